Context: an optimization exercise on an open-source flow, tuned for small area, a short achievable clock period and few clock cycles. The choices shown serve that exercise and are no tape-out recipe. At most, simulation tests tie the RTL to the original design; equivalence was not proved. The runs stand in the order in which they began. Some may have run side by side, so a run need not build on the results above it, and the first need not be the original design. Not every run is shown, and edits may drop behaviour that the tests do not exercise. For runs 4, 7 to 11 and 30, only the layout was checked, not whether the RTL still works. Power figures rest on the tool's default switching activity, not on a simulated workload.

==> flow/design.v <==
module flex_counter 
#( 
    parameter NUM_CNT_BITS = 4 
) 
(   input logic clk, 
    input logic n_rst, 
    input logic clear,  
    input logic count_enable,  
    input logic [(NUM_CNT_BITS - 1):0] rollover_val, 
    output logic [(NUM_CNT_BITS - 1):0] count_out, 
    output logic rollover_flag 
); 
  logic [(NUM_CNT_BITS - 1):0] count; 
  logic [(NUM_CNT_BITS - 1):0] next_count; 
  logic next_rollover_flag; 
  always_ff @(posedge clk, negedge n_rst) begin 
    if(n_rst == 1'b0) begin 
      count <= 'b0; 
      rollover_flag <= 'b0; 
    end 
    else begin 
        count <= next_count; 
        rollover_flag <= next_rollover_flag; 
    end 
  end 
  always_comb begin 
    next_rollover_flag = 1'b0; 
    if(clear == 1'b1) begin  
      next_count = '0;
      next_rollover_flag = 1'b0;
    end
    else begin
      if(count_enable == 1'b1) begin  
        if(count == rollover_val) 
          next_count = 'b1;  
        else 
          next_count = count + 1;  
        if(next_count == rollover_val)
          next_rollover_flag = 1'b1;  
        else
          next_rollover_flag = 1'b0;  
      end
      else begin 
        next_count = count; 
        next_rollover_flag = rollover_flag; 
      end
    end
  end
  assign count_out = count;
endmodule
module counter(
    input logic clk,
    input logic n_rst,
    input logic cnt_up,
    input logic clear,
    output logic one_k_samples
);
    logic [9:0] count_value;  
    flex_counter #(.NUM_CNT_BITS(10))
    count_to_a_thousand(
        .clk(clk),
        .n_rst(n_rst),
        .clear(clear),
        .count_enable(cnt_up),
        .rollover_val(10'd1000),  
        .count_out(count_value),
        .rollover_flag(one_k_samples)  
    );
endmodule
module magnitude(input logic [16:0] in, output logic [15:0] out);
    always_comb begin
        if(in[16] == 1'b1)
            out = ~in[15:0] + 1;
        else
            out = in[15:0];
    end
endmodule
module flex_sreg
#(
    parameter NUM_BITS = 17
)
(
    input logic clk,
    input logic n_reset,
    input logic write_enable,
    input logic [(NUM_BITS - 1):0] new_value,
    output logic [(NUM_BITS - 1):0] current_value
);
    always_ff @(posedge clk, negedge n_reset) begin
        if(n_reset == 1'b0)
            current_value <= '0;
        else if(write_enable == 1'b1)
            current_value <= new_value;
    end
endmodule
module register_file(
    input logic clk,
    input logic n_reset,
    input logic w_en,
    input logic [3:0] r1_sel,
    input logic [3:0] r2_sel,
    input logic [3:0] w_sel,
    input logic [16:0] w_data,
    output logic [16:0] r1_data,
    output logic [16:0] r2_data,
    output logic [16:0] outreg_data
);
    logic [15:0][16:0] regs_matrix;
    genvar i;
    generate
        for(i = 0; i < 16; i = i + 1) begin : genblk1
            flex_sreg #(.NUM_BITS(17)) REGX(
                .clk(clk),
                .n_reset(n_reset),
                .write_enable(w_en && (w_sel == i)),
                .new_value(w_data),
                .current_value(regs_matrix[i])
            );
        end
    endgenerate
    assign r1_data = regs_matrix[r1_sel];
    assign r2_data = regs_matrix[r2_sel];
    assign outreg_data = regs_matrix[0];
endmodule
module datapath_decode(
    input logic [2:0] op,
    output logic w_en,
    output logic [1:0] w_data_sel,
    output logic [1:0] alu_op
);
    always_comb begin
        w_en = (op != 3'b000);
        w_data_sel[1] = ~(op[1] & ~op[2]);
        w_data_sel[0] = ~w_data_sel[1] & op[0];
        alu_op[0] = op[2] & ~op[0];
        alu_op[1] = op[1] ? (op[2] & ~op[0]) : (op[2] & op[0]);
    end
endmodule
module alu(
    input logic [16:0] src1_data,
    input logic [16:0] src2_data,
    input logic [1:0] alu_op,
    output logic [16:0] result,
    output logic overflow
);
    logic [31:0] full_mult;
    logic [17:0] large_sum;
    logic [17:0] large_dif;
    always_comb begin
        full_mult = src1_data[15:0] * src2_data[15:0];
        large_sum = {src1_data[16], src1_data} + {src2_data[16], src2_data};
        large_dif = {src1_data[16], src1_data} - {src2_data[16], src2_data};
        case(alu_op)
            2'b00: begin
                result = src1_data;
                overflow = 1'b0;
            end
            2'b01: begin
                result = large_sum[16:0];
                overflow = large_sum[17] ^ large_sum[16];
            end
            2'b10: begin
                result = large_dif[16:0];
                overflow = large_dif[17] ^ large_dif[16];
            end
            default: begin
                result = {1'b0, full_mult[30:15]};
                overflow = full_mult[31];
            end
        endcase
    end
endmodule
module datapath(
    input logic clk,
    input logic n_reset,
    input logic [2:0] op,
    input logic [3:0] src1,
    input logic [3:0] src2,
    input logic [3:0] dest,
    input logic [15:0] ext_data1,
    input logic [15:0] ext_data2,
    output logic [16:0] outreg_data,
    output logic overflow
);
    logic w_en;
    logic [1:0] w_data_sel;
    logic [1:0] alu_op;
    logic [16:0] src1_data;
    logic [16:0] src2_data;
    logic [16:0] alu_result;
    logic [16:0] dest_data;
    datapath_decode DEC(.op(op), .w_en(w_en), .w_data_sel(w_data_sel), .alu_op(alu_op));
    alu CORE(.src1_data(src1_data), .src2_data(src2_data), .alu_op(alu_op),
             .result(alu_result), .overflow(overflow));
    register_file RF(.clk(clk), .n_reset(n_reset), .w_en(w_en), .r1_sel(src1),
                     .r2_sel(src2), .w_sel(dest), .w_data(dest_data),
                     .r1_data(src1_data), .r2_data(src2_data), .outreg_data(outreg_data));
    always_comb begin
        case(w_data_sel)
            2'b00: dest_data = {1'b0, ext_data1};
            2'b01: dest_data = {1'b0, ext_data2};
            default: dest_data = alu_result;
        endcase
    end
endmodule
module controller(
    input logic clk,
    input logic n_rst,
    input logic dr,
    input logic lc,
    input logic overflow,
    output logic cnt_up,
    output logic clear,
    output logic modwait,
    output logic [2:0] op,
    output logic [3:0] src1,
    output logic [3:0] src2,
    output logic [3:0] dest,
    output logic err
);
    typedef enum logic [4:0] {IDLE, COLOAD1, WAIT1, COLOAD2,
                              WAIT2, COLOAD3, WAIT3, COLOAD4,
                              STORE, ZERO, SORT1, SORT2, SORT3,
                              SORT4, MUL1, ADD1, MUL2, SUB2, MUL3,
                              ADD3, MUL4, SUB4, EIDLE} state_t;
    state_t state;
    state_t next_state;
    logic next_modwait;
    always_ff @(posedge clk, negedge n_rst) begin
        if(~n_rst) begin
            state <= IDLE;
            modwait <= 1'b0;
        end
        else begin
            state <= next_state;
            modwait <= next_modwait;
        end
    end
    always_comb begin
        case(state)
        IDLE: begin
            if(dr == 1)
                next_state = STORE;
            else if(lc == 1)
                next_state = COLOAD1;
            else
                next_state = IDLE;
        end
        COLOAD1: begin
            next_state = WAIT1;
        end
        WAIT1: begin
            if(lc == 1)
                next_state = COLOAD2;
            else
                next_state = WAIT1;
        end
        COLOAD2: begin
            next_state = WAIT2;
        end
        WAIT2: begin
            if(lc == 1)
                next_state = COLOAD3;
            else
                next_state = WAIT2;
        end
        COLOAD3: begin
            next_state = WAIT3;
        end
        WAIT3: begin
            if(lc == 1)
                next_state = COLOAD4;
            else
                next_state = WAIT3;
        end
        COLOAD4: begin
            next_state = IDLE;
        end
        STORE: begin
            if(dr == 1)
                next_state = ZERO;
            else
                next_state = EIDLE;
        end
        ZERO: begin
            next_state = SORT1;
        end
        SORT1: begin
            next_state = SORT2;
        end
        SORT2: begin
            next_state = SORT3;
        end
        SORT3: begin
            next_state = SORT4;
        end
        SORT4: begin
            next_state = MUL1;
        end
        MUL1: begin
            if(overflow == 0)
                next_state = ADD1;
            else
                next_state = EIDLE;
        end
        ADD1: begin
            if(overflow == 0)
                next_state = MUL2;
            else
                next_state = EIDLE;
        end
        MUL2: begin
            if(overflow == 0)
                next_state = SUB2;
            else
                next_state = EIDLE;
        end
        SUB2: begin
            if(overflow == 0)
                next_state = MUL3;
            else
                next_state = EIDLE;
        end
        MUL3: begin
            if(overflow == 0)
                next_state = ADD3;
            else
                next_state = EIDLE;
        end
        ADD3: begin
            if(overflow == 0)
                next_state = MUL4;
            else
                next_state = EIDLE;
        end
        MUL4: begin
            if(overflow == 0)
                next_state = SUB4;
            else
                next_state = EIDLE;
        end
        SUB4: begin
            if(overflow == 0)
                next_state = IDLE;
            else
                next_state = EIDLE;
        end
        EIDLE: begin
            if(dr == 1)
                next_state = STORE;
            else if(lc == 1)
                next_state = COLOAD1;
            else
                next_state = EIDLE;
        end
        default: next_state = IDLE;
        endcase
    end
    always_comb begin
        case(state)
        IDLE: begin
            next_modwait = lc || dr;
            cnt_up = 0;
            err = 0;
            op = 3'b000;
            dest = 4'b0000;
            src1 = 4'b0000;
            src2 = 4'b0000;
        end
        COLOAD1: begin
            next_modwait = 1;  
            cnt_up = 0;
            err = 0;
            dest = 4'b1001;
            op = 3'b011;
            src1 = 4'b0000;
            src2 = 4'b0000;
        end
        WAIT1: begin
            next_modwait = 0;
            cnt_up = 0;
            err = 0;
            dest = 4'b0000;
            op = 3'b000;
            src1 = 4'b0000;
            src2 = 4'b0000;
        end
        COLOAD2: begin
            next_modwait = 1;
            cnt_up = 0;
            err = 0;
            dest = 4'b1000;
            op = 3'b011;
            src1 = 4'b0000;
            src2 = 4'b0000;
        end
        WAIT2: begin
            next_modwait = 0;
            cnt_up = 0;
            err = 0;
            dest = 4'b0000;
            op = 3'b000;
            src1 = 4'b0000;
            src2 = 4'b0000;
        end
        COLOAD3: begin
            next_modwait = 1;
            cnt_up = 0;
            err = 0;
            dest = 4'b0111;
            op = 3'b011;
            src1 = 4'b0000;
            src2 = 4'b0000;
        end
        WAIT3: begin
            next_modwait = 0;
            cnt_up = 0;
            err = 0;
            dest = 4'b0000;
            src1 = 4'b0000;
            op = 3'b000;
            src2 = 4'b0000;
        end
        COLOAD4: begin
            next_modwait = 1;
            cnt_up = 0;
            err = 0;
            dest = 4'b0110;
            op = 3'b011;
            src1 = 4'b0000;
            src2 = 4'b0000;
        end
        STORE: begin
            next_modwait = 1;
            cnt_up = 1;
            err = 0;
            dest = 4'b0101;
            op = 3'b010;
            src1 = 4'b0000;
            src2 = 4'b0000;
        end
        ZERO: begin
            next_modwait = 1;
            cnt_up = 0;
            err = 0;
            dest = 4'b0000;
            op = 3'b101;
            src1 = 4'b0000;
            src2 = 4'b0000;
        end
        SORT1: begin
            next_modwait = 1;
            cnt_up = 0;
            err = 0;
            dest = 4'b0001;
            op = 3'b001;
            src1 = 4'b0010;
            src2 = 4'b0000;
        end
        SORT2: begin
            next_modwait = 1;
            cnt_up = 0;
            err = 0;
            dest = 4'b0010;
            src1 = 4'b0011;
            op = 3'b001;
            src2 = 4'b0000;
        end
        SORT3: begin
            next_modwait = 1;
            cnt_up = 0;
            err = 0;
            dest = 4'b0011;
            src1 = 4'b0100;
            op = 3'b001;
            src2 = 4'b0000;
        end
        SORT4: begin
            next_modwait = 1;
            cnt_up = 0;
            err = 0;
            dest = 4'b0100;
            src1 = 4'b0101;
            op = 3'b001;
            src2 = 4'b0000;
        end
        MUL1: begin
            next_modwait = 1;
            cnt_up = 0;
            err = 0;
            dest = 4'b1010;
            op = 3'b110;
            src1 = 4'b0100;
            src2 = 4'b1001;
        end
        ADD1: begin
            next_modwait = 1;
            cnt_up = 0;
            err = 0;
            dest = 4'b0000;
            op = 3'b100;
            src1 = 4'b0000;
            src2 = 4'b1010;
        end
        MUL2: begin
            next_modwait = 1;
            cnt_up = 0;
            err = 0;
            dest = 4'b1010;
            op = 3'b110;
            src1 = 4'b0011;
            src2 = 4'b1000;
        end
        SUB2: begin
            next_modwait = 1;
            cnt_up = 0;
            err = 0;
            dest = 4'b0000;
            op = 3'b101;
            src1 = 4'b0000;
            src2 = 4'b1010;
        end
        MUL3: begin
            next_modwait = 1;
            cnt_up = 0;
            err = 0;
            dest = 4'b1010;
            op = 3'b110;
            src1 = 4'b0010;
            src2 = 4'b0111;
        end
        ADD3: begin
            next_modwait = 1;
            cnt_up = 0;
            err = 0;
            dest = 4'b0000;
            op = 3'b100;
            src1 = 4'b0000;
            src2 = 4'b1010;
        end
        MUL4: begin
            next_modwait = 1;
            cnt_up = 0;
            err = 0;
            dest = 4'b1010;
            op = 3'b110;
            src1 = 4'b0001;
            src2 = 4'b0110;
        end
        SUB4: begin
            next_modwait = 0;  
            cnt_up = 0;
            err = 0;
            dest = 4'b0000;
            op = 3'b101;
            src1 = 4'b0000;
            src2 = 4'b1010;
        end
        EIDLE: begin
            next_modwait = lc || dr;
            cnt_up = 0;
            err = 1;
            op = 3'b000;
            src1 = 4'b0000;
            src2 = 4'b0000;
            dest = 4'b0000;
        end
        default: begin
            next_modwait = 0;
            cnt_up = 0;
            err = 0;
            op = 3'b000;
            src1 = 4'b0000;
            src2 = 4'b0000;
            dest = 4'b0000;
        end
        endcase
    clear = lc;
    end
endmodule
module fir_filter(
    input logic clk,
    input logic n_reset,
    input logic [15:0] sample_data,
    input logic [15:0] fir_coefficient,
    input logic load_coeff,
    input logic data_ready,
    output logic one_k_samples,
    output logic modwait,
    output logic [15:0] fir_out,
    output logic err
);
    logic cnt_up;
    logic clear;
    logic [2:0] op;
    logic [3:0] src1;
    logic [3:0] src2;
    logic [3:0] dest;
    logic [16:0] outreg_data;
    logic overflow;
    controller whooop_whoop(
        .clk(clk),
        .n_rst(n_reset),
        .dr(data_ready),
        .lc(load_coeff),
        .overflow(overflow),
        .cnt_up(cnt_up),
        .clear(clear),
        .modwait(modwait),
        .op(op),
        .src1(src1),
        .src2(src2),
        .dest(dest),
        .err(err)
    );
    counter thats_the(
        .clk(clk),
        .n_rst(n_reset),
        .cnt_up(cnt_up),
        .clear(clear),
        .one_k_samples(one_k_samples)
    );
    datapath sound_of_the(
        .clk(clk),
        .n_reset(n_reset),
        .op(op),
        .src1(src1),
        .src2(src2),
        .dest(dest),
        .ext_data1(sample_data),
        .ext_data2(fir_coefficient),
        .outreg_data(outreg_data),
        .overflow(overflow)
    );
    magnitude police(
        .in(outreg_data),
        .out(fir_out)
    );
endmodule
module coefficient_loader(
    input logic clk,
    input logic n_reset,
    input logic new_coefficient_set,
    input logic modwait,
    output logic load_coeff,
    output logic [1:0] coefficient_num,
    output logic clear_new_coefficient
);
    typedef enum logic [3:0] {IDLE, COLOAD0, WAIT0, COLOAD1,
                              WAIT1, COLOAD2, WAIT2, COLOAD3, WAIT3} state_t;
    state_t state;
    state_t next_state;
    logic next_load_coeff;
    logic next_clear_new_coefficient;
    logic [1:0] next_coefficient_num;
    always_ff @(posedge clk, negedge n_reset) begin
        if(~n_reset) begin
            state <= IDLE;
            load_coeff <= '0;
            coefficient_num <= '0;
        end
        else begin
            state <= next_state;
            load_coeff <= next_load_coeff;
            coefficient_num <= next_coefficient_num;
        end
    end
    always_comb begin
        case(state)
            IDLE: begin
                if(new_coefficient_set == 1)
                    next_state = COLOAD0;
                else
                    next_state = IDLE;
            end
            COLOAD0: begin
                next_state = WAIT0;
            end
            WAIT0: begin
                if(modwait == 1)
                    next_state = WAIT0;
                else
                    next_state = COLOAD1;
            end
            COLOAD1: begin
                next_state = WAIT1;
            end
            WAIT1: begin
                if(modwait == 1)
                    next_state = WAIT1;
                else
                    next_state = COLOAD2;
            end
            COLOAD2: begin
                next_state = WAIT2;
            end
            WAIT2: begin
                if(modwait == 1)
                    next_state = WAIT2;
                else 
                    next_state = COLOAD3;
            end
            COLOAD3: begin
                next_state = WAIT3;
            end
            WAIT3: begin  
                next_state = IDLE;
            end
            default: begin
                next_state = IDLE;
            end
        endcase
    end
    always_comb begin
         case(state)
            IDLE: begin
                next_load_coeff = 0;
                next_coefficient_num = 2'd0;
                next_clear_new_coefficient = 1'b0;
            end
            COLOAD0: begin
                next_load_coeff = 1;
                next_coefficient_num = 2'd0;
                next_clear_new_coefficient = 1'b0;
            end
            WAIT0: begin
                next_load_coeff = 0;
                next_coefficient_num = 2'd0;
                next_clear_new_coefficient = 1'b0;
            end
            COLOAD1: begin
                next_load_coeff = 1;
                next_coefficient_num = 2'd1;
                next_clear_new_coefficient = 1'b0;
            end
            WAIT1: begin
                next_load_coeff = 0;
                next_coefficient_num = 2'd1;
                next_clear_new_coefficient = 1'b0;
            end
            COLOAD2: begin
                next_load_coeff = 1;
                next_coefficient_num = 2'd2;
                next_clear_new_coefficient = 1'b0;
            end
            WAIT2: begin
                next_load_coeff = 0;
                next_coefficient_num = 2'd2;
                next_clear_new_coefficient = 1'b0;
            end
            COLOAD3: begin
                next_load_coeff = 1;
                next_coefficient_num = 2'd3;
                next_clear_new_coefficient = 1'b0;
            end
            WAIT3: begin
                next_load_coeff = 0;
                next_coefficient_num = 2'd3;
                next_clear_new_coefficient = 1'b1;
            end
            default: begin
                next_load_coeff = '0;
                next_coefficient_num = '0;
                next_clear_new_coefficient = '0;
            end
        endcase
    end
endmodule
module ahb_lite_slave
(
	input logic clk,
	input logic n_rst,
	input logic [1:0] coefficient_num,
	input logic modwait,
	input logic [15:0] fir_out,
	input logic err,
	input logic hsel,
	input logic [3:0] haddr,
	input logic hsize,
	input logic [1:0] htrans,
	input logic hwrite,
	input logic [15:0] hwdata,
    input logic clear_new_coefficient,
	output logic [15:0] sample_data,
	output logic data_ready,
	output logic new_coefficient_set,
	output logic [15:0] fir_coefficient,
	output logic [15:0] hrdata,
	output logic hresp
);
	logic [1:0] state;
	logic [1:0] next_state;
	logic [15:0][7:0] Register_Map;
	logic [15:0][7:0] next_Register_Map;
	logic next_data_ready;
	logic [3:0] address_mapping;
	logic size_buffer;
typedef enum logic [1:0] {IDLE,
			WRITE,
			READ,
			ERROR} state_t;
always_comb begin
	next_state = state;
	case(state)
		IDLE: next_state  = (hsel && ((hwrite && ((haddr == 0) | (haddr == 1) | (haddr == 2) | (haddr == 3) | (haddr == 15))) 
					| ((!hwrite) && (haddr == 15)))) ? ERROR :
				   (hsel && hwrite && (htrans != 0)) ? WRITE :
				   (hsel && !hwrite && (htrans != 0)) ? READ :
				   IDLE;
		WRITE: next_state = (hsel && ((hwrite && ((haddr == 0) | (haddr == 1) | (haddr == 2) | (haddr == 3) | (haddr == 15))) 
					| ((!hwrite) && (haddr == 15)))) ? ERROR :
				   (hsel && hwrite && (htrans != 0)) ? WRITE :
				   (hsel && !hwrite && (htrans != 0)) ? READ :
				   IDLE;
		READ: next_state  = (hsel && ((hwrite && ((haddr == 0) | (haddr == 1) | (haddr == 2) | (haddr == 3) | (haddr == 15))) 
					| ((!hwrite) && (haddr == 15)))) ? ERROR :
				   (hsel && hwrite && (htrans != 0)) ? WRITE :
				   (hsel && !hwrite && (htrans != 0)) ? READ :
				   IDLE;
		ERROR: next_state = (hsel && ((hwrite && ((haddr == 0) | (haddr == 1) | (haddr == 2) | (haddr == 3) | (haddr == 15))) 
					| ((!hwrite) && (haddr == 15)))) ? ERROR :
				   (hsel && hwrite && (htrans != 0)) ? WRITE :
				   (hsel && !hwrite && (htrans != 0)) ? READ :
				   IDLE;
	endcase
end
always_ff @(posedge clk, negedge n_rst) begin
	if(!n_rst) begin
		state <= IDLE;
		data_ready <= 0;
		Register_Map <= 0;
		address_mapping <= 0; 
		size_buffer <= 0; 
	end
	else begin
		state <= next_state;
		data_ready <= next_data_ready;
		Register_Map <= next_Register_Map;
		address_mapping <= haddr;
		size_buffer <= hsize;
	end
end
always_comb begin
	hrdata = 0;
	hresp = (hsel && ((hwrite && ((haddr == 0) | (haddr == 1) | (haddr == 2) | (haddr == 3) | (haddr == 15))) 
					| ((!hwrite) && (haddr == 15)))) ? 1 : 0;
	case(state)
		READ: begin
			if (size_buffer == 1)
				if (address_mapping % 2 == 1)
					hrdata = {Register_Map[address_mapping], Register_Map[address_mapping - 1'b1]};
				else
					hrdata = {Register_Map[address_mapping + 1'b1], Register_Map[address_mapping]};
			else
				if (address_mapping % 2 == 1)
					hrdata = {Register_Map[address_mapping], 8'b0};
				else
					hrdata = {8'b0, Register_Map[address_mapping]};
			if (address_mapping == 4'd14) hrdata = {8'b0, Register_Map[14]};
		end
	endcase
end
always_comb begin
	next_Register_Map = Register_Map;
	next_data_ready = data_ready;
	next_Register_Map[1] = {7'b0, err};
	next_Register_Map[0] = {7'b0, new_coefficient_set | modwait};
	next_Register_Map[2] = fir_out[7:0];
	next_Register_Map[3] = fir_out[15:8];
	next_Register_Map[15] = '0;
	if (coefficient_num == 3) begin
		next_Register_Map[14] = '0;
	end
	new_coefficient_set = Register_Map[14];
	sample_data = {Register_Map[5], Register_Map[4]};
	fir_coefficient = {Register_Map[coefficient_num * 2 + 7], Register_Map[coefficient_num * 2 + 6]};
	case(state)
		WRITE: begin
			if(size_buffer == 1)
				if(address_mapping % 2 == 1) begin
					next_Register_Map[address_mapping - 1'b1] = hwdata[7:0];
					next_Register_Map[address_mapping] = hwdata[15:8];
				end
				else begin
					next_Register_Map[address_mapping] = hwdata[7:0];
					next_Register_Map[address_mapping + 1'b1] = hwdata[15:8];
				end
			else
				if(address_mapping % 2 == 1)
					next_Register_Map[address_mapping] = hwdata[15:8];
				else
					next_Register_Map[address_mapping] = hwdata[7:0];
			if(address_mapping == 4 | address_mapping == 5)
				next_data_ready = 1;
		end
	endcase
	if (modwait) next_data_ready = 0;
end
endmodule
module ahb_lite_fir_filter(
    input logic clk,
    input logic n_rst,
    input logic hsel,
    input logic [3:0] haddr,
    input logic hsize,
    input logic [1:0] htrans,
    input logic hwrite,
    input logic [15:0] hwdata,
    output logic [15:0] hrdata,
    output logic hresp
);
    logic [1:0] coefficient_num;
    logic [15:0] sample_data;
    logic data_ready;
    logic new_coefficient_set;
    logic [15:0] fir_coefficient;
    logic modwait;
    logic [15:0] fir_out;
    logic err;
    logic load_coeff;
    logic one_k_samples;
    logic clear_new_coefficient;
    ahb_lite_slave whoever_threw_that_paper(
        .clk(clk),
        .n_rst(n_rst),
        .sample_data(sample_data),
        .data_ready(data_ready),
        .new_coefficient_set(new_coefficient_set),
        .coefficient_num(coefficient_num),
        .fir_coefficient(fir_coefficient),
        .modwait(modwait),
        .fir_out(fir_out),
        .err(err),
        .hsel(hsel),
        .haddr(haddr),
        .hsize(hsize),
        .htrans(htrans),
        .hwrite(hwrite),
        .hwdata(hwdata),
        .clear_new_coefficient(clear_new_coefficient),
        .hrdata(hrdata),
        .hresp(hresp)
    );
    coefficient_loader your_moms(
        .clk(clk),
        .n_reset(n_rst),
        .new_coefficient_set(new_coefficient_set),
        .modwait(modwait),
        .load_coeff(load_coeff),
        .coefficient_num(coefficient_num),
        .clear_new_coefficient(clear_new_coefficient)
    );
    fir_filter a_ho(
        .clk(clk),
        .n_reset(n_rst),
        .sample_data(sample_data),
        .fir_coefficient(fir_coefficient),
        .load_coeff(load_coeff),
        .data_ready(data_ready),
        .one_k_samples(one_k_samples),
        .modwait(modwait),
        .fir_out(fir_out),
        .err(err)
    );
endmodule
==> flow/run.sh <==
#!/bin/bash
# synth_recipe.tcl (not shown) runs the flow's synth.tcl, then flattens the netlist and writes it again
# the make line also repeats each setting of config.mk as NAME=value (left out here)
make -C /OpenROAD-flow-scripts/flow DESIGN_CONFIG=/design/flow/config.mk WORK_HOME=/design/flow/orfs CLKGATE_MAP_FILE= SYNTH_SCRIPT=/design/flow/synth_recipe.tcl finish
==> flow/config.mk <==
export PLATFORM = sky130hd
export DESIGN_NAME = ahb_lite_fir_filter
export DESIGN_NICKNAME = ahb_lite_fir_filter
export VERILOG_FILES = /design/flow/design.v
export SDC_FILE = /design/flow/constraint.sdc
export NUM_CORES = 4
export LEC_CHECK = 0
export CAP_MARGIN = 20
export CORE_MARGIN = 2
export CORE_UTILIZATION = 40
export SLEW_MARGIN = 20
==> flow/constraint.sdc <==
create_clock -name core_clock -period 10.0 [get_ports {clk}]
set_input_delay 2.0000 -clock core_clock [delete_from_list [all_inputs] [get_ports {clk}]]
set_output_delay 2.0000 -clock core_clock [all_outputs]
set_load 0.01 [all_outputs]
==> results of run 1 <==
[cell type report]
class                   instances  area (µm²)  area share (%)
clock buffers                  54        1130            3.33
clock inverters                15         148           0.435
diodes                          1        2.50         0.00737
well taps                    1030        1290            3.80
multi-input cells            2502       20500            60.3
inverters                     323        1210            3.58
flip-flops and latches        336        8410            24.8
repair buffers                156        1300            3.82
[state kept, by name, indices dropped and copies added (netlist names)]
register,count
whoever_threw_that_paper.data_ready,1
your_moms.load_coeff,1
your_moms.state,4
whoever_threw_that_paper.state,2
whoever_threw_that_paper.address_mapping,4
your_moms.coefficient_num,2
whoever_threw_that_paper.size_buffer,1
a_ho.whooop_whoop.state,5
a_ho.sound_of_the.RF.genblk1.REGX.current_value,187
whoever_threw_that_paper.Register_Map,128
a_ho.whooop_whoop.modwait,1
[Yosys cell counts, drive strengths merged (17+ instances only)]
| cell type | n |
|---|---|
| a21o | 50 |
| a21oi | 188 |
| a221oi | 17 |
| a22o | 24 |
| a22oi | 32 |
| a31oi | 20 |
| a32o | 38 |
| and2 | 19 |
| and3 | 18 |
| buf | 61 |
| clkbuf | 154 |
| dfrtp | 336 |
| fa | 195 |
| ha | 156 |
| inv | 313 |
| mux2 | 35 |
| mux2i | 53 |
| mux4 | 140 |
| nand2 | 472 |
| nand2b | 21 |
| nand3 | 52 |
| nand4 | 30 |
| nor2 | 336 |
| nor2b | 20 |
| nor3 | 31 |
| o211ai | 19 |
| o21ai | 206 |
| o22ai | 54 |
| o31ai | 24 |
| xnor2 | 23 |
[worst reg2reg max path: cells and delay by family, from the launching register on]
family | cells | cell delay (ns)
AOI/OAI and AO/OA | 9 | 2.63
DFF | 1 | 0.53
and+or+nand+nor | 4 | 1.61
muxes | 2 | 0.51
buffers and inverters | 5 | 1.05
adders and majority gates | 7 | 2.99
[per-layer routing]
| metal | vias to the layer above | GRT usage (%) | part of all wire (%) |
|---|---|---|---|
| met2 | 1611 | 46.0 | 45 |
| met5 | - | 0 | 0.025 |
| li1 | 11900 | - | - |
| met3 | 344 | 6.02 | 9.7 |
| met1 | 13700 | 38.9 | 39 |
| met4 | 4 | 16.0 | 6.3 |
[metrics by stage]
step                      setup WS [ns]  hold slack, ns  cell area (µm²)
after floorplan                    1.60           0.422            30900
after global placement            0.812           0.454            32700
after detailed placement          0.760           0.457            32700
after CTS                         0.736           0.473            34000
after global routing              0.216           0.491            34000
final                             0.622           0.469            34000
[cell families after synthesis]
family | count (synthesis) | synth area share, %
compound gates | 817 | 17.6
simple gates | 1069 | 15.1
fa+ha+maj | 351 | 19.0
mux | 228 | 13.2
buf+inv | 538 | 6.80
xor+xnor | 37 | 1.05
flops | 336 | 27.2
[path summary, 6_finish.rpt]
check,from,end,slack (ns),cells after the start
hold reg to reg,register,register,0.47,2
min in group asynchronous,n_rst,whoever_threw_that_paper.Register_Map[108],1.40,1
setup reg to reg,a_ho.whooop_whoop.state[1],register,0.62,27
max in group asynchronous,n_rst,asynchronous set/reset pin,6.96,2
hold / removal,register,register,0.47,2
setup / recovery,a_ho.whooop_whoop.state[1],register,0.62,27
==> impl_results.md, run 1 <==
- Initial DRC count: 3425
- Crit path capture type: register
- Htree depth: 2
- Number of flops mapped to enable cells by yosys: 0
- Clock-pin slew on the worst setup and hold paths: 0.06 ns
- Area growth syn-to-layout: 10.0%
- Critical Path Source Type: register
- CTS tree: yes
- Most frequent cells in the layout: nand2_1, dfrtp_1, nor2_1
- Post-Syn Area: 30900 µm²
- Hold Buf Count CTS: 0
- Port bufs: 43
- Post-route setup TNS: 0 ns
- Yosys reg bits: 336
- Top FF cell, synth: dfrtp_1
- Crit path kind: reg2reg
- Cell count after synthesis: 3376
- Fin nets: 3736
- RePlAce Congestion: 0.987
- CTS Sinks: 336
- Routed Antenna Nets: 0
- Post_cts resized: 0
- Maxcap violations: 0
- Vias: 27600
- Final core utilization: 44.6%
- Netlist cell types: 95
- Core area: 76200 µm²
- Largest net degree at the start of global routing: 162
- Final Hold Viols: 0
- Worst EP required: 10.51 ns
- Syn Area/Cell: 9.14 µm²
- Worst Path Buf+Inv: 5
- Seq/Total Area, Yosys: 27.2%
- DP HPWL: 85.6 mm
- Fill cells: 7410
- CP max stage delay: 0.61 ns
- Root Buffer: clkbuf_16
- Post-Syn Nets: 3754
- Global-route wire length before repair: 175 mm
- Initial antenna violation count: 2
- Family with the most delay on the worst path: adder cells
- Vias in the first global route: 27000
- Yosys warns: 9
- Worst hold path type: reg2reg
- Layout cells sized above 1: 12.3%
- Worst-Margin Slew: 1.17 ns
- Final max-slew violation count: 0
- Final worst path period share: 93.8%
- Post-route insts no fill: 4417
- Placed cell count: 4347
- Gr ovfl total: 0
- CP most frequent cell: fa_1
- Chip width: 282 µm
- Arr. time, crit path: 9.88 ns
- 1st-pass router iterations: 6
- # setup viols final: 0
- Skew final: 0.0208 ns
- Synth area leader: dfrtp_1
- Initial Utilization: 40.5%
- Post-synth ARST share: 100%
- Share of the synthesized area in the top cell type: 27.2%
- I/O Pins: 44
- CTS buffer count: 39
- Worst-Skew Late Latency: 0.58 ns
- Status: finished clean
- Die ar.: 79400 µm²
- Fmax: 0.107 GHz
- Core Rows: 101
- Unrepaired setup endpoints after global routing: no
- CTS Buffer Depth: 3
- Drt drc: 0
- Detailed Route WL: 116 mm
- GRT Resource Usage Total: 29.6%
- Crit path max fanout: 16
- Area contributors post-synth: dfrtp_1, fa_1, mux4_2, ha_1, nand2_1
- Slowest CP cell: or4b_1
- Min Clock Period, post-route: 9.38 ns
- Slew margin rel.: 22.2%
- Vias per std cell: 6.24
- Commonest non-fill, non-tap cell in the layout: nand2_1
- Wire per inst: 26.3 µm
- Post-CTS Setup Bufs: 0
- DIE HEIGHT: 282 µm
Testbench counts, summed over its fixed seeds: cycles 8,069.
Power of run 1 is left out: the tool's default activity adds up to more than one toggle a clock period on the data nets, which glitch-free logic cannot reach.
==> run 2: changes to the inputs <==
==> flow/design.v (replaced) <==
module magnitude(input logic [16:0] in, output logic [15:0] out);
    assign out = in[16] ? (~in[15:0] + 16'd1) : in[15:0];
endmodule
module datapath(
    input  logic [15:0] a,
    input  logic [15:0] b,
    output logic [16:0] p
);
    logic [31:0] full;
    assign full = a * b;
    assign p = full[31:15];
endmodule
module fir_filter(
    input  logic        clk,
    input  logic        n_rst,
    input  logic        start_sample,    
    input  logic        start_load,      
    input  logic [15:0] new_sample,      
    input  logic [63:0] coeff_regs,      
    output logic        busy,
    output logic        err,
    output logic [15:0] fir_out
);
    logic [15:0] x0, x1, x2;             
    logic [15:0] f0, f1, f2, f3;         
    logic [16:0] p0;                     
    logic [16:0] q1, q2, q3;             
    logic        act, ld;
    logic [1:0]  slot;
    logic [15:0] ma, mb;
    logic [16:0] mp;
    assign x0 = new_sample;
    always_comb begin
        case (slot)
            2'd0: begin ma = x0; mb = f0; end
            2'd1: begin ma = x0; mb = f1; end
            2'd2: begin ma = x1; mb = f2; end
            default: begin ma = x2; mb = f3; end
        endcase
    end
    datapath mul(.a(ma), .b(mb), .p(mp));
    always_ff @(posedge clk) p0 <= mp;
    logic [17:0] t2, t3, t4;
    logic        ovf3, ovf4, e_next;
    logic [16:0] r;
    logic [15:0] mag;
    always_comb begin
        t2 = {1'b0, p0[15:0]} - {2'b00, q1[15:0]};
        t3 = {1'b0, p0[15:0]} - {2'b00, q1[15:0]} + {2'b00, q2[15:0]};
        t4 = {t3[16], t3[16:0]} - {2'b00, q3[15:0]};
        ovf3 = t3[17] ^ t3[16];
        ovf4 = t4[17] ^ t4[16];
        e_next = 1'b1;
        if (p0[16])       r = 17'd0;
        else if (q1[16])  r = {1'b0, p0[15:0]};
        else if (q2[16])  r = t2[16:0];
        else if (ovf3)    r = t3[16:0];
        else if (q3[16])  r = t3[16:0];
        else begin
            r = t4[16:0];
            e_next = ovf4;
        end
    end
    magnitude mag_u(.in(r), .out(mag));
    wire acc = act & ~ld & (slot == 2'd1);
    always_ff @(posedge clk, negedge n_rst) begin
        if (!n_rst) begin
            x1 <= '0; x2 <= '0;
            f0 <= '0; f1 <= '0; f2 <= '0; f3 <= '0;
            q1 <= '0; q2 <= '0; q3 <= '0;
            act <= 1'b0; ld <= 1'b0; slot <= 2'd0;
            busy <= 1'b0; err <= 1'b0; fir_out <= '0;
        end else begin
            if (start_sample) begin
                x1 <= x0;
                x2 <= x1;
            end
            if (start_load) begin
                f0 <= coeff_regs[15:0];
                f1 <= coeff_regs[31:16];
                f2 <= coeff_regs[47:32];
                f3 <= coeff_regs[63:48];
            end
            if (act) begin
                case (slot)
                    2'd1: q1 <= mp;
                    2'd2: q2 <= mp;
                    2'd3: q3 <= mp;
                    default: ;
                endcase
            end
            if (acc) begin
                fir_out <= mag;
                err <= e_next;
            end else if (start_load) begin
                err <= 1'b0;
            end
            if (start_sample) begin
                act <= 1'b1; ld <= 1'b0; slot <= 2'd0;
            end else if (start_load) begin
                act <= 1'b1; ld <= 1'b1; slot <= 2'd1;
            end else if (act) begin
                slot <= slot + 2'd1;
                if (slot == 2'd3) act <= 1'b0;
            end
            busy <= start_sample | start_load | (act & ~ld & slot == 2'd0)
                  | (act & ld & slot != 2'd3);
        end
    end
endmodule
module ahb_lite_fir_filter(
    input logic clk,
    input logic n_rst,
    input logic hsel,
    input logic [3:0] haddr,
    input logic hsize,
    input logic [1:0] htrans,
    input logic hwrite,
    input logic [15:0] hwdata,
    output logic [15:0] hrdata,
    output logic hresp
);
    logic        wr_q;           
    logic [3:0]  a_q;
    logic        sz_q;
    logic [13:4][7:0] regs;      
    logic [7:1]  reg14;          
    logic        busy, err;
    logic [15:0] fir_out;
    logic [13:4] be;
    assign hresp = hsel & ((hwrite & ((haddr <= 4'd3) | (haddr == 4'd15)))
                         | (~hwrite & (haddr == 4'd15)));
    always_comb begin
        for (int i = 4; i <= 13; i++)
            be[i] = wr_q & (a_q[3:1] == i[3:1]) & (sz_q | (a_q[0] == i[0]));
    end
    wire be14 = wr_q & (a_q == 4'd14);
    wire start_sample = be[4] | be[5];
    wire start_load = be14 & hwdata[0];
    always_ff @(posedge clk, negedge n_rst) begin
        if (!n_rst) begin
            wr_q <= 1'b0;
            a_q <= '0;
            sz_q <= 1'b0;
            for (int i = 4; i <= 13; i++) regs[i] <= '0;
            reg14 <= '0;
        end else begin
            wr_q <= hsel & (htrans != 2'b00) & hwrite & ~hresp;
            a_q <= haddr;
            sz_q <= hsize;
            for (int i = 4; i <= 13; i++)
                if (be[i]) regs[i] <= i[0] ? hwdata[15:8] : hwdata[7:0];
            if (be14) reg14 <= hwdata[0] ? 7'd0 : hwdata[7:1];
        end
    end
    logic [7:0] rb [0:15];
    always_comb begin
        rb[0] = {7'd0, busy};
        rb[1] = {7'd0, err};
        rb[2] = fir_out[7:0];
        rb[3] = fir_out[15:8];
        for (int i = 4; i <= 13; i++) rb[i] = regs[i];
        rb[14] = {reg14, 1'b0};
        rb[15] = 8'd0;
        hrdata[15:8] = (a_q == 4'd14 || (!sz_q && !a_q[0])) ? 8'd0 : rb[{a_q[3:1], 1'b1}];
        hrdata[7:0]  = (!sz_q && a_q[0]) ? 8'd0 : rb[{a_q[3:1], 1'b0}];
    end
    fir_filter filt(
        .clk(clk), .n_rst(n_rst),
        .start_sample(start_sample), .start_load(start_load),
        .new_sample({regs[5], regs[4]}),
        .coeff_regs({regs[13], regs[12], regs[11], regs[10], regs[9], regs[8], regs[7], regs[6]}),
        .busy(busy), .err(err), .fir_out(fir_out)
    );
endmodule
==> impl_results.md, run 2 <==
- Reg-to-reg slack, setup: 0.69 ns (was 0.62 ns)
- Largest Register: regs (was a_ho.sound_of_the.RF.genblk1.REGX.current_value)
- CP max stage delay: 0.83 ns (was 0.61 ns)
- Layout cells sized above 1: 12.6% (was 12.3%)
- Area contributors post-synth: dfrtp_1, fa_1, mux2_2, ha_1, nand2_1 (was dfrtp_1, fa_1, mux4_2, ha_1, nand2_1)
- Post_cts resized: 0 (unchanged)
- Maxcap violations: 0 (unchanged)
- CTS buffer count: 30 (was 39)
- Top FF cell, synth: dfrtp_1 (unchanged)
- # setup viols final: 0 (unchanged)
- Most frequent cell after synthesis: nand2_1 (unchanged)
- Post-route setup TNS: 0 ns (unchanged)
- Initial Utilization: 40.4% (was 40.5%)
- Wire per inst: 19.7 µm (was 26.3 µm)
- Core Rows: 88 (was 101)
- Skew final: 0.0110 ns (was 0.0208 ns)
- Global-route wire length before repair: 103 mm (was 175 mm)
- Commonest non-fill, non-tap cell in the layout: nand2_1 (unchanged)
- DP HPWL: 49.5 mm (was 85.6 mm)
- CTS Buffer Depth: 3 (unchanged)
- CTS Sinks: 279 (was 336)
- Area growth syn-to-layout: 10.5% (was 10.0%)
- Hold Buf Count CTS: 0 (unchanged)
- Die ar.: 59900 µm² (was 79400 µm²)
- GRT Resource Usage Total: 21.9% (was 29.6%)
- I/O Pins: 44 (unchanged)
- R2R depth: 30 (was 27)
- Endpoint of the worst hold path: reg14[3]
- RePlAce Congestion: 0.938 (was 0.987)
- Critical Path Source Type: register (unchanged)
- 1st-pass router iterations: 7 (was 6)
- Worst Hold Depth: 2 (unchanged)
- Worst EP required: 10.45 ns (was 10.51 ns)
- Clock-pin slew on the worst setup and hold paths: 0.06 ns (about the same)
- R2r endpoint: filt.q1[16]
- Chip width: 245 µm (was 282 µm)
- Yosys warns: 3 (was 9)
- Top post-synthesis cells by count: nand2_1, inv_1, dfrtp_1 (was nand2_1, dfrtp_1, nor2_1)
- Routed Antenna Nets: 0 (unchanged)
- Crit path capture type: register (unchanged)
- Worst-Skew Late Latency: 0.60 ns (was 0.58 ns)
- Final max-slew violation count: 0 (unchanged)
- Share of the synthesized area in the top cell type: 28.3% (was 27.2%)
- Detailed Route WL: 64.6 mm (was 116 mm)
- Unrepaired setup endpoints after global routing: no (unchanged)
- Gr ovfl total: 0 (unchanged)
- Min Clock Period, post-route: 9.31 ns (was 9.38 ns)
- Netlist cell types: 80 (was 95)
- Initial DRC count: 1236 (was 3425)
- Initial antenna violation count: 1 (was 2)
- Post-synth ARST share: 93.9% (was 100%)
- # diodes: 0 (was 1)
- Arr. time, crit path: 9.76 ns (was 9.88 ns)
- Drt drc: 0 (unchanged)
- Post-CTS Setup Bufs: 0 (unchanged)
- Final Hold Viols: 0 (unchanged)
- Fmax: 0.107 GHz (about the same)
- Root Buffer: clkbuf_16 (unchanged)
- Most frequent cells in the layout: nand2_1, inv_1, dfrtp_1 (was nand2_1, dfrtp_1, nor2_1)
- Synth area leader: dfrtp_1 (unchanged)
- DIE HEIGHT: 245 µm (was 282 µm)
- Yosys reg bits: 279 (was 336)
- Cell count after synthesis: 2462 (was 3376)
- Worst reg2reg path startpoint: filt.slot[0] (was a_ho.whooop_whoop.state[1])
- CTS tree: yes (unchanged)
- Hold path start: reg14[3]
- Vias per std cell: 5.45 (was 6.24)
- Worst hold path type: reg2reg (unchanged)
- Slowest CP cell: ha_1 (was or4b_1)
- Core area: 57500 µm² (was 76200 µm²)
- Number of flops mapped to enable cells by yosys: 0 (unchanged)
- Slew margin rel.: 23.5% (was 22.2%)
- Crit path max fanout: 20 (was 16)
- Fin nets: 2871 (was 3736)
- Worst-Margin Slew: 1.13 ns (was 1.17 ns)
- Syn Area/Cell: 9.42 µm² (was 9.14 µm²)
- Seq/Total Area, Yosys: 29.7% (was 27.2%)
- Post-Syn Nets: 2841 (was 3754)
- Htree depth: 1 (was 2)
- Vias: 17900 (was 27600)
- Crit path kind: reg2reg (unchanged)
- Post-Syn Area: 23200 µm² (was 30900 µm²)
- Max reg flops: 80 (was 187)
- Final worst path period share: 93.1% (was 93.8%)
- Largest net degree at the start of global routing: 132 (was 162)
- Port bufs: 43 (unchanged)
- Vias in the first global route: 18400 (was 27000)
- Status: finished clean (unchanged)
run 2: critical path: cells and delay by family (launching register included):
family	cells	cell delay [ns]
AOI/OAI and AO/OA	12	3.36
buffers and inverters	6	0.35
xor gates and xnor gates	1	0.19
DFF	1	0.42
and+or+nand+nor	3	0.72
adders and majority gates	8	4.11
run 2: worst max path at each step:
stage / start / end / slack, ns / depth (start not counted)
after global placement: filt.slot[0] / filt.q3[16] / 0.93 / 29
after CTS: filt.slot[0] / filt.q1[16] / 0.65 / 29
final: filt.slot[0] / filt.q1[16] / 0.69 / 30
after detailed placement: filt.slot[0] / filt.q1[16] / 0.71 / 29
after floorplan: filt.slot[0] / filt.q1[16] / 1.89 / 34
after global routing: filt.slot[0] / filt.q1[16] / 0.14 / 29
run 2: kinds of logic after synthesis:
family | count (synthesis) | share of synthesized area (%)
AOI/OAI and AO/OA | 368 | 10.7
xor gates and xnor gates | 65 | 2.45
adders and majority gates | 352 | 25.3
buffers and inverters | 387 | 6.34
DFF | 279 | 29.7
muxes | 213 | 10.4
and+or+nand+nor | 798 | 15.0
run 2: final cells by class:
| class | count | area (µm²) |
|---|---|---|
| clock buffer | 44 | 893 |
| clock inverter | 11 | 114 |
| fill | 5530 | 31800 |
| inverter | 299 | 1120 |
| multi-input combinational | 1796 | 14900 |
| sequential | 279 | 6900 |
| tap | 765 | 957 |
| timing repair buffer | 86 | 791 |
run 2: through the flow:
stage          hold slack (ns)  utilization [%]  instance area (µm²)  cells  setup slack [ns]
2_1_floorplan            0.433                -                23200   2462              1.89
3_3_place_gp             0.450             42.8                24600   3224             0.928
3_5_place_dp             0.461             42.8                24600   3224             0.710
4_1_cts                  0.474             44.5                25600   3279             0.654
5_1_grt                  0.492             44.6                25600   3280             0.141
6_report                 0.475             44.6                25600   3280             0.690
run 2: per-layer routing:
metal / up-vias / part of all wire (%) / GRT usage, %
li1: 8237 / - / -
met1: 9056 / 45 / 30.7
met2: 502 / 48 / 36.4
met3: 78 / 5.0 / 2.38
met4: 0 / 2.0 / 4.77
met5: - / 0 / 0
Testbench counts for the RTL of run 2, summed over its fixed seeds: cycles 2,696.
Power of run 2 is not shown: the default activity estimate is doubtful for this run.
==> run 3: changes to the inputs <==
--- a/flow/config.mk
+++ b/flow/config.mk
@@ -9,3 +9,5 @@
 export CORE_MARGIN = 2
 export CORE_UTILIZATION = 40
+export SETUP_SLACK_MARGIN = 5
 export SLEW_MARGIN = 20
+export TNS_END_PERCENT = 100
==> impl_results.md, run 3 <==
- Status: finished clean (unchanged)
- Crit path kind: reg2reg (unchanged)
- CTS tree: yes (unchanged)
- Family with the most delay on the worst path: adder cells (unchanged)
- RePlAce Congestion: 0.978 (was 0.938)
- Reg-to-reg slack, setup: 2.59 ns (was 0.69 ns)
- Max reg flops: 80 (unchanged)
- Yosys warns: 3 (unchanged)
- Min Clock Period, post-route: 7.41 ns (was 9.31 ns)
- Top FF cell, synth: dfrtp_1 (unchanged)
- Worst-Margin Slew: 1.20 ns (was 1.13 ns)
- Mux cell area share after synthesis: 10.4% (unchanged)
- Crit path max fanout: 16 (was 20)
- Wire per inst: 20.3 µm (was 19.7 µm)
- Fin nets: 3061 (was 2871)
- Arr. time, crit path: 7.87 ns (was 9.76 ns)
- R2r endpoint: filt.q2[14] (was filt.q1[16])
- Final max-slew violation count: 0 (unchanged)
- Fill cells: 5221 (was 5530)
- Worst-Skew Late Latency: 0.57 ns (was 0.60 ns)
- Crit path capture type: register (unchanged)
- Post-route insts no fill: 3474 (was 3280)
- Yosys reg bits: 279 (unchanged)
- Hold path start: reg14[4] (was reg14[3])
- Port bufs: 43 (unchanged)
- I/O Pins: 44 (unchanged)
- Maxcap violations: 0 (unchanged)
- Post-synth ARST share: 93.9% (unchanged)
- Worst hold slack: 0.471 ns (was 0.475 ns)
- CP max stage delay: 0.57 ns (was 0.83 ns)
- Final Hold Viols: 0 (unchanged)
- Core area: 57500 µm² (unchanged)
- Seq/Total Area, Yosys: 29.7% (unchanged)
- Post-Syn Nets: 2841 (unchanged)
- Final worst path period share: 74.1% (was 93.1%)
- Drt drc: 0 (unchanged)
- Worst Path Buf+Inv: 7 (was 6)
- Top post-synthesis cells by count: nand2_1, inv_1, dfrtp_1 (unchanged)
- Endpoint of the worst hold path: reg14[4] (was reg14[3])
- Vias per std cell: 5.48 (was 5.45)
- CTS Sinks: 279 (unchanged)
- Worst reg2reg path startpoint: filt.slot[0] (unchanged)
- DP HPWL: 50.9 mm (was 49.5 mm)
- Die ar.: 59900 µm² (unchanged)
- GRT Resource Usage Total: 24.0% (was 21.9%)
- Post-synthesis xor/xnor area fraction: 2.45% (unchanged)
- DP Area: 25000 µm² (was 24600 µm²)
- Largest family of logic cells by synthesized area: adder cells (unchanged)
- Htree depth: 1 (unchanged)
- CTS buffer count: 30 (unchanged)
- Worst hold path type: reg2reg (unchanged)
- Netlist cell types: 80 (unchanged)
- Syn Area/Cell: 9.42 µm² (unchanged)
- Largest net degree at the start of global routing: 151 (was 132)
- Synth area leader: dfrtp_1 (unchanged)
- Worst EP required: 10.45 ns (about the same)
- 1st-pass router iterations: 5 (was 7)
- Simple-gate area share of the yosys netlist: 15.0% (unchanged)
- Post-Syn Area: 23200 µm² (unchanged)
- Initial Utilization: 40.4% (unchanged)
- Area contributors post-synth: dfrtp_1, fa_1, mux2_2, ha_1, nand2_1 (unchanged)
- Detailed Route WL: 70.7 mm (was 64.6 mm)
- Slowest CP cell: fa_1 (was ha_1)
- Critical Path Source Type: register (unchanged)
- Vias in the first global route: 20100 (was 18400)
- Vias: 19000 (was 17900)
- Placed cell count: 3214 (was 3224)
- R2R depth: 30 (unchanged)
- Initial DRC count: 1347 (was 1236)
- Largest Register: regs (unchanged)
- Area growth syn-to-layout: 25.3% (was 10.5%)
- Slew margin rel.: 20.1% (was 23.5%)
- Hold Buf Count CTS: 0 (unchanged)
- Layout cells sized above 1: 27.8% (was 12.6%)
- CTS Buffer Depth: 3 (unchanged)
- CP most frequent cell: fa_1
- Number of flops mapped to enable cells by yosys: 0 (unchanged)
- Most frequent cell after synthesis: nand2_1 (unchanged)
- Post-synthesis compound-gate area fraction: 10.7% (unchanged)
- Gr ovfl total: 0 (unchanged)
- Post-route setup TNS: 0 ns (unchanged)
- Root Buffer: clkbuf_16 (unchanged)
- Cell count after synthesis: 2462 (unchanged)
- Worst Hold Depth: 2 (unchanged)
- Chip width: 245 µm (unchanged)
- Initial antenna violation count: 4 (was 1)
- Commonest non-fill, non-tap cell in the layout: nand2_1 (unchanged)
- Adder-Cell Fraction of Synth Area: 25.3% (unchanged)
- Core Rows: 88 (unchanged)
- Skew final: 0.0126 ns (was 0.0110 ns)
- Global-route wire length before repair: 113 mm (was 103 mm)
- Unrepaired setup endpoints after global routing: yes (was no)
- Clock-pin slew on the worst setup and hold paths: 0.06 ns (about the same)
- Post-route cell area: 29100 µm² (was 25600 µm²)
- Routed Antenna Nets: 0 (unchanged)
- DIE HEIGHT: 245 µm (unchanged)
- Share of the synthesized area in the top cell type: 28.3% (unchanged)
- Most frequent cells in the layout: nand2_1, inv_1, dfrtp_1 (unchanged)
- # setup viols final: 0 (unchanged)
- Fmax: 0.135 GHz (was 0.107 GHz)
## run 3: cell counts after synthesis
No cell type changed its count.
## run 3: how the worst max path moves through the flow
| stage | endpoint | startpoint | depth (start not counted) | slack, ns |
|---|---|---|---|---|
| detailed placement | filt.q3[15] | filt.slot[0] | 24 | 1.58 |
| finish | filt.q2[14] | filt.slot[0] | 30 | 2.59 |
| CTS | filt.q1[16] | filt.slot[1] | 30 | 2.62 |
| global placement | filt.q1[16] | filt.slot[0] | 27 | 1.79 |
| floorplan | filt.q1[16] | filt.slot[0] | 32 | 2.78 |
| global route | filt.q2[16] | filt.slot[0] | 30 | 2.32 |
## run 3: final cells by class
class / instances / area [µm²] / area share [%]
Clock inverter: 11 / 111 / 0.383
Clock buffer: 45 / 858 / 2.95
Sequential cell: 279 / 6900 / 23.7
Inverter: 299 / 1140 / 3.94
Timing Repair Buffer: 274 / 2540 / 8.74
Tap cell: 765 / 957 / 3.29
Antenna cell: 3 / 7.51 / 0.0258
Multi-Input combinational cell: 1797 / 16500 / 56.9
Timing Repair inverter: 1 / 8.76 / 0.0301
## run 3: through the flow
stage,worst slack (ns),util (%)
after global placement,1.79,43.4
after global routing,2.32,50.6
after CTS,2.62,49.0
after floorplan,2.78,-
after detailed placement,1.58,43.4
final,2.59,50.6
## run 3: routing by layer
metal / track usage [%] / share of wire [%] / up-vias
met4: 6.92 / 3.4 / 0
met2: 40.7 / 48 / 548
met5: 0 / 0 / -
met3: 3.00 / 5.3 / 139
li1: - / - / 8627
met1: 32.2 / 43 / 9725
## run 3: worst register-to-register path, delay by kind of cell, from the launching register on
family | cells | cell delay (ns)
flip-flops | 1 | 0.43
buffers and inverters | 7 | 0.75
adder cells (fa/ha/maj) | 8 | 3.36
XOR/XNOR | 1 | 0.18
AO/OA/AOI/OAI | 11 | 2.05
AND/OR/NAND/NOR | 2 | 0.25
multiplexers | 1 | 0.28
## run 3: logic make-up after synthesis
family	Yosys count
AND/OR/NAND/NOR	798
buffers and inverters	387
AO/OA/AOI/OAI	368
adder cells (fa/ha/maj)	352
flip-flops	279
multiplexers	213
XOR/XNOR	65
## run 3: repair_timing
| item | 4_1_cts | 5_1_grt |
|---|---|---|
| gates cloned | 4 | 0 |
| gates resized for setup | 198 | 137 |
| pin swaps | 85 | 83 |
| endpoints found under the setup margin | 97 | 92 |
| buffers inserted | 142 | 55 |
Power of run 3 is not shown: default switching activity piles up to over one toggle a cycle in this logic, so the estimate is an artifact.
--- run 4: outline of the changes from run 3 ---
flow/design.v: 175 -> 864 lines; modules unchanged: 1
  mul_tree: new, 685 lines, shown in part
  fir_filter: edited, 98 -> 109 lines
  ahb_lite_fir_filter: edited, 65 -> 67 lines
  removed: datapath
==> module mul_tree as of run 4, first 60 of 685 lines <==
module mul_tree(
    input  logic [15:0] a,
    input  logic [15:0] b,
    output logic [31:0] ra,
    output logic [31:0] rb
);
    wire pp0_0 = a[0] & b[0];
    wire pp0_1 = a[1] & b[0];
    wire pp0_2 = a[2] & b[0];
    wire pp0_3 = a[3] & b[0];
    wire pp0_4 = a[4] & b[0];
    wire pp0_5 = a[5] & b[0];
    wire pp0_6 = a[6] & b[0];
    wire pp0_7 = a[7] & b[0];
    wire pp0_8 = a[8] & b[0];
    wire pp0_9 = a[9] & b[0];
    wire pp0_10 = a[10] & b[0];
    wire pp0_11 = a[11] & b[0];
    wire pp0_12 = a[12] & b[0];
    wire pp0_13 = a[13] & b[0];
    wire pp0_14 = a[14] & b[0];
    wire pp0_15 = a[15] & b[0];
    wire pp1_0 = a[0] & b[1];
    wire pp1_1 = a[1] & b[1];
    wire pp1_2 = a[2] & b[1];
    wire pp1_3 = a[3] & b[1];
    wire pp1_4 = a[4] & b[1];
    wire pp1_5 = a[5] & b[1];
    wire pp1_6 = a[6] & b[1];
    wire pp1_7 = a[7] & b[1];
    wire pp1_8 = a[8] & b[1];
    wire pp1_9 = a[9] & b[1];
    wire pp1_10 = a[10] & b[1];
    wire pp1_11 = a[11] & b[1];
    wire pp1_12 = a[12] & b[1];
    wire pp1_13 = a[13] & b[1];
    wire pp1_14 = a[14] & b[1];
    wire pp1_15 = a[15] & b[1];
    wire pp2_0 = a[0] & b[2];
    wire pp2_1 = a[1] & b[2];
    wire pp2_2 = a[2] & b[2];
    wire pp2_3 = a[3] & b[2];
    wire pp2_4 = a[4] & b[2];
    wire pp2_5 = a[5] & b[2];
    wire pp2_6 = a[6] & b[2];
    wire pp2_7 = a[7] & b[2];
    wire pp2_8 = a[8] & b[2];
    wire pp2_9 = a[9] & b[2];
    wire pp2_10 = a[10] & b[2];
    wire pp2_11 = a[11] & b[2];
    wire pp2_12 = a[12] & b[2];
    wire pp2_13 = a[13] & b[2];
    wire pp2_14 = a[14] & b[2];
    wire pp2_15 = a[15] & b[2];
    wire pp3_0 = a[0] & b[3];
    wire pp3_1 = a[1] & b[3];
    wire pp3_2 = a[2] & b[3];
    wire pp3_3 = a[3] & b[3];
    wire pp3_4 = a[4] & b[3];
    wire pp3_5 = a[5] & b[3];
==> module fir_filter as of run 4 <==
module fir_filter(
    input  logic        clk,
    input  logic        n_rst,
    input  logic        start_sample,    
    input  logic        start_load,      
    input  logic [15:0] new_sample,      
    input  logic [63:0] coeff_regs,      
    output logic        busy,
    output logic        err,
    output logic [16:0] r_q              
);
    logic [15:0] x0, x1, x2;             
    logic [15:0] f0, f1, f2, f3;         
    logic [16:0] q1, q2, q3;             
    logic [3:0]  s1;                     
    logic [3:0]  s2;                     
    logic        ld;                     
    logic [15:0] ma, mb;
    logic [31:0] ra, rb;                 
    logic [31:0] pa, pb;                 
    assign x0 = new_sample;
    always_comb begin
        ma = s1[2] ? x1 : (s1[3] ? x2 : x0);
        mb = ({16{s1[0]}} & f0) | ({16{s1[1]}} & f1) | ({16{s1[2]}} & f2) | ({16{s1[3]}} & f3);
    end
    mul_tree tree(.a(ma), .b(mb), .ra(ra), .rb(rb));
    always_ff @(posedge clk) begin
        pa <= ra;
        pb <= rb;
    end
    logic [15:0] lo;
    logic        c15;
    logic [16:0] ph;
    assign {c15, lo[14:0]} = {1'b0, pa[14:0]} + {1'b0, pb[14:0]};
    assign lo[15] = 1'b0;
    assign ph = pa[31:15] + pb[31:15] + {16'd0, c15};
    logic [18:0] ea, eb, nq1, eq2, nq3;
    logic [18:0] s1a, c1a, s2a, c2a, s3a, c3a;
    logic [18:0] t2, t3, t4;
    always_comb begin
        ea  = {2'b00, pa[31:15]};
        eb  = {2'b00, pb[31:15]};
        nq1 = ~{3'b000, q1[15:0]};
        eq2 = {3'b000, q2[15:0]};
        nq3 = ~{3'b000, q3[15:0]};
        s1a = ea ^ eb ^ nq1;
        c1a = {((ea & eb) | (ea & nq1) | (eb & nq1)), c15};
        t2  = s1a + c1a + 19'd1;
        s2a = s1a ^ c1a ^ eq2;
        c2a = {((s1a & c1a) | (s1a & eq2) | (c1a & eq2)), 1'b1};
        t3  = s2a + c2a;
        s3a = s2a ^ c2a ^ nq3;
        c3a = {((s2a & c2a) | (s2a & nq3) | (c2a & nq3)), 1'b1};
        t4  = s3a + c3a;
    end
    logic        ovf3, ovf4, e_next;
    logic [16:0] r;
    always_comb begin
        ovf3 = ~t3[18] & t3[16];
        ovf4 = t4[18] & ~t4[16];
        e_next = 1'b1;
        if (ph[16])       r = 17'd0;
        else if (q1[16])  r = {1'b0, ph[15:0]};
        else if (q2[16])  r = t2[16:0];
        else if (ovf3)    r = t3[16:0];
        else if (q3[16])  r = t3[16:0];
        else begin
            r = t4[16:0];
            e_next = ovf4;
        end
    end
    wire acc = s2[0];
    always_ff @(posedge clk, negedge n_rst) begin
        if (!n_rst) begin
            x1 <= '0; x2 <= '0;
            f0 <= '0; f1 <= '0; f2 <= '0; f3 <= '0;
            q1 <= '0; q2 <= '0; q3 <= '0;
            s1 <= '0; s2 <= '0; ld <= 1'b0;
            busy <= 1'b0; err <= 1'b0; r_q <= '0;
        end else begin
            if (start_sample) begin
                x1 <= x0;
                x2 <= x1;
            end
            if (start_load) begin
                f0 <= coeff_regs[15:0];
                f1 <= coeff_regs[31:16];
                f2 <= coeff_regs[47:32];
                f3 <= coeff_regs[63:48];
            end
            if (s2[1]) q1 <= ph;
            if (s2[2]) q2 <= ph;
            if (s2[3]) q3 <= ph;
            if (acc) begin
                r_q <= r;
                err <= e_next;
            end else if (start_load) begin
                err <= 1'b0;
            end
            if (start_sample)    s1 <= 4'b0001;
            else if (start_load) s1 <= 4'b0010;
            else                 s1 <= {s1[2:0], 1'b0};
            s2 <= s1;
            if (start_sample)    ld <= 1'b0;
            else if (start_load) ld <= 1'b1;
            busy <= start_sample | start_load | (~ld & s1[0]) | (ld & (s1[1] | s1[2] | s1[3]));
        end
    end
endmodule
==> module ahb_lite_fir_filter, changes in run 4 <==
@@ -18,4 +18,5 @@
     logic        busy, err;
     logic [15:0] fir_out;
+    logic [16:0] r_q;
     logic [13:4] be;
     assign hresp = hsel & ((hwrite & ((haddr <= 4'd3) | (haddr == 4'd15)))
@@ -44,4 +45,5 @@
         end
     end
+    magnitude mag_u(.in(r_q), .out(fir_out));
     logic [7:0] rb [0:15];
     always_comb begin
@@ -61,5 +63,5 @@
         .new_sample({regs[5], regs[4]}),
         .coeff_regs({regs[13], regs[12], regs[11], regs[10], regs[9], regs[8], regs[7], regs[6]}),
-        .busy(busy), .err(err), .fir_out(fir_out)
+        .busy(busy), .err(err), .r_q(r_q)
     );
 endmodule
==> impl_results.md, run 4 <==
- Number of flops mapped to enable cells by yosys: 0 (unchanged)
- Worst VDD drop: 125 µV
- Most frequent cell after synthesis: inv_1 (was nand2_1)
- R2R depth: 24 (was 30)
- Fmax: 0.196 GHz (was 0.135 GHz)
- Vias in the first global route: 18600 (was 20100)
- Met2 usage: 35.1% (was 40.7%)
- Layout cells sized above 1: 20.3% (was 27.8%)
- Post-Syn Area: 23900 µm² (was 23200 µm²)
- Arr. time, crit path: 5.55 ns (was 7.87 ns)
- Initial Utilization: 40.4% (about the same)
- Top post-synthesis cells by count: inv_1, nor2_1, dfrtp_1 (was nand2_1, inv_1, dfrtp_1)
- Crit path capture type: register (unchanged)
- CTS tree: yes (unchanged)
- Critical Path Source Type: register (unchanged)
- Final max-slew violation count: 0 (unchanged)
- Die ar.: 61600 µm² (was 59900 µm²)
- Htree depth: 2 (was 1)
- DP HPWL: 45.8 mm (was 50.9 mm)
- I/O Pins: 44 (unchanged)
- DIE HEIGHT: 248 µm (was 245 µm)
- Status: finished clean (unchanged)
- Post-route setup TNS: 0 ns (unchanged)
- Worst hold slack: 0.467 ns (was 0.471 ns)
- Worst hold path type: reg2reg (unchanged)
- Largest net degree at the start of global routing: 163 (was 151)
- Hold path start: reg14[7] (was reg14[4])
- Power density cells: 173 nW/µm²
- CTS Sinks: 328 (was 279)
- CP max stage delay: 0.58 ns (was 0.57 ns)
- Fin nets: 2805 (was 3061)
- Final WS setup: 4.90 ns (was 2.59 ns)
- Final Hold Viols: 0 (unchanged)
- CTS buffer count: 40 (was 30)
- Synth area leader: dfrtp_1 (unchanged)
- Chip width: 248 µm (was 245 µm)
- Core area: 59000 µm² (was 57500 µm²)
- GRT Resource Usage Total: 21.2% (was 24.0%)
- Crit path max fanout: 3 (was 16)
- Commonest non-fill, non-tap cell in the layout: inv_1 (was nand2_1)
- Drt drc: 0 (unchanged)
- Seq/Total Area, Yosys: 33.1% (was 29.7%)
- Cell count after synthesis: 2375 (was 2462)
- Wire per inst: 19.7 µm (was 20.3 µm)
- Global-route wire length before repair: 102 mm (was 113 mm)
- Worst-Margin Slew: 1.14 ns (was 1.20 ns)
- Most frequent cells in the layout: inv_1, nor2_1, dfrtp_1 (was nand2_1, inv_1, dfrtp_1)
- Unrepaired setup endpoints after global routing: yes (unchanged)
- P_leak: 0.0127 µW
- Regs by FF count: regs: 80 flops, filt.pa: 30 flops, filt.pb: 30 flops
- Routed Antenna Nets: 0 (unchanged)
- Endpoint of the worst hold path: reg14[7] (was reg14[4])
- Area contributors post-synth: dfrtp_1, fa_1, mux2_2, inv_1, dfxtp_1 (was dfrtp_1, fa_1, mux2_2, ha_1, nand2_1)
- Skew final: 0.0400 ns (was 0.0126 ns)
- Detailed Route WL: 63.9 mm (was 70.7 mm)
- Worst reg2reg path startpoint: filt.pa[2] (was filt.slot[0])
- R2r endpoint: filt.r_q[14] (was filt.q2[14])
- Syn Area/Cell: 10.1 µm² (was 9.42 µm²)
- Vias: 17500 (was 19000)
- Clock-pin slew on the worst setup and hold paths: 0.06 ns (about the same)
- Worst EP required: 10.46 ns (was 10.45 ns)
- Max reg flops: 80 (unchanged)
- Post-Syn Nets: 2745 (was 2841)
- Slowest CP cell: fa_2 (was fa_1)
- Worst-Skew Late Latency: 0.60 ns (was 0.57 ns)
- Crit path kind: reg2reg (unchanged)
- Slew margin rel.: 23.8% (was 20.1%)
- Port bufs: 43 (unchanged)
- Initial DRC count: 1153 (was 1347)
- Reg-to-reg slack, setup: 4.90 ns (was 2.59 ns)
- Core Rows: 89 (was 88)
- Largest Register: regs (unchanged)
- Gr ovfl total: 0 (unchanged)
- Met3 global-route usage: 2.80% (was 3.00%)
- Final core utilization: 46.7% (was 50.6%)
- Post-synth ARST share: 81.7% (was 93.9%)
- Final worst path period share: 51.0% (was 74.1%)
- Min Clock Period, post-route: 5.10 ns (was 7.41 ns)
- Initial antenna violation count: 1 (was 4)
- M1 GR Usage: 29.0% (was 32.2%)
- RePlAce Congestion: 0.887 (was 0.978)
- Critical path, cell by cell: ha_4, a31o_4, a21o_1, a21o_1, a21o_1, a21oi_2, o211ai_1, a21oi_2, o21ai_2, a21oi_4, fa_2, buf_6, fa_2, fa_2, nor2b_2, o31a_1, o31ai_4, a31oi_2, o211ai_1, buf_4, a21boi_2, or3_1, nand4_1, a22oi_1
- Yosys warns: 3 (unchanged)
- Top FF cell, synth: dfrtp_1 (unchanged)
- Area growth syn-to-layout: 15.5% (was 25.3%)
- 1st-pass router iterations: 6 (was 5)
- Yosys reg bits: 328 (was 279)
- Share of the synthesized area in the top cell type: 28.1% (was 28.3%)
- CTS Buffer Depth: 3 (unchanged)
- Netlist cell types: 70 (was 80)
- Maxcap violations: 0 (unchanged)
- Root Buffer: clkbuf_16 (unchanged)
- Worst slack at placement: 4.20 ns (was 1.58 ns)
- GR peak layer: met2 (unchanged)
- # setup viols final: 0 (unchanged)
- Worst Hold Depth: 2 (unchanged)
- Vias per std cell: 5.40 (was 5.48)
-- run 4: where the power goes --
group	internal, µW	leakage, µW	switching (µW)
Sequential	1480	0.00401	192
Clock	816	0.000617	605
Combinational	763	0.00807	921
Total	3060	0.0127	1720
-- run 4: cell type report --
| type | instances | area [µm²] |
|---|---|---|
| fill | 5436 | 31400 |
| tap | 773 | 967 |
| sequential | 328 | 7920 |
| inverter | 336 | 1260 |
| clock buffer | 60 | 1130 |
| antenna | 1 | 2.50 |
| multi-input combinational | 1613 | 15000 |
| timing repair buffer | 116 | 1110 |
| clock inverter | 13 | 156 |
-- run 4: routing by layer --
layer | vias up | wire (µm)
met2 | 497 | 30600
met3 | 100 | 3180
met5 | - | 0
met4 | 0 | 1640
met1 | 9016 | 28500
li1 | 7872 | -
-- run 4: metrics by stage --
step | std cells | total power, µW | area, µm²
2_1_floorplan | 2375 | 2520 | 23900
3_3_place_gp | 3129 | 2930 | 25300
3_5_place_dp | 3131 | 2940 | 25300
4_1_cts | 3229 | 4610 | 27200
5_1_grt | 3239 | 5010 | 27600
6_report | 3240 | 4780 | 27600
-- run 4: critical path: cells and delay by family (launching register included) --
kind	cells	cell delay (ns)
AOI/OAI and AO/OA	15	2.42
adders and majority gates	4	1.43
DFF	1	0.33
buffers and inverters	2	0.31
and+or+nand+nor	3	0.48
-- run 4: cell families (layout without fill, tap and decap cells) --
group,Yosys count,in the layout,synth area share (%)
buffers and inverters,434,525,6.88
muxes,229,229,10.8
AOI/OAI and AO/OA,330,330,9.39
other,0,1,0
xor gates and xnor gates,60,60,2.20
and+or+nand+nor,651,651,11.9
adders and majority gates,343,343,25.8
DFF,328,328,33.1
-- run 4: timing repair --
action	4_1_cts	5_1_grt
hold buffers	0	0
gates cloned	2	1
resized for setup	93	76
pin swaps	28	43
buffers inserted	23	9
hold endpoints to repair	0	0
setup endpoints to repair	57	52
-- run 4: worst max-delay path by stage --
stage | end | startpoint | depth (start not counted) | slack, ns
global placement | filt.r_q[2] | filt.pb[2] | 23 | 4.27
CTS | hrdata[13] | filt.r_q[2] | 9 | 4.83
global route | filt.err | filt.pa[2] | 23 | 4.65
detailed placement | filt.r_q[2] | filt.pb[2] | 23 | 4.20
finish | filt.r_q[14] | filt.pa[2] | 24 | 4.90
floorplan | filt.pa[16] | filt.s1[3] | 15 | 5.01
==> run 5: changes to the inputs <==
--- a/flow/design.v
+++ b/flow/design.v
@@ -700,5 +700,7 @@
     logic [15:0] x0, x1, x2;             
     logic [15:0] f0, f1, f2, f3;         
-    logic [16:0] q1, q2, q3;             
+    logic [16:0] q3;                     
+    logic [16:0] qd;                     
+    logic        e1, e2;                 
     logic [3:0]  s1;                     
     logic [3:0]  s2;                     
@@ -709,6 +711,6 @@
     assign x0 = new_sample;
     always_comb begin
-        ma = s1[2] ? x1 : (s1[3] ? x2 : x0);
-        mb = ({16{s1[0]}} & f0) | ({16{s1[1]}} & f1) | ({16{s1[2]}} & f2) | ({16{s1[3]}} & f3);
+        ma = s1[1] ? x1 : (s1[2] ? x2 : x0);
+        mb = ({16{s1[0]}} & f0) | ({16{s1[3]}} & f1) | ({16{s1[1]}} & f2) | ({16{s1[2]}} & f3);
     end
     mul_tree tree(.a(ma), .b(mb), .ra(ra), .rb(rb));
@@ -717,40 +719,34 @@
         pb <= rb;
     end
-    logic [15:0] lo;
+    logic [14:0] lo;
     logic        c15;
     logic [16:0] ph;
-    assign {c15, lo[14:0]} = {1'b0, pa[14:0]} + {1'b0, pb[14:0]};
-    assign lo[15] = 1'b0;
+    assign {c15, lo} = {1'b0, pa[14:0]} + {1'b0, pb[14:0]};
     assign ph = pa[31:15] + pb[31:15] + {16'd0, c15};
-    logic [18:0] ea, eb, nq1, eq2, nq3;
-    logic [18:0] s1a, c1a, s2a, c2a, s3a, c3a;
-    logic [18:0] t2, t3, t4;
+    logic [18:0] ea, eb, na, nq3;
+    logic [18:0] s1a, c1a, s2a, c2a;
+    logic [18:0] t3, t4;
     always_comb begin
         ea  = {2'b00, pa[31:15]};
         eb  = {2'b00, pb[31:15]};
-        nq1 = ~{3'b000, q1[15:0]};
-        eq2 = {3'b000, q2[15:0]};
+        if (s2[3]) na = ~{3'b000, qd[16] ? 16'd0 : qd[15:0]};
+        else       na = ~{{2{qd[16]}}, qd};
         nq3 = ~{3'b000, q3[15:0]};
-        s1a = ea ^ eb ^ nq1;
-        c1a = {((ea & eb) | (ea & nq1) | (eb & nq1)), c15};
-        t2  = s1a + c1a + 19'd1;
-        s2a = s1a ^ c1a ^ eq2;
-        c2a = {((s1a & c1a) | (s1a & eq2) | (c1a & eq2)), 1'b1};
-        t3  = s2a + c2a;
-        s3a = s2a ^ c2a ^ nq3;
-        c3a = {((s2a & c2a) | (s2a & nq3) | (c2a & nq3)), 1'b1};
-        t4  = s3a + c3a;
+        s1a = ea ^ eb ^ na;
+        c1a = {((ea & eb) | (ea & na) | (eb & na)), c15};
+        t3  = s1a + c1a + 19'd1;
+        s2a = s1a ^ c1a ^ nq3;
+        c2a = {((s1a & c1a) | (s1a & nq3) | (c1a & nq3)), 1'b1};
+        t4  = s2a + c2a + 19'd1;
     end
     logic        ovf3, ovf4, e_next;
     logic [16:0] r;
     always_comb begin
-        ovf3 = ~t3[18] & t3[16];
+        ovf3 = ~e2 & ~t3[18] & t3[16];
         ovf4 = t4[18] & ~t4[16];
         e_next = 1'b1;
-        if (ph[16])       r = 17'd0;
-        else if (q1[16])  r = {1'b0, ph[15:0]};
-        else if (q2[16])  r = t2[16:0];
-        else if (ovf3)    r = t3[16:0];
-        else if (q3[16])  r = t3[16:0];
+        if (ph[16])                      r = 17'd0;
+        else if (e1)                     r = {1'b0, ph[15:0]};
+        else if (e2 | ovf3 | q3[16])     r = t3[16:0];
         else begin
             r = t4[16:0];
@@ -763,5 +759,5 @@
             x1 <= '0; x2 <= '0;
             f0 <= '0; f1 <= '0; f2 <= '0; f3 <= '0;
-            q1 <= '0; q2 <= '0; q3 <= '0;
+            q3 <= '0; qd <= '0; e1 <= 1'b0; e2 <= 1'b0;
             s1 <= '0; s2 <= '0; ld <= 1'b0;
             busy <= 1'b0; err <= 1'b0; r_q <= '0;
@@ -777,7 +773,11 @@
                 f3 <= coeff_regs[63:48];
             end
-            if (s2[1]) q1 <= ph;
-            if (s2[2]) q2 <= ph;
-            if (s2[3]) q3 <= ph;
+            if (s2[1]) qd <= ph;
+            if (s2[2]) q3 <= ph;
+            if (s2[3]) begin
+                qd <= t3[16:0];
+                e1 <= ph[16];
+                e2 <= qd[16];
+            end
             if (acc) begin
                 r_q <= r;
==> impl_results.md, run 5 <==
- Placed cell count: 2963 (was 3131)
- Layout cells sized above 1: 19.3% (was 20.3%)
- Port bufs: 43 (unchanged)
- R2R depth: 11 (was 24)
- Initial antenna violation count: 2 (was 1)
- Netlist cell types: 74 (was 70)
- Yosys reg bits: 313 (was 328)
- DP HPWL: 43.0 mm (was 45.8 mm)
- Vias per std cell: 5.42 (was 5.40)
- Worst EP required: 8.00 ns (was 10.46 ns)
- Fin nets: 2621 (was 2805)
- Reg-to-reg slack, setup: 5.13 ns (was 4.90 ns)
- Crit path kind: reg2out (was reg2reg)
- Drt drc: 0 (unchanged)
- Yosys warns: 3 (unchanged)
- Clock-pin slew on the worst setup and hold paths: 0.06 ns (about the same)
- Status: finished with violations (was finished clean)
- Final max-slew violation count: 4 (was 0)
- Final worst path period share: 49.5% (was 51.0%)
- Family with the most delay on the worst path: buffers and inverters (was compound AO/OA/AOI/OAI gates)
- CP most frequent cell: buf_4
- Crit path capture type: primary output (was register)
- CTS tree: yes (unchanged)
- Commonest non-fill, non-tap cell in the layout: inv_1 (unchanged)
- Regs by FF count: regs: 80 flops, filt.pa: 30 flops, filt.pb: 30 flops (unchanged)
- Largest Register: regs (unchanged)
- RePlAce Congestion: 0.887 (about the same)
- DP Area: 23900 µm² (was 25300 µm²)
- Share of the synthesized area in the top cell type: 28.2% (was 28.1%)
- Worst-Skew Late Latency: 0.57 ns (was 0.60 ns)
- Worst Path Buf+Inv: 3 (was 2)
- Most frequent cell after synthesis: inv_1 (unchanged)
- Area contributors post-synth: dfrtp_1, fa_1, mux2_2, dfxtp_1, inv_1 (was dfrtp_1, fa_1, mux2_2, inv_1, dfxtp_1)
- Core area: 55300 µm² (was 59000 µm²)
- Slowest CP cell: a222oi_1 (was fa_2)
- Cell count after synthesis: 2222 (was 2375)
- Max reg flops: 80 (unchanged)
- CTS Buffer Depth: 3 (unchanged)
- I/O Pins: 44 (unchanged)
- CP endpoint: hrdata[3] (was filt.r_q[14])
- CTS buffer count: 38 (was 40)
- Worst slack at placement: 4.31 ns (was 4.20 ns)
- Wire per inst: 20.2 µm (was 19.7 µm)
- Routed Antenna Nets: 0 (unchanged)
- Area growth syn-to-layout: 14.7% (was 15.5%)
- Critical path, cell by cell: buf_4, nor2b_1, buf_4, nand2_1, o21ai_0, a222oi_1, nor2_1, clkdlybuf4s50_1 (was ha_4, a31o_4, a21o_1, a21o_1, a21o_1, a21oi_2, o211ai_1, a21oi_2, o21ai_2, a21oi_4, fa_2, buf_6, fa_2, fa_2, nor2b_2, o31a_1, o31ai_4, a31oi_2, o211ai_1, buf_4, a21boi_2, or3_1, nand4_1, a22oi_1)
- Root Buffer: clkbuf_16 (unchanged)
- Fmax: 0.202 GHz (was 0.196 GHz)
- Power density cells: 191 nW/µm² (was 173 nW/µm²)
- # setup viols final: 0 (unchanged)
- Chip width: 241 µm (was 248 µm)
- Top FF cell, synth: dfrtp_1 (unchanged)
- Initial DRC count: 1097 (was 1153)
- Synth area leader: dfrtp_1 (unchanged)
- Unrepaired setup endpoints after global routing: yes (unchanged)
- Crit path max fanout: 29 (was 3)
- GRT Resource Usage Total: 21.9% (was 21.2%)
- Worst-Margin Slew: 1.59 ns (was 1.14 ns)
- Maxcap violations: 1 (was 0)
- P_leak: 0.0117 µW (was 0.0127 µW)
- Post-Syn Nets: 2560 (was 2745)
- DIE HEIGHT: 241 µm (was 248 µm)
- Critical Path Source Type: register (unchanged)
- Htree depth: 2 (unchanged)
- Largest net degree at the start of global routing: 134 (was 163)
- Worst reg2reg path startpoint: filt.s1[0] (was filt.pa[2])
- Die ar.: 58000 µm² (was 61600 µm²)
- Worst setup startpoint: a_q[2] (was filt.pa[2])
- Layout Check Failures: capacitance limit, slew limit
- Slew margin rel.: -8.52% (was 23.8%)
- Worst VDD drop: 124 µV (was 125 µV)
- Final WS setup: 5.05 ns (was 4.90 ns)
- Gr ovfl total: 0 (unchanged)
- Hold Buf Count CTS: 0 (unchanged)
- Most frequent cells in the layout: inv_1, nor2_1, dfrtp_1 (unchanged)
- Vias in the first global route: 17500 (was 18600)
- Syn Area/Cell: 10.1 µm² (about the same)
- Skew final: 0.0200 ns (was 0.0400 ns)
- Top post-synthesis cells by count: inv_1, nor2_1, dfrtp_1 (unchanged)
- Critical path depth in cells: 8 (was 24)
- Core Rows: 86 (was 89)
- Post-route cell area: 25700 µm² (was 27600 µm²)
- Worst hold path type: reg2reg (unchanged)
- Seq/Total Area, Yosys: 33.6% (was 33.1%)
- R2r endpoint: filt.pa[17] (was filt.r_q[14])
- Global-route wire length before repair: 98.2 mm (was 102 mm)
- Detailed Route WL: 61.7 mm (was 63.9 mm)
- Min Clock Period, post-route: 4.95 ns (was 5.10 ns)
- 1st-pass router iterations: 7 (was 6)
- Post-synth ARST share: 80.8% (was 81.7%)
- CP max stage delay: 0.58 ns (about the same)
- CTS Sinks: 313 (was 328)
- Initial Utilization: 40.6% (was 40.4%)
- Post-route insts no fill: 3060 (was 3240)
- Final Hold Viols: 0 (unchanged)
- Vias: 16600 (was 17500)
- Post-route setup TNS: 0 ns (unchanged)
- Number of flops mapped to enable cells by yosys: 0 (unchanged)
- # diodes: 0 (was 1)
- Fill cells: 5133 (was 5436)
- Post-Syn Area: 22400 µm² (was 23900 µm²)
- Arr. time, crit path: 2.95 ns (was 5.55 ns)
[run 5: cell types whose count changed after synthesis, moves of 12 or more]
cell and change:
ha_1 -16, fa_1 -16, nand2_1 -12, mux2i_1 +17, nor2_1 -21, and2_1 +16, mux2_2 -24, dfrtp_1 -15
inv_1 -34
[run 5: what timing repair did]
item | CTS | global route
pin swaps | 10 | 8
buffers inserted | 5 | 20
gates resized for setup | 61 | 34
gates cloned | 0 | 2
setup endpoints to repair | 57 | 44
[run 5: logic make-up after synthesis]
family | after synthesis | synth area share [%]
AOI/OAI and AO/OA | 305 | 9.25
xor gates and xnor gates | 50 | 1.95
adders and majority gates | 311 | 25.1
buffers and inverters | 398 | 6.74
DFF | 313 | 33.6
muxes | 222 | 11.0
and+or+nand+nor | 623 | 12.4
[run 5: per-stage QoR]
stage	hold WS [ns]	utilization (%)	total power [µW]
floorplan	0.352	-	2770
global placement	0.457	43.2	3260
detailed placement	0.463	43.2	3290
CTS	0.477	46.0	4830
global route	0.510	46.5	5200
finish	0.476	46.5	4900
[run 5: where the power goes]
| part | switching (µW) | internal (µW) |
|---|---|---|
| clock network | 581 | 853 |
| registers | 212 | 1450 |
| logic | 1020 | 789 |
[run 5: layout make-up]
| type | instances | area (µm²) | area share [%] |
|---|---|---|---|
| timing repair buffer | 114 | 1020 | 3.97 |
| tap | 748 | 936 | 3.64 |
| clock buffer | 56 | 1140 | 4.43 |
| inverter | 304 | 1140 | 4.43 |
| multi-input combinational | 1512 | 13800 | 53.5 |
| sequential | 313 | 7550 | 29.4 |
| clock inverter | 13 | 165 | 0.642 |
[run 5: worst register-to-register path, cell delays in order, from the launching register on]
cell      delay [ns]
dfrtp_4         0.64
a22o_1          0.29
a221oi_2        0.27
buf_4           0.33
or2_2           0.17
fa_1            0.43
fa_1            0.60
fa_1            0.46
fa_1            0.50
fa_1            0.55
inv_1           0.05
fa_1            0.43
[run 5: metal layers]
| metal | GRT usage, % | part of all wire [%] | up-vias |
|---|---|---|---|
| met2 | 35.7 | 47 | 627 |
| met4 | 6.00 | 2.2 | 2 |
| met3 | 4.51 | 6.8 | 113 |
| li1 | - | - | 7356 |
| met1 | 29.6 | 44 | 8480 |
| met5 | 0 | 0.016 | - |
[run 5: how the worst min path moves through the flow]
stage	endpoint	from	slack, ns	cells past startpoint
floorplan	filt.s2[0]	filt.s1[0]	0.35	0
global placement	filt.x2[6]	filt.x2[6]	0.46	2
detailed placement	filt.x2[10]	filt.x2[10]	0.46	2
CTS	filt.x2[10]	filt.x2[10]	0.48	2
global route	reg14[7]	reg14[7]	0.51	2
finish	filt.x2[10]	filt.x2[10]	0.48	2
==> run 6: changes to the inputs <==
--- a/flow/config.mk
+++ b/flow/config.mk
@@ -9,5 +9,5 @@
 export CORE_MARGIN = 2
 export CORE_UTILIZATION = 40
-export SETUP_SLACK_MARGIN = 5
+export SETUP_SLACK_MARGIN = 4.5
 export SLEW_MARGIN = 20
 export TNS_END_PERCENT = 100
==> impl_results.md, run 6 <==
- Slew margin rel.: 24.5% (was -8.52%)
- Post-CTS Setup Bufs: 0 (was 5)
- Final Hold Viols: 0 (unchanged)
- Hold path start: filt.x2[9] (was filt.x2[10])
- Worst slack at placement: 4.32 ns (was 4.31 ns)
- Final worst path period share: 53.8% (was 49.5%)
- Clock-pin slew on the worst setup and hold paths: 0.06 ns (about the same)
- CTS tree: yes (unchanged)
- Fmax: 0.186 GHz (was 0.202 GHz)
- RePlAce Congestion: 0.883 (was 0.887)
- Power density cells: 190 nW/µm² (was 191 nW/µm²)
- Commonest non-fill, non-tap cell in the layout: inv_1 (unchanged)
- Vias in the first global route: 17400 (was 17500)
- Top FF cell, synth: dfrtp_1 (unchanged)
- Netlist cell types: 74 (unchanged)
- Share of the synthesized area in the top cell type: 28.2% (unchanged)
- DIE HEIGHT: 241 µm (unchanged)
- Initial antenna violation count: 0 (was 2)
- Fin nets: 2591 (was 2621)
- Port bufs: 43 (unchanged)
- Global-route wire length before repair: 97.9 mm (was 98.2 mm)
- Unrepaired setup endpoints after global routing: yes (unchanged)
- GRT Resource Usage Total: 21.8% (was 21.9%)
- I/O Pins: 44 (unchanged)
- Final max-slew violation count: 0 (was 4)
- Final WS setup: 4.62 ns (was 5.05 ns)
- Die ar.: 58000 µm² (unchanged)
- Vias: 16200 (was 16600)
- P_leak: 0.0115 µW (was 0.0117 µW)
- Post-Syn Nets: 2560 (unchanged)
- CTS Buffer Depth: 3 (unchanged)
- Post-route setup TNS: 0 ns (unchanged)
- DP Area: 23900 µm² (about the same)
- Yosys warns: 3 (unchanged)
- Routed Antenna Nets: 0 (unchanged)
- Min Clock Period, post-route: 5.38 ns (was 4.95 ns)
- Post-synth ARST share: 80.8% (unchanged)
- Vias per std cell: 5.34 (was 5.42)
- Worst EP required: 8.00 ns (about the same)
- Area contributors post-synth: dfrtp_1, fa_1, mux2_2, dfxtp_1, inv_1 (unchanged)
- Status: finished clean (was finished with violations)
- Arr. time, crit path: 3.38 ns (was 2.95 ns)
- Max reg flops: 80 (unchanged)
- # diodes: 0 (unchanged)
- Core area: 55300 µm² (unchanged)
- Post-Syn Area: 22400 µm² (unchanged)
- Top post-synthesis cells by count: inv_1, nor2_1, dfrtp_1 (unchanged)
- Maxcap violations: 0 (was 1)
- Crit path max fanout: 5 (was 29)
- Post-route cell area: 25300 µm² (was 25700 µm²)
- Wire per inst: 20.0 µm (was 20.2 µm)
- R2R depth: 13 (was 11)
- Htree depth: 2 (unchanged)
- Gr ovfl total: 0 (unchanged)
- Drt drc: 0 (unchanged)
- Crit path capture type: primary output (unchanged)
- # setup viols final: 0 (unchanged)
- Worst setup startpoint: filt.r_q[0] (was a_q[2])
- Layout cells sized above 1: 16.7% (was 19.3%)
- Worst VDD drop: 132 µV (was 124 µV)
- Critical Path Source Type: register (unchanged)
- Crit path kind: reg2out (unchanged)
- Detailed Route WL: 60.5 mm (was 61.7 mm)
- Cell count after synthesis: 2222 (unchanged)
- Skew final: 0.0222 ns (was 0.0200 ns)
- Power Total: 4810 µW (was 4900 µW)
- Chip width: 241 µm (unchanged)
- Synth area leader: dfrtp_1 (unchanged)
- Worst-Margin Slew: 1.13 ns (was 1.59 ns)
- Initial DRC count: 1029 (was 1097)
- Fill cells: 5241 (was 5133)
- Largest Register: regs (unchanged)
- Root Buffer: clkbuf_16 (unchanged)
- Worst Hold Depth: 2 (unchanged)
- Core Rows: 86 (unchanged)
- Regs by FF count: regs: 80 flops, filt.pa: 30 flops, filt.pb: 30 flops (unchanged)
- CTS Sinks: 313 (unchanged)
- Yosys reg bits: 313 (unchanged)
- Worst-Skew Late Latency: 0.57 ns (about the same)
- Worst hold path type: reg2reg (unchanged)
- Area growth syn-to-layout: 12.7% (was 14.7%)
- Worst reg2reg path startpoint: filt.s1[0] (unchanged)
- Most frequent cell after synthesis: inv_1 (unchanged)
- Seq/Total Area, Yosys: 33.6% (unchanged)
- Most frequent cells in the layout: inv_1, nor2_1, dfrtp_1 (unchanged)
- CTS buffer count: 38 (unchanged)
- Initial Utilization: 40.6% (unchanged)
- Largest net degree at the start of global routing: 124 (was 134)
- Number of flops mapped to enable cells by yosys: 0 (unchanged)
- Syn Area/Cell: 10.1 µm² (unchanged)
- DP HPWL: 43.0 mm (about the same)
- 1st-pass router iterations: 5 (was 7)
- Reg-to-reg slack, setup: 4.72 ns (was 5.13 ns)
run 6: repair_timing:
| action | 4_1_cts | 5_1_grt |
|---|---|---|
| setup endpoints to repair | 29 | 12 |
| gates resized for setup | 4 | 8 |
| hold buffers | 0 | 0 |
| cloned | 0 | 0 |
| pin swaps | 0 | 0 |
| hold endpoints to repair | 0 | 0 |
run 6: final timing paths:
check                                    to
worst max-delay path             hrdata[14]
worst min-delay path             filt.x2[9]
worst max register to register  filt.pa[18]
worst min register to register   filt.x2[9]
max in group asynchronous        filt.qd[3]
min in group asynchronous          regs[30]
run 6: metrics by stage:
| step | utilization [%] | hold slack [ns] | instances |
|---|---|---|---|
| 2_1_floorplan | - | 0.352 | 2222 |
| 3_3_place_gp | 43.2 | 0.451 | 2961 |
| 3_5_place_dp | 43.2 | 0.463 | 2961 |
| 4_1_cts | 45.7 | 0.479 | 3031 |
| 5_1_grt | 45.7 | 0.493 | 3031 |
| 6_report | 45.7 | 0.478 | 3031 |
run 6: layout make-up:
type	instances	area [µm²]	area share, %
inverter	304	1140	4.51
timing repair buffer	85	751	2.97
clock buffer	55	1140	4.50
clock inverter	15	230	0.911
sequential	313	7540	29.8
multi-input combinational	1511	13600	53.6
tap	748	936	3.70
run 6: worst max-delay path, stage by stage, from the launching register on:
cell and delay, ns:
dfrtp_1 0.49, inv_1 0.10, ha_1 0.16, nand2_1 0.06, or2_2 0.29, or3_1 0.44, o21ai_1 0.20, xnor2_1 0.25
a21oi_1 0.14, nor2_1 0.12, clkdlybuf4s50_1 0.54
run 6: kinds of logic after synthesis:
group | after synthesis | share of synthesized area, %
xor+xnor | 50 | 1.95
compound gates | 305 | 9.25
buf+inv | 398 | 6.74
flops | 313 | 33.6
mux | 222 | 11.0
fa+ha+maj | 311 | 25.1
simple gates | 623 | 12.4
run 6: power by group:
group | total, µW | internal, µW | switching [µW] | leakage, µW
Clock | 1500 | 906 | 593 | 0.000662
Sequential | 1650 | 1450 | 204 | 0.00380
Combinational | 1660 | 706 | 958 | 0.00700
Total | 4810 | 3060 | 1760 | 0.0115
run 6: routing by layer:
metal | track usage, % | vias to the layer above | part of all wire [%]
li1 | - | 7294 | -
met4 | 6.45 | 0 | 2.5
met2 | 35.6 | 490 | 47
met1 | 30.4 | 8299 | 45
met5 | 0 | - | 0
met3 | 2.69 | 99 | 5.5
==> run 7: changes to the inputs <==
--- a/flow/design.v
+++ b/flow/design.v
@@ -708,5 +708,6 @@
     logic [15:0] ma, mb;
     logic [31:0] ra, rb;                 
-    logic [31:0] pa, pb;                 
+    logic [16:0] pa, pb;                 
+    logic        c15;                    
     assign x0 = new_sample;
     always_comb begin
@@ -715,34 +716,35 @@
     end
     mul_tree tree(.a(ma), .b(mb), .ra(ra), .rb(rb));
+    logic [14:0] lo;
+    logic        c15_d;
+    assign {c15_d, lo} = {1'b0, ra[14:0]} + {1'b0, rb[14:0]};
     always_ff @(posedge clk) begin
-        pa <= ra;
-        pb <= rb;
+        pa <= ra[31:15];
+        pb <= rb[31:15];
+        c15 <= c15_d;
     end
-    logic [14:0] lo;
-    logic        c15;
     logic [16:0] ph;
-    assign {c15, lo} = {1'b0, pa[14:0]} + {1'b0, pb[14:0]};
-    assign ph = pa[31:15] + pb[31:15] + {16'd0, c15};
-    logic [18:0] ea, eb, na, nq3;
-    logic [18:0] s1a, c1a, s2a, c2a;
-    logic [18:0] t3, t4;
+    assign ph = pa + pb + {16'd0, c15};
+    logic [17:0] ea, eb, na, nq3;
+    logic [17:0] s1a, c1a, s2a, c2a;
+    logic [17:0] t3, t4;
     always_comb begin
-        ea  = {2'b00, pa[31:15]};
-        eb  = {2'b00, pb[31:15]};
-        if (s2[3]) na = ~{3'b000, qd[16] ? 16'd0 : qd[15:0]};
-        else       na = ~{{2{qd[16]}}, qd};
-        nq3 = ~{3'b000, q3[15:0]};
+        ea  = {1'b0, pa};
+        eb  = {1'b0, pb};
+        if (s2[3]) na = ~{2'b00, qd[16] ? 16'd0 : qd[15:0]};
+        else       na = ~{qd[16], qd};
+        nq3 = ~{2'b00, q3[15:0]};
         s1a = ea ^ eb ^ na;
-        c1a = {((ea & eb) | (ea & na) | (eb & na)), c15};
-        t3  = s1a + c1a + 19'd1;
+        c1a = {((ea[16:0] & eb[16:0]) | (ea[16:0] & na[16:0]) | (eb[16:0] & na[16:0])), c15};
+        t3  = s1a + c1a + 18'd1;
         s2a = s1a ^ c1a ^ nq3;
-        c2a = {((s1a & c1a) | (s1a & nq3) | (c1a & nq3)), 1'b1};
-        t4  = s2a + c2a + 19'd1;
+        c2a = {((s1a[16:0] & c1a[16:0]) | (s1a[16:0] & nq3[16:0]) | (c1a[16:0] & nq3[16:0])), 1'b1};
+        t4  = s2a + c2a + 18'd1;
     end
     logic        ovf3, ovf4, e_next;
     logic [16:0] r;
     always_comb begin
-        ovf3 = ~e2 & ~t3[18] & t3[16];
-        ovf4 = t4[18] & ~t4[16];
+        ovf3 = ~e2 & ~t3[17] & t3[16];
+        ovf4 = t4[17] & ~t4[16];
         e_next = 1'b1;
         if (ph[16])                      r = 17'd0;
--- a/flow/config.mk
+++ b/flow/config.mk
@@ -6,8 +6,8 @@
 export NUM_CORES = 4
 export LEC_CHECK = 0
-export CAP_MARGIN = 20
+export CAP_MARGIN = 30
 export CORE_MARGIN = 2
 export CORE_UTILIZATION = 40
-export SETUP_SLACK_MARGIN = 4.5
-export SLEW_MARGIN = 20
+export SETUP_SLACK_MARGIN = 5
+export SLEW_MARGIN = 30
 export TNS_END_PERCENT = 100
==> impl_results.md, run 7 <==
- Worst EP required: 10.47 ns (was 8.00 ns)
- Chip width: 238 µm (was 241 µm)
- Cell count after synthesis: 2210 (was 2222)
- Final worst path period share: 52.9% (was 53.8%)
- Worst slack at placement: 3.89 ns (was 4.32 ns)
- Top post-synthesis cells by count: inv_1, dfrtp_1, fa_1 (was inv_1, nor2_1, dfrtp_1)
- Power density cells: 186 nW/µm² (was 190 nW/µm²)
- Gr ovfl total: 0 (unchanged)
- Layout cells sized above 1: 20.2% (was 16.7%)
- Unrepaired setup endpoints after global routing: yes (unchanged)
- M1 GR Usage: 31.5% (was 30.4%)
- Port bufs: 43 (unchanged)
- Post-synth ARST share: 88.5% (was 80.8%)
- # diodes: 0 (unchanged)
- CP max stage delay: 0.53 ns (was 0.54 ns)
- Initial antenna violation count: 1 (was 0)
- Worst-Skew Late Latency: 0.55 ns (was 0.57 ns)
- Final WS setup: 4.71 ns (was 4.62 ns)
- Family with the most delay on the worst path: adder cells (was simple AND/OR/NAND/NOR gates)
- DP HPWL: 46.0 mm (was 43.0 mm)
- Critical path, cell by cell: buf_12, buf_12, mux2i_1, nor2_1, a21oi_4, nor2_2, fa_1, inv_1, fa_1, fa_1, fa_1, fa_1, inv_1, fa_1, ha_4, and4_4, o211ai_1, o21a_1, a31oi_1 (was inv_1, ha_1, nand2_1, or2_2, or3_1, o21ai_1, xnor2_1, a21oi_1, nor2_1, clkdlybuf4s50_1)
- Initial DRC count: 1254 (was 1029)
- Met3 global-route usage: 3.17% (was 2.69%)
- DIE HEIGHT: 238 µm (was 241 µm)
- Most frequent cells in the layout: inv_1, dfrtp_1, fa_1 (was inv_1, nor2_1, dfrtp_1)
- Most frequent cell after synthesis: inv_1 (unchanged)
- Largest Register: regs (unchanged)
- Adder-Cell Fraction of Synth Area: 25.6% (was 25.1%)
- CTS buffer count: 34 (was 38)
- Final max-slew violation count: 0 (unchanged)
- Number of flops mapped to enable cells by yosys: 0 (unchanged)
- Fmax: 0.189 GHz (was 0.186 GHz)
- Netlist cell types: 73 (was 74)
- CTS Buffer Depth: 3 (unchanged)
- Commonest non-fill, non-tap cell in the layout: inv_1 (unchanged)
- Largest family of logic cells by synthesized area: adder cells (unchanged)
- Critical Path Source Type: register (unchanged)
- I/O Pins: 44 (unchanged)
- Global-route wire length before repair: 100 mm (was 97.9 mm)
- Status: finished clean (unchanged)
- Area contributors post-synth: dfrtp_1, fa_1, mux2_2, inv_1, ha_1 (was dfrtp_1, fa_1, mux2_2, dfxtp_1, inv_1)
- Worst VDD drop: 119 µV (was 132 µV)
- Met2 usage: 37.9% (was 35.6%)
- Worst-Margin Slew: 1.00 ns (was 1.13 ns)
- Top FF cell, synth: dfrtp_1 (unchanged)
- Arr. time, crit path: 5.76 ns (was 3.38 ns)
- Post-synthesis compound-gate area fraction: 10.1% (was 9.25%)
- Vias in the first global route: 17100 (was 17400)
- Slowest CP cell: fa_1 (was clkdlybuf4s50_1)
- Skew final: 0.0395 ns (was 0.0222 ns)
- Clock-pin slew on the worst setup and hold paths: 0.08 ns (was 0.06 ns)
- Drt drc: 0 (unchanged)
- Share of the synthesized area in the top cell type: 28.8% (was 28.2%)
- Area growth syn-to-layout: 15.7% (was 12.7%)
- Die ar.: 56800 µm² (was 58000 µm²)
- Maxcap violations: 0 (unchanged)
- Root Buffer: clkbuf_16 (unchanged)
- Min Clock Period, post-route: 5.29 ns (was 5.38 ns)
- P_leak: 0.0117 µW (was 0.0115 µW)
- GRT Resource Usage Total: 22.7% (was 21.8%)
- Vias per std cell: 5.41 (was 5.34)
- Routed Antenna Nets: 0 (unchanged)
- Seq/Total Area, Yosys: 31.8% (was 33.6%)
- RePlAce Congestion: 0.881 (was 0.883)
- Worst Path Buf+Inv: 4 (was 2)
- Post-synthesis xor/xnor area fraction: 2.03% (was 1.95%)
- Crit path max fanout: 7 (was 5)
- Post-route setup TNS: 0 ns (unchanged)
- Post-Syn Area: 22000 µm² (was 22400 µm²)
- Mux cell area share after synthesis: 11.3% (was 11.0%)
- Core area: 54000 µm² (was 55300 µm²)
- Largest net degree at the start of global routing: 94 (was 124)
- Crit path capture type: register (was primary output)
- Simple-gate area share of the yosys netlist: 12.3% (was 12.4%)
- Max reg flops: 80 (unchanged)
- CTS Sinks: 286 (was 313)
- Final Hold Viols: 0 (unchanged)
- CTS tree: yes (unchanged)
- Syn Area/Cell: 9.93 µm² (was 10.1 µm²)
- Wire per inst: 21.3 µm (was 20.0 µm)
- Yosys reg bits: 286 (was 313)
- Yosys warns: 3 (unchanged)
- GR peak layer: met2 (unchanged)
- # setup viols final: 0 (unchanged)
- Slew margin rel.: 32.7% (was 24.5%)
- Detailed Route WL: 63.9 mm (was 60.5 mm)
- Vias: 16300 (was 16200)
- Synth area leader: dfrtp_1 (unchanged)
- Core Rows: 85 (was 86)
- 1st-pass router iterations: 6 (was 5)
- Post-Syn Nets: 2547 (was 2560)
- CP most frequent cell: fa_1
- Initial Utilization: 40.6% (about the same)
- Worst hold path type: reg2reg (unchanged)
- Htree depth: 2 (unchanged)
- Fin nets: 2620 (was 2591)
- Hold Buf Count CTS: 0 (unchanged)
- Crit path kind: reg2reg (was reg2out)
==> run 7: worst paths after layout <==
kind / cells past startpoint / start / slack [ns] / to
max: 19 / filt.s1[2] / 4.71 / filt.c15
min: 2 / filt.x2[1] / 0.47 / filt.x2[1]
max reg2reg: 19 / filt.s1[2] / 4.71 / filt.c15
min reg2reg: 2 / filt.x2[1] / 0.47 / filt.x2[1]
max in group asynchronous: 2 / n_rst / 7.09 / filt.s1[2]
min in group asynchronous: 1 / n_rst / 1.44 / filt.qd[3]
==> run 7: layout make-up <==
cell class / instances / area, µm²
clock buffers: 46 / 977
clock inverters: 15 / 200
fillers: 5071 / 28600
inverters: 303 / 1140
multi-input cells: 1526 / 13900
flip-flops and latches: 286 / 7010
well taps: 696 / 871
repair buffers: 132 / 1320
==> run 7: repair_timing <==
item	in CTS	in global routing
gates resized for setup	85	63
setup buffers	39	22
pin swaps	21	47
cloned	1	2
endpoints found under the setup margin	49	33
==> run 7: per-stage QoR <==
stage	hold WS (ns)	utilization (%)	instance area (µm²)	total power, µW	std cells
final	0.475	47.0	25400	4740	3004
after global routing	0.506	47.0	25400	5030	3004
after CTS	0.475	46.3	25000	4670	2980
after detailed placement	0.463	43.0	23200	3280	2879
after global placement	0.459	42.9	23200	3250	2878
after floorplan	0.352	-	22100	2760	2210
==> run 7: logic make-up (layout without fill, tap and decap cells) <==
family | count (synthesis) | count (layout)
buffers and inverters | 398 | 496
muxes | 225 | 225
adders and majority gates | 310 | 310
DFF | 286 | 286
xor gates and xnor gates | 51 | 51
and+or+nand+nor | 612 | 612
AOI/OAI and AO/OA | 328 | 328
==> run 7: worst min-delay path, delay by kind of cell, from the launching register on <==
family,cells,cell delay (ns)
flip-flops,1,0.34
AND/OR/NAND/NOR,2,0.11
==> run 7: report_power, final <==
group,internal (µW),leakage [µW],switching [µW]
combinational,835,0.00754,1060
clock,775,0.000581,527
sequential,1340,0.00357,201
total,2950,0.0117,1790
==> run 7: metal layers <==
layer	vias to the layer above	share of wire (%)
li1	7352	-
met2	513	48
met3	93	5.5
met5	-	0.020
met1	8301	44
met4	2	2.5
==> run 8: changes to the inputs <==
==> flow/design.v (replaced) <==
module magnitude(input logic [16:0] in, output logic [15:0] out);
    assign out = in[16] ? (~in[15:0] + 16'd1) : in[15:0];
endmodule
module mul_tree(
    input  logic [15:0] a,
    input  logic [15:0] b,
    output logic [31:0] ra,
    output logic [31:0] rb
);
    wire one0 = b[0] ^ 1'b0;
    wire two0 = (b[1] & ~b[0] & ~1'b0) | (~b[1] & b[0] & 1'b0);
    wire neg0 = b[1] & ~(b[0] & 1'b0);
    wire pp0_0 = ((one0 & a[0]) | (two0 & 1'b0)) ^ neg0;
    wire pp0_1 = ((one0 & a[1]) | (two0 & a[0])) ^ neg0;
    wire pp0_2 = ((one0 & a[2]) | (two0 & a[1])) ^ neg0;
    wire pp0_3 = ((one0 & a[3]) | (two0 & a[2])) ^ neg0;
    wire pp0_4 = ((one0 & a[4]) | (two0 & a[3])) ^ neg0;
    wire pp0_5 = ((one0 & a[5]) | (two0 & a[4])) ^ neg0;
    wire pp0_6 = ((one0 & a[6]) | (two0 & a[5])) ^ neg0;
    wire pp0_7 = ((one0 & a[7]) | (two0 & a[6])) ^ neg0;
    wire pp0_8 = ((one0 & a[8]) | (two0 & a[7])) ^ neg0;
    wire pp0_9 = ((one0 & a[9]) | (two0 & a[8])) ^ neg0;
    wire pp0_10 = ((one0 & a[10]) | (two0 & a[9])) ^ neg0;
    wire pp0_11 = ((one0 & a[11]) | (two0 & a[10])) ^ neg0;
    wire pp0_12 = ((one0 & a[12]) | (two0 & a[11])) ^ neg0;
    wire pp0_13 = ((one0 & a[13]) | (two0 & a[12])) ^ neg0;
    wire pp0_14 = ((one0 & a[14]) | (two0 & a[13])) ^ neg0;
    wire pp0_15 = ((one0 & a[15]) | (two0 & a[14])) ^ neg0;
    wire pp0_16 = ((one0 & 1'b0) | (two0 & a[15])) ^ neg0;
    wire one1 = b[2] ^ b[1];
    wire two1 = (b[3] & ~b[2] & ~b[1]) | (~b[3] & b[2] & b[1]);
    wire neg1 = b[3] & ~(b[2] & b[1]);
    wire pp1_0 = ((one1 & a[0]) | (two1 & 1'b0)) ^ neg1;
    wire pp1_1 = ((one1 & a[1]) | (two1 & a[0])) ^ neg1;
    wire pp1_2 = ((one1 & a[2]) | (two1 & a[1])) ^ neg1;
    wire pp1_3 = ((one1 & a[3]) | (two1 & a[2])) ^ neg1;
    wire pp1_4 = ((one1 & a[4]) | (two1 & a[3])) ^ neg1;
    wire pp1_5 = ((one1 & a[5]) | (two1 & a[4])) ^ neg1;
    wire pp1_6 = ((one1 & a[6]) | (two1 & a[5])) ^ neg1;
    wire pp1_7 = ((one1 & a[7]) | (two1 & a[6])) ^ neg1;
    wire pp1_8 = ((one1 & a[8]) | (two1 & a[7])) ^ neg1;
    wire pp1_9 = ((one1 & a[9]) | (two1 & a[8])) ^ neg1;
    wire pp1_10 = ((one1 & a[10]) | (two1 & a[9])) ^ neg1;
    wire pp1_11 = ((one1 & a[11]) | (two1 & a[10])) ^ neg1;
    wire pp1_12 = ((one1 & a[12]) | (two1 & a[11])) ^ neg1;
    wire pp1_13 = ((one1 & a[13]) | (two1 & a[12])) ^ neg1;
    wire pp1_14 = ((one1 & a[14]) | (two1 & a[13])) ^ neg1;
    wire pp1_15 = ((one1 & a[15]) | (two1 & a[14])) ^ neg1;
    wire pp1_16 = ((one1 & 1'b0) | (two1 & a[15])) ^ neg1;
    wire one2 = b[4] ^ b[3];
    wire two2 = (b[5] & ~b[4] & ~b[3]) | (~b[5] & b[4] & b[3]);
    wire neg2 = b[5] & ~(b[4] & b[3]);
    wire pp2_0 = ((one2 & a[0]) | (two2 & 1'b0)) ^ neg2;
    wire pp2_1 = ((one2 & a[1]) | (two2 & a[0])) ^ neg2;
    wire pp2_2 = ((one2 & a[2]) | (two2 & a[1])) ^ neg2;
    wire pp2_3 = ((one2 & a[3]) | (two2 & a[2])) ^ neg2;
    wire pp2_4 = ((one2 & a[4]) | (two2 & a[3])) ^ neg2;
    wire pp2_5 = ((one2 & a[5]) | (two2 & a[4])) ^ neg2;
    wire pp2_6 = ((one2 & a[6]) | (two2 & a[5])) ^ neg2;
    wire pp2_7 = ((one2 & a[7]) | (two2 & a[6])) ^ neg2;
    wire pp2_8 = ((one2 & a[8]) | (two2 & a[7])) ^ neg2;
    wire pp2_9 = ((one2 & a[9]) | (two2 & a[8])) ^ neg2;
    wire pp2_10 = ((one2 & a[10]) | (two2 & a[9])) ^ neg2;
    wire pp2_11 = ((one2 & a[11]) | (two2 & a[10])) ^ neg2;
    wire pp2_12 = ((one2 & a[12]) | (two2 & a[11])) ^ neg2;
    wire pp2_13 = ((one2 & a[13]) | (two2 & a[12])) ^ neg2;
    wire pp2_14 = ((one2 & a[14]) | (two2 & a[13])) ^ neg2;
    wire pp2_15 = ((one2 & a[15]) | (two2 & a[14])) ^ neg2;
    wire pp2_16 = ((one2 & 1'b0) | (two2 & a[15])) ^ neg2;
    wire one3 = b[6] ^ b[5];
    wire two3 = (b[7] & ~b[6] & ~b[5]) | (~b[7] & b[6] & b[5]);
    wire neg3 = b[7] & ~(b[6] & b[5]);
    wire pp3_0 = ((one3 & a[0]) | (two3 & 1'b0)) ^ neg3;
    wire pp3_1 = ((one3 & a[1]) | (two3 & a[0])) ^ neg3;
    wire pp3_2 = ((one3 & a[2]) | (two3 & a[1])) ^ neg3;
    wire pp3_3 = ((one3 & a[3]) | (two3 & a[2])) ^ neg3;
    wire pp3_4 = ((one3 & a[4]) | (two3 & a[3])) ^ neg3;
    wire pp3_5 = ((one3 & a[5]) | (two3 & a[4])) ^ neg3;
    wire pp3_6 = ((one3 & a[6]) | (two3 & a[5])) ^ neg3;
    wire pp3_7 = ((one3 & a[7]) | (two3 & a[6])) ^ neg3;
    wire pp3_8 = ((one3 & a[8]) | (two3 & a[7])) ^ neg3;
    wire pp3_9 = ((one3 & a[9]) | (two3 & a[8])) ^ neg3;
    wire pp3_10 = ((one3 & a[10]) | (two3 & a[9])) ^ neg3;
    wire pp3_11 = ((one3 & a[11]) | (two3 & a[10])) ^ neg3;
    wire pp3_12 = ((one3 & a[12]) | (two3 & a[11])) ^ neg3;
    wire pp3_13 = ((one3 & a[13]) | (two3 & a[12])) ^ neg3;
    wire pp3_14 = ((one3 & a[14]) | (two3 & a[13])) ^ neg3;
    wire pp3_15 = ((one3 & a[15]) | (two3 & a[14])) ^ neg3;
    wire pp3_16 = ((one3 & 1'b0) | (two3 & a[15])) ^ neg3;
    wire one4 = b[8] ^ b[7];
    wire two4 = (b[9] & ~b[8] & ~b[7]) | (~b[9] & b[8] & b[7]);
    wire neg4 = b[9] & ~(b[8] & b[7]);
    wire pp4_0 = ((one4 & a[0]) | (two4 & 1'b0)) ^ neg4;
    wire pp4_1 = ((one4 & a[1]) | (two4 & a[0])) ^ neg4;
    wire pp4_2 = ((one4 & a[2]) | (two4 & a[1])) ^ neg4;
    wire pp4_3 = ((one4 & a[3]) | (two4 & a[2])) ^ neg4;
    wire pp4_4 = ((one4 & a[4]) | (two4 & a[3])) ^ neg4;
    wire pp4_5 = ((one4 & a[5]) | (two4 & a[4])) ^ neg4;
    wire pp4_6 = ((one4 & a[6]) | (two4 & a[5])) ^ neg4;
    wire pp4_7 = ((one4 & a[7]) | (two4 & a[6])) ^ neg4;
    wire pp4_8 = ((one4 & a[8]) | (two4 & a[7])) ^ neg4;
    wire pp4_9 = ((one4 & a[9]) | (two4 & a[8])) ^ neg4;
    wire pp4_10 = ((one4 & a[10]) | (two4 & a[9])) ^ neg4;
    wire pp4_11 = ((one4 & a[11]) | (two4 & a[10])) ^ neg4;
    wire pp4_12 = ((one4 & a[12]) | (two4 & a[11])) ^ neg4;
    wire pp4_13 = ((one4 & a[13]) | (two4 & a[12])) ^ neg4;
    wire pp4_14 = ((one4 & a[14]) | (two4 & a[13])) ^ neg4;
    wire pp4_15 = ((one4 & a[15]) | (two4 & a[14])) ^ neg4;
    wire pp4_16 = ((one4 & 1'b0) | (two4 & a[15])) ^ neg4;
    wire one5 = b[10] ^ b[9];
    wire two5 = (b[11] & ~b[10] & ~b[9]) | (~b[11] & b[10] & b[9]);
    wire neg5 = b[11] & ~(b[10] & b[9]);
    wire pp5_0 = ((one5 & a[0]) | (two5 & 1'b0)) ^ neg5;
    wire pp5_1 = ((one5 & a[1]) | (two5 & a[0])) ^ neg5;
    wire pp5_2 = ((one5 & a[2]) | (two5 & a[1])) ^ neg5;
    wire pp5_3 = ((one5 & a[3]) | (two5 & a[2])) ^ neg5;
    wire pp5_4 = ((one5 & a[4]) | (two5 & a[3])) ^ neg5;
    wire pp5_5 = ((one5 & a[5]) | (two5 & a[4])) ^ neg5;
    wire pp5_6 = ((one5 & a[6]) | (two5 & a[5])) ^ neg5;
    wire pp5_7 = ((one5 & a[7]) | (two5 & a[6])) ^ neg5;
    wire pp5_8 = ((one5 & a[8]) | (two5 & a[7])) ^ neg5;
    wire pp5_9 = ((one5 & a[9]) | (two5 & a[8])) ^ neg5;
    wire pp5_10 = ((one5 & a[10]) | (two5 & a[9])) ^ neg5;
    wire pp5_11 = ((one5 & a[11]) | (two5 & a[10])) ^ neg5;
    wire pp5_12 = ((one5 & a[12]) | (two5 & a[11])) ^ neg5;
    wire pp5_13 = ((one5 & a[13]) | (two5 & a[12])) ^ neg5;
    wire pp5_14 = ((one5 & a[14]) | (two5 & a[13])) ^ neg5;
    wire pp5_15 = ((one5 & a[15]) | (two5 & a[14])) ^ neg5;
    wire pp5_16 = ((one5 & 1'b0) | (two5 & a[15])) ^ neg5;
    wire one6 = b[12] ^ b[11];
    wire two6 = (b[13] & ~b[12] & ~b[11]) | (~b[13] & b[12] & b[11]);
    wire neg6 = b[13] & ~(b[12] & b[11]);
    wire pp6_0 = ((one6 & a[0]) | (two6 & 1'b0)) ^ neg6;
    wire pp6_1 = ((one6 & a[1]) | (two6 & a[0])) ^ neg6;
    wire pp6_2 = ((one6 & a[2]) | (two6 & a[1])) ^ neg6;
    wire pp6_3 = ((one6 & a[3]) | (two6 & a[2])) ^ neg6;
    wire pp6_4 = ((one6 & a[4]) | (two6 & a[3])) ^ neg6;
    wire pp6_5 = ((one6 & a[5]) | (two6 & a[4])) ^ neg6;
    wire pp6_6 = ((one6 & a[6]) | (two6 & a[5])) ^ neg6;
    wire pp6_7 = ((one6 & a[7]) | (two6 & a[6])) ^ neg6;
    wire pp6_8 = ((one6 & a[8]) | (two6 & a[7])) ^ neg6;
    wire pp6_9 = ((one6 & a[9]) | (two6 & a[8])) ^ neg6;
    wire pp6_10 = ((one6 & a[10]) | (two6 & a[9])) ^ neg6;
    wire pp6_11 = ((one6 & a[11]) | (two6 & a[10])) ^ neg6;
    wire pp6_12 = ((one6 & a[12]) | (two6 & a[11])) ^ neg6;
    wire pp6_13 = ((one6 & a[13]) | (two6 & a[12])) ^ neg6;
    wire pp6_14 = ((one6 & a[14]) | (two6 & a[13])) ^ neg6;
    wire pp6_15 = ((one6 & a[15]) | (two6 & a[14])) ^ neg6;
    wire pp6_16 = ((one6 & 1'b0) | (two6 & a[15])) ^ neg6;
    wire one7 = b[14] ^ b[13];
    wire two7 = (b[15] & ~b[14] & ~b[13]) | (~b[15] & b[14] & b[13]);
    wire neg7 = b[15] & ~(b[14] & b[13]);
    wire pp7_0 = ((one7 & a[0]) | (two7 & 1'b0)) ^ neg7;
    wire pp7_1 = ((one7 & a[1]) | (two7 & a[0])) ^ neg7;
    wire pp7_2 = ((one7 & a[2]) | (two7 & a[1])) ^ neg7;
    wire pp7_3 = ((one7 & a[3]) | (two7 & a[2])) ^ neg7;
    wire pp7_4 = ((one7 & a[4]) | (two7 & a[3])) ^ neg7;
    wire pp7_5 = ((one7 & a[5]) | (two7 & a[4])) ^ neg7;
    wire pp7_6 = ((one7 & a[6]) | (two7 & a[5])) ^ neg7;
    wire pp7_7 = ((one7 & a[7]) | (two7 & a[6])) ^ neg7;
    wire pp7_8 = ((one7 & a[8]) | (two7 & a[7])) ^ neg7;
    wire pp7_9 = ((one7 & a[9]) | (two7 & a[8])) ^ neg7;
    wire pp7_10 = ((one7 & a[10]) | (two7 & a[9])) ^ neg7;
    wire pp7_11 = ((one7 & a[11]) | (two7 & a[10])) ^ neg7;
    wire pp7_12 = ((one7 & a[12]) | (two7 & a[11])) ^ neg7;
    wire pp7_13 = ((one7 & a[13]) | (two7 & a[12])) ^ neg7;
    wire pp7_14 = ((one7 & a[14]) | (two7 & a[13])) ^ neg7;
    wire pp7_15 = ((one7 & a[15]) | (two7 & a[14])) ^ neg7;
    wire pp7_16 = ((one7 & 1'b0) | (two7 & a[15])) ^ neg7;
    wire one8 = 1'b0 ^ b[15];
    wire two8 = (1'b0 & ~1'b0 & ~b[15]) | (~1'b0 & 1'b0 & b[15]);
    wire neg8 = 1'b0 & ~(1'b0 & b[15]);
    wire pp8_0 = ((one8 & a[0]) | (two8 & 1'b0)) ^ neg8;
    wire pp8_1 = ((one8 & a[1]) | (two8 & a[0])) ^ neg8;
    wire pp8_2 = ((one8 & a[2]) | (two8 & a[1])) ^ neg8;
    wire pp8_3 = ((one8 & a[3]) | (two8 & a[2])) ^ neg8;
    wire pp8_4 = ((one8 & a[4]) | (two8 & a[3])) ^ neg8;
    wire pp8_5 = ((one8 & a[5]) | (two8 & a[4])) ^ neg8;
    wire pp8_6 = ((one8 & a[6]) | (two8 & a[5])) ^ neg8;
    wire pp8_7 = ((one8 & a[7]) | (two8 & a[6])) ^ neg8;
    wire pp8_8 = ((one8 & a[8]) | (two8 & a[7])) ^ neg8;
    wire pp8_9 = ((one8 & a[9]) | (two8 & a[8])) ^ neg8;
    wire pp8_10 = ((one8 & a[10]) | (two8 & a[9])) ^ neg8;
    wire pp8_11 = ((one8 & a[11]) | (two8 & a[10])) ^ neg8;
    wire pp8_12 = ((one8 & a[12]) | (two8 & a[11])) ^ neg8;
    wire pp8_13 = ((one8 & a[13]) | (two8 & a[12])) ^ neg8;
    wire pp8_14 = ((one8 & a[14]) | (two8 & a[13])) ^ neg8;
    wire pp8_15 = ((one8 & a[15]) | (two8 & a[14])) ^ neg8;
    wire pp8_16 = ((one8 & 1'b0) | (two8 & a[15])) ^ neg8;
    wire hs0 = pp0_16 ^ pp1_14;
    wire hc0 = pp0_16 & pp1_14;
    wire fs1 = ~neg0 ^ pp1_15 ^ pp2_13;
    wire fc1 = (~neg0 & pp1_15) | (~neg0 & pp2_13) | (pp1_15 & pp2_13);
    wire hs2 = pp1_16 ^ pp2_14;
    wire hc2 = pp1_16 & pp2_14;
    wire hs3 = pp0_10 ^ pp1_8;
    wire hc3 = pp0_10 & pp1_8;
    wire hs4 = pp0_11 ^ pp1_9;
    wire hc4 = pp0_11 & pp1_9;
    wire fs5 = pp0_12 ^ pp1_10 ^ pp2_8;
    wire fc5 = (pp0_12 & pp1_10) | (pp0_12 & pp2_8) | (pp1_10 & pp2_8);
    wire hs6 = pp3_6 ^ pp4_4;
    wire hc6 = pp3_6 & pp4_4;
    wire fs7 = pp0_13 ^ pp1_11 ^ pp2_9;
    wire fc7 = (pp0_13 & pp1_11) | (pp0_13 & pp2_9) | (pp1_11 & pp2_9);
    wire hs8 = pp3_7 ^ pp4_5;
    wire hc8 = pp3_7 & pp4_5;
    wire fs9 = pp0_14 ^ pp1_12 ^ pp2_10;
    wire fc9 = (pp0_14 & pp1_12) | (pp0_14 & pp2_10) | (pp1_12 & pp2_10);
    wire fs10 = pp3_8 ^ pp4_6 ^ pp5_4;
    wire fc10 = (pp3_8 & pp4_6) | (pp3_8 & pp5_4) | (pp4_6 & pp5_4);
    wire hs11 = pp6_2 ^ pp7_0;
    wire hc11 = pp6_2 & pp7_0;
    wire fs12 = pp0_15 ^ pp1_13 ^ pp2_11;
    wire fc12 = (pp0_15 & pp1_13) | (pp0_15 & pp2_11) | (pp1_13 & pp2_11);
    wire fs13 = pp3_9 ^ pp4_7 ^ pp5_5;
    wire fc13 = (pp3_9 & pp4_7) | (pp3_9 & pp5_5) | (pp4_7 & pp5_5);
    wire hs14 = pp6_3 ^ pp7_1;
    wire hc14 = pp6_3 & pp7_1;
    wire fs15 = pp2_12 ^ pp3_10 ^ pp4_8;
    wire fc15 = (pp2_12 & pp3_10) | (pp2_12 & pp4_8) | (pp3_10 & pp4_8);
    wire fs16 = pp5_6 ^ pp6_4 ^ pp7_2;
    wire fc16 = (pp5_6 & pp6_4) | (pp5_6 & pp7_2) | (pp6_4 & pp7_2);
    wire fs17 = pp8_0 ^ neg8 ^ hs0;
    wire fc17 = (pp8_0 & neg8) | (pp8_0 & hs0) | (neg8 & hs0);
    wire fs18 = pp3_11 ^ pp4_9 ^ pp5_7;
    wire fc18 = (pp3_11 & pp4_9) | (pp3_11 & pp5_7) | (pp4_9 & pp5_7);
    wire fs19 = pp6_5 ^ pp7_3 ^ pp8_1;
    wire fc19 = (pp6_5 & pp7_3) | (pp6_5 & pp8_1) | (pp7_3 & pp8_1);
    wire fs20 = 1'b1 ^ fs1 ^ hc0;
    wire fc20 = (1'b1 & fs1) | (1'b1 & hc0) | (fs1 & hc0);
    wire fs21 = pp3_12 ^ pp4_10 ^ pp5_8;
    wire fc21 = (pp3_12 & pp4_10) | (pp3_12 & pp5_8) | (pp4_10 & pp5_8);
    wire fs22 = pp6_6 ^ pp7_4 ^ pp8_2;
    wire fc22 = (pp6_6 & pp7_4) | (pp6_6 & pp8_2) | (pp7_4 & pp8_2);
    wire fs23 = 1'b1 ^ hs2 ^ fc1;
    wire fc23 = (1'b1 & hs2) | (1'b1 & fc1) | (hs2 & fc1);
    wire fs24 = ~neg1 ^ pp2_15 ^ pp3_13;
    wire fc24 = (~neg1 & pp2_15) | (~neg1 & pp3_13) | (pp2_15 & pp3_13);
    wire fs25 = pp4_11 ^ pp5_9 ^ pp6_7;
    wire fc25 = (pp4_11 & pp5_9) | (pp4_11 & pp6_7) | (pp5_9 & pp6_7);
    wire fs26 = pp7_5 ^ pp8_3 ^ hc2;
    wire fc26 = (pp7_5 & pp8_3) | (pp7_5 & hc2) | (pp8_3 & hc2);
    wire fs27 = pp2_16 ^ pp3_14 ^ pp4_12;
    wire fc27 = (pp2_16 & pp3_14) | (pp2_16 & pp4_12) | (pp3_14 & pp4_12);
    wire fs28 = pp5_10 ^ pp6_8 ^ pp7_6;
    wire fc28 = (pp5_10 & pp6_8) | (pp5_10 & pp7_6) | (pp6_8 & pp7_6);
    wire hs29 = pp8_4 ^ 1'b1;
    wire hc29 = pp8_4 & 1'b1;
    wire fs30 = ~neg2 ^ pp3_15 ^ pp4_13;
    wire fc30 = (~neg2 & pp3_15) | (~neg2 & pp4_13) | (pp3_15 & pp4_13);
    wire fs31 = pp5_11 ^ pp6_9 ^ pp7_7;
    wire fc31 = (pp5_11 & pp6_9) | (pp5_11 & pp7_7) | (pp6_9 & pp7_7);
    wire fs32 = pp3_16 ^ pp4_14 ^ pp5_12;
    wire fc32 = (pp3_16 & pp4_14) | (pp3_16 & pp5_12) | (pp4_14 & pp5_12);
    wire hs33 = pp6_10 ^ pp7_8;
    wire hc33 = pp6_10 & pp7_8;
    wire fs34 = ~neg3 ^ pp4_15 ^ pp5_13;
    wire fc34 = (~neg3 & pp4_15) | (~neg3 & pp5_13) | (pp4_15 & pp5_13);
    wire hs35 = pp4_16 ^ pp5_14;
    wire hc35 = pp4_16 & pp5_14;
    wire hs36 = pp0_6 ^ pp1_4;
    wire hc36 = pp0_6 & pp1_4;
    wire hs37 = pp0_7 ^ pp1_5;
    wire hc37 = pp0_7 & pp1_5;
    wire fs38 = pp0_8 ^ pp1_6 ^ pp2_4;
    wire fc38 = (pp0_8 & pp1_6) | (pp0_8 & pp2_4) | (pp1_6 & pp2_4);
    wire hs39 = pp3_2 ^ pp4_0;
    wire hc39 = pp3_2 & pp4_0;
    wire fs40 = pp0_9 ^ pp1_7 ^ pp2_5;
    wire fc40 = (pp0_9 & pp1_7) | (pp0_9 & pp2_5) | (pp1_7 & pp2_5);
    wire hs41 = pp3_3 ^ pp4_1;
    wire hc41 = pp3_3 & pp4_1;
    wire fs42 = pp2_6 ^ pp3_4 ^ pp4_2;
    wire fc42 = (pp2_6 & pp3_4) | (pp2_6 & pp4_2) | (pp3_4 & pp4_2);
    wire fs43 = pp5_0 ^ neg5 ^ hs3;
    wire fc43 = (pp5_0 & neg5) | (pp5_0 & hs3) | (neg5 & hs3);
    wire fs44 = pp2_7 ^ pp3_5 ^ pp4_3;
    wire fc44 = (pp2_7 & pp3_5) | (pp2_7 & pp4_3) | (pp3_5 & pp4_3);
    wire fs45 = pp5_1 ^ hs4 ^ hc3;
    wire fc45 = (pp5_1 & hs4) | (pp5_1 & hc3) | (hs4 & hc3);
    wire fs46 = pp5_2 ^ pp6_0 ^ neg6;
    wire fc46 = (pp5_2 & pp6_0) | (pp5_2 & neg6) | (pp6_0 & neg6);
    wire fs47 = fs5 ^ hs6 ^ hc4;
    wire fc47 = (fs5 & hs6) | (fs5 & hc4) | (hs6 & hc4);
    wire fs48 = pp5_3 ^ pp6_1 ^ fs7;
    wire fc48 = (pp5_3 & pp6_1) | (pp5_3 & fs7) | (pp6_1 & fs7);
    wire fs49 = hs8 ^ fc5 ^ hc6;
    wire fc49 = (hs8 & fc5) | (hs8 & hc6) | (fc5 & hc6);
    wire fs50 = neg7 ^ fs9 ^ fs10;
    wire fc50 = (neg7 & fs9) | (neg7 & fs10) | (fs9 & fs10);
    wire fs51 = hs11 ^ fc7 ^ hc8;
    wire fc51 = (hs11 & fc7) | (hs11 & hc8) | (fc7 & hc8);
    wire fs52 = fs12 ^ fs13 ^ hs14;
    wire fc52 = (fs12 & fs13) | (fs12 & hs14) | (fs13 & hs14);
    wire fs53 = fc9 ^ fc10 ^ hc11;
    wire fc53 = (fc9 & fc10) | (fc9 & hc11) | (fc10 & hc11);
    wire fs54 = fs15 ^ fs16 ^ fs17;
    wire fc54 = (fs15 & fs16) | (fs15 & fs17) | (fs16 & fs17);
    wire fs55 = fc12 ^ fc13 ^ hc14;
    wire fc55 = (fc12 & fc13) | (fc12 & hc14) | (fc13 & hc14);
    wire fs56 = fs18 ^ fs19 ^ fs20;
    wire fc56 = (fs18 & fs19) | (fs18 & fs20) | (fs19 & fs20);
    wire fs57 = fc15 ^ fc16 ^ fc17;
    wire fc57 = (fc15 & fc16) | (fc15 & fc17) | (fc16 & fc17);
    wire fs58 = fs21 ^ fs22 ^ fs23;
    wire fc58 = (fs21 & fs22) | (fs21 & fs23) | (fs22 & fs23);
    wire fs59 = fc18 ^ fc19 ^ fc20;
    wire fc59 = (fc18 & fc19) | (fc18 & fc20) | (fc19 & fc20);
    wire fs60 = fs24 ^ fs25 ^ fs26;
    wire fc60 = (fs24 & fs25) | (fs24 & fs26) | (fs25 & fs26);
    wire fs61 = fc21 ^ fc22 ^ fc23;
    wire fc61 = (fc21 & fc22) | (fc21 & fc23) | (fc22 & fc23);
    wire fs62 = fs27 ^ fs28 ^ hs29;
    wire fc62 = (fs27 & fs28) | (fs27 & hs29) | (fs28 & hs29);
    wire fs63 = fc24 ^ fc25 ^ fc26;
    wire fc63 = (fc24 & fc25) | (fc24 & fc26) | (fc25 & fc26);
    wire fs64 = pp8_5 ^ fs30 ^ fs31;
    wire fc64 = (pp8_5 & fs30) | (pp8_5 & fs31) | (fs30 & fs31);
    wire fs65 = fc27 ^ fc28 ^ hc29;
    wire fc65 = (fc27 & fc28) | (fc27 & hc29) | (fc28 & hc29);
    wire fs66 = pp8_6 ^ 1'b1 ^ fs32;
    wire fc66 = (pp8_6 & 1'b1) | (pp8_6 & fs32) | (1'b1 & fs32);
    wire fs67 = hs33 ^ fc30 ^ fc31;
    wire fc67 = (hs33 & fc30) | (hs33 & fc31) | (fc30 & fc31);
    wire fs68 = pp6_11 ^ pp7_9 ^ pp8_7;
    wire fc68 = (pp6_11 & pp7_9) | (pp6_11 & pp8_7) | (pp7_9 & pp8_7);
    wire fs69 = fs34 ^ fc32 ^ hc33;
    wire fc69 = (fs34 & fc32) | (fs34 & hc33) | (fc32 & hc33);
    wire fs70 = pp6_12 ^ pp7_10 ^ pp8_8;
    wire fc70 = (pp6_12 & pp7_10) | (pp6_12 & pp8_8) | (pp7_10 & pp8_8);
    wire fs71 = 1'b1 ^ hs35 ^ fc34;
    wire fc71 = (1'b1 & hs35) | (1'b1 & fc34) | (hs35 & fc34);
    wire fs72 = ~neg4 ^ pp5_15 ^ pp6_13;
    wire fc72 = (~neg4 & pp5_15) | (~neg4 & pp6_13) | (pp5_15 & pp6_13);
    wire fs73 = pp7_11 ^ pp8_9 ^ hc35;
    wire fc73 = (pp7_11 & pp8_9) | (pp7_11 & hc35) | (pp8_9 & hc35);
    wire fs74 = pp5_16 ^ pp6_14 ^ pp7_12;
    wire fc74 = (pp5_16 & pp6_14) | (pp5_16 & pp7_12) | (pp6_14 & pp7_12);
    wire hs75 = pp8_10 ^ 1'b1;
    wire hc75 = pp8_10 & 1'b1;
    wire fs76 = ~neg5 ^ pp6_15 ^ pp7_13;
    wire fc76 = (~neg5 & pp6_15) | (~neg5 & pp7_13) | (pp6_15 & pp7_13);
    wire hs77 = pp6_16 ^ pp7_14;
    wire hc77 = pp6_16 & pp7_14;
    wire hs78 = pp0_4 ^ pp1_2;
    wire hc78 = pp0_4 & pp1_2;
    wire hs79 = pp0_5 ^ pp1_3;
    wire hc79 = pp0_5 & pp1_3;
    wire fs80 = pp2_2 ^ pp3_0 ^ neg3;
    wire fc80 = (pp2_2 & pp3_0) | (pp2_2 & neg3) | (pp3_0 & neg3);
    wire fs81 = pp2_3 ^ pp3_1 ^ hs37;
    wire fc81 = (pp2_3 & pp3_1) | (pp2_3 & hs37) | (pp3_1 & hs37);
    wire fs82 = neg4 ^ fs38 ^ hs39;
    wire fc82 = (neg4 & fs38) | (neg4 & hs39) | (fs38 & hs39);
    wire fs83 = fs40 ^ hs41 ^ fc38;
    wire fc83 = (fs40 & hs41) | (fs40 & fc38) | (hs41 & fc38);
    wire fs84 = fs42 ^ fs43 ^ fc40;
    wire fc84 = (fs42 & fs43) | (fs42 & fc40) | (fs43 & fc40);
    wire fs85 = fs44 ^ fs45 ^ fc42;
    wire fc85 = (fs44 & fs45) | (fs44 & fc42) | (fs45 & fc42);
    wire fs86 = fs46 ^ fs47 ^ fc44;
    wire fc86 = (fs46 & fs47) | (fs46 & fc44) | (fs47 & fc44);
    wire fs87 = fs48 ^ fs49 ^ fc46;
    wire fc87 = (fs48 & fs49) | (fs48 & fc46) | (fs49 & fc46);
    wire fs88 = fs50 ^ fs51 ^ fc48;
    wire fc88 = (fs50 & fs51) | (fs50 & fc48) | (fs51 & fc48);
    wire fs89 = fs52 ^ fs53 ^ fc50;
    wire fc89 = (fs52 & fs53) | (fs52 & fc50) | (fs53 & fc50);
    wire fs90 = fs54 ^ fs55 ^ fc52;
    wire fc90 = (fs54 & fs55) | (fs54 & fc52) | (fs55 & fc52);
    wire fs91 = fs56 ^ fs57 ^ fc54;
    wire fc91 = (fs56 & fs57) | (fs56 & fc54) | (fs57 & fc54);
    wire fs92 = fs58 ^ fs59 ^ fc56;
    wire fc92 = (fs58 & fs59) | (fs58 & fc56) | (fs59 & fc56);
    wire fs93 = fs60 ^ fs61 ^ fc58;
    wire fc93 = (fs60 & fs61) | (fs60 & fc58) | (fs61 & fc58);
    wire fs94 = fs62 ^ fs63 ^ fc60;
    wire fc94 = (fs62 & fs63) | (fs62 & fc60) | (fs63 & fc60);
    wire fs95 = fs64 ^ fs65 ^ fc62;
    wire fc95 = (fs64 & fs65) | (fs64 & fc62) | (fs65 & fc62);
    wire fs96 = fs66 ^ fs67 ^ fc64;
    wire fc96 = (fs66 & fs67) | (fs66 & fc64) | (fs67 & fc64);
    wire fs97 = fs68 ^ fs69 ^ fc66;
    wire fc97 = (fs68 & fs69) | (fs68 & fc66) | (fs69 & fc66);
    wire fs98 = fs70 ^ fs71 ^ fc68;
    wire fc98 = (fs70 & fs71) | (fs70 & fc68) | (fs71 & fc68);
    wire fs99 = fs72 ^ fs73 ^ fc70;
    wire fc99 = (fs72 & fs73) | (fs72 & fc70) | (fs73 & fc70);
    wire fs100 = fs74 ^ hs75 ^ fc72;
    wire fc100 = (fs74 & hs75) | (fs74 & fc72) | (hs75 & fc72);
    wire fs101 = pp8_11 ^ fs76 ^ fc74;
    wire fc101 = (pp8_11 & fs76) | (pp8_11 & fc74) | (fs76 & fc74);
    wire fs102 = pp8_12 ^ 1'b1 ^ hs77;
    wire fc102 = (pp8_12 & 1'b1) | (pp8_12 & hs77) | (1'b1 & hs77);
    wire fs103 = ~neg6 ^ pp7_15 ^ pp8_13;
    wire fc103 = (~neg6 & pp7_15) | (~neg6 & pp8_13) | (pp7_15 & pp8_13);
    wire hs104 = pp7_16 ^ pp8_14;
    wire hc104 = pp7_16 & pp8_14;
    wire hs105 = pp0_2 ^ pp1_0;
    wire hc105 = pp0_2 & pp1_0;
    wire hs106 = pp0_3 ^ pp1_1;
    wire hc106 = pp0_3 & pp1_1;
    wire fs107 = pp2_0 ^ neg2 ^ hs78;
    wire fc107 = (pp2_0 & neg2) | (pp2_0 & hs78) | (neg2 & hs78);
    wire fs108 = pp2_1 ^ hs79 ^ hc78;
    wire fc108 = (pp2_1 & hs79) | (pp2_1 & hc78) | (hs79 & hc78);
    wire fs109 = hs36 ^ fs80 ^ hc79;
    wire fc109 = (hs36 & fs80) | (hs36 & hc79) | (fs80 & hc79);
    wire fs110 = hc36 ^ fs81 ^ fc80;
    wire fc110 = (hc36 & fs81) | (hc36 & fc80) | (fs81 & fc80);
    wire fs111 = hc37 ^ fs82 ^ fc81;
    wire fc111 = (hc37 & fs82) | (hc37 & fc81) | (fs82 & fc81);
    wire fs112 = hc39 ^ fs83 ^ fc82;
    wire fc112 = (hc39 & fs83) | (hc39 & fc82) | (fs83 & fc82);
    wire fs113 = hc41 ^ fs84 ^ fc83;
    wire fc113 = (hc41 & fs84) | (hc41 & fc83) | (fs84 & fc83);
    wire fs114 = fc43 ^ fs85 ^ fc84;
    wire fc114 = (fc43 & fs85) | (fc43 & fc84) | (fs85 & fc84);
    wire fs115 = fc45 ^ fs86 ^ fc85;
    wire fc115 = (fc45 & fs86) | (fc45 & fc85) | (fs86 & fc85);
    wire fs116 = fc47 ^ fs87 ^ fc86;
    wire fc116 = (fc47 & fs87) | (fc47 & fc86) | (fs87 & fc86);
    wire fs117 = fc49 ^ fs88 ^ fc87;
    wire fc117 = (fc49 & fs88) | (fc49 & fc87) | (fs88 & fc87);
    wire fs118 = fc51 ^ fs89 ^ fc88;
    wire fc118 = (fc51 & fs89) | (fc51 & fc88) | (fs89 & fc88);
    wire fs119 = fc53 ^ fs90 ^ fc89;
    wire fc119 = (fc53 & fs90) | (fc53 & fc89) | (fs90 & fc89);
    wire fs120 = fc55 ^ fs91 ^ fc90;
    wire fc120 = (fc55 & fs91) | (fc55 & fc90) | (fs91 & fc90);
    wire fs121 = fc57 ^ fs92 ^ fc91;
    wire fc121 = (fc57 & fs92) | (fc57 & fc91) | (fs92 & fc91);
    wire fs122 = fc59 ^ fs93 ^ fc92;
    wire fc122 = (fc59 & fs93) | (fc59 & fc92) | (fs93 & fc92);
    wire fs123 = fc61 ^ fs94 ^ fc93;
    wire fc123 = (fc61 & fs94) | (fc61 & fc93) | (fs94 & fc93);
    wire fs124 = fc63 ^ fs95 ^ fc94;
    wire fc124 = (fc63 & fs95) | (fc63 & fc94) | (fs95 & fc94);
    wire fs125 = fc65 ^ fs96 ^ fc95;
    wire fc125 = (fc65 & fs96) | (fc65 & fc95) | (fs96 & fc95);
    wire fs126 = fc67 ^ fs97 ^ fc96;
    wire fc126 = (fc67 & fs97) | (fc67 & fc96) | (fs97 & fc96);
    wire fs127 = fc69 ^ fs98 ^ fc97;
    wire fc127 = (fc69 & fs98) | (fc69 & fc97) | (fs98 & fc97);
    wire fs128 = fc71 ^ fs99 ^ fc98;
    wire fc128 = (fc71 & fs99) | (fc71 & fc98) | (fs99 & fc98);
    wire fs129 = fc73 ^ fs100 ^ fc99;
    wire fc129 = (fc73 & fs100) | (fc73 & fc99) | (fs100 & fc99);
    wire fs130 = hc75 ^ fs101 ^ fc100;
    wire fc130 = (hc75 & fs101) | (hc75 & fc100) | (fs101 & fc100);
    wire fs131 = fc76 ^ fs102 ^ fc101;
    wire fc131 = (fc76 & fs102) | (fc76 & fc101) | (fs102 & fc101);
    wire fs132 = hc77 ^ fs103 ^ fc102;
    wire fc132 = (hc77 & fs103) | (hc77 & fc102) | (fs103 & fc102);
    wire fs133 = 1'b1 ^ hs104 ^ fc103;
    wire fc133 = (1'b1 & hs104) | (1'b1 & fc103) | (hs104 & fc103);
    wire fs134 = ~neg7 ^ pp8_15 ^ hc104;
    wire fc134 = (~neg7 & pp8_15) | (~neg7 & hc104) | (pp8_15 & hc104);
    assign ra = {fs134, fs133, fs132, fs131, fs130, fs129, fs128, fs127, fs126, fs125, fs124, fs123, fs122, fs121, fs120, fs119, fs118, fs117, fs116, fs115, fs114, fs113, fs112, fs111, fs110, fs109, fs108, fs107, hs106, neg1, pp0_1, pp0_0};
    assign rb = {fc133, fc132, fc131, fc130, fc129, fc128, fc127, fc126, fc125, fc124, fc123, fc122, fc121, fc120, fc119, fc118, fc117, fc116, fc115, fc114, fc113, fc112, fc111, fc110, fc109, fc108, fc107, hc106, hc105, hs105, 1'b0, neg0};
endmodule
module fir_filter(
    input  logic        clk,
    input  logic        n_rst,
    input  logic        start_sample,    
    input  logic        start_load,      
    input  logic [15:0] new_sample,      
    input  logic [63:0] coeff_regs,      
    output logic        busy,
    output logic        err,
    output logic [16:0] r_q              
);
    logic [15:0] x0, x1, x2;             
    logic [15:0] f0, f1, f2, f3;         
    logic [16:0] q3;                     
    logic [16:0] qd;                     
    logic        e1, e2;                 
    logic [3:0]  s1;                     
    logic [3:0]  s2;                     
    logic        ld;                     
    logic [15:0] ma, mb;
    logic [31:0] ra, rb;                 
    logic [16:0] pa, pb;                 
    logic        c15;                    
    assign x0 = new_sample;
    always_comb begin
        ma = s1[1] ? x1 : (s1[2] ? x2 : x0);
        mb = ({16{s1[0]}} & f0) | ({16{s1[3]}} & f1) | ({16{s1[1]}} & f2) | ({16{s1[2]}} & f3);
    end
    mul_tree tree(.a(ma), .b(mb), .ra(ra), .rb(rb));
    logic [14:0] lo;
    logic        c15_d;
    assign {c15_d, lo} = {1'b0, ra[14:0]} + {1'b0, rb[14:0]};
    always_ff @(posedge clk) begin
        pa <= ra[31:15];
        pb <= rb[31:15];
        c15 <= c15_d;
    end
    logic [16:0] ph;
    assign ph = pa + pb + {16'd0, c15};
    logic [17:0] ea, eb, na, nq3;
    logic [17:0] s1a, c1a, s2a, c2a;
    logic [17:0] t3, t4;
    always_comb begin
        ea  = {1'b0, pa};
        eb  = {1'b0, pb};
        if (s2[3]) na = ~{2'b00, qd[16] ? 16'd0 : qd[15:0]};
        else       na = ~{qd[16], qd};
        nq3 = ~{2'b00, q3[15:0]};
        s1a = ea ^ eb ^ na;
        c1a = {((ea[16:0] & eb[16:0]) | (ea[16:0] & na[16:0]) | (eb[16:0] & na[16:0])), c15};
        t3  = s1a + c1a + 18'd1;
        s2a = s1a ^ c1a ^ nq3;
        c2a = {((s1a[16:0] & c1a[16:0]) | (s1a[16:0] & nq3[16:0]) | (c1a[16:0] & nq3[16:0])), 1'b1};
        t4  = s2a + c2a + 18'd1;
    end
    logic        ovf3, ovf4, e_next;
    logic [16:0] r;
    always_comb begin
        ovf3 = ~e2 & ~t3[17] & t3[16];
        ovf4 = t4[17] & ~t4[16];
        e_next = 1'b1;
        if (ph[16])                      r = 17'd0;
        else if (e1)                     r = {1'b0, ph[15:0]};
        else if (e2 | ovf3 | q3[16])     r = t3[16:0];
        else begin
            r = t4[16:0];
            e_next = ovf4;
        end
    end
    wire acc = s2[0];
    always_ff @(posedge clk, negedge n_rst) begin
        if (!n_rst) begin
            x1 <= '0; x2 <= '0;
            f0 <= '0; f1 <= '0; f2 <= '0; f3 <= '0;
            q3 <= '0; qd <= '0; e1 <= 1'b0; e2 <= 1'b0;
            s1 <= '0; s2 <= '0; ld <= 1'b0;
            busy <= 1'b0; err <= 1'b0; r_q <= '0;
        end else begin
            if (start_sample) begin
                x1 <= x0;
                x2 <= x1;
            end
            if (start_load) begin
                f0 <= coeff_regs[15:0];
                f1 <= coeff_regs[31:16];
                f2 <= coeff_regs[47:32];
                f3 <= coeff_regs[63:48];
            end
            if (s2[1]) qd <= ph;
            if (s2[2]) q3 <= ph;
            if (s2[3]) begin
                qd <= t3[16:0];
                e1 <= ph[16];
                e2 <= qd[16];
            end
            if (acc) begin
                r_q <= r;
                err <= e_next;
            end else if (start_load) begin
                err <= 1'b0;
            end
            if (start_sample)    s1 <= 4'b0001;
            else if (start_load) s1 <= 4'b0010;
            else                 s1 <= {s1[2:0], 1'b0};
            s2 <= s1;
            if (start_sample)    ld <= 1'b0;
            else if (start_load) ld <= 1'b1;
            busy <= start_sample | start_load | (~ld & s1[0]) | (ld & (s1[1] | s1[2] | s1[3]));
        end
    end
endmodule
module ahb_lite_fir_filter(
    input logic clk,
    input logic n_rst,
    input logic hsel,
    input logic [3:0] haddr,
    input logic hsize,
    input logic [1:0] htrans,
    input logic hwrite,
    input logic [15:0] hwdata,
    output logic [15:0] hrdata,
    output logic hresp
);
    logic        wr_q;           
    logic [3:0]  a_q;
    logic        sz_q;
    logic [13:4][7:0] regs;      
    logic [7:1]  reg14;          
    logic        busy, err;
    logic [15:0] fir_out;
    logic [16:0] r_q;
    logic [13:4] be;
    assign hresp = hsel & ((hwrite & ((haddr <= 4'd3) | (haddr == 4'd15)))
                         | (~hwrite & (haddr == 4'd15)));
    always_comb begin
        for (int i = 4; i <= 13; i++)
            be[i] = wr_q & (a_q[3:1] == i[3:1]) & (sz_q | (a_q[0] == i[0]));
    end
    wire be14 = wr_q & (a_q == 4'd14);
    wire start_sample = be[4] | be[5];
    wire start_load = be14 & hwdata[0];
    always_ff @(posedge clk, negedge n_rst) begin
        if (!n_rst) begin
            wr_q <= 1'b0;
            a_q <= '0;
            sz_q <= 1'b0;
            for (int i = 4; i <= 13; i++) regs[i] <= '0;
            reg14 <= '0;
        end else begin
            wr_q <= hsel & (htrans != 2'b00) & hwrite & ~hresp;
            a_q <= haddr;
            sz_q <= hsize;
            for (int i = 4; i <= 13; i++)
                if (be[i]) regs[i] <= i[0] ? hwdata[15:8] : hwdata[7:0];
            if (be14) reg14 <= hwdata[0] ? 7'd0 : hwdata[7:1];
        end
    end
    magnitude mag_u(.in(r_q), .out(fir_out));
    logic [7:0] rb [0:15];
    always_comb begin
        rb[0] = {7'd0, busy};
        rb[1] = {7'd0, err};
        rb[2] = fir_out[7:0];
        rb[3] = fir_out[15:8];
        for (int i = 4; i <= 13; i++) rb[i] = regs[i];
        rb[14] = {reg14, 1'b0};
        rb[15] = 8'd0;
        hrdata[15:8] = (a_q == 4'd14 || (!sz_q && !a_q[0])) ? 8'd0 : rb[{a_q[3:1], 1'b1}];
        hrdata[7:0]  = (!sz_q && a_q[0]) ? 8'd0 : rb[{a_q[3:1], 1'b0}];
    end
    fir_filter filt(
        .clk(clk), .n_rst(n_rst),
        .start_sample(start_sample), .start_load(start_load),
        .new_sample({regs[5], regs[4]}),
        .coeff_regs({regs[13], regs[12], regs[11], regs[10], regs[9], regs[8], regs[7], regs[6]}),
        .busy(busy), .err(err), .r_q(r_q)
    );
endmodule
==> impl_results.md, run 8 <==
- Post-Syn Area: 21900 µm² (was 22000 µm²)
- Seq/Total Area, Yosys: 32.1% (was 31.8%)
- Worst setup startpoint: filt.r_q[4] (was filt.s1[2])
- Clock-pin slew on the worst setup and hold paths: 0.06 ns (was 0.08 ns)
- Status: finished clean (unchanged)
- Drt drc: 0 (unchanged)
- Fmax: 0.199 GHz (was 0.189 GHz)
- Most frequent cell after synthesis: nand2_1 (was inv_1)
- Routed Antenna Nets: 0 (unchanged)
- Max reg flops: 80 (unchanged)
- Core area: 53900 µm² (was 54000 µm²)
- Cell count after synthesis: 2315 (was 2210)
- Worst EP required: 8.00 ns (was 10.47 ns)
- Worst hold path type: reg2reg (unchanged)
- Chip width: 238 µm (about the same)
- Commonest non-fill, non-tap cell in the layout: nand2_1 (was inv_1)
- Hold path start: filt.x2[3] (was filt.x2[1])
- Min Clock Period, post-route: 5.03 ns (was 5.29 ns)
- CTS Sinks: 288 (was 286)
- Post-synth ARST share: 87.8% (was 88.5%)
- I/O Pins: 44 (unchanged)
- DP HPWL: 47.4 mm (was 46.0 mm)
- Share of the synthesized area in the top cell type: 28.9% (was 28.8%)
- Initial antenna violation count: 0 (was 1)
- Crit path max fanout: 3 (was 7)
- Root Buffer: clkbuf_16 (unchanged)
- Die ar.: 56600 µm² (was 56800 µm²)
- CTS Buffer Depth: 3 (unchanged)
- GRT Resource Usage Total: 23.4% (was 22.7%)
- DP Area: 23100 µm² (was 23200 µm²)
- Final worst path period share: 50.3% (was 52.9%)
- Worst reg2reg path startpoint: filt.s1[3] (was filt.s1[2])
- Post-Syn Nets: 2579 (was 2547)
- Core Rows: 85 (unchanged)
- Maxcap violations: 0 (unchanged)
- P_leak: 0.0117 µW (about the same)
- Layout cells sized above 1: 18.6% (was 20.2%)
- Initial DRC count: 1451 (was 1254)
- Placed cell count: 2986 (was 2879)
- Wire per inst: 21.6 µm (was 21.3 µm)
- Number of flops mapped to enable cells by yosys: 0 (unchanged)
- Most frequent cells in the layout: nand2_1, inv_1, dfrtp_1 (was inv_1, dfrtp_1, fa_1)
- Vias in the first global route: 17400 (was 17100)
- Largest Register: regs (unchanged)
- Syn Area/Cell: 9.45 µm² (was 9.93 µm²)
- Worst hold slack: 0.476 ns (was 0.475 ns)
- Slew margin rel.: 32.3% (was 32.7%)
- # setup viols final: 0 (unchanged)
- Detailed Route WL: 67.4 mm (was 63.9 mm)
- Skew final: 0.0383 ns (was 0.0395 ns)
- Post-route insts no fill: 3125 (was 3004)
- 1st-pass router iterations: 6 (unchanged)
- Top post-synthesis cells by count: nand2_1, inv_1, dfrtp_1 (was inv_1, dfrtp_1, fa_1)
- Area of the multi-input gates: 14000 µm² (was 13900 µm²)
- Register area: 7050 µm² (was 7010 µm²)
- Gr ovfl total: 0 (unchanged)
- Crit path capture type: primary output (was register)
- Area growth syn-to-layout: 16.5% (was 15.7%)
- CTS buffer count: 34 (unchanged)
- # diodes: 0 (unchanged)
- Port bufs: 43 (unchanged)
- Post-route setup TNS: 0 ns (unchanged)
- Crit path kind: reg2out (was reg2reg)
- Htree depth: 2 (unchanged)
- Synth area leader: dfrtp_1 (unchanged)
- CTS tree: yes (unchanged)
- Yosys warns: 3 (unchanged)
- Critical Path Source Type: register (unchanged)
- Power Total: 6870 µW (was 4740 µW)
- Yosys reg bits: 288 (was 286)
- Netlist cell types: 71 (was 73)
- Power density cells: 270 nW/µm² (was 186 nW/µm²)
- Arr. time, crit path: 3.03 ns (was 5.76 ns)
- Final max-slew violation count: 0 (unchanged)
- Worst-Skew Late Latency: 0.55 ns (about the same)
- Unrepaired setup endpoints after global routing: yes (unchanged)
- Worst-Margin Slew: 1.01 ns (was 1.00 ns)
- Post-route cell area: 25500 µm² (was 25400 µm²)
- Fin nets: 2668 (was 2620)
- RePlAce Congestion: 0.932 (was 0.881)
- Vias per std cell: 5.53 (was 5.41)
- DIE HEIGHT: 238 µm (about the same)
- Vias: 17300 (was 16300)
- Largest net degree at the start of global routing: 90 (was 94)
- Hold Buf Count CTS: 0 (unchanged)
- Global-route wire length before repair: 103 mm (was 100 mm)
- Area contributors post-synth: dfrtp_1, fa_1, mux2_2, ha_1, nand2_1 (was dfrtp_1, fa_1, mux2_2, inv_1, ha_1)
- Fill cells: 5083 (was 5071)
- Worst VDD drop: 258 µV (was 119 µV)
- Final Hold Viols: 0 (unchanged)
- Initial Utilization: 40.6% (about the same)
- Top FF cell, synth: dfrtp_1 (unchanged)
[run 8: cell count changes in the layout (fill, tap and decap cells not counted), moves of 15 or more]
cell and delta:
nand2_1 +93, o31ai_1 +15, nor2_1 -117, xnor2_1 +71
nor2b_1 +15, or2_2 -31, nand2b_1 -18, o21ai_0 +93
xor2_1 +43, inv_1 -45, o21ai_1 +21, buf_4 +24
fa_1 -87
[run 8: kinds of logic (layout without fill, tap and decap cells)]
kind of cell | count (synthesis) | after routing | synth area share (%)
AND/OR/NAND/NOR | 553 | 553 | 10.8
AO/OA/AOI/OAI | 481 | 482 | 14.0
buffers and inverters | 360 | 473 | 6.42
flip-flops | 288 | 288 | 32.1
adder cells (fa/ha/maj) | 237 | 237 | 18.3
multiplexers | 222 | 222 | 11.3
XOR/XNOR | 174 | 174 | 7.00
[run 8: repair_timing]
item                                    in CTS  in global routing
endpoints found under the hold margin        0                  0
pin swaps                                   11                 33
gates cloned                                 1                  4
gates resized for setup                     73                 74
endpoints found under the setup margin      39                 31
setup buffers                               16                 57
[run 8: metrics by stage]
step	util, %	worst slack [ns]
final	47.3	4.97
after global routing	47.3	4.83
after CTS	45.8	4.85
after detailed placement	42.8	4.36
after global placement	42.8	4.43
after floorplan	-	5.00
[run 8: metal layers]
| layer | track usage [%] | up-vias | wire length, µm |
|---|---|---|---|
| li1 | - | 7922 | - |
| met1 | 31.2 | 8649 | 28400 |
| met2 | 39.4 | 585 | 32600 |
| met3 | 3.63 | 123 | 4290 |
| met4 | 6.63 | 0 | 1990 |
| met5 | 0 | - | 0 |
[run 8: final timing paths]
kind	slack, ns	depth (start not counted)	end
min in group asynchronous	1.48	1	filt.err
worst max register to register	5.01	17	filt.c15
worst min-delay path	0.48	2	filt.x2[3]
max in group asynchronous	7.14	2	filt.s1[0]
worst min register to register	0.48	2	filt.x2[3]
worst max-delay path	4.97	9	hrdata[13]
[run 8: cell type report]
class,count,share of cell area (%)
Timing Repair Buffer,155,5.72
Clock inverter,10,0.658
Sequential cell,288,27.7
Multi-Input combinational cell,1668,54.7
Tap cell,696,3.42
Inverter,257,3.86
Clock buffer,51,3.95
[run 8: worst max-delay path, stage by stage, from the launching register on]
cell           delay, ns
dfrtp_2             0.43
nor3_2              0.19
nand2_1             0.09
or3_4               0.35
or4_4               0.49
o41ai_4             0.27
xnor2_2             0.15
a21oi_2             0.19
nor2_1              0.06
dlygate4sd2_1       0.29
[run 8: report_power, final]
part,switching (µW),internal [µW]
clock,517,781
sequential,236,1380
combinational,2370,1590
==> run 9: changes to the inputs <==
--- a/flow/design.v
+++ b/flow/design.v
@@ -482,6 +482,5 @@
     logic [15:0] ma, mb;
     logic [31:0] ra, rb;                 
-    logic [16:0] pa, pb;                 
-    logic        c15;                    
+    logic [31:0] pa, pb;                 
     assign x0 = new_sample;
     always_comb begin
@@ -490,35 +489,34 @@
     end
     mul_tree tree(.a(ma), .b(mb), .ra(ra), .rb(rb));
-    logic [14:0] lo;
-    logic        c15_d;
-    assign {c15_d, lo} = {1'b0, ra[14:0]} + {1'b0, rb[14:0]};
     always_ff @(posedge clk) begin
-        pa <= ra[31:15];
-        pb <= rb[31:15];
-        c15 <= c15_d;
+        pa <= ra;
+        pb <= rb;
     end
+    logic [14:0] lo;
+    logic        c15;
     logic [16:0] ph;
-    assign ph = pa + pb + {16'd0, c15};
-    logic [17:0] ea, eb, na, nq3;
-    logic [17:0] s1a, c1a, s2a, c2a;
-    logic [17:0] t3, t4;
+    assign {c15, lo} = {1'b0, pa[14:0]} + {1'b0, pb[14:0]};
+    assign ph = pa[31:15] + pb[31:15] + {16'd0, c15};
+    logic [18:0] ea, eb, na, nq3;
+    logic [18:0] s1a, c1a, s2a, c2a;
+    logic [18:0] t3, t4;
     always_comb begin
-        ea  = {1'b0, pa};
-        eb  = {1'b0, pb};
-        if (s2[3]) na = ~{2'b00, qd[16] ? 16'd0 : qd[15:0]};
-        else       na = ~{qd[16], qd};
-        nq3 = ~{2'b00, q3[15:0]};
+        ea  = {2'b00, pa[31:15]};
+        eb  = {2'b00, pb[31:15]};
+        if (s2[3]) na = ~{3'b000, qd[16] ? 16'd0 : qd[15:0]};
+        else       na = ~{{2{qd[16]}}, qd};
+        nq3 = ~{3'b000, q3[15:0]};
         s1a = ea ^ eb ^ na;
-        c1a = {((ea[16:0] & eb[16:0]) | (ea[16:0] & na[16:0]) | (eb[16:0] & na[16:0])), c15};
-        t3  = s1a + c1a + 18'd1;
+        c1a = {((ea & eb) | (ea & na) | (eb & na)), c15};
+        t3  = s1a + c1a + 19'd1;
         s2a = s1a ^ c1a ^ nq3;
-        c2a = {((s1a[16:0] & c1a[16:0]) | (s1a[16:0] & nq3[16:0]) | (c1a[16:0] & nq3[16:0])), 1'b1};
-        t4  = s2a + c2a + 18'd1;
+        c2a = {((s1a & c1a) | (s1a & nq3) | (c1a & nq3)), 1'b1};
+        t4  = s2a + c2a + 19'd1;
     end
     logic        ovf3, ovf4, e_next;
     logic [16:0] r;
     always_comb begin
-        ovf3 = ~e2 & ~t3[17] & t3[16];
-        ovf4 = t4[17] & ~t4[16];
+        ovf3 = ~e2 & ~t3[18] & t3[16];
+        ovf4 = t4[18] & ~t4[16];
         e_next = 1'b1;
         if (ph[16])                      r = 17'd0;
==> impl_results.md, run 9 <==
- Wire per inst: 20.0 µm (was 21.6 µm)
- DP HPWL: 45.6 mm (was 47.4 mm)
- Unrepaired setup endpoints after global routing: yes (unchanged)
- Placed cell count: 3068 (was 2986)
- Initial Utilization: 40.6% (about the same)
- Maxcap violations: 0 (unchanged)
- Vias in the first global route: 17600 (was 17400)
- Most frequent cell after synthesis: nand2_1 (unchanged)
- Min Clock Period, post-route: 4.96 ns (was 5.03 ns)
- CTS Sinks: 316 (was 288)
- Final worst path period share: 49.6% (was 50.3%)
- Die ar.: 58000 µm² (was 56600 µm²)
- R2r endpoint: filt.pa[17] (was filt.c15)
- Chip width: 241 µm (was 238 µm)
- Largest Register: regs (unchanged)
- Worst EP required: 8.00 ns (about the same)
- Yosys warns: 3 (unchanged)
- Top FF cell, synth: dfrtp_1 (unchanged)
- Simple-gate area share of the yosys netlist: 10.9% (was 10.8%)
- Drt drc: 0 (unchanged)
- Arr. time, crit path: 2.96 ns (was 3.03 ns)
- Critical path, cell by cell: buf_12, nor2b_4, buf_12, a22oi_1, a21oi_1, a21oi_1, nor2_1, clkdlybuf4s50_1 (was nor3_2, nand2_1, or3_4, or4_4, o41ai_4, xnor2_2, a21oi_2, nor2_1, dlygate4sd2_1)
- GRT Resource Usage Total: 22.2% (was 23.4%)
- Crit path max fanout: 39 (was 3)
- Post-route setup TNS: 0 ns (unchanged)
- Detailed Route WL: 63.1 mm (was 67.4 mm)
- Final Hold Viols: 0 (unchanged)
- # setup viols final: 0 (unchanged)
- Global-route wire length before repair: 100 mm (was 103 mm)
- Seq/Total Area, Yosys: 33.8% (was 32.1%)
- Reg-to-reg slack, setup: 5.19 ns (was 5.01 ns)
- Core area: 55300 µm² (was 53900 µm²)
- Gr ovfl total: 0 (unchanged)
- Worst hold slack: 0.470 ns (was 0.476 ns)
- Status: finished clean (unchanged)
- Final max-slew violation count: 0 (unchanged)
- Post-Syn Nets: 2612 (was 2579)
- Most frequent cells in the layout: nand2_1, dfrtp_1, inv_1 (was nand2_1, inv_1, dfrtp_1)
- Port bufs: 43 (unchanged)
- Number of flops mapped to enable cells by yosys: 0 (unchanged)
- Post-Syn Area: 22400 µm² (was 21900 µm²)
- Vias per std cell: 5.42 (was 5.53)
- Layout cells sized above 1: 16.6% (was 18.6%)
- Fmax: 0.202 GHz (was 0.199 GHz)
- Fin nets: 2650 (was 2668)
- Post-synthesis xor/xnor area fraction: 6.83% (was 7.00%)
- RePlAce Congestion: 0.896 (was 0.932)
- Fill cells: 5259 (was 5083)
- CTS buffer count: 37 (was 34)
- Worst reg2reg path startpoint: filt.s1[0] (was filt.s1[3])
- Crit path capture type: primary output (unchanged)
- Power density cells: 281 nW/µm² (was 270 nW/µm²)
- CP max stage delay: 0.56 ns (was 0.49 ns)
- Clock-pin slew on the worst setup and hold paths: 0.06 ns (about the same)
- # diodes: 0 (unchanged)
- Post-route insts no fill: 3160 (was 3125)
- Netlist cell types: 74 (was 71)
- Worst VDD drop: 271 µV (was 258 µV)
- Regs by FF count: regs: 80 flops, filt.pa: 32 flops, filt.pb: 31 flops
- Area growth syn-to-layout: 14.2% (was 16.5%)
- Area contributors post-synth: dfrtp_1, fa_1, mux2_2, ha_1, nand2_1 (unchanged)
- Crit path kind: reg2out (unchanged)
- Cell count after synthesis: 2345 (was 2315)
- Max reg flops: 80 (unchanged)
- Initial DRC count: 1250 (was 1451)
- Largest family of logic cells by synthesized area: adder cells (unchanged)
- Vias: 17100 (was 17300)
- Critical Path Source Type: register (unchanged)
- Synth area leader: dfrtp_1 (unchanged)
- Mux cell area share after synthesis: 11.3% (about the same)
- DIE HEIGHT: 241 µm (was 238 µm)
- Worst-Skew Late Latency: 0.58 ns (was 0.55 ns)
- Post-synthesis compound-gate area fraction: 13.2% (was 14.0%)
- CTS tree: yes (unchanged)
- Worst Hold Depth: 2 (unchanged)
- 1st-pass router iterations: 5 (was 6)
- R2R depth: 14 (was 17)
- Largest net degree at the start of global routing: 129 (was 90)
- Hold Buf Count CTS: 0 (unchanged)
- Endpoint of the worst hold path: reg14[3] (was filt.x2[3])
- Routed Antenna Nets: 0 (unchanged)
- Yosys reg bits: 316 (was 288)
- Syn Area/Cell: 9.57 µm² (was 9.45 µm²)
- Worst setup startpoint: a_q[2] (was filt.r_q[4])
- Initial antenna violation count: 1 (was 0)
- Commonest non-fill, non-tap cell in the layout: nand2_1 (unchanged)
- Top post-synthesis cells by count: nand2_1, dfrtp_1, inv_1 (was nand2_1, inv_1, dfrtp_1)
- Adder-Cell Fraction of Synth Area: 18.0% (was 18.3%)
- Slowest CP cell: clkdlybuf4s50_1 (was or4_4)
- Root Buffer: clkbuf_16 (unchanged)
- Slew margin rel.: 28.5% (was 32.3%)
- Worst-Margin Slew: 1.07 ns (was 1.01 ns)
- Core Rows: 86 (was 85)
- Share of the synthesized area in the top cell type: 28.2% (was 28.9%)
- Post-synth ARST share: 80.1% (was 87.8%)
- Hold path start: reg14[3] (was filt.x2[3])
- I/O Pins: 44 (unchanged)
- Skew final: 0.0373 ns (was 0.0383 ns)
- Htree depth: 2 (unchanged)
- P_leak: 0.0116 µW (was 0.0117 µW)
- Worst hold path type: reg2reg (unchanged)
- CTS Buffer Depth: 3 (unchanged)
## run 9: cell count changes after synthesis, moves of 15 or more
cell and delta:
dfxtp_1 +28, inv_1 -20, nand2_1 +16, o31ai_1 -18, xnor2_1 +15
## run 9: power by group
group | internal (µW) | switching [µW] | leakage (µW)
Clock | 851 | 573 | 0.000630
Combinational | 1690 | 2360 | 0.00713
Sequential | 1500 | 227 | 0.00380
Total | 4040 | 3150 | 0.0116
## run 9: layout make-up
| class | instances | area, µm² | area share, % |
|---|---|---|---|
| multi-input combinational | 1687 | 14000 | 54.5 |
| tap | 748 | 936 | 3.65 |
| sequential | 316 | 7600 | 29.7 |
| clock buffer | 54 | 1100 | 4.29 |
| timing repair buffer | 101 | 921 | 3.59 |
| inverter | 240 | 905 | 3.53 |
| clock inverter | 14 | 204 | 0.796 |
## run 9: repair_timing
item                                    CTS  global route
pin swaps                                 8            17
gates cloned                              2             0
buffers inserted                          9            12
resized for setup                        58            58
endpoints found under the setup margin   62            57
## run 9: logic make-up after synthesis
kind of cell | Yosys count
AOI/OAI and AO/OA | 475
DFF | 316
muxes | 228
xor gates and xnor gates | 175
and+or+nand+nor | 569
adders and majority gates | 240
buffers and inverters | 342
## run 9: critical path, delay by kind of cell (launching register included)
kind                   cells  cell delay, ns
buffers and inverters      3            0.95
AO/OA/AOI/OAI              3            0.64
AND/OR/NAND/NOR            2            0.40
flip-flops                 1            0.37
## run 9: worst max path at each step
stage                              to  depth (start not counted)  slack (ns)
after floorplan           filt.pa[19]                         17        5.05
after global placement    filt.pa[19]                         15        4.60
after detailed placement  filt.pa[19]                         15        4.60
after CTS                  hrdata[13]                          9        4.95
after global routing       hrdata[13]                          9        4.95
final                       hrdata[5]                          8        5.04
## run 9: metrics by stage
| stage | utilization [%] | total power, µW | worst slack (ns) | instance area [µm²] |
|---|---|---|---|---|
| after global placement | 42.8 | 5430 | 4.60 | 23700 |
| after global routing | 46.3 | 7720 | 4.95 | 25600 |
| final | 46.3 | 7190 | 5.04 | 25600 |
| after floorplan | - | 4430 | 5.05 | 22400 |
| after CTS | 45.7 | 7070 | 4.95 | 25300 |
| after detailed placement | 42.9 | 5480 | 4.60 | 23700 |
## run 9: routing by layer
layer / track usage, % / vias to the layer above / share of wire [%]
met5: 0 / - / 0
met4: 7.88 / 0 / 3.1
met3: 2.61 / 131 / 4.8
met2: 36.4 / 510 / 47
met1: 30.5 / 8563 / 45
li1: - / 7928 / -
==> run 10: changes to the inputs <==
==> flow/flow/run.sh (new file) <==
#!/bin/bash
set -euo pipefail
bash standard.sh SETUP_SLACK_MARGIN=5.6 finish > orfs_make.log 2>&1
==> flow/standard.sh (new file) <==
#!/bin/bash
# synth_recipe.tcl (not shown) runs the flow's synth.tcl, then flattens the netlist and writes it again
# the make line also repeats each setting of config.mk as NAME=value (left out here)
make -C /OpenROAD-flow-scripts/flow DESIGN_CONFIG=/design/flow/config.mk WORK_HOME=/design/flow/orfs CLKGATE_MAP_FILE= SYNTH_SCRIPT=/design/flow/synth_recipe.tcl "${@:-finish}"
removed: flow/run.sh
==> impl_results.md, run 10 <==
- Power density cells: 296 nW/µm² (was 281 nW/µm²)
- CTS buffer count: 37 (unchanged)
- Crit path kind: reg2out (unchanged)
- Initial Utilization: 40.6% (unchanged)
- Slew margin rel.: 34.1% (was 28.5%)
- Detailed Route WL: 68.8 mm (was 63.1 mm)
- Worst-Margin Slew: 0.987 ns (was 1.07 ns)
- Commonest non-fill, non-tap cell in the layout: nand2_1 (unchanged)
- Post-Syn Area: 22400 µm² (unchanged)
- Clock-pin slew on the worst setup and hold paths: 0.06 ns (about the same)
- Yosys warns: 3 (unchanged)
- Met3 global-route usage: 2.86% (was 2.61%)
- Final Hold Viols: 0 (unchanged)
- Status: finished clean (unchanged)
- Synth area leader: dfrtp_1 (unchanged)
- Initial antenna violation count: 0 (was 1)
- Area growth syn-to-layout: 24.5% (was 14.2%)
- Met2 usage: 39.0% (was 36.4%)
- Worst slack at placement: 4.51 ns (was 4.60 ns)
- Slowest CP cell: or4_4 (was clkdlybuf4s50_1)
- Fill cells: 5037 (was 5259)
- Netlist cell types: 74 (unchanged)
- Min Clock Period, post-route: 4.94 ns (was 4.96 ns)
- Top post-synthesis cells by count: nand2_1, dfrtp_1, inv_1 (unchanged)
- Max reg flops: 80 (unchanged)
- Root Buffer: clkbuf_16 (unchanged)
- Worst EP required: 8.00 ns (about the same)
- Post-route setup TNS: 0 ns (unchanged)
- Largest Register: regs (unchanged)
- Crit path max fanout: 3 (was 39)
- Post-Syn Nets: 2612 (unchanged)
- M1 GR Usage: 31.9% (was 30.5%)
- Vias per std cell: 5.48 (was 5.42)
- Arr. time, crit path: 2.94 ns (was 2.96 ns)
- Final max-slew violation count: 0 (unchanged)
- Core Rows: 86 (unchanged)
- R2r endpoint: filt.r_q[9] (was filt.pa[17])
- Worst-Skew Late Latency: 0.58 ns (about the same)
- # setup viols final: 0 (unchanged)
- Vias in the first global route: 18100 (was 17600)
- CTS tree: yes (unchanged)
- Final core utilization: 50.5% (was 46.3%)
- Number of flops mapped to enable cells by yosys: 0 (unchanged)
- Die ar.: 58000 µm² (unchanged)
- Gr ovfl total: 0 (unchanged)
- Worst reg2reg path startpoint: filt.s2[3] (was filt.s1[0])
- Final worst path period share: 49.4% (was 49.6%)
- Worst VDD drop: 255 µV (was 271 µV)
- Worst Hold Depth: 2 (unchanged)
- Top FF cell, synth: dfrtp_1 (unchanged)
- Endpoint of the worst hold path: reg14[6] (was reg14[3])
- Most frequent cell after synthesis: nand2_1 (unchanged)
- Post-synth ARST share: 80.1% (unchanged)
- Worst hold slack: 0.462 ns (was 0.470 ns)
- Reg-to-reg slack, setup: 5.41 ns (was 5.19 ns)
- Wire per inst: 21.0 µm (was 20.0 µm)
- DP HPWL: 45.7 mm (was 45.6 mm)
- Unrepaired setup endpoints after global routing: yes (unchanged)
- P_leak: 0.0125 µW (was 0.0116 µW)
- Final WS setup: 5.06 ns (was 5.04 ns)
- Crit path capture type: primary output (unchanged)
- Critical path, cell by cell: nor3_4, nand2_2, or3_4, or4_4, o41ai_4, xnor2_1, nand2_1, a21oi_1, buf_2 (was buf_12, nor2b_4, buf_12, a22oi_1, a21oi_1, a21oi_1, nor2_1, clkdlybuf4s50_1)
- Worst hold path type: reg2reg (unchanged)
- Initial DRC count: 1375 (was 1250)
- Syn Area/Cell: 9.57 µm² (unchanged)
- Htree depth: 2 (unchanged)
- # diodes: 0 (unchanged)
- GR peak layer: met2 (unchanged)
- GRT Resource Usage Total: 23.5% (was 22.2%)
- DIE HEIGHT: 241 µm (unchanged)
- CTS Buffer Depth: 3 (unchanged)
- Skew final: 0.0389 ns (was 0.0373 ns)
- Core area: 55300 µm² (unchanged)
- Cell count after synthesis: 2345 (unchanged)
- Fin nets: 2767 (was 2650)
- Maxcap violations: 0 (unchanged)
- Drt drc: 0 (unchanged)
- I/O Pins: 44 (unchanged)
- Layout cells sized above 1: 27.6% (was 16.6%)
- Routed Antenna Nets: 0 (unchanged)
- Vias: 17900 (was 17100)
- Hold Buf Count CTS: 0 (unchanged)
- CP max stage delay: 0.48 ns (was 0.56 ns)
- Area contributors post-synth: dfrtp_1, fa_1, mux2_2, ha_1, nand2_1 (unchanged)
- Global-route wire length before repair: 106 mm (was 100 mm)
- Hold path start: reg14[6] (was reg14[3])
- Chip width: 241 µm (unchanged)
- 1st-pass router iterations: 6 (was 5)
- Regs by FF count: regs: 80 flops, filt.pa: 32 flops, filt.pb: 31 flops (unchanged)
- Largest net degree at the start of global routing: 118 (was 129)
- Share of the synthesized area in the top cell type: 28.2% (unchanged)
- RePlAce Congestion: 0.896 (about the same)
- R2R depth: 18 (was 14)
- Most frequent cells in the layout: nand2_1, dfrtp_1, inv_1 (unchanged)
- Seq/Total Area, Yosys: 33.8% (unchanged)
- Port bufs: 43 (unchanged)
- Yosys reg bits: 316 (unchanged)
- CTS Sinks: 316 (unchanged)
- Fmax: 0.203 GHz (was 0.202 GHz)
- Critical Path Source Type: register (unchanged)
[run 10: worst max-delay path by stage]
| stage | startpoint | endpoint | cells after the start |
|---|---|---|---|
| 2_1_floorplan | filt.s1[1] | filt.pa[19] | 17 |
| 3_3_place_gp | filt.s1[1] | filt.pa[17] | 13 |
| 3_5_place_dp | filt.s1[2] | filt.pa[17] | 14 |
| 4_1_cts | filt.r_q[0] | hrdata[13] | 9 |
| 5_1_grt | filt.r_q[1] | hrdata[13] | 9 |
| 6_report | filt.r_q[0] | hrdata[13] | 9 |
[run 10: worst max-delay path, delay by kind of cell (launching register included)]
kind	cells	cell delay (ns)
AOI/OAI and AO/OA	2	0.38
DFF	1	0.43
buffers and inverters	1	0.16
and+or+nand+nor	5	1.23
xor gates and xnor gates	1	0.17
[run 10: timing repair]
item / 4_1_cts / 5_1_grt
pin swaps: 78 / 119
buffers inserted: 64 / 66
resized for setup: 301 / 206
cloned: 8 / 6
setup endpoints to repair: 86 / 68
[run 10: logic make-up (layout without fill, tap and decap cells)]
group           Yosys count  after routing  share of synthesized area, %
simple gates            569            569                          10.9
flops                   316            316                          33.8
mux                     228            228                          11.3
compound gates          475            475                          13.2
fa+ha+maj               240            240                          18.0
xor+xnor                175            176                          6.83
buf+inv                 342            523                          5.84
[run 10: metal layers]
layer	routed length [µm]	vias to the layer above	share of wire (%)
li1	-	8178	-
met1	29500	8944	43
met2	32700	649	47
met3	4140	174	6.0
met4	2470	0	3.6
met5	0	-	0
[run 10: layout make-up]
class | count | area, µm² | area share [%]
flip-flops and latches | 316 | 7620 | 27.3
clock buffers | 50 | 1060 | 3.78
multi-input cells | 1688 | 15100 | 54.0
well taps | 748 | 936 | 3.35
repair buffers | 217 | 2140 | 7.66
clock inverters | 16 | 188 | 0.672
inverters | 240 | 915 | 3.27
[run 10: power breakdown]
part           switching, µW  leakage [µW]  total, µW  internal, µW
clock                    591      0.000617       1400           806
sequential               244       0.00379       1740          1500
combinational           2810       0.00808       5140          2330
total                   3650        0.0125       8280          4640
[run 10: metrics by stage]
step           total power [µW]  cells  area, µm²
5_1_grt                    8780   3275      27900
2_1_floorplan              4430   2345      22500
3_3_place_gp               5410   3064      23700
3_5_place_dp               5460   3064      23700
6_report                   8280   3275      27900
4_1_cts                    7900   3202      26600
==> run 11: changes to the inputs <==
--- a/flow/design.v
+++ b/flow/design.v
@@ -5,6 +5,6 @@
     input  logic [15:0] a,
     input  logic [15:0] b,
-    output logic [31:0] ra,
-    output logic [31:0] rb
+    output logic [32:0] ra,
+    output logic [32:0] rb
 );
     wire one0 = b[0] ^ 1'b0;
@@ -458,6 +458,8 @@
     wire fs134 = ~neg7 ^ pp8_15 ^ hc104;
     wire fc134 = (~neg7 & pp8_15) | (~neg7 & hc104) | (pp8_15 & hc104);
-    assign ra = {fs134, fs133, fs132, fs131, fs130, fs129, fs128, fs127, fs126, fs125, fs124, fs123, fs122, fs121, fs120, fs119, fs118, fs117, fs116, fs115, fs114, fs113, fs112, fs111, fs110, fs109, fs108, fs107, hs106, neg1, pp0_1, pp0_0};
-    assign rb = {fc133, fc132, fc131, fc130, fc129, fc128, fc127, fc126, fc125, fc124, fc123, fc122, fc121, fc120, fc119, fc118, fc117, fc116, fc115, fc114, fc113, fc112, fc111, fc110, fc109, fc108, fc107, hc106, hc105, hs105, 1'b0, neg0};
+    wire hs135 = pp8_16 ^ 1'b1;
+    wire hc135 = pp8_16 & 1'b1;
+    assign ra = {hs135, fs134, fs133, fs132, fs131, fs130, fs129, fs128, fs127, fs126, fs125, fs124, fs123, fs122, fs121, fs120, fs119, fs118, fs117, fs116, fs115, fs114, fs113, fs112, fs111, fs110, fs109, fs108, fs107, hs106, neg1, pp0_1, pp0_0};
+    assign rb = {fc134, fc133, fc132, fc131, fc130, fc129, fc128, fc127, fc126, fc125, fc124, fc123, fc122, fc121, fc120, fc119, fc118, fc117, fc116, fc115, fc114, fc113, fc112, fc111, fc110, fc109, fc108, fc107, hc106, hc105, hs105, 1'b0, neg0};
 endmodule
 module fir_filter(
@@ -481,6 +483,6 @@
     logic        ld;                     
     logic [15:0] ma, mb;
-    logic [31:0] ra, rb;                 
-    logic [31:0] pa, pb;                 
+    logic [32:0] ra, rb;                 
+    logic [32:0] pa, pb;                 
     assign x0 = new_sample;
     always_comb begin
@@ -498,25 +500,25 @@
     assign {c15, lo} = {1'b0, pa[14:0]} + {1'b0, pb[14:0]};
     assign ph = pa[31:15] + pb[31:15] + {16'd0, c15};
-    logic [18:0] ea, eb, na, nq3;
-    logic [18:0] s1a, c1a, s2a, c2a;
-    logic [18:0] t3, t4;
+    logic [17:0] ea, eb, na, nq3;
+    logic [17:0] s1a, c1a, s2a, c2a;
+    logic [17:0] t3, t4;
     always_comb begin
-        ea  = {2'b00, pa[31:15]};
-        eb  = {2'b00, pb[31:15]};
-        if (s2[3]) na = ~{3'b000, qd[16] ? 16'd0 : qd[15:0]};
-        else       na = ~{{2{qd[16]}}, qd};
-        nq3 = ~{3'b000, q3[15:0]};
+        ea  = pa[32:15];
+        eb  = pb[32:15];
+        if (s2[3]) na = ~{2'b00, qd[16] ? 16'd0 : qd[15:0]};
+        else       na = ~{qd[16], qd};
+        nq3 = ~{2'b00, q3[15:0]};
         s1a = ea ^ eb ^ na;
         c1a = {((ea & eb) | (ea & na) | (eb & na)), c15};
-        t3  = s1a + c1a + 19'd1;
+        t3  = s1a + c1a + 18'd1;
         s2a = s1a ^ c1a ^ nq3;
         c2a = {((s1a & c1a) | (s1a & nq3) | (c1a & nq3)), 1'b1};
-        t4  = s2a + c2a + 19'd1;
+        t4  = s2a + c2a + 18'd1;
     end
     logic        ovf3, ovf4, e_next;
     logic [16:0] r;
     always_comb begin
-        ovf3 = ~e2 & ~t3[18] & t3[16];
-        ovf4 = t4[18] & ~t4[16];
+        ovf3 = ~e2 & ~t3[17] & t3[16];
+        ovf4 = t4[17] & ~t4[16];
         e_next = 1'b1;
         if (ph[16])                      r = 17'd0;
==> flow/run.sh (new file) <==
#!/bin/bash
# synth_recipe.tcl (not shown) runs the flow's synth.tcl, then flattens the netlist and writes it again
# the make line also repeats each setting of config.mk as NAME=value (left out here)
make -C /OpenROAD-flow-scripts/flow DESIGN_CONFIG=/design/flow/config.mk WORK_HOME=/design/flow/orfs CLKGATE_MAP_FILE= SYNTH_SCRIPT=/design/flow/synth_recipe.tcl finish
--- a/flow/config.mk
+++ b/flow/config.mk
@@ -9,4 +9,5 @@
 export CORE_MARGIN = 2
 export CORE_UTILIZATION = 40
+export CTS_BUF_LIST = sky130_fd_sc_hd__clkbuf_4
 export SETUP_SLACK_MARGIN = 5
 export SLEW_MARGIN = 30
removed: flow/flow/run.sh
removed: flow/standard.sh
==> impl_results.md, run 11 <==
- Wire per inst: 19.9 µm (was 21.0 µm)
- Most frequent cell after synthesis: nand2_1 (unchanged)
- Gr ovfl total: 0 (unchanged)
- Largest Register: regs (unchanged)
- Maxcap violations: 0 (unchanged)
- Area growth syn-to-layout: 14.5% (was 24.5%)
- Unrepaired setup endpoints after global routing: yes (unchanged)
- Placed cell count: 3054 (was 3064)
- Power Total: 6830 µW (was 8280 µW)
- Largest net degree at the start of global routing: 134 (was 118)
- Yosys reg bits: 317 (was 316)
- Worst-Margin Slew: 1.04 ns (was 0.987 ns)
- Top FF cell, synth: dfrtp_1 (unchanged)
- Crit path capture type: primary output (unchanged)
- Slew margin rel.: 30.3% (was 34.1%)
- Min Clock Period, post-route: 5.21 ns (was 4.94 ns)
- Hold Buf Count CTS: 0 (unchanged)
- Global-route wire length before repair: 101 mm (was 106 mm)
- Area contributors post-synth: dfrtp_1, fa_1, mux2_2, dfxtp_1, nand2_1 (was dfrtp_1, fa_1, mux2_2, ha_1, nand2_1)
- Worst EP required: 8.00 ns (about the same)
- Post-synth ARST share: 79.8% (was 80.1%)
- P_leak: 0.0117 µW (was 0.0125 µW)
- Synth area leader: dfrtp_1 (unchanged)
- Seq/Total Area, Yosys: 33.9% (was 33.8%)
- Vias per std cell: 5.36 (was 5.48)
- Core Rows: 86 (unchanged)
- Fmax: 0.192 GHz (was 0.203 GHz)
- Htree depth: 3 (was 2)
- DP Area: 23700 µm² (about the same)
- Worst-Skew Late Latency: 0.85 ns (was 0.58 ns)
- Core area: 55300 µm² (unchanged)
- Arr. time, crit path: 3.21 ns (was 2.94 ns)
- Worst VDD drop: 255 µV (about the same)
- Chip width: 241 µm (about the same)
- CTS buffer count: 88 (was 37)
- Skew final: 0.0885 ns (was 0.0389 ns)
- # setup viols final: 0 (unchanged)
- DP HPWL: 45.9 mm (was 45.7 mm)
- Syn Area/Cell: 9.66 µm² (was 9.57 µm²)
- Post-route insts no fill: 3252 (was 3275)
- Detailed Route WL: 64.8 mm (was 68.8 mm)
- Final Hold Viols: 0 (unchanged)
- Power density cells: 266 nW/µm² (was 296 nW/µm²)
- Sw Pwr: 3060 µW (was 3650 µW)
- Comb pwr share: 57.8% (was 62.1%)
- Crit path kind: reg2out (unchanged)
- Share of the synthesized area in the top cell type: 28.2% (about the same)
- Die ar.: 58100 µm² (was 58000 µm²)
- Max reg flops: 80 (unchanged)
- Worst hold slack: 0.466 ns (was 0.462 ns)
- Clk pwr share: 17.1% (was 16.9%)
- Fin nets: 2701 (was 2767)
- Seq pwr share: 25.1% (was 21.1%)
- Initial DRC count: 1261 (was 1375)
- Post-Syn Area: 22500 µm² (was 22400 µm²)
- Layout cells sized above 1: 20.8% (was 27.6%)
- Regs by FF count: regs: 80 flops, filt.pa: 32 flops, filt.pb: 32 flops (was regs: 80 flops, filt.pa: 32 flops, filt.pb: 31 flops)
- Drt drc: 0 (unchanged)
- Post-route cell area: 25700 µm² (was 27900 µm²)
- Root Buffer: clkbuf_4 (was clkbuf_16)
- Vias: 17400 (was 17900)
- CTS tree: yes (unchanged)
- Commonest non-fill, non-tap cell in the layout: nand2_1 (unchanged)
- Initial antenna violation count: 2 (was 0)
- Initial Utilization: 40.6% (about the same)
- Routed Antenna Nets: 0 (unchanged)
- 1st-pass router iterations: 5 (was 6)
- Critical Path Source Type: register (unchanged)
- Vias in the first global route: 17700 (was 18100)
- CTS Buffer Depth: 3 (unchanged)
- Crit path max fanout: 3 (unchanged)
- Internal Power: 3780 µW (was 4640 µW)
- Number of flops mapped to enable cells by yosys: 0 (unchanged)
- GRT Resource Usage Total: 22.6% (was 23.5%)
- I/O Pins: 44 (unchanged)
- Top post-synthesis cells by count: nand2_1, dfrtp_1, inv_1 (unchanged)
- Final max-slew violation count: 0 (unchanged)
- Sw Share: 44.7% (was 44.0%)
- Cell count after synthesis: 2327 (was 2345)
- Port bufs: 43 (unchanged)
- Post-route setup TNS: 0 ns (unchanged)
- Yosys warns: 3 (unchanged)
- Final worst path period share: 52.1% (was 49.4%)
- RePlAce Congestion: 0.901 (was 0.896)
- Netlist cell types: 88 (was 74)
- CTS Sinks: 317 (was 316)
- Worst hold path type: reg2reg (unchanged)
- Clock-pin slew on the worst setup and hold paths: 0.07 ns (was 0.06 ns)
- Post-Syn Nets: 2592 (was 2612)
- Status: finished clean (unchanged)
- DIE HEIGHT: 241 µm (about the same)
- Most frequent cells in the layout: nand2_1, dfrtp_1, inv_1 (unchanged)
run 11: changes by cell type after synthesis, sizes merged, moves of 8 or more:
cell | previous run | this run
o31ai | 3 | 11
a21oi | 87 | 77
nor2b | 23 | 15
nor2 | 102 | 94
buf | 36 | 44
xor2 | 40 | 30
xnor2 | 135 | 144
a31oi | 4 | 13
clkbuf | 66 | 53
run 11: per-stage QoR:
step	setup slack (ns)	util, %
2_1_floorplan	5.18	-
3_3_place_gp	4.52	42.8
3_5_place_dp	4.39	42.9
4_1_cts	4.75	45.6
5_1_grt	4.60	46.5
6_report	4.79	46.5
run 11: final timing paths:
check                            start      endpoint  slack (ns)  cells past startpoint
min                           reg14[3]      reg14[3]        0.47                      2
max                        filt.r_q[2]    hrdata[15]        4.79                     10
min reg2reg                   reg14[3]      reg14[3]        0.47                      2
min in group asynchronous        n_rst    filt.f0[7]        1.08                      1
max in group asynchronous        n_rst    filt.s1[1]        7.58                      4
max reg2reg                 filt.pa[2]  filt.r_q[14]        5.22                     23
run 11: power by group through the flow:
stage	Sequential [µW]	Combinational (µW)	Clock, µW
floorplan	1630	2680	0
global placement	1720	3490	0
detailed placement	1730	3550	0
CTS	1710	3750	1210
global route	1740	4330	1280
finish	1720	3950	1170
run 11: routing by layer:
layer  share of wire (%)  vias to the layer above  track usage [%]
met5                   0                        -                0
met4                 2.5                        0             7.65
met3                 5.9                      115             4.33
met2                  47                      559             36.1
met1                  45                     8681             30.9
li1                    -                     8078                -
run 11: logic make-up (layout without fill, tap and decap cells):
logic type / Yosys count / count (layout) / share of synthesized area [%]
adder cells (fa/ha/maj): 238 / 238 / 17.9
other: 0 / 5 / 0
XOR/XNOR: 174 / 174 / 6.81
AND/OR/NAND/NOR: 561 / 561 / 10.9
flip-flops: 317 / 317 / 33.9
buffers and inverters: 338 / 510 / 5.95
AO/OA/AOI/OAI: 468 / 468 / 13.1
multiplexers: 231 / 231 / 11.4
run 11: worst max-delay path, cell delays in order, from the launching register on:
cell and delay (ns):
dfrtp_1 0.40, nor2_2 0.15, nand4b_1 0.14, or3_4 0.35, or4_4 0.48, buf_6 0.15, o31ai_4 0.19, xnor2_2 0.14
nand2_1 0.10, a21oi_2 0.12, buf_2 0.15
run 11: timing repair:
| item | in CTS | in global routing |
|---|---|---|
| gates cloned | 2 | 1 |
| setup endpoints to repair | 61 | 56 |
| gates resized for setup | 95 | 65 |
| setup buffers | 14 | 20 |
| pin swaps | 12 | 21 |
run 11: final cells by class:
class	instances	area [µm²]
diodes	5	12.5
clock buffers	131	983
clock inverters	22	108
fillers	5258	29600
inverters	240	911
multi-input cells	1672	14000
flip-flops and latches	317	7620
well taps	748	936
repair buffers	117	1130
==> run 12: changes to the inputs <==
--- a/flow/design.v
+++ b/flow/design.v
@@ -5,6 +5,6 @@
     input  logic [15:0] a,
     input  logic [15:0] b,
-    output logic [32:0] ra,
-    output logic [32:0] rb
+    output logic [33:0] ra,
+    output logic [33:0] rb
 );
     wire one0 = b[0] ^ 1'b0;
@@ -460,6 +460,6 @@
     wire hs135 = pp8_16 ^ 1'b1;
     wire hc135 = pp8_16 & 1'b1;
-    assign ra = {hs135, fs134, fs133, fs132, fs131, fs130, fs129, fs128, fs127, fs126, fs125, fs124, fs123, fs122, fs121, fs120, fs119, fs118, fs117, fs116, fs115, fs114, fs113, fs112, fs111, fs110, fs109, fs108, fs107, hs106, neg1, pp0_1, pp0_0};
-    assign rb = {fc134, fc133, fc132, fc131, fc130, fc129, fc128, fc127, fc126, fc125, fc124, fc123, fc122, fc121, fc120, fc119, fc118, fc117, fc116, fc115, fc114, fc113, fc112, fc111, fc110, fc109, fc108, fc107, hc106, hc105, hs105, 1'b0, neg0};
+    assign ra = {~neg8, hs135, fs134, fs133, fs132, fs131, fs130, fs129, fs128, fs127, fs126, fs125, fs124, fs123, fs122, fs121, fs120, fs119, fs118, fs117, fs116, fs115, fs114, fs113, fs112, fs111, fs110, fs109, fs108, fs107, hs106, neg1, pp0_1, pp0_0};
+    assign rb = {hc135, fc134, fc133, fc132, fc131, fc130, fc129, fc128, fc127, fc126, fc125, fc124, fc123, fc122, fc121, fc120, fc119, fc118, fc117, fc116, fc115, fc114, fc113, fc112, fc111, fc110, fc109, fc108, fc107, hc106, hc105, hs105, 1'b0, neg0};
 endmodule
 module fir_filter(
@@ -483,6 +483,6 @@
     logic        ld;                     
     logic [15:0] ma, mb;
-    logic [32:0] ra, rb;                 
-    logic [32:0] pa, pb;                 
+    logic [33:0] ra, rb;                 
+    logic [33:0] pa, pb;                 
     assign x0 = new_sample;
     always_comb begin
@@ -500,25 +500,25 @@
     assign {c15, lo} = {1'b0, pa[14:0]} + {1'b0, pb[14:0]};
     assign ph = pa[31:15] + pb[31:15] + {16'd0, c15};
-    logic [17:0] ea, eb, na, nq3;
-    logic [17:0] s1a, c1a, s2a, c2a;
-    logic [17:0] t3, t4;
+    logic [18:0] ea, eb, na, nq3;
+    logic [18:0] s1a, c1a, s2a, c2a;
+    logic [18:0] t3, t4;
     always_comb begin
-        ea  = pa[32:15];
-        eb  = pb[32:15];
-        if (s2[3]) na = ~{2'b00, qd[16] ? 16'd0 : qd[15:0]};
-        else       na = ~{qd[16], qd};
-        nq3 = ~{2'b00, q3[15:0]};
+        ea  = pa[33:15];
+        eb  = pb[33:15];
+        if (s2[3]) na = ~{3'b000, qd[16] ? 16'd0 : qd[15:0]};
+        else       na = ~{{2{qd[16]}}, qd};
+        nq3 = ~{3'b000, q3[15:0]};
         s1a = ea ^ eb ^ na;
         c1a = {((ea & eb) | (ea & na) | (eb & na)), c15};
-        t3  = s1a + c1a + 18'd1;
+        t3  = s1a + c1a + 19'd1;
         s2a = s1a ^ c1a ^ nq3;
         c2a = {((s1a & c1a) | (s1a & nq3) | (c1a & nq3)), 1'b1};
-        t4  = s2a + c2a + 18'd1;
+        t4  = s2a + c2a + 19'd1;
     end
     logic        ovf3, ovf4, e_next;
     logic [16:0] r;
     always_comb begin
-        ovf3 = ~e2 & ~t3[17] & t3[16];
-        ovf4 = t4[17] & ~t4[16];
+        ovf3 = ~e2 & ~t3[18] & t3[16];
+        ovf4 = t4[18] & ~t4[16];
         e_next = 1'b1;
         if (ph[16])                      r = 17'd0;
--- a/flow/config.mk
+++ b/flow/config.mk
@@ -9,5 +9,4 @@
 export CORE_MARGIN = 2
 export CORE_UTILIZATION = 40
-export CTS_BUF_LIST = sky130_fd_sc_hd__clkbuf_4
 export SETUP_SLACK_MARGIN = 5
 export SLEW_MARGIN = 30
==> impl_results.md, run 12 <==
- Post-synth ARST share: 79.8% (unchanged)
- Die ar.: 57600 µm² (was 58100 µm²)
- Syn Area/Cell: 9.04 µm² (was 9.66 µm²)
- GRT Resource Usage Total: 23.2% (was 22.6%)
- Netlist cell types: 65 (was 88)
- Regs by FF count: regs: 80 flops, filt.pa: 32 flops, filt.pb: 32 flops (unchanged)
- P_leak: 0.0118 µW (was 0.0117 µW)
- Top FF cell, synth: dfrtp_1 (unchanged)
- I/O Pins: 44 (unchanged)
- Maxcap violations: 0 (unchanged)
- Worst-Margin Slew: 1.01 ns (was 1.04 ns)
- RePlAce Congestion: 0.950 (was 0.901)
- Yosys reg bits: 317 (unchanged)
- Vias in the first global route: 18400 (was 17700)
- # setup viols final: 0 (unchanged)
- Status: finished clean (unchanged)
- Most frequent cells in the layout: nand2_1, dfrtp_1, inv_1 (unchanged)
- DP Area: 23500 µm² (was 23700 µm²)
- Layout cells sized above 1: 13.3% (was 20.8%)
- Wire per inst: 19.8 µm (was 19.9 µm)
- CTS Buffer Depth: 3 (unchanged)
- Power density cells: 271 nW/µm² (was 266 nW/µm²)
- Cell count after synthesis: 2465 (was 2327)
- DP HPWL: 47.0 mm (was 45.9 mm)
- Root Buffer: clkbuf_16 (was clkbuf_4)
- Yosys warns: 3 (unchanged)
- Final worst path period share: 49.8% (was 52.1%)
- Post-route setup TNS: 0 ns (unchanged)
- CTS Sinks: 317 (unchanged)
- CTS buffer count: 38 (was 88)
- Fin nets: 2795 (was 2701)
- Post-route cell area: 25600 µm² (was 25700 µm²)
- Final Hold Viols: 0 (unchanged)
- Htree depth: 2 (was 3)
- Worst VDD drop: 211 µV (was 255 µV)
- Initial DRC count: 1350 (was 1261)
- Core area: 55100 µm² (was 55300 µm²)
- Worst-Skew Late Latency: 0.59 ns (was 0.85 ns)
- Fmax: 0.201 GHz (was 0.192 GHz)
- DIE HEIGHT: 240 µm (was 241 µm)
- CTS tree: yes (unchanged)
- Top post-synthesis cells by count: nand2_1, dfrtp_1, inv_1 (unchanged)
- Seq/Total Area, Yosys: 34.2% (was 33.9%)
- Worst EP required: 8.00 ns (about the same)
- Drt drc: 0 (unchanged)
- # diodes: 0 (was 5)
- Final max-slew violation count: 0 (unchanged)
- Initial Utilization: 40.4% (was 40.6%)
- Min Clock Period, post-route: 4.98 ns (was 5.21 ns)
- Crit path max fanout: 4 (was 3)
- Vias per std cell: 5.36 (about the same)
- 1st-pass router iterations: 5 (unchanged)
- Synth area leader: dfrtp_1 (unchanged)
- Core Rows: 86 (unchanged)
- Commonest non-fill, non-tap cell in the layout: nand2_1 (unchanged)
- Post-Syn Area: 22300 µm² (was 22500 µm²)
- Slew margin rel.: 32.0% (was 30.3%)
- Fill cells: 5260 (was 5258)
- Chip width: 240 µm (was 241 µm)
- Crit path capture type: primary output (unchanged)
- Share of the synthesized area in the top cell type: 28.4% (was 28.2%)
- Detailed Route WL: 65.4 mm (was 64.8 mm)
- Most frequent cell after synthesis: nand2_1 (unchanged)
- Number of flops mapped to enable cells by yosys: 0 (unchanged)
- Unrepaired setup endpoints after global routing: yes (unchanged)
- Clock-pin slew on the worst setup and hold paths: 0.06 ns (was 0.07 ns)
- Hold Buf Count CTS: 0 (unchanged)
- Skew final: 0.0431 ns (was 0.0885 ns)
- Gr ovfl total: 0 (unchanged)
- Max reg flops: 80 (unchanged)
- Vias: 17700 (was 17400)
- Area growth syn-to-layout: 14.8% (was 14.5%)
- Largest Register: regs (unchanged)
- Area contributors post-synth: dfrtp_1, fa_1, nand2_1, mux2_2, ha_1 (was dfrtp_1, fa_1, mux2_2, dfxtp_1, nand2_1)
- Arr. time, crit path: 2.98 ns (was 3.21 ns)
- Largest net degree at the start of global routing: 113 (was 134)
- Critical Path Source Type: register (unchanged)
- Worst hold path type: reg2reg (unchanged)
- Port bufs: 43 (unchanged)
- Initial antenna violation count: 0 (was 2)
- Routed Antenna Nets: 0 (unchanged)
- Global-route wire length before repair: 104 mm (was 101 mm)
- Post-Syn Nets: 2734 (was 2592)
- Crit path kind: reg2out (unchanged)
-- run 12: cell types whose count changed after synthesis, moves of 5 or more --
cell      previous run  this run
o211ai_1            13        24
or2_2                6         1
mux2_2             176       115
o31ai_1              9         4
buf_2               13         4
a221oi_1             7        12
mux2i_1             52        44
a21oi_1             73        81
clkbuf_1            51        83
nand2_1            335       540
-- run 12: worst max-delay path: stages, from the launching register on --
cell and delay [ns]:
dfrtp_2 0.46, nor3_2 0.26, nand4_1 0.19, or4_4 0.49, o41ai_2 0.27, xnor2_1 0.20, nand2_1 0.09, a21oi_1 0.17
dlygate4sd2_1 0.29
-- run 12: metrics by stage --
step	util (%)	hold WS [ns]	std cells	total power (µW)	setup slack, ns
floorplan	-	0.352	2465	4160	5.20
global placement	42.7	0.447	3180	5170	4.49
CTS	45.8	0.466	3284	6800	4.85
detailed placement	42.7	0.451	3180	5230	4.53
finish	46.4	0.463	3303	6930	5.02
global route	46.4	0.492	3303	7430	4.90
-- run 12: timing repair --
item / CTS / global route
cloned: 0 / 0
setup buffers: 35 / 18
pin swaps: 6 / 17
endpoints found under the setup margin: 55 / 54
gates resized for setup: 43 / 48
-- run 12: layer usage --
metal	vias to the layer above	routed length, µm	share of wire, %	track usage [%]
met3	133	3940	6.0	3.89
met2	555	30600	47	37.9
met5	-	0	0	0
li1	8245	-	-	-
met4	0	1890	2.9	8.15
met1	8777	29000	44	31.1
-- run 12: worst paths after layout --
kind / start / end / slack (ns) / depth (start not counted)
worst min register to register: reg14[3] / reg14[3] / 0.46 / 2
worst min-delay path: reg14[3] / reg14[3] / 0.46 / 2
min in group asynchronous: n_rst / filt.q3[16] / 1.34 / 1
max in group asynchronous: n_rst / filt.s1[0] / 7.17 / 3
worst max register to register: filt.s1[0] / filt.pa[17] / 5.15 / 13
worst max-delay path: filt.r_q[4] / hrdata[13] / 5.02 / 8
-- run 12: power breakdown --
part	internal (µW)	total (µW)	switching (µW)
Clock	860	1450	587
Combinational	1520	3750	2230
Sequential	1500	1720	221
-- run 12: area by class of cell --
class | count | area (µm²) | area share, %
clock inverters | 20 | 265 | 1.04
repair buffers | 130 | 1150 | 4.50
well taps | 748 | 936 | 3.66
flip-flops and latches | 317 | 7620 | 29.8
inverters | 243 | 921 | 3.60
multi-input cells | 1796 | 13600 | 53.3
clock buffers | 49 | 1050 | 4.12
-- run 12: cell families (layout without fill, tap and decap cells) --
logic type	after synthesis	count (layout)	synth area share (%)
compound gates	463	463	12.7
xor+xnor	176	176	6.92
fa+ha+maj	242	242	18.3
buf+inv	352	442	5.95
flops	317	317	34.2
mux	160	160	7.89
simple gates	755	755	14.0
Testbench counts for the RTL of run 12, summed over its fixed seeds: cycles 2,696.
==> run 13: changes to the inputs <==
--- a/flow/design.v
+++ b/flow/design.v
@@ -5,6 +5,6 @@
     input  logic [15:0] a,
     input  logic [15:0] b,
-    output logic [33:0] ra,
-    output logic [33:0] rb
+    output logic [32:0] ra,
+    output logic [32:0] rb
 );
     wire one0 = b[0] ^ 1'b0;
@@ -460,6 +460,6 @@
     wire hs135 = pp8_16 ^ 1'b1;
     wire hc135 = pp8_16 & 1'b1;
-    assign ra = {~neg8, hs135, fs134, fs133, fs132, fs131, fs130, fs129, fs128, fs127, fs126, fs125, fs124, fs123, fs122, fs121, fs120, fs119, fs118, fs117, fs116, fs115, fs114, fs113, fs112, fs111, fs110, fs109, fs108, fs107, hs106, neg1, pp0_1, pp0_0};
-    assign rb = {hc135, fc134, fc133, fc132, fc131, fc130, fc129, fc128, fc127, fc126, fc125, fc124, fc123, fc122, fc121, fc120, fc119, fc118, fc117, fc116, fc115, fc114, fc113, fc112, fc111, fc110, fc109, fc108, fc107, hc106, hc105, hs105, 1'b0, neg0};
+    assign ra = {hs135, fs134, fs133, fs132, fs131, fs130, fs129, fs128, fs127, fs126, fs125, fs124, fs123, fs122, fs121, fs120, fs119, fs118, fs117, fs116, fs115, fs114, fs113, fs112, fs111, fs110, fs109, fs108, fs107, hs106, neg1, pp0_1, pp0_0};
+    assign rb = {fc134, fc133, fc132, fc131, fc130, fc129, fc128, fc127, fc126, fc125, fc124, fc123, fc122, fc121, fc120, fc119, fc118, fc117, fc116, fc115, fc114, fc113, fc112, fc111, fc110, fc109, fc108, fc107, hc106, hc105, hs105, 1'b0, neg0};
 endmodule
 module fir_filter(
@@ -483,6 +483,6 @@
     logic        ld;                     
     logic [15:0] ma, mb;
-    logic [33:0] ra, rb;                 
-    logic [33:0] pa, pb;                 
+    logic [32:0] ra, rb;                 
+    logic [32:0] pa, pb;                 
     assign x0 = new_sample;
     always_comb begin
@@ -497,32 +497,33 @@
     logic [14:0] lo;
     logic        c15;
-    logic [16:0] ph;
+    logic [16:0] xs;
     assign {c15, lo} = {1'b0, pa[14:0]} + {1'b0, pb[14:0]};
-    assign ph = pa[31:15] + pb[31:15] + {16'd0, c15};
-    logic [18:0] ea, eb, na, nq3;
-    logic [18:0] s1a, c1a, s2a, c2a;
-    logic [18:0] t3, t4;
+    assign xs = pa[31:15] + pb[31:15] + {16'd0, c15};
+    wire e0 = xs[16];
+    logic [17:0] ea, eb, na, nq3;
+    logic [17:0] s1a, c1a, s2a, c2a;
+    logic [17:0] t3, t4;
     always_comb begin
-        ea  = pa[33:15];
-        eb  = pb[33:15];
-        if (s2[3]) na = ~{3'b000, qd[16] ? 16'd0 : qd[15:0]};
-        else       na = ~{{2{qd[16]}}, qd};
-        nq3 = ~{3'b000, q3[15:0]};
+        ea  = pa[32:15];
+        eb  = pb[32:15];
+        if (s2[3])           na = ~{2'b00, qd[16] ? 16'd0 : qd[15:0]};
+        else if (s2[0] & ~e1) na = ~{qd[16], qd};
+        else                 na = '1;
+        nq3 = ~{2'b00, q3[15:0]};
         s1a = ea ^ eb ^ na;
-        c1a = {((ea & eb) | (ea & na) | (eb & na)), c15};
-        t3  = s1a + c1a + 19'd1;
+        c1a = {((ea[16:0] & eb[16:0]) | (ea[16:0] & na[16:0]) | (eb[16:0] & na[16:0])), c15};
+        t3  = s1a + c1a + 18'd1;
         s2a = s1a ^ c1a ^ nq3;
-        c2a = {((s1a & c1a) | (s1a & nq3) | (c1a & nq3)), 1'b1};
-        t4  = s2a + c2a + 19'd1;
+        c2a = {((s1a[16:0] & c1a[16:0]) | (s1a[16:0] & nq3[16:0]) | (c1a[16:0] & nq3[16:0])), 1'b1};
+        t4  = s2a + c2a + 18'd1;
     end
     logic        ovf3, ovf4, e_next;
     logic [16:0] r;
     always_comb begin
-        ovf3 = ~e2 & ~t3[18] & t3[16];
-        ovf4 = t4[18] & ~t4[16];
+        ovf3 = ~e2 & ~t3[17] & t3[16];
+        ovf4 = t4[17] & ~t4[16];
         e_next = 1'b1;
-        if (ph[16])                      r = 17'd0;
-        else if (e1)                     r = {1'b0, ph[15:0]};
-        else if (e2 | ovf3 | q3[16])     r = t3[16:0];
+        if (e0)                               r = 17'd0;
+        else if (e1 | e2 | ovf3 | q3[16])     r = t3[16:0];
         else begin
             r = t4[16:0];
@@ -549,9 +550,9 @@
                 f3 <= coeff_regs[63:48];
             end
-            if (s2[1]) qd <= ph;
-            if (s2[2]) q3 <= ph;
+            if (s2[1]) qd <= t3[16:0];
+            if (s2[2]) q3 <= t3[16:0];
             if (s2[3]) begin
                 qd <= t3[16:0];
-                e1 <= ph[16];
+                e1 <= e0;
                 e2 <= qd[16];
             end
==> impl_results.md, run 13 <==
- Crit path capture type: primary output (unchanged)
- Largest net degree at the start of global routing: 125 (was 113)
- # diodes: 0 (unchanged)
- Min Clock Period, post-route: 5.15 ns (was 4.98 ns)
- Routed Antenna Nets: 0 (unchanged)
- Detailed Route WL: 63.4 mm (was 65.4 mm)
- Core area: 53900 µm² (was 55100 µm²)
- Placed cell count: 3030 (was 3180)
- Clk pwr share: 23.2% (was 20.9%)
- DP Area: 23100 µm² (was 23500 µm²)
- Seq/Total Area, Yosys: 34.8% (was 34.2%)
- Fin nets: 2658 (was 2795)
- Initial DRC count: 1446 (was 1350)
- Yosys warns: 3 (unchanged)
- Worst EP required: 8.00 ns (about the same)
- Skew final: 0.0215 ns (was 0.0431 ns)
- GRT Resource Usage Total: 22.7% (was 23.2%)
- Post-route setup TNS: 0 ns (unchanged)
- Max reg flops: 80 (unchanged)
- CTS buffer count: 39 (was 38)
- 1st-pass router iterations: 5 (unchanged)
- CTS tree: yes (unchanged)
- Vias in the first global route: 17000 (was 18400)
- Port bufs: 43 (unchanged)
- Netlist cell types: 75 (was 65)
- Final max-slew violation count: 0 (unchanged)
- Worst-Skew Late Latency: 0.58 ns (was 0.59 ns)
- Die ar.: 56600 µm² (was 57600 µm²)
- Synth area leader: dfrtp_1 (unchanged)
- Global-route wire length before repair: 99.5 mm (was 104 mm)
- # setup viols final: 0 (unchanged)
- Core Rows: 85 (was 86)
- Cell count after synthesis: 2356 (was 2465)
- Post-synth ARST share: 79.8% (unchanged)
- DP HPWL: 45.7 mm (was 47.0 mm)
- Regs by FF count: regs: 80 flops, filt.pa: 32 flops, filt.pb: 32 flops (unchanged)
- Sw Share: 42.7% (was 43.9%)
- RePlAce Congestion: 0.929 (was 0.950)
- Top post-synthesis cells by count: nand2_1, dfrtp_1, inv_1 (unchanged)
- Number of flops mapped to enable cells by yosys: 0 (unchanged)
- Most frequent cell after synthesis: nand2_1 (unchanged)
- Share of the synthesized area in the top cell type: 28.9% (was 28.4%)
- Sw Pwr: 2610 µW (was 3040 µW)
- Drt drc: 0 (unchanged)
- Layout cells sized above 1: 13.5% (was 13.3%)
- Fmax: 0.194 GHz (was 0.201 GHz)
- Post-route cell area: 25000 µm² (was 25600 µm²)
- Final Hold Viols: 0 (unchanged)
- Fill cells: 5066 (was 5260)
- Crit path max fanout: 3 (was 4)
- Area contributors post-synth: dfrtp_1, fa_1, nand2_1, mux2_2, dfxtp_1 (was dfrtp_1, fa_1, nand2_1, mux2_2, ha_1)
- Initial Utilization: 40.6% (was 40.4%)
- Critical Path Source Type: register (unchanged)
- Vias: 16900 (was 17700)
- Slew margin rel.: 32.1% (was 32.0%)
- Maxcap violations: 0 (unchanged)
- Internal Power: 3500 µW (was 3890 µW)
- Wire per inst: 20.3 µm (was 19.8 µm)
- Commonest non-fill, non-tap cell in the layout: nand2_1 (unchanged)
- Gr ovfl total: 0 (unchanged)
- Yosys reg bits: 317 (unchanged)
- Post-Syn Area: 21900 µm² (was 22300 µm²)
- Most frequent cells in the layout: nand2_1, dfrtp_1, inv_1 (unchanged)
- DIE HEIGHT: 238 µm (was 240 µm)
- Vias per std cell: 5.42 (was 5.36)
- Chip width: 238 µm (was 240 µm)
- Final core utilization: 46.3% (was 46.4%)
- Crit path kind: reg2out (unchanged)
- CTS Buffer Depth: 3 (unchanged)
- Unrepaired setup endpoints after global routing: yes (unchanged)
- Post-route insts no fill: 3120 (was 3303)
- Comb pwr share: 48.3% (was 54.2%)
- Seq pwr share: 28.5% (was 24.9%)
- Largest Register: regs (unchanged)
- Worst-Margin Slew: 1.01 ns (about the same)
- Arr. time, crit path: 3.15 ns (was 2.98 ns)
- Power density cells: 245 nW/µm² (was 271 nW/µm²)
- Worst VDD drop: 183 µV (was 211 µV)
- Top FF cell, synth: dfrtp_1 (unchanged)
- P_leak: 0.0116 µW (was 0.0118 µW)
- Root Buffer: clkbuf_16 (unchanged)
- Status: finished clean (unchanged)
- Htree depth: 2 (unchanged)
- CTS Sinks: 317 (unchanged)
- Post-Syn Nets: 2620 (was 2734)
- Clock-pin slew on the worst setup and hold paths: 0.06 ns (about the same)
- I/O Pins: 44 (unchanged)
- Worst hold path type: reg2reg (unchanged)
- Initial antenna violation count: 1 (was 0)
- Area growth syn-to-layout: 14.0% (was 14.8%)
- Final worst path period share: 51.5% (was 49.8%)
- Syn Area/Cell: 9.29 µm² (was 9.04 µm²)
- Reg-to-reg slack, setup: 5.20 ns (was 5.15 ns)
-- run 13: changes by cell type after synthesis, moves of 10 or more --
cell      previous run  this run
inv_1              239       223
o31ai_1              4        22
buf_2                4        14
o21ai_0            183       147
nand2_1            540       503
clkbuf_1            83        64
a21oi_1             81        62
o211ai_1            24         3
-- run 13: per-stage QoR --
stage | setup WS, ns | hold WS [ns] | power (µW)
detailed placement | 4.24 | 0.460 | 4520
floorplan | 5.17 | 0.349 | 3600
global placement | 4.29 | 0.453 | 4500
CTS | 4.82 | 0.475 | 6070
global route | 4.74 | 0.494 | 6510
finish | 4.85 | 0.470 | 6110
-- run 13: final timing paths --
path,startpoint,to,depth (start not counted)
worst max-delay path,filt.r_q[4],hrdata[15],9
worst min-delay path,reg14[4],reg14[4],2
worst max register to register,filt.pb[8],filt.r_q[2],17
worst min register to register,reg14[4],reg14[4],2
max in group asynchronous,n_rst,filt.x2[5],3
min in group asynchronous,n_rst,filt.q3[5],1
-- run 13: critical path, stage by stage, from the launching register on --
cell and delay (ns):
dfrtp_2 0.44, nor3_2 0.17, nand2_1 0.09, or3_4 0.34, or4_4 0.49, o31ai_4 0.23, xnor2_2 0.19, a221oi_2 0.26
nor2_1 0.06, dlygate4sd2_1 0.29
-- run 13: logic make-up (layout without fill, tap and decap cells) --
kind of cell | Yosys count | in the layout | synth area share [%]
AO/OA/AOI/OAI | 396 | 396 | 11.4
XOR/XNOR | 174 | 174 | 6.96
adder cells (fa/ha/maj) | 237 | 237 | 18.2
buffers and inverters | 332 | 400 | 5.86
flip-flops | 317 | 317 | 34.8
multiplexers | 174 | 174 | 8.83
AND/OR/NAND/NOR | 726 | 726 | 14.0
-- run 13: layer usage --
layer	GRT usage, %	up-vias	routed length (µm)
met5	0	-	0
met4	9.17	0	2370
met3	4.03	122	4360
met2	36.1	549	29200
met1	30.7	8391	27400
li1	-	7840	-
-- run 13: layout make-up --
cell class                      count  area (µm²)  share of cell area, %
Multi-Input combinational cell   1707       13400                   53.6
Sequential cell                   317        7620                   30.5
Clock buffer                       57        1100                   4.42
Timing Repair Buffer              100         917                   3.67
Tap cell                          696         871                   3.49
Inverter                          228         868                   3.48
Clock inverter                     14         198                  0.792
Timing Repair inverter              1        5.00                 0.0201
-- run 13: power groups by stage --
| stage | registers, µW | logic (µW) | clock network [µW] |
|---|---|---|---|
| floorplan | 1650 | 1950 | 0 |
| global placement | 1740 | 2770 | 0 |
| detailed placement | 1740 | 2780 | 0 |
| CTS | 1740 | 2870 | 1460 |
| global route | 1770 | 3220 | 1520 |
| finish | 1740 | 2950 | 1420 |
-- run 13: timing repair --
action,in CTS,in global routing
endpoints found under the hold margin,0,0
cloned,0,1
hold buffers,0,0
pin swaps,5,12
endpoints found under the setup margin,57,43
gates resized for setup,60,35
buffers inserted,9,7
Testbench counts for the RTL of run 13, summed over its fixed seeds: cycles 2,696.
==> run 14: changes to the inputs <==
--- a/flow/config.mk
+++ b/flow/config.mk
@@ -9,4 +9,6 @@
 export CORE_MARGIN = 2
 export CORE_UTILIZATION = 40
+export CTS_CLUSTER_DIAMETER = 100
+export CTS_CLUSTER_SIZE = 30
 export SETUP_SLACK_MARGIN = 5
 export SLEW_MARGIN = 30
==> impl_results.md, run 14 <==
- Unrepaired setup endpoints after global routing: yes (unchanged)
- Wire per inst: 20.4 µm (was 20.3 µm)
- Netlist cell types: 75 (unchanged)
- Worst-Skew Late Latency: 0.56 ns (was 0.58 ns)
- Share of the synthesized area in the top cell type: 28.9% (unchanged)
- Post-route setup TNS: 0 ns (unchanged)
- Top post-synthesis cells by count: nand2_1, dfrtp_1, inv_1 (unchanged)
- CP max stage delay: 0.47 ns (was 0.49 ns)
- Post-Syn Area: 21900 µm² (unchanged)
- Initial antenna violation count: 1 (unchanged)
- Drt drc: 0 (unchanged)
- Syn Area/Cell: 9.29 µm² (unchanged)
- RePlAce Congestion: 0.929 (unchanged)
- Area contributors post-synth: dfrtp_1, fa_1, nand2_1, mux2_2, dfxtp_1 (unchanged)
- DP HPWL: 45.7 mm (unchanged)
- Final WS setup: 4.89 ns (was 4.85 ns)
- Vias: 16700 (was 16900)
- Crit path kind: reg2out (unchanged)
- Gr ovfl total: 0 (unchanged)
- Initial DRC count: 1440 (was 1446)
- Largest Register: regs (unchanged)
- Worst VDD drop: 188 µV (was 183 µV)
- Final Hold Viols: 0 (unchanged)
- Vias in the first global route: 16900 (was 17000)
- Die ar.: 56600 µm² (unchanged)
- Fin nets: 2640 (was 2658)
- Global-route wire length before repair: 98.7 mm (was 99.5 mm)
- Largest net degree at the start of global routing: 125 (unchanged)
- Worst EP required: 8.00 ns (about the same)
- CTS Buffer Depth: 3 (unchanged)
- Layout cells sized above 1: 12.6% (was 13.5%)
- Fmax: 0.196 GHz (was 0.194 GHz)
- Post-Syn Nets: 2620 (unchanged)
- Critical path, cell by cell: nor3_2, nand2_1, or3_4, or4_4, buf_4, o41ai_4, xnor2_2, a21oi_2, nor2_1, buf_2 (was nor3_2, nand2_1, or3_4, or4_4, o31ai_4, xnor2_2, a221oi_2, nor2_1, dlygate4sd2_1)
- CTS buffer count: 18 (was 39)
- Family with the most delay on the worst path: simple AND/OR/NAND/NOR gates (unchanged)
- Clock-pin slew on the worst setup and hold paths: 0.10 ns (was 0.06 ns)
- Min Clock Period, post-route: 5.11 ns (was 5.15 ns)
- CTS tree: yes (unchanged)
- # setup viols final: 0 (unchanged)
- Slew margin rel.: 31.3% (was 32.1%)
- Port bufs: 43 (unchanged)
- Core area: 53900 µm² (unchanged)
- Detailed Route WL: 63.1 mm (was 63.4 mm)
- Commonest non-fill, non-tap cell in the layout: nand2_1 (unchanged)
- Synth area leader: dfrtp_1 (unchanged)
- Seq/Total Area, Yosys: 34.8% (unchanged)
- Htree depth: 1 (was 2)
- Power density cells: 231 nW/µm² (was 245 nW/µm²)
- Core Rows: 85 (unchanged)
- Worst-Margin Slew: 1.02 ns (was 1.01 ns)
- Worst hold path type: reg2reg (unchanged)
- Yosys reg bits: 317 (unchanged)
- Vias per std cell: 5.42 (about the same)
- Maxcap violations: 0 (unchanged)
- Critical Path Source Type: register (unchanged)
- Chip width: 238 µm (unchanged)
- GRT Resource Usage Total: 22.4% (was 22.7%)
- Post-synth ARST share: 79.8% (unchanged)
- P_leak: 0.0113 µW (was 0.0116 µW)
- I/O Pins: 44 (unchanged)
- Regs by FF count: regs: 80 flops, filt.pa: 32 flops, filt.pb: 32 flops (unchanged)
- Slowest CP cell: or4_4 (unchanged)
- Hold Buf Count CTS: 0 (unchanged)
- Top FF cell, synth: dfrtp_1 (unchanged)
- Initial Utilization: 40.6% (unchanged)
- Crit path max fanout: 3 (unchanged)
- 1st-pass router iterations: 6 (was 5)
- Worst Path Buf+Inv: 2 (was 1)
- Final worst path period share: 51.1% (was 51.5%)
- Area growth syn-to-layout: 11.3% (was 14.0%)
- Worst slack at placement: 4.24 ns (unchanged)
- CTS Sinks: 317 (unchanged)
- Root Buffer: clkbuf_16 (unchanged)
- Yosys warns: 3 (unchanged)
- Cell count after synthesis: 2356 (unchanged)
- Most frequent cell after synthesis: nand2_1 (unchanged)
- DIE HEIGHT: 238 µm (unchanged)
- Most frequent cells in the layout: nand2_1, dfrtp_1, inv_1 (unchanged)
- Skew final: 0.0380 ns (was 0.0215 ns)
- Crit path capture type: primary output (unchanged)
- # diodes: 0 (unchanged)
- Final max-slew violation count: 0 (unchanged)
- Routed Antenna Nets: 0 (unchanged)
- Final core utilization: 45.2% (was 46.3%)
- Number of flops mapped to enable cells by yosys: 0 (unchanged)
- Max reg flops: 80 (unchanged)
- Status: finished clean (unchanged)
- Arr. time, crit path: 3.11 ns (was 3.15 ns)
-- run 14: path summary, 6_finish.rpt --
kind | cells after the start | slack [ns] | endpoint | startpoint
max in group asynchronous | 3 | 7.09 | filt.x2[3] | n_rst
setup / recovery | 10 | 4.89 | hrdata[13] | filt.r_q[4]
hold reg to reg | 2 | 0.48 | filt.x2[11] | filt.x2[11]
min in group asynchronous | 1 | 1.34 | filt.r_q[9] | n_rst
setup reg to reg | 14 | 5.21 | filt.pa[17] | filt.s1[2]
hold / removal | 2 | 0.48 | filt.x2[11] | filt.x2[11]
-- run 14: tightest hold or removal path: stages (launching register included) --
cell	delay (ns)
dfrtp_1	0.35
nand2_1	0.05
nand2_1	0.05
-- run 14: per-layer routing --
metal | wire length (µm) | global-route usage [%] | up-vias
li1 | - | - | 7791
met3 | 3710 | 3.38 | 112
met1 | 27700 | 30.6 | 8315
met2 | 29300 | 36.4 | 493
met4 | 2320 | 7.68 | 0
met5 | 0 | 0 | -
-- run 14: final cells by class --
cell class | instances | area [µm²]
clock buffer | 24 | 504
clock inverter | 8 | 166
fill | 5108 | 29600
inverter | 228 | 868
multi-input combinational | 1707 | 13400
sequential | 317 | 7620
tap | 696 | 871
timing repair buffer | 103 | 925
timing repair inverter | 1 | 5.00
-- run 14: cells by family (layout without fill, tap and decap cells) --
kind of cell / Yosys count / count (layout) / share of synthesized area, %
AO/OA/AOI/OAI: 396 / 396 / 11.4
XOR/XNOR: 174 / 174 / 6.96
adder cells (fa/ha/maj): 237 / 237 / 18.2
buffers and inverters: 332 / 364 / 5.86
flip-flops: 317 / 317 / 34.8
multiplexers: 174 / 174 / 8.83
AND/OR/NAND/NOR: 726 / 726 / 14.0
-- run 14: repair_timing --
action / 4_1_cts / 5_1_grt
cloned: 0 / 1
resized for setup: 75 / 34
pin swaps: 9 / 15
setup endpoints to repair: 59 / 48
buffers inserted: 13 / 6
-- run 14: through the flow --
| step | instances | hold WS, ns | instance area (µm²) | power (µW) |
|---|---|---|---|---|
| 6_report | 3084 | 0.482 | 24400 | 5620 |
| 3_3_place_gp | 3030 | 0.453 | 23100 | 4500 |
| 5_1_grt | 3084 | 0.509 | 24400 | 5980 |
| 3_5_place_dp | 3030 | 0.460 | 23100 | 4520 |
| 2_1_floorplan | 2356 | 0.349 | 21900 | 3600 |
| 4_1_cts | 3075 | 0.487 | 24100 | 5560 |
-- run 14: power breakdown --
group	internal (µW)	switching, µW	leakage [µW]
sequential	1510	229	0.00379
clock	391	504	0.000314
combinational	1170	1820	0.00719
==> run 15: changes to the inputs <==
--- a/flow/config.mk
+++ b/flow/config.mk
@@ -10,5 +10,5 @@
 export CORE_UTILIZATION = 40
 export CTS_CLUSTER_DIAMETER = 100
-export CTS_CLUSTER_SIZE = 30
+export CTS_CLUSTER_SIZE = 20
 export SETUP_SLACK_MARGIN = 5
 export SLEW_MARGIN = 30
==> impl_results.md, run 15 <==
- Post-route cell area: 24400 µm² (about the same)
- # setup viols final: 0 (unchanged)
- Regs by FF count: regs: 80 flops, filt.pa: 32 flops, filt.pb: 32 flops (unchanged)
- Htree depth: 1 (unchanged)
- Power Total: 5670 µW (was 5620 µW)
- Drt drc: 0 (unchanged)
- Slew margin rel.: 30.8% (was 31.3%)
- Slowest CP cell: or4_4 (unchanged)
- CTS buffer count: 23 (was 18)
- Initial DRC count: 1340 (was 1440)
- I/O Pins: 44 (unchanged)
- Max reg flops: 80 (unchanged)
- Skew final: 0.0350 ns (was 0.0380 ns)
- Maxcap violations: 0 (unchanged)
- Final max-slew violation count: 0 (unchanged)
- Clock-pin slew on the worst setup and hold paths: 0.09 ns (was 0.10 ns)
- Post-Syn Nets: 2620 (unchanged)
- Worst-Margin Slew: 1.03 ns (was 1.02 ns)
- Root Buffer: clkbuf_16 (unchanged)
- Worst-Skew Late Latency: 0.59 ns (was 0.56 ns)
- Power density cells: 232 nW/µm² (was 231 nW/µm²)
- Post-synth ARST share: 79.8% (unchanged)
- Crit path capture type: primary output (unchanged)
- Top FF cell, synth: dfrtp_1 (unchanged)
- Worst slack at placement: 4.24 ns (unchanged)
- Syn Area/Cell: 9.29 µm² (unchanged)
- Final Hold Viols: 0 (unchanged)
- Port bufs: 43 (unchanged)
- CP max stage delay: 0.49 ns (was 0.47 ns)
- Post-route setup TNS: 0 ns (unchanged)
- Final WS setup: 4.86 ns (was 4.89 ns)
- Worst Hold Depth: 2 (unchanged)
- Number of flops mapped to enable cells by yosys: 0 (unchanged)
- Most frequent cells in the layout: nand2_1, dfrtp_1, inv_1 (unchanged)
- Die ar.: 56600 µm² (unchanged)
- Critical path, cell by cell: nor3_2, nand2_1, or3_4, or4_4, o41ai_4, xnor2_2, a21oi_2, nor2_1, dlygate4sd2_1 (was nor3_2, nand2_1, or3_4, or4_4, buf_4, o41ai_4, xnor2_2, a21oi_2, nor2_1, buf_2)
- Post-Syn Area: 21900 µm² (unchanged)
- Yosys warns: 3 (unchanged)
- Global-route wire length before repair: 98.8 mm (was 98.7 mm)
- Vias: 16700 (about the same)
- Largest Register: regs (unchanged)
- Fmax: 0.195 GHz (was 0.196 GHz)
- Routed Antenna Nets: 0 (unchanged)
- CTS Sinks: 317 (unchanged)
- Cell count after synthesis: 2356 (unchanged)
- Core area: 53900 µm² (unchanged)
- Core Rows: 85 (unchanged)
- Status: finished clean (unchanged)
- Seq/Total Area, Yosys: 34.8% (unchanged)
- Worst EP required: 8.00 ns (about the same)
- Final worst path period share: 51.4% (was 51.1%)
- Area growth syn-to-layout: 11.5% (was 11.3%)
- Crit path max fanout: 3 (unchanged)
- 1st-pass router iterations: 6 (unchanged)
- Chip width: 238 µm (unchanged)
- Worst hold path type: reg2reg (unchanged)
- Wire per inst: 20.3 µm (was 20.4 µm)
- Fin nets: 2642 (was 2640)
- Worst VDD drop: 183 µV (was 188 µV)
- DIE HEIGHT: 238 µm (unchanged)
- Gr ovfl total: 0 (unchanged)
- Unrepaired setup endpoints after global routing: yes (unchanged)
- RePlAce Congestion: 0.929 (unchanged)
- Initial antenna violation count: 1 (unchanged)
- Area of the multi-input gates: 13400 µm² (about the same)
- CTS Buffer Depth: 3 (unchanged)
- # diodes: 0 (unchanged)
- Arr. time, crit path: 3.14 ns (was 3.11 ns)
- DP HPWL: 45.7 mm (unchanged)
- R2R depth: 17 (was 14)
- Crit path kind: reg2out (unchanged)
- GRT Resource Usage Total: 22.4% (about the same)
- Most frequent cell after synthesis: nand2_1 (unchanged)
- Placed cell count: 3030 (unchanged)
- CTS tree: yes (unchanged)
- Yosys reg bits: 317 (unchanged)
- Top post-synthesis cells by count: nand2_1, dfrtp_1, inv_1 (unchanged)
- Share of the synthesized area in the top cell type: 28.9% (unchanged)
- Vias per std cell: 5.42 (about the same)
- Area contributors post-synth: dfrtp_1, fa_1, nand2_1, mux2_2, dfxtp_1 (unchanged)
- Min Clock Period, post-route: 5.14 ns (was 5.11 ns)
- Synth area leader: dfrtp_1 (unchanged)
- DP Area: 23100 µm² (unchanged)
- Largest net degree at the start of global routing: 125 (unchanged)
- Vias in the first global route: 16800 (was 16900)
- P_leak: 0.0113 µW (about the same)
- Layout cells sized above 1: 12.5% (was 12.6%)
- Detailed Route WL: 62.9 mm (was 63.1 mm)
- Post-route insts no fill: 3091 (was 3084)
- Initial Utilization: 40.6% (unchanged)
- Commonest non-fill, non-tap cell in the layout: nand2_1 (unchanged)
- Critical Path Source Type: register (unchanged)
- Fill cells: 5110 (was 5108)
- Register area: 7620 µm² (unchanged)
- Netlist cell types: 75 (unchanged)
-- run 15: cell counts after synthesis --
Identical to the previous run, type by type.
-- run 15: per-stage QoR --
step | hold slack, ns | utilization (%)
2_1_floorplan | 0.349 | -
3_3_place_gp | 0.453 | 42.8
3_5_place_dp | 0.460 | 42.9
4_1_cts | 0.479 | 44.9
5_1_grt | 0.503 | 45.3
6_report | 0.477 | 45.3
-- run 15: cell type report --
| cell class | count | share of cell area, % |
|---|---|---|
| clock buffer | 34 | 2.53 |
| clock inverter | 8 | 0.472 |
| inverter | 228 | 3.56 |
| multi-input combinational | 1707 | 54.9 |
| sequential | 317 | 31.2 |
| tap | 696 | 3.57 |
| timing repair buffer | 100 | 3.73 |
| timing repair inverter | 1 | 0.0205 |
-- run 15: cell families (layout without fill, tap and decap cells) --
family / Yosys count / in the layout / share of synthesized area (%)
AO/OA/AOI/OAI: 396 / 396 / 11.4
XOR/XNOR: 174 / 174 / 6.96
adder cells (fa/ha/maj): 237 / 237 / 18.2
buffers and inverters: 332 / 371 / 5.86
flip-flops: 317 / 317 / 34.8
multiplexers: 174 / 174 / 8.83
AND/OR/NAND/NOR: 726 / 726 / 14.0
-- run 15: worst paths after layout --
path                             start     endpoint  slack (ns)
setup / recovery           filt.r_q[4]   hrdata[13]        4.86
hold / removal                reg14[4]     reg14[4]        0.48
setup reg to reg            filt.pb[8]  filt.r_q[2]        5.20
hold reg to reg               reg14[4]     reg14[4]        0.48
max in group asynchronous        n_rst   filt.x2[1]        7.11
min in group asynchronous        n_rst  filt.q3[12]        1.32
-- run 15: where the power goes --
| part | switching (µW) | total [µW] | internal (µW) | leakage [µW] |
|---|---|---|---|---|
| clock network | 512 | 967 | 455 | 0.000351 |
| registers | 227 | 1740 | 1510 | 0.00379 |
| logic | 1810 | 2960 | 1160 | 0.00717 |
-- run 15: routing by layer --
metal | share of wire, % | GRT usage [%] | vias up | wire, µm
li1 | - | - | 7819 | -
met1 | 43 | 30.8 | 8240 | 27300
met2 | 46 | 36.3 | 565 | 29200
met3 | 6.6 | 3.23 | 119 | 4180
met4 | 3.5 | 7.66 | 0 | 2200
met5 | 0 | 0 | - | 0
-- run 15: timing repair --
item	in CTS	in global routing
cloned	0	1
resized for setup	67	33
setup endpoints to repair	58	48
buffers inserted	12	4
hold buffers	0	0
pin swaps	10	11
-- run 15: critical path, delay by kind of cell (launching register included) --
family,cells,cell delay (ns)
buffers and inverters,1,0.29
XOR/XNOR,1,0.17
AO/OA/AOI/OAI,2,0.51
flip-flops,1,0.44
AND/OR/NAND/NOR,5,1.16
==> run 16: changes to the inputs <==
--- a/flow/config.mk
+++ b/flow/config.mk
@@ -8,7 +8,7 @@
 export CAP_MARGIN = 30
 export CORE_MARGIN = 2
-export CORE_UTILIZATION = 40
+export CORE_UTILIZATION = 55
 export CTS_CLUSTER_DIAMETER = 100
-export CTS_CLUSTER_SIZE = 20
+export CTS_CLUSTER_SIZE = 30
 export SETUP_SLACK_MARGIN = 5
 export SLEW_MARGIN = 30
==> impl_results.md, run 16 <==
- Status: finished clean (unchanged)
- DP HPWL: 45.4 mm (was 45.7 mm)
- Post-Syn Nets: 2620 (unchanged)
- Root Buffer: clkbuf_16 (unchanged)
- Top post-synthesis cells by count: nand2_1, dfrtp_1, inv_1 (unchanged)
- Adder-Cell Fraction of Synth Area: 18.2% (unchanged)
- Worst EP required: 8.00 ns (about the same)
- Layout cells sized above 1: 12.8% (was 12.5%)
- # setup viols final: 0 (unchanged)
- Worst-Skew Late Latency: 0.55 ns (was 0.59 ns)
- Worst slack at placement: 4.28 ns (was 4.24 ns)
- Fin nets: 2640 (was 2642)
- Crit path max fanout: 2 (was 3)
- CTS tree: yes (unchanged)
- DIE HEIGHT: 204 µm (was 238 µm)
- 1st-pass router iterations: 6 (unchanged)
- Core area: 39500 µm² (was 53900 µm²)
- CTS Sinks: 317 (unchanged)
- Fill cells: 3461 (was 5110)
- GRT Resource Usage Total: 31.2% (was 22.4%)
- Final worst path period share: 49.6% (was 51.4%)
- CP max stage delay: 0.55 ns (was 0.49 ns)
- Area of the multi-input gates: 13500 µm² (was 13400 µm²)
- Worst Path Buf+Inv: 2 (was 1)
- Chip width: 204 µm (was 238 µm)
- Largest Register: regs (unchanged)
- Worst VDD drop: 200 µV (was 183 µV)
- Die ar.: 41400 µm² (was 56600 µm²)
- Fmax: 0.201 GHz (was 0.195 GHz)
- Area contributors post-synth: dfrtp_1, fa_1, nand2_1, mux2_2, dfxtp_1 (unchanged)
- Critical Path Source Type: register (unchanged)
- Vias in the first global route: 17400 (was 16800)
- Final core utilization: 61.1% (was 45.3%)
- Worst-Margin Slew: 1.09 ns (was 1.03 ns)
- Slew margin rel.: 26.9% (was 30.8%)
- Reg-to-reg slack, setup: 5.17 ns (was 5.20 ns)
- Slowest CP cell: clkdlybuf4s50_1 (was or4_4)
- Initial DRC count: 1586 (was 1340)
- I/O Pins: 44 (unchanged)
- Detailed Route WL: 63.3 mm (was 62.9 mm)
- Clock-pin slew on the worst setup and hold paths: 0.12 ns (was 0.09 ns)
- CTS buffer count: 16 (was 23)
- Regs by FF count: regs: 80 flops, filt.pa: 32 flops, filt.pb: 32 flops (unchanged)
- Family with the most delay on the worst path: simple AND/OR/NAND/NOR gates (unchanged)
- Htree depth: 1 (unchanged)
- Global-route wire length before repair: 99.9 mm (was 98.8 mm)
- Crit path capture type: primary output (unchanged)
- Final WS setup: 5.04 ns (was 4.86 ns)
- Top FF cell, synth: dfrtp_1 (unchanged)
- Worst hold path type: reg2reg (unchanged)
- RePlAce Congestion: 0.908 (was 0.929)
- Syn Area/Cell: 9.29 µm² (unchanged)
- Netlist cell types: 75 (unchanged)
- Vias: 16900 (was 16700)
- Arr. time, crit path: 2.96 ns (was 3.14 ns)
- Max reg flops: 80 (unchanged)
- Wire per inst: 21.8 µm (was 20.3 µm)
- Post-synth ARST share: 79.8% (unchanged)
- Yosys reg bits: 317 (unchanged)
- Crit path kind: reg2out (unchanged)
- Post-synthesis compound-gate area fraction: 11.4% (unchanged)
- Synth area leader: dfrtp_1 (unchanged)
- Final Hold Viols: 0 (unchanged)
- Yosys warns: 3 (unchanged)
- Largest net degree at the start of global routing: 178 (was 125)
- Routed Antenna Nets: 0 (unchanged)
- P_leak: 0.0113 µW (about the same)
- Largest family of logic cells by synthesized area: adder cells (unchanged)
- Critical path, cell by cell: nor3_2, nand2_1, or3_4, buf_12, o31ai_4, xnor2_2, a221oi_2, nor2_1, clkdlybuf4s50_1 (was nor3_2, nand2_1, or3_4, or4_4, o41ai_4, xnor2_2, a21oi_2, nor2_1, dlygate4sd2_1)
- Post-route setup TNS: 0 ns (unchanged)
- Number of flops mapped to enable cells by yosys: 0 (unchanged)
- Worst hold slack: 0.486 ns (was 0.477 ns)
- Port bufs: 43 (unchanged)
- Post-synthesis xor/xnor area fraction: 6.96% (unchanged)
- Cell count after synthesis: 2356 (unchanged)
- Initial Utilization: 55.4% (was 40.6%)
- Commonest non-fill, non-tap cell in the layout: nand2_1 (unchanged)
- CTS Buffer Depth: 3 (unchanged)
- Unrepaired setup endpoints after global routing: yes (unchanged)
- Gr ovfl total: 0 (unchanged)
- Mux cell area share after synthesis: 8.83% (unchanged)
- Maxcap violations: 0 (unchanged)
- Most frequent cell after synthesis: nand2_1 (unchanged)
- Most frequent cells in the layout: nand2_1, dfrtp_1, inv_1 (unchanged)
- Drt drc: 0 (unchanged)
- Area growth syn-to-layout: 10.3% (was 11.5%)
- Post-Syn Area: 21900 µm² (unchanged)
- Skew final: 0.0300 ns (was 0.0350 ns)
- Share of the synthesized area in the top cell type: 28.9% (unchanged)
- Register area: 7620 µm² (about the same)
- Initial antenna violation count: 0 (was 1)
- Min Clock Period, post-route: 4.96 ns (was 5.14 ns)
- # diodes: 0 (unchanged)
- Core Rows: 73 (was 85)
- Final max-slew violation count: 0 (unchanged)
- Simple-gate area share of the yosys netlist: 14.0% (unchanged)
- Vias per std cell: 5.81 (was 5.42)
- Power density cells: 231 nW/µm² (was 232 nW/µm²)
- Seq/Total Area, Yosys: 34.8% (unchanged)
[run 16: cell counts after synthesis]
No cell type changed its count.
[run 16: worst register-to-register path, cell delays in order (launching register included)]
cell and delay, ns:
dfrtp_2 0.59, a22o_1 0.31, a221oi_4 0.37, inv_1 0.13, ha_2 0.60, nand2_1 0.09, o21ai_0 0.14, xnor2_1 0.17
fa_1 0.45, ha_1 0.32, fa_1 0.47, fa_1 0.54, inv_1 0.05, fa_1 0.45
[run 16: cells by family after synthesis]
family / after synthesis
and+or+nand+nor: 726
AOI/OAI and AO/OA: 396
buffers and inverters: 332
DFF: 317
adders and majority gates: 237
xor gates and xnor gates: 174
muxes: 174
[run 16: power by group]
| part | leakage (µW) | internal [µW] | total (µW) | switching (µW) |
|---|---|---|---|---|
| combinational | 0.00721 | 1200 | 3020 | 1820 |
| sequential | 0.00380 | 1510 | 1730 | 223 |
| clock | 0.000264 | 360 | 828 | 468 |
| total | 0.0113 | 3070 | 5580 | 2510 |
[run 16: final cells by class]
cell class	instances	area share, %
Inverter	228	3.60
Clock buffer	21	1.82
Timing Repair Buffer	105	4.01
Sequential cell	317	31.6
Multi-Input combinational cell	1707	55.8
Tap cell	525	2.72
Timing Repair inverter	1	0.0207
Clock inverter	6	0.446
[run 16: what timing repair did]
item,CTS,global route
pin swaps,18,17
cloned,0,1
hold buffers,0,0
resized for setup,82,32
setup buffers,13,7
setup endpoints to repair,65,37
[run 16: routing by layer]
metal  GRT usage, %  share of wire [%]
met5              0                  0
met3           4.19                6.5
met2           51.3                 48
met1           43.4                 43
met4           9.31                2.7
[run 16: final timing paths]
path / endpoint / cells past startpoint / start
setup / recovery: hrdata[9] / 9 / filt.r_q[1]
hold / removal: reg14[6] / 2 / reg14[6]
setup reg to reg: filt.pa[17] / 13 / filt.s1[3]
hold reg to reg: reg14[6] / 2 / reg14[6]
max in group asynchronous: filt.s1[1] / 3 / n_rst
min in group asynchronous: filt.qd[5] / 1 / n_rst
[run 16: metrics by stage]
stage                     cells  power, µW  area, µm²
after floorplan            2356       3600      21900
after global placement     2858       4490      22900
after detailed placement   2859       4500      22900
after CTS                  2899       5450      23800
after global routing       2910       5940      24100
final                      2910       5580      24100
==> run 17: changes to the inputs <==
--- a/flow/config.mk
+++ b/flow/config.mk
@@ -8,5 +8,5 @@
 export CAP_MARGIN = 30
 export CORE_MARGIN = 2
-export CORE_UTILIZATION = 55
+export CORE_UTILIZATION = 65
 export CTS_CLUSTER_DIAMETER = 100
 export CTS_CLUSTER_SIZE = 30
==> impl_results.md, run 17 <==
- Cell count after synthesis: 2356 (unchanged)
- Most frequent cell after synthesis: nand2_1 (unchanged)
- Syn Area/Cell: 9.29 µm² (unchanged)
- 1st-pass router iterations: 5 (was 6)
- Hold Buf Count CTS: 0 (unchanged)
- Largest Register: regs (unchanged)
- Wire per inst: 21.6 µm (was 21.8 µm)
- Core Rows: 67 (was 73)
- Max reg flops: 80 (unchanged)
- Die ar.: 35200 µm² (was 41400 µm²)
- R2R depth: 18 (was 13)
- CTS Buffer Depth: 3 (unchanged)
- Fin nets: 2628 (was 2640)
- Area contributors post-synth: dfrtp_1, fa_1, nand2_1, mux2_2, dfxtp_1 (unchanged)
- Crit path capture type: primary output (unchanged)
- Initial DRC count: 1495 (was 1586)
- Root Buffer: clkbuf_16 (unchanged)
- Final Hold Viols: 0 (unchanged)
- Area growth syn-to-layout: 8.95% (was 10.3%)
- Fill cells: 2645 (was 3461)
- Post-Syn Nets: 2620 (unchanged)
- Synth area leader: dfrtp_1 (unchanged)
- Share of the synthesized area in the top cell type: 28.9% (unchanged)
- Yosys reg bits: 317 (unchanged)
- Fmax: 0.197 GHz (was 0.201 GHz)
- Drt drc: 0 (unchanged)
- Skew final: 0.0496 ns (was 0.0300 ns)
- I/O Pins: 44 (unchanged)
- Global-route wire length before repair: 96.5 mm (was 99.9 mm)
- Met3 wire len: 5.10 mm (was 4.09 mm)
- Worst hold path type: reg2reg (unchanged)
- Netlist cell types: 75 (unchanged)
- M1 WL: 25.0 mm (was 27.3 mm)
- Number of flops mapped to enable cells by yosys: 0 (unchanged)
- R2r endpoint: filt.err (was filt.pa[17])
- RePlAce Congestion: 0.936 (was 0.908)
- Worst reg2reg path startpoint: filt.s2[0] (was filt.s1[3])
- Slew margin rel.: 29.5% (was 26.9%)
- Chip width: 188 µm (was 204 µm)
- CTS tree: yes (unchanged)
- Met2 Routed Length: 28.4 mm (was 30.2 mm)
- Top FF cell, synth: dfrtp_1 (unchanged)
- Worst-Skew Late Latency: 0.56 ns (was 0.55 ns)
- Final core utilization: 71.5% (was 61.1%)
- Final worst path period share: 50.8% (was 49.6%)
- CP endpoint: hrdata[13] (was hrdata[9])
- Slowest CP cell: or4_4 (was clkdlybuf4s50_1)
- Maxcap violations: 0 (unchanged)
- Core area: 33400 µm² (was 39500 µm²)
- Routed Antenna Nets: 0 (unchanged)
- Unrepaired setup endpoints after global routing: yes (unchanged)
- Worst setup startpoint: filt.r_q[4] (was filt.r_q[1])
- Vias per std cell: 6.11 (was 5.81)
- Crit path kind: reg2out (unchanged)
- Worst slack at placement: 4.15 ns (was 4.28 ns)
- Gr ovfl total: 0 (unchanged)
- Clock-pin slew on the worst setup and hold paths: 0.12 ns (about the same)
- Area of the multi-input gates: 13400 µm² (was 13500 µm²)
- CTS Sinks: 317 (unchanged)
- Final WS setup: 4.92 ns (was 5.04 ns)
- # diodes: 0 (unchanged)
- Port bufs: 43 (unchanged)
- DR top layer: met4 (unchanged)
- Arr. time, crit path: 3.08 ns (was 2.96 ns)
- Reg-to-reg slack, setup: 5.08 ns (was 5.17 ns)
- Worst-Margin Slew: 1.05 ns (was 1.09 ns)
- GRT Resource Usage Total: 35.1% (was 31.2%)
- Vias in the first global route: 17500 (was 17400)
- Regs by FF count: regs: 80 flops, filt.pa: 32 flops, filt.pb: 32 flops (unchanged)
- Post-Syn Area: 21900 µm² (unchanged)
- Status: finished clean (unchanged)
- Worst EP required: 8.00 ns (about the same)
- Critical Path Source Type: register (unchanged)
- Initial antenna violation count: 0 (unchanged)
- Worst VDD drop: 245 µV (was 200 µV)
- DIE HEIGHT: 188 µm (was 204 µm)
- Register area: 7620 µm² (about the same)
- Min Clock Period, post-route: 5.08 ns (was 4.96 ns)
- Top post-synthesis cells by count: nand2_1, dfrtp_1, inv_1 (unchanged)
- CP max stage delay: 0.48 ns (was 0.55 ns)
- Seq/Total Area, Yosys: 34.8% (unchanged)
- DP HPWL: 44.2 mm (was 45.4 mm)
- Detailed Route WL: 60.9 mm (was 63.3 mm)
- Crit path max fanout: 3 (was 2)
- Post-synth ARST share: 79.8% (unchanged)
- P_leak: 0.0112 µW (was 0.0113 µW)
- Most frequent cells in the layout: nand2_1, dfrtp_1, inv_1 (unchanged)
- Final max-slew violation count: 0 (unchanged)
- # setup viols final: 0 (unchanged)
- CTS buffer count: 16 (unchanged)
- Htree depth: 1 (unchanged)
- Yosys warns: 3 (unchanged)
- Power density cells: 231 nW/µm² (about the same)
- Layout cells sized above 1: 12.3% (was 12.8%)
- Largest net degree at the start of global routing: 115 (was 178)
- Critical path, cell by cell: nor3_2, nand2_1, or3_4, or4_4, o41ai_4, xnor2_2, a21oi_1, nor2_1, clkdlybuf4s15_2 (was nor3_2, nand2_1, or3_4, buf_12, o31ai_4, xnor2_2, a221oi_2, nor2_1, clkdlybuf4s50_1)
- Post-route setup TNS: 0 ns (unchanged)
- Vias: 17200 (was 16900)
- Initial Utilization: 65.6% (was 55.4%)
- Commonest non-fill, non-tap cell in the layout: nand2_1 (unchanged)
-- run 17: power breakdown --
group | switching [µW] | internal [µW]
clock network | 474 | 332
logic | 1780 | 1170
registers | 235 | 1510
-- run 17: metal layers --
| metal | GRT usage [%] | vias to the layer above |
|---|---|---|
| met5 | 0 | - |
| met4 | 12.4 | 0 |
| met3 | 6.74 | 177 |
| met2 | 56.7 | 758 |
| met1 | 47.6 | 8533 |
| li1 | - | 7775 |
-- run 17: worst min-delay path by stage --
stage / from / to / slack, ns / depth (start not counted)
after floorplan: filt.s1[2] / filt.s2[2] / 0.35 / 0
after global placement: filt.s1[1] / filt.s2[1] / 0.38 / 0
after detailed placement: filt.s1[1] / filt.s2[1] / 0.39 / 0
after CTS: filt.s1[1] / filt.s2[1] / 0.43 / 0
after global routing: filt.s1[1] / filt.s2[1] / 0.44 / 0
final: filt.s1[1] / filt.s2[1] / 0.44 / 0
-- run 17: kinds of logic (layout without fill, tap and decap cells) --
family | after synthesis | after routing | synth area share [%]
multiplexers | 174 | 174 | 8.83
buffers and inverters | 332 | 350 | 5.86
adder cells (fa/ha/maj) | 237 | 237 | 18.2
AND/OR/NAND/NOR | 726 | 726 | 14.0
XOR/XNOR | 174 | 174 | 6.96
AO/OA/AOI/OAI | 396 | 396 | 11.4
flip-flops | 317 | 317 | 34.8
-- run 17: per-stage QoR --
stage / total power, µW / std cells / hold WS [ns] / cell area, µm²
2_1_floorplan: 3600 / 2356 / 0.349 / 21900
3_3_place_gp: 4430 / 2780 / 0.383 / 22800
3_5_place_dp: 4480 / 2780 / 0.388 / 22800
4_1_cts: 5360 / 2814 / 0.429 / 23600
5_1_grt: 5820 / 2822 / 0.443 / 23900
6_report: 5500 / 2822 / 0.444 / 23900
-- run 17: layout make-up --
cell class,instances,share of cell area (%)
multi-input combinational,1707,56.2
sequential,317,32.0
inverter,228,3.64
timing repair buffer,94,3.62
tap,448,2.35
clock buffer,22,1.82
clock inverter,6,0.420
-- run 17: worst max-delay path: cells and delay by family (launching register included) --
kind            cells  cell delay (ns)
buf+inv             1             0.24
xor+xnor            1             0.17
compound gates      2             0.40
flops               1             0.47
simple gates        5             1.25
-- run 17: timing repair --
item,CTS,global route
gates resized for setup,66,38
hold endpoints to repair,0,0
pin swaps,9,9
setup buffers,6,6
endpoints found under the setup margin,62,49
==> run 18: changes to the inputs <==
--- a/flow/config.mk
+++ b/flow/config.mk
@@ -8,7 +8,7 @@
 export CAP_MARGIN = 30
 export CORE_MARGIN = 2
-export CORE_UTILIZATION = 65
+export CORE_UTILIZATION = 55
 export CTS_CLUSTER_DIAMETER = 100
-export CTS_CLUSTER_SIZE = 30
+export CTS_CLUSTER_SIZE = 25
 export SETUP_SLACK_MARGIN = 5
 export SLEW_MARGIN = 30
==> impl_results.md, run 18 <==
- P_leak: 0.0113 µW (was 0.0112 µW)
- Final max-slew violation count: 0 (unchanged)
- GR peak layer: met2 (unchanged)
- Root Buffer: clkbuf_16 (unchanged)
- Most frequent cell after synthesis: nand2_1 (unchanged)
- Crit path capture type: primary output (unchanged)
- Seq pwr share: 31.1% (was 31.7%)
- Worst-Margin Slew: 1.10 ns (was 1.05 ns)
- Core area: 39500 µm² (was 33400 µm²)
- R2r endpoint: filt.pa[17] (was filt.err)
- Worst reg2reg path startpoint: filt.s1[3] (was filt.s2[0])
- Area growth syn-to-layout: 10.4% (was 8.95%)
- DP HPWL: 45.4 mm (was 44.2 mm)
- 1st-pass router iterations: 6 (was 5)
- Worst-Skew Late Latency: 0.56 ns (about the same)
- Yosys warns: 3 (unchanged)
- Post-synth ARST share: 79.8% (unchanged)
- Layout cells sized above 1: 12.9% (was 12.3%)
- Area contributors post-synth: dfrtp_1, fa_1, nand2_1, mux2_2, dfxtp_1 (unchanged)
- Seq/Total Area, Yosys: 34.8% (unchanged)
- Clock-pin slew on the worst setup and hold paths: 0.10 ns (was 0.12 ns)
- Global-route wire length before repair: 100 mm (was 96.5 mm)
- Fill cells: 3463 (was 2645)
- CTS tree: yes (unchanged)
- Routed Antenna Nets: 0 (unchanged)
- Share of the synthesized area in the top cell type: 28.9% (unchanged)
- Slew margin rel.: 26.0% (was 29.5%)
- Port bufs: 43 (unchanged)
- Most frequent cells in the layout: nand2_1, dfrtp_1, inv_1 (unchanged)
- Crit path max fanout: 3 (unchanged)
- Worst hold slack: 0.479 ns (was 0.444 ns)
- Arr. time, crit path: 2.97 ns (was 3.08 ns)
- Netlist cell types: 75 (unchanged)
- Min Clock Period, post-route: 4.97 ns (was 5.08 ns)
- Largest Register: regs (unchanged)
- Commonest non-fill, non-tap cell in the layout: nand2_1 (unchanged)
- Final worst path period share: 49.7% (was 50.8%)
- Yosys reg bits: 317 (unchanged)
- Power density cells: 231 nW/µm² (about the same)
- Worst hold path type: reg2reg (unchanged)
- M1 GR Usage: 43.7% (was 47.6%)
- Number of flops mapped to enable cells by yosys: 0 (unchanged)
- CTS buffer count: 18 (was 16)
- Met3 global-route usage: 4.51% (was 6.74%)
- Post-Syn Area: 21900 µm² (unchanged)
- Worst VDD drop: 199 µV (was 245 µV)
- Htree depth: 1 (unchanged)
- Sw Share: 45.0% (was 45.3%)
- DIE HEIGHT: 204 µm (was 188 µm)
- # diodes: 0 (unchanged)
- GRT Resource Usage Total: 31.3% (was 35.1%)
- Worst setup startpoint: filt.r_q[1] (was filt.r_q[4])
- Met2 usage: 50.9% (was 56.7%)
- Largest net degree at the start of global routing: 178 (was 115)
- Sw Pwr: 2500 µW (was 2490 µW)
- Clk pwr share: 14.9% (was 14.6%)
- Top FF cell, synth: dfrtp_1 (unchanged)
- Syn Area/Cell: 9.29 µm² (unchanged)
- CTS Buffer Depth: 3 (unchanged)
- Comb pwr share: 54.1% (was 53.6%)
- Synth area leader: dfrtp_1 (unchanged)
- CTS Sinks: 317 (unchanged)
- Initial DRC count: 1542 (was 1495)
- Initial Utilization: 55.4% (was 65.6%)
- I/O Pins: 44 (unchanged)
- Unrepaired setup endpoints after global routing: yes (unchanged)
- Fin nets: 2641 (was 2628)
- Gr ovfl total: 0 (unchanged)
- Initial antenna violation count: 0 (unchanged)
- Vias per std cell: 5.81 (was 6.11)
- Worst EP required: 8.00 ns (about the same)
- Maxcap violations: 0 (unchanged)
- Drt drc: 0 (unchanged)
- Post-Syn Nets: 2620 (unchanged)
- RePlAce Congestion: 0.908 (was 0.936)
- Final Hold Viols: 0 (unchanged)
- Top post-synthesis cells by count: nand2_1, dfrtp_1, inv_1 (unchanged)
- Internal Power: 3070 µW (was 3010 µW)
- Post-route setup TNS: 0 ns (unchanged)
- Wire per inst: 21.7 µm (was 21.6 µm)
- R2R depth: 13 (was 18)
- Skew final: 0.0400 ns (was 0.0496 ns)
- Chip width: 204 µm (was 188 µm)
- Power Total: 5570 µW (was 5500 µW)
- Cell count after synthesis: 2356 (unchanged)
- Status: finished clean (unchanged)
- Core Rows: 73 (was 67)
- Die ar.: 41400 µm² (was 35200 µm²)
- Fmax: 0.201 GHz (was 0.197 GHz)
- Crit path kind: reg2out (unchanged)
- Regs by FF count: regs: 80 flops, filt.pa: 32 flops, filt.pb: 32 flops (unchanged)
- Reg-to-reg slack, setup: 5.12 ns (was 5.08 ns)
- Vias in the first global route: 17400 (was 17500)
- Vias: 16900 (was 17200)
- # setup viols final: 0 (unchanged)
- Detailed Route WL: 63.3 mm (was 60.9 mm)
- Critical Path Source Type: register (unchanged)
- Max reg flops: 80 (unchanged)
- CP endpoint: hrdata[15] (was hrdata[13])
-- run 18: cell counts after synthesis --
No cell type changed its count.
-- run 18: layer usage --
layer | wire length, µm | part of all wire [%] | vias to the layer above
li1 | - | - | 7799
met4 | 1920 | 3.0 | 0
met1 | 27300 | 43 | 8419
met5 | 0 | 0 | -
met3 | 3930 | 6.2 | 126
met2 | 30200 | 48 | 588
-- run 18: cells by family after synthesis --
group           share of synthesized area (%)
compound gates                           11.4
xor+xnor                                 6.96
fa+ha+maj                                18.2
buf+inv                                  5.86
flops                                    34.8
mux                                      8.83
simple gates                             14.0
-- run 18: power by group through the flow --
stage	clock network, µW	logic (µW)	registers, µW
after floorplan	0	1950	1650
after global placement	0	2760	1730
after detailed placement	0	2760	1740
after CTS	847	2880	1720
after global routing	895	3280	1760
final	827	3010	1730
-- run 18: critical path: stages (launching register included) --
cell and delay, ns:
dfrtp_2 0.44, nor3_2 0.17, nand2_1 0.09, or3_4 0.36
or4_4 0.49, o31ai_4 0.28, xnor2_4 0.15, a221oi_2 0.24
nor2_1 0.07, buf_2 0.14
-- run 18: stage by stage --
stage,setup WS [ns],area (µm²),std cells,util (%)
final,5.03,24200,2914,61.1
after global routing,4.89,24200,2914,61.1
after CTS,4.81,23900,2904,60.3
after detailed placement,4.28,22900,2859,58.0
after global placement,4.27,22900,2858,57.9
after floorplan,5.17,21900,2356,-
-- run 18: how the worst min path moves through the flow --
stage                     from          to  slack (ns)  depth (start not counted)
global placement      reg14[6]    reg14[6]        0.45                          2
global route          reg14[2]    reg14[2]        0.51                          2
floorplan           filt.s1[2]  filt.s2[2]        0.35                          0
CTS                   reg14[6]    reg14[6]        0.48                          2
detailed placement    reg14[6]    reg14[6]        0.46                          2
finish                reg14[6]    reg14[6]        0.48                          2
-- run 18: cell type report --
cell class / instances / area (µm²) / area share [%]
Clock buffer: 26 / 490 / 2.03
Clock inverter: 6 / 68.8 / 0.285
Inverter: 228 / 871 / 3.60
Multi-Input combinational cell: 1707 / 13500 / 55.8
Sequential cell: 317 / 7620 / 31.6
Tap cell: 525 / 657 / 2.72
Timing Repair Buffer: 104 / 961 / 3.98
Timing Repair inverter: 1 / 5.00 / 0.0207
-- run 18: timing repair --
item                                    in CTS  in global routing
gates resized for setup                     82                 33
endpoints found under the setup margin      64                 37
pin swaps                                   18                 18
cloned                                       0                  1
hold endpoints to repair                     0                  0
buffers inserted                            13                  8
hold buffers                                 0                  0
==> run 19: changes to the inputs <==
--- a/flow/config.mk
+++ b/flow/config.mk
@@ -6,4 +6,5 @@
 export NUM_CORES = 4
 export LEC_CHECK = 0
+export ABC_AREA = 1
 export CAP_MARGIN = 30
 export CORE_MARGIN = 2
==> impl_results.md, run 19 <==
- Crit path kind: reg2out (unchanged)
- Die ar.: 40800 µm² (was 41400 µm²)
- Sw Share: 49.6% (was 45.0%)
- Critical Path Source Type: register (unchanged)
- Fmax: 0.198 GHz (was 0.201 GHz)
- Gr ovfl total: 0 (unchanged)
- Port bufs: 43 (unchanged)
- Internal Power: 3580 µW (was 3070 µW)
- Reg-to-reg slack, setup: 5.21 ns (was 5.12 ns)
- Layout cells sized above 1: 9.71% (was 12.9%)
- CTS Sinks: 317 (unchanged)
- Worst hold path type: reg2reg (unchanged)
- Hold Buf Count CTS: 0 (unchanged)
- Initial DRC count: 1230 (was 1542)
- Mux cell area share after synthesis: 0.836% (was 8.83%)
- Final core utilization: 60.9% (was 61.1%)
- Maxcap violations: 0 (unchanged)
- Crit path max fanout: 9 (was 3)
- Vias: 17100 (was 16900)
- Worst-Skew Late Latency: 0.58 ns (was 0.56 ns)
- Htree depth: 1 (unchanged)
- Final Hold Viols: 0 (unchanged)
- Fin nets: 2776 (was 2641)
- Post-route setup TNS: 0 ns (unchanged)
- # diodes: 0 (unchanged)
- Syn Area/Cell: 8.67 µm² (was 9.29 µm²)
- Area contributors post-synth: dfrtp_1, fa_1, nand2_1, inv_1, xor2_1 (was dfrtp_1, fa_1, nand2_1, mux2_2, dfxtp_1)
- Drt drc: 0 (unchanged)
- Largest net degree at the start of global routing: 166 (was 178)
- Worst EP required: 8.00 ns (about the same)
- P_leak: 0.0119 µW (was 0.0113 µW)
- Yosys reg bits: 317 (unchanged)
- Clock-pin slew on the worst setup and hold paths: 0.11 ns (was 0.10 ns)
- CTS Buffer Depth: 3 (unchanged)
- Worst VDD drop: 226 µV (was 199 µV)
- Routed Antenna Nets: 0 (unchanged)
- Worst Path Buf+Inv: 4 (was 1)
- Initial Utilization: 55.7% (was 55.4%)
- Seq/Total Area, Yosys: 35.3% (was 34.8%)
- Sw Pwr: 3510 µW (was 2500 µW)
- Yosys warns: 3 (unchanged)
- Simple-gate area share of the yosys netlist: 13.2% (was 14.0%)
- Top FF cell, synth: dfrtp_1 (unchanged)
- Arr. time, crit path: 3.05 ns (was 2.97 ns)
- CTS buffer count: 18 (unchanged)
- Fill cells: 3490 (was 3463)
- Core area: 38600 µm² (was 39500 µm²)
- Largest Register: regs (unchanged)
- Post-synth ARST share: 79.8% (unchanged)
- # setup viols final: 0 (unchanged)
- Vias per std cell: 5.63 (was 5.81)
- Worst-Margin Slew: 1.00 ns (was 1.10 ns)
- Area growth syn-to-layout: 9.19% (was 10.4%)
- Unrepaired setup endpoints after global routing: yes (unchanged)
- Post-Syn Area: 21500 µm² (was 21900 µm²)
- Chip width: 202 µm (was 204 µm)
- Global-route wire length before repair: 95.2 mm (was 100 mm)
- Largest family of logic cells by synthesized area: adder cells (unchanged)
- Max reg flops: 80 (unchanged)
- RePlAce Congestion: 0.928 (was 0.908)
- Post-synthesis xor/xnor area fraction: 6.95% (was 6.96%)
- Number of flops mapped to enable cells by yosys: 0 (unchanged)
- Skew final: 0.0471 ns (was 0.0400 ns)
- Commonest non-fill, non-tap cell in the layout: nand2_1 (unchanged)
- Status: finished clean (unchanged)
- Power density cells: 301 nW/µm² (was 231 nW/µm²)
- Final worst path period share: 50.5% (was 49.7%)
- Synth area leader: dfrtp_1 (unchanged)
- Most frequent cell after synthesis: nand2_1 (unchanged)
- Most frequent cells in the layout: nand2_1, inv_1, dfrtp_1 (was nand2_1, dfrtp_1, inv_1)
- Root Buffer: clkbuf_16 (unchanged)
- Cell count after synthesis: 2485 (was 2356)
- CP max stage delay: 0.55 ns (was 0.49 ns)
- Final max-slew violation count: 0 (unchanged)
- Family with the most delay on the worst path: buffers and inverters (was simple AND/OR/NAND/NOR gates)
- Vias in the first global route: 17000 (was 17400)
- Share of the synthesized area in the top cell type: 29.4% (was 28.9%)
- Crit path capture type: primary output (unchanged)
- Register area: 7620 µm² (about the same)
- Post-synthesis compound-gate area fraction: 15.6% (was 11.4%)
- Slowest CP cell: clkdlybuf4s50_1 (was or4_4)
- Area of the multi-input gates: 12100 µm² (was 13500 µm²)
- GRT Resource Usage Total: 29.8% (was 31.3%)
- Netlist cell types: 64 (was 75)
- Post-Syn Nets: 2749 (was 2620)
- Min Clock Period, post-route: 5.05 ns (was 4.97 ns)
- Critical path, cell by cell: nor3_2, buf_6, clkinvlp_4, buf_4, nor3_4, nor4_1, nor2_1, clkdlybuf4s50_1 (was nor3_2, nand2_1, or3_4, or4_4, o31ai_4, xnor2_4, a221oi_2, nor2_1, buf_2)
- Clk pwr share: 11.6% (was 14.9%)
- I/O Pins: 44 (unchanged)
- Detailed Route WL: 59.2 mm (was 63.3 mm)
- Top post-synthesis cells by count: nand2_1, inv_1, dfrtp_1 (was nand2_1, dfrtp_1, inv_1)
- Wire per inst: 19.5 µm (was 21.7 µm)
- Core Rows: 72 (was 73)
- Adder-Cell Fraction of Synth Area: 18.5% (was 18.2%)
- DIE HEIGHT: 202 µm (was 204 µm)
- Slew margin rel.: 33.2% (was 26.0%)
- DP HPWL: 43.1 mm (was 45.4 mm)
- Regs by FF count: regs: 80 flops, filt.pa: 32 flops, filt.pb: 32 flops (unchanged)
- Comb pwr share: 62.0% (was 54.1%)
- Seq pwr share: 26.4% (was 31.1%)
- 1st-pass router iterations: 6 (unchanged)
- Initial antenna violation count: 0 (unchanged)
- CTS tree: yes (unchanged)
## run 19: changes by cell type after synthesis, moves of 21 or more
| cell | previous run | this run |
|---|---|---|
| mux2i_1 | 51 | 0 |
| a21oi_1 | 62 | 99 |
| a22oi_1 | 31 | 1 |
| xor2_1 | 28 | 149 |
| inv_1 | 223 | 396 |
| o22ai_1 | 13 | 137 |
| xnor2_1 | 146 | 17 |
| mux2_2 | 119 | 16 |
| nand2_1 | 503 | 426 |
| nand3_1 | 11 | 34 |
| o21a_1 | 22 | 1 |
| o21ai_0 | 147 | 223 |
| buf_1 | 23 | 2 |
## run 19: cell type report
| class | instances | share of cell area (%) |
|---|---|---|
| Tap cell | 518 | 2.76 |
| Multi-Input combinational cell | 1654 | 51.5 |
| Timing Repair Buffer | 108 | 4.17 |
| Inverter | 412 | 6.80 |
| Clock inverter | 4 | 0.282 |
| Sequential cell | 317 | 32.4 |
| Timing Repair inverter | 1 | 0.0213 |
| Clock buffer | 28 | 2.12 |
## run 19: final timing paths
check,startpoint,end,cells past startpoint
setup / recovery,a_q[3],hrdata[7],8
hold / removal,filt.x2[8],filt.x2[8],2
setup reg to reg,filt.s1[1],filt.pa[16],13
hold reg to reg,filt.x2[8],filt.x2[8],2
max in group asynchronous,n_rst,filt.qd[3],3
min in group asynchronous,n_rst,filt.x1[2],1
## run 19: metal layers
metal  share of wire (%)  GRT usage [%]  vias to the layer above
li1                    -              -                     8110
met1                  45           42.8                     8351
met2                  46           47.0                      573
met3                 6.5           4.80                       83
met5                   0              0                        -
met4                 2.3           7.77                        0
## run 19: stage by stage
step	cells	hold slack [ns]	worst slack, ns	cell area (µm²)	total power, µW
finish	3042	0.484	4.95	23500	7090
global route	3042	0.508	4.75	23500	7770
detailed placement	2971	0.461	4.27	22400	6120
CTS	3012	0.486	4.86	23100	7000
floorplan	2485	0.349	5.19	21500	4990
global placement	2971	0.454	4.27	22400	6080
## run 19: power by group through the flow
| stage | clock (µW) | combinational (µW) | sequential (µW) |
|---|---|---|---|
| 4_1_cts | 844 | 4280 | 1870 |
| 3_5_place_dp | 0 | 4230 | 1890 |
| 5_1_grt | 883 | 4980 | 1910 |
| 2_1_floorplan | 0 | 3190 | 1800 |
| 3_3_place_gp | 0 | 4200 | 1880 |
| 6_report | 824 | 4400 | 1870 |
## run 19: cells by family (layout without fill, tap and decap cells)
family	count (synthesis)	in the layout
AO/OA/AOI/OAI	572	572
XOR/XNOR	168	168
adder cells (fa/ha/maj)	237	237
buffers and inverters	514	553
flip-flops	317	317
multiplexers	16	16
AND/OR/NAND/NOR	661	661
## run 19: what timing repair did
action,CTS,global route
endpoints found under the hold margin,0,0
pin swaps,3,12
gates cloned,0,1
gates resized for setup,47,53
setup endpoints to repair,42,47
buffers inserted,9,28
## run 19: tightest hold or removal path, stage by stage, from the launching register on
cell and delay [ns]:
dfrtp_1 0.36, nand2_1 0.05, nand2_1 0.05
==> run 20: changes to the inputs <==
==> flow/flow/run.sh (new file) <==
#!/bin/bash
set -euo pipefail
bash standard.sh \
    "BUFFER_PORTS_ARGS=-buffer_cell sky130_fd_sc_hd__buf_2" \
    MATCH_CELL_FOOTPRINT=0 \
    SETUP_SLACK_MARGIN=5.3 \
    finish > orfs_make.log 2>&1
==> flow/standard.sh (new file) <==
#!/bin/bash
# synth_recipe.tcl (not shown) runs the flow's synth.tcl, then flattens the netlist and writes it again
# the make line also repeats each setting of config.mk as NAME=value (left out here)
make -C /OpenROAD-flow-scripts/flow DESIGN_CONFIG=/design/flow/config.mk WORK_HOME=/design/flow/orfs CLKGATE_MAP_FILE= SYNTH_SCRIPT=/design/flow/synth_recipe.tcl "${@:-finish}"
--- a/flow/config.mk
+++ b/flow/config.mk
@@ -6,5 +6,4 @@
 export NUM_CORES = 4
 export LEC_CHECK = 0
-export ABC_AREA = 1
 export CAP_MARGIN = 30
 export CORE_MARGIN = 2
removed: flow/run.sh
==> impl_results.md, run 20 <==
- Status: finished clean (unchanged)
- Slew margin rel.: 32.2% (was 33.2%)
- # diodes: 0 (unchanged)
- R2R depth: 18 (was 13)
- Core Rows: 73 (was 72)
- Largest net degree at the start of global routing: 175 (was 166)
- Crit path capture type: primary output (unchanged)
- CTS buffer count: 18 (unchanged)
- Post-Syn Area: 21900 µm² (was 21500 µm²)
- Core area: 39500 µm² (was 38600 µm²)
- Register area: 7630 µm² (was 7620 µm²)
- Post-Syn Nets: 2620 (was 2749)
- Post-synth ARST share: 79.8% (unchanged)
- Gr ovfl total: 0 (unchanged)
- Chip width: 204 µm (was 202 µm)
- Area of the multi-input gates: 13600 µm² (was 12100 µm²)
- # setup viols final: 0 (unchanged)
- Critical Path Source Type: register (unchanged)
- Worst-Skew Late Latency: 0.57 ns (was 0.58 ns)
- Met2 usage: 50.8% (was 47.0%)
- Fmax: 0.201 GHz (was 0.198 GHz)
- Initial DRC count: 1496 (was 1230)
- Syn Area/Cell: 9.29 µm² (was 8.67 µm²)
- Seq/Total Area, Yosys: 34.8% (was 35.3%)
- Reg-to-reg slack, setup: 5.33 ns (was 5.21 ns)
- Worst Hold Depth: 2 (unchanged)
- Final worst path period share: 49.8% (was 50.5%)
- Top FF cell, synth: dfrtp_1 (unchanged)
- CTS Sinks: 317 (unchanged)
- Final Hold Viols: 0 (unchanged)
- Vias per std cell: 5.83 (was 5.63)
- Maxcap violations: 0 (unchanged)
- Routed Antenna Nets: 0 (unchanged)
- Yosys reg bits: 317 (unchanged)
- 1st-pass router iterations: 6 (unchanged)
- Hold Buf Count CTS: 0 (unchanged)
- Global-route wire length before repair: 99.7 mm (was 95.2 mm)
- Crit path max fanout: 4 (was 9)
- DIE HEIGHT: 204 µm (was 202 µm)
- Layout cells sized above 1: 16.2% (was 9.71%)
- Top post-synthesis cells by count: nand2_1, dfrtp_1, inv_1 (was nand2_1, inv_1, dfrtp_1)
- Post-route setup TNS: 0 ns (unchanged)
- Wire per inst: 21.8 µm (was 19.5 µm)
- Yosys warns: 3 (unchanged)
- Skew final: 0.0483 ns (was 0.0471 ns)
- Root Buffer: clkbuf_16 (unchanged)
- Crit path kind: reg2out (unchanged)
- M1 GR Usage: 43.5% (was 42.8%)
- Drt drc: 0 (unchanged)
- Area contributors post-synth: dfrtp_1, fa_1, nand2_1, mux2_2, dfxtp_1 (was dfrtp_1, fa_1, nand2_1, inv_1, xor2_1)
- Regs by FF count: regs: 80 flops, filt.pa: 32 flops, filt.pb: 32 flops (unchanged)
- P_leak: 0.0113 µW (was 0.0119 µW)
- Worst reg2reg path startpoint: filt.s2[3] (was filt.s1[1])
- Commonest non-fill, non-tap cell in the layout: nand2_1 (unchanged)
- Synth area leader: dfrtp_1 (unchanged)
- Port bufs: 43 (unchanged)
- Final max-slew violation count: 0 (unchanged)
- Cell count after synthesis: 2356 (was 2485)
- Fin nets: 2660 (was 2776)
- Initial Utilization: 55.4% (was 55.7%)
- Most frequent cell after synthesis: nand2_1 (unchanged)
- Arr. time, crit path: 2.98 ns (was 3.05 ns)
- Initial antenna violation count: 1 (was 0)
- Area growth syn-to-layout: 11.0% (was 9.19%)
- Worst EP required: 8.00 ns (about the same)
- Hold path start: reg14[1] (was filt.x2[8])
- Htree depth: 1 (unchanged)
- Worst-Margin Slew: 1.01 ns (was 1.00 ns)
- GRT Resource Usage Total: 31.3% (was 29.8%)
- Die ar.: 41400 µm² (was 40800 µm²)
- CTS Buffer Depth: 3 (unchanged)
- Number of flops mapped to enable cells by yosys: 0 (unchanged)
- Worst VDD drop: 193 µV (was 226 µV)
- Met3 global-route usage: 4.78% (was 4.80%)
- RePlAce Congestion: 0.920 (was 0.928)
- Worst hold slack: 0.475 ns (was 0.484 ns)
- Clock-pin slew on the worst setup and hold paths: 0.10 ns (was 0.11 ns)
- Worst hold path type: reg2reg (unchanged)
- Max reg flops: 80 (unchanged)
- Largest Register: regs (unchanged)
- Netlist cell types: 75 (was 64)
- Fill cells: 3503 (was 3490)
- Endpoint of the worst hold path: reg14[1] (was filt.x2[8])
- Share of the synthesized area in the top cell type: 28.9% (was 29.4%)
- Vias in the first global route: 17400 (was 17000)
- Min Clock Period, post-route: 4.98 ns (was 5.05 ns)
- DP HPWL: 45.5 mm (was 43.1 mm)
- R2r endpoint: filt.err (was filt.pa[16])
- Unrepaired setup endpoints after global routing: yes (unchanged)
- Power density cells: 234 nW/µm² (was 301 nW/µm²)
- Vias: 17100 (about the same)
- Most frequent cells in the layout: nand2_1, dfrtp_1, inv_1 (was nand2_1, inv_1, dfrtp_1)
- GR peak layer: met2 (unchanged)
- Detailed Route WL: 63.8 mm (was 59.2 mm)
- CTS tree: yes (unchanged)
- I/O Pins: 44 (unchanged)
==> run 20: cell types whose count changed after synthesis, sizes merged, moves of 30 or more <==
| cell | change |
|---|---|
| inv | -183 |
| o22ai | -129 |
| xnor2 | +129 |
| xor2 | -123 |
| mux2 | +104 |
| o21ai | -98 |
| nand2 | +66 |
| mux2i | +51 |
| a21oi | -38 |
| a22oi | +30 |
| nor2 | -30 |
==> run 20: critical path, cell delays in order (launching register included) <==
cell and delay, ns:
dfrtp_2 0.45, nor3_2 0.17, nand2_1 0.09, or3_4 0.33
or4_4 0.48, o31ai_4 0.28, xnor2_4 0.15, a221oi_2 0.25
nor2_1 0.07, buf_2 0.15
==> run 20: power by group <==
group	internal [µW]	total, µW	switching [µW]
clock network	403	869	466
registers	1510	1730	222
logic	1210	3080	1870
==> run 20: cells by family after synthesis <==
logic type	after synthesis	share of synthesized area, %
buffers and inverters	332	5.86
adders and majority gates	237	18.2
and+or+nand+nor	726	14.0
muxes	174	8.83
DFF	317	34.8
AOI/OAI and AO/OA	396	11.4
xor gates and xnor gates	174	6.96
==> run 20: worst max path at each step <==
stage | slack (ns) | cells after the start | start | end
final | 5.02 | 9 | filt.r_q[1] | hrdata[15]
after detailed placement | 4.48 | 16 | filt.s2[0] | filt.err
after global routing | 4.92 | 9 | filt.r_q[1] | hrdata[15]
after floorplan | 5.24 | 18 | filt.s1[2] | filt.pa[17]
after global placement | 4.31 | 12 | filt.s1[0] | filt.pa[17]
after CTS | 4.98 | 9 | filt.r_q[1] | hrdata[15]
==> run 20: metal layers <==
layer	wire length, µm	vias to the layer above
met5	0	-
met4	2120	0
met3	4300	126
met2	30100	603
met1	27300	8540
li1	-	7843
==> run 20: layout make-up <==
| type | count | share of cell area [%] |
|---|---|---|
| multi-input combinational | 1707 | 56.0 |
| sequential | 317 | 31.4 |
| timing repair buffer | 123 | 3.75 |
| inverter | 228 | 3.57 |
| tap | 525 | 2.70 |
| clock buffer | 25 | 1.96 |
| clock inverter | 7 | 0.541 |
| timing repair inverter | 1 | 0.0206 |
==> run 20: metrics by stage <==
| step | setup WS (ns) | instances | total power, µW | utilization (%) | instance area (µm²) |
|---|---|---|---|---|---|
| 3_3_place_gp | 4.31 | 2857 | 4470 | 57.3 | 22700 |
| 6_report | 5.02 | 2933 | 5680 | 61.4 | 24300 |
| 5_1_grt | 4.92 | 2933 | 6040 | 61.4 | 24300 |
| 4_1_cts | 4.98 | 2908 | 5480 | 60.1 | 23800 |
| 3_5_place_dp | 4.48 | 2857 | 4490 | 57.4 | 22700 |
| 2_1_floorplan | 5.24 | 2356 | 3600 | - | 21900 |
==> run 20: what timing repair did <==
item,in CTS,in global routing
buffers inserted,18,22
gates cloned,1,2
setup endpoints to repair,73,43
gates resized for setup,66,63
pin swaps,4,16
==> run 21: changes to the inputs <==
--- a/flow/design.v
+++ b/flow/design.v
@@ -1,4 +1,17 @@
-module magnitude(input logic [16:0] in, output logic [15:0] out);
-    assign out = in[16] ? (~in[15:0] + 16'd1) : in[15:0];
+module magnitude(
+    input  logic [16:0] in,
+    input  logic [3:1]  nz,
+    output logic [15:0] out
+);
+    logic [3:0] g;            
+    logic       below;
+    always_comb begin
+        g = {nz, 1'b0};
+        for (int i = 0; i < 16; i++) begin
+            below = g[i / 4];
+            for (int j = 4 * (i / 4); j < i; j++) below = below | in[j];
+            out[i] = in[i] ^ (in[16] & below);
+        end
+    end
 endmodule
 module mul_tree(
@@ -472,5 +485,6 @@
     output logic        busy,
     output logic        err,
-    output logic [16:0] r_q              
+    output logic [16:0] r_q,             
+    output logic [3:1]  nz_q             
 );
     logic [15:0] x0, x1, x2;             
@@ -520,12 +534,20 @@
     logic        ovf3, ovf4, e_next;
     logic [16:0] r;
+    logic [3:1]  nz3, nz4, nz;
     always_comb begin
         ovf3 = ~e2 & ~t3[17] & t3[16];
         ovf4 = t4[17] & ~t4[16];
+        nz3 = {|t3[11:0], |t3[7:0], |t3[3:0]};
+        nz4 = {|t4[11:0], |t4[7:0], |t4[3:0]};
         e_next = 1'b1;
-        if (e0)                               r = 17'd0;
-        else if (e1 | e2 | ovf3 | q3[16])     r = t3[16:0];
-        else begin
+        if (e0) begin
+            r = 17'd0;
+            nz = 3'd0;
+        end else if (e1 | e2 | ovf3 | q3[16]) begin
+            r = t3[16:0];
+            nz = nz3;
+        end else begin
             r = t4[16:0];
+            nz = nz4;
             e_next = ovf4;
         end
@@ -538,5 +560,5 @@
             q3 <= '0; qd <= '0; e1 <= 1'b0; e2 <= 1'b0;
             s1 <= '0; s2 <= '0; ld <= 1'b0;
-            busy <= 1'b0; err <= 1'b0; r_q <= '0;
+            busy <= 1'b0; err <= 1'b0; r_q <= '0; nz_q <= '0;
         end else begin
             if (start_sample) begin
@@ -559,4 +581,5 @@
             if (acc) begin
                 r_q <= r;
+                nz_q <= nz;
                 err <= e_next;
             end else if (start_load) begin
@@ -593,4 +616,5 @@
     logic [15:0] fir_out;
     logic [16:0] r_q;
+    logic [3:1]  nz_q;
     logic [13:4] be;
     assign hresp = hsel & ((hwrite & ((haddr <= 4'd3) | (haddr == 4'd15)))
@@ -619,5 +643,5 @@
         end
     end
-    magnitude mag_u(.in(r_q), .out(fir_out));
+    magnitude mag_u(.in(r_q), .nz(nz_q), .out(fir_out));
     logic [7:0] rb [0:15];
     always_comb begin
@@ -637,5 +661,5 @@
         .new_sample({regs[5], regs[4]}),
         .coeff_regs({regs[13], regs[12], regs[11], regs[10], regs[9], regs[8], regs[7], regs[6]}),
-        .busy(busy), .err(err), .r_q(r_q)
+        .busy(busy), .err(err), .r_q(r_q), .nz_q(nz_q)
     );
 endmodule
==> impl_results.md, run 21 <==
- Vias in the first global route: 17100 (was 17400)
- Post-route setup TNS: 0 ns (unchanged)
- Gr ovfl total: 0 (unchanged)
- Netlist cell types: 76 (was 75)
- Area contributors post-synth: dfrtp_1, fa_1, mux2_2, dfxtp_1, ha_1 (was dfrtp_1, fa_1, nand2_1, mux2_2, dfxtp_1)
- DP Area: 22800 µm² (was 22700 µm²)
- Synth area leader: dfrtp_1 (unchanged)
- Detailed Route WL: 63.3 mm (was 63.8 mm)
- CTS buffer count: 17 (was 18)
- Crit path kind: reg2reg (was reg2out)
- Endpoint of the worst hold path: filt.x2[14] (was reg14[1])
- Worst VDD drop: 241 µV (was 193 µV)
- Worst Hold Depth: 2 (unchanged)
- Commonest non-fill, non-tap cell in the layout: nand2_1 (unchanged)
- Worst reg2reg path startpoint: filt.s2[3] (unchanged)
- Largest net degree at the start of global routing: 111 (was 175)
- P_leak: 0.0112 µW (was 0.0113 µW)
- Worst hold path type: reg2reg (unchanged)
- Fmax: 0.213 GHz (was 0.201 GHz)
- CP max stage delay: 0.55 ns (was 0.48 ns)
- Min Clock Period, post-route: 4.69 ns (was 4.98 ns)
- Arr. time, crit path: 5.12 ns (was 2.98 ns)
- Share of the synthesized area in the top cell type: 29.2% (was 28.9%)
- Initial antenna violation count: 0 (was 1)
- Slowest CP cell: fa_1 (was or4_4)
- 1st-pass router iterations: 8 (was 6)
- Routed Antenna Nets: 0 (unchanged)
- Post-synth ARST share: 80.0% (was 79.8%)
- DP HPWL: 44.7 mm (was 45.5 mm)
- Critical path, cell by cell: mux2i_4, buf_6, and2_4, fa_1, inv_2, fa_1, inv_1, ha_2, inv_2, fa_2, a211oi_2, o21bai_1, a21oi_1, xor2_1, buf_4, nand2_4, nor4_4, or4b_4, o2111ai_2, o221ai_1 (was nor3_2, nand2_1, or3_4, or4_4, o31ai_4, xnor2_4, a221oi_2, nor2_1, buf_2)
- Max reg flops: 80 (unchanged)
- Crit path capture type: register (was primary output)
- CTS tree: yes (unchanged)
- Post-Syn Area: 21900 µm² (about the same)
- Power density cells: 249 nW/µm² (was 234 nW/µm²)
- Root Buffer: clkbuf_16 (unchanged)
- Fin nets: 2587 (was 2660)
- Number of flops mapped to enable cells by yosys: 0 (unchanged)
- Post-Syn Nets: 2508 (was 2620)
- R2R depth: 20 (was 18)
- Final Hold Viols: 0 (unchanged)
- Wire per inst: 22.1 µm (was 21.8 µm)
- Reg-to-reg slack, setup: 5.31 ns (was 5.33 ns)
- Largest Register: regs (unchanged)
- GRT Resource Usage Total: 31.1% (was 31.3%)
- Hold path start: filt.x2[14] (was reg14[1])
- Drt drc: 0 (unchanged)
- Layout cells sized above 1: 20.4% (was 16.2%)
- CTS Buffer Depth: 3 (unchanged)
- Htree depth: 1 (unchanged)
- Most frequent cell after synthesis: nand2_1 (unchanged)
- Yosys reg bits: 320 (was 317)
- Worst-Margin Slew: 1.05 ns (was 1.01 ns)
- DIE HEIGHT: 204 µm (about the same)
- Area growth syn-to-layout: 11.8% (was 11.0%)
- Initial Utilization: 55.4% (about the same)
- Worst EP required: 10.43 ns (was 8.00 ns)
- Worst setup startpoint: filt.s2[3] (was filt.r_q[1])
- # setup viols final: 0 (unchanged)
- Crit path max fanout: 5 (was 4)
- Cell count after synthesis: 2245 (was 2356)
- RePlAce Congestion: 0.912 (was 0.920)
- Top post-synthesis cells by count: nand2_1, dfrtp_1, inv_1 (unchanged)
- R2r endpoint: filt.nz_q[3] (was filt.err)
- Initial DRC count: 1457 (was 1496)
- Unrepaired setup endpoints after global routing: yes (unchanged)
- Worst hold slack: 0.485 ns (was 0.475 ns)
- # diodes: 0 (unchanged)
- Core area: 39500 µm² (unchanged)
- Syn Area/Cell: 9.76 µm² (was 9.29 µm²)
- Vias per std cell: 5.90 (was 5.83)
- I/O Pins: 44 (unchanged)
- Slew margin rel.: 29.4% (was 32.2%)
- Critical Path Source Type: register (unchanged)
- Worst-Skew Late Latency: 0.55 ns (was 0.57 ns)
- Core Rows: 73 (unchanged)
- Die ar.: 41500 µm² (was 41400 µm²)
- Status: finished clean (unchanged)
- Yosys warns: 4 (was 3)
- Post-route cell area: 24500 µm² (was 24300 µm²)
- Global-route wire length before repair: 99.3 mm (was 99.7 mm)
- Top FF cell, synth: dfrtp_1 (unchanged)
- Final worst path period share: 46.9% (was 49.8%)
- Regs by FF count: regs: 80 flops, filt.pa: 32 flops, filt.pb: 32 flops (unchanged)
- CTS Sinks: 320 (was 317)
- Skew final: 0.0350 ns (was 0.0483 ns)
- Most frequent cells in the layout: nand2_1, dfrtp_1, inv_1 (unchanged)
- Vias: 16900 (was 17100)
- Seq/Total Area, Yosys: 35.1% (was 34.8%)
- Final core utilization: 61.9% (was 61.4%)
- Final max-slew violation count: 0 (unchanged)
- Maxcap violations: 0 (unchanged)
- Port bufs: 43 (unchanged)
- Chip width: 204 µm (about the same)
- Clock-pin slew on the worst setup and hold paths: 0.11 ns (was 0.10 ns)
-- run 21: timing repair --
item | CTS | global route
pin swaps | 8 | 36
gates resized for setup | 50 | 70
buffers inserted | 39 | 34
setup endpoints to repair | 72 | 53
hold buffers | 0 | 0
cloned | 2 | 2
-- run 21: how the worst max path moves through the flow --
| stage | slack [ns] | depth (start not counted) | endpoint |
|---|---|---|---|
| finish | 5.31 | 20 | filt.nz_q[3] |
| global route | 5.10 | 20 | filt.nz_q[3] |
| CTS | 5.14 | 21 | filt.nz_q[3] |
| detailed placement | 4.32 | 20 | filt.nz_q[3] |
| global placement | 4.46 | 20 | filt.nz_q[3] |
| floorplan | 5.31 | 18 | filt.pa[17] |
-- run 21: routing by layer --
layer | vias to the layer above | part of all wire, % | track usage [%]
met5 | - | 0 | 0
met2 | 706 | 46 | 50.1
met4 | 0 | 2.7 | 8.58
met1 | 8372 | 44 | 44.1
met3 | 121 | 7.5 | 4.47
li1 | 7667 | - | -
-- run 21: cell families (layout without fill, tap and decap cells) --
family                   count (synthesis)  count (layout)  share of synthesized area, %
AO/OA/AOI/OAI                          429             431                          12.4
XOR/XNOR                               166             166                          6.64
adder cells (fa/ha/maj)                236             236                          18.2
buffers and inverters                  355             442                          6.16
flip-flops                             320             320                          35.1
multiplexers                           229             229                          11.6
AND/OR/NAND/NOR                        510             510                          9.98
-- run 21: worst max-delay path, delay by kind of cell, from the launching register on --
kind                     cells  cell delay [ns]
adder cells (fa/ha/maj)      4             1.51
AND/OR/NAND/NOR              4             0.86
AO/OA/AOI/OAI                5             0.83
buffers and inverters        5             0.49
flip-flops                   1             0.48
multiplexers                 1             0.21
XOR/XNOR                     1             0.16
-- run 21: area by class of cell --
cell class              instances  area, µm²
well taps                     525        657
inverters                     256        982
multi-input cells            1572      13400
clock buffers                  26        469
flip-flops and latches        320       7700
repair inverters                1       5.00
clock inverters                 3       36.3
repair buffers                156       1230
fillers                      3360      15100
-- run 21: power breakdown --
part	leakage (µW)	switching, µW	internal, µW	total (µW)
clock	0.000244	451	336	787
sequential	0.00384	199	1530	1730
combinational	0.00712	2090	1480	3580
-- run 21: per-stage QoR --
stage / total power [µW] / instances / setup slack (ns)
2_1_floorplan: 3770 / 2245 / 5.31
6_report: 6100 / 2859 / 5.31
5_1_grt: 6480 / 2859 / 5.10
4_1_cts: 5630 / 2822 / 5.14
3_3_place_gp: 4630 / 2750 / 4.46
3_5_place_dp: 4660 / 2752 / 4.32
Testbench counts for the RTL of run 21, summed over its fixed seeds: cycles 2,696.
==> run 22: changes to the inputs <==
==> flow/run.sh (new file) <==
#!/bin/bash
# synth_recipe.tcl (not shown) runs the flow's synth.tcl, then flattens the netlist and writes it again
# the make line also repeats each setting of config.mk as NAME=value (left out here)
make -C /OpenROAD-flow-scripts/flow DESIGN_CONFIG=/design/flow/config.mk WORK_HOME=/design/flow/orfs CLKGATE_MAP_FILE= SYNTH_SCRIPT=/design/flow/synth_recipe.tcl finish
removed: flow/flow/run.sh
removed: flow/standard.sh
==> impl_results.md, run 22 <==
- Root Buffer: clkbuf_16 (unchanged)
- Seq/Total Area, Yosys: 35.1% (unchanged)
- Register area: 7700 µm² (about the same)
- Worst Hold Depth: 2 (unchanged)
- Top post-synthesis cells by count: nand2_1, dfrtp_1, inv_1 (unchanged)
- Global-route wire length before repair: 94.2 mm (was 99.3 mm)
- Post-Syn Area: 21900 µm² (unchanged)
- Worst EP required: 8.00 ns (was 10.43 ns)
- CP max stage delay: 0.48 ns (was 0.55 ns)
- Htree depth: 1 (unchanged)
- Crit path kind: in2out (was reg2reg)
- Slew margin rel.: 32.1% (was 29.4%)
- RePlAce Congestion: 0.879 (was 0.912)
- Worst VDD drop: 199 µV (was 241 µV)
- Maxcap violations: 0 (unchanged)
- Detailed Route WL: 60.3 mm (was 63.3 mm)
- CTS Buffer Depth: 3 (unchanged)
- Clock-pin slew on the worst setup and hold paths: 0.10 ns (was 0.11 ns)
- Syn Area/Cell: 9.76 µm² (unchanged)
- # setup viols final: 0 (unchanged)
- Wire per inst: 21.5 µm (was 22.1 µm)
- Status: finished clean (unchanged)
- Vias per std cell: 5.86 (was 5.90)
- Fill cells: 3396 (was 3360)
- Netlist cell types: 76 (unchanged)
- Largest Register: regs (unchanged)
- CTS tree: yes (unchanged)
- Drt drc: 0 (unchanged)
- GRT Resource Usage Total: 29.3% (was 31.1%)
- Fmax: 0.205 GHz (was 0.213 GHz)
- Routed Antenna Nets: 0 (unchanged)
- Critical Path Source Type: input port (was register)
- Post-route setup TNS: 0 ns (unchanged)
- 1st-pass router iterations: 6 (was 8)
- Initial Utilization: 55.4% (unchanged)
- Critical path, cell by cell: clkdlybuf4s50_1, nand4_1, nand2_1, and2_1, buf_2 (was mux2i_4, buf_6, and2_4, fa_1, inv_2, fa_1, inv_1, ha_2, inv_2, fa_2, a211oi_2, o21bai_1, a21oi_1, xor2_1, buf_4, nand2_4, nor4_4, or4b_4, o2111ai_2, o221ai_1)
- Number of flops mapped to enable cells by yosys: 0 (unchanged)
- Slowest CP cell: clkdlybuf4s50_1 (was fa_1)
- Die ar.: 41500 µm² (unchanged)
- Area of the multi-input gates: 13200 µm² (was 13400 µm²)
- Most frequent cells in the layout: nand2_1, dfrtp_1, inv_1 (unchanged)
- Yosys warns: 4 (unchanged)
- Area contributors post-synth: dfrtp_1, fa_1, mux2_2, dfxtp_1, ha_1 (unchanged)
- Synth area leader: dfrtp_1 (unchanged)
- P_leak: 0.0109 µW (was 0.0112 µW)
- R2R depth: 13 (was 20)
- Regs by FF count: regs: 80 flops, filt.pa: 32 flops, filt.pb: 32 flops (unchanged)
- Top FF cell, synth: dfrtp_1 (unchanged)
- Core Rows: 73 (unchanged)
- CTS Sinks: 320 (unchanged)
- Chip width: 204 µm (unchanged)
- Yosys reg bits: 320 (unchanged)
- Post-Syn Nets: 2508 (unchanged)
- Skew final: 0.0155 ns (was 0.0350 ns)
- Worst-Margin Slew: 1.02 ns (was 1.05 ns)
- Final max-slew violation count: 0 (unchanged)
- Vias: 16500 (was 16900)
- I/O Pins: 44 (unchanged)
- Crit path capture type: primary output (was register)
- Final Hold Viols: 0 (unchanged)
- Post-synth ARST share: 80.0% (unchanged)
- Min Clock Period, post-route: 4.89 ns (was 4.69 ns)
- Cell count after synthesis: 2245 (unchanged)
- Power density cells: 238 nW/µm² (was 249 nW/µm²)
- Most frequent cell after synthesis: nand2_1 (unchanged)
- Unrepaired setup endpoints after global routing: yes (unchanged)
- Port bufs: 43 (unchanged)
- Share of the synthesized area in the top cell type: 29.2% (unchanged)
- CTS buffer count: 17 (unchanged)
- Gr ovfl total: 0 (unchanged)
- Max reg flops: 80 (unchanged)
- Worst setup startpoint: haddr[0] (was filt.s2[3])
- Largest net degree at the start of global routing: 125 (was 111)
- Fin nets: 2535 (was 2587)
- Hold path start: filt.x2[8] (was filt.x2[14])
- Final worst path period share: 48.9% (was 46.9%)
- Worst-Skew Late Latency: 0.53 ns (was 0.55 ns)
- Arr. time, crit path: 2.89 ns (was 5.12 ns)
- Hold Buf Count CTS: 0 (unchanged)
- Final core utilization: 60.6% (was 61.9%)
- Layout cells sized above 1: 15.7% (was 20.4%)
- Initial DRC count: 1300 (was 1457)
- Area growth syn-to-layout: 9.44% (was 11.8%)
- Initial antenna violation count: 1 (was 0)
- DP HPWL: 43.3 mm (was 44.7 mm)
- Crit path max fanout: 2 (was 5)
- DIE HEIGHT: 204 µm (unchanged)
- Commonest non-fill, non-tap cell in the layout: nand2_1 (unchanged)
- Vias in the first global route: 16400 (was 17100)
- Worst hold path type: reg2reg (unchanged)
- Worst reg2reg path startpoint: filt.s1[2] (was filt.s2[3])
- Core area: 39500 µm² (unchanged)
- # diodes: 0 (unchanged)
==> run 22: report_power, final <==
part           switching (µW)  total (µW)  internal [µW]
logic                    1930        3230           1300
clock network             437         763            326
registers                 192        1720           1530
==> run 22: layout make-up <==
type                            count  area share, %
Sequential cell                   320           32.1
Timing Repair inverter              1         0.0209
Clock inverter                      4          0.151
Multi-Input combinational cell   1572           55.0
Clock buffer                       24           1.88
Inverter                          256           4.08
Tap cell                          525           2.74
Timing Repair Buffer              104           4.02
==> run 22: cell families after synthesis <==
family	after synthesis	synth area share, %
AND/OR/NAND/NOR	510	9.98
XOR/XNOR	166	6.64
adder cells (fa/ha/maj)	236	18.2
buffers and inverters	355	6.16
flip-flops	320	35.1
multiplexers	229	11.6
AO/OA/AOI/OAI	429	12.4
==> run 22: path summary, 6_finish.rpt <==
kind | end | slack [ns]
setup / recovery | hresp | 5.11
hold / removal | filt.x2[8] | 0.48
setup reg to reg | filt.pa[17] | 5.19
hold reg to reg | filt.x2[8] | 0.48
max in group asynchronous | filt.s2[2] | 7.58
min in group asynchronous | filt.x1[3] | 1.33
==> run 22: layer usage <==
metal	track usage, %	vias to the layer above	part of all wire (%)
met5	0	-	0
met4	5.81	0	1.6
met3	3.71	83	6.4
met2	48.5	544	47
met1	41.7	8267	45
li1	-	7563	-
==> run 22: worst max-delay path: cells and delay by family <==
family / cells / cell delay [ns]
buffers and inverters: 2 / 0.60
and+or+nand+nor: 3 / 0.29
==> run 22: timing repair <==
item / CTS / global route
setup endpoints to repair: 66 / 57
gates cloned: 1 / 4
resized for setup: 40 / 41
setup buffers: 9 / 12
pin swaps: 2 / 7
==> run 22: through the flow <==
stage	total power [µW]	cell area (µm²)	setup WS [ns]	cells	hold WS, ns
6_report	5720	24000	5.11	2806	0.485
5_1_grt	6090	24000	4.93	2806	0.510
3_3_place_gp	4580	22900	4.24	2750	0.457
3_5_place_dp	4630	22900	4.07	2750	0.463
2_1_floorplan	3760	21900	5.02	2245	0.352
4_1_cts	5460	23600	4.98	2788	0.488
==> run 23: changes to the inputs <==
--- a/flow/config.mk
+++ b/flow/config.mk
@@ -6,4 +6,5 @@
 export NUM_CORES = 4
 export LEC_CHECK = 0
+export ABC_AREA = 1
 export CAP_MARGIN = 30
 export CORE_MARGIN = 2
==> impl_results.md, run 23 <==
- Worst-Skew Late Latency: 0.57 ns (was 0.53 ns)
- CTS Buffer Depth: 3 (unchanged)
- Power density cells: 306 nW/µm² (was 238 nW/µm²)
- Worst hold slack: 0.483 ns (was 0.485 ns)
- Critical path, cell by cell: dlygate4sd2_1, or3b_4, a21boi_2, buf_2 (was clkdlybuf4s50_1, nand4_1, nand2_1, and2_1, buf_2)
- Clock-pin slew on the worst setup and hold paths: 0.10 ns (about the same)
- Crit path max fanout: 3 (was 2)
- Layout cells sized above 1: 8.63% (was 15.7%)
- Fmax: 0.203 GHz (was 0.205 GHz)
- Netlist cell types: 63 (was 76)
- Most frequent cell after synthesis: nand2_1 (unchanged)
- 1st-pass router iterations: 5 (was 6)
- # diodes: 0 (unchanged)
- Root Buffer: clkbuf_16 (unchanged)
- CTS buffer count: 18 (was 17)
- Endpoint of the worst hold path: filt.x2[8] (unchanged)
- Status: finished clean (unchanged)
- DP HPWL: 43.2 mm (was 43.3 mm)
- Chip width: 202 µm (was 204 µm)
- Global-route wire length before repair: 93.9 mm (was 94.2 mm)
- Vias in the first global route: 17000 (was 16400)
- Port bufs: 43 (unchanged)
- Synth area leader: dfrtp_1 (unchanged)
- Crit path capture type: primary output (unchanged)
- Top post-synthesis cells by count: nand2_1, inv_1, dfrtp_1 (was nand2_1, dfrtp_1, inv_1)
- Fill cells: 3548 (was 3396)
- CTS Sinks: 320 (unchanged)
- Worst slack at placement: 4.27 ns (was 4.07 ns)
- Number of flops mapped to enable cells by yosys: 0 (unchanged)
- Yosys warns: 4 (unchanged)
- Family with the most delay on the worst path: buffers and inverters (unchanged)
- Post-route insts no fill: 3091 (was 2806)
- Initial DRC count: 1491 (was 1300)
- Worst EP required: 8.00 ns (about the same)
- Htree depth: 1 (unchanged)
- Seq/Total Area, Yosys: 35.5% (was 35.1%)
- Post-route setup TNS: 0 ns (unchanged)
- Slew margin rel.: 31.1% (was 32.1%)
- Core area: 38700 µm² (was 39500 µm²)
- Worst Hold Depth: 2 (unchanged)
- GRT Resource Usage Total: 28.9% (was 29.3%)
- Worst VDD drop: 268 µV (was 199 µV)
- I/O Pins: 44 (unchanged)
- Max reg flops: 80 (unchanged)
- CP max stage delay: 0.39 ns (was 0.48 ns)
- Crit path kind: in2out (unchanged)
- CTS tree: yes (unchanged)
- Placed cell count: 3023 (was 2750)
- DP Area: 22600 µm² (was 22900 µm²)
- Routed Antenna Nets: 0 (unchanged)
- Reg-to-reg slack, setup: 5.17 ns (was 5.19 ns)
- Register area: 7700 µm² (about the same)
- Final Hold Viols: 0 (unchanged)
- Worst reg2reg path startpoint: filt.s1[1] (was filt.s1[2])
- Unrepaired setup endpoints after global routing: no (was yes)
- Syn Area/Cell: 8.55 µm² (was 9.76 µm²)
- Worst-Margin Slew: 1.03 ns (was 1.02 ns)
- Commonest non-fill, non-tap cell in the layout: nand2_1 (unchanged)
- Vias: 17200 (was 16500)
- Share of the synthesized area in the top cell type: 29.6% (was 29.2%)
- # setup viols final: 0 (unchanged)
- Post-Syn Nets: 2798 (was 2508)
- Worst Path Buf+Inv: 2 (unchanged)
- Worst hold path type: reg2reg (unchanged)
- Area contributors post-synth: dfrtp_1, fa_1, nand2_1, inv_1, xor2_1 (was dfrtp_1, fa_1, mux2_2, dfxtp_1, ha_1)
- Min Clock Period, post-route: 4.93 ns (was 4.89 ns)
- Detailed Route WL: 58.1 mm (was 60.3 mm)
- Final worst path period share: 49.3% (was 48.9%)
- Skew final: 0.0494 ns (was 0.0155 ns)
- Yosys reg bits: 320 (unchanged)
- R2R depth: 14 (was 13)
- Post-Syn Area: 21700 µm² (was 21900 µm²)
- Area growth syn-to-layout: 8.84% (was 9.44%)
- Regs by FF count: regs: 80 flops, filt.pa: 32 flops, filt.pb: 32 flops (unchanged)
- Core Rows: 72 (was 73)
- Hold path start: filt.x2[8] (unchanged)
- Final WS setup: 5.07 ns (was 5.11 ns)
- Largest Register: regs (unchanged)
- Drt drc: 0 (unchanged)
- Vias per std cell: 5.56 (was 5.86)
- Initial antenna violation count: 0 (was 1)
- Post-route cell area: 23600 µm² (was 24000 µm²)
- DIE HEIGHT: 202 µm (was 204 µm)
- Cell count after synthesis: 2535 (was 2245)
- Fin nets: 2824 (was 2535)
- Largest net degree at the start of global routing: 161 (was 125)
- Top FF cell, synth: dfrtp_1 (unchanged)
- RePlAce Congestion: 0.927 (was 0.879)
- R2r endpoint: filt.pa[23] (was filt.pa[17])
- Gr ovfl total: 0 (unchanged)
- Arr. time, crit path: 2.93 ns (was 2.89 ns)
- Initial Utilization: 55.9% (was 55.4%)
- Most frequent cells in the layout: nand2_1, inv_1, dfrtp_1 (was nand2_1, dfrtp_1, inv_1)
- Final max-slew violation count: 0 (unchanged)
- Slowest CP cell: or3b_4 (was clkdlybuf4s50_1)
- Die ar.: 41000 µm² (was 41500 µm²)
- Post-synth ARST share: 80.0% (unchanged)
- Maxcap violations: 0 (unchanged)
- P_leak: 0.0121 µW (was 0.0109 µW)
- Area of the multi-input gates: 12000 µm² (was 13200 µm²)
- Wire per inst: 18.8 µm (was 21.5 µm)
- Critical Path Source Type: input port (unchanged)
run 23: repair_timing:
item	in CTS	in global routing
setup endpoints to repair	35	31
pin swaps	1	3
hold buffers	0	0
cloned	0	2
buffers inserted	0	33
resized for setup	29	31
run 23: cell families (layout without fill, tap and decap cells):
kind of cell    Yosys count  count (layout)  synth area share (%)
xor+xnor                169             169                  6.83
mux                      14              14                 0.728
compound gates          574             574                  15.5
flops                   320             320                  35.5
simple gates            697             697                  13.5
buf+inv                 525             563                  9.61
fa+ha+maj               236             236                  18.4
run 23: worst reg2reg max path, stage by stage (launching register included):
cell and delay [ns]:
dfrtp_1 0.37, buf_4 0.26, a22o_1 0.29, nor2_2 0.35, inv_1 0.16, ha_1 0.35, clkinvlp_4 0.28, o22ai_1 0.28
xor2_1 0.23, fa_1 0.49, fa_1 0.56, inv_1 0.06, fa_1 0.50, inv_1 0.05, fa_1 0.45
run 23: layer usage:
metal | part of all wire, % | vias to the layer above | GRT usage [%]
met2 | 46 | 513 | 46.6
met5 | 0 | - | 0
met4 | 2.9 | 0 | 7.98
li1 | - | 8239 | -
met1 | 46 | 8324 | 41.4
met3 | 5.2 | 96 | 3.43
run 23: through the flow:
stage / util, % / power (µW)
2_1_floorplan: - / 5080
3_3_place_gp: 58.2 / 6260
3_5_place_dp: 58.2 / 6320
4_1_cts: 59.8 / 7180
5_1_grt: 60.9 / 7900
6_report: 60.9 / 7220
run 23: area by class of cell:
type,count,area share [%]
tap,518,2.75
timing repair buffer,111,4.38
inverter,418,6.88
sequential,320,32.6
clock inverter,6,0.324
multi-input combinational,1690,50.9
clock buffer,26,2.04
timing repair inverter,2,0.0531
run 23: worst max-delay path by stage:
stage,slack (ns),start,depth (start not counted),end
finish,5.07,haddr[3],4,hresp
global route,4.98,filt.s1[1],16,filt.pa[17]
CTS,4.94,a_q[2],8,hrdata[10]
detailed placement,4.27,hwrite,4,hresp
global placement,4.25,hwrite,4,hresp
floorplan,5.19,filt.s1[1],16,filt.pa[17]
run 23: where the power goes:
part	internal (µW)	total [µW]	switching [µW]	leakage [µW]
Combinational	1590	4520	2930	0.00821
Clock	352	813	461	0.000268
Sequential	1650	1890	243	0.00364
==> run 24: changes to the inputs <==
--- a/flow/config.mk
+++ b/flow/config.mk
@@ -9,7 +9,7 @@
 export CAP_MARGIN = 30
 export CORE_MARGIN = 2
-export CORE_UTILIZATION = 55
+export CORE_UTILIZATION = 62
 export CTS_CLUSTER_DIAMETER = 100
-export CTS_CLUSTER_SIZE = 25
+export CTS_CLUSTER_SIZE = 28
 export SETUP_SLACK_MARGIN = 5
 export SLEW_MARGIN = 30
==> impl_results.md, run 24 <==
- Status: finished clean (unchanged)
- Most frequent cell after synthesis: nand2_1 (unchanged)
- Detailed Route WL: 55.5 mm (was 58.1 mm)
- Seq pwr share: 26.3% (was 26.2%)
- Clock-pin slew on the worst setup and hold paths: 0.11 ns (was 0.10 ns)
- Chip width: 191 µm (was 202 µm)
- Initial Utilization: 62.9% (was 55.9%)
- Die ar.: 36500 µm² (was 41000 µm²)
- 1st-pass router iterations: 6 (was 5)
- Post-Syn Nets: 2798 (unchanged)
- Fill cells: 2957 (was 3548)
- Skew final: 0.0276 ns (was 0.0494 ns)
- Worst-Margin Slew: 0.981 ns (was 1.03 ns)
- Core Rows: 68 (was 72)
- Initial DRC count: 1311 (was 1491)
- DP HPWL: 41.9 mm (was 43.2 mm)
- Port bufs: 43 (unchanged)
- Vias in the first global route: 17100 (was 17000)
- M1 GR Usage: 44.6% (was 41.4%)
- Root Buffer: clkbuf_16 (unchanged)
- Top FF cell, synth: dfrtp_1 (unchanged)
- Final max-slew violation count: 0 (unchanged)
- Worst-Skew Late Latency: 0.54 ns (was 0.57 ns)
- Comb pwr share: 62.9% (was 62.6%)
- DIE HEIGHT: 191 µm (was 202 µm)
- Drt drc: 0 (unchanged)
- Worst EP required: 8.00 ns (about the same)
- Commonest non-fill, non-tap cell in the layout: nand2_1 (unchanged)
- Routed Antenna Nets: 0 (unchanged)
- Initial antenna violation count: 0 (unchanged)
- CTS buffer count: 16 (was 18)
- GR peak layer: met2 (unchanged)
- Clk pwr share: 10.8% (was 11.3%)
- Met3 global-route usage: 2.99% (was 3.43%)
- Global-route wire length before repair: 90.4 mm (was 93.9 mm)
- Yosys reg bits: 320 (unchanged)
- Post-route setup TNS: 0 ns (unchanged)
- Htree depth: 1 (unchanged)
- Seq/Total Area, Yosys: 35.5% (unchanged)
- Internal Power: 3550 µW (was 3590 µW)
- Met2 usage: 52.1% (was 46.6%)
- Sw Share: 50.5% (was 50.4%)
- DP Area: 22500 µm² (was 22600 µm²)
- Largest Register: regs (unchanged)
- Max reg flops: 80 (unchanged)
- Wire per inst: 18.5 µm (was 18.8 µm)
- CTS tree: yes (unchanged)
- Number of flops mapped to enable cells by yosys: 0 (unchanged)
- # diodes: 0 (unchanged)
- Largest net degree at the start of global routing: 114 (was 161)
- Crit path kind: in2out (unchanged)
- # setup viols final: 0 (unchanged)
- Share of the synthesized area in the top cell type: 29.6% (unchanged)
- Area contributors post-synth: dfrtp_1, fa_1, nand2_1, inv_1, xor2_1 (unchanged)
- Crit path max fanout: 3 (unchanged)
- Power Total: 7170 µW (was 7220 µW)
- Post-Syn Area: 21700 µm² (unchanged)
- Post-route cell area: 23200 µm² (was 23600 µm²)
- Top post-synthesis cells by count: nand2_1, inv_1, dfrtp_1 (unchanged)
- I/O Pins: 44 (unchanged)
- Vias per std cell: 5.75 (was 5.56)
- Fmax: 0.202 GHz (was 0.203 GHz)
- Worst VDD drop: 367 µV (was 268 µV)
- Area growth syn-to-layout: 7.01% (was 8.84%)
- Area of the multi-input gates: 12000 µm² (about the same)
- Maxcap violations: 0 (unchanged)
- CTS Sinks: 320 (unchanged)
- Gr ovfl total: 0 (unchanged)
- Syn Area/Cell: 8.55 µm² (unchanged)
- Arr. time, crit path: 2.96 ns (was 2.93 ns)
- Power density cells: 309 nW/µm² (was 306 nW/µm²)
- Synth area leader: dfrtp_1 (unchanged)
- Fin nets: 2799 (was 2824)
- GRT Resource Usage Total: 31.4% (was 28.9%)
- Crit path capture type: primary output (unchanged)
- Final Hold Viols: 0 (unchanged)
- P_leak: 0.0119 µW (was 0.0121 µW)
- Final worst path period share: 49.6% (was 49.3%)
- Core area: 34500 µm² (was 38700 µm²)
- Post-synth ARST share: 80.0% (unchanged)
- Regs by FF count: regs: 80 flops, filt.pa: 32 flops, filt.pb: 32 flops (unchanged)
- Layout cells sized above 1: 7.34% (was 8.63%)
- RePlAce Congestion: 0.904 (was 0.927)
- CTS Buffer Depth: 3 (unchanged)
- Netlist cell types: 63 (unchanged)
- Vias: 17300 (was 17200)
- Most frequent cells in the layout: nand2_1, inv_1, dfrtp_1 (unchanged)
- Critical Path Source Type: input port (unchanged)
- Cell count after synthesis: 2535 (unchanged)
- Register area: 7690 µm² (was 7700 µm²)
- Yosys warns: 4 (unchanged)
- Slew margin rel.: 34.6% (was 31.1%)
- Unrepaired setup endpoints after global routing: yes (was no)
- Sw Pwr: 3620 µW (was 3640 µW)
- Min Clock Period, post-route: 4.96 ns (was 4.93 ns)
- Worst hold path type: reg2reg (unchanged)
- Reg-to-reg slack, setup: 5.12 ns (was 5.17 ns)
run 24: cell count changes in the layout (fill, tap and decap cells not counted), moves of 3 or more:
cell	change
buf_12	-3
buf_4	-16
nor2_1	+3
nor2_2	-3
run 24: stage by stage:
stage	util, %	hold slack [ns]	setup slack [ns]	std cells
4_1_cts	66.7	0.487	4.87	2987
2_1_floorplan	-	0.349	5.19	2535
5_1_grt	67.3	0.510	4.90	3001
3_3_place_gp	65.0	0.453	4.25	2957
6_report	67.3	0.487	5.04	3001
3_5_place_dp	65.2	0.461	4.24	2959
run 24: per-layer routing:
| layer | vias up | wire [µm] |
|---|---|---|
| met2 | 573 | 26300 |
| met1 | 8408 | 24900 |
| li1 | 8181 | - |
| met4 | 0 | 1360 |
| met5 | - | 0 |
| met3 | 96 | 2980 |
run 24: power by group through the flow:
stage	Sequential, µW	Combinational, µW	Clock (µW)
finish	1890	4500	774
global route	1930	5060	834
CTS	1890	4440	789
detailed placement	1910	4410	0
global placement	1900	4320	0
floorplan	1830	3250	0
run 24: worst max-delay path: stages:
cell and delay (ns):
dlygate4sd2_1 0.25, or3b_4 0.39, a21boi_2 0.16, buf_2 0.15
run 24: final cells by class:
cell class              instances  area share (%)
clock buffers                  24            1.90
clock inverters                 4           0.281
inverters                     418            6.96
multi-input cells            1690            51.7
flip-flops and latches        320            33.2
well taps                     455            2.46
repair buffers                 90            3.53
run 24: timing repair:
action                     CTS  global route
setup endpoints to repair   25            33
resized for setup           19            25
hold buffers                 0             0
pin swaps                    1             4
buffers inserted             0            14
run 24: kinds of logic after synthesis:
group / Yosys count / synth area share, %
fa+ha+maj: 236 / 18.4
xor+xnor: 169 / 6.83
compound gates: 574 / 15.5
mux: 14 / 0.728
buf+inv: 525 / 9.61
flops: 320 / 35.5
simple gates: 697 / 13.5
run 24: worst paths after layout:
check | depth (start not counted) | start | endpoint
max | 4 | haddr[3] | hresp
min | 2 | filt.x2[4] | filt.x2[4]
max reg2reg | 14 | filt.s1[2] | filt.pa[17]
min reg2reg | 2 | filt.x2[4] | filt.x2[4]
max in group asynchronous | 3 | n_rst | filt.qd[2]
min in group asynchronous | 1 | n_rst | filt.x2[1]
==> run 25: changes to the inputs <==
==> flow/flow/run.sh (new file) <==
#!/bin/bash
set -euo pipefail
bash standard.sh \
    "BUFFER_PORTS_ARGS=-buffer_cell sky130_fd_sc_hd__buf_2" \
    MATCH_CELL_FOOTPRINT=0 \
    SETUP_SLACK_MARGIN=5.5 \
    finish > orfs_make.log 2>&1
==> flow/standard.sh (new file) <==
#!/bin/bash
# synth_recipe.tcl (not shown) runs the flow's synth.tcl, then flattens the netlist and writes it again
# the make line also repeats each setting of config.mk as NAME=value (left out here)
make -C /OpenROAD-flow-scripts/flow DESIGN_CONFIG=/design/flow/config.mk WORK_HOME=/design/flow/orfs CLKGATE_MAP_FILE= SYNTH_SCRIPT=/design/flow/synth_recipe.tcl "${@:-finish}"
--- a/flow/config.mk
+++ b/flow/config.mk
@@ -9,7 +9,7 @@
 export CAP_MARGIN = 30
 export CORE_MARGIN = 2
-export CORE_UTILIZATION = 62
+export CORE_UTILIZATION = 55
 export CTS_CLUSTER_DIAMETER = 100
-export CTS_CLUSTER_SIZE = 28
+export CTS_CLUSTER_SIZE = 25
 export SETUP_SLACK_MARGIN = 5
 export SLEW_MARGIN = 30
removed: flow/run.sh
==> impl_results.md, run 25 <==
- Global-route wire length before repair: 95.1 mm (was 90.4 mm)
- R2R depth: 17 (was 14)
- GRT Resource Usage Total: 29.3% (was 31.4%)
- Internal Power: 3620 µW (was 3550 µW)
- DIE HEIGHT: 202 µm (was 191 µm)
- Core Rows: 72 (was 68)
- Worst EP required: 8.00 ns (about the same)
- Port bufs: 43 (unchanged)
- Cell count after synthesis: 2535 (unchanged)
- Routed Antenna Nets: 0 (unchanged)
- CTS Sinks: 320 (unchanged)
- Worst VDD drop: 281 µV (was 367 µV)
- Post-synth ARST share: 80.0% (unchanged)
- Met2 Routed Length: 27.6 mm (was 26.3 mm)
- Unrepaired setup endpoints after global routing: yes (unchanged)
- Crit path capture type: primary output (unchanged)
- Met3 wire len: 3.78 mm (was 2.98 mm)
- CTS tree: yes (unchanged)
- Htree depth: 1 (unchanged)
- Drt drc: 0 (unchanged)
- Regs by FF count: regs: 80 flops, filt.pa: 32 flops, filt.pb: 32 flops (unchanged)
- Power density cells: 306 nW/µm² (was 309 nW/µm²)
- Min Clock Period, post-route: 4.75 ns (was 4.96 ns)
- Vias in the first global route: 17200 (was 17100)
- I/O Pins: 44 (unchanged)
- Slew margin rel.: 27.9% (was 34.6%)
- Reg-to-reg slack, setup: 5.56 ns (was 5.12 ns)
- Worst Hold Depth: 2 (unchanged)
- 1st-pass router iterations: 5 (was 6)
- Syn Area/Cell: 8.55 µm² (unchanged)
- Worst-Skew Late Latency: 0.55 ns (was 0.54 ns)
- CP most frequent cell: buf_6
- Clk pwr share: 10.6% (was 10.8%)
- Die ar.: 41000 µm² (was 36500 µm²)
- Max reg flops: 80 (unchanged)
- Critical path, cell by cell: buf_6, or3b_4, a21boi_4, buf_6 (was dlygate4sd2_1, or3b_4, a21boi_2, buf_2)
- Final max-slew violation count: 0 (unchanged)
- Sw Pwr: 3800 µW (was 3620 µW)
- R2r endpoint: filt.pa[14] (was filt.pa[17])
- Layout cells sized above 1: 14.1% (was 7.34%)
- Yosys warns: 4 (unchanged)
- Final Hold Viols: 0 (unchanged)
- Top post-synthesis cells by count: nand2_1, inv_1, dfrtp_1 (unchanged)
- Final worst path period share: 47.5% (was 49.6%)
- Netlist cell types: 63 (unchanged)
- P_leak: 0.0124 µW (was 0.0119 µW)
- Largest Register: regs (unchanged)
- Arr. time, crit path: 2.75 ns (was 2.96 ns)
- Synth area leader: dfrtp_1 (unchanged)
- # diodes: 0 (unchanged)
- Hold path start: filt.x2[15] (was filt.x2[4])
- Vias: 17600 (was 17300)
- CTS Buffer Depth: 3 (unchanged)
- DR top layer: met4 (unchanged)
- Largest net degree at the start of global routing: 122 (was 114)
- Detailed Route WL: 60.8 mm (was 55.5 mm)
- Worst-Margin Slew: 1.08 ns (was 0.981 ns)
- Crit path max fanout: 2 (was 3)
- Top FF cell, synth: dfrtp_1 (unchanged)
- Worst Path Buf+Inv: 2 (unchanged)
- Family with the most delay on the worst path: simple AND/OR/NAND/NOR gates (was buffers and inverters)
- Worst hold slack: 0.487 ns (about the same)
- Most frequent cell after synthesis: nand2_1 (unchanged)
- Worst setup startpoint: haddr[2] (was haddr[3])
- Post-Syn Nets: 2798 (unchanged)
- Seq/Total Area, Yosys: 35.5% (unchanged)
- Skew final: 0.0221 ns (was 0.0276 ns)
- CTS buffer count: 17 (was 16)
- RePlAce Congestion: 0.911 (was 0.904)
- Clock-pin slew on the worst setup and hold paths: 0.10 ns (was 0.11 ns)
- Critical Path Source Type: input port (unchanged)
- Yosys reg bits: 320 (unchanged)
- Gr ovfl total: 0 (unchanged)
- Area growth syn-to-layout: 12.0% (was 7.01%)
- Slowest CP cell: or3b_4 (unchanged)
- Post-route setup TNS: 0 ns (unchanged)
- Number of flops mapped to enable cells by yosys: 0 (unchanged)
- DP HPWL: 44.4 mm (was 41.9 mm)
- Endpoint of the worst hold path: filt.x2[15] (was filt.x2[4])
- Initial DRC count: 1372 (was 1311)
- Initial Utilization: 55.9% (was 62.9%)
- Root Buffer: clkbuf_16 (unchanged)
- Wire per inst: 19.3 µm (was 18.5 µm)
- # setup viols final: 0 (unchanged)
- Fmax: 0.210 GHz (was 0.202 GHz)
- Status: finished clean (unchanged)
- Worst hold path type: reg2reg (unchanged)
- Worst reg2reg path startpoint: filt.s1[1] (was filt.s1[2])
- Vias per std cell: 5.59 (was 5.75)
- Seq pwr share: 25.6% (was 26.3%)
- Post-Syn Area: 21700 µm² (unchanged)
- Share of the synthesized area in the top cell type: 29.6% (unchanged)
- CP max stage delay: 0.39 ns (about the same)
- Chip width: 202 µm (was 191 µm)
- Area contributors post-synth: dfrtp_1, fa_1, nand2_1, inv_1, xor2_1 (unchanged)
- Initial antenna violation count: 0 (unchanged)
- Maxcap violations: 0 (unchanged)
- Sw Share: 51.2% (was 50.5%)
- Comb pwr share: 63.7% (was 62.9%)
- Core area: 38700 µm² (was 34500 µm²)
- Most frequent cells in the layout: nand2_1, inv_1, dfrtp_1 (unchanged)
- Fin nets: 2885 (was 2799)
- M1 WL: 27.2 mm (was 24.9 mm)
- Crit path kind: in2out (unchanged)
- Commonest non-fill, non-tap cell in the layout: nand2_1 (unchanged)
[run 25: what timing repair did]
item | CTS | global route
pin swaps | 6 | 34
buffers inserted | 33 | 59
resized for setup | 54 | 80
endpoints found under the setup margin | 49 | 47
hold buffers | 0 | 0
cloned | 2 | 4
[run 25: how the worst max path moves through the flow]
stage                       end  slack [ns]  cells past startpoint
floorplan                 hresp        5.45                      2
global placement    filt.pa[17]        4.93                     14
detailed placement  filt.pa[17]        4.84                     14
CTS                       hresp        5.21                      4
global route              hresp        5.22                      4
finish                    hresp        5.25                      4
[run 25: stage by stage]
| step | cells | cell area, µm² | power [µW] | util (%) | setup slack, ns |
|---|---|---|---|---|---|
| finish | 3151 | 24300 | 7420 | 62.6 | 5.25 |
| global route | 3151 | 24300 | 8090 | 62.6 | 5.22 |
| CTS | 3087 | 23300 | 7260 | 60.2 | 5.21 |
| detailed placement | 3022 | 22300 | 6400 | 57.7 | 4.84 |
| global placement | 3021 | 22300 | 6340 | 57.6 | 4.93 |
| floorplan | 2535 | 21700 | 5080 | - | 5.45 |
[run 25: logic make-up after synthesis]
group                      after synthesis  share of synthesized area (%)
AOI/OAI and AO/OA                      574                           15.5
xor gates and xnor gates               169                           6.83
adders and majority gates              236                           18.4
buffers and inverters                  525                           9.61
DFF                                    320                           35.5
muxes                                   14                          0.728
and+or+nand+nor                        697                           13.5
[run 25: final cells by class]
class / count / area [µm²]
clock buffer: 26 / 469
clock inverter: 4 / 48.8
fill: 3429 / 14500
inverter: 418 / 1630
multi-input combinational: 1690 / 12400
sequential: 320 / 7700
tap: 518 / 648
timing repair buffer: 171 / 1360
timing repair inverter: 4 / 27.5
[run 25: power by group through the flow]
stage / logic (µW) / registers (µW) / clock network, µW
after floorplan: 3250 / 1830 / 0
after global placement: 4430 / 1920 / 0
after detailed placement: 4480 / 1920 / 0
after CTS: 4560 / 1900 / 811
after global routing: 5310 / 1940 / 842
final: 4730 / 1900 / 790
[run 25: worst reg2reg max path, delay by kind of cell (launching register included)]
family | cells | cell delay, ns
buf+inv | 8 | 1.00
compound gates | 3 | 0.55
simple gates | 1 | 0.20
flops | 1 | 0.42
xor+xnor | 1 | 0.34
fa+ha+maj | 4 | 1.80
[run 25: metal layers]
metal  global-route usage (%)  vias up
li1                         -     8348
met5                        0        -
met3                     3.72      119
met1                     41.9     8514
met2                     46.9      643
met4                     8.94        0
==> run 26: changes to the inputs <==
==> flow/flow/run.sh (replaced) <==
#!/bin/bash
set -euo pipefail
bash standard.sh \
    "BUFFER_PORTS_ARGS=-buffer_cell sky130_fd_sc_hd__buf_2" \
    MATCH_CELL_FOOTPRINT=0 \
    SETUP_SLACK_MARGIN=5.3 \
    finish > orfs_make.log 2>&1
==> impl_results.md, run 26 <==
- Root Buffer: clkbuf_16 (unchanged)
- P_leak: 0.0122 µW (was 0.0124 µW)
- Die ar.: 41000 µm² (unchanged)
- Yosys reg bits: 320 (unchanged)
- Top post-synthesis cells by count: nand2_1, inv_1, dfrtp_1 (unchanged)
- Area contributors post-synth: dfrtp_1, fa_1, nand2_1, inv_1, xor2_1 (unchanged)
- Htree depth: 1 (unchanged)
- Worst VDD drop: 230 µV (was 281 µV)
- Final max-slew violation count: 0 (unchanged)
- Commonest non-fill, non-tap cell in the layout: nand2_1 (unchanged)
- Worst hold path type: reg2reg (unchanged)
- Share of the synthesized area in the top cell type: 29.6% (unchanged)
- # diodes: 0 (unchanged)
- R2R depth: 13 (was 17)
- Worst slack at placement: 4.69 ns (was 4.84 ns)
- Clock-pin slew on the worst setup and hold paths: 0.10 ns (about the same)
- Vias per std cell: 5.58 (was 5.59)
- Status: finished clean (unchanged)
- Skew final: 0.0229 ns (was 0.0221 ns)
- Crit path max fanout: 3 (was 2)
- Most frequent cells in the layout: nand2_1, inv_1, dfrtp_1 (unchanged)
- Worst-Skew Late Latency: 0.54 ns (was 0.55 ns)
- Initial antenna violation count: 0 (unchanged)
- Final WS setup: 5.22 ns (was 5.25 ns)
- # setup viols final: 0 (unchanged)
- Largest net degree at the start of global routing: 114 (was 122)
- Area of the multi-input gates: 12100 µm² (was 12400 µm²)
- Area growth syn-to-layout: 8.66% (was 12.0%)
- Worst reg2reg path startpoint: filt.s1[1] (unchanged)
- Initial DRC count: 1515 (was 1372)
- Vias: 17300 (was 17600)
- Final core utilization: 60.8% (was 62.6%)
- Largest Register: regs (unchanged)
- CTS tree: yes (unchanged)
- GRT Resource Usage Total: 29.8% (was 29.3%)
- Worst Hold Depth: 2 (unchanged)
- Port bufs: 43 (unchanged)
- DP HPWL: 44.4 mm (about the same)
- Final Hold Viols: 0 (unchanged)
- Endpoint of the worst hold path: filt.x2[11] (was filt.x2[15])
- I/O Pins: 44 (unchanged)
- Layout cells sized above 1: 10.9% (was 14.1%)
- Worst setup startpoint: haddr[2] (unchanged)
- Chip width: 202 µm (unchanged)
- Min Clock Period, post-route: 4.78 ns (was 4.75 ns)
- Post-synth ARST share: 80.0% (unchanged)
- RePlAce Congestion: 0.917 (was 0.911)
- Yosys warns: 4 (unchanged)
- Fmax: 0.209 GHz (was 0.210 GHz)
- Wire per inst: 19.4 µm (was 19.3 µm)
- Arr. time, crit path: 2.78 ns (was 2.75 ns)
- Slew margin rel.: 33.2% (was 27.9%)
- DP Area: 22300 µm² (about the same)
- Post-route cell area: 23500 µm² (was 24300 µm²)
- CTS Buffer Depth: 3 (unchanged)
- Crit path kind: in2out (unchanged)
- Reg-to-reg slack, setup: 5.48 ns (was 5.56 ns)
- Global-route wire length before repair: 95.8 mm (was 95.1 mm)
- Core area: 38700 µm² (unchanged)
- Worst-Margin Slew: 1.00 ns (was 1.08 ns)
- Drt drc: 0 (unchanged)
- Seq/Total Area, Yosys: 35.5% (unchanged)
- Final worst path period share: 47.8% (was 47.5%)
- Unrepaired setup endpoints after global routing: yes (unchanged)
- Top FF cell, synth: dfrtp_1 (unchanged)
- Netlist cell types: 63 (unchanged)
- Post-Syn Area: 21700 µm² (unchanged)
- Worst EP required: 8.00 ns (about the same)
- Gr ovfl total: 0 (unchanged)
- Max reg flops: 80 (unchanged)
- Syn Area/Cell: 8.55 µm² (unchanged)
- Post-route setup TNS: 0 ns (unchanged)
- Fill cells: 3505 (was 3429)
- Vias in the first global route: 17400 (was 17200)
- Initial Utilization: 55.9% (unchanged)
- Power density cells: 311 nW/µm² (was 306 nW/µm²)
- Cell count after synthesis: 2535 (unchanged)
- R2r endpoint: filt.pa[17] (was filt.pa[14])
- CTS Sinks: 320 (unchanged)
- CTS buffer count: 17 (unchanged)
- Synth area leader: dfrtp_1 (unchanged)
- Fin nets: 2835 (was 2885)
- Hold path start: filt.x2[11] (was filt.x2[15])
- Core Rows: 72 (unchanged)
- Detailed Route WL: 60.0 mm (was 60.8 mm)
- Most frequent cell after synthesis: nand2_1 (unchanged)
- Maxcap violations: 0 (unchanged)
- Number of flops mapped to enable cells by yosys: 0 (unchanged)
- Register area: 7700 µm² (about the same)
- Post-Syn Nets: 2798 (unchanged)
- Regs by FF count: regs: 80 flops, filt.pa: 32 flops, filt.pb: 32 flops (unchanged)
- DIE HEIGHT: 202 µm (unchanged)
- Critical Path Source Type: input port (unchanged)
- 1st-pass router iterations: 7 (was 5)
- Crit path capture type: primary output (unchanged)
- Routed Antenna Nets: 0 (unchanged)
[run 26: changes by cell type in the layout (fill, tap and decap cells not counted), moves of 5 or more]
| cell | previous run | this run |
|---|---|---|
| buf_4 | 106 | 70 |
| xor2_2 | 6 | 1 |
| buf_12 | 6 | 0 |
| buf_6 | 14 | 9 |
| dfrtp_2 | 9 | 4 |
| o22ai_2 | 12 | 2 |
| o22ai_1 | 129 | 141 |
| xor2_1 | 153 | 158 |
| clkbuf_1 | 8 | 3 |
| ha_4 | 7 | 2 |
| ha_1 | 92 | 97 |
[run 26: worst max path at each step]
stage                       end  cells after the start
floorplan           filt.pa[17]                     16
global placement    filt.pa[21]                     15
detailed placement  filt.pa[21]                     15
CTS                       hresp                      4
global route              hresp                      4
finish                    hresp                      4
[run 26: where the power goes]
part | switching, µW | internal (µW)
clock network | 438 | 396
registers | 254 | 1650
logic | 3010 | 1590
total | 3700 | 3630
[run 26: cell families after synthesis]
group                      Yosys count  share of synthesized area, %
AOI/OAI and AO/OA                  574                          15.5
xor gates and xnor gates           169                          6.83
adders and majority gates          236                          18.4
buffers and inverters              525                          9.61
DFF                                320                          35.5
muxes                               14                         0.728
and+or+nand+nor                    697                          13.5
[run 26: per-stage QoR]
| step | hold WS (ns) | total power [µW] | cells |
|---|---|---|---|
| 6_report | 0.480 | 7330 | 3096 |
| 5_1_grt | 0.509 | 8020 | 3096 |
| 4_1_cts | 0.484 | 7250 | 3056 |
| 2_1_floorplan | 0.349 | 5080 | 2535 |
| 3_5_place_dp | 0.460 | 6360 | 3017 |
| 3_3_place_gp | 0.454 | 6310 | 3017 |
[run 26: critical path: stages]
cell,delay (ns)
buf_6,0.09
or3b_4,0.38
a21boi_2,0.16
buf_2,0.15
[run 26: cell type report]
type                    count  area share, %
clock inverters             5          0.468
repair buffers            123           3.79
inverters                 418           6.89
multi-input cells        1690           51.5
repair inverters            2         0.0425
clock buffers              20           1.86
well taps                 518           2.75
flip-flops and latches    320           32.7
[run 26: repair_timing]
item / CTS / global route
pin swaps: 4 / 11
buffers inserted: 14 / 37
gates resized for setup: 30 / 38
cloned: 0 / 2
setup endpoints to repair: 36 / 40
hold buffers: 0 / 0
[run 26: layer usage]
metal / up-vias / global-route usage [%] / part of all wire [%]
li1: 8239 / - / -
met1: 8353 / 42.6 / 45
met2: 580 / 47.8 / 46
met3: 96 / 3.61 / 6.0
met4: 0 / 8.84 / 2.8
met5: - / 0 / 0
==> run 27: changes to the inputs <==
--- a/flow/config.mk
+++ b/flow/config.mk
@@ -9,7 +9,7 @@
 export CAP_MARGIN = 30
 export CORE_MARGIN = 2
-export CORE_UTILIZATION = 55
+export CORE_UTILIZATION = 62
 export CTS_CLUSTER_DIAMETER = 100
-export CTS_CLUSTER_SIZE = 25
+export CTS_CLUSTER_SIZE = 28
 export SETUP_SLACK_MARGIN = 5
 export SLEW_MARGIN = 30
==> impl_results.md, run 27 <==
- Status: finished clean (unchanged)
- Largest family of logic cells by synthesized area: adder cells (unchanged)
- Regs by FF count: regs: 80 flops, filt.pa: 32 flops, filt.pb: 32 flops (unchanged)
- Worst VDD drop: 268 µV (was 230 µV)
- Simple-gate area share of the yosys netlist: 13.5% (unchanged)
- Largest Register: regs (unchanged)
- Power density cells: 310 nW/µm² (was 311 nW/µm²)
- Top post-synthesis cells by count: nand2_1, inv_1, dfrtp_1 (unchanged)
- Internal Power: 3550 µW (was 3630 µW)
- Max reg flops: 80 (unchanged)
- CTS Sinks: 320 (unchanged)
- 1st-pass router iterations: 6 (was 7)
- Top FF cell, synth: dfrtp_1 (unchanged)
- Synth area leader: dfrtp_1 (unchanged)
- Vias in the first global route: 17000 (was 17400)
- Share of the synthesized area in the top cell type: 29.6% (unchanged)
- Hold Buf Count CTS: 0 (unchanged)
- Vias per std cell: 5.79 (was 5.58)
- Largest net degree at the start of global routing: 117 (was 114)
- Arr. time, crit path: 2.84 ns (was 2.78 ns)
- Core area: 34500 µm² (was 38700 µm²)
- Post-Syn Area: 21700 µm² (unchanged)
- Slew margin rel.: 31.0% (was 33.2%)
- Area growth syn-to-layout: 7.78% (was 8.66%)
- Initial DRC count: 1538 (was 1515)
- GRT Resource Usage Total: 32.6% (was 29.8%)
- Post-synthesis xor/xnor area fraction: 6.83% (unchanged)
- CTS buffer count: 16 (was 17)
- Commonest non-fill, non-tap cell in the layout: nand2_1 (unchanged)
- Drt drc: 0 (unchanged)
- Sw Pwr: 3700 µW (about the same)
- Crit path capture type: primary output (unchanged)
- Clock-pin slew on the worst setup and hold paths: 0.12 ns (was 0.10 ns)
- Comb pwr share: 63.0% (was 62.7%)
- P_leak: 0.0122 µW (about the same)
- Final core utilization: 67.8% (was 60.8%)
- Worst EP required: 8.00 ns (about the same)
- Cell count after synthesis: 2535 (unchanged)
- CTS tree: yes (unchanged)
- Seq/Total Area, Yosys: 35.5% (unchanged)
- # diodes: 0 (unchanged)
- Layout cells sized above 1: 10.6% (was 10.9%)
- Most frequent cell after synthesis: nand2_1 (unchanged)
- Crit path max fanout: 3 (unchanged)
- Port bufs: 43 (unchanged)
- Yosys warns: 4 (unchanged)
- Mux cell area share after synthesis: 0.728% (unchanged)
- Area contributors post-synth: dfrtp_1, fa_1, nand2_1, inv_1, xor2_1 (unchanged)
- Fmax: 0.207 GHz (was 0.209 GHz)
- Post-Syn Nets: 2798 (unchanged)
- # setup viols final: 0 (unchanged)
- Routed Antenna Nets: 0 (unchanged)
- Unrepaired setup endpoints after global routing: yes (unchanged)
- Syn Area/Cell: 8.55 µm² (unchanged)
- Global-route wire length before repair: 93.2 mm (was 95.8 mm)
- CTS Buffer Depth: 3 (unchanged)
- Gr ovfl total: 0 (unchanged)
- Htree depth: 1 (unchanged)
- Worst-Margin Slew: 1.03 ns (was 1.00 ns)
- RePlAce Congestion: 0.971 (was 0.917)
- Sw Share: 51.0% (was 50.5%)
- Worst hold path type: reg2reg (unchanged)
- Detailed Route WL: 58.6 mm (was 60.0 mm)
- Final worst path period share: 48.4% (was 47.8%)
- Adder-Cell Fraction of Synth Area: 18.4% (unchanged)
- Critical Path Source Type: input port (unchanged)
- Final Hold Viols: 0 (unchanged)
- Initial antenna violation count: 0 (unchanged)
- Die ar.: 36500 µm² (was 41000 µm²)
- Core Rows: 68 (was 72)
- DIE HEIGHT: 191 µm (was 202 µm)
- DP HPWL: 43.5 mm (was 44.4 mm)
- Min Clock Period, post-route: 4.84 ns (was 4.78 ns)
- Root Buffer: clkbuf_16 (unchanged)
- Post-route setup TNS: 0 ns (unchanged)
- Yosys reg bits: 320 (unchanged)
- Seq pwr share: 26.2% (was 25.9%)
- Most frequent cells in the layout: nand2_1, inv_1, dfrtp_1 (unchanged)
- Maxcap violations: 0 (unchanged)
- Worst-Skew Late Latency: 0.55 ns (was 0.54 ns)
- Skew final: 0.0317 ns (was 0.0229 ns)
- Final max-slew violation count: 0 (unchanged)
- Post-synthesis compound-gate area fraction: 15.5% (unchanged)
- Fin nets: 2838 (was 2835)
- Crit path kind: in2out (unchanged)
- Vias: 17600 (was 17300)
- Clk pwr share: 10.8% (was 11.4%)
- Netlist cell types: 63 (unchanged)
- Initial Utilization: 62.9% (was 55.9%)
- Wire per inst: 19.3 µm (was 19.4 µm)
- Post-synth ARST share: 80.0% (unchanged)
- Number of flops mapped to enable cells by yosys: 0 (unchanged)
- I/O Pins: 44 (unchanged)
- Chip width: 191 µm (was 202 µm)
run 27: routing by layer:
layer	wire, µm	vias up	share of wire [%]	global-route usage [%]
li1	-	8263	-	-
met1	25900	8551	44	47.1
met2	27500	692	47	52.9
met3	3410	100	5.8	2.90
met4	1860	0	3.2	9.15
met5	0	-	0	0
run 27: path summary, 6_finish.rpt:
check | slack, ns | end | cells past startpoint | startpoint
max in group asynchronous | 7.23 | filt.s2[0] | 3 | n_rst
worst max-delay path | 5.16 | hresp | 4 | haddr[3]
min in group asynchronous | 1.31 | filt.qd[3] | 1 | n_rst
worst min register to register | 0.48 | filt.x2[9] | 2 | filt.x2[9]
worst max register to register | 5.39 | filt.pa[17] | 14 | filt.s1[1]
worst min-delay path | 0.48 | filt.x2[9] | 2 | filt.x2[9]
run 27: cells by family (layout without fill, tap and decap cells):
family                     Yosys count  count (layout)
and+or+nand+nor                    697             697
AOI/OAI and AO/OA                  574             574
buffers and inverters              525             575
DFF                                320             320
adders and majority gates          236             236
xor gates and xnor gates           169             169
muxes                               14              14
run 27: metrics by stage:
stage          std cells  total power [µW]  setup WS (ns)  hold slack [ns]  instance area, µm²
2_1_floorplan       2535              5080           5.33            0.349               21700
3_3_place_gp        2959              6240           5.13            0.455               22200
3_5_place_dp        2959              6320           5.01            0.463               22200
4_1_cts             3007              7140           5.25            0.490               23000
5_1_grt             3040              7880           5.13            0.516               23300
6_report            3040              7250           5.16            0.484               23300
run 27: layout make-up:
class                           count  area [µm²]
Multi-Input combinational cell   1690       12000
Fill cell                        2903       11100
Sequential cell                   320        7700
Inverter                          418        1620
Timing Repair Buffer              127         915
Tap cell                          455         569
Clock buffer                       24         440
Clock inverter                      4        63.8
Timing Repair inverter              2        12.5
run 27: critical path: stages:
cell and delay, ns:
buf_6 0.09, or3b_4 0.39, a21boi_2 0.19, buf_2 0.16
run 27: power by group through the flow:
stage | clock network [µW] | logic [µW] | registers [µW]
floorplan | 0 | 3250 | 1830
global placement | 0 | 4330 | 1910
detailed placement | 0 | 4400 | 1920
CTS | 796 | 4450 | 1900
global route | 835 | 5100 | 1940
finish | 781 | 4560 | 1900
run 27: timing repair:
| action | CTS | global route |
|---|---|---|
| endpoints found under the setup margin | 23 | 47 |
| resized for setup | 19 | 31 |
| buffers inserted | 19 | 31 |
| pin swaps | 3 | 7 |
| gates cloned | 1 | 1 |
==> run 28: changes to the inputs <==
==> flow/flow/run.sh (replaced) <==
#!/bin/bash
set -euo pipefail
bash standard.sh \
    "BUFFER_PORTS_ARGS=-buffer_cell sky130_fd_sc_hd__buf_1" \
    MATCH_CELL_FOOTPRINT=0 \
    SETUP_SLACK_MARGIN=5.3 \
    finish > orfs_make.log 2>&1
--- a/flow/config.mk
+++ b/flow/config.mk
@@ -9,7 +9,7 @@
 export CAP_MARGIN = 30
 export CORE_MARGIN = 2
-export CORE_UTILIZATION = 62
+export CORE_UTILIZATION = 55
 export CTS_CLUSTER_DIAMETER = 100
-export CTS_CLUSTER_SIZE = 28
+export CTS_CLUSTER_SIZE = 25
 export SETUP_SLACK_MARGIN = 5
 export SLEW_MARGIN = 30
==> impl_results.md, run 28 <==
- Status: finished clean (unchanged)
- Worst hold path type: reg2reg (unchanged)
- Fill cells: 3462 (was 2903)
- Mux cell area share after synthesis: 0.728% (unchanged)
- Global-route wire length before repair: 96.4 mm (was 93.2 mm)
- Die ar.: 41000 µm² (was 36500 µm²)
- CTS tree: yes (unchanged)
- Yosys warns: 4 (unchanged)
- Simple-gate area share of the yosys netlist: 13.5% (unchanged)
- Power density cells: 309 nW/µm² (was 310 nW/µm²)
- Htree depth: 1 (unchanged)
- Synth area leader: dfrtp_1 (unchanged)
- Port bufs: 43 (unchanged)
- R2r endpoint: filt.pa[18] (was filt.pa[17])
- Slew margin rel.: 31.9% (was 31.0%)
- Gr ovfl total: 0 (unchanged)
- Crit path max fanout: 2 (was 3)
- Max reg flops: 80 (unchanged)
- Placed cell count: 3019 (was 2959)
- Number of flops mapped to enable cells by yosys: 0 (unchanged)
- Hold path start: filt.x2[12] (was filt.x2[9])
- Post-route insts no fill: 3117 (was 3040)
- Area growth syn-to-layout: 9.74% (was 7.78%)
- RePlAce Congestion: 0.942 (was 0.971)
- Largest family of logic cells by synthesized area: adder cells (unchanged)
- Worst EP required: 8.00 ns (about the same)
- CTS Sinks: 320 (unchanged)
- Min Clock Period, post-route: 4.78 ns (was 4.84 ns)
- Most frequent cells in the layout: nand2_1, inv_1, dfrtp_1 (unchanged)
- # diodes: 0 (unchanged)
- Sw Share: 50.9% (was 51.0%)
- Reg-to-reg slack, setup: 5.44 ns (was 5.39 ns)
- Worst-Margin Slew: 1.02 ns (was 1.03 ns)
- Yosys reg bits: 320 (unchanged)
- # setup viols final: 0 (unchanged)
- Post-route cell area: 23800 µm² (was 23300 µm²)
- Crit path capture type: primary output (unchanged)
- DP HPWL: 44.6 mm (was 43.5 mm)
- Initial Utilization: 55.9% (was 62.9%)
- Initial DRC count: 1566 (was 1538)
- Top post-synthesis cells by count: nand2_1, inv_1, dfrtp_1 (unchanged)
- Seq pwr share: 25.9% (was 26.2%)
- Clk pwr share: 11.5% (was 10.8%)
- Skew final: 0.0496 ns (was 0.0317 ns)
- Worst reg2reg path startpoint: filt.s1[1] (unchanged)
- Clock-pin slew on the worst setup and hold paths: 0.10 ns (was 0.12 ns)
- Worst slack at placement: 4.95 ns (was 5.01 ns)
- Unrepaired setup endpoints after global routing: yes (unchanged)
- Vias: 17600 (about the same)
- CTS Buffer Depth: 3 (unchanged)
- Netlist cell types: 63 (unchanged)
- Cell count after synthesis: 2535 (unchanged)
- Vias per std cell: 5.63 (was 5.79)
- Core area: 38700 µm² (was 34500 µm²)
- Final Hold Viols: 0 (unchanged)
- Arr. time, crit path: 2.78 ns (was 2.84 ns)
- DIE HEIGHT: 202 µm (was 191 µm)
- DP Area: 22300 µm² (was 22200 µm²)
- P_leak: 0.0122 µW (about the same)
- Syn Area/Cell: 8.55 µm² (unchanged)
- Largest Register: regs (unchanged)
- Share of the synthesized area in the top cell type: 29.6% (unchanged)
- Post-synthesis compound-gate area fraction: 15.5% (unchanged)
- Vias in the first global route: 17200 (was 17000)
- Regs by FF count: regs: 80 flops, filt.pa: 32 flops, filt.pb: 32 flops (unchanged)
- Top FF cell, synth: dfrtp_1 (unchanged)
- Post-synthesis xor/xnor area fraction: 6.83% (unchanged)
- Fmax: 0.209 GHz (was 0.207 GHz)
- I/O Pins: 44 (unchanged)
- Worst VDD drop: 285 µV (was 268 µV)
- CTS buffer count: 18 (was 16)
- Final worst path period share: 47.8% (was 48.4%)
- GRT Resource Usage Total: 29.9% (was 32.6%)
- Sw Pwr: 3740 µW (was 3700 µW)
- Final WS setup: 5.22 ns (was 5.16 ns)
- 1st-pass router iterations: 6 (unchanged)
- Initial antenna violation count: 0 (unchanged)
- Commonest non-fill, non-tap cell in the layout: nand2_1 (unchanged)
- Critical Path Source Type: input port (unchanged)
- Post-route setup TNS: 0 ns (unchanged)
- Largest net degree at the start of global routing: 144 (was 117)
- Post-synth ARST share: 80.0% (unchanged)
- Adder-Cell Fraction of Synth Area: 18.4% (unchanged)
- Post-Syn Area: 21700 µm² (unchanged)
- Layout cells sized above 1: 10.0% (was 10.6%)
- Routed Antenna Nets: 0 (unchanged)
- Most frequent cell after synthesis: nand2_1 (unchanged)
- Post-Syn Nets: 2798 (unchanged)
- Worst Hold Depth: 2 (unchanged)
- Final max-slew violation count: 0 (unchanged)
- Worst-Skew Late Latency: 0.57 ns (was 0.55 ns)
- Maxcap violations: 0 (unchanged)
- Fin nets: 2850 (was 2838)
- Internal Power: 3610 µW (was 3550 µW)
- Drt drc: 0 (unchanged)
- Root Buffer: clkbuf_16 (unchanged)
- Seq/Total Area, Yosys: 35.5% (unchanged)
- Worst hold slack: 0.483 ns (was 0.484 ns)
- Crit path kind: in2out (unchanged)
- R2R depth: 14 (unchanged)
- Endpoint of the worst hold path: filt.x2[12] (was filt.x2[9])
- Chip width: 202 µm (was 191 µm)
- Detailed Route WL: 60.7 mm (was 58.6 mm)
- Wire per inst: 19.5 µm (was 19.3 µm)
- Area contributors post-synth: dfrtp_1, fa_1, nand2_1, inv_1, xor2_1 (unchanged)
- Comb pwr share: 62.5% (was 63.0%)
- Core Rows: 72 (was 68)
run 28: cell counts after synthesis:
Identical to the previous run, type by type.
run 28: cell type report:
class	instances	area (µm²)	area share, %
Timing Repair Buffer	138	1040	4.37
Clock buffer	27	494	2.08
Inverter	418	1620	6.82
Clock inverter	5	91.3	0.384
Tap cell	518	648	2.73
Timing Repair inverter	1	7.51	0.0316
Multi-Input combinational cell	1690	12200	51.2
Sequential cell	320	7700	32.4
run 28: worst max-delay path by stage:
stage / start / endpoint / slack, ns / cells past startpoint
after global routing: hwrite / hresp / 5.17 / 4
after floorplan: filt.s1[1] / filt.pa[17] / 5.33 / 16
final: haddr[3] / hresp / 5.22 / 4
after global placement: filt.s1[1] / filt.pa[21] / 4.88 / 17
after CTS: filt.s1[1] / filt.pa[17] / 5.23 / 15
after detailed placement: filt.s1[3] / filt.pa[17] / 4.95 / 13
run 28: cell families (layout without fill, tap and decap cells):
family | count (synthesis) | count (layout)
buffers and inverters | 525 | 589
AO/OA/AOI/OAI | 574 | 574
AND/OR/NAND/NOR | 697 | 697
adder cells (fa/ha/maj) | 236 | 236
XOR/XNOR | 169 | 169
multiplexers | 14 | 14
flip-flops | 320 | 320
run 28: power groups by stage:
| stage | Combinational [µW] | Clock [µW] | Sequential (µW) |
|---|---|---|---|
| after floorplan | 3250 | 0 | 1830 |
| after global placement | 4370 | 0 | 1910 |
| after detailed placement | 4430 | 0 | 1920 |
| after CTS | 4480 | 870 | 1900 |
| after global routing | 5150 | 912 | 1940 |
| final | 4590 | 847 | 1910 |
run 28: critical path, stage by stage:
cell and delay, ns:
buf_6 0.09, or3b_4 0.38, a21boi_2 0.16, buf_2 0.15
run 28: stage by stage:
stage,total power (µW),utilization (%)
after floorplan,5080,-
after global placement,6280,57.4
after detailed placement,6360,57.5
after CTS,7250,59.6
after global routing,8010,61.4
final,7350,61.4
run 28: repair_timing:
action,CTS,global route
gates cloned,1,2
gates resized for setup,35,48
hold buffers,0,0
setup endpoints to repair,32,44
pin swaps,3,19
buffers inserted,16,45
run 28: layer usage:
layer	vias up	global-route usage, %	share of wire, %
met2	582	47.6	46
met3	99	3.60	6.0
met1	8584	43.6	46
met5	-	0	0
li1	8294	-	-
met4	0	7.51	2.4
==> run 29: changes to the inputs <==
==> flow/flow/run.sh (replaced) <==
#!/bin/bash
set -euo pipefail
bash standard.sh \
    "BUFFER_PORTS_ARGS=-buffer_cell sky130_fd_sc_hd__buf_2" \
    MATCH_CELL_FOOTPRINT=0 \
    SETUP_SLACK_MARGIN=5.2 \
    finish > orfs_make.log 2>&1
==> impl_results.md, run 29 <==
- Power Total: 7360 µW (was 7350 µW)
- Global-route wire length before repair: 95.0 mm (was 96.4 mm)
- Fin nets: 2829 (was 2850)
- Family with the most delay on the worst path: simple AND/OR/NAND/NOR gates (unchanged)
- 1st-pass router iterations: 7 (was 6)
- Worst setup startpoint: haddr[2] (was haddr[3])
- Reg-to-reg slack, setup: 5.40 ns (was 5.44 ns)
- Post-route setup TNS: 0 ns (unchanged)
- Final worst path period share: 47.8% (about the same)
- Seq pwr share: 25.9% (about the same)
- Yosys reg bits: 320 (unchanged)
- Gr ovfl total: 0 (unchanged)
- Chip width: 202 µm (unchanged)
- Largest net degree at the start of global routing: 111 (was 144)
- Worst Path Buf+Inv: 2 (unchanged)
- Comb pwr share: 62.7% (was 62.5%)
- Top post-synthesis cells by count: nand2_1, inv_1, dfrtp_1 (unchanged)
- Wire per inst: 19.1 µm (was 19.5 µm)
- Final Hold Viols: 0 (unchanged)
- Worst VDD drop: 261 µV (was 285 µV)
- # diodes: 0 (unchanged)
- Regs by FF count: regs: 80 flops, filt.pa: 32 flops, filt.pb: 32 flops (unchanged)
- Worst-Skew Late Latency: 0.57 ns (about the same)
- Worst-Margin Slew: 1.00 ns (was 1.02 ns)
- # setup viols final: 0 (unchanged)
- Cell count after synthesis: 2535 (unchanged)
- Clk pwr share: 11.4% (was 11.5%)
- Area contributors post-synth: dfrtp_1, fa_1, nand2_1, inv_1, xor2_1 (unchanged)
- Vias: 17300 (was 17600)
- Worst hold slack: 0.483 ns (about the same)
- Slew margin rel.: 33.0% (was 31.9%)
- CP max stage delay: 0.39 ns (was 0.38 ns)
- Most frequent cell after synthesis: nand2_1 (unchanged)
- Sw Pwr: 3760 µW (was 3740 µW)
- Synth area leader: dfrtp_1 (unchanged)
- CP endpoint: hresp (unchanged)
- Initial antenna violation count: 0 (unchanged)
- Initial DRC count: 1600 (was 1566)
- Htree depth: 1 (unchanged)
- Port bufs: 43 (unchanged)
- Netlist cell types: 63 (unchanged)
- Die ar.: 41000 µm² (unchanged)
- Layout cells sized above 1: 10.4% (was 10.0%)
- Routed Antenna Nets: 0 (unchanged)
- Seq/Total Area, Yosys: 35.5% (unchanged)
- Post-Syn Nets: 2798 (unchanged)
- Final max-slew violation count: 0 (unchanged)
- DP HPWL: 44.6 mm (about the same)
- Yosys warns: 4 (unchanged)
- P_leak: 0.0121 µW (was 0.0122 µW)
- Most frequent cells in the layout: nand2_1, inv_1, dfrtp_1 (unchanged)
- Critical Path Source Type: input port (unchanged)
- Core Rows: 72 (unchanged)
- Post-synth ARST share: 80.0% (unchanged)
- R2r endpoint: filt.pa[14] (was filt.pa[18])
- CTS tree: yes (unchanged)
- Core area: 38700 µm² (unchanged)
- CTS Buffer Depth: 3 (unchanged)
- Sw Share: 51.0% (was 50.9%)
- Critical path, cell by cell: buf_6, or3b_4, a21boi_2, buf_2 (unchanged)
- RePlAce Congestion: 0.946 (was 0.942)
- Crit path capture type: primary output (unchanged)
- Worst reg2reg path startpoint: filt.s1[1] (unchanged)
- Crit path kind: in2out (unchanged)
- CTS Sinks: 320 (unchanged)
- Status: finished clean (unchanged)
- Initial Utilization: 55.9% (unchanged)
- Vias per std cell: 5.60 (was 5.63)
- DIE HEIGHT: 202 µm (unchanged)
- Min Clock Period, post-route: 4.78 ns (about the same)
- Arr. time, crit path: 2.78 ns (about the same)
- Number of flops mapped to enable cells by yosys: 0 (unchanged)
- Top FF cell, synth: dfrtp_1 (unchanged)
- Largest Register: regs (unchanged)
- Critical path depth in cells: 4 (unchanged)
- Hold Buf Count CTS: 0 (unchanged)
- Skew final: 0.0484 ns (was 0.0496 ns)
- Maxcap violations: 0 (unchanged)
- GRT Resource Usage Total: 29.3% (was 29.9%)
- Detailed Route WL: 59.1 mm (was 60.7 mm)
- Root Buffer: clkbuf_16 (unchanged)
- Internal Power: 3610 µW (about the same)
- I/O Pins: 44 (unchanged)
- Worst hold path type: reg2reg (unchanged)
- Unrepaired setup endpoints after global routing: yes (unchanged)
- Vias in the first global route: 17300 (was 17200)
- Slowest CP cell: or3b_4 (unchanged)
- Area growth syn-to-layout: 8.24% (was 9.74%)
- Fmax: 0.209 GHz (about the same)
- CTS buffer count: 18 (unchanged)
- Power density cells: 314 nW/µm² (was 309 nW/µm²)
- Crit path max fanout: 3 (was 2)
- R2R depth: 15 (was 14)
- Syn Area/Cell: 8.55 µm² (unchanged)
- Post-Syn Area: 21700 µm² (unchanged)
- Share of the synthesized area in the top cell type: 29.6% (unchanged)
- Commonest non-fill, non-tap cell in the layout: nand2_1 (unchanged)
- Drt drc: 0 (unchanged)
- Worst EP required: 8.00 ns (about the same)
- Max reg flops: 80 (unchanged)
- Clock-pin slew on the worst setup and hold paths: 0.10 ns (about the same)
==> run 29: tightest hold or removal path, stage by stage (launching register included) <==
cell and delay [ns]:
dfrtp_1 0.35, nand2_1 0.05, nand2_1 0.05
==> run 29: worst min path at each step <==
stage | depth (start not counted) | endpoint | start | slack, ns
after floorplan | 0 | filt.s2[3] | filt.s1[3] | 0.35
after global routing | 2 | filt.x2[9] | filt.x2[9] | 0.50
final | 2 | filt.e2 | filt.e2 | 0.48
after global placement | 2 | filt.x2[11] | filt.x2[11] | 0.45
after CTS | 2 | filt.x2[9] | filt.x2[9] | 0.49
after detailed placement | 2 | filt.x2[4] | filt.x2[4] | 0.46
==> run 29: logic make-up after synthesis <==
family | Yosys count | synth area share, %
xor+xnor | 169 | 6.83
simple gates | 697 | 13.5
flops | 320 | 35.5
compound gates | 574 | 15.5
buf+inv | 525 | 9.61
fa+ha+maj | 236 | 18.4
mux | 14 | 0.728
==> run 29: power groups by stage <==
stage	Sequential [µW]	Clock, µW	Combinational [µW]
6_report	1910	838	4620
4_1_cts	1900	861	4530
3_3_place_gp	1920	0	4420
3_5_place_dp	1920	0	4490
2_1_floorplan	1830	0	3250
5_1_grt	1950	901	5230
==> run 29: layer usage <==
layer / share of wire, % / vias up / global-route usage (%)
met4: 3.3 / 2 / 9.05
met2: 45 / 635 / 46.8
met1: 45 / 8328 / 42.2
li1: - / 8244 / -
met5: 0.061 / - / 0.595
met3: 6.1 / 114 / 3.40
==> run 29: layout make-up <==
class,count,area (µm²)
Clock inverter,5,85.1
Sequential cell,320,7700
Tap cell,518,648
Clock buffer,27,505
Multi-Input combinational cell,1690,12000
Fill cell,3560,15300
Timing Repair Buffer,116,833
Timing Repair inverter,2,10.0
Inverter,418,1620
==> run 29: repair_timing <==
| item | CTS | global route |
|---|---|---|
| pin swaps | 1 | 7 |
| endpoints found under the setup margin | 20 | 37 |
| resized for setup | 12 | 37 |
| cloned | 0 | 2 |
| buffers inserted | 5 | 38 |
==> run 29: stage by stage <==
stage | utilization, % | instances | setup slack (ns) | instance area, µm²
finish | 60.5 | 3096 | 5.22 | 23400
global route | 60.5 | 3096 | 5.15 | 23400
CTS | 59.3 | 3056 | 5.17 | 23000
detailed placement | 57.5 | 3019 | 5.00 | 22300
global placement | 57.5 | 3019 | 5.06 | 22300
floorplan | - | 2535 | 5.28 | 21700
==> run 30: changes to the inputs <==
--- a/flow/design.v
+++ b/flow/design.v
@@ -618,6 +618,6 @@
     logic [3:1]  nz_q;
     logic [13:4] be;
-    assign hresp = hsel & ((hwrite & ((haddr <= 4'd3) | (haddr == 4'd15)))
-                         | (~hwrite & (haddr == 4'd15)));
+    wire   bad_addr = (hwrite & (haddr <= 4'd3)) | (haddr == 4'd15);
+    assign hresp = bad_addr;
     always_comb begin
         for (int i = 4; i <= 13; i++)
@@ -635,5 +635,5 @@
             reg14 <= '0;
         end else begin
-            wr_q <= hsel & (htrans != 2'b00) & hwrite & ~hresp;
+            wr_q <= hsel & (htrans != 2'b00) & hwrite & ~bad_addr;
             a_q <= haddr;
             sz_q <= hsize;
==> flow/flow/run.sh (replaced) <==
#!/bin/bash
set -euo pipefail
bash standard.sh \
    "BUFFER_PORTS_ARGS=-buffer_cell sky130_fd_sc_hd__buf_2" \
    MATCH_CELL_FOOTPRINT=0 \
    SETUP_SLACK_MARGIN=5.3 \
    finish > orfs_make.log 2>&1
==> impl_results.md, run 30 <==
- Final Hold Viols: 0 (unchanged)
- Power density cells: 303 nW/µm² (was 314 nW/µm²)
- Gr ovfl total: 0 (unchanged)
- Clock-pin slew on the worst setup and hold paths: 0.11 ns (was 0.10 ns)
- # setup viols final: 0 (unchanged)
- Slew margin rel.: 40.2% (was 33.0%)
- Placed cell count: 3013 (was 3019)
- Area contributors post-synth: dfrtp_1, fa_1, nand2_1, inv_1, xor2_1 (unchanged)
- Post-route setup TNS: 0 ns (unchanged)
- Die ar.: 40700 µm² (was 41000 µm²)
- Skew final: 0.0222 ns (was 0.0484 ns)
- Wire per inst: 19.3 µm (was 19.1 µm)
- Htree depth: 1 (unchanged)
- # diodes: 0 (unchanged)
- Core area: 38600 µm² (was 38700 µm²)
- Post-Syn Nets: 2791 (was 2798)
- 1st-pass router iterations: 5 (was 7)
- Register area: 7700 µm² (about the same)
- Maxcap violations: 0 (unchanged)
- Share of the synthesized area in the top cell type: 29.8% (was 29.6%)
- Area growth syn-to-layout: 8.56% (was 8.24%)
- Max reg flops: 80 (unchanged)
- R2R depth: 16 (was 15)
- CTS Buffer Depth: 3 (unchanged)
- Layout cells sized above 1: 9.95% (was 10.4%)
- CTS Sinks: 320 (unchanged)
- Routed Antenna Nets: 0 (unchanged)
- Post-route insts no fill: 3092 (was 3096)
- Chip width: 202 µm (about the same)
- Regs by FF count: regs: 80 flops, filt.pa: 32 flops, filt.pb: 32 flops (unchanged)
- Worst EP required: 8.00 ns (about the same)
- GRT Resource Usage Total: 29.9% (was 29.3%)
- DIE HEIGHT: 202 µm (about the same)
- Reg-to-reg slack, setup: 5.47 ns (was 5.40 ns)
- Critical Path Source Type: register (was input port)
- Core Rows: 72 (unchanged)
- Syn Area/Cell: 8.51 µm² (was 8.55 µm²)
- Status: finished clean (unchanged)
- Post-Syn Area: 21500 µm² (was 21700 µm²)
- Largest Register: regs (unchanged)
- Most frequent cell after synthesis: nand2_1 (unchanged)
- Fin nets: 2826 (was 2829)
- Port bufs: 43 (unchanged)
- RePlAce Congestion: 0.917 (was 0.946)
- DP HPWL: 44.9 mm (was 44.6 mm)
- Crit path kind: reg2out (was in2out)
- Number of flops mapped to enable cells by yosys: 0 (unchanged)
- Hold Buf Count CTS: 0 (unchanged)
- P_leak: 0.0120 µW (was 0.0121 µW)
- Detailed Route WL: 59.6 mm (was 59.1 mm)
- Min Clock Period, post-route: 4.74 ns (was 4.78 ns)
- Final max-slew violation count: 0 (unchanged)
- Fill cells: 3487 (was 3560)
- Synth area leader: dfrtp_1 (unchanged)
- Worst reg2reg path startpoint: filt.s1[2] (was filt.s1[1])
- Final WS setup: 5.26 ns (was 5.22 ns)
- Initial Utilization: 55.7% (was 55.9%)
- Top post-synthesis cells by count: nand2_1, inv_1, o21ai_0 (was nand2_1, inv_1, dfrtp_1)
- Crit path capture type: primary output (unchanged)
- Vias: 17200 (was 17300)
- Area of the multi-input gates: 12000 µm² (about the same)
- Initial antenna violation count: 0 (unchanged)
- Seq/Total Area, Yosys: 35.7% (was 35.5%)
- Worst slack at placement: 4.76 ns (was 5.00 ns)
- Yosys reg bits: 320 (unchanged)
- Worst-Margin Slew: 0.875 ns (was 1.00 ns)
- I/O Pins: 44 (unchanged)
- Worst hold path type: reg2reg (unchanged)
- Yosys warns: 4 (unchanged)
- Final worst path period share: 47.4% (was 47.8%)
- Worst setup startpoint: a_q[1] (was haddr[2])
- CTS buffer count: 17 (was 18)
- Post-synth ARST share: 80.0% (unchanged)
- Vias per std cell: 5.57 (was 5.60)
- Vias in the first global route: 17100 (was 17300)
- Worst VDD drop: 305 µV (was 261 µV)
- Fmax: 0.211 GHz (was 0.209 GHz)
- Commonest non-fill, non-tap cell in the layout: nand2_1 (unchanged)
- Worst-Skew Late Latency: 0.55 ns (was 0.57 ns)
- Hold path start: regs[51] (was filt.e2)
- Top FF cell, synth: dfrtp_1 (unchanged)
- CTS tree: yes (unchanged)
- R2r endpoint: filt.pa[21] (was filt.pa[14])
- Initial DRC count: 1282 (was 1600)
- Most frequent cells in the layout: nand2_1, inv_1, o21ai_0 (was nand2_1, inv_1, dfrtp_1)
- Crit path max fanout: 12 (was 3)
- Unrepaired setup endpoints after global routing: yes (unchanged)
- Cell count after synthesis: 2528 (was 2535)
- CP endpoint: hrdata[12] (was hresp)
- Largest net degree at the start of global routing: 112 (was 111)
- Drt drc: 0 (unchanged)
- Arr. time, crit path: 2.74 ns (was 2.78 ns)
- Netlist cell types: 55 (was 63)
- Root Buffer: clkbuf_16 (unchanged)
- Global-route wire length before repair: 95.9 mm (was 95.0 mm)
## run 30: cell count changes in the layout (fill, tap and decap cells not counted), moves of 4 or more
cell      previous run  this run
nand2_1            447       422
inv_2               20        13
o21ai_0            217       257
buf_4               64        73
a22o_1              17        21
inv_1              385       405
o21ai_1             35        24
a221oi_1            10         6
nand3_1             51        42
nor3_1               8        12
a21oi_1             92        84
o21ai_4              4         8
nor2_2               9         5
o21ai_2             19         3
## run 30: final cells by class
cell class                 count  share of cell area (%)
clock buffer                  24                    1.98
clock inverter                 6                   0.187
inverter                     430                    7.11
multi-input combinational   1671                    51.3
sequential                   320                    33.0
tap                          518                    2.77
timing repair buffer         123                    3.70
## run 30: metal layers
metal,vias to the layer above,wire [µm],track usage (%)
met2,531,27100,47.8
met1,8368,27100,43.1
met5,-,0,0
met3,88,3640,4.03
li1,8234,-,-
met4,0,1710,7.83
## run 30: stage by stage
step	area [µm²]	total power, µW	utilization, %	hold slack, ns
final	23400	7080	60.5	0.493
after global routing	23400	7730	60.5	0.521
after CTS	23100	6950	59.7	0.496
after detailed placement	22200	6070	57.5	0.473
after global placement	22200	6040	57.4	0.465
after floorplan	21500	4770	-	0.349
## run 30: worst min path at each step
stage	endpoint	slack, ns	cells past startpoint
2_1_floorplan	filt.s2[1]	0.35	0
3_3_place_gp	filt.x2[12]	0.47	2
3_5_place_dp	regs[71]	0.47	2
4_1_cts	filt.qd[2]	0.50	2
5_1_grt	filt.x2[12]	0.52	2
6_report	regs[51]	0.49	2
## run 30: kinds of logic (layout without fill, tap and decap cells)
logic type	after synthesis	after routing	share of synthesized area, %
DFF	320	320	35.7
AOI/OAI and AO/OA	585	585	15.5
adders and majority gates	236	236	18.5
buffers and inverters	537	583	9.71
xor gates and xnor gates	168	168	6.87
and+or+nand+nor	670	670	13.1
muxes	12	12	0.628
## run 30: timing repair
action,4_1_cts,5_1_grt
pin swaps,2,7
endpoints found under the setup margin,50,41
resized for setup,44,26
buffers inserted,23,26
endpoints found under the hold margin,0,0
## run 30: worst max-delay path: stages, from the launching register on
cell	delay, ns
dfrtp_1	0.41
inv_1	0.14
nor3_1	0.07
buf_4	0.17
inv_1	0.38
nor2_1	0.20
a2111oi_0	0.50
nor2_1	0.12
buf_2	0.19
## run 30: power by group
group	switching, µW	internal (µW)	total, µW
Combinational	2950	1450	4410
Clock	453	334	787
Sequential	250	1630	1880
==> run 31: changes to the inputs <==
--- a/flow/design.v
+++ b/flow/design.v
@@ -609,6 +609,7 @@
 );
     logic        wr_q;           
-    logic [3:0]  a_q;
-    logic        sz_q;
+    logic [7:0]  sel_q;
+    logic        a0_q, sz_q;
+    logic        lo_q, hi_q;
     logic [13:4][7:0] regs;      
     logic [7:1]  reg14;          
@@ -622,7 +623,7 @@
     always_comb begin
         for (int i = 4; i <= 13; i++)
-            be[i] = wr_q & (a_q[3:1] == i[3:1]) & (sz_q | (a_q[0] == i[0]));
+            be[i] = wr_q & sel_q[i / 2] & (sz_q | (a0_q == i[0]));
     end
-    wire be14 = wr_q & (a_q == 4'd14);
+    wire be14 = wr_q & sel_q[7] & ~a0_q;
     wire start_sample = be[4] | be[5];
     wire start_load = be14 & hwdata[0];
@@ -630,12 +631,18 @@
         if (!n_rst) begin
             wr_q <= 1'b0;
-            a_q <= '0;
+            sel_q <= '0;
+            a0_q <= 1'b0;
             sz_q <= 1'b0;
+            lo_q <= 1'b0;
+            hi_q <= 1'b0;
             for (int i = 4; i <= 13; i++) regs[i] <= '0;
             reg14 <= '0;
         end else begin
             wr_q <= hsel & (htrans != 2'b00) & hwrite & ~bad_addr;
-            a_q <= haddr;
+            for (int k = 0; k < 8; k++) sel_q[k] <= (haddr[3:1] == k[2:0]);
+            a0_q <= haddr[0];
             sz_q <= hsize;
+            lo_q <= hsize | ~haddr[0];
+            hi_q <= (hsize | haddr[0]) & (haddr != 4'd14);
             for (int i = 4; i <= 13; i++)
                 if (be[i]) regs[i] <= i[0] ? hwdata[15:8] : hwdata[7:0];
@@ -653,6 +660,11 @@
         rb[14] = {reg14, 1'b0};
         rb[15] = 8'd0;
-        hrdata[15:8] = (a_q == 4'd14 || (!sz_q && !a_q[0])) ? 8'd0 : rb[{a_q[3:1], 1'b1}];
-        hrdata[7:0]  = (!sz_q && a_q[0]) ? 8'd0 : rb[{a_q[3:1], 1'b0}];
+        hrdata = '0;
+        for (int k = 0; k < 8; k++) begin
+            hrdata[7:0]  = hrdata[7:0]  | ({8{sel_q[k]}} & rb[2 * k]);
+            hrdata[15:8] = hrdata[15:8] | ({8{sel_q[k]}} & rb[2 * k + 1]);
+        end
+        hrdata[7:0]  = hrdata[7:0]  & {8{lo_q}};
+        hrdata[15:8] = hrdata[15:8] & {8{hi_q}};
     end
     fir_filter filt(
==> impl_results.md, run 31 <==
- Hold Buf Count CTS: 0 (unchanged)
- Initial antenna violation count: 0 (unchanged)
- Unrepaired setup endpoints after global routing: yes (unchanged)
- Arr. time, crit path: 2.66 ns (was 2.74 ns)
- Crit path max fanout: 5 (was 12)
- CP max stage delay: 0.16 ns (was 0.50 ns)
- RePlAce Congestion: 0.934 (was 0.917)
- Worst-Margin Slew: 0.950 ns (was 0.875 ns)
- Skew final: 0.0499 ns (was 0.0222 ns)
- Top post-synthesis cells by count: nand2_1, inv_1, dfrtp_1 (was nand2_1, inv_1, o21ai_0)
- Global-route wire length before repair: 96.6 mm (was 95.9 mm)
- R2R depth: 13 (was 16)
- Routed Antenna Nets: 0 (unchanged)
- Commonest non-fill, non-tap cell in the layout: nand2_1 (unchanged)
- Largest Register: regs (unchanged)
- Final max-slew violation count: 0 (unchanged)
- Regs by FF count: regs: 80 flops, filt.pa: 32 flops, filt.pb: 32 flops (unchanged)
- Seq/Total Area, Yosys: 36.2% (was 35.7%)
- Fin nets: 2849 (was 2826)
- Syn Area/Cell: 8.54 µm² (was 8.51 µm²)
- Share of the synthesized area in the top cell type: 30.3% (was 29.8%)
- Layout cells sized above 1: 10.4% (was 9.95%)
- Post-route insts no fill: 3116 (was 3092)
- Worst Hold Depth: 2 (unchanged)
- Status: finished clean (unchanged)
- Vias: 17400 (was 17200)
- Maxcap violations: 0 (unchanged)
- Most frequent cell after synthesis: nand2_1 (unchanged)
- Worst EP required: 8.00 ns (about the same)
- Slew margin rel.: 36.6% (was 40.2%)
- Most frequent cells in the layout: nand2_1, inv_1, dfrtp_1 (was nand2_1, inv_1, o21ai_0)
- Clock-pin slew on the worst setup and hold paths: 0.09 ns (was 0.11 ns)
- Post-synth ARST share: 80.4% (was 80.0%)
- Placed cell count: 3032 (was 3013)
- Port bufs: 43 (unchanged)
- Hold path start: filt.f1[2] (was regs[51])
- Crit path capture type: primary output (unchanged)
- Slowest CP cell: nor3_4 (was a2111oi_0)
- Initial Utilization: 56.0% (was 55.7%)
- Die ar.: 41100 µm² (was 40700 µm²)
- Critical path, cell by cell: clkbuf_4, inv_4, nor3_4, a32o_1, buf_2 (was inv_1, nor3_1, buf_4, inv_1, nor2_1, a2111oi_0, nor2_1, buf_2)
- I/O Pins: 44 (unchanged)
- Min Clock Period, post-route: 4.66 ns (was 4.74 ns)
- Final Hold Viols: 0 (unchanged)
- 1st-pass router iterations: 5 (unchanged)
- Largest net degree at the start of global routing: 160 (was 112)
- CTS tree: yes (unchanged)
- Critical Path Source Type: input port (was register)
- DP HPWL: 45.1 mm (was 44.9 mm)
- Family with the most delay on the worst path: buffers and inverters (unchanged)
- Post-Syn Nets: 2810 (was 2791)
- Cell count after synthesis: 2547 (was 2528)
- Initial DRC count: 1562 (was 1282)
- Drt drc: 0 (unchanged)
- Yosys warns: 4 (unchanged)
- Crit path kind: in2out (was reg2out)
- Chip width: 203 µm (was 202 µm)
- # setup viols final: 0 (unchanged)
- Max reg flops: 80 (unchanged)
- Detailed Route WL: 60.6 mm (was 59.6 mm)
- Fmax: 0.215 GHz (was 0.211 GHz)
- Area contributors post-synth: dfrtp_1, fa_1, nand2_1, inv_1, xor2_1 (unchanged)
- Htree depth: 1 (unchanged)
- Yosys reg bits: 327 (was 320)
- # diodes: 0 (unchanged)
- Netlist cell types: 55 (unchanged)
- Root Buffer: clkbuf_16 (unchanged)
- Core Rows: 72 (unchanged)
- R2r endpoint: filt.pa[20] (was filt.pa[21])
- Worst-Skew Late Latency: 0.58 ns (was 0.55 ns)
- Worst hold path type: reg2reg (unchanged)
- Area growth syn-to-layout: 8.66% (was 8.56%)
- Top FF cell, synth: dfrtp_1 (unchanged)
- DIE HEIGHT: 203 µm (was 202 µm)
- Endpoint of the worst hold path: filt.f1[2] (was regs[51])
- GRT Resource Usage Total: 30.0% (was 29.9%)
- Number of flops mapped to enable cells by yosys: 0 (unchanged)
- CTS buffer count: 18 (was 17)
- Gr ovfl total: 0 (unchanged)
- Vias per std cell: 5.59 (was 5.57)
- Post-route setup TNS: 0 ns (unchanged)
- Worst Path Buf+Inv: 3 (was 4)
- Vias in the first global route: 17300 (was 17100)
- CTS Sinks: 327 (was 320)
- Core area: 38800 µm² (was 38600 µm²)
- Reg-to-reg slack, setup: 5.41 ns (was 5.47 ns)
- Post-Syn Area: 21700 µm² (was 21500 µm²)
- CTS Buffer Depth: 3 (unchanged)
- Worst reg2reg path startpoint: filt.s1[2] (unchanged)
- Final worst path period share: 46.6% (was 47.4%)
- Synth area leader: dfrtp_1 (unchanged)
- Wire per inst: 19.5 µm (was 19.3 µm)
[run 31: cell types whose count changed after synthesis, moves of 7 or more]
cell       before  now
o21ai_0       261  208
a21oi_1        85  106
o22ai_1       145  135
dfrtp_1       256  263
nand4_1        26   14
inv_1         416  402
nand2_1       428  476
xor2_1        158  151
nand3_1        43   51
o2111ai_1       0    7
a22o_1         21   11
[run 31: final cells by class]
| class | instances | area, µm² |
|---|---|---|
| fillers | 3504 | 15200 |
| multi-input cells | 1693 | 12000 |
| flip-flops and latches | 327 | 7870 |
| inverters | 420 | 1620 |
| repair buffers | 125 | 922 |
| well taps | 518 | 648 |
| clock buffers | 26 | 480 |
| clock inverters | 6 | 97.6 |
| repair inverters | 1 | 5.00 |
[run 31: worst min-delay path: cells and delay by family, from the launching register on]
family	cells	cell delay [ns]
flip-flops	1	0.36
AO/OA/AOI/OAI	1	0.06
AND/OR/NAND/NOR	1	0.05
[run 31: how the worst max path moves through the flow]
stage                     startpoint           end  slack, ns  depth (start not counted)
after floorplan           filt.s1[0]   filt.pa[17]       5.35                         17
after global placement    filt.s1[0]   filt.pa[17]       4.85                         14
after detailed placement  filt.s1[1]   filt.pa[21]       4.77                         16
after CTS                 filt.s2[3]  filt.nz_q[3]       5.30                         22
after global routing      filt.s1[0]   filt.pa[17]       5.25                         15
final                       haddr[3]         hresp       5.34                          5
[run 31: cell families after synthesis]
| group | Yosys count | synth area share [%] |
|---|---|---|
| xor+xnor | 165 | 6.68 |
| flops | 327 | 36.2 |
| mux | 18 | 0.932 |
| simple gates | 721 | 13.7 |
| buf+inv | 527 | 9.44 |
| compound gates | 553 | 14.8 |
| fa+ha+maj | 236 | 18.3 |
[run 31: timing repair]
item	CTS	global route
pin swaps	4	14
endpoints found under the setup margin	27	46
buffers inserted	20	29
hold endpoints to repair	0	0
cloned	0	1
resized for setup	26	35
[run 31: through the flow]
step | hold slack, ns | utilization, % | cell area (µm²) | setup slack, ns
floorplan | 0.349 | - | 21700 | 5.35
global placement | 0.462 | 57.7 | 22400 | 4.85
detailed placement | 0.468 | 57.7 | 22400 | 4.77
CTS | 0.492 | 59.8 | 23200 | 5.30
global route | 0.505 | 60.9 | 23600 | 5.25
finish | 0.492 | 60.9 | 23600 | 5.34
[run 31: per-layer routing]
metal / part of all wire [%] / vias to the layer above / global-route usage, %
met5: 0 / - / 0
met4: 3.3 / 0 / 8.94
met3: 6.0 / 109 / 3.40
met2: 46 / 571 / 48.4
met1: 45 / 8477 / 42.8
li1: - / 8274 / -
Testbench counts for the RTL of run 31, summed over its fixed seeds: cycles 2,696.
Power of run 31 is not shown: the default activity estimate is doubtful for this run.
==> run 32: changes to the inputs <==
==> flow/flow/run.sh (replaced) <==
#!/bin/bash
set -euo pipefail
bash standard.sh \
    "BUFFER_PORTS_ARGS=-buffer_cell sky130_fd_sc_hd__buf_2" \
    MATCH_CELL_FOOTPRINT=0 \
    SETUP_SLACK_MARGIN=5.5 \
    finish > orfs_make.log 2>&1
==> impl_results.md, run 32 <==
- Core Rows: 72 (unchanged)
- Reg-to-reg slack, setup: 5.60 ns (was 5.41 ns)
- Worst-Margin Slew: 0.989 ns (was 0.950 ns)
- Drt drc: 0 (unchanged)
- Post-synth ARST share: 80.4% (unchanged)
- Worst-Skew Late Latency: 0.57 ns (was 0.58 ns)
- # diodes: 0 (unchanged)
- Most frequent cell after synthesis: nand2_1 (unchanged)
- Wire per inst: 19.6 µm (was 19.5 µm)
- Fin nets: 2894 (was 2849)
- Core area: 38800 µm² (unchanged)
- Crit path max fanout: 2 (was 5)
- Syn Area/Cell: 8.54 µm² (unchanged)
- Yosys reg bits: 327 (unchanged)
- Seq/Total Area, Yosys: 36.2% (unchanged)
- Worst hold path type: reg2reg (unchanged)
- Die ar.: 41100 µm² (unchanged)
- Post-route setup TNS: 0 ns (unchanged)
- Initial antenna violation count: 0 (unchanged)
- Area growth syn-to-layout: 12.0% (was 8.66%)
- Post-Syn Area: 21700 µm² (unchanged)
- Worst Hold Depth: 2 (unchanged)
- Gr ovfl total: 0 (unchanged)
- Netlist cell types: 55 (unchanged)
- GRT Resource Usage Total: 30.3% (was 30.0%)
- Crit path kind: in2out (unchanged)
- Final worst path period share: 45.7% (was 46.6%)
- Vias per std cell: 5.60 (was 5.59)
- Routed Antenna Nets: 0 (unchanged)
- Vias: 17700 (was 17400)
- Fmax: 0.219 GHz (was 0.215 GHz)
- I/O Pins: 44 (unchanged)
- Chip width: 203 µm (unchanged)
- Crit path capture type: primary output (unchanged)
- # setup viols final: 0 (unchanged)
- Yosys warns: 4 (unchanged)
- DP HPWL: 44.5 mm (was 45.1 mm)
- Largest net degree at the start of global routing: 127 (was 160)
- Top post-synthesis cells by count: nand2_1, inv_1, dfrtp_1 (unchanged)
- Post-Syn Nets: 2810 (unchanged)
- Layout cells sized above 1: 13.4% (was 10.4%)
- Skew final: 0.0368 ns (was 0.0499 ns)
- Largest Register: regs (unchanged)
- R2R depth: 15 (was 13)
- Vias in the first global route: 17300 (about the same)
- Number of flops mapped to enable cells by yosys: 0 (unchanged)
- Endpoint of the worst hold path: filt.x2[15] (was filt.f1[2])
- Regs by FF count: regs: 80 flops, filt.pa: 32 flops, filt.pb: 32 flops (unchanged)
- DIE HEIGHT: 203 µm (unchanged)
- Worst reg2reg path startpoint: filt.s1[0] (was filt.s1[2])
- Commonest non-fill, non-tap cell in the layout: nand2_1 (unchanged)
- Maxcap violations: 0 (unchanged)
- CTS tree: yes (unchanged)
- R2r endpoint: filt.pa[17] (was filt.pa[20])
- 1st-pass router iterations: 5 (unchanged)
- Initial DRC count: 1434 (was 1562)
- Final Hold Viols: 0 (unchanged)
- Port bufs: 43 (unchanged)
- Arr. time, crit path: 2.57 ns (was 2.66 ns)
- Unrepaired setup endpoints after global routing: yes (unchanged)
- Most frequent cells in the layout: nand2_1, inv_1, dfrtp_1 (unchanged)
- Synth area leader: dfrtp_1 (unchanged)
- Global-route wire length before repair: 97.9 mm (was 96.6 mm)
- Htree depth: 1 (unchanged)
- CTS buffer count: 18 (unchanged)
- Cell count after synthesis: 2547 (unchanged)
- Min Clock Period, post-route: 4.57 ns (was 4.66 ns)
- Share of the synthesized area in the top cell type: 30.3% (unchanged)
- Clock-pin slew on the worst setup and hold paths: 0.10 ns (was 0.09 ns)
- CTS Sinks: 327 (unchanged)
- Initial Utilization: 56.0% (unchanged)
- Slew margin rel.: 34.1% (was 36.6%)
- Worst setup startpoint: haddr[1] (was haddr[3])
- Detailed Route WL: 61.9 mm (was 60.6 mm)
- Status: finished clean (unchanged)
- Root Buffer: clkbuf_16 (unchanged)
- Worst EP required: 8.00 ns (about the same)
- Final max-slew violation count: 0 (unchanged)
- CTS Buffer Depth: 3 (unchanged)
- Area contributors post-synth: dfrtp_1, fa_1, nand2_1, inv_1, xor2_1 (unchanged)
- Hold Buf Count CTS: 0 (unchanged)
- Max reg flops: 80 (unchanged)
- Top FF cell, synth: dfrtp_1 (unchanged)
- RePlAce Congestion: 0.926 (was 0.934)
- Hold path start: filt.x2[15] (was filt.f1[2])
- Critical Path Source Type: input port (unchanged)
run 32: cell types whose count changed in the layout (fill, tap and decap cells not counted), sizes merged:
cell,change
inv,-2
bufinv,-1
clkbuf,+1
clkinv,+2
buf,+40
clkinvlp,+5
run 32: area by class of cell:
type	count	area (µm²)
multi-input cells	1693	12300
clock inverters	6	66.3
fillers	3470	14500
well taps	518	648
repair inverters	5	38.8
clock buffers	26	480
inverters	420	1660
flip-flops and latches	327	7880
repair buffers	166	1330
run 32: how the worst max path moves through the flow:
| stage | end | slack, ns | depth (start not counted) |
|---|---|---|---|
| 2_1_floorplan | filt.pa[17] | 5.52 | 16 |
| 3_3_place_gp | filt.pa[21] | 4.54 | 16 |
| 3_5_place_dp | filt.pa[21] | 4.44 | 16 |
| 4_1_cts | hresp | 5.42 | 5 |
| 5_1_grt | hresp | 5.39 | 5 |
| 6_report | hresp | 5.43 | 5 |
run 32: metrics by stage:
| stage | cell area, µm² | std cells | setup slack (ns) | hold WS, ns | util (%) |
|---|---|---|---|---|---|
| global placement | 22400 | 3027 | 4.54 | 0.463 | 57.6 |
| floorplan | 21800 | 2547 | 5.52 | 0.349 | - |
| global route | 24300 | 3161 | 5.39 | 0.508 | 62.7 |
| detailed placement | 22400 | 3027 | 4.44 | 0.465 | 57.6 |
| CTS | 23400 | 3096 | 5.42 | 0.492 | 60.3 |
| finish | 24300 | 3161 | 5.43 | 0.492 | 62.7 |
run 32: routing by layer:
metal	vias up	routed length, µm	GRT usage, %
li1	8347	-	-
met1	8720	28200	44.2
met2	558	29000	49.5
met3	79	3330	2.84
met4	0	1340	6.39
met5	-	0	0
run 32: timing repair:
item	4_1_cts	5_1_grt
setup endpoints to repair	55	53
setup buffers	35	58
gates resized for setup	66	79
pin swaps	10	37
gates cloned	2	6
hold endpoints to repair	0	0
run 32: critical path, stage by stage:
cell,delay (ns)
buf_8,0.08
inv_6,0.03
nor3_4,0.18
a32o_2,0.17
buf_6,0.10
run 32: logic make-up after synthesis:
family	share of synthesized area, %
AOI/OAI and AO/OA	14.8
xor gates and xnor gates	6.68
adders and majority gates	18.3
buffers and inverters	9.44
DFF	36.2
muxes	0.932
and+or+nand+nor	13.7
Power of run 32 is not shown: the default activity estimate is doubtful for this run.
==> run 33: changes to the inputs <==
==> flow/flow/run.sh (replaced) <==
#!/bin/bash
set -euo pipefail
bash standard.sh \
    "BUFFER_PORTS_ARGS=-buffer_cell sky130_fd_sc_hd__buf_2" \
    MATCH_CELL_FOOTPRINT=0 \
    SETUP_SLACK_MARGIN=5.4 \
    finish > orfs_make.log 2>&1
==> impl_results.md, run 33 <==
- Yosys reg bits: 327 (unchanged)
- Gr ovfl total: 0 (unchanged)
- Core area: 38800 µm² (unchanged)
- Met3 global-route usage: 3.63% (was 2.84%)
- Worst slack at placement: 4.71 ns (was 4.44 ns)
- # diodes: 0 (unchanged)
- DIE HEIGHT: 203 µm (unchanged)
- Vias in the first global route: 17300 (about the same)
- Drt drc: 0 (unchanged)
- Final worst path period share: 46.0% (was 45.7%)
- DP HPWL: 45.1 mm (was 44.5 mm)
- Detailed Route WL: 61.2 mm (was 61.9 mm)
- Critical Path Source Type: input port (unchanged)
- Post-Syn Nets: 2810 (unchanged)
- Regs by FF count: regs: 80 flops, filt.pa: 32 flops, filt.pb: 32 flops (unchanged)
- Crit path kind: in2out (unchanged)
- Min Clock Period, post-route: 4.60 ns (was 4.57 ns)
- Seq/Total Area, Yosys: 36.2% (unchanged)
- Arr. time, crit path: 2.60 ns (was 2.57 ns)
- GR peak layer: met2 (unchanged)
- Netlist cell types: 55 (unchanged)
- Fmax: 0.217 GHz (was 0.219 GHz)
- Worst hold path type: reg2reg (unchanged)
- Worst-Margin Slew: 1.02 ns (was 0.989 ns)
- Post-synth ARST share: 80.4% (unchanged)
- Slew margin rel.: 31.9% (was 34.1%)
- Share of the synthesized area in the top cell type: 30.3% (unchanged)
- R2R depth: 16 (was 15)
- RePlAce Congestion: 0.922 (was 0.926)
- CTS Sinks: 327 (unchanged)
- Yosys warns: 4 (unchanged)
- Layout cells sized above 1: 11.5% (was 13.4%)
- Routed Antenna Nets: 0 (unchanged)
- Area growth syn-to-layout: 9.52% (was 12.0%)
- Core Rows: 72 (unchanged)
- Number of flops mapped to enable cells by yosys: 0 (unchanged)
- Crit path max fanout: 4 (was 2)
- Fin nets: 2865 (was 2894)
- Global-route wire length before repair: 97.1 mm (was 97.9 mm)
- Initial Utilization: 56.0% (unchanged)
- Cell count after synthesis: 2547 (unchanged)
- Wire per inst: 19.6 µm (about the same)
- Worst EP required: 8.00 ns (about the same)
- Root Buffer: clkbuf_16 (unchanged)
- Largest Register: regs (unchanged)
- Vias: 17600 (was 17700)
- GRT Resource Usage Total: 30.1% (was 30.3%)
- Skew final: 0.0213 ns (was 0.0368 ns)
- Final Hold Viols: 0 (unchanged)
- Most frequent cells in the layout: nand2_1, inv_1, dfrtp_1 (unchanged)
- Unrepaired setup endpoints after global routing: yes (unchanged)
- I/O Pins: 44 (unchanged)
- Crit path capture type: primary output (unchanged)
- 1st-pass router iterations: 8 (was 5)
- Fill cells: 3545 (was 3470)
- Post-Syn Area: 21700 µm² (unchanged)
- Synth area leader: dfrtp_1 (unchanged)
- Initial antenna violation count: 0 (unchanged)
- Status: finished clean (unchanged)
- Top post-synthesis cells by count: nand2_1, inv_1, dfrtp_1 (unchanged)
- Clock-pin slew on the worst setup and hold paths: 0.10 ns (about the same)
- M1 GR Usage: 43.3% (was 44.2%)
- CTS buffer count: 18 (unchanged)
- Port bufs: 43 (unchanged)
- Top FF cell, synth: dfrtp_1 (unchanged)
- CTS Buffer Depth: 3 (unchanged)
- Worst-Skew Late Latency: 0.55 ns (was 0.57 ns)
- Met2 usage: 49.0% (was 49.5%)
- Maxcap violations: 0 (unchanged)
- Reg-to-reg slack, setup: 5.53 ns (was 5.60 ns)
- Final WS setup: 5.40 ns (was 5.43 ns)
- Area contributors post-synth: dfrtp_1, fa_1, nand2_1, inv_1, xor2_1 (unchanged)
- Chip width: 203 µm (unchanged)
- Vias per std cell: 5.64 (was 5.60)
- Most frequent cell after synthesis: nand2_1 (unchanged)
- Post-route setup TNS: 0 ns (unchanged)
- Die ar.: 41100 µm² (unchanged)
- Htree depth: 1 (unchanged)
- CTS tree: yes (unchanged)
- Syn Area/Cell: 8.54 µm² (unchanged)
- Commonest non-fill, non-tap cell in the layout: nand2_1 (unchanged)
- Initial DRC count: 1743 (was 1434)
- Largest net degree at the start of global routing: 133 (was 127)
- Max reg flops: 80 (unchanged)
- Worst Hold Depth: 2 (unchanged)
- Final max-slew violation count: 0 (unchanged)
- # setup viols final: 0 (unchanged)
-- run 33: cell counts after synthesis --
No cell type changed its count.
-- run 33: repair_timing --
action / in CTS / in global routing
setup endpoints to repair: 39 / 42
hold buffers: 0 / 0
gates resized for setup: 47 / 47
pin swaps: 5 / 14
buffers inserted: 30 / 38
gates cloned: 0 / 4
-- run 33: final cells by class --
type                            count  area, µm²  share of cell area (%)
Clock inverter                      6       70.1                   0.294
Multi-Input combinational cell   1694      12000                    50.6
Sequential cell                   327       7870                    33.1
Timing Repair Buffer              138       1050                    4.42
Tap cell                          518        648                    2.72
Inverter                          420       1650                    6.92
Clock buffer                       19        464                    1.95
Timing Repair inverter              3       17.5                  0.0736
-- run 33: worst max-delay path, cell delays in order --
cell and delay [ns]:
buf_8 0.09, inv_6 0.03, nor3_4 0.19, a32o_1 0.16, buf_2 0.13
-- run 33: worst paths after layout --
path | start | to
setup / recovery | haddr[3] | hresp
hold / removal | filt.x2[15] | filt.x2[15]
setup reg to reg | filt.s1[2] | filt.pa[21]
hold reg to reg | filt.x2[15] | filt.x2[15]
max in group asynchronous | n_rst | filt.r_q[16]
min in group asynchronous | n_rst | filt.x1[4]
-- run 33: logic make-up (layout without fill, tap and decap cells) --
family          count (synthesis)  in the layout  synth area share, %
simple gates                  721            722                 13.7
compound gates                553            553                 14.8
buf+inv                       527            586                 9.44
flops                         327            327                 36.2
fa+ha+maj                     236            236                 18.3
xor+xnor                      165            165                 6.68
mux                            18             18                0.932
-- run 33: per-layer routing --
layer / vias up / share of wire [%]
met5: - / 0
met4: 0 / 2.2
met3: 100 / 6.5
met2: 622 / 46
met1: 8601 / 45
li1: 8305 / -
-- run 33: stage by stage --
step,hold slack [ns],cells,utilization [%],cell area [µm²]
floorplan,0.349,2547,-,21800
global placement,0.462,3027,57.6,22400
detailed placement,0.465,3028,57.7,22400
CTS,0.492,3083,60.1,23300
global route,0.519,3125,61.3,23800
finish,0.491,3125,61.3,23800
Power of run 33 is not shown: the default activity estimate is doubtful for this run.
==> run 34: changes to the inputs <==
==> flow/flow/run.sh (replaced) <==
#!/bin/bash
set -euo pipefail
bash standard.sh \
    "BUFFER_PORTS_ARGS=-buffer_cell sky130_fd_sc_hd__buf_2" \
    MATCH_CELL_FOOTPRINT=0 \
    SETUP_SLACK_MARGIN=5.3 \
    finish > orfs_make.log 2>&1
--- a/flow/config.mk
+++ b/flow/config.mk
@@ -9,5 +9,5 @@
 export CAP_MARGIN = 30
 export CORE_MARGIN = 2
-export CORE_UTILIZATION = 55
+export CORE_UTILIZATION = 62
 export CTS_CLUSTER_DIAMETER = 100
 export CTS_CLUSTER_SIZE = 25
==> impl_results.md, run 34 <==
- Status: finished clean (unchanged)
- Slew margin rel.: 33.1% (was 31.9%)
- Critical Path Source Type: input port (unchanged)
- Final worst path period share: 46.6% (was 46.0%)
- Most frequent cells in the layout: nand2_1, inv_1, dfrtp_1 (unchanged)
- Number of flops mapped to enable cells by yosys: 0 (unchanged)
- Chip width: 191 µm (was 203 µm)
- DIE HEIGHT: 191 µm (was 203 µm)
- Worst hold path type: reg2reg (unchanged)
- Fmax: 0.215 GHz (was 0.217 GHz)
- Drt drc: 0 (unchanged)
- Wire per inst: 19.4 µm (was 19.6 µm)
- DP Area: 22300 µm² (was 22400 µm²)
- Routed Antenna Nets: 0 (unchanged)
- Area of the multi-input gates: 12000 µm² (about the same)
- Max reg flops: 80 (unchanged)
- Initial antenna violation count: 1 (was 0)
- Vias per std cell: 5.79 (was 5.64)
- Post-Syn Nets: 2810 (unchanged)
- Min Clock Period, post-route: 4.66 ns (was 4.60 ns)
- Vias: 17600 (about the same)
- Layout cells sized above 1: 10.3% (was 11.5%)
- Crit path capture type: primary output (unchanged)
- Register area: 7870 µm² (about the same)
- Endpoint of the worst hold path: regs[62] (was filt.x2[15])
- Share of the synthesized area in the top cell type: 30.3% (unchanged)
- Vias in the first global route: 17300 (about the same)
- Netlist cell types: 55 (unchanged)
- Largest net degree at the start of global routing: 134 (was 133)
- Hold path start: regs[62] (was filt.x2[15])
- Worst-Skew Late Latency: 0.54 ns (was 0.55 ns)
- Hold Buf Count CTS: 0 (unchanged)
- Crit path kind: in2out (unchanged)
- RePlAce Congestion: 0.961 (was 0.922)
- R2R depth: 14 (was 16)
- GRT Resource Usage Total: 33.0% (was 30.1%)
- Core area: 34500 µm² (was 38800 µm²)
- Cell count after synthesis: 2547 (unchanged)
- CTS buffer count: 17 (was 18)
- Post-Syn Area: 21700 µm² (unchanged)
- # diodes: 0 (unchanged)
- Seq/Total Area, Yosys: 36.2% (unchanged)
- Yosys warns: 4 (unchanged)
- 1st-pass router iterations: 7 (was 8)
- Root Buffer: clkbuf_16 (unchanged)
- Crit path max fanout: 5 (was 4)
- Area contributors post-synth: dfrtp_1, fa_1, nand2_1, inv_1, xor2_1 (unchanged)
- Initial Utilization: 62.9% (was 56.0%)
- Post-route setup TNS: 0 ns (unchanged)
- Reg-to-reg slack, setup: 5.46 ns (was 5.53 ns)
- Syn Area/Cell: 8.54 µm² (unchanged)
- R2r endpoint: filt.pa[20] (was filt.pa[21])
- Fill cells: 2870 (was 3545)
- Top post-synthesis cells by count: nand2_1, inv_1, dfrtp_1 (unchanged)
- Synth area leader: dfrtp_1 (unchanged)
- Top FF cell, synth: dfrtp_1 (unchanged)
- Post-route cell area: 23500 µm² (was 23800 µm²)
- Initial DRC count: 1663 (was 1743)
- CTS tree: yes (unchanged)
- Final Hold Viols: 0 (unchanged)
- Most frequent cell after synthesis: nand2_1 (unchanged)
- Maxcap violations: 0 (unchanged)
- Core Rows: 68 (was 72)
- Regs by FF count: regs: 80 flops, filt.pa: 32 flops, filt.pb: 32 flops (unchanged)
- CTS Sinks: 327 (unchanged)
- Htree depth: 1 (unchanged)
- DP HPWL: 44.0 mm (was 45.1 mm)
- Clock-pin slew on the worst setup and hold paths: 0.09 ns (was 0.10 ns)
- Worst-Margin Slew: 1.00 ns (was 1.02 ns)
- Detailed Route WL: 58.9 mm (was 61.2 mm)
- Global-route wire length before repair: 94.1 mm (was 97.1 mm)
- Yosys reg bits: 327 (unchanged)
- CTS Buffer Depth: 3 (unchanged)
- # setup viols final: 0 (unchanged)
- Area growth syn-to-layout: 7.93% (was 9.52%)
- Final max-slew violation count: 0 (unchanged)
- Arr. time, crit path: 2.66 ns (was 2.60 ns)
- Port bufs: 43 (unchanged)
- Fin nets: 2844 (was 2865)
- Skew final: 0.0173 ns (was 0.0213 ns)
- Commonest non-fill, non-tap cell in the layout: nand2_1 (unchanged)
- Worst Hold Depth: 2 (unchanged)
- Worst EP required: 8.00 ns (about the same)
- Largest Register: regs (unchanged)
- Unrepaired setup endpoints after global routing: yes (unchanged)
- I/O Pins: 44 (unchanged)
- Gr ovfl total: 0 (unchanged)
- Die ar.: 36600 µm² (was 41100 µm²)
- Worst reg2reg path startpoint: filt.s1[2] (unchanged)
- Post-synth ARST share: 80.4% (unchanged)
-- run 34: cell counts after synthesis --
No cell type changed its count.
-- run 34: kinds of logic after synthesis --
logic type | after synthesis | share of synthesized area (%)
AO/OA/AOI/OAI | 553 | 14.8
XOR/XNOR | 165 | 6.68
adder cells (fa/ha/maj) | 236 | 18.3
multiplexers | 18 | 0.932
AND/OR/NAND/NOR | 721 | 13.7
buffers and inverters | 527 | 9.44
flip-flops | 327 | 36.2
-- run 34: worst max-delay path: stages --
cell and delay (ns):
buf_4 0.13, inv_2 0.10, nor3_4 0.05, a32o_2 0.23, buf_2 0.13
-- run 34: worst max-delay path by stage --
stage	from	endpoint	slack, ns	cells after the start
floorplan	filt.s1[0]	filt.pa[17]	5.35	17
global placement	filt.s1[2]	filt.pa[21]	4.82	16
detailed placement	filt.s1[2]	filt.pa[21]	4.66	16
CTS	filt.s1[2]	filt.pa[21]	5.30	16
global route	filt.s2[0]	filt.nz_q[3]	5.21	24
finish	haddr[3]	hresp	5.34	5
-- run 34: layout make-up --
type,count,share of cell area [%]
repair buffers,120,3.82
multi-input cells,1693,51.1
flip-flops and latches,327,33.5
inverters,420,6.89
clock inverters,4,0.251
repair inverters,2,0.0533
well taps,455,2.43
clock buffers,20,1.90
-- run 34: metal layers --
metal | part of all wire (%) | track usage, % | vias up
met3 | 7.1 | 4.70 | 139
li1 | - | - | 8264
met2 | 46 | 52.7 | 703
met1 | 43 | 46.7 | 8509
met4 | 3.5 | 10.3 | 0
met5 | 0 | 0 | -
-- run 34: timing repair --
action,4_1_cts,5_1_grt
gates cloned,0,2
pin swaps,3,10
endpoints found under the setup margin,32,43
buffers inserted,23,22
resized for setup,30,33
-- run 34: per-stage QoR --
step | hold WS, ns | setup WS [ns] | cells | util (%)
6_report | 0.495 | 5.34 | 3041 | 67.9
5_1_grt | 0.522 | 5.21 | 3041 | 67.9
4_1_cts | 0.493 | 5.30 | 3016 | 67.0
3_5_place_dp | 0.466 | 4.66 | 2969 | 64.7
3_3_place_gp | 0.462 | 4.82 | 2968 | 64.6
2_1_floorplan | 0.349 | 5.35 | 2547 | -
Power of run 34 is not shown: the default activity estimate is doubtful for this run.
==> run 35: changes to the inputs <==
--- a/flow/config.mk
+++ b/flow/config.mk
@@ -9,7 +9,8 @@
 export CAP_MARGIN = 30
 export CORE_MARGIN = 2
-export CORE_UTILIZATION = 62
+export CORE_UTILIZATION = 55
 export CTS_CLUSTER_DIAMETER = 100
 export CTS_CLUSTER_SIZE = 25
+export GPL_TIMING_DRIVEN = 0
 export SETUP_SLACK_MARGIN = 5
 export SLEW_MARGIN = 30
==> impl_results.md, run 35 <==
- Arr. time, crit path: 2.65 ns (was 2.66 ns)
- GRT Resource Usage Total: 31.8% (was 33.0%)
- Min Clock Period, post-route: 4.65 ns (was 4.66 ns)
- Routed Antenna Nets: 0 (unchanged)
- Most frequent cells in the layout: nand2_1, inv_1, dfrtp_1 (unchanged)
- Vias per std cell: 5.70 (was 5.79)
- Crit path capture type: primary output (unchanged)
- Most frequent cell after synthesis: nand2_1 (unchanged)
- Slew margin rel.: 40.2% (was 33.1%)
- Fin nets: 2894 (was 2844)
- Top post-synthesis cells by count: nand2_1, inv_1, dfrtp_1 (unchanged)
- DIE HEIGHT: 203 µm (was 191 µm)
- Share of the synthesized area in the top cell type: 30.3% (unchanged)
- Htree depth: 1 (unchanged)
- Chip width: 203 µm (was 191 µm)
- I/O Pins: 44 (unchanged)
- Area contributors post-synth: dfrtp_1, fa_1, nand2_1, inv_1, xor2_1 (unchanged)
- Die ar.: 41100 µm² (was 36600 µm²)
- # setup viols final: 0 (unchanged)
- Post-route setup TNS: 0 ns (unchanged)
- Cell count after synthesis: 2547 (unchanged)
- Area growth syn-to-layout: 9.39% (was 7.93%)
- CP max stage delay: 0.23 ns (about the same)
- Syn Area/Cell: 8.54 µm² (unchanged)
- Netlist cell types: 55 (unchanged)
- Seq/Total Area, Yosys: 36.2% (unchanged)
- Regs by FF count: regs: 80 flops, filt.pa: 32 flops, filt.pb: 32 flops (unchanged)
- CTS Sinks: 327 (unchanged)
- Detailed Route WL: 64.0 mm (was 58.9 mm)
- CTS tree: yes (unchanged)
- Hold Buf Count CTS: 0 (unchanged)
- Worst Path Buf+Inv: 3 (unchanged)
- DP HPWL: 50.9 mm (was 44.0 mm)
- Final Hold Viols: 0 (unchanged)
- CP most frequent cell: buf_2
- Largest Register: regs (unchanged)
- Post-Syn Area: 21700 µm² (unchanged)
- Largest net degree at the start of global routing: 81 (was 134)
- Post-synth ARST share: 80.4% (unchanged)
- RePlAce Congestion: 0.956 (was 0.961)
- Yosys warns: 4 (unchanged)
- # diodes: 0 (unchanged)
- Final max-slew violation count: 0 (unchanged)
- Vias: 18000 (was 17600)
- Crit path max fanout: 5 (unchanged)
- Root Buffer: clkbuf_16 (unchanged)
- Initial DRC count: 1561 (was 1663)
- Number of flops mapped to enable cells by yosys: 0 (unchanged)
- Clock-pin slew on the worst setup and hold paths: 0.10 ns (was 0.09 ns)
- Critical path, cell by cell: buf_2, inv_2, nor3_4, a32o_2, buf_2 (was buf_4, inv_2, nor3_4, a32o_2, buf_2)
- Initial Utilization: 56.0% (was 62.9%)
- Post-Syn Nets: 2810 (unchanged)
- Fmax: 0.215 GHz (about the same)
- Global-route wire length before repair: 101 mm (was 94.1 mm)
- Family with the most delay on the worst path: buffers and inverters (unchanged)
- Wire per inst: 20.3 µm (was 19.4 µm)
- Layout cells sized above 1: 10.6% (was 10.3%)
- 1st-pass router iterations: 5 (was 7)
- Fill cells: 3488 (was 2870)
- Initial antenna violation count: 0 (was 1)
- Synth area leader: dfrtp_1 (unchanged)
- Skew final: 0.0255 ns (was 0.0173 ns)
- Unrepaired setup endpoints after global routing: yes (unchanged)
- Critical Path Source Type: input port (unchanged)
- Worst hold path type: reg2reg (unchanged)
- Worst-Margin Slew: 0.891 ns (was 1.00 ns)
- Drt drc: 0 (unchanged)
- Slowest CP cell: a32o_2 (unchanged)
- Port bufs: 43 (unchanged)
- Vias in the first global route: 17900 (was 17300)
- CTS buffer count: 18 (was 17)
- Gr ovfl total: 0 (unchanged)
- Maxcap violations: 0 (unchanged)
- CTS Buffer Depth: 3 (unchanged)
- Commonest non-fill, non-tap cell in the layout: nand2_1 (unchanged)
- Crit path kind: in2out (unchanged)
- Core area: 38800 µm² (was 34500 µm²)
- Max reg flops: 80 (unchanged)
- Worst EP required: 8.00 ns (about the same)
- Core Rows: 72 (was 68)
- Top FF cell, synth: dfrtp_1 (unchanged)
- Worst-Skew Late Latency: 0.53 ns (was 0.54 ns)
- Final worst path period share: 46.5% (was 46.6%)
- Status: finished clean (unchanged)
- Yosys reg bits: 327 (unchanged)
-- run 35: cell counts after synthesis --
Identical to the previous run, type by type.
-- run 35: cells by family after synthesis --
| logic type | share of synthesized area, % |
|---|---|
| adders and majority gates | 18.3 |
| and+or+nand+nor | 13.7 |
| buffers and inverters | 9.44 |
| DFF | 36.2 |
| xor gates and xnor gates | 6.68 |
| AOI/OAI and AO/OA | 14.8 |
| muxes | 0.932 |
-- run 35: cell type report --
cell class	count	area (µm²)	share of cell area [%]
Multi-Input combinational cell	1693	12100	50.9
Clock buffer	22	487	2.05
Timing Repair Buffer	64	448	1.88
Sequential cell	327	7860	33.1
Inverter	420	1600	6.71
Tap cell	518	648	2.72
Buffer	107	578	2.43
Clock inverter	7	61.3	0.258
-- run 35: final timing paths --
path,endpoint,slack [ns],cells after the start,from
hold / removal,filt.s2[3],0.39,0,filt.s1[3]
max in group asynchronous,filt.qd[1],7.87,2,n_rst
hold reg to reg,filt.s2[3],0.39,0,filt.s1[3]
setup / recovery,hresp,5.35,5,haddr[2]
min in group asynchronous,filt.x1[6],1.37,1,n_rst
setup reg to reg,filt.pa[17],5.41,15,filt.s1[2]
-- run 35: worst reg2reg max path: cells and delay by family (launching register included) --
kind | cells | cell delay (ns)
flip-flops | 1 | 0.39
AO/OA/AOI/OAI | 4 | 0.64
buffers and inverters | 5 | 0.94
adder cells (fa/ha/maj) | 5 | 2.32
XOR/XNOR | 1 | 0.18
-- run 35: stage by stage --
step	hold WS, ns	cells	instance area (µm²)	setup slack, ns	utilization (%)
floorplan	0.349	2547	21700	5.35	-
global placement	0.358	3108	22600	2.10	58.2
detailed placement	0.362	3111	22700	4.39	58.5
CTS	0.381	3146	23500	5.26	60.4
global route	0.403	3158	23800	5.24	61.3
finish	0.387	3158	23800	5.35	61.3
-- run 35: layer usage --
metal / global-route usage (%) / vias to the layer above / share of wire (%)
met3: 3.85 / 100 / 6.7
met5: 0 / - / 0
met2: 51.3 / 700 / 46
li1: - / 8370 / -
met4: 9.83 / 0 / 3.1
met1: 45.1 / 8826 / 44
-- run 35: repair_timing --
| action | CTS | global route |
|---|---|---|
| setup buffers | 6 | 12 |
| resized for setup | 78 | 77 |
| gates cloned | 0 | 0 |
| endpoints found under the setup margin | 39 | 36 |
| pin swaps | 8 | 9 |
Power of run 35 is not shown: the default activity estimate is doubtful for this run.
==> run 36: changes to the inputs <==
--- a/flow/config.mk
+++ b/flow/config.mk
@@ -12,5 +12,5 @@
 export CTS_CLUSTER_DIAMETER = 100
 export CTS_CLUSTER_SIZE = 25
-export GPL_TIMING_DRIVEN = 0
+export GPL_ROUTABILITY_DRIVEN = 0
 export SETUP_SLACK_MARGIN = 5
 export SLEW_MARGIN = 30
==> impl_results.md, run 36 <==
- Worst reg2reg path startpoint: filt.s1[2] (unchanged)
- Min Clock Period, post-route: 4.66 ns (was 4.65 ns)
- Htree depth: 1 (unchanged)
- Post-Syn Area: 21700 µm² (unchanged)
- Yosys reg bits: 327 (unchanged)
- Netlist cell types: 55 (unchanged)
- CTS tree: yes (unchanged)
- Core Rows: 72 (unchanged)
- CTS buffer count: 17 (was 18)
- Vias: 17300 (was 18000)
- Syn Area/Cell: 8.54 µm² (unchanged)
- Crit path max fanout: 5 (unchanged)
- Status: finished clean (unchanged)
- DIE HEIGHT: 203 µm (unchanged)
- Vias in the first global route: 17100 (was 17900)
- Largest Register: regs (unchanged)
- Post-Syn Nets: 2810 (unchanged)
- Critical Path Source Type: input port (unchanged)
- Synth area leader: dfrtp_1 (unchanged)
- Slew margin rel.: 28.1% (was 40.2%)
- Largest net degree at the start of global routing: 135 (was 81)
- CTS Sinks: 327 (unchanged)
- # setup viols final: 0 (unchanged)
- Worst-Skew Late Latency: 0.55 ns (was 0.53 ns)
- 1st-pass router iterations: 7 (was 5)
- Top FF cell, synth: dfrtp_1 (unchanged)
- Commonest non-fill, non-tap cell in the layout: nand2_1 (unchanged)
- CTS Buffer Depth: 3 (unchanged)
- Crit path capture type: primary output (unchanged)
- Most frequent cells in the layout: nand2_1, inv_1, dfrtp_1 (unchanged)
- Hold path start: filt.x2[12] (was filt.s1[3])
- Worst setup startpoint: haddr[2] (unchanged)
- Gr ovfl total: 0 (unchanged)
- Vias per std cell: 5.59 (was 5.70)
- Routed Antenna Nets: 0 (unchanged)
- Worst hold slack: 0.491 ns (was 0.387 ns)
- Most frequent cell after synthesis: nand2_1 (unchanged)
- Maxcap violations: 0 (unchanged)
- Yosys warns: 4 (unchanged)
- Max reg flops: 80 (unchanged)
- Port bufs: 43 (unchanged)
- Initial DRC count: 1364 (was 1561)
- Area growth syn-to-layout: 8.31% (was 9.39%)
- Root Buffer: clkbuf_16 (unchanged)
- Layout cells sized above 1: 10.3% (was 10.6%)
- Top post-synthesis cells by count: nand2_1, inv_1, dfrtp_1 (unchanged)
- Initial Utilization: 56.0% (unchanged)
- Chip width: 203 µm (unchanged)
- Wire per inst: 19.4 µm (was 20.3 µm)
- Post-route setup TNS: 0 ns (unchanged)
- Unrepaired setup endpoints after global routing: no (was yes)
- Die ar.: 41100 µm² (unchanged)
- Final max-slew violation count: 0 (unchanged)
- Clock-pin slew on the worst setup and hold paths: 0.10 ns (about the same)
- DP HPWL: 44.4 mm (was 50.9 mm)
- Cell count after synthesis: 2547 (unchanged)
- GRT Resource Usage Total: 29.8% (was 31.8%)
- Fmax: 0.214 GHz (was 0.215 GHz)
- Post-synth ARST share: 80.4% (unchanged)
- Worst Hold Depth: 2 (was 0)
- R2R depth: 16 (was 15)
- # diodes: 0 (unchanged)
- Fin nets: 2844 (was 2894)
- Final Hold Viols: 0 (unchanged)
- Core area: 38800 µm² (unchanged)
- Global-route wire length before repair: 95.6 mm (was 101 mm)
- Drt drc: 0 (unchanged)
- Final worst path period share: 46.6% (was 46.5%)
- Worst EP required: 8.00 ns (about the same)
- Skew final: 0.0204 ns (was 0.0255 ns)
- Seq/Total Area, Yosys: 36.2% (unchanged)
- Area contributors post-synth: dfrtp_1, fa_1, nand2_1, inv_1, xor2_1 (unchanged)
- Crit path kind: in2out (unchanged)
- Worst hold path type: reg2reg (unchanged)
- I/O Pins: 44 (unchanged)
- Number of flops mapped to enable cells by yosys: 0 (unchanged)
- Worst-Margin Slew: 1.08 ns (was 0.891 ns)
- Initial antenna violation count: 0 (unchanged)
- Regs by FF count: regs: 80 flops, filt.pa: 32 flops, filt.pb: 32 flops (unchanged)
- Share of the synthesized area in the top cell type: 30.3% (unchanged)
- Arr. time, crit path: 2.66 ns (was 2.65 ns)
- Detailed Route WL: 60.2 mm (was 64.0 mm)
## run 36: cell counts after synthesis
Identical to the previous run, type by type.
## run 36: cell type report
class                           instances  area (µm²)
Fill cell                            3507       15300
Multi-Input combinational cell       1693       12000
Sequential cell                       327        7880
Inverter                              420        1620
Timing Repair Buffer                  120         941
Tap cell                              518         648
Clock buffer                           18         429
Clock inverter                          5        38.8
Timing Repair inverter                  2        12.5
## run 36: logic make-up (layout without fill, tap and decap cells)
| family | Yosys count | count (layout) | share of synthesized area [%] |
|---|---|---|---|
| buffers and inverters | 527 | 565 | 9.44 |
| flip-flops | 327 | 327 | 36.2 |
| adder cells (fa/ha/maj) | 236 | 236 | 18.3 |
| multiplexers | 18 | 18 | 0.932 |
| AO/OA/AOI/OAI | 553 | 553 | 14.8 |
| XOR/XNOR | 165 | 165 | 6.68 |
| AND/OR/NAND/NOR | 721 | 721 | 13.7 |
## run 36: timing repair
| action | CTS | global route |
|---|---|---|
| buffers inserted | 23 | 24 |
| hold buffers | 0 | 0 |
| endpoints found under the hold margin | 0 | 0 |
| resized for setup | 28 | 37 |
| cloned | 0 | 2 |
| pin swaps | 4 | 9 |
| endpoints found under the setup margin | 32 | 41 |
## run 36: per-layer routing
metal	wire length, µm	global-route usage, %	part of all wire, %	vias to the layer above
li1	-	-	-	8258
met1	27100	42.6	45	8395
met2	27700	47.9	46	588
met3	3650	4.06	6.1	95
met4	1720	8.13	2.9	0
met5	0	0	0	-
## run 36: worst paths after layout
check,endpoint,slack (ns)
setup / recovery,hresp,5.34
hold / removal,filt.x2[12],0.49
setup reg to reg,filt.pa[21],5.45
hold reg to reg,filt.x2[12],0.49
max in group asynchronous,filt.qd[1],7.49
min in group asynchronous,filt.x2[6],1.36
## run 36: critical path, stage by stage
cell and delay, ns:
buf_2 0.13, inv_2 0.12, nor3_4 0.06, a32o_2 0.24
buf_6 0.12
## run 36: metrics by stage
step / instance area, µm² / utilization [%] / setup WS, ns / std cells
floorplan: 21700 / - / 5.35 / 2547
global placement: 22400 / 57.7 / 4.79 / 3030
detailed placement: 22400 / 57.7 / 4.70 / 3030
CTS: 23100 / 59.6 / 5.30 / 3076
global route: 23600 / 60.7 / 5.28 / 3103
finish: 23600 / 60.7 / 5.34 / 3103
Power of run 36 is not shown: the default activity estimate is doubtful for this run.
==> run 37: changes to the inputs <==
--- a/flow/config.mk
+++ b/flow/config.mk
@@ -11,6 +11,5 @@
 export CORE_UTILIZATION = 55
 export CTS_CLUSTER_DIAMETER = 100
-export CTS_CLUSTER_SIZE = 25
-export GPL_ROUTABILITY_DRIVEN = 0
+export CTS_CLUSTER_SIZE = 30
 export SETUP_SLACK_MARGIN = 5
 export SLEW_MARGIN = 30
==> impl_results.md, run 37 <==
- Htree depth: 1 (unchanged)
- Wire per inst: 19.4 µm (about the same)
- Largest Register: regs (unchanged)
- Post-synth ARST share: 80.4% (unchanged)
- Area growth syn-to-layout: 8.31% (unchanged)
- Fill cells: 3517 (was 3507)
- Initial Utilization: 56.0% (unchanged)
- Unrepaired setup endpoints after global routing: yes (was no)
- R2R depth: 15 (was 16)
- Root Buffer: clkbuf_16 (unchanged)
- Worst Hold Depth: 2 (unchanged)
- Vias per std cell: 5.61 (was 5.59)
- Worst-Margin Slew: 1.02 ns (was 1.08 ns)
- Initial antenna violation count: 0 (unchanged)
- DP HPWL: 45.1 mm (was 44.4 mm)
- Core area: 38800 µm² (unchanged)
- CP endpoint: hrdata[11] (was hresp)
- Chip width: 203 µm (unchanged)
- Clock-pin slew on the worst setup and hold paths: 0.11 ns (was 0.10 ns)
- RePlAce Congestion: 0.934
- Area contributors post-synth: dfrtp_1, fa_1, nand2_1, inv_1, xor2_1 (unchanged)
- Share of the synthesized area in the top cell type: 30.3% (unchanged)
- CTS Sinks: 327 (unchanged)
- Slew margin rel.: 31.7% (was 28.1%)
- Fin nets: 2846 (was 2844)
- Regs by FF count: regs: 80 flops, filt.pa: 32 flops, filt.pb: 32 flops (unchanged)
- Detailed Route WL: 60.2 mm (about the same)
- Register area: 7870 µm² (was 7880 µm²)
- Hold Buf Count CTS: 0 (unchanged)
- Worst reg2reg path startpoint: filt.s1[2] (unchanged)
- 1st-pass router iterations: 5 (was 7)
- Routed Antenna Nets: 0 (unchanged)
- Skew final: 0.0313 ns (was 0.0204 ns)
- Post-Syn Nets: 2810 (unchanged)
- Arr. time, crit path: 2.67 ns (was 2.66 ns)
- CTS buffer count: 16 (was 17)
- Final core utilization: 60.7% (unchanged)
- Core Rows: 72 (unchanged)
- Layout cells sized above 1: 10.2% (was 10.3%)
- # setup viols final: 0 (unchanged)
- Worst-Skew Late Latency: 0.55 ns (about the same)
- R2r endpoint: filt.pa[21] (unchanged)
- Worst hold path type: reg2reg (unchanged)
- Yosys warns: 4 (unchanged)
- Critical Path Source Type: register (was input port)
- Crit path max fanout: 10 (was 5)
- Port bufs: 43 (unchanged)
- Slowest CP cell: dfrtp_1 (was a32o_2)
- Die ar.: 41100 µm² (unchanged)
- Max reg flops: 80 (unchanged)
- Min Clock Period, post-route: 4.67 ns (was 4.66 ns)
- Family with the most delay on the worst path: compound AO/OA/AOI/OAI gates (was buffers and inverters)
- Crit path kind: reg2out (was in2out)
- Final Hold Viols: 0 (unchanged)
- Initial DRC count: 1491 (was 1364)
- Worst Path Buf+Inv: 2 (was 3)
- Fmax: 0.214 GHz (about the same)
- Vias in the first global route: 17300 (was 17100)
- Commonest non-fill, non-tap cell in the layout: nand2_1 (unchanged)
- Top post-synthesis cells by count: nand2_1, inv_1, dfrtp_1 (unchanged)
- Final max-slew violation count: 0 (unchanged)
- Gr ovfl total: 0 (unchanged)
- Vias: 17400 (was 17300)
- Yosys reg bits: 327 (unchanged)
- Critical path depth in cells: 5 (unchanged)
- Maxcap violations: 0 (unchanged)
- Post-route insts no fill: 3106 (was 3103)
- Placed cell count: 3032 (was 3030)
- Worst EP required: 8.00 ns (about the same)
- Most frequent cell after synthesis: nand2_1 (unchanged)
- Reg-to-reg slack, setup: 5.41 ns (was 5.45 ns)
- Worst setup startpoint: sel_q[5] (was haddr[2])
- Drt drc: 0 (unchanged)
- Cell count after synthesis: 2547 (unchanged)
- Most frequent cells in the layout: nand2_1, inv_1, dfrtp_1 (unchanged)
- I/O Pins: 44 (unchanged)
- Post-Syn Area: 21700 µm² (unchanged)
- Syn Area/Cell: 8.54 µm² (unchanged)
- Final worst path period share: 46.7% (was 46.6%)
- Synth area leader: dfrtp_1 (unchanged)
- Post-route setup TNS: 0 ns (unchanged)
- Top FF cell, synth: dfrtp_1 (unchanged)
- # diodes: 0 (unchanged)
- CTS tree: yes (unchanged)
- Crit path capture type: primary output (unchanged)
- CP max stage delay: 0.64 ns (was 0.24 ns)
- Largest net degree at the start of global routing: 160 (was 135)
- Seq/Total Area, Yosys: 36.2% (unchanged)
- Critical path, cell by cell: inv_1, o221ai_1, a221oi_1, a21oi_1, buf_2 (was buf_2, inv_2, nor3_4, a32o_2, buf_6)
- Area of the multi-input gates: 12000 µm² (about the same)
- Netlist cell types: 55 (unchanged)
- GRT Resource Usage Total: 29.8% (about the same)
- Global-route wire length before repair: 96.0 mm (was 95.6 mm)
- DIE HEIGHT: 203 µm (unchanged)
- CTS Buffer Depth: 3 (unchanged)
- Number of flops mapped to enable cells by yosys: 0 (unchanged)
- Status: finished clean (unchanged)
==> run 37: cell counts after synthesis <==
No cell type changed its count.
==> run 37: cells by family (layout without fill, tap and decap cells) <==
family | count (synthesis) | in the layout | share of synthesized area (%)
AND/OR/NAND/NOR | 721 | 721 | 13.7
AO/OA/AOI/OAI | 553 | 553 | 14.8
buffers and inverters | 527 | 568 | 9.44
flip-flops | 327 | 327 | 36.2
adder cells (fa/ha/maj) | 236 | 236 | 18.3
XOR/XNOR | 165 | 165 | 6.68
multiplexers | 18 | 18 | 0.932
==> run 37: area by class of cell <==
| class | instances | share of cell area (%) |
|---|---|---|
| clock inverters | 6 | 0.377 |
| clock buffers | 17 | 1.72 |
| repair buffers | 125 | 4.02 |
| well taps | 518 | 2.75 |
| flip-flops and latches | 327 | 33.4 |
| inverters | 420 | 6.87 |
| multi-input cells | 1693 | 50.8 |
==> run 37: metrics by stage <==
step           hold WS, ns  cell area, µm²  worst slack, ns
2_1_floorplan        0.349           21700             5.35
3_3_place_gp         0.462           22400             4.85
3_5_place_dp         0.468           22400             4.77
4_1_cts              0.494           23100             5.32
5_1_grt              0.507           23600             5.25
6_report             0.492           23600             5.33
==> run 37: metal layers <==
layer	track usage, %	vias to the layer above	wire (µm)
met5	0	-	0
met4	8.71	0	1860
met3	3.35	105	3590
met2	48.5	559	27900
met1	42.5	8514	26800
li1	-	8256	-
==> run 37: how the worst min path moves through the flow <==
stage / start / end / slack [ns]
6_report: filt.q3[0] / filt.q3[0] / 0.49
5_1_grt: filt.x2[12] / filt.x2[12] / 0.51
4_1_cts: filt.x2[7] / filt.x2[7] / 0.49
3_5_place_dp: filt.x2[7] / filt.x2[7] / 0.47
3_3_place_gp: filt.x2[5] / filt.x2[5] / 0.46
2_1_floorplan: filt.s1[2] / filt.s2[2] / 0.35
==> run 37: what timing repair did <==
action | in CTS | in global routing
resized for setup | 26 | 33
pin swaps | 4 | 8
setup buffers | 21 | 29
endpoints found under the setup margin | 29 | 42
==> run 37: tightest hold or removal path: stages (launching register included) <==
cell and delay [ns]:
dfrtp_1 0.35, nand2_1 0.05, o21ai_0 0.06
Power of run 37 is not shown: the default activity estimate is doubtful for this run.
==> run 38: changes to the inputs <==
--- a/flow/config.mk
+++ b/flow/config.mk
@@ -7,10 +7,10 @@
 export LEC_CHECK = 0
 export ABC_AREA = 1
-export CAP_MARGIN = 30
+export CAP_MARGIN = 20
 export CORE_MARGIN = 2
 export CORE_UTILIZATION = 55
 export CTS_CLUSTER_DIAMETER = 100
-export CTS_CLUSTER_SIZE = 30
+export CTS_CLUSTER_SIZE = 25
 export SETUP_SLACK_MARGIN = 5
-export SLEW_MARGIN = 30
+export SLEW_MARGIN = 20
 export TNS_END_PERCENT = 100
==> impl_results.md, run 38 <==
- Netlist cell types: 55 (unchanged)
- Core area: 38800 µm² (unchanged)
- CTS tree: yes (unchanged)
- Final max-slew violation count: 0 (unchanged)
- CTS Buffer Depth: 3 (unchanged)
- Initial Utilization: 56.0% (unchanged)
- Wire per inst: 19.4 µm (about the same)
- Hold Buf Count CTS: 0 (unchanged)
- Skew final: 0.0494 ns (was 0.0313 ns)
- Layout cells sized above 1: 10.3% (was 10.2%)
- Worst hold path type: reg2reg (unchanged)
- Unrepaired setup endpoints after global routing: yes (unchanged)
- Global-route wire length before repair: 96.6 mm (was 96.0 mm)
- Slowest CP cell: nor3_4 (was dfrtp_1)
- Root Buffer: clkbuf_16 (unchanged)
- Drt drc: 0 (unchanged)
- Critical path, cell by cell: clkbuf_4, inv_4, nor3_4, a32o_1, buf_2 (was inv_1, o221ai_1, a221oi_1, a21oi_1, buf_2)
- # setup viols final: 0 (unchanged)
- Crit path max fanout: 5 (was 10)
- Worst-Skew Late Latency: 0.58 ns (was 0.55 ns)
- RePlAce Congestion: 0.934 (unchanged)
- Critical Path Source Type: input port (was register)
- Most frequent cells in the layout: nand2_1, inv_1, dfrtp_1 (unchanged)
- Worst Path Buf+Inv: 3 (was 2)
- Die ar.: 41100 µm² (unchanged)
- Placed cell count: 3032 (unchanged)
- Area of the multi-input gates: 12000 µm² (about the same)
- Vias in the first global route: 17300 (about the same)
- 1st-pass router iterations: 5 (unchanged)
- Max reg flops: 80 (unchanged)
- Fmax: 0.215 GHz (was 0.214 GHz)
- Number of flops mapped to enable cells by yosys: 0 (unchanged)
- I/O Pins: 44 (unchanged)
- Yosys warns: 4 (unchanged)
- Post-Syn Area: 21700 µm² (unchanged)
- DP HPWL: 45.1 mm (unchanged)
- Fin nets: 2847 (was 2846)
- GRT Resource Usage Total: 30.0% (was 29.8%)
- Met3 global-route usage: 3.40% (was 3.35%)
- Fill cells: 3509 (was 3517)
- Status: finished clean (unchanged)
- Worst-Margin Slew: 1.05 ns (was 1.02 ns)
- Post-synth ARST share: 80.4% (unchanged)
- Port bufs: 43 (unchanged)
- CP max stage delay: 0.16 ns (was 0.64 ns)
- Core Rows: 72 (unchanged)
- Crit path kind: in2out (was reg2out)
- CTS buffer count: 18 (was 16)
- Regs by FF count: regs: 80 flops, filt.pa: 32 flops, filt.pb: 32 flops (unchanged)
- Synth area leader: dfrtp_1 (unchanged)
- Seq/Total Area, Yosys: 36.2% (unchanged)
- Initial antenna violation count: 0 (unchanged)
- Largest net degree at the start of global routing: 160 (unchanged)
- Worst EP required: 8.00 ns (about the same)
- Cell count after synthesis: 2547 (unchanged)
- Htree depth: 1 (unchanged)
- Slew margin rel.: 29.9% (was 31.7%)
- Crit path capture type: primary output (unchanged)
- Met2 usage: 48.4% (was 48.5%)
- Min Clock Period, post-route: 4.66 ns (was 4.67 ns)
- Share of the synthesized area in the top cell type: 30.3% (unchanged)
- Vias: 17400 (about the same)
- Maxcap violations: 0 (unchanged)
- DIE HEIGHT: 203 µm (unchanged)
- GR peak layer: met2 (unchanged)
- Routed Antenna Nets: 0 (unchanged)
- Top post-synthesis cells by count: nand2_1, inv_1, dfrtp_1 (unchanged)
- Vias per std cell: 5.59 (was 5.61)
- Post-route setup TNS: 0 ns (unchanged)
- Register area: 7870 µm² (unchanged)
- Yosys reg bits: 327 (unchanged)
- Syn Area/Cell: 8.54 µm² (unchanged)
- Detailed Route WL: 60.5 mm (was 60.2 mm)
- CTS Sinks: 327 (unchanged)
- Arr. time, crit path: 2.66 ns (was 2.67 ns)
- Most frequent cell after synthesis: nand2_1 (unchanged)
- Family with the most delay on the worst path: buffers and inverters (was compound AO/OA/AOI/OAI gates)
- M1 GR Usage: 42.8% (was 42.5%)
- Commonest non-fill, non-tap cell in the layout: nand2_1 (unchanged)
- # diodes: 0 (unchanged)
- Final Hold Viols: 0 (unchanged)
- Gr ovfl total: 0 (unchanged)
- Post-route insts no fill: 3114 (was 3106)
- Clock-pin slew on the worst setup and hold paths: 0.09 ns (was 0.11 ns)
- Chip width: 203 µm (unchanged)
- Largest Register: regs (unchanged)
- Post-Syn Nets: 2810 (unchanged)
- Area contributors post-synth: dfrtp_1, fa_1, nand2_1, inv_1, xor2_1 (unchanged)
- Area growth syn-to-layout: 8.47% (was 8.31%)
- Final worst path period share: 46.6% (was 46.7%)
- Top FF cell, synth: dfrtp_1 (unchanged)
- Initial DRC count: 1468 (was 1491)
## run 38: changes by cell type in the layout (fill, tap and decap cells not counted), sizes merged
| cell | delta |
|---|---|
| buf | -2 |
| clkbuf | +9 |
| inv | -2 |
| clkinv | +1 |
| clkinvlp | +2 |
## run 38: cell type report
class,instances,area share [%]
flip-flops and latches,327,33.4
clock inverters,6,0.414
inverters,420,6.86
multi-input cells,1693,50.8
well taps,518,2.75
repair inverters,1,0.0212
clock buffers,26,2.04
repair buffers,123,3.75
## run 38: kinds of logic after synthesis
kind of cell               count (synthesis)  synth area share (%)
and+or+nand+nor                          721                  13.7
muxes                                     18                 0.932
DFF                                      327                  36.2
buffers and inverters                    527                  9.44
adders and majority gates                236                  18.3
AOI/OAI and AO/OA                        553                  14.8
xor gates and xnor gates                 165                  6.68
## run 38: worst reg2reg max path, stage by stage, from the launching register on
cell and delay [ns]:
dfrtp_2 0.49, inv_4 0.16, o22ai_1 0.12, nor2_2 0.23, inv_6 0.16, ha_1 0.23, nor2_1 0.13, buf_6 0.21
inv_2 0.14, xor2_2 0.20, fa_1 0.49, ha_1 0.33, fa_1 0.48, fa_1 0.55, inv_1 0.05, fa_1 0.44
## run 38: path summary, 6_finish.rpt
| check | start | endpoint | slack (ns) | cells past startpoint |
|---|---|---|---|---|
| worst max-delay path | haddr[3] | hresp | 5.34 | 5 |
| worst min-delay path | filt.qd[8] | filt.qd[8] | 0.49 | 2 |
| worst max register to register | filt.s1[0] | filt.pa[17] | 5.42 | 15 |
| worst min register to register | filt.qd[8] | filt.qd[8] | 0.49 | 2 |
| max in group asynchronous | n_rst | filt.s1[0] | 7.18 | 2 |
| min in group asynchronous | n_rst | filt.x2[4] | 1.45 | 1 |
## run 38: timing repair
item                       in CTS  in global routing
cloned                          0                  1
buffers inserted               20                 29
pin swaps                       4                 14
gates resized for setup        26                 35
setup endpoints to repair      27                 46
## run 38: per-layer routing
metal	wire [µm]	part of all wire [%]
met5	0	0
met4	2000	3.3
met3	3360	5.5
met2	27800	46
met1	27400	45
## run 38: metrics by stage
step | hold WS (ns) | utilization (%) | setup WS [ns] | cell area [µm²]
global placement | 0.462 | 57.7 | 4.85 | 22400
finish | 0.492 | 60.7 | 5.34 | 23600
detailed placement | 0.468 | 57.7 | 4.77 | 22400
global route | 0.505 | 60.7 | 5.25 | 23600
CTS | 0.492 | 59.8 | 5.30 | 23200
floorplan | 0.349 | - | 5.35 | 21700
Power of run 38 is not shown: the default activity estimate is doubtful for this run.
==> run 39: changes to the inputs <==
==> flow/flow/run.sh (replaced) <==
#!/bin/bash
# The standard layout (standard.sh) with these changes:
#  - synthesis is synth_recipe.tcl unchanged except that ABC maps the logic
#    with flow/abc.script (more area recovery) instead of ORFS's abc script;
#    registers are untouched (ABC runs without -dff),
#  - port buffers are buf_2 cells instead of the delay buffers buffer_ports
#    picks by default,
#  - timing repair may resize a cell to one with a different footprint,
set -euo pipefail
work=$PWD
{
    head -n 1 synth_recipe.tcl
    echo "proc abc {args} { set i [lsearch -exact \$args -script]; if {\$i >= 0} { lset args [expr {\$i + 1}] $work/flow/abc.script }; yosys abc {*}\$args }"
    tail -n +2 synth_recipe.tcl
} > synth_custom.tcl
bash standard.sh \
    "SYNTH_SCRIPT=$work/synth_custom.tcl" \
    "BUFFER_PORTS_ARGS=-buffer_cell sky130_fd_sc_hd__buf_2" \
    MATCH_CELL_FOOTPRINT=0 \
    SETUP_SLACK_MARGIN=5.3 \
    finish > orfs_make.log 2>&1
==> flow/flow/abc.script (new file) <==
strash
dch -f
map -a
topo
stime -c
buffer -c
upsize -c
dnsize -c
--- a/flow/config.mk
+++ b/flow/config.mk
@@ -7,5 +7,5 @@
 export LEC_CHECK = 0
 export ABC_AREA = 1
-export CAP_MARGIN = 20
+export CAP_MARGIN = 30
 export CORE_MARGIN = 2
 export CORE_UTILIZATION = 55
@@ -13,4 +13,4 @@
 export CTS_CLUSTER_SIZE = 25
 export SETUP_SLACK_MARGIN = 5
-export SLEW_MARGIN = 20
+export SLEW_MARGIN = 30
 export TNS_END_PERCENT = 100
==> impl_results.md, run 39 <==
- Most frequent cells in the layout: inv_1, nand2_1, dfrtp_1 (was nand2_1, inv_1, dfrtp_1)
- Yosys warns: 4 (unchanged)
- Slew margin rel.: 39.5% (was 29.9%)
- Worst reg2reg path startpoint: filt.s1[1] (was filt.s1[0])
- # setup viols final: 0 (unchanged)
- Core area: 37700 µm² (was 38800 µm²)
- Arr. time, crit path: 2.66 ns (about the same)
- Final core utilization: 62.4% (was 60.7%)
- Port bufs: 43 (unchanged)
- Largest net degree at the start of global routing: 76 (was 160)
- Global-route wire length before repair: 91.5 mm (was 96.6 mm)
- Share of the synthesized area in the top cell type: 31.3% (was 30.3%)
- Synth area leader: dfrtp_1 (unchanged)
- Top FF cell, synth: dfrtp_1 (unchanged)
- Final max-slew violation count: 0 (unchanged)
- Skew final: 0.0474 ns (was 0.0494 ns)
- CTS Buffer Depth: 3 (unchanged)
- Die ar.: 39800 µm² (was 41100 µm²)
- CTS buffer count: 18 (unchanged)
- Fill cells: 3349 (was 3509)
- Layout cells sized above 1: 12.1% (was 10.3%)
- DP HPWL: 41.3 mm (was 45.1 mm)
- Clock-pin slew on the worst setup and hold paths: 0.10 ns (was 0.09 ns)
- Worst slack at placement: 4.42 ns (was 4.77 ns)
- Regs by FF count: regs: 80 flops, filt.pa: 32 flops, filt.pb: 32 flops (unchanged)
- Crit path capture type: primary output (unchanged)
- Final Hold Viols: 0 (unchanged)
- CTS Sinks: 327 (unchanged)
- Worst-Skew Late Latency: 0.57 ns (was 0.58 ns)
- Final worst path period share: 46.6% (about the same)
- Fin nets: 2745 (was 2847)
- Post-synth ARST share: 80.4% (unchanged)
- Post-route setup TNS: 0 ns (unchanged)
- Power density cells: 333 nW/µm²
- Most frequent cell after synthesis: inv_1 (was nand2_1)
- Commonest non-fill, non-tap cell in the layout: inv_1 (was nand2_1)
- Vias in the first global route: 16200 (was 17300)
- Vias per std cell: 5.60 (was 5.59)
- Simple-gate area share of the yosys netlist: 11.2% (was 13.7%)
- Hold Buf Count CTS: 0 (unchanged)
- Crit path kind: in2out (unchanged)
- Syn Area/Cell: 8.71 µm² (was 8.54 µm²)
- Power Total: 7820 µW
- Worst setup startpoint: haddr[3] (unchanged)
- Largest Register: regs (unchanged)
- Root Buffer: clkbuf_16 (unchanged)
- Hold path start: filt.x2[1] (was filt.qd[8])
- Crit path max fanout: 5 (unchanged)
- Post-Syn Nets: 2677 (was 2810)
- Worst VDD drop: 341 µV
- Largest family of logic cells by synthesized area: adder cells (unchanged)
- GRT Resource Usage Total: 29.7% (was 30.0%)
- Initial Utilization: 55.8% (was 56.0%)
- Fmax: 0.215 GHz (about the same)
- 1st-pass router iterations: 5 (unchanged)
- Adder-Cell Fraction of Synth Area: 18.9% (was 18.3%)
- Max reg flops: 80 (unchanged)
- Unrepaired setup endpoints after global routing: yes (unchanged)
- Yosys reg bits: 327 (unchanged)
- Final WS setup: 5.34 ns (about the same)
- CTS tree: yes (unchanged)
- Critical Path Source Type: input port (unchanged)
- Detailed Route WL: 58.1 mm (was 60.5 mm)
- Gr ovfl total: 0 (unchanged)
- # diodes: 0 (unchanged)
- Core Rows: 71 (was 72)
- Wire per inst: 19.3 µm (was 19.4 µm)
- R2R depth: 14 (was 15)
- Drt drc: 0 (unchanged)
- Post-synthesis compound-gate area fraction: 16.4% (was 14.8%)
- Initial antenna violation count: 0 (unchanged)
- Chip width: 200 µm (was 203 µm)
- R2r endpoint: filt.pa[17] (unchanged)
- Seq/Total Area, Yosys: 37.4% (was 36.2%)
- Number of flops mapped to enable cells by yosys: 0 (unchanged)
- Area growth syn-to-layout: 11.7% (was 8.47%)
- RePlAce Congestion: 0.894 (was 0.934)
- Reg-to-reg slack, setup: 5.36 ns (was 5.42 ns)
- Maxcap violations: 0 (unchanged)
- Status: finished clean (unchanged)
- Area contributors post-synth: dfrtp_1, fa_1, inv_1, xor2_1, dfxtp_1 (was dfrtp_1, fa_1, nand2_1, inv_1, xor2_1)
- Worst-Margin Slew: 0.907 ns (was 1.05 ns)
- Netlist cell types: 54 (was 55)
- Worst hold path type: reg2reg (unchanged)
- DIE HEIGHT: 200 µm (was 203 µm)
- Initial DRC count: 1314 (was 1468)
- Cell count after synthesis: 2414 (was 2547)
- Worst hold slack: 0.492 ns (about the same)
- Min Clock Period, post-route: 4.66 ns (about the same)
- P_leak: 0.0114 µW
- Vias: 16800 (was 17400)
- Post-Syn Area: 21000 µm² (was 21700 µm²)
- I/O Pins: 44 (unchanged)
- Worst EP required: 8.00 ns (about the same)
- Htree depth: 1 (unchanged)
- Routed Antenna Nets: 0 (unchanged)
- Mux cell area share after synthesis: 0.0535% (was 0.932%)
- CP endpoint: hresp (unchanged)
- Top post-synthesis cells by count: inv_1, nand2_1, dfrtp_1 (was nand2_1, inv_1, dfrtp_1)
- Post-synthesis xor/xnor area fraction: 6.95% (was 6.68%)
run 39: cell count changes after synthesis, moves of 30 or more:
cell      previous run  this run
a21oi_1            106       138
buf_2               37         4
clkbuf_1            63        96
nand2_1            476       326
nor2_1             124       169
o21ai_0            208       178
run 39: worst max-delay path: stages:
cell and delay (ns):
clkbuf_4 0.15, inv_4 0.05, nor3_4 0.18, a32o_2 0.15, buf_2 0.12
run 39: metal layers:
layer / wire (µm) / vias up / global-route usage [%]
met4: 1380 / 0 / 7.27
met2: 27500 / 548 / 48.4
met5: 0 / - / 0
met3: 3540 / 92 / 3.78
li1: - / 7975 / -
met1: 25700 / 8217 / 42.4
run 39: cell type report:
type                            instances  area (µm²)  area share (%)
Sequential cell                       327        7880            33.5
Tap cell                              511         639            2.72
Inverter                              398        1540            6.54
Clock inverter                          6        88.8           0.378
Multi-Input combinational cell       1581       11700            50.0
Clock buffer                           26         480            2.04
Timing Repair inverter                  2        12.5          0.0532
Timing Repair Buffer                  154        1120            4.77
run 39: what timing repair did:
action                     in CTS  in global routing
setup endpoints to repair      59                 45
cloned                          1                  1
gates resized for setup        43                 76
buffers inserted               16                 56
pin swaps                       4                 36
run 39: where the power goes:
part	leakage [µW]	internal, µW	switching [µW]
registers	0.00364	1700	224
clock network	0.000270	355	478
logic	0.00746	1960	3100
total	0.0114	4020	3800
run 39: metrics by stage:
| stage | cell area (µm²) | instances |
|---|---|---|
| after floorplan | 21000 | 2414 |
| after global placement | 21800 | 2898 |
| after detailed placement | 21800 | 2899 |
| after CTS | 22700 | 2948 |
| after global routing | 23500 | 3005 |
| final | 23500 | 3005 |
run 39: cell families (layout without fill, tap and decap cells):
group | after synthesis | after routing
AO/OA/AOI/OAI | 595 | 595
buffers and inverters | 506 | 586
flip-flops | 327 | 327
XOR/XNOR | 167 | 167
multiplexers | 1 | 1
adder cells (fa/ha/maj) | 236 | 236
AND/OR/NAND/NOR | 582 | 582
run 39: how the worst min path moves through the flow:
stage               slack, ns  depth (start not counted)          to
floorplan                0.35                          0  filt.s2[0]
global placement         0.46                          2  filt.x2[0]
detailed placement       0.47                          2  filt.x2[6]
CTS                      0.49                          2  filt.x2[1]
global route             0.51                          2  filt.x2[1]
finish                   0.49                          2  filt.x2[1]
==> run 40: changes to the inputs <==
==> flow/flow/abc.script (replaced) <==
strash
dch -f
map -a
strash
dch -f
map -a
topo
stime -c
buffer -c
upsize -c
dnsize -c
==> impl_results.md, run 40 <==
- Routed Antenna Nets: 0 (unchanged)
- Netlist cell types: 53 (was 54)
- Initial Utilization: 55.8% (about the same)
- Status: finished clean (unchanged)
- Worst EP required: 8.00 ns (about the same)
- Cell count after synthesis: 2403 (was 2414)
- Comb pwr share: 63.9% (was 64.7%)
- Number of flops mapped to enable cells by yosys: 0 (unchanged)
- Most frequent cells in the layout: inv_1, nand2_1, dfrtp_1 (unchanged)
- Post-route setup TNS: 0 ns (unchanged)
- Sw Share: 50.4% (was 48.6%)
- CTS Buffer Depth: 3 (unchanged)
- # setup viols final: 0 (unchanged)
- Worst setup startpoint: sel_q[2] (was haddr[3])
- Largest Register: regs (unchanged)
- Crit path kind: reg2out (was in2out)
- Sw Pwr: 3850 µW (was 3800 µW)
- Regs by FF count: regs: 80 flops, filt.pa: 32 flops, filt.pb: 32 flops (unchanged)
- Arr. time, crit path: 2.68 ns (was 2.66 ns)
- Share of the synthesized area in the top cell type: 31.4% (was 31.3%)
- Worst hold path type: reg2reg (unchanged)
- Vias: 16900 (was 16800)
- Post-synth ARST share: 80.4% (unchanged)
- Area growth syn-to-layout: 10.7% (was 11.7%)
- Fmax: 0.214 GHz (was 0.215 GHz)
- CP endpoint: hrdata[1] (was hresp)
- Vias in the first global route: 16800 (was 16200)
- Area contributors post-synth: dfrtp_1, fa_1, inv_1, dfxtp_1, ha_1 (was dfrtp_1, fa_1, inv_1, xor2_1, dfxtp_1)
- P_leak: 0.0111 µW (was 0.0114 µW)
- GRT Resource Usage Total: 31.4% (was 29.7%)
- Yosys warns: 4 (unchanged)
- Worst VDD drop: 366 µV (was 341 µV)
- RePlAce Congestion: 0.939 (was 0.894)
- R2r endpoint: filt.nz_q[3] (was filt.pa[17])
- CTS Sinks: 327 (unchanged)
- Seq/Total Area, Yosys: 37.5% (was 37.4%)
- DP HPWL: 43.1 mm (was 41.3 mm)
- Synth area leader: dfrtp_1 (unchanged)
- Commonest non-fill, non-tap cell in the layout: inv_1 (unchanged)
- M1 WL: 26.2 mm (was 25.7 mm)
- Clk pwr share: 10.9% (was 10.7%)
- CTS tree: yes (unchanged)
- Critical Path Source Type: register (was input port)
- Gr ovfl total: 0 (unchanged)
- Most frequent cell after synthesis: inv_1 (unchanged)
- Crit path max fanout: 12 (was 5)
- Worst hold slack: 0.482 ns (was 0.492 ns)
- Largest net degree at the start of global routing: 167 (was 76)
- DR top layer: met4 (unchanged)
- Initial antenna violation count: 0 (unchanged)
- Worst reg2reg path startpoint: filt.pa[4] (was filt.s1[1])
- Clock-pin slew on the worst setup and hold paths: 0.11 ns (was 0.10 ns)
- Slew margin rel.: 40.9% (was 39.5%)
- Syn Area/Cell: 8.73 µm² (was 8.71 µm²)
- Post-Syn Area: 21000 µm² (about the same)
- Met3 wire len: 3.50 mm (was 3.54 mm)
- Worst-Skew Late Latency: 0.58 ns (was 0.57 ns)
- Maxcap violations: 0 (unchanged)
- Power Total: 7640 µW (was 7820 µW)
- Crit path capture type: primary output (unchanged)
- Skew final: 0.0500 ns (was 0.0474 ns)
- Wire per inst: 20.3 µm (was 19.3 µm)
- Fill cells: 3416 (was 3349)
- Global-route wire length before repair: 94.9 mm (was 91.5 mm)
- Post-Syn Nets: 2666 (was 2677)
- Chip width: 199 µm (was 200 µm)
- 1st-pass router iterations: 7 (was 5)
- Final Hold Viols: 0 (unchanged)
- Min Clock Period, post-route: 4.68 ns (was 4.66 ns)
- I/O Pins: 44 (unchanged)
- Final max-slew violation count: 0 (unchanged)
- Core Rows: 71 (unchanged)
- Max reg flops: 80 (unchanged)
- Worst-Margin Slew: 0.885 ns (was 0.907 ns)
- Initial DRC count: 1470 (was 1314)
- # diodes: 0 (unchanged)
- Die ar.: 39700 µm² (was 39800 µm²)
- DIE HEIGHT: 199 µm (was 200 µm)
- Port bufs: 43 (unchanged)
- R2R depth: 30 (was 14)
- Met2 Routed Length: 28.1 mm (was 27.5 mm)
- Yosys reg bits: 327 (unchanged)
- Unrepaired setup endpoints after global routing: yes (unchanged)
- Layout cells sized above 1: 11.0% (was 12.1%)
- Power density cells: 329 nW/µm² (was 333 nW/µm²)
- Detailed Route WL: 60.6 mm (was 58.1 mm)
- Fin nets: 2719 (was 2745)
- Core area: 37600 µm² (was 37700 µm²)
- Internal Power: 3790 µW (was 4020 µW)
- Root Buffer: clkbuf_16 (unchanged)
- Seq pwr share: 25.3% (was 24.7%)
- Top FF cell, synth: dfrtp_1 (unchanged)
- CTS buffer count: 18 (unchanged)
- Top post-synthesis cells by count: inv_1, nand2_1, dfrtp_1 (unchanged)
- Final worst path period share: 46.8% (was 46.6%)
- Htree depth: 1 (unchanged)
- Vias per std cell: 5.67 (was 5.60)
- Drt drc: 0 (unchanged)
- Reg-to-reg slack, setup: 5.41 ns (was 5.36 ns)
## run 40: worst max-delay path, stage by stage, from the launching register on
cell        delay (ns)
dfrtp_1           0.71
clkinvlp_4        0.49
o22ai_1           0.35
a21oi_1           0.07
a31oi_1           0.28
buf_2             0.19
## run 40: how the worst min path moves through the flow
stage | start | end | slack [ns] | cells past startpoint
floorplan | filt.s1[0] | filt.s2[0] | 0.35 | 0
CTS | filt.x2[11] | filt.x2[11] | 0.48 | 2
global route | filt.x2[15] | filt.x2[15] | 0.50 | 2
finish | filt.x2[1] | filt.x2[1] | 0.48 | 2
global placement | filt.x2[7] | filt.x2[7] | 0.45 | 2
detailed placement | filt.x2[7] | filt.x2[7] | 0.46 | 2
## run 40: cell families after synthesis
| group | after synthesis | synth area share [%] |
|---|---|---|
| AOI/OAI and AO/OA | 601 | 16.6 |
| xor gates and xnor gates | 161 | 6.76 |
| adders and majority gates | 236 | 19.0 |
| buffers and inverters | 498 | 8.93 |
| DFF | 327 | 37.5 |
| and+or+nand+nor | 580 | 11.2 |
## run 40: cell type report
cell class	instances	area (µm²)	area share, %
clock inverters	6	78.8	0.339
inverters	391	1530	6.59
repair buffers	140	1090	4.69
well taps	511	639	2.75
flip-flops and latches	327	7870	33.9
clock buffers	26	480	2.07
multi-input cells	1578	11500	49.7
## run 40: repair_timing
| item | 4_1_cts | 5_1_grt |
|---|---|---|
| setup buffers | 17 | 34 |
| endpoints found under the setup margin | 66 | 48 |
| pin swaps | 1 | 30 |
| gates resized for setup | 33 | 66 |
| hold buffers | 0 | 0 |
| gates cloned | 0 | 1 |
## run 40: layer usage
| metal | track usage, % | vias to the layer above |
|---|---|---|
| li1 | - | 7939 |
| met1 | 43.8 | 8248 |
| met2 | 49.8 | 576 |
| met3 | 3.76 | 137 |
| met4 | 13.1 | 0 |
| met5 | 0 | - |
## run 40: power by group through the flow
stage	logic, µW	registers [µW]	clock network (µW)
floorplan	3160	1870	0
global placement	4410	1950	0
detailed placement	4440	1950	0
CTS	4520	1930	851
global route	5400	1980	894
finish	4880	1930	830
## run 40: metrics by stage
stage / area, µm² / cells / util [%] / worst slack, ns
after CTS: 22600 / 2942 / 60.2 / 5.29
after global routing: 23200 / 2979 / 61.8 / 5.10
final: 23200 / 2979 / 61.8 / 5.32
after floorplan: 21000 / 2403 / - / 5.32
after detailed placement: 21800 / 2893 / 58.1 / 4.57
after global placement: 21800 / 2893 / 58.0 / 4.63
==> run 41: changes to the inputs <==
--- a/flow/flow/run.sh
+++ b/flow/flow/run.sh
@@ -18,4 +18,4 @@
     "BUFFER_PORTS_ARGS=-buffer_cell sky130_fd_sc_hd__buf_2" \
     MATCH_CELL_FOOTPRINT=0 \
-    SETUP_SLACK_MARGIN=5.3 \
+    SETUP_SLACK_MARGIN=5.4 \
     finish > orfs_make.log 2>&1
==> impl_results.md, run 41 <==
- # setup viols final: 0 (unchanged)
- Final Hold Viols: 0 (unchanged)
- Max reg flops: 80 (unchanged)
- CTS Buffer Depth: 3 (unchanged)
- # diodes: 0 (unchanged)
- Number of flops mapped to enable cells by yosys: 0 (unchanged)
- Root Buffer: clkbuf_16 (unchanged)
- Min Clock Period, post-route: 4.60 ns (was 4.68 ns)
- Cell count after synthesis: 2403 (unchanged)
- Post-synth ARST share: 80.4% (unchanged)
- Unrepaired setup endpoints after global routing: yes (unchanged)
- Slowest CP cell: a32o_2 (was dfrtp_1)
- Top FF cell, synth: dfrtp_1 (unchanged)
- Seq/Total Area, Yosys: 37.5% (unchanged)
- CP max stage delay: 0.18 ns (was 0.71 ns)
- GRT Resource Usage Total: 31.8% (was 31.4%)
- Syn Area/Cell: 8.73 µm² (unchanged)
- Post-route setup TNS: 0 ns (unchanged)
- RePlAce Congestion: 0.911 (was 0.939)
- Netlist cell types: 53 (unchanged)
- Fin nets: 2763 (was 2719)
- Commonest non-fill, non-tap cell in the layout: inv_1 (unchanged)
- Final worst path period share: 46.0% (was 46.8%)
- Most frequent cells in the layout: inv_1, nand2_1, dfrtp_1 (unchanged)
- Core Rows: 71 (unchanged)
- Status: finished clean (unchanged)
- Final max-slew violation count: 0 (unchanged)
- Largest Register: regs (unchanged)
- I/O Pins: 44 (unchanged)
- CP most frequent cell: buf_6
- Worst-Margin Slew: 0.929 ns (was 0.885 ns)
- Post-Syn Area: 21000 µm² (unchanged)
- Regs by FF count: regs: 80 flops, filt.pa: 32 flops, filt.pb: 32 flops (unchanged)
- Initial DRC count: 1485 (was 1470)
- DP HPWL: 43.4 mm (was 43.1 mm)
- Largest net degree at the start of global routing: 90 (was 167)
- CTS buffer count: 18 (unchanged)
- Gr ovfl total: 0 (unchanged)
- Worst-Skew Late Latency: 0.57 ns (was 0.58 ns)
- Hold Buf Count CTS: 0 (unchanged)
- 1st-pass router iterations: 5 (was 7)
- Clock-pin slew on the worst setup and hold paths: 0.10 ns (was 0.11 ns)
- Global-route wire length before repair: 96.1 mm (was 94.9 mm)
- Slew margin rel.: 37.9% (was 40.9%)
- Initial antenna violation count: 0 (unchanged)
- Vias in the first global route: 16800 (about the same)
- Die ar.: 39700 µm² (unchanged)
- Chip width: 199 µm (unchanged)
- Core area: 37600 µm² (unchanged)
- Wire per inst: 20.5 µm (was 20.3 µm)
- Maxcap violations: 0 (unchanged)
- Routed Antenna Nets: 0 (unchanged)
- Initial Utilization: 55.8% (unchanged)
- Most frequent cell after synthesis: inv_1 (unchanged)
- DIE HEIGHT: 199 µm (unchanged)
- Port bufs: 43 (unchanged)
- Drt drc: 0 (unchanged)
- Yosys warns: 4 (unchanged)
- Top post-synthesis cells by count: inv_1, nand2_1, dfrtp_1 (unchanged)
- Vias per std cell: 5.72 (was 5.67)
- Post-Syn Nets: 2666 (unchanged)
- CTS tree: yes (unchanged)
- Layout cells sized above 1: 13.3% (was 11.0%)
- Worst EP required: 8.00 ns (about the same)
- Area growth syn-to-layout: 13.1% (was 10.7%)
- Detailed Route WL: 61.9 mm (was 60.6 mm)
- Arr. time, crit path: 2.60 ns (was 2.68 ns)
- Area contributors post-synth: dfrtp_1, fa_1, inv_1, dfxtp_1, ha_1 (unchanged)
- Fmax: 0.217 GHz (was 0.214 GHz)
- Worst hold slack: 0.481 ns (was 0.482 ns)
- Crit path capture type: primary output (unchanged)
- Synth area leader: dfrtp_1 (unchanged)
- Vias: 17300 (was 16900)
- Worst hold path type: reg2reg (unchanged)
- Htree depth: 1 (unchanged)
- CTS Sinks: 327 (unchanged)
- Critical path, cell by cell: buf_6, inv_6, nor3_4, a32o_2, buf_6 (was clkinvlp_4, o22ai_1, a21oi_1, a31oi_1, buf_2)
- Crit path kind: in2out (was reg2out)
- Critical Path Source Type: input port (was register)
- Skew final: 0.0448 ns (was 0.0500 ns)
- Yosys reg bits: 327 (unchanged)
- Share of the synthesized area in the top cell type: 31.4% (unchanged)
- Crit path max fanout: 5 (was 12)
[run 41: changes by cell type in the layout (fill, tap and decap cells not counted), sizes merged]
cell and delta:
clkinvlp +2, buf +43, clkbuf -1, clkinv -1
[run 41: path summary, 6_finish.rpt]
path | startpoint | cells after the start | to | slack [ns]
max in group asynchronous | n_rst | 3 | filt.s1[1] | 6.38
setup reg to reg | filt.s2[0] | 30 | filt.nz_q[3] | 5.45
hold / removal | filt.x2[12] | 2 | filt.x2[12] | 0.48
setup / recovery | haddr[2] | 5 | hresp | 5.40
hold reg to reg | filt.x2[12] | 2 | filt.x2[12] | 0.48
min in group asynchronous | n_rst | 1 | filt.q3[12] | 1.40
[run 41: logic make-up (layout without fill, tap and decap cells)]
logic type,count (synthesis),in the layout,synth area share (%)
AOI/OAI and AO/OA,601,601,16.6
and+or+nand+nor,580,580,11.2
buffers and inverters,498,606,8.93
DFF,327,327,37.5
adders and majority gates,236,236,19.0
xor gates and xnor gates,161,161,6.76
[run 41: critical path, delay by kind of cell]
kind,cells,cell delay (ns)
AND/OR/NAND/NOR,1,0.17
buffers and inverters,3,0.25
AO/OA/AOI/OAI,1,0.18
[run 41: final cells by class]
class,count,area (µm²)
Fill cell,3288,13800
Multi-Input combinational cell,1578,11600
Sequential cell,327,7870
Inverter,391,1550
Timing Repair Buffer,183,1470
Tap cell,511,639
Clock buffer,25,477
Clock inverter,6,93.8
Timing Repair inverter,1,5.00
[run 41: metrics by stage]
step / setup slack [ns] / area (µm²) / instances / util (%)
floorplan: 5.38 / 21000 / 2403 / -
global placement: 4.73 / 21800 / 2895 / 58.0
detailed placement: 4.62 / 21800 / 2895 / 58.1
CTS: 5.41 / 22800 / 2955 / 60.8
global route: 5.21 / 23700 / 3022 / 63.2
finish: 5.40 / 23700 / 3022 / 63.2
[run 41: layer usage]
metal  track usage (%)  wire length (µm)  vias up
met3              4.62              3800      144
met1              43.7             26400     8499
li1                  -                 -     8022
met5                 0                 0        -
met2              51.1             28900      628
met4              12.2              2850        0
[run 41: repair_timing]
item | CTS | global route
pin swaps | 2 | 49
buffers inserted | 28 | 65
gates cloned | 1 | 2
endpoints found under the setup margin | 69 | 47
resized for setup | 55 | 87
Power of run 41 is not shown: the default activity estimate is doubtful for this run.
==> run 42: changes to the inputs <==
--- a/flow/flow/run.sh
+++ b/flow/flow/run.sh
@@ -18,4 +18,4 @@
     "BUFFER_PORTS_ARGS=-buffer_cell sky130_fd_sc_hd__buf_2" \
     MATCH_CELL_FOOTPRINT=0 \
-    SETUP_SLACK_MARGIN=5.4 \
+    SETUP_SLACK_MARGIN=5.3 \
     finish > orfs_make.log 2>&1
--- a/flow/config.mk
+++ b/flow/config.mk
@@ -9,5 +9,5 @@
 export CAP_MARGIN = 30
 export CORE_MARGIN = 2
-export CORE_UTILIZATION = 55
+export CORE_UTILIZATION = 62
 export CTS_CLUSTER_DIAMETER = 100
 export CTS_CLUSTER_SIZE = 25
==> impl_results.md, run 42 <==
- # diodes: 0 (unchanged)
- Wire per inst: 20.3 µm (was 20.5 µm)
- Unrepaired setup endpoints after global routing: yes (unchanged)
- Top post-synthesis cells by count: inv_1, nand2_1, dfrtp_1 (unchanged)
- Crit path max fanout: 5 (unchanged)
- Share of the synthesized area in the top cell type: 31.4% (unchanged)
- RePlAce Congestion: 0.976 (was 0.911)
- Fmax: 0.213 GHz (was 0.217 GHz)
- Core area: 33400 µm² (was 37600 µm²)
- Synth area leader: dfrtp_1 (unchanged)
- Simple-gate area share of the yosys netlist: 11.2% (unchanged)
- Skew final: 0.0563 ns (was 0.0448 ns)
- Post-synthesis xor/xnor area fraction: 6.76% (unchanged)
- Commonest non-fill, non-tap cell in the layout: inv_1 (unchanged)
- Post-synthesis compound-gate area fraction: 16.6% (unchanged)
- GRT Resource Usage Total: 33.7% (was 31.8%)
- Routed Antenna Nets: 0 (unchanged)
- Vias per std cell: 5.91 (was 5.72)
- Vias: 17100 (was 17300)
- Top FF cell, synth: dfrtp_1 (unchanged)
- Final Hold Viols: 0 (unchanged)
- Adder-Cell Fraction of Synth Area: 19.0% (unchanged)
- Core Rows: 67 (was 71)
- Area growth syn-to-layout: 9.80% (was 13.1%)
- Worst-Skew Late Latency: 0.58 ns (was 0.57 ns)
- CTS tree: yes (unchanged)
- CTS buffer count: 18 (unchanged)
- Area of the multi-input gates: 11500 µm² (was 11600 µm²)
- Largest family of logic cells by synthesized area: adder cells (unchanged)
- Most frequent cells in the layout: inv_1, nand2_1, dfrtp_1 (unchanged)
- Crit path capture type: primary output (unchanged)
- Root Buffer: clkbuf_16 (unchanged)
- Netlist cell types: 53 (unchanged)
- Register area: 7870 µm² (unchanged)
- Htree depth: 1 (unchanged)
- Worst EP required: 8.00 ns (about the same)
- Final worst path period share: 46.8% (was 46.0%)
- Post-Syn Area: 21000 µm² (unchanged)
- Status: finished clean (unchanged)
- Yosys reg bits: 327 (unchanged)
- Clock-pin slew on the worst setup and hold paths: 0.10 ns (about the same)
- Final max-slew violation count: 0 (unchanged)
- Seq/Total Area, Yosys: 37.5% (unchanged)
- Max reg flops: 80 (unchanged)
- Initial antenna violation count: 0 (unchanged)
- Fin nets: 2707 (was 2763)
- DP HPWL: 41.9 mm (was 43.4 mm)
- DIE HEIGHT: 188 µm (was 199 µm)
- Post-Syn Nets: 2666 (unchanged)
- Yosys warns: 4 (unchanged)
- Post-synth ARST share: 80.4% (unchanged)
- Vias in the first global route: 16900 (was 16800)
- Mux cell area share after synthesis: 0% (unchanged)
- Largest net degree at the start of global routing: 143 (was 90)
- Largest Register: regs (unchanged)
- Number of flops mapped to enable cells by yosys: 0 (unchanged)
- Fill cells: 2740 (was 3288)
- Cell count after synthesis: 2403 (unchanged)
- # setup viols final: 0 (unchanged)
- Layout cells sized above 1: 10.2% (was 13.3%)
- CTS Sinks: 327 (unchanged)
- Worst-Margin Slew: 0.865 ns (was 0.929 ns)
- Maxcap violations: 0 (unchanged)
- I/O Pins: 44 (unchanged)
- Drt drc: 0 (unchanged)
- Area contributors post-synth: dfrtp_1, fa_1, inv_1, dfxtp_1, ha_1 (unchanged)
- Post-route setup TNS: 0 ns (unchanged)
- Worst hold slack: 0.483 ns (was 0.481 ns)
- 1st-pass router iterations: 6 (was 5)
- Most frequent cell after synthesis: inv_1 (unchanged)
- Critical Path Source Type: input port (unchanged)
- Crit path kind: in2out (unchanged)
- Syn Area/Cell: 8.73 µm² (unchanged)
- Regs by FF count: regs: 80 flops, filt.pa: 32 flops, filt.pb: 32 flops (unchanged)
- Chip width: 188 µm (was 199 µm)
- CTS Buffer Depth: 3 (unchanged)
- Global-route wire length before repair: 92.8 mm (was 96.1 mm)
- Arr. time, crit path: 2.68 ns (was 2.60 ns)
- Port bufs: 43 (unchanged)
- Gr ovfl total: 0 (unchanged)
- Worst hold path type: reg2reg (unchanged)
- Detailed Route WL: 58.9 mm (was 61.9 mm)
- Hold Buf Count CTS: 0 (unchanged)
- Initial Utilization: 62.7% (was 55.8%)
- Min Clock Period, post-route: 4.68 ns (was 4.60 ns)
- Slew margin rel.: 42.2% (was 37.9%)
- Die ar.: 35300 µm² (was 39700 µm²)
- Initial DRC count: 1546 (was 1485)
-- run 42: cell counts after synthesis --
Identical to the previous run, type by type.
-- run 42: kinds of logic after synthesis --
logic type                 Yosys count
AOI/OAI and AO/OA                  601
xor gates and xnor gates           161
adders and majority gates          236
buffers and inverters              498
DFF                                327
and+or+nand+nor                    580
-- run 42: layout make-up --
class | instances | share of cell area [%]
Clock buffer | 26 | 2.09
Clock inverter | 6 | 0.407
Inverter | 391 | 6.63
Multi-Input combinational cell | 1578 | 50.0
Sequential cell | 327 | 34.2
Tap cell | 448 | 2.43
Timing Repair Buffer | 128 | 4.28
-- run 42: per-stage QoR --
stage | area, µm² | utilization (%) | setup WS [ns] | instances
finish | 23000 | 68.9 | 5.32 | 2904
global route | 23000 | 68.9 | 5.19 | 2904
CTS | 22600 | 67.4 | 5.21 | 2874
detailed placement | 21700 | 64.9 | 4.70 | 2825
global placement | 21700 | 64.8 | 4.58 | 2825
floorplan | 21000 | - | 5.32 | 2403
-- run 42: final timing paths --
check / startpoint / endpoint / slack [ns] / cells after the start
max: haddr[2] / hresp / 5.32 / 5
min: filt.x2[9] / filt.x2[9] / 0.48 / 2
max reg2reg: filt.s1[3] / filt.pa[16] / 5.42 / 12
min reg2reg: filt.x2[9] / filt.x2[9] / 0.48 / 2
max in group asynchronous: n_rst / filt.s1[2] / 7.59 / 2
min in group asynchronous: n_rst / sel_q[7] / 1.33 / 1
-- run 42: routing by layer --
metal | vias up | GRT usage (%) | wire length (µm)
li1 | 7915 | - | -
met1 | 8304 | 45.5 | 24000
met2 | 762 | 54.8 | 27300
met3 | 168 | 4.74 | 4600
met4 | 0 | 14.9 | 3070
met5 | - | 0 | 0
-- run 42: what timing repair did --
item / in CTS / in global routing
setup buffers: 17 / 28
cloned: 0 / 1
setup endpoints to repair: 59 / 48
pin swaps: 1 / 20
resized for setup: 37 / 48
-- run 42: worst max-delay path, cell delays in order --
cell    delay (ns)
buf_2         0.13
inv_2         0.08
nor3_4        0.16
a32o_1        0.17
buf_2         0.13
Power of run 42 is not shown: the default activity estimate is doubtful for this run.
==> run 43: changes to the inputs <==
--- a/flow/config.mk
+++ b/flow/config.mk
@@ -9,7 +9,7 @@
 export CAP_MARGIN = 30
 export CORE_MARGIN = 2
-export CORE_UTILIZATION = 62
+export CORE_UTILIZATION = 55
 export CTS_CLUSTER_DIAMETER = 100
-export CTS_CLUSTER_SIZE = 25
+export CTS_CLUSTER_SIZE = 30
 export SETUP_SLACK_MARGIN = 5
 export SLEW_MARGIN = 30
==> impl_results.md, run 43 <==
- Worst-Margin Slew: 0.876 ns (was 0.865 ns)
- Yosys reg bits: 327 (unchanged)
- Worst-Skew Late Latency: 0.56 ns (was 0.58 ns)
- Power density cells: 326 nW/µm²
- Area growth syn-to-layout: 10.5% (was 9.80%)
- Fin nets: 2726 (was 2707)
- DIE HEIGHT: 199 µm (was 188 µm)
- Netlist cell types: 53 (unchanged)
- Regs by FF count: regs: 80 flops, filt.pa: 32 flops, filt.pb: 32 flops (unchanged)
- Arr. time, crit path: 2.64 ns (was 2.68 ns)
- Port bufs: 43 (unchanged)
- Gr ovfl total: 0 (unchanged)
- Crit path capture type: primary output (unchanged)
- Slew margin rel.: 41.6% (was 42.2%)
- DP HPWL: 43.1 mm (was 41.9 mm)
- Cell count after synthesis: 2403 (unchanged)
- Post-Syn Area: 21000 µm² (unchanged)
- # diodes: 0 (unchanged)
- Fill cells: 3411 (was 2740)
- RePlAce Congestion: 0.939 (was 0.976)
- Area contributors post-synth: dfrtp_1, fa_1, inv_1, dfxtp_1, ha_1 (unchanged)
- GRT Resource Usage Total: 31.3% (was 33.7%)
- Top FF cell, synth: dfrtp_1 (unchanged)
- CTS Sinks: 327 (unchanged)
- Initial antenna violation count: 0 (unchanged)
- Core area: 37600 µm² (was 33400 µm²)
- Vias per std cell: 5.67 (was 5.91)
- Detailed Route WL: 60.3 mm (was 58.9 mm)
- P_leak: 0.0111 µW
- Min Clock Period, post-route: 4.64 ns (was 4.68 ns)
- Share of the synthesized area in the top cell type: 31.4% (unchanged)
- I/O Pins: 44 (unchanged)
- Commonest non-fill, non-tap cell in the layout: inv_1 (unchanged)
- Maxcap violations: 0 (unchanged)
- Worst hold path type: reg2reg (unchanged)
- 1st-pass router iterations: 5 (was 6)
- Skew final: 0.0395 ns (was 0.0563 ns)
- Fmax: 0.216 GHz (was 0.213 GHz)
- Routed Antenna Nets: 0 (unchanged)
- Final max-slew violation count: 0 (unchanged)
- Number of flops mapped to enable cells by yosys: 0 (unchanged)
- Seq/Total Area, Yosys: 37.5% (unchanged)
- Layout cells sized above 1: 11.0% (was 10.2%)
- Crit path kind: in2out (unchanged)
- Global-route wire length before repair: 94.7 mm (was 92.8 mm)
- Initial DRC count: 1461 (was 1546)
- Root Buffer: clkbuf_16 (unchanged)
- Htree depth: 1 (unchanged)
- Top post-synthesis cells by count: inv_1, nand2_1, dfrtp_1 (unchanged)
- Synth area leader: dfrtp_1 (unchanged)
- Vias in the first global route: 16700 (was 16900)
- Wire per inst: 20.2 µm (was 20.3 µm)
- Die ar.: 39700 µm² (was 35300 µm²)
- Worst slack at placement: 4.57 ns (was 4.70 ns)
- Final WS setup: 5.36 ns (was 5.32 ns)
- Vias: 16900 (was 17100)
- Unrepaired setup endpoints after global routing: yes (unchanged)
- Core Rows: 71 (was 67)
- Max reg flops: 80 (unchanged)
- Power Total: 7570 µW
- Post-route setup TNS: 0 ns (unchanged)
- CTS Buffer Depth: 3 (unchanged)
- Worst VDD drop: 368 µV
- Final worst path period share: 46.4% (was 46.8%)
- Final Hold Viols: 0 (unchanged)
- Largest Register: regs (unchanged)
- Drt drc: 0 (unchanged)
- CTS tree: yes (unchanged)
- # setup viols final: 0 (unchanged)
- Initial Utilization: 55.8% (was 62.7%)
- Post-Syn Nets: 2666 (unchanged)
- Post-synth ARST share: 80.4% (unchanged)
- Crit path max fanout: 5 (unchanged)
- Chip width: 199 µm (was 188 µm)
- Status: finished clean (unchanged)
- Largest net degree at the start of global routing: 167 (was 143)
- Final core utilization: 61.7% (was 68.9%)
- CTS buffer count: 16 (was 18)
- Most frequent cell after synthesis: inv_1 (unchanged)
- Syn Area/Cell: 8.73 µm² (unchanged)
- Most frequent cells in the layout: inv_1, nand2_1, dfrtp_1 (unchanged)
- Worst EP required: 8.00 ns (about the same)
- Yosys warns: 4 (unchanged)
- Clock-pin slew on the worst setup and hold paths: 0.11 ns (was 0.10 ns)
- Critical Path Source Type: input port (unchanged)
[run 43: cell counts after synthesis]
Identical to the previous run, type by type.
[run 43: path summary, 6_finish.rpt]
path / startpoint / to / slack [ns] / depth (start not counted)
worst min register to register: filt.x2[0] / filt.x2[0] / 0.48 / 2
worst max-delay path: haddr[2] / hresp / 5.36 / 5
min in group asynchronous: n_rst / filt.qd[9] / 1.45 / 1
max in group asynchronous: n_rst / filt.s1[2] / 7.20 / 3
worst min-delay path: filt.x2[0] / filt.x2[0] / 0.48 / 2
worst max register to register: filt.pa[4] / filt.nz_q[3] / 5.45 / 30
[run 43: cell type report]
type	instances	area [µm²]	share of cell area, %
multi-input combinational	1578	11500	49.6
sequential	327	7870	34.0
inverter	391	1530	6.60
timing repair buffer	149	1150	4.96
tap	511	639	2.76
clock buffer	23	427	1.84
clock inverter	5	67.6	0.291
[run 43: worst max-delay path: stages]
cell and delay [ns]:
buf_4 0.12, inv_4 0.05, nor3_4 0.18, a32o_1 0.16, buf_2 0.13
[run 43: per-layer routing]
layer | GRT usage (%) | vias up | share of wire, %
met5 | 0 | - | 0
met2 | 50.0 | 559 | 47
met4 | 12.4 | 0 | 4.3
met1 | 43.6 | 8283 | 43
met3 | 4.05 | 135 | 6.2
li1 | - | 7947 | -
[run 43: power breakdown]
| group | leakage [µW] | total [µW] | switching (µW) | internal (µW) |
|---|---|---|---|---|
| sequential | 0.00362 | 1930 | 224 | 1710 |
| combinational | 0.00721 | 4860 | 3130 | 1730 |
| clock | 0.000232 | 776 | 461 | 315 |
| total | 0.0111 | 7570 | 3820 | 3750 |
[run 43: repair_timing]
action | in CTS | in global routing
setup endpoints to repair | 67 | 47
setup buffers | 18 | 42
pin swaps | 1 | 29
hold buffers | 0 | 0
gates cloned | 0 | 1
gates resized for setup | 33 | 57
[run 43: cells by family after synthesis]
kind of cell | share of synthesized area (%)
simple gates | 11.2
flops | 37.5
fa+ha+maj | 19.0
buf+inv | 8.93
xor+xnor | 6.76
compound gates | 16.6
[run 43: stage by stage]
stage	cells	area [µm²]	hold slack, ns
floorplan	2403	21000	0.352
global placement	2893	21800	0.453
detailed placement	2893	21800	0.459
CTS	2939	22600	0.487
global route	2984	23200	0.501
finish	2984	23200	0.485
==> run 44: changes to the inputs <==
--- a/flow/config.mk
+++ b/flow/config.mk
@@ -9,7 +9,7 @@
 export CAP_MARGIN = 30
 export CORE_MARGIN = 2
-export CORE_UTILIZATION = 55
+export CORE_UTILIZATION = 48
 export CTS_CLUSTER_DIAMETER = 100
-export CTS_CLUSTER_SIZE = 30
+export CTS_CLUSTER_SIZE = 25
 export SETUP_SLACK_MARGIN = 5
 export SLEW_MARGIN = 30
==> impl_results.md, run 44 <==
- Core area: 43100 µm² (was 37600 µm²)
- Post-route setup TNS: 0 ns (unchanged)
- Most frequent cell after synthesis: inv_1 (unchanged)
- Fmax: 0.215 GHz (was 0.216 GHz)
- Power Total: 7410 µW (was 7570 µW)
- Cell count after synthesis: 2403 (unchanged)
- # diodes: 0 (unchanged)
- Area contributors post-synth: dfrtp_1, fa_1, inv_1, dfxtp_1, ha_1 (unchanged)
- Status: finished clean (unchanged)
- Clock-pin slew on the worst setup and hold paths: 0.10 ns (was 0.11 ns)
- Crit path max fanout: 10 (was 5)
- Vias: 16800 (was 16900)
- DIE HEIGHT: 213 µm (was 199 µm)
- Netlist cell types: 53 (unchanged)
- Maxcap violations: 0 (unchanged)
- Synth area leader: dfrtp_1 (unchanged)
- Port bufs: 43 (unchanged)
- RePlAce Congestion: 0.924 (was 0.939)
- Max reg flops: 80 (unchanged)
- DP HPWL: 43.4 mm (was 43.1 mm)
- Regs by FF count: regs: 80 flops, filt.pa: 32 flops, filt.pb: 32 flops (unchanged)
- Worst-Margin Slew: 0.778 ns (was 0.876 ns)
- Commonest non-fill, non-tap cell in the layout: inv_1 (unchanged)
- 1st-pass router iterations: 5 (unchanged)
- Htree depth: 1 (unchanged)
- Largest Register: regs (unchanged)
- Crit path capture type: primary output (unchanged)
- Routed Antenna Nets: 0 (unchanged)
- Top post-synthesis cells by count: inv_1, nand2_1, dfrtp_1 (unchanged)
- Layout cells sized above 1: 9.99% (was 11.0%)
- Slew margin rel.: 48.1% (was 41.6%)
- Yosys reg bits: 327 (unchanged)
- Share of the synthesized area in the top cell type: 31.4% (unchanged)
- Final WS setup: 5.34 ns (was 5.36 ns)
- Worst VDD drop: 305 µV (was 368 µV)
- Fin nets: 2704 (was 2726)
- Detailed Route WL: 60.3 mm (about the same)
- Wire per inst: 19.8 µm (was 20.2 µm)
- CTS tree: yes (unchanged)
- I/O Pins: 44 (unchanged)
- Core Rows: 76 (was 71)
- CTS Sinks: 327 (unchanged)
- Syn Area/Cell: 8.73 µm² (unchanged)
- Final max-slew violation count: 0 (unchanged)
- CTS buffer count: 18 (was 16)
- Post-Syn Area: 21000 µm² (unchanged)
- Worst slack at placement: 4.61 ns (was 4.57 ns)
- Chip width: 213 µm (was 199 µm)
- Vias per std cell: 5.52 (was 5.67)
- Skew final: 0.0401 ns (was 0.0395 ns)
- CTS Buffer Depth: 3 (unchanged)
- Worst hold path type: reg2reg (unchanged)
- Hold Buf Count CTS: 0 (unchanged)
- # setup viols final: 0 (unchanged)
- Worst EP required: 8.00 ns (about the same)
- Initial antenna violation count: 1 (was 0)
- Yosys warns: 4 (unchanged)
- Drt drc: 0 (unchanged)
- Worst hold slack: 0.482 ns (was 0.485 ns)
- GRT Resource Usage Total: 27.2% (was 31.3%)
- Largest net degree at the start of global routing: 172 (was 167)
- Worst-Skew Late Latency: 0.57 ns (was 0.56 ns)
- Post-synth ARST share: 80.4% (unchanged)
- Crit path kind: reg2out (was in2out)
- Unrepaired setup endpoints after global routing: yes (unchanged)
- Initial Utilization: 48.7% (was 55.8%)
- Area growth syn-to-layout: 10.4% (was 10.5%)
- Global-route wire length before repair: 94.8 mm (was 94.7 mm)
- Root Buffer: clkbuf_16 (unchanged)
- Seq/Total Area, Yosys: 37.5% (unchanged)
- Critical Path Source Type: register (was input port)
- P_leak: 0.0110 µW (was 0.0111 µW)
- Power density cells: 320 nW/µm² (was 326 nW/µm²)
- Post-Syn Nets: 2666 (unchanged)
- Vias in the first global route: 16600 (was 16700)
- Number of flops mapped to enable cells by yosys: 0 (unchanged)
- Final Hold Viols: 0 (unchanged)
- Final worst path period share: 46.6% (was 46.4%)
- Gr ovfl total: 0 (unchanged)
- Most frequent cells in the layout: inv_1, nand2_1, dfrtp_1 (unchanged)
- Initial DRC count: 1433 (was 1461)
- Arr. time, crit path: 2.66 ns (was 2.64 ns)
- Min Clock Period, post-route: 4.66 ns (was 4.64 ns)
- Die ar.: 45400 µm² (was 39700 µm²)
- Top FF cell, synth: dfrtp_1 (unchanged)
==> run 44: kinds of logic after synthesis <==
group | after synthesis | share of synthesized area (%)
xor+xnor | 161 | 6.76
simple gates | 580 | 11.2
buf+inv | 498 | 8.93
fa+ha+maj | 236 | 19.0
flops | 327 | 37.5
compound gates | 601 | 16.6
==> run 44: timing repair <==
action	CTS	global route
setup endpoints to repair	62	46
setup buffers	15	23
cloned	0	2
endpoints found under the hold margin	0	0
pin swaps	2	14
gates resized for setup	28	51
==> run 44: worst max-delay path, cell delays in order (launching register included) <==
cell and delay, ns:
dfrtp_1 0.66, inv_2 0.38, o22ai_1 0.17, a211oi_2 0.54, a21oi_1 0.17, buf_2 0.17
==> run 44: layer usage <==
layer	vias up	track usage (%)	part of all wire (%)
li1	7905	-	-
met1	8204	38.1	44
met2	557	44.1	47
met3	96	3.72	6.4
met4	2	8.25	3.2
met5	-	0	0.022
==> run 44: where the power goes <==
| part | switching, µW | total, µW | internal [µW] |
|---|---|---|---|
| Combinational | 2980 | 4640 | 1660 |
| Sequential | 226 | 1930 | 1710 |
| Clock | 482 | 837 | 354 |
| Total | 3690 | 7410 | 3720 |
==> run 44: path summary, 6_finish.rpt <==
check,start,endpoint,slack [ns],cells after the start
setup / recovery,sel_q[6],hrdata[11],5.34,5
hold / removal,filt.x2[11],filt.x2[11],0.48,2
setup reg to reg,filt.s1[3],filt.pa[17],5.42,13
hold reg to reg,filt.x2[11],filt.x2[11],0.48,2
max in group asynchronous,n_rst,filt.s1[2],7.13,3
min in group asynchronous,n_rst,filt.qd[9],1.45,1
==> run 44: metrics by stage <==
stage | utilization [%] | std cells | area (µm²)
3_3_place_gp | 50.8 | 2964 | 21900
6_report | 53.8 | 3038 | 23200
5_1_grt | 53.8 | 3038 | 23200
3_5_place_dp | 50.8 | 2964 | 21900
4_1_cts | 52.6 | 3011 | 22700
2_1_floorplan | - | 2403 | 21000
==> run 44: layout make-up <==
type                       count  area [µm²]
timing repair inverter         1        5.00
fill                        3992       19900
timing repair buffer         124         971
inverter                     391        1530
clock buffer                  27         484
clock inverter                 5        77.6
sequential                   327        7870
tap                          585         732
multi-input combinational   1578       11500

[static timing again, ports no longer ideal]
Ports are ideal in the flow. The routed layouts listed here were re-timed in OpenROAD. Step 1: set_driving_cell puts a clkbuf_16 on clk and a buf_2 on each other input, an assumption about the parent block. Step 2 moves the port delays by t, midway between the first and last clock arrival at a register: inputs arrive t later, outputs are due t later. That takes back most of the time a late clock gives input paths. Three values: no drivers, after step 1, after step 2; two values: the first two.
| run | t (ns) | slack for setup (ns) | worst setup path at the end | clock arrival spread, ns | worst register clock-pin slew, ns |
|---|---|---|---|---|---|
| run 1 | 0.631 | 0.622 / 0.622 / 0.622 | register to register | 0.020 / 0.021 | 0.07 / 0.07 |
| run 2 | 0.651 | 0.690 / 0.690 / 0.690 | register to register | 0.012 / 0.011 | 0.07 / 0.07 |
| run 3 | 0.625 | 2.585 / 2.585 / 2.585 | register to register | 0.013 / 0.013 | 0.07 / 0.07 |
| run 4 | 0.635 | 4.904 / 4.904 / 4.904 | register to register | 0.040 / 0.040 | 0.07 / 0.07 |
| run 5 | 0.620 | 5.045 / 4.987 / 5.099 | input to output | 0.020 / 0.020 | 0.06 / 0.06 |
| run 6 | 0.624 | 4.615 / 4.553 / 4.633 | input to output | 0.023 / 0.022 | 0.06 / 0.06 |
| run 7 | 0.583 | 4.708 / 4.708 / 4.708 | register to register | 0.040 / 0.040 | 0.08 / 0.08 |
| run 8 | 0.590 | 4.972 / 4.913 / 5.005 | register to register | 0.039 / 0.038 | 0.07 / 0.07 |
| run 9 | 0.612 | 5.042 / 4.988 / 5.080 | input to output | 0.038 / 0.038 | 0.07 / 0.07 |
| run 10 | 0.617 | 5.064 / 5.005 / 5.405 | input to output | 0.039 / 0.038 | 0.07 / 0.07 |
| run 11 | 0.856 | 4.793 / 4.742 / 5.072 | input to output | 0.092 / 0.092 | 0.08 / 0.08 |
| run 12 | 0.623 | 5.022 / 4.964 / 4.514 | input to register | 0.043 / 0.043 | 0.06 / 0.06 |
| run 13 | 0.630 | 4.851 / 4.793 / 5.130 | input to output | 0.023 / 0.022 | 0.06 / 0.06 |
| run 14 | 0.604 | 4.890 / 4.831 / 5.130 | input to output | 0.038 / 0.038 | 0.12 / 0.12 |
| run 15 | 0.627 | 4.862 / 4.803 / 5.117 | input to output | 0.035 / 0.035 | 0.09 / 0.09 |
| run 16 | 0.593 | 5.035 / 4.976 / 5.134 | input to output | 0.030 / 0.030 | 0.12 / 0.12 |
| run 17 | 0.590 | 4.921 / 4.864 / 5.083 | register to register | 0.050 / 0.050 | 0.12 / 0.12 |
| run 18 | 0.596 | 5.032 / 4.974 / 5.123 | register to register | 0.040 / 0.040 | 0.11 / 0.11 |
| run 19 | 0.607 | 4.947 / 4.893 / 5.110 | input to output | 0.047 / 0.047 | 0.11 / 0.11 |
| run 20 | 0.605 | 5.023 / 4.963 / 5.330 | register to register | 0.049 / 0.048 | 0.10 / 0.10 |
| run 21 | 0.589 | 5.308 / 5.308 / 5.308 | register to register | 0.035 / 0.035 | 0.11 / 0.11 |
| run 22 | 0.581 | 5.111 / 5.080 / 5.085 | input to output | 0.016 / 0.016 | 0.10 / 0.10 |
| run 23 | 0.605 | 5.067 / 5.025 / 5.046 | input to output | 0.050 / 0.049 | 0.10 / 0.10 |
| run 24 | 0.589 | 5.045 / 5.005 / 5.022 | input to output | 0.028 / 0.028 | 0.11 / 0.11 |
| run 25 | 0.603 | 5.246 / 5.213 / 5.213 | input to output | 0.022 / 0.022 | 0.11 / 0.11 |
| run 26 | 0.593 | 5.218 / 5.186 / 5.186 | input to output | 0.023 / 0.023 | 0.10 / 0.10 |
| run 27 | 0.586 | 5.164 / 5.131 / 5.131 | input to output | 0.032 / 0.032 | 0.12 / 0.12 |
| run 28 | 0.605 | 5.221 / 5.190 / 5.190 | input to output | 0.052 / 0.052 | 0.11 / 0.11 |
| run 29 | 0.609 | 5.217 / 5.185 / 5.185 | input to output | 0.048 / 0.049 | 0.11 / 0.11 |
| run 30 | 0.605 | 5.262 / 5.201 / 5.391 | input to output | 0.023 / 0.022 | 0.11 / 0.11 |
| run 31 | 0.615 | 5.345 / 5.284 / 5.323 | input to output | 0.050 / 0.050 | 0.10 / 0.10 |
| run 32 | 0.609 | 5.427 / 5.377 / 5.377 | input to output | 0.037 / 0.037 | 0.11 / 0.11 |
| run 33 | 0.601 | 5.399 / 5.348 / 5.348 | input to output | 0.022 / 0.022 | 0.10 / 0.10 |
| run 34 | 0.589 | 5.343 / 5.312 / 5.321 | input to output | 0.019 / 0.019 | 0.10 / 0.10 |
| run 35 | 0.581 | 5.351 / 5.330 / 5.330 | input to output | 0.026 / 0.026 | 0.10 / 0.10 |
| run 36 | 0.602 | 5.335 / 5.305 / 5.316 | input to output | 0.020 / 0.020 | 0.10 / 0.10 |
| run 37 | 0.596 | 5.327 / 5.264 / 5.323 | input to output | 0.032 / 0.032 | 0.12 / 0.12 |
| run 38 | 0.613 | 5.345 / 5.298 / 5.323 | input to output | 0.049 / 0.049 | 0.10 / 0.10 |
| run 39 | 0.603 | 5.340 / 5.318 / 5.318 | input to output | 0.048 / 0.047 | 0.10 / 0.10 |
| run 40 | 0.610 | 5.320 / 5.261 / 5.336 | input to output | 0.050 / 0.050 | 0.11 / 0.11 |
| run 41 | 0.611 | 5.400 / 5.354 / 5.354 | input to output | 0.045 / 0.045 | 0.11 / 0.11 |
| run 42 | 0.604 | 5.316 / 5.280 / 5.293 | input to output | 0.056 / 0.056 | 0.10 / 0.10 |
| run 43 | 0.593 | 5.364 / 5.339 / 5.339 | input to output | 0.039 / 0.040 | 0.12 / 0.12 |
| run 44 | 0.608 | 5.340 / 5.286 / 5.317 | input to output | 0.040 / 0.040 | 0.11 / 0.11 |
For run 12, which loses most, drivers alone change the setup slack by -0.058 ns; drivers and shift together by -0.508 ns.
